This is an optimization exercise on Yosys and OpenROAD, whose aim is small area, a short achievable clock period and few clock cycles, not a production implementation. At most, simulation tests tie the RTL to the original design; equivalence was not proved. Runs are listed by start time; runs that overlapped did not see each other's results, and the first one shown may already differ from the original design. Some runs may be left out. An edit can pass the tests and still lose a function that they never use. Only the layout flow was run in runs 2 to 10, 13, 14, 19, 24, 31, 34, 37 to 39, 43, 49, 52 and 62 to 64; the RTL was not checked for function there. Power figures rest on the tool's default switching activity, not on a simulated workload.

[flow/design.v]
`timescale 1ns / 1ps
module div32(
    input clk,
    input rst,
    input start,
    input [31:0] dividend,
    input [31:0] divisor,
    output [31:0] quotient,
    output [31:0] remainder,
    output reg finish
);
reg [63:0] rem_reg;
reg [31:0] divisor_reg;
reg [5:0] count;
reg running;
assign quotient = rem_reg[31:0];
assign remainder = rem_reg[63:32];
wire [63:0] rem_shifted = rem_reg << 1;
wire [32:0] sub_temp = {1'b0, rem_shifted[63:32]} - {1'b0, divisor_reg}; 
wire sub_borrow = sub_temp[32];
wire [31:0] sub_result = sub_temp[31:0];
always @(posedge clk or posedge rst) begin
    if (rst) begin
        rem_reg <= 64'b0;
        divisor_reg <= 32'b0;
        finish <= 1'b0;
        running <= 1'b0;
        count <= 6'b0;
    end else begin
        if (start) begin  
            if (divisor == 32'b0) begin   
                rem_reg <= 64'b0;
                finish <= 1'b1;
                running <= 1'b0;
            end 
            else if (dividend < divisor) begin  
                rem_reg <= {dividend, 32'b0};  
                finish <= 1'b1;
                running <= 1'b0;
            end 
            else begin  
                rem_reg <= {32'b0, dividend};  
                divisor_reg <= divisor;
                finish <= 1'b0;
                running <= 1'b1;
                count <= 6'b0;
            end
        end 
        else if (running) begin
            if (count < 32) begin
                if (sub_borrow) begin  
                    rem_reg <= {rem_shifted[63:32], rem_shifted[31:1], 1'b0};  
                end 
                else begin
                    rem_reg <= {sub_result, rem_shifted[31:1], 1'b1};  
                end
                count <= count + 1;
            end 
            else begin
                finish <= 1'b1;
                running <= 1'b0;
            end
        end
    end
end
endmodule
[flow/run.sh]
#!/bin/bash
# synth_recipe.tcl (not shown) runs the flow's synth.tcl, then flattens the netlist and writes it again
# the make line also repeats each setting of config.mk as NAME=value (left out here)
make -C /OpenROAD-flow-scripts/flow DESIGN_CONFIG=/design/flow/config.mk WORK_HOME=/design/flow/orfs CLKGATE_MAP_FILE= SYNTH_SCRIPT=/design/flow/synth_recipe.tcl finish
[flow/config.mk]
export PLATFORM = sky130hd
export DESIGN_NAME = div32
export DESIGN_NICKNAME = div32
export VERILOG_FILES = /design/flow/design.v
export SDC_FILE = /design/flow/constraint.sdc
export NUM_CORES = 8
export LEC_CHECK = 0
export CAP_MARGIN = 20
export CORE_MARGIN = 2
export CORE_UTILIZATION = 40
export PLACE_DENSITY = 0.6
export SLEW_MARGIN = 20
[flow/constraint.sdc]
create_clock -name core_clock -period 5.0 [get_ports {clk}]
set_input_delay 1.0000 -clock core_clock [delete_from_list [all_inputs] [get_ports {clk}]]
set_output_delay 1.0000 -clock core_clock [all_outputs]
set_load 0.01 [all_outputs]
==> results_dict.tcl, run 1 <==
set metrics [dict create \
    wire_per_inst_um 19.60 \
    worst_pin_slew_ns 0.9034 \
    timing.setup.tns_ns 0 \
    p_int_mw 2.522 \
    cts_setup_buffers 0 \
    syn_to_final_growth_pct 24.74 \
    grt_usage 0.2503 \
    ys_seq_area_frac 0.3541 \
    crit_slowest_cell "nor2b_4" \
    rsz0062_at_grt "no" \
    worstSetupEndpointType "register" \
    gp_congestion 0.9163 \
    synth_top_cell_by_area "dfrtp_1" \
    vdd_drop_max_uv 256.1 \
    drt_iter0_drc 487 \
    crit_family "simple AND/OR/NAND/NOR gates" \
    comb_power_share 0.552 \
    drt-total-wl_mm 24.05 \
    power_frac_seq 0.280 \
    drv_slew 0 \
    cp_max_fo 38 \
    fillers 1765 \
    grt_max_degree 64 \
    synth_area_mm2 0.007350 \
    startpoint_type "primary input" \
    drc_errors 0 \
    synth_top_area_frac 0.3541 \
    finalHoldViolCount 0 \
    gr-total-overflow 0 \
    clkPwrFrac 0.168 \
    synth_warnings 1 \
    fmax_ghz 0.2414 \
    p_total_mw 4.404 \
    layout.cells.non_filler 1227 \
    pre_cts_slack_ns 0.5002 \
    crit_chain "clkdlybuf4s50_1, inv_1, ha_1, a21o_1, a211o_1, a31oi_1, or4_1, o211ai_1, a211oi_4, nor2b_4, buf_4, nand2_1, o21ai_1" \
    outcome "timing/DRC/antenna clean" \
    dp_hpwl_mm 17.50 \
    die_width_um 139.6 \
    design.core.area_mm2 0.01802 \
    clk_latency_ns 0.37 \
    synth_ff_type "dfrtp_1" \
    cts-buffers-inserted 9 \
    swShare 0.4274 \
    placed_area_mm2 0.008867 \
    viasPerCell 5.767 \
    critical_path.max_stage_delay_ns 0.73 \
    postCtsResizedCells 0 \
    slew_headroom 0.3965 \
    design_area_mm2 0.009168 \
    crit_type "primary input to register" \
    clk_path_buf_depth 2 \
    cts_tree "built" \
    period_share 0.8284 \
    arrival_ns 4.43 \
    n_antenna_cell 0 \
    setup_ws_ns 0.8580 \
    period_needed_ns 4.142 \
    fin_skew_ns 0.01303 \
    drive_gt1_frac 0.04409 \
    synthCells 886 \
    critPathBufInv 3 \
    via_count 7076 \
    numClockSinks 104 \
    clock-root-buffer "clkbuf_16" \
    rows 49 \
    grt_first_pass_wirelength_mm 38.50 \
    min_path_type "register to register" \
    async_flop_share 1.000 \
    dp.cells 1212 \
    die-area_mm2 0.01947 \
    antenna_found_initial 0 \
    synth_area_leaders "dfrtp_1 (35%), ha_1 (11%), nand2_1 (5.3%)" \
    mostFrequentLayoutCells "clkdlybuf4s50_1 (130), nand2_1 (104), dfrtp_1 (104), nor2_1 (81), inv_1 (73)" \
    htreeDepth 3 \
    syn-num-nets 1018 \
    grt_pass1_vias 6654 \
    final_common_cell "clkdlybuf4s50_1" \
    die_h_um 139.6 \
    setup_viol 0 \
    drt_first_pass_iters 5 \
    clk_pin_slew_ns 0.07 \
    p_switching_mw 1.882 \
    yosys.cell_types.count 56 \
    synth_edf_count 0 \
    ant_nets 0 \
    crit_required_ns 5.29 \
    largest_reg_flops 64 \
    synth-seq-cells 104 \
    power.density_mw_per_mm2 480.4 \
    power.leakage_nw 4.079 \
    syn-mean-instance-area_um2 8.295 \
    initial_utilization 0.4077 \
    numPortBuffers 131 \
    fin_nets 1126 \
    hold_buffers 0 \
    maxCapViolCount 0 \
    io_pins 132 \
]
[synthesized netlist by cell type, drive strengths merged (4+ instances only)]
| library cell | count |
|---|---|
| nor2 | 82 |
| nand4 | 12 |
| a31oi | 10 |
| nor2b | 12 |
| clkbuf | 28 |
| o21ai | 77 |
| o211ai | 9 |
| a31o | 4 |
| xor2 | 11 |
| dfrtp | 104 |
| inv | 74 |
| o31ai | 5 |
| o22a | 4 |
| nor4 | 9 |
| mux2i | 6 |
| o31a | 4 |
| xnor2 | 16 |
| o21a | 36 |
| nand2 | 104 |
| nand3 | 10 |
| a21boi | 5 |
| o22ai | 30 |
| a21oi | 51 |
| buf | 21 |
| a211oi | 10 |
| and3 | 7 |
| a21o | 13 |
| a32oi | 25 |
| nand2b | 6 |
| o21bai | 4 |
| ha | 64 |
[cells by family after synthesis]
logic type               Yosys count  share of synthesized area
flip-flops                       104                     0.3541
AND/OR/NAND/NOR                  257                     0.1542
multiplexers                       7                   0.009704
adder cells (fa/ha/maj)           65                     0.1117
XOR/XNOR                          27                    0.03217
AO/OA/AOI/OAI                    303                     0.2712
buffers and inverters            123                    0.06691
[power groups by stage]
stage | clock network [mW] | registers [mW] | logic [mW]
after floorplan | 0 | 1.25 | 1.58
after global placement | 0 | 1.25 | 2.40
after detailed placement | 0 | 1.25 | 2.41
after CTS | 0.752 | 1.23 | 2.42
after global routing | 0.781 | 1.27 | 2.70
final | 0.739 | 1.23 | 2.43
[layout make-up]
type                            instances  area [µm²]  share of cell area
Multi-Input combinational cell        659        4269              0.4657
Sequential cell                       104        2603              0.2839
Timing Repair Buffer                  146        1431              0.1561
Tap cell                              229       286.5             0.03125
Inverter                               74       280.3             0.03057
Clock buffer                           11       242.7             0.02648
Clock inverter                          4       55.05            0.006005
[stage by stage]
stage / utilization / hold WS (ns)
finish: 0.5086 / 0.5011
global route: 0.5086 / 0.5265
CTS: 0.5085 / 0.5062
detailed placement: 0.4919 / 0.4909
global placement: 0.4919 / 0.4750
floorplan: - / 0.4623
[layer usage]
metal,GRT usage,up-vias,share of wire
li1,-,3392,-
met4,0.06684,0,0.019
met3,0.03613,34,0.061
met5,0,-,0
met1,0.3420,3403,0.45
met2,0.4182,247,0.47
[path summary, 6_finish.rpt]
check,from,to,slack (ns),cells after the start
max in group asynchronous,rst,divisor_reg[31],3.02,3
min reg2reg,divisor_reg[0],divisor_reg[0],0.50,1
min,divisor_reg[0],divisor_reg[0],0.50,1
min in group asynchronous,rst,rem_reg[3],1.12,2
max reg2reg,rem_reg[31],rem_reg[36],1.03,13
max,divisor[9],divisor_reg[8],0.86,13
Testbench counts, summed over its fixed seeds: cycles 136,437.
==> inputs of run 2 (changes only) <==
==> flow/design.v (replaced) <==
`timescale 1ns / 1ps
module div32(
    input clk,
    input rst,
    input start,
    input [31:0] dividend,
    input [31:0] divisor,
    output [31:0] quotient,
    output [31:0] remainder,
    output reg finish
);
reg [31:0] r;       
reg [31:0] q;       
reg [31:0] d;       
reg [4:0]  j;       
reg        norm;    
reg        iter;    
assign quotient  = q;
assign remainder = r;
function [5:0] lzc;
    input [31:0] x;
    integer i;
    begin
        lzc = 6'd32;
        for (i = 0; i < 32; i = i + 1)
            if (x[i]) lzc = 6'd31 - i[5:0];
    end
endfunction
wire [5:0] za = lzc(r);
wire [5:0] zb = lzc(d);
wire       dz = (d == 32'b0);
wire [5:0] sh = zb - za;           
wire       lt = zb < za;           
wire [32:0] sub = {1'b0, r} - {1'b0, d};
wire        ge  = ~sub[32];
always @(posedge clk or posedge rst) begin
    if (rst) begin
        finish <= 1'b0;
        norm   <= 1'b0;
        iter   <= 1'b0;
    end else if (start) begin
        finish <= 1'b0;
        norm   <= 1'b1;
        iter   <= 1'b0;
    end else if (norm) begin
        norm <= 1'b0;
        if (dz | lt) finish <= 1'b1;
        else         iter   <= 1'b1;
    end else if (iter) begin
        if (j == 5'd0) begin
            iter   <= 1'b0;
            finish <= 1'b1;
        end
    end
end
always @(posedge clk) begin
    if (start) begin
        r <= dividend;
        d <= divisor;
        q <= 32'b0;
    end else if (norm) begin
        if (dz) r <= 32'b0;
        d <= d << sh[4:0];
        j <= sh[4:0];
    end else if (iter) begin
        if (ge) r <= sub[31:0];
        q <= {q[30:0], ge};
        d <= d >> 1;
        j <= j - 5'd1;
    end
end
endmodule
==> results_dict.tcl, run 2 <==
set metrics [dict create \
    gp_congestion 0.9313 \
    drv_slew 0 \
    seqCellArea_mm2 0.002788 \
    synth_ff_type "edfxtp_1" \
    viasPerCell 5.834 \
    synth_common_cells "nand2_1 (171), a21oi_1 (88), o21ai_0 (80), edfxtp_1 (69), nor2_1 (58)" \
    worst_pin_slew_ns 0.6943 \
    design_area_mm2 0.01037 \
    rsz0062_at_grt "no" \
    fin_nets 1217 \
    dp.cells 1367 \
    cts_tree "built" \
    synth_top_area_frac 0.2509 \
    worstSetupEndpointType "register" \
    synthCells 984 \
    via_count 8068 \
    setup_ws_ns 0.3730 \
    placed_area_mm2 0.01006 \
    multi_input_area_mm2 0.005069 \
    clk_latency_ns 0.37 \
    crit_required_ns 5.12 \
    synth-seq-cells 104 \
    cts_setup_buffers 0 \
    slew_headroom 0.5362 \
    finalHoldViolCount 0 \
    drive_gt1_frac 0.08086 \
    die_width_um 147.7 \
    async_flop_share 0.02885 \
    drc_errors 0 \
    grt_first_pass_wirelength_mm 42.65 \
    period_share 0.9254 \
    ant_nets 0 \
    timing.setup.tns_ns 0 \
    dp_hpwl_mm 20.38 \
    gr-total-overflow 0 \
    fmax_ghz 0.2161 \
    design.core.area_mm2 0.02023 \
    synth_area_mm2 0.008257 \
    antenna_found_initial 0 \
    postCtsResizedCells 0 \
    fin_hold_ws_ns 0.4593 \
    yosysMostFrequentCell "nand2_1" \
    n_antenna_cell 0 \
    clock-root-buffer "clkbuf_16" \
    layout.cells.non_filler 1383 \
    numClockSinks 104 \
    period_needed_ns 4.627 \
    synth_area_leaders "edfxtp_1 (25%), nand2_1 (7.8%), dfxtp_1 (7.8%)" \
    utilization 0.5124 \
    startpoint_type "register" \
    pre_cts_slack_ns 0.4677 \
    drt-total-wl_mm 27.29 \
    htreeDepth 3 \
    outcome "timing/DRC/antenna clean" \
    initial_utilization 0.4081 \
    ys_seq_area_frac 0.3376 \
    wire_per_inst_um 19.73 \
    grt_max_degree 60 \
    cts-buffers-inserted 9 \
    die_h_um 147.7 \
    grt_pass1_vias 7593 \
    final_common_cell "nand2_1" \
    fin_skew_ns 0.01127 \
    min_path_type "register to register" \
    synth_edf_count 69 \
    crit_type "register to register" \
    setup_viol 0 \
    clk_path_buf_depth 2 \
    synth_top_cell_by_area "edfxtp_1" \
    hold_buffers 0 \
    arrival_ns 4.74 \
    die-area_mm2 0.02181 \
    maxCapViolCount 0 \
    syn-num-nets 1093 \
    drt_first_pass_iters 8 \
    fillers 1925 \
    cp_max_fo 26 \
    grt_usage 0.2496 \
    yosys.cell_types.count 74 \
    synth_warnings 1 \
    mostFrequentLayoutCells "nand2_1 (171), clkdlybuf4s50_1 (130), a21oi_1 (88), o21ai_0 (80), edfxtp_1 (69)" \
    clk_pin_slew_ns 0.08 \
    numPortBuffers 131 \
    syn-mean-instance-area_um2 8.391 \
    syn_to_final_growth_pct 25.56 \
    io_pins 132 \
    rows 52 \
    drt_iter0_drc 762 \
]
[run 2: area by class of cell]
cell class / count / area share
multi-input combinational: 768 / 0.4889
sequential: 104 / 0.2689
timing repair buffer: 168 / 0.1591
tap: 270 / 0.03259
clock buffer: 9 / 0.02172
inverter: 57 / 0.02064
clock inverter: 7 / 0.008207
[run 2: logic make-up (layout without fill, tap and decap cells)]
| family | count (synthesis) | after routing | synth area share |
|---|---|---|---|
| buf+inv | 112 | 241 | 0.05243 |
| flops | 104 | 104 | 0.3376 |
| simple gates | 339 | 339 | 0.1847 |
| fa+ha+maj | 42 | 42 | 0.06546 |
| mux | 51 | 51 | 0.08623 |
| compound gates | 309 | 309 | 0.2449 |
| xor+xnor | 27 | 27 | 0.02864 |
[run 2: critical path: stages, from the launching register on]
cell and delay (ns):
edfxtp_1 0.52, nor2_1 0.18, o311ai_0 0.14, a311oi_1 0.36
nor3_1 0.08, o311ai_0 0.45, a311oi_1 0.17, o31ai_1 0.27
a31oi_1 0.18, fa_1 0.56, buf_12 0.19, mux4_2 0.37
mux2i_1 0.31, mux2i_1 0.23, a221oi_1 0.27, o31ai_1 0.11
[run 2: worst paths after layout]
path | start | end | slack [ns] | cells past startpoint
setup / recovery | d[1] | d[30] | 0.37 | 15
hold reg to reg | q[31] | q[31] | 0.46 | 2
hold / removal | q[31] | q[31] | 0.46 | 2
setup reg to reg | d[1] | d[30] | 0.37 | 15
max in group asynchronous | rst | norm | 4.08 | 2
min in group asynchronous | rst | iter | 0.79 | 2
[run 2: per-layer routing]
layer / up-vias / GRT usage / part of all wire
met4: 0 / 0.06154 / 0.016
met1: 3815 / 0.3565 / 0.46
met3: 31 / 0.04167 / 0.071
met5: - / 0 / 0
li1: 3894 / - / -
met2: 328 / 0.3953 / 0.45
Power of run 2 is not shown: the default activity estimate is doubtful for this run.
==> inputs of run 3 (changes only) <==
==> flow/design.v (replaced) <==
`timescale 1ns / 1ps
module div32(
    input clk,
    input rst,
    input start,
    input [31:0] dividend,
    input [31:0] divisor,
    output [31:0] quotient,
    output [31:0] remainder,
    output reg finish
);
reg [31:0] r;       
reg [31:0] q;       
reg [31:0] d;       
reg [4:0]  j;       
reg        norm;    
reg        iter;    
assign quotient  = q;
assign remainder = r;
function [5:0] lzc32;    
    input [31:0] x;
    reg [15:0] v1; reg [15:0] c1;           
    reg [7:0]  v2; reg [15:0] c2;           
    reg [3:0]  v3; reg [11:0] c3;           
    reg [1:0]  v4; reg [7:0]  c4;           
    integer i;
    begin
        for (i = 0; i < 16; i = i + 1) begin
            v1[i] = x[2*i+1] | x[2*i];
            c1[i] = ~x[2*i+1];
        end
        for (i = 0; i < 8; i = i + 1) begin
            v2[i] = v1[2*i+1] | v1[2*i];
            c2[2*i+:2] = v1[2*i+1] ? {1'b0, c1[2*i+1]} : {1'b1, c1[2*i]};
        end
        for (i = 0; i < 4; i = i + 1) begin
            v3[i] = v2[2*i+1] | v2[2*i];
            c3[3*i+:3] = v2[2*i+1] ? {1'b0, c2[2*(2*i+1)+:2]} : {1'b1, c2[2*(2*i)+:2]};
        end
        for (i = 0; i < 2; i = i + 1) begin
            v4[i] = v3[2*i+1] | v3[2*i];
            c4[4*i+:4] = v3[2*i+1] ? {1'b0, c3[3*(2*i+1)+:3]} : {1'b1, c3[3*(2*i)+:3]};
        end
        lzc32 = {~(v4[1] | v4[0]), v4[1] ? {1'b0, c4[7:4]} : {1'b1, c4[3:0]}};
    end
endfunction
wire [5:0] la = lzc32(dividend);
wire [5:0] lb = lzc32(divisor);
wire       bz = lb[5];                           
wire [5:0] sh = {1'b0, lb[4:0]} - {1'b0, la[4:0]};   
wire       triv = bz | sh[5];                    
wire [32:0] sub = {1'b0, r} - {1'b0, d};
wire        ge  = ~sub[32];
always @(posedge clk or posedge rst) begin
    if (rst) begin
        finish <= 1'b0;
        norm   <= 1'b0;
        iter   <= 1'b0;
    end else if (start) begin
        finish <= triv;
        norm   <= ~triv;
        iter   <= 1'b0;
    end else if (norm) begin
        norm <= 1'b0;
        iter <= 1'b1;
    end else if (iter) begin
        if (j == 5'd0) begin
            iter   <= 1'b0;
            finish <= 1'b1;
        end
    end
end
always @(posedge clk) begin
    if (start) begin
        r <= bz ? 32'b0 : dividend;
        d <= divisor;
        q <= 32'b0;
        j <= sh[4:0];
    end else if (norm) begin
        d <= d << j;
    end else if (iter) begin
        if (ge) r <= sub[31:0];
        q <= {q[30:0], ge};
        d <= d >> 1;
        j <= j - 5'd1;
    end else begin
        d <= d >> 1;
    end
end
endmodule
--- a/flow/config.mk
+++ b/flow/config.mk
@@ -5,8 +5,10 @@
 export SDC_FILE = /design/flow/constraint.sdc
 export NUM_CORES = 8
 export LEC_CHECK = 0
+export ABC_CLOCK_PERIOD_IN_PS = 2500
 export CAP_MARGIN = 20
 export CORE_MARGIN = 2
 export CORE_UTILIZATION = 40
 export PLACE_DENSITY = 0.6
+export SETUP_SLACK_MARGIN = 2.5
 export SLEW_MARGIN = 20
==> results_dict.tcl, run 3 <==
set metrics [dict create \
    outcome "timing/DRC/antenna clean" \
    dp_hpwl_mm 20.40 \
    rows 51 \
    hold_buffers 0 \
    setup_ws_ns 1.706 \
    n_antenna_cell 0 \
    drt_first_pass_iters 6 \
    timing.setup.tns_ns 0 \
    r2r_start "r[17]" \
    reg2reg_depth 10 \
    pre_cts_slack_ns 0.8282 \
    synth_top_area_frac 0.1545 \
    hold_path_end "q[31]" \
    antenna_found_initial 0 \
    synth_mux_area_frac 0.1087 \
    die-area_mm2 0.02124 \
    synth_edf_count 39 \
    drv_slew 0 \
    met1_usage 0.3544 \
    use_met3 0.03793 \
    worst_pin_slew_ns 0.7943 \
    syn-num-nets 1132 \
    critPathBufInv 4 \
    clk_path_buf_depth 2 \
    grt_usage 0.2654 \
    synth-adder-area-share 0.06571 \
    synthCells 1024 \
    clk_pin_slew_ns 0.08 \
    hold_depth 2 \
    min_path_type "register to register" \
    ant_nets 0 \
    synth_common_cells "nand2_1 (193), a21oi_1 (102), o21ai_0 (87), nor2_1 (77), dfxtp_1 (62)" \
    ys_seq_area_frac 0.3096 \
    top_layer "met4" \
    gp_congestion 0.9235 \
    clock-root-buffer "clkbuf_16" \
    async_flop_share 0.02885 \
    synth_area_mm2 0.008035 \
    io_pins 132 \
    cts_tree "built" \
    synth_top_family_by_area "compound AO/OA/AOI/OAI gates" \
    grt_use_met2 0.4375 \
    synth_compound_area_frac 0.2339 \
    gr-total-overflow 0 \
    synth-seq-cells 104 \
    design.core.area_mm2 0.01959 \
    synth-simple-area-share 0.1932 \
    drt-total-wl_mm 29.04 \
    syn_to_final_growth_pct 37.73 \
    initial_utilization 0.4102 \
    synthXorXnorAreaFrac 0.03161 \
    die_h_um 145.7 \
    period_share 0.6588 \
    setup_viol 0 \
    design_area_mm2 0.01107 \
    arrival_ns 3.39 \
    wl_met2_mm 13.92 \
    drive_gt1_frac 0.2349 \
    dr_wl_met3_mm 1.577 \
    period_needed_ns 3.294 \
    crit_type "primary input to register" \
    clk_latency_ns 0.37 \
    grt_first_pass_wirelength_mm 44.62 \
    cts-buffers-inserted 9 \
    crit_family "buffers and inverters" \
    synth_top_cell_by_area "dfxtp_1" \
    via_count 8383 \
    drc_errors 0 \
    grt-busiest-layer "met2" \
    multi_input_area_mm2 0.005828 \
    grt_pass1_vias 8054 \
]
-- run 3: cell types whose count changed after synthesis, moves of 8 or more --
cell       delta
dfxtp_1      +30
edfxtp_1     -30
nand2_1      +22
nor2_1       +19
a21oi_1      +14
mux2_2        +9
a222oi_1      -8
a2bb2oi_1     -8
-- run 3: worst min-delay path, delay by kind of cell (launching register included) --
kind	cells	cell delay, ns
AO/OA/AOI/OAI	1	0.05
AND/OR/NAND/NOR	1	0.05
flip-flops	1	0.31
-- run 3: worst max-delay path by stage --
stage | to | cells after the start | start | slack [ns]
after floorplan | j[4] | 14 | dividend[27] | 1.68
after global placement | j[4] | 14 | divisor[15] | 0.86
after global routing | j[4] | 17 | dividend[15] | 1.63
after CTS | j[4] | 15 | dividend[25] | 1.78
final | j[2] | 14 | divisor[8] | 1.71
after detailed placement | j[4] | 14 | divisor[15] | 0.83
-- run 3: stage by stage --
| stage | cells | hold WS [ns] |
|---|---|---|
| after global placement | 1376 | 0.4436 |
| after CTS | 1440 | 0.4561 |
| after floorplan | 1024 | 0.4805 |
| final | 1457 | 0.4558 |
| after global routing | 1457 | 0.4875 |
| after detailed placement | 1376 | 0.4455 |
-- run 3: area by class of cell --
class	count	area share
clock buffer	9	0.02035
clock inverter	7	0.006670
inverter	60	0.02125
multi-input combinational	806	0.5266
sequential	104	0.2275
tap	265	0.02996
timing repair buffer	206	0.1677
-- run 3: where the power goes --
part	leakage, nW	total (mW)	internal (mW)	switching (mW)
clock network	0.147	0.735	0.356	0.379
logic	3.23	2.37	1.07	1.30
registers	0.942	1.17	1.05	0.128
total	4.32	4.28	2.47	1.81
-- run 3: what timing repair did --
item,4_1_cts,5_1_grt
cloned,4,0
buffers inserted,44,17
gates resized for setup,231,104
pin swaps,57,33
setup endpoints to repair,99,81
==> inputs of run 4 (changes only) <==
==> flow/config.mk (replaced) <==
export PLATFORM = sky130hd
export DESIGN_NAME = div32
export DESIGN_NICKNAME = div32
export VERILOG_FILES = /design/flow/design.v
export SDC_FILE = /design/flow/constraint.sdc
export NUM_CORES = 8
export LEC_CHECK = 0
export ABC_CLOCK_PERIOD_IN_PS = 2000
export CAP_MARGIN = 20
export CORE_MARGIN = 2
export CORE_UTILIZATION = 40
export PLACE_DENSITY = 0.6
export SETUP_SLACK_MARGIN = 3.0
export SLEW_MARGIN = 20
==> results_dict.tcl, run 4 <==
set metrics [dict create \
    outcome "timing/DRC/antenna clean" \
    crit_type "primary input to register" \
    gr-total-overflow 0 \
    clk_latency_ns 0.37 \
    ys_seq_area_frac 0.3096 \
    r2r_start "r[0]" \
    cts-buffers-inserted 9 \
    rows 51 \
    grt-busiest-layer "met2" \
    initial_utilization 0.4102 \
    syn_to_final_growth_pct 57.52 \
    synth_top_cell_by_area "dfxtp_1" \
    period_share 0.6520 \
    n_antenna_cell 0 \
    antenna_found_initial 0 \
    grt_usage 0.2876 \
    drt_first_pass_iters 6 \
    grt_use_met2 0.4778 \
    clock-root-buffer "clkbuf_16" \
    synth_compound_area_frac 0.2339 \
    grt_first_pass_wirelength_mm 48.16 \
    drc_errors 0 \
    synth_mux_area_frac 0.1087 \
    synth_common_cells "nand2_1 (193), a21oi_1 (102), o21ai_0 (87), nor2_1 (77), dfxtp_1 (62)" \
    min-delay-start "q[31]" \
    reg2reg_depth 12 \
    synth-seq-cells 104 \
    dr_wl_met3_mm 2.478 \
    clk_path_buf_depth 2 \
    gp_congestion 0.9077 \
    synthCells 1024 \
    synthXorXnorAreaFrac 0.03161 \
    hold_depth 2 \
    crit_family "compound AO/OA/AOI/OAI gates" \
    drv_slew 0 \
    wl_met2_mm 15.65 \
    synth_area_mm2 0.008035 \
    synth_top_family_by_area "compound AO/OA/AOI/OAI gates" \
    arrival_ns 3.37 \
    syn-num-nets 1132 \
    hold_buffers 0 \
    worstSetupPathDepth 15 \
    htreeDepth 3 \
    async_flop_share 0.02885 \
    use_met3 0.04828 \
    io_pins 132 \
    crit_top_cell "a211oi_2" \
    reg2reg_to "r[30]" \
    top_layer "met4" \
    period_needed_ns 3.260 \
    hold_path_end "q[31]" \
    synth_top_area_frac 0.1545 \
    synth_edf_count 39 \
    power.density_mw_per_mm2 393.7 \
    synth-adder-area-share 0.06571 \
    synth_area_leaders "dfxtp_1 (15%), edfxtp_1 (15%), nand2_1 (9.0%)" \
    cts_tree "built" \
    min_path_type "register to register" \
    worst_pin_slew_ns 0.5852 \
    die-area_mm2 0.02124 \
    drive_gt1_frac 0.4228 \
    dp_hpwl_mm 20.67 \
    design.core.area_mm2 0.01959 \
    via_count 9166 \
    drt-total-wl_mm 32.65 \
    crit_chain "buf_8, nor2_4, o31ai_4, a211oi_2, nor3_2, nor4_4, o41ai_2, a211oi_2, buf_4, fa_2, a21o_1, a21oi_2, xnor2_1, nand2_1, o21ai_1" \
    die_h_um 145.7 \
    met1_usage 0.3790 \
    timing.setup.tns_ns 0 \
    clk_pin_slew_ns 0.08 \
    critPathBufInv 2 \
]
run 4: cell counts after synthesis:
Identical to the previous run, type by type.
run 4: layout make-up:
cell class	instances	area [µm²]
Tap cell	265	331.6
Timing Repair inverter	1	7.507
Clock buffer	9	225.2
Inverter	60	251.5
Fill cell	1622	6933
Sequential cell	104	2550
Clock inverter	7	83.83
Multi-Input combinational cell	808	6513
Timing Repair Buffer	293	2695
run 4: worst max-delay path by stage:
| stage | start | to | slack [ns] |
|---|---|---|---|
| final | divisor[3] | j[4] | 1.74 |
| after global routing | dividend[26] | j[4] | 1.69 |
| after CTS | dividend[25] | j[4] | 1.75 |
| after detailed placement | divisor[3] | j[4] | 0.80 |
| after global placement | divisor[3] | j[4] | 0.87 |
| after floorplan | dividend[27] | j[4] | 1.68 |
run 4: repair_timing:
action,4_1_cts,5_1_grt
endpoints found under the hold margin,0,0
resized for setup,581,229
setup endpoints to repair,207,167
gates cloned,10,1
pin swaps,76,74
setup buffers,94,54
run 4: cell families after synthesis:
kind of cell | count (synthesis)
compound gates | 306
fa+ha+maj | 41
xor+xnor | 29
buf+inv | 117
mux | 66
flops | 104
simple gates | 361
run 4: stage by stage:
stage / cell area [µm²] / utilization / setup WS, ns / hold WS [ns] / cells
finish: 12660 / 0.6461 / 1.740 / 0.4548 / 1547
global placement: 9769 / 0.4987 / 0.8708 / 0.4458 / 1372
floorplan: 8357 / - / 1.677 / 0.4805 / 1024
detailed placement: 9769 / 0.4987 / 0.7979 / 0.4536 / 1372
CTS: 11750 / 0.5999 / 1.750 / 0.4595 / 1492
global route: 12660 / 0.6461 / 1.690 / 0.4756 / 1547
run 4: where the power goes:
part	internal (mW)	switching, mW	total (mW)
sequential	1.05	0.150	1.20
clock	0.361	0.389	0.750
combinational	1.45	1.59	3.04
==> inputs of run 5 (changes only) <==
--- a/flow/design.v
+++ b/flow/design.v
@@ -12,17 +12,18 @@
 reg [31:0] r;       
 reg [31:0] q;       
 reg [31:0] d;       
-reg [4:0]  j;       
+reg [4:0]  za;      
+reg [5:0]  j;       
 reg        norm;    
 reg        iter;    
 assign quotient  = q;
 assign remainder = r;
-function [5:0] lzc32;    
+function [5:0] lzc32;
     input [31:0] x;
-    reg [15:0] v1; reg [15:0] c1;           
-    reg [7:0]  v2; reg [15:0] c2;           
-    reg [3:0]  v3; reg [11:0] c3;           
-    reg [1:0]  v4; reg [7:0]  c4;           
+    reg [15:0] v1; reg [15:0] c1;
+    reg [7:0]  v2; reg [15:0] c2;
+    reg [3:0]  v3; reg [11:0] c3;
+    reg [1:0]  v4; reg [7:0]  c4;
     integer i;
     begin
         for (i = 0; i < 16; i = i + 1) begin
@@ -46,9 +47,8 @@
 endfunction
 wire [5:0] la = lzc32(dividend);
 wire [5:0] lb = lzc32(divisor);
-wire       bz = lb[5];                           
-wire [5:0] sh = {1'b0, lb[4:0]} - {1'b0, la[4:0]};   
-wire       triv = bz | sh[5];                    
+wire [5:0] sh   = {1'b0, j[4:0]} - {1'b0, za};    
+wire       triv = j[5] | sh[5];                   
 wire [32:0] sub = {1'b0, r} - {1'b0, d};
 wire        ge  = ~sub[32];
 always @(posedge clk or posedge rst) begin
@@ -57,14 +57,15 @@
         norm   <= 1'b0;
         iter   <= 1'b0;
     end else if (start) begin
-        finish <= triv;
-        norm   <= ~triv;
+        finish <= 1'b0;
+        norm   <= 1'b1;
         iter   <= 1'b0;
     end else if (norm) begin
-        norm <= 1'b0;
-        iter <= 1'b1;
+        norm   <= 1'b0;
+        finish <= triv;
+        iter   <= ~triv;
     end else if (iter) begin
-        if (j == 5'd0) begin
+        if (j[4:0] == 5'd0) begin
             iter   <= 1'b0;
             finish <= 1'b1;
         end
@@ -72,17 +73,19 @@
 end
 always @(posedge clk) begin
     if (start) begin
-        r <= bz ? 32'b0 : dividend;
-        d <= divisor;
-        q <= 32'b0;
-        j <= sh[4:0];
+        r  <= lb[5] ? 32'b0 : dividend;
+        d  <= divisor;
+        q  <= 32'b0;
+        za <= la[4:0];
+        j  <= lb;
     end else if (norm) begin
-        d <= d << j;
+        d <= d << sh[4:0];
+        j <= sh;
     end else if (iter) begin
         if (ge) r <= sub[31:0];
         q <= {q[30:0], ge};
         d <= d >> 1;
-        j <= j - 5'd1;
+        j <= j - 6'd1;
     end else begin
         d <= d >> 1;
     end
==> flow/config.mk (replaced) <==
export PLATFORM = sky130hd
export DESIGN_NAME = div32
export DESIGN_NICKNAME = div32
export VERILOG_FILES = /design/flow/design.v
export SDC_FILE = /design/flow/constraint.sdc
export NUM_CORES = 8
export LEC_CHECK = 0
export CAP_MARGIN = 20
export CORE_MARGIN = 2
export CORE_UTILIZATION = 40
export PLACE_DENSITY = 0.6
export SETUP_SLACK_MARGIN = 2.8
export SLEW_MARGIN = 20
==> results_dict.tcl, run 5 <==
set metrics [dict create \
    viasPerCell 5.976 \
    num-multi-input-gates 819 \
    synth_ff_type "dfxtp_1" \
    power.leakage_nw 4.941 \
    syn-num-nets 1159 \
    drv_slew 0 \
    fmax_ghz 0.3363 \
    drt-total-wl_mm 31.91 \
    worstSetupEndpointType "register" \
    crit_family "adder cells" \
    drc_errors 0 \
    startpoint_type "register" \
    maxCapViolCount 0 \
    drt_iter0_drc 904 \
    dominant_cells "multi-input combinational cells" \
    finalHoldViolCount 0 \
    clk_path_buf_depth 2 \
    arrival_ns 3.22 \
    multi_input_area_mm2 0.006545 \
    final_common_cell "nand2_1" \
    outcome "timing/DRC/antenna clean" \
    fillers 1854 \
    yosysMostFrequentCell "nand2_1" \
    worst_pin_slew_ns 0.5796 \
    synth_top_cell_by_area "edfxtp_1" \
    numClockSinks 110 \
    die_h_um 149.0 \
    crit_chain "inv_2, ha_4, inv_2, fa_2, buf_6, buf_12, mux4_2, nand2_2, nand2_2, or2_1, a32oi_1, o21ai_1" \
    yosys.cell_types.count 72 \
    rsz0062_at_grt "yes" \
    setup_ws_ns 2.027 \
    drive_gt1_frac 0.3163 \
    timing.setup.tns_ns 0 \
    antenna_found_initial 0 \
    grt_max_degree 75 \
    clkbuf_count 9 \
    tap_cells 275 \
    cts_tree "built" \
    p_total_mw 6.071 \
    numPortBuffers 131 \
    synthCells 1052 \
    critPathBufInv 4 \
    placed_area_mm2 0.01021 \
    initial_utilization 0.4038 \
    io_pins 132 \
    period_needed_ns 2.973 \
    ant_nets 0 \
    design.core.area_mm2 0.02082 \
    dp_hpwl_mm 21.68 \
    clk_latency_ns 0.38 \
    cts-buffers-inserted 9 \
    clk_pin_slew_ns 0.08 \
    async_flop_share 0.02727 \
    syn_to_final_growth_pct 46.00 \
    via_count 9108 \
    crit_type "register to register" \
    die_width_um 149.0 \
    pre_cts_slack_ns 1.400 \
    syn-mean-instance-area_um2 7.992 \
    layout.cells.non_filler 1524 \
    drt_first_pass_iters 5 \
    n_antenna_cell 0 \
    dp.cells 1415 \
    design_area_mm2 0.01228 \
    flops_and_latches 110 \
    critical_path.max_stage_delay_ns 0.62 \
    crit_required_ns 5.25 \
    postCtsResizedCells 370 \
    synth-seq-cells 110 \
    rows 53 \
    fin_skew_ns 0.01345 \
    fin_hold_ws_ns 0.4670 \
    multi_input_area_share 0.5332 \
    min_path_type "register to register" \
    grt_usage 0.2798 \
    grt_first_pass_wirelength_mm 47.53 \
    htreeDepth 3 \
    clock-root-buffer "clkbuf_16" \
    vdd_drop_max_uv 232.7 \
    final-clk-cell-share 0.02538 \
    nNonClkBuffers 234 \
    ys_seq_area_frac 0.3173 \
    synth_area_leaders "edfxtp_1 (16%), dfxtp_1 (15%), nand2_1 (8.4%)" \
    final-nonclk-buf-share 0.1710 \
    gp_congestion 0.9243 \
    synth_common_cells "nand2_1 (188), a21oi_1 (109), inv_1 (69), dfxtp_1 (62), nor2_1 (61)" \
    gr-total-overflow 0 \
    cts_setup_buffers 69 \
    grt_pass1_vias 8540 \
    seqCellArea_mm2 0.002713 \
    seq_share 0.2210 \
    period_share 0.5947 \
    setup_viol 0 \
    synth_area_mm2 0.008408 \
    crit_slowest_cell "fa_2" \
    utilization 0.5895 \
    synth_top_area_frac 0.1607 \
    hold_buffers 0 \
    synth_edf_count 45 \
    power.density_mw_per_mm2 494.5 \
    die-area_mm2 0.02220 \
    inv_count 70 \
]
-- run 5: cell types whose count changed in the layout (fill, tap and decap cells not counted), moves of 16 or more --
cell	before	now
mux2i_4	19	3
nor3_1	12	47
buf_4	99	72
dfxtp_2	26	9
clkbuf_2	34	9
buf_6	84	25
dlygate4sd2_1	13	80
-- run 5: per-layer routing --
| layer | wire [µm] | track usage | vias up |
|---|---|---|---|
| met1 | 13280 | 0.3755 | 4340 |
| met3 | 2501 | 0.05566 | 90 |
| li1 | - | - | 4231 |
| met2 | 14930 | 0.4369 | 447 |
| met5 | 0 | 0 | - |
| met4 | 1193 | 0.1267 | 0 |
-- run 5: worst paths after layout --
kind	endpoint	cells after the start	slack [ns]	startpoint
max	d[12]	12	2.03	j[0]
min	q[26]	2	0.47	q[25]
max reg2reg	d[12]	12	2.03	j[0]
min reg2reg	q[26]	2	0.47	q[25]
max in group asynchronous	finish	2	4.07	rst
min in group asynchronous	norm	2	0.80	rst
-- run 5: worst min-delay path, stage by stage (launching register included) --
cell	delay, ns
dfxtp_1	0.33
nand2_1	0.05
a21oi_1	0.05
-- run 5: logic make-up (layout without fill, tap and decap cells) --
logic type | after synthesis | count (layout) | share of synthesized area
multiplexers | 49 | 49 | 0.09048
AO/OA/AOI/OAI | 311 | 314 | 0.2338
XOR/XNOR | 33 | 33 | 0.03438
AND/OR/NAND/NOR | 380 | 383 | 0.2021
adder cells (fa/ha/maj) | 40 | 40 | 0.06131
buffers and inverters | 129 | 320 | 0.06071
flip-flops | 110 | 110 | 0.3173
-- run 5: power breakdown --
part | internal, mW | leakage (nW) | total (mW) | switching, mW
registers | 1.14 | 1.01 | 1.31 | 0.168
clock network | 0.366 | 0.154 | 0.779 | 0.413
logic | 1.79 | 3.78 | 3.98 | 2.19
==> inputs of run 6 (changes only) <==
--- a/flow/config.mk
+++ b/flow/config.mk
@@ -5,6 +5,7 @@
 export SDC_FILE = /design/flow/constraint.sdc
 export NUM_CORES = 8
 export LEC_CHECK = 0
+export ABC_CLOCK_PERIOD_IN_PS = 2000
 export CAP_MARGIN = 20
 export CORE_MARGIN = 2
 export CORE_UTILIZATION = 40
==> results_dict.tcl, run 6 <==
set metrics [dict create \
    rows 53 \
    seqCellArea_mm2 0.002713 \
    rsz0062_at_grt "yes" \
    synth_top_cell_by_area "edfxtp_1" \
    dr_wl_met3_mm 2.501 \
    wl_met2_mm 14.93 \
    use_met3 0.05566 \
    yosysMostFrequentCell "nand2_1" \
    numPortBuffers 131 \
    grt_usage 0.2798 \
    min_path_type "register to register" \
    initial_utilization 0.4038 \
    synth_ff_type "dfxtp_1" \
    synth_top_family_by_area "compound AO/OA/AOI/OAI gates" \
    io_pins 132 \
    vdd_drop_max_uv 232.7 \
    final_common_cell "nand2_1" \
    numClockSinks 110 \
    period_share 0.5947 \
    grt_first_pass_wirelength_mm 47.53 \
    fin_skew_ns 0.01345 \
    clk_path_buf_depth 2 \
    crit_family "adder cells" \
    syn-num-nets 1159 \
    antenna_found_initial 0 \
    htreeDepth 3 \
    timing.setup.tns_ns 0 \
    clock-root-buffer "clkbuf_16" \
    arrival_ns 3.22 \
    cts_tree "built" \
    async_flop_share 0.02727 \
    power.leakage_nw 4.941 \
    cp_max_fo 7 \
    die-area_mm2 0.02220 \
    grt_max_degree 75 \
    synth_area_leaders "edfxtp_1 (16%), dfxtp_1 (15%), nand2_1 (8.4%)" \
    synth-adder-area-share 0.06131 \
    synth_edf_count 45 \
    wire_per_inst_um 20.94 \
    crit_required_ns 5.25 \
    via_count 9108 \
    mostFrequentLayoutCells "nand2_1 (169), a21oi_1 (93), dlygate4sd2_1 (80), buf_4 (72), inv_1 (61)" \
    synthXorXnorAreaFrac 0.03438 \
    gp_congestion 0.9243 \
    drc_errors 0 \
    slew_headroom 0.6136 \
    grt-busiest-layer "met2" \
    dp_hpwl_mm 21.68 \
    grt_pass1_vias 8540 \
    worst_pin_slew_ns 0.5796 \
    critical_path.max_stage_delay_ns 0.62 \
    maxCapViolCount 0 \
    cts-buffers-inserted 9 \
    ys_seq_area_frac 0.3173 \
    synth_mux_area_frac 0.09048 \
    power.density_mw_per_mm2 494.5 \
    synth-seq-cells 110 \
    critPathBufInv 4 \
    hold_buffers 0 \
    die_h_um 149.0 \
    worstSetupEndpointType "register" \
    fillers 1854 \
    synth_top_area_frac 0.1607 \
    outcome "timing/DRC/antenna clean" \
    fmax_ghz 0.3363 \
    multi_input_area_mm2 0.006545 \
    drt_first_pass_iters 5 \
    fin_nets 1351 \
    grt_use_met2 0.4369 \
    viasPerCell 5.976 \
    gr-total-overflow 0 \
    n_antenna_cell 0 \
    met1_usage 0.3755 \
    synth-simple-area-share 0.2021 \
    crit_chain "inv_2, ha_4, inv_2, fa_2, buf_6, buf_12, mux4_2, nand2_2, nand2_2, or2_1, a32oi_1, o21ai_1" \
    drv_slew 0 \
    yosys.cell_types.count 72 \
    clk_pin_slew_ns 0.08 \
    crit_type "register to register" \
    ant_nets 0 \
    die_width_um 149.0 \
    top_layer "met4" \
    synth_warnings 1 \
    synthCells 1052 \
    synth_compound_area_frac 0.2338 \
    startpoint_type "register" \
    design.core.area_mm2 0.02082 \
    clk_latency_ns 0.38 \
    wl_met1_mm 13.28 \
    setup_ws_ns 2.027 \
    synth_common_cells "nand2_1 (188), a21oi_1 (109), inv_1 (69), dfxtp_1 (62), nor2_1 (61)" \
    syn_to_final_growth_pct 46.00 \
    drt_iter0_drc 904 \
    pre_cts_slack_ns 1.400 \
    crit_slowest_cell "fa_2" \
    finalHoldViolCount 0 \
    synth_area_mm2 0.008408 \
    syn-mean-instance-area_um2 7.992 \
    period_needed_ns 2.973 \
    drive_gt1_frac 0.3163 \
    setup_viol 0 \
    drt-total-wl_mm 31.91 \
]
-- run 6: cell counts after synthesis --
Identical to the previous run, type by type.
-- run 6: repair_timing --
action / CTS / global route
pin swaps: 84 / 67
gates resized for setup: 370 / 117
gates cloned: 5 / 3
buffers inserted: 69 / 16
endpoints found under the setup margin: 174 / 113
-- run 6: final timing paths --
kind	startpoint	endpoint	slack (ns)	cells past startpoint
max	j[0]	d[12]	2.03	12
min	q[25]	q[26]	0.47	2
max reg2reg	j[0]	d[12]	2.03	12
min reg2reg	q[25]	q[26]	0.47	2
max in group asynchronous	rst	finish	4.07	2
min in group asynchronous	rst	norm	0.80	2
-- run 6: logic make-up after synthesis --
group | Yosys count
compound gates | 311
xor+xnor | 33
fa+ha+maj | 40
buf+inv | 129
flops | 110
mux | 49
simple gates | 380
-- run 6: stage by stage --
stage | instance area [µm²] | util | std cells | hold WS (ns) | power [mW]
floorplan | 8711 | - | 1052 | 0.4805 | 3.432
global placement | 10210 | 0.4904 | 1415 | 0.4460 | 4.302
detailed placement | 10210 | 0.4904 | 1415 | 0.4598 | 4.292
CTS | 11760 | 0.5649 | 1505 | 0.4696 | 5.658
global route | 12280 | 0.5895 | 1524 | 0.4852 | 6.400
finish | 12280 | 0.5895 | 1524 | 0.4670 | 6.071
-- run 6: layout make-up --
cell class / instances / area share
multi-input cells: 819 / 0.5332
flip-flops and latches: 110 / 0.2210
repair buffers: 234 / 0.1710
well taps: 275 / 0.02803
inverters: 70 / 0.02140
clock buffers: 9 / 0.01835
clock inverters: 7 / 0.007033
-- run 6: where the power goes --
group	internal, mW	switching, mW
combinational	1.79	2.19
clock	0.366	0.413
sequential	1.14	0.168
total	3.30	2.77
==> inputs of run 7 (changes only) <==
--- a/flow/design.v
+++ b/flow/design.v
@@ -47,7 +47,18 @@
 endfunction
 wire [5:0] la = lzc32(dividend);
 wire [5:0] lb = lzc32(divisor);
-wire [5:0] sh   = {1'b0, j[4:0]} - {1'b0, za};    
+wire [4:0] sp = j[4:0] ^ ~za;
+wire [4:0] sg = j[4:0] & ~za;
+wire [5:0] sc;                                    
+assign sc[0] = 1'b1;
+assign sc[1] = sg[0] | sp[0];
+assign sc[2] = sg[1] | (sp[1] & sg[0]) | (sp[1] & sp[0]);
+assign sc[3] = sg[2] | (sp[2] & sg[1]) | (sp[2] & sp[1] & sg[0]) | (sp[2] & sp[1] & sp[0]);
+assign sc[4] = sg[3] | (sp[3] & sg[2]) | (sp[3] & sp[2] & sg[1]) | (sp[3] & sp[2] & sp[1] & sg[0])
+             | (sp[3] & sp[2] & sp[1] & sp[0]);
+assign sc[5] = sg[4] | (sp[4] & sg[3]) | (sp[4] & sp[3] & sg[2]) | (sp[4] & sp[3] & sp[2] & sg[1])
+             | (sp[4] & sp[3] & sp[2] & sp[1] & sg[0]) | (sp[4] & sp[3] & sp[2] & sp[1] & sp[0]);
+wire [5:0] sh   = {~sc[5], sp ^ sc[4:0]};         
 wire       triv = j[5] | sh[5];                   
 wire [32:0] sub = {1'b0, r} - {1'b0, d};
 wire        ge  = ~sub[32];
--- a/flow/config.mk
+++ b/flow/config.mk
@@ -5,7 +5,6 @@
 export SDC_FILE = /design/flow/constraint.sdc
 export NUM_CORES = 8
 export LEC_CHECK = 0
-export ABC_CLOCK_PERIOD_IN_PS = 2000
 export CAP_MARGIN = 20
 export CORE_MARGIN = 2
 export CORE_UTILIZATION = 40
==> results_dict.tcl, run 7 <==
set metrics [dict create \
    syn_to_final_growth_pct 54.64 \
    hold_buffers 0 \
    yosys.cell_types.count 77 \
    fmax_ghz 0.3531 \
    clk_pin_slew_ns 0.08 \
    synth_area_leaders "edfxtp_1 (16%), dfxtp_1 (14%), mux2i_1 (9.1%)" \
    power.leakage_nw 5.470 \
    r2r_slack_ns 2.17 \
    crit_family "multiplexers" \
    antenna_found_initial 0 \
    crit_chain "inv_2, ha_4, xnor2_4, buf_12, buf_8, mux2i_4, mux2i_1, mux2_4, mux2i_4, nand2_1, a32o_1" \
    startpoint_type "register" \
    critPathBufInv 3 \
    r2r_start "za[1]" \
    finalHoldViolCount 0 \
    layout.cells.non_filler 1590 \
    clock-root-buffer "clkbuf_16" \
    final_common_cell "nand2_1" \
    async_flop_share 0.02727 \
    period_share 0.5664 \
    synth_top_area_frac 0.1573 \
    rsz0062_at_grt "yes" \
    drt_iter0_drc 1073 \
    utilization 0.6320 \
    vdd_drop_max_uv 209.6 \
    wl_met2_mm 17.30 \
    synth_area_mm2 0.008592 \
    via_count 9718 \
    drv_slew 0 \
    synthCells 1079 \
    numClockSinks 110 \
    drt_first_pass_iters 5 \
    timing.setup.tns_ns 0 \
    cts-buffers-inserted 9 \
    wl_met1_mm 14.70 \
    dp_hpwl_mm 22.83 \
    min-delay-start "q[31]" \
    cts_tree "built" \
    maxCapViolCount 0 \
    grt_pass1_vias 8855 \
    ant_nets 0 \
    pre_cts_slack_ns 1.103 \
    fin_hold_ws_ns 0.4632 \
    met1_usage 0.4024 \
    numPortBuffers 131 \
    initial_utilization 0.4087 \
    synth_top_cell_by_area "edfxtp_1" \
    synth-seq-cells 110 \
    synth_ff_type "dfxtp_1" \
    reg2reg_to "d[31]" \
    drt-total-wl_mm 36.92 \
    gr-total-overflow 0 \
    gp_congestion 0.9301 \
    reg2reg_depth 11 \
    setup_viol 0 \
    design.core.area_mm2 0.02102 \
    fillers 1735 \
    n_antenna_cell 0 \
    clk_path_buf_depth 2 \
    crit_slowest_cell "edfxtp_1" \
    fin_skew_ns 0.009543 \
    p_total_mw 6.663 \
    synth_warnings 1 \
    syn-mean-instance-area_um2 7.963 \
    critical_path.max_stage_delay_ns 0.42 \
    grt_use_met2 0.4732 \
    crit_type "register to register" \
    mostFrequentLayoutCells "nand2_1 (125), buf_4 (98), a21oi_1 (89), dlygate4sd2_1 (81), nor2_1 (70)" \
    outcome "timing/DRC/antenna clean" \
    die_h_um 150.6 \
    clk_latency_ns 0.37 \
    die-area_mm2 0.02267 \
    die_width_um 150.6 \
    design_area_mm2 0.01329 \
    drive_gt1_frac 0.3483 \
    worst_pin_slew_ns 0.7939 \
    worstSetupEndpointType "register" \
    synth_common_cells "nand2_1 (157), a21oi_1 (110), mux2i_1 (78), nor2_1 (77), o21ai_0 (69)" \
    viasPerCell 6.112 \
    use_met3 0.03636 \
    placed_area_mm2 0.01027 \
    dp.cells 1436 \
    ys_seq_area_frac 0.3105 \
    arrival_ns 2.96 \
    io_pins 132 \
    synth_edf_count 45 \
    dr_wl_met3_mm 3.089 \
    htreeDepth 3 \
    crit_required_ns 5.12 \
    hold_depth 2 \
    drc_errors 0 \
    top_layer "met4" \
    setup_ws_ns 2.168 \
    min_path_type "register to register" \
    cp_max_fo 6 \
    slew_headroom 0.4708 \
    period_needed_ns 2.832 \
    grt_usage 0.2979 \
    grt-busiest-layer "met2" \
    fin_nets 1417 \
    wire_per_inst_um 23.22 \
    grt_max_degree 82 \
]
[run 7: power breakdown]
group	total, mW	switching [mW]	leakage [nW]	internal (mW)
Sequential	1.31	0.176	1.00	1.13
Combinational	4.63	2.47	4.33	2.17
Clock	0.723	0.374	0.140	0.349
Total	6.66	3.02	5.47	3.64
[run 7: final cells by class]
type / instances / area [µm²] / share of cell area
clock buffers: 10 / 229.0 / 0.01723
clock inverters: 6 / 52.55 / 0.003955
inverters: 66 / 251.5 / 0.01893
multi-input cells: 842 / 6922 / 0.5210
flip-flops and latches: 110 / 2701 / 0.2033
well taps: 275 / 344.1 / 0.02590
repair buffers: 281 / 2786 / 0.2097
[run 7: worst min-delay path, delay by kind of cell (launching register included)]
kind	cells	cell delay, ns
AOI/OAI and AO/OA	1	0.05
DFF	1	0.32
and+or+nand+nor	1	0.05
[run 7: worst max-delay path by stage]
stage	start	endpoint	slack, ns	cells after the start
finish	za[1]	d[31]	2.17	11
detailed placement	divisor[25]	r[31]	1.10	9
global placement	divisor[25]	r[31]	1.18	9
CTS	divisor[26]	r[31]	2.22	9
floorplan	divisor[25]	r[28]	1.99	7
global route	divisor[26]	r[31]	2.14	9
[run 7: cells by family after synthesis]
| family | share of synthesized area |
|---|---|
| xor+xnor | 0.02942 |
| flops | 0.3105 |
| fa+ha+maj | 0.05912 |
| simple gates | 0.2008 |
| mux | 0.1131 |
| buf+inv | 0.06145 |
| compound gates | 0.2256 |
[run 7: repair_timing]
| action | 4_1_cts | 5_1_grt |
|---|---|---|
| pin swaps | 65 | 57 |
| resized for setup | 372 | 218 |
| setup endpoints to repair | 182 | 117 |
| cloned | 10 | 3 |
| setup buffers | 80 | 45 |
==> inputs of run 8 (changes only) <==
--- a/flow/design.v
+++ b/flow/design.v
@@ -58,10 +58,12 @@
              | (sp[3] & sp[2] & sp[1] & sp[0]);
 assign sc[5] = sg[4] | (sp[4] & sg[3]) | (sp[4] & sp[3] & sg[2]) | (sp[4] & sp[3] & sp[2] & sg[1])
              | (sp[4] & sp[3] & sp[2] & sp[1] & sg[0]) | (sp[4] & sp[3] & sp[2] & sp[1] & sp[0]);
-wire [5:0] sh   = {~sc[5], sp ^ sc[4:0]};         
+wire [5:0] sh   = {~sc[5], sp ^ sc[4:0]};
 wire       triv = j[5] | sh[5];                   
 wire [32:0] sub = {1'b0, r} - {1'b0, d};
 wire        ge  = ~sub[32];
+wire        take = iter & ge;
+wire [31:0] flip = {32{take}} & (r ^ sub[31:0]);
 always @(posedge clk or posedge rst) begin
     if (rst) begin
         finish <= 1'b0;
@@ -83,22 +85,22 @@
     end
 end
 always @(posedge clk) begin
+    za <= la[4:0];
     if (start) begin
-        r  <= lb[5] ? 32'b0 : dividend;
-        d  <= divisor;
-        q  <= 32'b0;
-        za <= la[4:0];
-        j  <= lb;
-    end else if (norm) begin
-        d <= d << sh[4:0];
-        j <= sh;
-    end else if (iter) begin
-        if (ge) r <= sub[31:0];
-        q <= {q[30:0], ge};
-        d <= d >> 1;
-        j <= j - 6'd1;
+        r <= lb[5] ? 32'b0 : dividend;
+        d <= divisor;
+        j <= lb;
     end else begin
-        d <= d >> 1;
+        r <= r ^ flip;
+        if (norm) begin
+            d <= d << sh[4:0];
+            j <= sh;
+        end else begin
+            d <= d >> 1;
+            j <= j - 6'd1;
+        end
     end
+    if (start)     q <= 32'b0;
+    else if (iter) q <= {q[30:0], ge};
 end
 endmodule
--- a/flow/config.mk
+++ b/flow/config.mk
@@ -9,5 +9,5 @@
 export CORE_MARGIN = 2
 export CORE_UTILIZATION = 40
 export PLACE_DENSITY = 0.6
-export SETUP_SLACK_MARGIN = 2.8
+export SETUP_SLACK_MARGIN = 3.2
 export SLEW_MARGIN = 20
==> results_dict.tcl, run 8 <==
set metrics [dict create \
    outcome "timing/DRC/antenna clean" \
    synth_top_family_by_area "compound AO/OA/AOI/OAI gates" \
    min_path_type "register to register" \
    synth-adder-area-share 0.06163 \
    reg2reg_depth 13 \
    design.core.area_mm2 0.02023 \
    synthXorXnorAreaFrac 0.04129 \
    synth_top_area_frac 0.1773 \
    setup_viol 0 \
    power_frac_seq 0.235 \
    wl_met1_mm 13.65 \
    initial_utilization 0.4074 \
    grt-busiest-layer "met2" \
    worstSetupEndpointType "register" \
    drc_errors 0 \
    grt_use_met2 0.4270 \
    antenna_found_initial 0 \
    use_met3 0.04599 \
    fmax_ghz 0.3504 \
    synth-seq-cells 110 \
    crit_family "compound AO/OA/AOI/OAI gates" \
    p_switching_mw 2.214 \
    wl_met2_mm 14.20 \
    setup_ws_ns 2.146 \
    synth-simple-area-share 0.1554 \
    r2r_slack_ns 2.15 \
    die-area_mm2 0.02177 \
    cts_tree "built" \
    async_flop_share 0.02727 \
    drt_iter0_drc 825 \
    crit_type "register to register" \
    synth_edf_count 34 \
    fin_nets 1307 \
    drv_slew 0 \
    synth_common_cells "nor2_1 (100), mux2i_1 (89), dfxtp_1 (73), nand2_1 (73), a21oi_1 (66)" \
    top_layer "met4" \
    drive_gt1_frac 0.3983 \
    worst_pin_slew_ns 0.9773 \
    crit_chain "inv_2, ha_4, fa_2, nand2b_4, a21oi_4, o31a_4, o211ai_1, buf_4, a211oi_4, o21ai_4, nor2_4, buf_12, a32o_1" \
    cts-buffers-inserted 9 \
    grt_usage 0.2756 \
    vdd_drop_max_uv 203.2 \
    clock-root-buffer "clkbuf_16" \
    synth_area_leaders "dfxtp_1 (18%), edfxtp_1 (12%), mux2i_1 (11%)" \
    critPathBufInv 3 \
    numPortBuffers 131 \
    gp_congestion 0.9119 \
    clk_path_buf_depth 2 \
    final_common_cell "buf_6" \
    mostFrequentLayoutCells "buf_6 (104), nor2_1 (86), buf_4 (77), mux2i_1 (75), nand2_1 (69)" \
    met1_usage 0.3870 \
    min-delay-start "q[31]" \
    clkPwrFrac 0.145 \
    crit_required_ns 5.23 \
    timing.setup.tns_ns 0 \
    io_pins 132 \
    synth_warnings 1 \
    die_h_um 147.6 \
    startpoint_type "register" \
    numClockSinks 110 \
    viasPerCell 5.845 \
    period_needed_ns 2.854 \
    drt_first_pass_iters 5 \
    gr-total-overflow 0 \
    drt-total-wl_mm 31.00 \
    comb_power_share 0.620 \
    dp.cells 1329 \
    finalHoldViolCount 0 \
    grt_max_degree 58 \
    via_count 8622 \
    dr_wl_met3_mm 2.156 \
    fin_skew_ns 0.01213 \
    clk_latency_ns 0.37 \
    ant_nets 0 \
    synth_top_cell_by_area "dfxtp_1" \
    fin_hold_ws_ns 0.5163 \
    slew_headroom 0.3485 \
    n_antenna_cell 0 \
    swShare 0.4419 \
    syn-mean-instance-area_um2 8.498 \
    synthCells 970 \
    hold_buffers 0 \
    maxCapViolCount 0 \
    rows 52 \
    pre_cts_slack_ns 1.647 \
    yosys.cell_types.count 81 \
    ys_seq_area_frac 0.3103 \
    syn_to_final_growth_pct 50.61 \
    critical_path.max_stage_delay_ns 0.39 \
    hold_depth 2 \
    dp_hpwl_mm 20.92 \
    p_int_mw 2.797 \
    die_width_um 147.6 \
    utilization 0.6135 \
    wire_per_inst_um 21.01 \
    layout.cells.non_filler 1475 \
    power.leakage_nw 5.105 \
    synth_mux_area_frac 0.1340 \
    clk_pin_slew_ns 0.08 \
    crit_slowest_cell "fa_2" \
    synth_compound_area_frac 0.2406 \
    synth_area_mm2 0.008243 \
]
run 8: cell types whose count changed in the layout (fill, tap and decap cells not counted), sizes merged, moves of 24 or more:
cell         change
a22oi           +29
dlygate4sd2     -63
nor2            +24
buf             +50
a21oi           -43
nand2           -84
a22o            +27
run 8: layout make-up:
| class | count | area, µm² | share of cell area |
|---|---|---|---|
| repair buffers | 261 | 2522 | 0.2032 |
| well taps | 270 | 337.8 | 0.02721 |
| flip-flops and latches | 110 | 2619 | 0.2109 |
| clock buffers | 10 | 229.0 | 0.01844 |
| clock inverters | 6 | 51.30 | 0.004132 |
| multi-input cells | 753 | 6409 | 0.5162 |
| inverters | 65 | 246.5 | 0.01985 |
run 8: power groups by stage:
stage | Clock (mW) | Sequential [mW] | Combinational, mW
after floorplan | 0 | 1.15 | 1.77
after global placement | 0 | 1.18 | 2.37
after detailed placement | 0 | 1.17 | 2.35
after CTS | 0.737 | 1.16 | 2.87
after global routing | 0.774 | 1.19 | 3.31
final | 0.728 | 1.18 | 3.11
run 8: repair_timing:
item                       CTS  global route
setup buffers              104            16
resized for setup          666            99
setup endpoints to repair  181           177
gates cloned                 8             2
pin swaps                   74            61
run 8: metrics by stage:
step / instance area [µm²] / power [mW]
2_1_floorplan: 8613 / 2.923
3_3_place_gp: 9995 / 3.546
3_5_place_dp: 9995 / 3.528
4_1_cts: 11970 / 4.766
5_1_grt: 12410 / 5.268
6_report: 12410 / 5.011
run 8: worst max path at each step:
stage                 from       end  slack (ns)  cells after the start
3_3_place_gp   divisor[13]  register        1.65                      8
6_report          register  register        2.15                     13
4_1_cts              d[17]  register        2.21                     11
5_1_grt           register  register        2.09                     13
3_5_place_dp   divisor[13]  register        1.65                      8
2_1_floorplan  divisor[13]  register        2.34                      8
==> inputs of run 9 (changes only) <==
--- a/flow/config.mk
+++ b/flow/config.mk
@@ -9,5 +9,5 @@
 export CORE_MARGIN = 2
 export CORE_UTILIZATION = 40
 export PLACE_DENSITY = 0.6
-export SETUP_SLACK_MARGIN = 3.2
+export SETUP_SLACK_MARGIN = 2.8
 export SLEW_MARGIN = 20
==> results_dict.tcl, run 9 <==
set metrics [dict create \
    outcome "timing/DRC/antenna clean" \
    ant_nets 0 \
    gp_congestion 0.9246 \
    design_area_mm2 0.01164 \
    grt_max_degree 75 \
    die-area_mm2 0.02177 \
    period_needed_ns 2.890 \
    postCtsResizedCells 224 \
    clkPwrFrac 0.161 \
    min_path_type "register to register" \
    worstSetupPathDepth 12 \
    synth_area_leaders "dfxtp_1 (18%), edfxtp_1 (12%), mux2i_1 (11%)" \
    clk_path_buf_depth 2 \
    synth_top_cell_by_area "dfxtp_1" \
    synth_edf_count 34 \
    synthCells 970 \
    cts_setup_buffers 56 \
    drive_gt1_frac 0.2370 \
    slew_headroom 0.3386 \
    crit_family "compound AO/OA/AOI/OAI gates" \
    synth_top_area_frac 0.1773 \
    final_common_cell "nor2_1" \
    worst_pin_slew_ns 0.9921 \
    met1_usage 0.3585 \
    viasPerCell 5.901 \
    dp.cells 1329 \
    cts_tree "built" \
    die_width_um 147.6 \
    grt-busiest-layer "met2" \
    r2r_slack_ns 2.11 \
    vdd_drop_max_uv 252.3 \
    via_count 8391 \
    comb_power_share 0.600 \
    synth_warnings 1 \
    timing.setup.tns_ns 0 \
    min-delay-start "q[31]" \
    fmax_ghz 0.3460 \
    drt_iter0_drc 707 \
    setup_viol 0 \
    layout.cells.non_filler 1422 \
    io_pins 132 \
    use_met3 0.05463 \
    die_h_um 147.6 \
    power.leakage_nw 4.958 \
    numPortBuffers 131 \
    drt_first_pass_iters 6 \
    dp_hpwl_mm 20.18 \
    antenna_found_initial 0 \
    mostFrequentLayoutCells "nor2_1 (91), mux2i_1 (87), dlygate4sd2_1 (86), nand2_1 (71), inv_1 (64)" \
    power_frac_seq 0.239 \
    finalHoldViolCount 0 \
    design.core.area_mm2 0.02023 \
    synth_ff_type "dfxtp_1" \
    swShare 0.4460 \
    p_total_mw 4.990 \
    p_int_mw 2.765 \
    drt-total-wl_mm 29.91 \
    startpoint_type "register" \
    critical_path.max_stage_delay_ns 0.39 \
    hold_buffers 0 \
    drc_errors 0 \
    ys_seq_area_frac 0.3103 \
    drv_slew 0 \
    placed_area_mm2 0.009908 \
    utilization 0.5753 \
    yosysMostFrequentCell "nor2_1" \
    clock-root-buffer "clkbuf_16" \
    fin_skew_ns 0.01469 \
    cts-buffers-inserted 9 \
    crit_required_ns 5.13 \
    p_switching_mw 2.226 \
    fin_nets 1254 \
    n_antenna_cell 0 \
    worstSetupEndpointType "register" \
    synth_area_mm2 0.008243 \
    clk_latency_ns 0.38 \
    pre_cts_slack_ns 1.551 \
    reg2reg_depth 12 \
    grt_pass1_vias 8170 \
    hold_depth 2 \
    synth_common_cells "nor2_1 (100), mux2i_1 (89), dfxtp_1 (73), nand2_1 (73), a21oi_1 (66)" \
    setup_ws_ns 2.110 \
    maxCapViolCount 0 \
    crit_type "register to register" \
    syn-mean-instance-area_um2 8.498 \
    grt_use_met2 0.4179 \
    crit_slowest_cell "edfxtp_1" \
    wire_per_inst_um 21.04 \
    grt_usage 0.2683 \
    crit_chain "inv_1, ha_2, fa_2, nand2b_4, a21oi_2, o31a_2, o211ai_1, a211oi_2, o21ai_4, nor2_4, buf_12, a32o_1" \
    numClockSinks 110 \
    synth-seq-cells 110 \
    hold_path_end "q[31]" \
    gr-total-overflow 0 \
    critPathBufInv 2 \
    clk_pin_slew_ns 0.10 \
    rows 52 \
    async_flop_share 0.02727 \
    yosys.cell_types.count 81 \
    initial_utilization 0.4074 \
    syn_to_final_growth_pct 41.23 \
    fin_hold_ws_ns 0.5022 \
]
-- run 9: changes by cell type in the layout (fill, tap and decap cells not counted), sizes merged --
cell	before	now
or2	7	8
nand2b	11	10
dlymetal6s2s	1	10
bufbuf	0	2
clkdlybuf4s15	13	2
clkinv	0	2
buf	213	76
dlygate4sd2	18	86
clkbuf	22	19
clkinvlp	1	0
clkdlybuf4s50	4	22
-- run 9: kinds of logic (layout without fill, tap and decap cells) --
| logic type | after synthesis | count (layout) | synth area share |
|---|---|---|---|
| fa+ha+maj | 40 | 40 | 0.06163 |
| buf+inv | 115 | 289 | 0.05677 |
| flops | 110 | 110 | 0.3103 |
| xor+xnor | 35 | 39 | 0.04129 |
| simple gates | 274 | 278 | 0.1554 |
| mux | 107 | 107 | 0.1340 |
| compound gates | 289 | 289 | 0.2406 |
-- run 9: routing by layer --
layer | wire (µm) | vias to the layer above
li1 | - | 3939
met1 | 12910 | 3963
met2 | 13280 | 395
met3 | 2251 | 94
met4 | 1467 | 0
met5 | 0 | -
-- run 9: power by group through the flow --
stage                     logic, mW  registers (mW)  clock network (mW)
final                          2.99            1.19               0.803
after global routing           3.18            1.21               0.843
after CTS                      2.75            1.19               0.809
after detailed placement       2.30            1.21                   0
after global placement         2.32            1.21                   0
after floorplan                1.75            1.15                   0
-- run 9: area by class of cell --
cell class | instances | area (µm²)
multi-input combinational | 753 | 6150
inverter | 65 | 244.0
clock buffer | 9 | 225.2
tap | 270 | 337.8
clock inverter | 7 | 103.9
fill | 1823 | 8593
timing repair buffer | 208 | 2002
sequential | 110 | 2579
-- run 9: worst min-delay path: stages, from the launching register on --
cell and delay [ns]:
dfxtp_1 0.34, mux2i_1 0.06, nor2_1 0.07
==> inputs of run 10 (changes only) <==
==> flow/flow/run.sh (new file) <==
#!/bin/bash
# Standard layout, with plain buffers on the ports instead of the default delay-cell buffers.
set -euo pipefail
bash standard.sh BUFFER_PORTS_ARGS="-buffer_cell sky130_fd_sc_hd__buf_2" finish > standard.log 2>&1
==> flow/standard.sh (new file) <==
#!/bin/bash
# synth_recipe.tcl (not shown) runs the flow's synth.tcl, then flattens the netlist and writes it again
# the make line also repeats each setting of config.mk as NAME=value (left out here)
make -C /OpenROAD-flow-scripts/flow DESIGN_CONFIG=/design/flow/config.mk WORK_HOME=/design/flow/orfs CLKGATE_MAP_FILE= SYNTH_SCRIPT=/design/flow/synth_recipe.tcl "${@:-finish}"
removed: flow/run.sh
==> results_dict.tcl, run 10 <==
set metrics [dict create \
    synthCells 970 \
    seqCellArea_mm2 0.002567 \
    power.density_mw_per_mm2 457.1 \
    vdd_drop_max_uv 235.5 \
    gp_congestion 0.9100 \
    mostFrequentLayoutCells "buf_2 (131), nor2_1 (89), mux2i_1 (85), nand2_1 (68), dfxtp_1 (68)" \
    numClockSinks 110 \
    drt_first_pass_iters 5 \
    power.leakage_nw 4.623 \
    p_switching_mw 2.226 \
    hold_buffers 0 \
    wire_per_inst_um 20.73 \
    worst_pin_slew_ns 0.9540 \
    gr-total-overflow 0 \
    fin_hold_ws_ns 0.4769 \
    synth_area_leaders "dfxtp_1 (18%), edfxtp_1 (12%), mux2i_1 (11%)" \
    fmax_ghz 0.3439 \
    rows 52 \
    pre_cts_slack_ns 1.909 \
    synth-simple-area-share 0.1554 \
    synth_top_family_by_area "compound AO/OA/AOI/OAI gates" \
    die-area_mm2 0.02177 \
    startpoint_type "register" \
    ys_seq_area_frac 0.3103 \
    syn-num-nets 1077 \
    design_area_mm2 0.01082 \
    period_share 0.5816 \
    final_common_cell "buf_2" \
    initial_utilization 0.4074 \
    p_total_mw 4.947 \
    async_flop_share 0.02727 \
    crit_type "register to register" \
    drive_gt1_frac 0.3169 \
    synth_mux_area_frac 0.1340 \
    top_power_group "combinational cells" \
    clock-root-buffer "clkbuf_16" \
    timing.setup.tns_ns 0 \
    finalHoldViolCount 0 \
    die_h_um 147.6 \
    via_count 8329 \
    ant_nets 0 \
    synth-adder-area-share 0.06163 \
    clk_pin_slew_ns 0.09 \
    setup_ws_ns 2.092 \
    fillers 1856 \
    worstSetupEndpointType "register" \
    multi_input_area_mm2 0.006036 \
    setup_viol 0 \
    comb_power_share 0.602 \
    power_frac_seq 0.236 \
    antenna_found_initial 0 \
    synth_compound_area_frac 0.2406 \
    syn_to_final_growth_pct 31.30 \
    synth_warnings 1 \
    synth_edf_count 34 \
    numPortBuffers 131 \
    n_antenna_cell 0 \
    placed_area_mm2 0.009248 \
    swShare 0.4498 \
    p_comb_mw 2.98 \
    die_width_um 147.6 \
    maxCapViolCount 0 \
    p_int_mw 2.722 \
    dp_hpwl_mm 19.90 \
    drt-total-wl_mm 29.21 \
    outcome "timing/DRC/antenna clean" \
    synth_area_mm2 0.008243 \
    drt_iter0_drc 694 \
    grt_max_degree 66 \
    cts-buffers-inserted 9 \
    drv_slew 0 \
    yosys.cell_types.count 81 \
    synth_ff_type "dfxtp_1" \
    design.core.area_mm2 0.02023 \
    cts_tree "built" \
    synth_top_cell_by_area "dfxtp_1" \
    synth_common_cells "nor2_1 (100), mux2i_1 (89), dfxtp_1 (73), nand2_1 (73), a21oi_1 (66)" \
    viasPerCell 5.911 \
    clk_path_buf_depth 2 \
    fin_skew_ns 0.01443 \
    clk_latency_ns 0.38 \
    postCtsResizedCells 91 \
    syn-mean-instance-area_um2 8.498 \
    period_needed_ns 2.908 \
    drc_errors 0 \
    clkPwrFrac 0.162 \
    yosysMostFrequentCell "nor2_1" \
    min_path_type "primary input to asynchronous set/reset pin" \
    synth-seq-cells 110 \
    grt_first_pass_wirelength_mm 43.79 \
    synthXorXnorAreaFrac 0.04129 \
    pg_seq_mw 1.17 \
    io_pins 132 \
    p_clk_uw 801 \
    arrival_ns 3.14 \
    synth_top_area_frac 0.1773 \
    grt_usage 0.2565 \
    slew_headroom 0.3640 \
    grt_pass1_vias 7923 \
    crit_required_ns 5.23 \
    fin_nets 1241 \
    cts_setup_buffers 39 \
]
==> run 10: cell count changes in the layout (fill, tap and decap cells not counted), moves of 9 or more <==
cell	change
buf_2	+130
dlygate4sd2_1	-86
clkdlybuf4s50_1	-22
buf_4	-18
dlymetal6s2s_1	-10
buf_6	+9
clkbuf_2	-9
mux2_2	-9
mux2_4	+9
==> run 10: routing by layer <==
metal,vias up,part of all wire,track usage
met5,-,0,0
met4,0,0.058,0.1365
met3,102,0.059,0.03395
met2,350,0.45,0.4007
met1,3978,0.43,0.3457
li1,3899,-,-
==> run 10: per-stage QoR <==
stage / utilization / std cells
4_1_cts: 0.5141 / 1391
2_1_floorplan: - / 970
3_3_place_gp: 0.4570 / 1327
3_5_place_dp: 0.4570 / 1327
5_1_grt: 0.5349 / 1409
6_report: 0.5349 / 1409
==> run 10: critical path: stages, from the launching register on <==
cell,delay (ns)
dfxtp_1,0.39
ha_2,0.22
fa_2,0.40
nand2b_4,0.16
a21oi_2,0.13
o31a_2,0.19
o211ai_1,0.15
a211oi_2,0.45
o21ai_4,0.12
nor2_4,0.20
buf_12,0.19
a32o_1,0.17
==> run 10: worst paths after layout <==
kind / end / slack (ns) / depth (start not counted)
setup / recovery: register / 2.09 / 11
hold reg to reg: q[31] / 0.50 / 2
max in group asynchronous: iter / 4.38 / 2
min in group core_clock: q[31] / 0.50 / 2
hold / removal: finish / 0.48 / 2
setup reg to reg: register / 2.09 / 11
==> run 10: final cells by class <==
class / count / area share
Clock buffer: 9 / 0.02081
Clock inverter: 7 / 0.008208
Inverter: 65 / 0.02254
Multi-Input combinational cell: 753 / 0.5577
Sequential cell: 110 / 0.2372
Tap cell: 270 / 0.03121
Timing Repair Buffer: 195 / 0.1223
==> inputs of run 11 (changes only) <==
--- a/flow/design.v
+++ b/flow/design.v
@@ -60,7 +60,203 @@
              | (sp[4] & sp[3] & sp[2] & sp[1] & sg[0]) | (sp[4] & sp[3] & sp[2] & sp[1] & sp[0]);
 wire [5:0] sh   = {~sc[5], sp ^ sc[4:0]};
 wire       triv = j[5] | sh[5];                   
-wire [32:0] sub = {1'b0, r} - {1'b0, d};
+wire [31:0] kp = r ^ ~d;
+wire [31:0] kg = r & ~d;
+wire kc1 = r[0] | ~d[0];    
+wire kG0_1 = kg[1] | (kp[1] & kc1);
+wire kP0_1 = kp[1] & kp[0];
+wire kG0_3 = kg[3] | (kp[3] & kg[2]);
+wire kP0_3 = kp[3] & kp[2];
+wire kG0_5 = kg[5] | (kp[5] & kg[4]);
+wire kP0_5 = kp[5] & kp[4];
+wire kG0_7 = kg[7] | (kp[7] & kg[6]);
+wire kP0_7 = kp[7] & kp[6];
+wire kG0_9 = kg[9] | (kp[9] & kg[8]);
+wire kP0_9 = kp[9] & kp[8];
+wire kG0_11 = kg[11] | (kp[11] & kg[10]);
+wire kP0_11 = kp[11] & kp[10];
+wire kG0_13 = kg[13] | (kp[13] & kg[12]);
+wire kP0_13 = kp[13] & kp[12];
+wire kG0_15 = kg[15] | (kp[15] & kg[14]);
+wire kP0_15 = kp[15] & kp[14];
+wire kG0_17 = kg[17] | (kp[17] & kg[16]);
+wire kP0_17 = kp[17] & kp[16];
+wire kG0_19 = kg[19] | (kp[19] & kg[18]);
+wire kP0_19 = kp[19] & kp[18];
+wire kG0_21 = kg[21] | (kp[21] & kg[20]);
+wire kP0_21 = kp[21] & kp[20];
+wire kG0_23 = kg[23] | (kp[23] & kg[22]);
+wire kP0_23 = kp[23] & kp[22];
+wire kG0_25 = kg[25] | (kp[25] & kg[24]);
+wire kP0_25 = kp[25] & kp[24];
+wire kG0_27 = kg[27] | (kp[27] & kg[26]);
+wire kP0_27 = kp[27] & kp[26];
+wire kG0_29 = kg[29] | (kp[29] & kg[28]);
+wire kP0_29 = kp[29] & kp[28];
+wire kG0_31 = kg[31] | (kp[31] & kg[30]);
+wire kP0_31 = kp[31] & kp[30];
+wire kG1_2 = kg[2] | (kp[2] & kG0_1);
+wire kP1_2 = kp[2] & kP0_1;
+wire kG1_3 = kG0_3 | (kP0_3 & kG0_1);
+wire kP1_3 = kP0_3 & kP0_1;
+wire kG1_6 = kg[6] | (kp[6] & kG0_5);
+wire kP1_6 = kp[6] & kP0_5;
+wire kG1_7 = kG0_7 | (kP0_7 & kG0_5);
+wire kP1_7 = kP0_7 & kP0_5;
+wire kG1_10 = kg[10] | (kp[10] & kG0_9);
+wire kP1_10 = kp[10] & kP0_9;
+wire kG1_11 = kG0_11 | (kP0_11 & kG0_9);
+wire kP1_11 = kP0_11 & kP0_9;
+wire kG1_14 = kg[14] | (kp[14] & kG0_13);
+wire kP1_14 = kp[14] & kP0_13;
+wire kG1_15 = kG0_15 | (kP0_15 & kG0_13);
+wire kP1_15 = kP0_15 & kP0_13;
+wire kG1_18 = kg[18] | (kp[18] & kG0_17);
+wire kP1_18 = kp[18] & kP0_17;
+wire kG1_19 = kG0_19 | (kP0_19 & kG0_17);
+wire kP1_19 = kP0_19 & kP0_17;
+wire kG1_22 = kg[22] | (kp[22] & kG0_21);
+wire kP1_22 = kp[22] & kP0_21;
+wire kG1_23 = kG0_23 | (kP0_23 & kG0_21);
+wire kP1_23 = kP0_23 & kP0_21;
+wire kG1_26 = kg[26] | (kp[26] & kG0_25);
+wire kP1_26 = kp[26] & kP0_25;
+wire kG1_27 = kG0_27 | (kP0_27 & kG0_25);
+wire kP1_27 = kP0_27 & kP0_25;
+wire kG1_30 = kg[30] | (kp[30] & kG0_29);
+wire kP1_30 = kp[30] & kP0_29;
+wire kG1_31 = kG0_31 | (kP0_31 & kG0_29);
+wire kP1_31 = kP0_31 & kP0_29;
+wire kG2_4 = kg[4] | (kp[4] & kG1_3);
+wire kP2_4 = kp[4] & kP1_3;
+wire kG2_5 = kG0_5 | (kP0_5 & kG1_3);
+wire kP2_5 = kP0_5 & kP1_3;
+wire kG2_6 = kG1_6 | (kP1_6 & kG1_3);
+wire kP2_6 = kP1_6 & kP1_3;
+wire kG2_7 = kG1_7 | (kP1_7 & kG1_3);
+wire kP2_7 = kP1_7 & kP1_3;
+wire kG2_12 = kg[12] | (kp[12] & kG1_11);
+wire kP2_12 = kp[12] & kP1_11;
+wire kG2_13 = kG0_13 | (kP0_13 & kG1_11);
+wire kP2_13 = kP0_13 & kP1_11;
+wire kG2_14 = kG1_14 | (kP1_14 & kG1_11);
+wire kP2_14 = kP1_14 & kP1_11;
+wire kG2_15 = kG1_15 | (kP1_15 & kG1_11);
+wire kP2_15 = kP1_15 & kP1_11;
+wire kG2_20 = kg[20] | (kp[20] & kG1_19);
+wire kP2_20 = kp[20] & kP1_19;
+wire kG2_21 = kG0_21 | (kP0_21 & kG1_19);
+wire kP2_21 = kP0_21 & kP1_19;
+wire kG2_22 = kG1_22 | (kP1_22 & kG1_19);
+wire kP2_22 = kP1_22 & kP1_19;
+wire kG2_23 = kG1_23 | (kP1_23 & kG1_19);
+wire kP2_23 = kP1_23 & kP1_19;
+wire kG2_28 = kg[28] | (kp[28] & kG1_27);
+wire kP2_28 = kp[28] & kP1_27;
+wire kG2_29 = kG0_29 | (kP0_29 & kG1_27);
+wire kP2_29 = kP0_29 & kP1_27;
+wire kG2_30 = kG1_30 | (kP1_30 & kG1_27);
+wire kP2_30 = kP1_30 & kP1_27;
+wire kG2_31 = kG1_31 | (kP1_31 & kG1_27);
+wire kP2_31 = kP1_31 & kP1_27;
+wire kG3_8 = kg[8] | (kp[8] & kG2_7);
+wire kP3_8 = kp[8] & kP2_7;
+wire kG3_9 = kG0_9 | (kP0_9 & kG2_7);
+wire kP3_9 = kP0_9 & kP2_7;
+wire kG3_10 = kG1_10 | (kP1_10 & kG2_7);
+wire kP3_10 = kP1_10 & kP2_7;
+wire kG3_11 = kG1_11 | (kP1_11 & kG2_7);
+wire kP3_11 = kP1_11 & kP2_7;
+wire kG3_12 = kG2_12 | (kP2_12 & kG2_7);
+wire kP3_12 = kP2_12 & kP2_7;
+wire kG3_13 = kG2_13 | (kP2_13 & kG2_7);
+wire kP3_13 = kP2_13 & kP2_7;
+wire kG3_14 = kG2_14 | (kP2_14 & kG2_7);
+wire kP3_14 = kP2_14 & kP2_7;
+wire kG3_15 = kG2_15 | (kP2_15 & kG2_7);
+wire kP3_15 = kP2_15 & kP2_7;
+wire kG3_24 = kg[24] | (kp[24] & kG2_23);
+wire kP3_24 = kp[24] & kP2_23;
+wire kG3_25 = kG0_25 | (kP0_25 & kG2_23);
+wire kP3_25 = kP0_25 & kP2_23;
+wire kG3_26 = kG1_26 | (kP1_26 & kG2_23);
+wire kP3_26 = kP1_26 & kP2_23;
+wire kG3_27 = kG1_27 | (kP1_27 & kG2_23);
+wire kP3_27 = kP1_27 & kP2_23;
+wire kG3_28 = kG2_28 | (kP2_28 & kG2_23);
+wire kP3_28 = kP2_28 & kP2_23;
+wire kG3_29 = kG2_29 | (kP2_29 & kG2_23);
+wire kP3_29 = kP2_29 & kP2_23;
+wire kG3_30 = kG2_30 | (kP2_30 & kG2_23);
+wire kP3_30 = kP2_30 & kP2_23;
+wire kG3_31 = kG2_31 | (kP2_31 & kG2_23);
+wire kP3_31 = kP2_31 & kP2_23;
+wire kG4_16 = kg[16] | (kp[16] & kG3_15);
+wire kP4_16 = kp[16] & kP3_15;
+wire kG4_17 = kG0_17 | (kP0_17 & kG3_15);
+wire kP4_17 = kP0_17 & kP3_15;
+wire kG4_18 = kG1_18 | (kP1_18 & kG3_15);
+wire kP4_18 = kP1_18 & kP3_15;
+wire kG4_19 = kG1_19 | (kP1_19 & kG3_15);
+wire kP4_19 = kP1_19 & kP3_15;
+wire kG4_20 = kG2_20 | (kP2_20 & kG3_15);
+wire kP4_20 = kP2_20 & kP3_15;
+wire kG4_21 = kG2_21 | (kP2_21 & kG3_15);
+wire kP4_21 = kP2_21 & kP3_15;
+wire kG4_22 = kG2_22 | (kP2_22 & kG3_15);
+wire kP4_22 = kP2_22 & kP3_15;
+wire kG4_23 = kG2_23 | (kP2_23 & kG3_15);
+wire kP4_23 = kP2_23 & kP3_15;
+wire kG4_24 = kG3_24 | (kP3_24 & kG3_15);
+wire kP4_24 = kP3_24 & kP3_15;
+wire kG4_25 = kG3_25 | (kP3_25 & kG3_15);
+wire kP4_25 = kP3_25 & kP3_15;
+wire kG4_26 = kG3_26 | (kP3_26 & kG3_15);
+wire kP4_26 = kP3_26 & kP3_15;
+wire kG4_27 = kG3_27 | (kP3_27 & kG3_15);
+wire kP4_27 = kP3_27 & kP3_15;
+wire kG4_28 = kG3_28 | (kP3_28 & kG3_15);
+wire kP4_28 = kP3_28 & kP3_15;
+wire kG4_29 = kG3_29 | (kP3_29 & kG3_15);
+wire kP4_29 = kP3_29 & kP3_15;
+wire kG4_30 = kG3_30 | (kP3_30 & kG3_15);
+wire kP4_30 = kP3_30 & kP3_15;
+wire kG4_31 = kG3_31 | (kP3_31 & kG3_15);
+wire kP4_31 = kP3_31 & kP3_15;
+wire [32:0] sub;
+assign sub[0] = ~(r[0] ^ ~d[0]);
+assign sub[1] = kp[1] ^ ~(~r[0] & d[0]);
+assign sub[2] = kp[2] ^ kG0_1;
+assign sub[3] = kp[3] ^ kG1_2;
+assign sub[4] = kp[4] ^ kG1_3;
+assign sub[5] = kp[5] ^ kG2_4;
+assign sub[6] = kp[6] ^ kG2_5;
+assign sub[7] = kp[7] ^ kG2_6;
+assign sub[8] = kp[8] ^ kG2_7;
+assign sub[9] = kp[9] ^ kG3_8;
+assign sub[10] = kp[10] ^ kG3_9;
+assign sub[11] = kp[11] ^ kG3_10;
+assign sub[12] = kp[12] ^ kG3_11;
+assign sub[13] = kp[13] ^ kG3_12;
+assign sub[14] = kp[14] ^ kG3_13;
+assign sub[15] = kp[15] ^ kG3_14;
+assign sub[16] = kp[16] ^ kG3_15;
+assign sub[17] = kp[17] ^ kG4_16;
+assign sub[18] = kp[18] ^ kG4_17;
+assign sub[19] = kp[19] ^ kG4_18;
+assign sub[20] = kp[20] ^ kG4_19;
+assign sub[21] = kp[21] ^ kG4_20;
+assign sub[22] = kp[22] ^ kG4_21;
+assign sub[23] = kp[23] ^ kG4_22;
+assign sub[24] = kp[24] ^ kG4_23;
+assign sub[25] = kp[25] ^ kG4_24;
+assign sub[26] = kp[26] ^ kG4_25;
+assign sub[27] = kp[27] ^ kG4_26;
+assign sub[28] = kp[28] ^ kG4_27;
+assign sub[29] = kp[29] ^ kG4_28;
+assign sub[30] = kp[30] ^ kG4_29;
+assign sub[31] = kp[31] ^ kG4_30;
+assign sub[32] = ~kG4_31;
 wire        ge  = ~sub[32];
 wire        take = iter & ge;
 wire [31:0] flip = {32{take}} & (r ^ sub[31:0]);
@@ -87,11 +283,12 @@
 always @(posedge clk) begin
     za <= la[4:0];
     if (start) begin
-        r <= lb[5] ? 32'b0 : dividend;
+        r <= dividend;
         d <= divisor;
         j <= lb;
     end else begin
-        r <= r ^ flip;
+        if (norm & j[5]) r <= 32'b0;      
+        else             r <= r ^ flip;
         if (norm) begin
             d <= d << sh[4:0];
             j <= sh;
--- a/flow/config.mk
+++ b/flow/config.mk
@@ -5,9 +5,10 @@
 export SDC_FILE = /design/flow/constraint.sdc
 export NUM_CORES = 8
 export LEC_CHECK = 0
+export ABC_AREA = 1
 export CAP_MARGIN = 20
 export CORE_MARGIN = 2
 export CORE_UTILIZATION = 40
 export PLACE_DENSITY = 0.6
-export SETUP_SLACK_MARGIN = 2.8
+export SETUP_SLACK_MARGIN = 3.0
 export SLEW_MARGIN = 20
==> results_dict.tcl, run 11 <==
set metrics [dict create \
    outcome "timing/DRC/antenna clean" \
    syn_to_final_growth_pct 38.61 \
    grt_max_degree 42 \
    worstSetupEndpointType "register" \
    vdd_drop_max_uv 234.8 \
    fin_nets 1697 \
    crit_family "simple AND/OR/NAND/NOR gates" \
    ant_nets 0 \
    dp_hpwl_mm 20.96 \
    grt_usage 0.2771 \
    synth_compound_area_frac 0.1587 \
    fin_hold_ws_ns 0.4864 \
    clk_path_buf_depth 2 \
    critical_path.max_stage_delay_ns 0.37 \
    r2r_slack_ns 2.64 \
    ys_seq_area_frac 0.2657 \
    critPathBufInv 3 \
    period_share 0.4723 \
    startpoint_type "register" \
    period_needed_ns 2.362 \
    synth_ff_type "dfxtp_1" \
    gr-total-overflow 0 \
    clk_pin_slew_ns 0.09 \
    setup_ws_ns 2.638 \
    rows 53 \
    yosysMostFrequentCell "nand2_1" \
    yosys.cell_types.count 51 \
    synth_top_cell_by_area "dfxtp_1" \
    cts-buffers-inserted 9 \
    worst_pin_slew_ns 0.7338 \
    syn-num-nets 1514 \
    final_common_cell "nand2_1" \
    initial_utilization 0.4043 \
    multi_input_area_mm2 0.006301 \
    synthCells 1404 \
    async_flop_share 0.02727 \
    die_h_um 149.1 \
    numClockSinks 110 \
    cts_tree "built" \
    drt_first_pass_iters 5 \
    crit_chain "ha_4, nand2_2, nand3b_1, nand2_4, nand2_4, or2_1, nand2_2, buf_12, buf_8, buf_6, nand2_1, o21ai_1, o21ai_1, nand2_1" \
    synth-simple-area-share 0.3810 \
    maxCapViolCount 0 \
    design.core.area_mm2 0.02082 \
    viasPerCell 5.399 \
    syn-mean-instance-area_um2 5.997 \
    crit_type "register to register" \
    drt_iter0_drc 913 \
    n_antenna_cell 0 \
    fmax_ghz 0.4235 \
    reg2reg_to "d[23]" \
    synth_top_area_frac 0.2497 \
    arrival_ns 2.66 \
    reg2reg_depth 14 \
    synth_area_leaders "dfxtp_1 (25%), nand2_1 (21%), inv_1 (7.8%)" \
    crit_slowest_cell "dfxtp_4" \
    synth_top_family_by_area "simple AND/OR/NAND/NOR gates" \
    timing.setup.tns_ns 0 \
    grt_first_pass_wirelength_mm 48.16 \
    pre_cts_slack_ns 1.972 \
    die-area_mm2 0.02222 \
    wire_per_inst_um 17.00 \
    die_width_um 149.1 \
    synth_edf_count 2 \
    drt-total-wl_mm 31.73 \
    via_count 10080 \
    power.density_mw_per_mm2 557.6 \
    synth_warnings 1 \
    clk_latency_ns 0.37 \
    synth-adder-area-share 0.06836 \
    synth-seq-cells 110 \
]
run 11: cell types whose count changed after synthesis, sizes merged, moves of 19 or more:
cell / previous run / this run
nand2: 73 / 491
inv: 65 / 179
nand3: 12 / 102
mux2i: 89 / 0
o21ai: 60 / 141
nor2: 101 / 134
dfxtp: 73 / 105
edfxtp: 34 / 2
a22o: 27 / 0
a21oi: 67 / 48
run 11: worst max-delay path by stage:
stage,depth (start not counted),start,to
detailed placement,17,r[0],r[23]
global placement,17,r[0],r[23]
CTS,17,r[0],r[20]
global route,14,za[1],d[10]
finish,14,j[1],d[23]
floorplan,14,r[0],r[16]
run 11: layer usage:
layer  wire [µm]  global-route usage
met3        2358             0.04220
met1       13160              0.3590
met4        2003              0.1500
met5           0                   0
met2       14210              0.4442
run 11: power breakdown:
group	total [mW]	switching, mW	leakage [nW]	internal [mW]
clock network	0.797	0.388	0.156	0.408
registers	1.33	0.223	0.942	1.11
logic	4.38	2.64	4.76	1.74
run 11: area by class of cell:
type / count / area share
clock buffers: 9 / 0.01930
inverters: 179 / 0.06219
multi-input cells: 1065 / 0.5399
repair buffers: 215 / 0.1366
well taps: 275 / 0.02948
repair inverters: 7 / 0.006433
flip-flops and latches: 110 / 0.1976
clock inverters: 7 / 0.008470
run 11: stage by stage:
stage / area, µm² / instances / utilization
5_1_grt: 11670 / 1867 / 0.5604
3_3_place_gp: 9258 / 1764 / 0.4446
2_1_floorplan: 8492 / 1404 / -
6_report: 11670 / 1867 / 0.5604
3_5_place_dp: 9258 / 1764 / 0.4446
4_1_cts: 11100 / 1847 / 0.5329
run 11: what timing repair did:
item | CTS | global route
cloned | 19 | 1
gates resized for setup | 239 | 111
setup endpoints to repair | 72 | 79
hold buffers | 0 | 0
pin swaps | 62 | 46
buffers inserted | 48 | 19
Testbench counts for the RTL of run 11, summed over its fixed seeds: cycles 47,977.
==> inputs of run 12 (changes only) <==
--- a/flow/config.mk
+++ b/flow/config.mk
@@ -10,5 +10,5 @@
 export CORE_MARGIN = 2
 export CORE_UTILIZATION = 40
 export PLACE_DENSITY = 0.6
-export SETUP_SLACK_MARGIN = 3.0
+export SETUP_SLACK_MARGIN = 2.8
 export SLEW_MARGIN = 20
==> results_dict.tcl, run 12 <==
set metrics [dict create \
    dp_hpwl_mm 21.19 \
    power_frac_seq 0.216 \
    startpoint_type "register" \
    wl_met2_mm 14.55 \
    crit_top_cell "nand2_2" \
    synth_area_mm2 0.008419 \
    wire_per_inst_um 16.99 \
    ant_nets 0 \
    p_switching_mw 3.110 \
    fin_hold_ws_ns 0.4765 \
    syn-mean-instance-area_um2 5.997 \
    multi_input_area_mm2 0.006187 \
    power.leakage_nw 5.647 \
    grt_max_degree 67 \
    r2r_slack_ns 2.72 \
    clock-root-buffer "clkbuf_16" \
    swShare 0.5024 \
    synth_warnings 1 \
    fmax_ghz 0.4394 \
    initial_utilization 0.4043 \
    clk_path_buf_depth 2 \
    gr-total-overflow 0 \
    top_power_group "combinational cells" \
    dp.cells 1762 \
    grt_use_met2 0.4440 \
    drt_first_pass_iters 7 \
    design.core.area_mm2 0.02082 \
    maxCapViolCount 0 \
    die_width_um 149.1 \
    synth-seq-cells 110 \
    timing.setup.tns_ns 0 \
    power.density_mw_per_mm2 547.4 \
    synthCells 1404 \
    async_flop_share 0.02727 \
    clk_pin_slew_ns 0.09 \
    rows 53 \
    arrival_ns 2.59 \
    critPathBufInv 4 \
    synth_edf_count 2 \
    synth_area_leaders "dfxtp_1 (25%), nand2_1 (21%), inv_1 (7.8%)" \
    drt_iter0_drc 802 \
    yosysMostFrequentCell "nand2_1" \
    reg2reg_depth 16 \
    vdd_drop_max_uv 310.7 \
    grt_first_pass_wirelength_mm 47.55 \
    crit_slowest_cell "dfxtp_2" \
    synth_top_cell_by_area "dfxtp_1" \
    period_share 0.4552 \
    drt-total-wl_mm 31.40 \
    syn-num-nets 1514 \
    worstSetupEndpointType "register" \
    crit_chain "inv_2, ha_4, buf_12, nand2_4, nand3b_1, nand2_2, nand2_2, or2_1, nand2_2, buf_12, inv_12, nor2_4, nand2_2, nand2_2, o21ai_2, nand2_1" \
    mostFrequentLayoutCells "nand2_1 (439), inv_1 (158), buf_2 (131), nor2_1 (123), o21ai_0 (85)" \
    setup_ws_ns 2.724 \
    clk_latency_ns 0.37 \
    ys_seq_area_frac 0.2657 \
    worst_pin_slew_ns 0.7549 \
    clkPwrFrac 0.126 \
    pre_cts_slack_ns 1.932 \
    syn_to_final_growth_pct 34.30 \
    top_layer "met4" \
    die-area_mm2 0.02222 \
    dr_wl_met3_mm 1.741 \
    placed_area_mm2 0.009196 \
    outcome "timing/DRC/antenna clean" \
    met1_usage 0.3694 \
    crit_end "d[22]" \
    grt-busiest-layer "met2" \
    design_area_mm2 0.01131 \
    startpoint "za[0]" \
    yosys.cell_types.count 51 \
    via_count 9831 \
    hold_buffers 0 \
    numClockSinks 110 \
    cts_tree "built" \
    die_h_um 149.1 \
    io_pins 132 \
    numPortBuffers 131 \
    comb_power_share 0.658 \
    grt_usage 0.2736 \
    crit_family "simple AND/OR/NAND/NOR gates" \
    n_antenna_cell 0 \
    critical_path.max_stage_delay_ns 0.35 \
    final_common_cell "nand2_1" \
    use_met3 0.03180 \
    reg2reg_to "d[22]" \
    p_clk_uw 781 \
    p_comb_mw 4.07 \
    layout.cells.non_filler 1848 \
    crit_type "register to register" \
    worstSetupPathDepth 16 \
    viasPerCell 5.320 \
    fillers 2082 \
    synth_top_area_frac 0.2497 \
    utilization 0.5430 \
    period_needed_ns 2.276 \
    fin_nets 1678 \
    synth_ff_type "dfxtp_1" \
    wl_met1_mm 13.92 \
    pg_seq_mw 1.34 \
    cts-buffers-inserted 9 \
    p_int_mw 3.080 \
]
[run 12: cell counts after synthesis]
Identical to the previous run, type by type.
[run 12: worst register-to-register path, stage by stage (launching register included)]
cell	delay, ns
dfxtp_2	0.35
inv_2	0.05
ha_4	0.26
buf_12	0.14
nand2_4	0.05
nand3b_1	0.12
nand2_2	0.10
nand2_2	0.06
or2_1	0.22
nand2_2	0.12
buf_12	0.15
inv_12	0.08
nor2_4	0.21
nand2_2	0.13
nand2_2	0.08
o21ai_2	0.05
nand2_1	0.05
[run 12: area by class of cell]
class	instances	share of cell area
Inverter	179	0.06440
Sequential cell	110	0.2043
Tap cell	275	0.03043
Clock buffer	9	0.01992
Multi-Input combinational cell	1068	0.5472
Timing Repair inverter	5	0.005201
Timing Repair Buffer	195	0.1209
Clock inverter	7	0.007635
[run 12: how the worst min path moves through the flow]
| stage | endpoint | slack [ns] | start | cells past startpoint |
|---|---|---|---|---|
| after floorplan | d[19] | 0.44 | d[20] | 2 |
| after global placement | d[19] | 0.46 | d[20] | 2 |
| after detailed placement | d[19] | 0.47 | d[20] | 2 |
| after CTS | finish | 0.48 | rst | 2 |
| after global routing | iter | 0.48 | rst | 2 |
| final | norm | 0.48 | rst | 2 |
[run 12: repair_timing]
| action | 4_1_cts | 5_1_grt |
|---|---|---|
| gates cloned | 13 | 4 |
| setup endpoints to repair | 72 | 74 |
| setup buffers | 28 | 25 |
| pin swaps | 27 | 61 |
| resized for setup | 131 | 146 |
[run 12: kinds of logic after synthesis]
| family | count (synthesis) | share of synthesized area |
|---|---|---|
| compound gates | 239 | 0.1587 |
| xor+xnor | 9 | 0.01025 |
| fa+ha+maj | 43 | 0.06836 |
| buf+inv | 234 | 0.1159 |
| flops | 110 | 0.2657 |
| simple gates | 769 | 0.3810 |
==> inputs of run 13 (changes only) <==
--- a/flow/design.v
+++ b/flow/design.v
@@ -62,9 +62,8 @@
 wire       triv = j[5] | sh[5];                   
 wire [31:0] kp = r ^ ~d;
 wire [31:0] kg = r & ~d;
-wire kc1 = r[0] | ~d[0];    
-wire kG0_1 = kg[1] | (kp[1] & kc1);
-wire kP0_1 = kp[1] & kp[0];
+wire kC_0 = r[0] | ~d[0];
+wire kC_1 = kg[1] | (kp[1] & r[0]) | (kp[1] & ~d[0]);
 wire kG0_3 = kg[3] | (kp[3] & kg[2]);
 wire kP0_3 = kp[3] & kp[2];
 wire kG0_5 = kg[5] | (kp[5] & kg[4]);
@@ -95,10 +94,10 @@
 wire kP0_29 = kp[29] & kp[28];
 wire kG0_31 = kg[31] | (kp[31] & kg[30]);
 wire kP0_31 = kp[31] & kp[30];
-wire kG1_2 = kg[2] | (kp[2] & kG0_1);
-wire kP1_2 = kp[2] & kP0_1;
-wire kG1_3 = kG0_3 | (kP0_3 & kG0_1);
-wire kP1_3 = kP0_3 & kP0_1;
+wire kQ_2 = kg[2] | (kp[2] & kg[1]);
+wire kR_2 = kp[2] & kp[1];
+wire kC_2 = kQ_2 | (kR_2 & kC_0);
+wire kG1_3 = kG0_3 | (kP0_3 & kC_1);
 wire kG1_6 = kg[6] | (kp[6] & kG0_5);
 wire kP1_6 = kp[6] & kP0_5;
 wire kG1_7 = kG0_7 | (kP0_7 & kG0_5);
@@ -127,14 +126,12 @@
 wire kP1_30 = kp[30] & kP0_29;
 wire kG1_31 = kG0_31 | (kP0_31 & kG0_29);
 wire kP1_31 = kP0_31 & kP0_29;
-wire kG2_4 = kg[4] | (kp[4] & kG1_3);
-wire kP2_4 = kp[4] & kP1_3;
+wire kQ_4 = kg[4] | (kp[4] & kg[3]);
+wire kR_4 = kp[4] & kp[3];
+wire kC_4 = kQ_4 | (kR_4 & kC_2);
 wire kG2_5 = kG0_5 | (kP0_5 & kG1_3);
-wire kP2_5 = kP0_5 & kP1_3;
 wire kG2_6 = kG1_6 | (kP1_6 & kG1_3);
-wire kP2_6 = kP1_6 & kP1_3;
 wire kG2_7 = kG1_7 | (kP1_7 & kG1_3);
-wire kP2_7 = kP1_7 & kP1_3;
 wire kG2_12 = kg[12] | (kp[12] & kG1_11);
 wire kP2_12 = kp[12] & kP1_11;
 wire kG2_13 = kG0_13 | (kP0_13 & kG1_11);
@@ -159,22 +156,16 @@
 wire kP2_30 = kP1_30 & kP1_27;
 wire kG2_31 = kG1_31 | (kP1_31 & kG1_27);
 wire kP2_31 = kP1_31 & kP1_27;
-wire kG3_8 = kg[8] | (kp[8] & kG2_7);
-wire kP3_8 = kp[8] & kP2_7;
+wire kQ_8 = kg[8] | (kp[8] & kg[7]);
+wire kR_8 = kp[8] & kp[7];
+wire kC_8 = kQ_8 | (kR_8 & kG2_6);
 wire kG3_9 = kG0_9 | (kP0_9 & kG2_7);
-wire kP3_9 = kP0_9 & kP2_7;
 wire kG3_10 = kG1_10 | (kP1_10 & kG2_7);
-wire kP3_10 = kP1_10 & kP2_7;
 wire kG3_11 = kG1_11 | (kP1_11 & kG2_7);
-wire kP3_11 = kP1_11 & kP2_7;
 wire kG3_12 = kG2_12 | (kP2_12 & kG2_7);
-wire kP3_12 = kP2_12 & kP2_7;
 wire kG3_13 = kG2_13 | (kP2_13 & kG2_7);
-wire kP3_13 = kP2_13 & kP2_7;
 wire kG3_14 = kG2_14 | (kP2_14 & kG2_7);
-wire kP3_14 = kP2_14 & kP2_7;
 wire kG3_15 = kG2_15 | (kP2_15 & kG2_7);
-wire kP3_15 = kP2_15 & kP2_7;
 wire kG3_24 = kg[24] | (kp[24] & kG2_23);
 wire kP3_24 = kp[24] & kP2_23;
 wire kG3_25 = kG0_25 | (kP0_25 & kG2_23);
@@ -191,49 +182,35 @@
 wire kP3_30 = kP2_30 & kP2_23;
 wire kG3_31 = kG2_31 | (kP2_31 & kG2_23);
 wire kP3_31 = kP2_31 & kP2_23;
-wire kG4_16 = kg[16] | (kp[16] & kG3_15);
-wire kP4_16 = kp[16] & kP3_15;
+wire kQ_16 = kg[16] | (kp[16] & kg[15]);
+wire kR_16 = kp[16] & kp[15];
+wire kC_16 = kQ_16 | (kR_16 & kG3_14);
 wire kG4_17 = kG0_17 | (kP0_17 & kG3_15);
-wire kP4_17 = kP0_17 & kP3_15;
 wire kG4_18 = kG1_18 | (kP1_18 & kG3_15);
-wire kP4_18 = kP1_18 & kP3_15;
 wire kG4_19 = kG1_19 | (kP1_19 & kG3_15);
-wire kP4_19 = kP1_19 & kP3_15;
 wire kG4_20 = kG2_20 | (kP2_20 & kG3_15);
-wire kP4_20 = kP2_20 & kP3_15;
 wire kG4_21 = kG2_21 | (kP2_21 & kG3_15);
-wire kP4_21 = kP2_21 & kP3_15;
 wire kG4_22 = kG2_22 | (kP2_22 & kG3_15);
-wire kP4_22 = kP2_22 & kP3_15;
 wire kG4_23 = kG2_23 | (kP2_23 & kG3_15);
-wire kP4_23 = kP2_23 & kP3_15;
 wire kG4_24 = kG3_24 | (kP3_24 & kG3_15);
-wire kP4_24 = kP3_24 & kP3_15;
 wire kG4_25 = kG3_25 | (kP3_25 & kG3_15);
-wire kP4_25 = kP3_25 & kP3_15;
 wire kG4_26 = kG3_26 | (kP3_26 & kG3_15);
-wire kP4_26 = kP3_26 & kP3_15;
 wire kG4_27 = kG3_27 | (kP3_27 & kG3_15);
-wire kP4_27 = kP3_27 & kP3_15;
 wire kG4_28 = kG3_28 | (kP3_28 & kG3_15);
-wire kP4_28 = kP3_28 & kP3_15;
 wire kG4_29 = kG3_29 | (kP3_29 & kG3_15);
-wire kP4_29 = kP3_29 & kP3_15;
 wire kG4_30 = kG3_30 | (kP3_30 & kG3_15);
-wire kP4_30 = kP3_30 & kP3_15;
 wire kG4_31 = kG3_31 | (kP3_31 & kG3_15);
-wire kP4_31 = kP3_31 & kP3_15;
 wire [32:0] sub;
-assign sub[0] = ~(r[0] ^ ~d[0]);
-assign sub[1] = kp[1] ^ ~(~r[0] & d[0]);
-assign sub[2] = kp[2] ^ kG0_1;
-assign sub[3] = kp[3] ^ kG1_2;
+assign sub[0] = r[0] ^ d[0];
+assign sub[1] = kp[1] ^ kC_0;
+assign sub[2] = kp[2] ^ kC_1;
+assign sub[3] = kp[3] ^ kC_2;
 assign sub[4] = kp[4] ^ kG1_3;
-assign sub[5] = kp[5] ^ kG2_4;
+assign sub[5] = kp[5] ^ kC_4;
 assign sub[6] = kp[6] ^ kG2_5;
 assign sub[7] = kp[7] ^ kG2_6;
 assign sub[8] = kp[8] ^ kG2_7;
-assign sub[9] = kp[9] ^ kG3_8;
+assign sub[9] = kp[9] ^ kC_8;
 assign sub[10] = kp[10] ^ kG3_9;
 assign sub[11] = kp[11] ^ kG3_10;
 assign sub[12] = kp[12] ^ kG3_11;
@@ -241,7 +218,7 @@
 assign sub[14] = kp[14] ^ kG3_13;
 assign sub[15] = kp[15] ^ kG3_14;
 assign sub[16] = kp[16] ^ kG3_15;
-assign sub[17] = kp[17] ^ kG4_16;
+assign sub[17] = kp[17] ^ kC_16;
 assign sub[18] = kp[18] ^ kG4_17;
 assign sub[19] = kp[19] ^ kG4_18;
 assign sub[20] = kp[20] ^ kG4_19;
@@ -297,7 +274,7 @@
             j <= j - 6'd1;
         end
     end
-    if (start)     q <= 32'b0;
+    if (norm)      q <= 32'b0;
     else if (iter) q <= {q[30:0], ge};
 end
 endmodule
--- a/flow/config.mk
+++ b/flow/config.mk
@@ -10,5 +10,5 @@
 export CORE_MARGIN = 2
 export CORE_UTILIZATION = 40
 export PLACE_DENSITY = 0.6
-export SETUP_SLACK_MARGIN = 2.8
+export SETUP_SLACK_MARGIN = 2.9
 export SLEW_MARGIN = 20
==> results_dict.tcl, run 13 <==
set metrics [dict create \
    period_needed_ns 2.277 \
    viasPerCell 5.554 \
    gr-total-overflow 0 \
    cts-buffers-inserted 9 \
    synth_top_area_frac 0.2540 \
    synth-adder-area-share 0.05897 \
    power.density_mw_per_mm2 534.9 \
    drt_first_pass_iters 5 \
    mostFrequentLayoutCells "nand2_1 (349), inv_1 (140), buf_2 (131), nor2_1 (118), o21ai_0 (81)" \
    synth_mux_area_frac 0.002419 \
    worstSetupEndpointType "register" \
    design.core.area_mm2 0.02030 \
    pre_cts_slack_ns 1.960 \
    setup_ws_ns 2.723 \
    synthXorXnorAreaFrac 0.01663 \
    crit_slowest_cell "dfxtp_2" \
    clk_path_buf_depth 2 \
    crit_top_cell "nand2_1" \
    final_common_cell "nand2_1" \
    dp_hpwl_mm 20.81 \
    synth_edf_count 2 \
    syn-num-nets 1468 \
    synth_area_leaders "dfxtp_1 (25%), nand2_1 (18%), inv_1 (8.0%)" \
    io_pins 132 \
    synthCells 1362 \
    cts_tree "built" \
    synth_ff_type "dfxtp_1" \
    maxCapViolCount 0 \
    n_antenna_cell 0 \
    numClockSinks 110 \
    async_flop_share 0.02727 \
    timing.setup.tns_ns 0 \
    critPathBufInv 5 \
    ys_seq_area_frac 0.2704 \
    period_share 0.4554 \
    crit_chain "inv_2, ha_4, buf_12, nand2_8, nand3_4, nand2_4, nand2_4, buf_12, clkinvlp_4, buf_6, nand2_2, nand2_1, nand2_1, o21ai_1, nand2_1, nand3_1" \
    die_width_um 147.8 \
    die_h_um 147.8 \
    syn-mean-instance-area_um2 6.075 \
    grt_first_pass_wirelength_mm 49.70 \
    hold_buffers 0 \
    grt_usage 0.2849 \
    drt_iter0_drc 881 \
    crit_family "simple AND/OR/NAND/NOR gates" \
    vdd_drop_max_uv 246.3 \
    via_count 10180 \
    outcome "timing/DRC/antenna clean" \
    crit_type "register to register" \
    reg2reg_depth 16 \
    critical_path.max_stage_delay_ns 0.36 \
    drt-total-wl_mm 33.21 \
    drv_slew 0 \
    synth_compound_area_frac 0.2082 \
    startpoint_type "register" \
    numPortBuffers 131 \
    r2r_slack_ns 2.72 \
    synth_top_family_by_area "simple AND/OR/NAND/NOR gates" \
    synth_area_mm2 0.008274 \
    grt_max_degree 56 \
    synth_warnings 1 \
    clk_latency_ns 0.37 \
    synth_top_cell_by_area "dfxtp_1" \
    clock-root-buffer "clkbuf_16" \
    fin_hold_ws_ns 0.4810 \
    arrival_ns 2.40 \
    synth-simple-area-share 0.3263 \
    yosysMostFrequentCell "nand2_1" \
    die-area_mm2 0.02185 \
    rows 52 \
    reg2reg_to "d[30]" \
    fin_nets 1663 \
]
==> run 13: changes by cell type in the layout (fill, tap and decap cells not counted), sizes merged, moves of 8 or more <==
cell	before	now
a21oi	48	67
o221ai	2	12
nand4	12	3
or2	12	4
o21ai	141	174
buf	193	220
nand2	496	413
==> run 13: how the worst max path moves through the flow <==
stage | from | to | slack, ns | cells after the start
4_1_cts | za[0] | d[31] | 2.81 | 15
6_report | za[0] | d[30] | 2.72 | 16
2_1_floorplan | start | d[30] | 2.90 | 6
5_1_grt | za[0] | d[26] | 2.68 | 11
3_5_place_dp | za[0] | d[31] | 1.96 | 15
3_3_place_gp | za[0] | d[30] | 2.05 | 15
==> run 13: through the flow <==
stage	utilization	std cells	cell area [µm²]
floorplan	-	1362	8308
detailed placement	0.4484	1718	9102
global placement	0.4479	1718	9091
finish	0.5791	1832	11760
CTS	0.5483	1808	11130
global route	0.5791	1832	11760
==> run 13: metal layers <==
metal	vias up	global-route usage	part of all wire
li1	4847	-	-
met1	4655	0.3579	0.41
met2	540	0.4753	0.47
met3	133	0.05154	0.073
met4	0	0.1319	0.050
met5	-	0	0
==> run 13: power by group <==
group | internal [mW] | total (mW) | switching [mW]
logic | 1.70 | 4.18 | 2.48
clock network | 0.374 | 0.798 | 0.424
registers | 1.10 | 1.31 | 0.217
==> run 13: what timing repair did <==
action	CTS	global route
gates resized for setup	207	142
pin swaps	35	57
setup endpoints to repair	76	74
setup buffers	58	20
gates cloned	16	4
==> run 13: layout make-up <==
type / instances / area [µm²]
clock buffers: 9 / 225.2
clock inverters: 7 / 101.3
fillers: 1972 / 8544
inverters: 185 / 740.7
multi-input cells: 1023 / 6371
flip-flops and latches: 110 / 2300
well taps: 270 / 337.8
repair buffers: 224 / 1650
repair inverters: 4 / 28.78
==> inputs of run 14 (changes only) <==
--- a/flow/config.mk
+++ b/flow/config.mk
@@ -10,5 +10,5 @@
 export CORE_MARGIN = 2
 export CORE_UTILIZATION = 40
 export PLACE_DENSITY = 0.6
-export SETUP_SLACK_MARGIN = 2.9
+export SETUP_SLACK_MARGIN = 2.8
 export SLEW_MARGIN = 20
==> results_dict.tcl, run 14 <==
set metrics [dict create \
    clock-root-buffer "clkbuf_16" \
    synth_top_cell_by_area "dfxtp_1" \
    via_count 9738 \
    crit_family "simple AND/OR/NAND/NOR gates" \
    final_common_cell "nand2_1" \
    comb_power_share 0.644 \
    numPortBuffers 131 \
    worstSetupEndpointType "register" \
    top_power_group "combinational cells" \
    synth_mux_area_frac 0.002419 \
    synth_top_area_frac 0.2540 \
    p_switching_mw 2.980 \
    power_frac_seq 0.219 \
    cts_tree "built" \
    synth_top_family_by_area "simple AND/OR/NAND/NOR gates" \
    critPathBufInv 4 \
    fin_hold_ws_ns 0.4633 \
    cts-buffers-inserted 9 \
    synth_ff_type "dfxtp_1" \
    rsz0062_at_grt "yes" \
    worst_pin_slew_ns 0.6014 \
    min_path_type "primary input to asynchronous set/reset pin" \
    setup_viol 0 \
    pre_cts_slack_ns 2.144 \
    outcome "timing/DRC/antenna clean" \
    die-area_mm2 0.02185 \
    crit_type "register to register" \
    gp_congestion 0.9629 \
    drt_iter0_drc 756 \
    numClockSinks 110 \
    swShare 0.5030 \
    pg_seq_mw 1.30 \
    ys_seq_area_frac 0.2704 \
    gr-total-overflow 0 \
    dp_hpwl_mm 21.05 \
    synth_area_mm2 0.008274 \
    syn-mean-instance-area_um2 6.075 \
    hold_buffers 0 \
    async_flop_share 0.02727 \
    p_int_mw 2.945 \
    vdd_drop_max_uv 285.2 \
    grt_usage 0.2731 \
    yosys.cell_types.count 54 \
    yosysMostFrequentCell "nand2_1" \
    die_h_um 147.8 \
    synth_warnings 1 \
    n_antenna_cell 0 \
    initial_utilization 0.4076 \
    syn-num-nets 1468 \
    crit_required_ns 5.12 \
    p_total_mw 5.924 \
    synth_edf_count 2 \
    drive_gt1_frac 0.2670 \
    crit_slowest_cell "dfxtp_2" \
    grt_first_pass_wirelength_mm 47.28 \
    p_clk_uw 810 \
    period_share 0.4779 \
    clk_pin_slew_ns 0.09 \
    fin_nets 1629 \
    maxCapViolCount 0 \
    synth_area_leaders "dfxtp_1 (25%), nand2_1 (18%), inv_1 (8.0%)" \
    arrival_ns 2.51 \
    postCtsResizedCells 90 \
    timing.setup.tns_ns 0 \
    p_comb_mw 3.82 \
    drt_first_pass_iters 5 \
    cts_setup_buffers 23 \
    cp_max_fo 19 \
    rows 52 \
    slew_headroom 0.5986 \
    setup_ws_ns 2.611 \
    design.core.area_mm2 0.02030 \
    wire_per_inst_um 17.88 \
    io_pins 132 \
    synth-simple-area-share 0.3263 \
    antenna_found_initial 0 \
    drc_errors 0 \
    power.density_mw_per_mm2 531.6 \
    viasPerCell 5.416 \
    syn_to_final_growth_pct 34.69 \
    clk_latency_ns 0.38 \
    synth_compound_area_frac 0.2082 \
    period_needed_ns 2.389 \
    crit_chain "inv_2, ha_4, buf_12, nand2_8, nand3_4, nand2_4, inv_2, o21ai_4, nand2_1, nand2_2, nand2_4, nand2_8, inv_12, o211ai_1, nand3_1" \
    clkPwrFrac 0.137 \
    critical_path.max_stage_delay_ns 0.36 \
    drv_slew 0 \
    grt_pass1_vias 8785 \
    die_width_um 147.8 \
    ant_nets 0 \
    fmax_ghz 0.4185 \
    grt_max_degree 56 \
    synth-adder-area-share 0.05897 \
    htreeDepth 3 \
    startpoint_type "register" \
    mostFrequentLayoutCells "nand2_1 (366), inv_1 (157), buf_2 (131), nor2_1 (122), o21ai_0 (99)" \
    clk_path_buf_depth 2 \
    synth-seq-cells 110 \
    synthXorXnorAreaFrac 0.01663 \
    drt-total-wl_mm 32.16 \
    synthCells 1362 \
    r2r_slack_ns 2.61 \
]
==> run 14: changes by cell type in the layout (fill, tap and decap cells not counted), moves of 14 or more <==
| cell | delta |
|---|---|
| nand3_2 | -14 |
| buf_4 | -24 |
| nand2_1 | +17 |
| o21ai_0 | +18 |
| nand3_1 | +15 |
| inv_1 | +17 |
==> run 14: path summary, 6_finish.rpt <==
path                             from     to  cells past startpoint
worst min-delay path              rst   norm                      2
min in group core_clock          q[0]   q[0]                      2
worst max-delay path            za[0]  d[31]                     15
worst min register to register   q[0]   q[0]                      2
max in group asynchronous         rst   iter                      2
worst max register to register  za[0]  d[31]                     15
==> run 14: metal layers <==
layer / routed length [µm] / up-vias / GRT usage
met5: 0 / - / 0
met1: 13490 / 4446 / 0.3564
met2: 14890 / 420 / 0.4481
li1: - / 4773 / -
met4: 1504 / 0 / 0.1095
met3: 2266 / 99 / 0.04877
==> run 14: cell type report <==
type,count,area (µm²)
timing repair buffer,191,1313
clock inverter,7,101.3
fill,2004,9155
tap,270,337.8
inverter,185,723.2
sequential,110,2288
clock buffer,9,225.2
multi-input combinational,1021,6121
timing repair inverter,5,35.03
==> run 14: stage by stage <==
step / instance area (µm²) / std cells / util
finish: 11140 / 1798 / 0.5490
global route: 11140 / 1798 / 0.5490
CTS: 10180 / 1768 / 0.5013
detailed placement: 9075 / 1718 / 0.4471
global placement: 9064 / 1718 / 0.4465
floorplan: 8274 / 1362 / -
==> run 14: logic make-up (layout without fill, tap and decap cells) <==
logic type	Yosys count	after routing
xor gates and xnor gates	14	16
DFF	110	110
adders and majority gates	39	39
AOI/OAI and AO/OA	302	303
muxes	2	2
buffers and inverters	239	397
and+or+nand+nor	656	661
--- run 15: outline of the changes from run 14 ---
flow/design.v: 280 -> 280 lines; modules unchanged: 0
  div32: edited, 279 -> 279 lines, shown in part
==> module div32, changes in run 15, first 48 of 254 lines <==
@@ -59,104 +59,104 @@
              | (sp[4] & sp[3] & sp[2] & sp[1] & sg[0]) | (sp[4] & sp[3] & sp[2] & sp[1] & sp[0]);
 wire [5:0] sh   = {~sc[5], sp ^ sc[4:0]};
 wire       triv = j[5] | sh[5];                   
-wire [31:0] kp = r ^ ~d;
 wire [31:0] kg = r & ~d;
+wire [31:0] kt = r | ~d;
 wire kC_0 = r[0] | ~d[0];
-wire kC_1 = kg[1] | (kp[1] & r[0]) | (kp[1] & ~d[0]);
-wire kG0_3 = kg[3] | (kp[3] & kg[2]);
-wire kP0_3 = kp[3] & kp[2];
-wire kG0_5 = kg[5] | (kp[5] & kg[4]);
-wire kP0_5 = kp[5] & kp[4];
-wire kG0_7 = kg[7] | (kp[7] & kg[6]);
-wire kP0_7 = kp[7] & kp[6];
-wire kG0_9 = kg[9] | (kp[9] & kg[8]);
-wire kP0_9 = kp[9] & kp[8];
-wire kG0_11 = kg[11] | (kp[11] & kg[10]);
-wire kP0_11 = kp[11] & kp[10];
-wire kG0_13 = kg[13] | (kp[13] & kg[12]);
-wire kP0_13 = kp[13] & kp[12];
-wire kG0_15 = kg[15] | (kp[15] & kg[14]);
-wire kP0_15 = kp[15] & kp[14];
-wire kG0_17 = kg[17] | (kp[17] & kg[16]);
-wire kP0_17 = kp[17] & kp[16];
-wire kG0_19 = kg[19] | (kp[19] & kg[18]);
-wire kP0_19 = kp[19] & kp[18];
-wire kG0_21 = kg[21] | (kp[21] & kg[20]);
-wire kP0_21 = kp[21] & kp[20];
-wire kG0_23 = kg[23] | (kp[23] & kg[22]);
-wire kP0_23 = kp[23] & kp[22];
-wire kG0_25 = kg[25] | (kp[25] & kg[24]);
-wire kP0_25 = kp[25] & kp[24];
-wire kG0_27 = kg[27] | (kp[27] & kg[26]);
-wire kP0_27 = kp[27] & kp[26];
-wire kG0_29 = kg[29] | (kp[29] & kg[28]);
-wire kP0_29 = kp[29] & kp[28];
-wire kG0_31 = kg[31] | (kp[31] & kg[30]);
-wire kP0_31 = kp[31] & kp[30];
-wire kQ_2 = kg[2] | (kp[2] & kg[1]);
-wire kR_2 = kp[2] & kp[1];
+wire kC_1 = kg[1] | (kt[1] & r[0]) | (kt[1] & ~d[0]);
+wire kG0_3 = kg[3] | (kt[3] & kg[2]);
+wire kP0_3 = kt[3] & kt[2];
+wire kG0_5 = kg[5] | (kt[5] & kg[4]);
+wire kP0_5 = kt[5] & kt[4];
+wire kG0_7 = kg[7] | (kt[7] & kg[6]);
+wire kP0_7 = kt[7] & kt[6];
--- a/flow/config.mk
+++ b/flow/config.mk
@@ -10,5 +10,5 @@
 export CORE_MARGIN = 2
 export CORE_UTILIZATION = 40
 export PLACE_DENSITY = 0.6
-export SETUP_SLACK_MARGIN = 2.8
+export SETUP_SLACK_MARGIN = 3.0
 export SLEW_MARGIN = 20
==> results_dict.tcl, run 15 <==
set metrics [dict create \
    crit_type "register to register" \
    synth_ff_type "dfxtp_1" \
    pg_seq_mw 1.32 \
    synth_top_area_frac 0.2499 \
    ant_nets 0 \
    rsz0062_at_grt "yes" \
    hold_buffers 0 \
    fillers 1982 \
    synth_warnings 1 \
    htreeDepth 3 \
    grt_usage 0.2830 \
    cts_tree "built" \
    utilization 0.5975 \
    drv_slew 0 \
    gp_congestion 0.9727 \
    mostFrequentLayoutCells "nand2_1 (395), nor2_1 (137), inv_1 (130), buf_2 (128), buf_4 (74)" \
    crit_slowest_cell "dfxtp_4" \
    async_flop_share 0.02727 \
    maxCapViolCount 0 \
    grt_use_met2 0.4465 \
    drt-total-wl_mm 34.22 \
    crit_family "compound AO/OA/AOI/OAI gates" \
    syn_to_final_growth_pct 47.90 \
    reg2reg_to "d[22]" \
    drc_errors 0 \
    die-area_mm2 0.02221 \
    period_needed_ns 2.234 \
    power.density_mw_per_mm2 537.8 \
    drt_first_pass_iters 6 \
    synth-seq-cells 110 \
    fin_nets 1727 \
    numPortBuffers 131 \
    worst_pin_slew_ns 0.6737 \
    min_path_type "primary input to asynchronous set/reset pin" \
    antenna_found_initial 4 \
    gr-total-overflow 0 \
    synth_top_cell_by_area "dfxtp_1" \
    final_common_cell "nand2_1" \
    critPathBufInv 2 \
    clk_path_buf_depth 2 \
    startpoint "j[0]" \
    drt_iter0_drc 973 \
    startpoint_type "register" \
    p_total_mw 6.691 \
    top_layer "met5" \
    wl_met1_mm 14.26 \
    outcome "timing/DRC/antenna clean" \
    grt_max_degree 58 \
    design.core.area_mm2 0.02082 \
    syn-mean-instance-area_um2 5.842 \
    p_switching_mw 3.453 \
    p_clk_uw 811 \
    fmax_ghz 0.4476 \
    crit_chain "ha_4, buf_4, buf_16, o21ai_0, nand2_1, o21ai_2, o21ai_0, nand2_1, o21ai_1, o22ai_4, nand3_1" \
    p_int_mw 3.239 \
    clk_pin_slew_ns 0.09 \
    yosysMostFrequentCell "nand2_1" \
    die_h_um 149.0 \
    crit_required_ns 5.27 \
    arrival_ns 2.50 \
    cts-buffers-inserted 9 \
    worstSetupPathDepth 11 \
    synthCells 1440 \
    dp_hpwl_mm 21.12 \
    met1_usage 0.3819 \
    viasPerCell 5.484 \
    top_power_group "combinational cells" \
    rows 53 \
    r2r_start "j[0]" \
    fin_hold_ws_ns 0.4562 \
    clock-root-buffer "clkbuf_16" \
    grt-busiest-layer "met2" \
    swShare 0.5160 \
    timing.setup.tns_ns 0 \
    synth_area_mm2 0.008412 \
    clk_latency_ns 0.39 \
    ys_seq_area_frac 0.2660 \
    synth_area_leaders "dfxtp_1 (25%), nand2_1 (21%), nor2_1 (7.5%)" \
    io_pins 132 \
    comb_power_share 0.681 \
    reg2reg_depth 11 \
    crit_end "d[22]" \
    numClockSinks 110 \
    clkPwrFrac 0.121 \
    synth_edf_count 2 \
    die_width_um 149.0 \
    initial_utilization 0.4040 \
    use_met3 0.04801 \
    placed_area_mm2 0.009213 \
    r2r_slack_ns 2.77 \
    p_comb_mw 4.56 \
    wl_met2_mm 15.70 \
    drive_gt1_frac 0.3929 \
    vdd_drop_max_uv 246.3 \
    period_share 0.4468 \
    critical_path.max_stage_delay_ns 0.37 \
    worstSetupEndpointType "register" \
    syn-num-nets 1515 \
    yosys.cell_types.count 51 \
    grt_pass1_vias 9265 \
    via_count 10600 \
    setup_viol 0 \
]
run 15: stage by stage:
stage | cells | worst slack, ns
floorplan | 1440 | 2.917
global placement | 1796 | 1.739
detailed placement | 1796 | 1.747
CTS | 1875 | 2.907
global route | 1932 | 2.692
finish | 1933 | 2.766
run 15: worst register-to-register path: stages (launching register included):
cell and delay [ns]:
dfxtp_4 0.37, ha_4 0.29, buf_4 0.17, buf_16 0.16, o21ai_0 0.26, nand2_1 0.11
o21ai_2 0.09, o21ai_0 0.19, nand2_1 0.12, o21ai_1 0.10, o22ai_4 0.18, nand3_1 0.09
run 15: cell families (layout without fill, tap and decap cells):
group / count (synthesis) / in the layout / share of synthesized area
buffers and inverters: 237 / 444 / 0.1171
other: 0 / 1 / 0
AOI/OAI and AO/OA: 274 / 274 / 0.1868
adders and majority gates: 8 / 8 / 0.01190
DFF: 110 / 110 / 0.2660
and+or+nand+nor: 795 / 805 / 0.4007
xor gates and xnor gates: 16 / 16 / 0.01755
run 15: cell type report:
| type | instances | area (µm²) | share of cell area |
|---|---|---|---|
| multi-input combinational | 1103 | 6680 | 0.5370 |
| sequential | 110 | 2323 | 0.1868 |
| timing repair buffer | 242 | 1923 | 0.1546 |
| inverter | 181 | 787.0 | 0.06326 |
| tap | 275 | 344.1 | 0.02766 |
| clock buffer | 9 | 225.2 | 0.01810 |
| clock inverter | 7 | 93.84 | 0.007543 |
| timing repair inverter | 5 | 61.31 | 0.004928 |
| antenna | 1 | 2.502 | 0.0002011 |
run 15: timing repair:
item / in CTS / in global routing
gates cloned: 17 / 6
buffers inserted: 46 / 51
endpoints found under the setup margin: 78 / 85
gates resized for setup: 210 / 301
hold endpoints to repair: 0 / 0
pin swaps: 52 / 84
Testbench counts for the RTL of run 15, summed over its fixed seeds: cycles 47,977.
==> inputs of run 16 (changes only) <==
--- a/flow/config.mk
+++ b/flow/config.mk
@@ -10,5 +10,5 @@
 export CORE_MARGIN = 2
 export CORE_UTILIZATION = 40
 export PLACE_DENSITY = 0.6
-export SETUP_SLACK_MARGIN = 3.0
+export SETUP_SLACK_MARGIN = 2.8
 export SLEW_MARGIN = 20
==> results_dict.tcl, run 16 <==
set metrics [dict create \
    outcome "timing/DRC/antenna clean" \
    seq_share 0.2079 \
    die_width_um 149.0 \
    ys_seq_area_frac 0.2660 \
    drt-total-wl_mm 32.70 \
    synth_ff_type "dfxtp_1" \
    rows 53 \
    final_common_cell "nand2_1" \
    yosys.cell_types.count 51 \
    r2r_slack_ns 2.73 \
    cts-buffers-inserted 9 \
    vdd_drop_max_uv 235.0 \
    clk_latency_ns 0.38 \
    syn_to_final_growth_pct 28.40 \
    inv_count 187 \
    clk_pin_slew_ns 0.09 \
    met1_usage 0.3832 \
    multi_input_area_mm2 0.005881 \
    fmax_ghz 0.4397 \
    via_count 10050 \
    worst_pin_slew_ns 0.6934 \
    synth_edf_count 2 \
    io_pins 132 \
    tap_cells 275 \
    crit_end "d[20]" \
    maxCapViolCount 0 \
    top_layer "met4" \
    synth_area_mm2 0.008412 \
    synth_top_area_frac 0.2499 \
    startpoint "za[0]" \
    drive_gt1_frac 0.2533 \
    period_share 0.4549 \
    synth_top_family_by_area "simple AND/OR/NAND/NOR gates" \
    grt-busiest-layer "met2" \
    synth_mux_area_frac 0 \
    arrival_ns 2.54 \
    crit_required_ns 5.26 \
    synthCells 1440 \
    finalHoldViolCount 0 \
    worstSetupEndpointType "register" \
    nNonClkBuffers 181 \
    ant_nets 0 \
    crit_type "register to register" \
    clkbuf_count 9 \
    period_needed_ns 2.274 \
    syn-num-nets 1515 \
    seqCellArea_mm2 0.002246 \
    n_antenna_cell 0 \
    dp_hpwl_mm 22.36 \
    clk_path_buf_depth 2 \
    wl_met1_mm 14.08 \
    startpoint_type "register" \
    cts_tree "built" \
    synth-simple-area-share 0.4007 \
    numClockSinks 110 \
    drv_slew 0 \
    placed_area_mm2 0.009156 \
    initial_utilization 0.4040 \
    r2r_start "za[0]" \
    grt_use_met2 0.4309 \
    fillers 2147 \
    mostFrequentLayoutCells "nand2_1 (451), nor2_1 (153), inv_1 (148), buf_2 (131), dfxtp_1 (100)" \
    grt_usage 0.2755 \
    syn-mean-instance-area_um2 5.842 \
    reg2reg_to "d[20]" \
    async_flop_share 0.02727 \
    synth-adder-area-share 0.01190 \
    design.core.area_mm2 0.02082 \
    yosysMostFrequentCell "nand2_1" \
    drc_errors 0 \
    multi_input_area_share 0.5445 \
    use_met3 0.03639 \
    final-clk-cell-share 0.02908 \
    dr_wl_met3_mm 2.625 \
    timing.setup.tns_ns 0 \
    synth_warnings 1 \
    synth_compound_area_frac 0.1868 \
    dominant_cells "multi-input combinational cells" \
    setup_viol 0 \
    num-multi-input-gates 1101 \
    die-area_mm2 0.02221 \
    die_h_um 149.0 \
    drt_iter0_drc 1082 \
    final-nonclk-buf-share 0.1114 \
    flops_and_latches 110 \
    grt_pass1_vias 8775 \
    viasPerCell 5.372 \
    synth_top_cell_by_area "dfxtp_1" \
    min_path_type "primary input to asynchronous set/reset pin" \
    antenna_found_initial 0 \
    gp_congestion 0.9867 \
    power.density_mw_per_mm2 547.2 \
    drt_first_pass_iters 5 \
    gr-total-overflow 0 \
    synthXorXnorAreaFrac 0.01755 \
    numPortBuffers 131 \
    rsz0062_at_grt "yes" \
    fin_nets 1665 \
    synth_area_leaders "dfxtp_1 (25%), nand2_1 (21%), nor2_1 (7.5%)" \
    p_total_mw 5.910 \
    htreeDepth 3 \
    grt_max_degree 58 \
]
[run 16: cell count changes in the layout (fill, tap and decap cells not counted), sizes merged]
cell	before	now
clkbuf	11	9
clkinvlp	5	4
diode	1	0
bufbuf	0	2
nand2	499	498
buf	240	179
inv	183	185
nor2	181	180
[run 16: cells by family (layout without fill, tap and decap cells)]
family | Yosys count | after routing
and+or+nand+nor | 795 | 803
AOI/OAI and AO/OA | 274 | 274
buffers and inverters | 237 | 384
DFF | 110 | 110
xor gates and xnor gates | 16 | 16
adders and majority gates | 8 | 8
[run 16: critical path, cell delays in order (launching register included)]
cell and delay, ns:
dfxtp_2 0.37, inv_2 0.05, ha_4 0.27, nand2_4 0.09
nand3_4 0.09, nand2_4 0.12, inv_4 0.04, o21ai_4 0.16
inv_2 0.09, nor2_2 0.13, nand2_2 0.10, nand2_8 0.13
buf_4 0.14, inv_4 0.06, o22ai_1 0.25, nand2_1 0.07
[run 16: repair_timing]
action,4_1_cts,5_1_grt
endpoints found under the setup margin,74,75
pin swaps,20,34
hold buffers,0,0
setup buffers,15,26
gates cloned,9,8
resized for setup,107,99
[run 16: per-stage QoR]
stage               setup WS (ns)  hold WS, ns  utilization  std cells
floorplan                   2.821       0.4645            -       1440
global placement            1.753       0.4737       0.4397       1796
detailed placement          1.783       0.4746       0.4397       1796
CTS                         2.764       0.4829       0.4857       1836
global route                2.666       0.4850       0.5187       1870
finish                      2.726       0.4833       0.5187       1870
[run 16: power breakdown]
group	leakage (nW)	internal, mW	switching [mW]	total (mW)
clock network	0.153	0.367	0.434	0.800
registers	0.935	1.09	0.215	1.30
logic	4.43	1.35	2.45	3.81
==> inputs of run 17 (changes only) <==
--- a/flow/design.v
+++ b/flow/design.v
@@ -47,18 +47,23 @@
 endfunction
 wire [5:0] la = lzc32(dividend);
 wire [5:0] lb = lzc32(divisor);
-wire [4:0] sp = j[4:0] ^ ~za;
-wire [4:0] sg = j[4:0] & ~za;
+wire [4:0] sp = j[4:0] | ~za;                     
+wire [4:0] sg = j[4:0] & ~za;                     
 wire [5:0] sc;                                    
 assign sc[0] = 1'b1;
-assign sc[1] = sg[0] | sp[0];
-assign sc[2] = sg[1] | (sp[1] & sg[0]) | (sp[1] & sp[0]);
-assign sc[3] = sg[2] | (sp[2] & sg[1]) | (sp[2] & sp[1] & sg[0]) | (sp[2] & sp[1] & sp[0]);
-assign sc[4] = sg[3] | (sp[3] & sg[2]) | (sp[3] & sp[2] & sg[1]) | (sp[3] & sp[2] & sp[1] & sg[0])
-             | (sp[3] & sp[2] & sp[1] & sp[0]);
+assign sc[1] = sp[0];
+assign sc[2] = sg[1] | (sp[1] & j[0]) | (sp[1] & ~za[0]);
+assign sc[3] = sg[2] | (sp[2] & sg[1]) | (sp[2] & sp[1] & sp[0]);
+assign sc[4] = sg[3] | (sp[3] & sg[2]) | (sp[3] & sp[2] & sg[1]) | (sp[3] & sp[2] & sp[1] & sp[0]);
 assign sc[5] = sg[4] | (sp[4] & sg[3]) | (sp[4] & sp[3] & sg[2]) | (sp[4] & sp[3] & sp[2] & sg[1])
-             | (sp[4] & sp[3] & sp[2] & sp[1] & sg[0]) | (sp[4] & sp[3] & sp[2] & sp[1] & sp[0]);
-wire [5:0] sh   = {~sc[5], sp ^ sc[4:0]};
+             | (sp[4] & sp[3] & sp[2] & sp[1] & sp[0]);
+wire [5:0] sh;                                    
+assign sh[0] = j[0] ^ za[0];
+assign sh[1] = j[1] ^ (~za[1] ^ sc[1]);
+assign sh[2] = j[2] ^ (~za[2] ^ sc[2]);
+assign sh[3] = j[3] ^ (~za[3] ^ sc[3]);
+assign sh[4] = j[4] ^ (~za[4] ^ sc[4]);
+assign sh[5] = ~sc[5];
 wire       triv = j[5] | sh[5];                   
 wire [31:0] kg = r & ~d;
 wire [31:0] kt = r | ~d;
--- a/flow/config.mk
+++ b/flow/config.mk
@@ -10,5 +10,5 @@
 export CORE_MARGIN = 2
 export CORE_UTILIZATION = 40
 export PLACE_DENSITY = 0.6
-export SETUP_SLACK_MARGIN = 2.8
+export SETUP_SLACK_MARGIN = 2.9
 export SLEW_MARGIN = 20
==> results_dict.tcl, run 17 <==
set metrics [dict create \
    use_met3 0.06166 \
    ant_nets 0 \
    period_share 0.4327 \
    setup_ws_ns 2.837 \
    pre_cts_slack_ns 2.097 \
    drc_errors 0 \
    synth_area_mm2 0.008309 \
    r2r_start "j[0]" \
    die_width_um 148.1 \
    syn-num-nets 1505 \
    final_common_cell "nand2_1" \
    finalHoldViolCount 0 \
    p_int_mw 2.615 \
    outcome "timing/DRC/antenna clean" \
    period_needed_ns 2.163 \
    gr-total-overflow 0 \
    synth_top_area_frac 0.2530 \
    fillers 2115 \
    rows 52 \
    grt_use_met2 0.4481 \
    fmax_ghz 0.4623 \
    worstSetupEndpointType "register" \
    synth-adder-area-share 0.004517 \
    drt_first_pass_iters 6 \
    fin_hold_ws_ns 0.4835 \
    die-area_mm2 0.02194 \
    viasPerCell 5.366 \
    setup_viol 0 \
    p_total_mw 5.118 \
    synthXorXnorAreaFrac 0.01671 \
    placed_area_mm2 0.009111 \
    crit_family "simple AND/OR/NAND/NOR gates" \
    worstSetupPathDepth 12 \
    initial_utilization 0.4093 \
    fin_nets 1673 \
    r2r_slack_ns 2.84 \
    met1_usage 0.3696 \
    comb_power_share 0.601 \
    drt-total-wl_mm 32.35 \
    cts-buffers-inserted 9 \
    grt-busiest-layer "met2" \
    numClockSinks 110 \
    clk_latency_ns 0.37 \
    timing.setup.tns_ns 0 \
    synth_compound_area_frac 0.1882 \
    yosys.cell_types.count 50 \
    clk_pin_slew_ns 0.08 \
    mostFrequentLayoutCells "nand2_1 (458), nor2_1 (151), inv_1 (143), buf_2 (129), dfxtp_1 (87)" \
    ys_seq_area_frac 0.2692 \
    numPortBuffers 131 \
    synth_edf_count 2 \
    maxCapViolCount 0 \
    grt_usage 0.2787 \
    grt_first_pass_wirelength_mm 48.03 \
    worst_pin_slew_ns 0.6032 \
    swShare 0.4890 \
    io_pins 132 \
    yosysMostFrequentCell "nand2_1" \
    crit_type "register to register" \
    synth-simple-area-share 0.4011 \
    synth_top_cell_by_area "dfxtp_1" \
    synth_warnings 1 \
    min_path_type "primary input to asynchronous set/reset pin" \
    hold_buffers 0 \
    drt_iter0_drc 809 \
    antenna_found_initial 1 \
    syn-mean-instance-area_um2 5.790 \
    cts_tree "built" \
    crit_chain "inv_4, buf_4, a31oi_2, or2_1, nand2_4, buf_12, clkinvlp_4, nand2_1, o21ai_2, or2_1, nand3_1, nand3_1" \
    synth_top_family_by_area "simple AND/OR/NAND/NOR gates" \
    dp_hpwl_mm 21.83 \
    p_switching_mw 2.503 \
    postCtsResizedCells 61 \
    clkPwrFrac 0.152 \
    startpoint "j[0]" \
    critical_path.max_stage_delay_ns 0.33 \
    async_flop_share 0.02727 \
    arrival_ns 2.29 \
    power_frac_seq 0.247 \
    crit_end "d[30]" \
    synthCells 1435 \
    htreeDepth 3 \
    vdd_drop_max_uv 202.1 \
    cts_setup_buffers 29 \
    rsz0062_at_grt "yes" \
    design_area_mm2 0.01079 \
    syn_to_final_growth_pct 29.86 \
    clk_path_buf_depth 2 \
    critPathBufInv 4 \
    synth_ff_type "dfxtp_1" \
    synth_mux_area_frac 0.006023 \
    die_h_um 148.1 \
    grt_max_degree 56 \
    gp_congestion 0.9390 \
    n_antenna_cell 0 \
    reg2reg_to "d[30]" \
    synth_area_leaders "dfxtp_1 (25%), nand2_1 (22%), nor2_1 (7.8%)" \
    drv_slew 0 \
    drive_gt1_frac 0.2525 \
    grt_pass1_vias 8983 \
    via_count 10080 \
    power.density_mw_per_mm2 474.3 \
]
## run 17: area by class of cell
class / count / area [µm²] / area share
multi-input combinational: 1101 / 5662 / 0.5247
sequential: 110 / 2266 / 0.2100
timing repair buffer: 206 / 1526 / 0.1415
inverter: 173 / 675.6 / 0.06262
tap: 270 / 337.8 / 0.03131
clock buffer: 11 / 264.0 / 0.02447
clock inverter: 5 / 46.29 / 0.004290
timing repair inverter: 2 / 12.51 / 0.001160
## run 17: logic make-up (layout without fill, tap and decap cells)
kind of cell               Yosys count  count (layout)
AOI/OAI and AO/OA                  272             273
xor gates and xnor gates            15              15
adders and majority gates            3               3
buffers and inverters              229             397
DFF                                110             110
muxes                                5               5
and+or+nand+nor                    801             805
## run 17: metal layers
| metal | vias up | part of all wire | wire length [µm] |
|---|---|---|---|
| met1 | 4598 | 0.44 | 14170 |
| met2 | 439 | 0.45 | 14560 |
| met4 | 2 | 0.037 | 1199 |
| met3 | 75 | 0.074 | 2404 |
| met5 | - | 0.00040 | 13 |
| li1 | 4963 | - | - |
## run 17: per-stage QoR
stage | std cells | util
finish | 1878 | 0.5316
floorplan | 1435 | -
detailed placement | 1789 | 0.4488
CTS | 1841 | 0.4920
global placement | 1789 | 0.4488
global route | 1878 | 0.5316
## run 17: power groups by stage
stage          Clock (mW)  Combinational [mW]  Sequential, mW
2_1_floorplan           0                1.73            1.23
3_3_place_gp            0                2.31            1.25
3_5_place_dp            0                2.31            1.25
4_1_cts             0.785                2.55            1.24
5_1_grt             0.823                3.38            1.28
6_report            0.780                3.08            1.26
## run 17: worst reg2reg max path, delay by kind of cell, from the launching register on
family / cells / cell delay [ns]
buffers and inverters: 4 / 0.52
flip-flops: 1 / 0.33
AO/OA/AOI/OAI: 2 / 0.16
AND/OR/NAND/NOR: 6 / 0.90
Testbench counts for the RTL of run 17, summed over its fixed seeds: cycles 47,977.
==> inputs of run 18 (changes only) <==
--- a/flow/config.mk
+++ b/flow/config.mk
@@ -10,5 +10,5 @@
 export CORE_MARGIN = 2
 export CORE_UTILIZATION = 40
 export PLACE_DENSITY = 0.6
-export SETUP_SLACK_MARGIN = 2.9
+export SETUP_SLACK_MARGIN = 3.0
 export SLEW_MARGIN = 20
==> results_dict.tcl, run 18 <==
set metrics [dict create \
    num-multi-input-gates 1101 \
    async_flop_share 0.02727 \
    synthXorXnorAreaFrac 0.01671 \
    setup_ws_ns 2.777 \
    maxCapViolCount 0 \
    die_h_um 148.1 \
    synth-adder-area-share 0.004517 \
    met1_usage 0.3848 \
    arrival_ns 2.51 \
    period_share 0.4445 \
    crit_end "j[2]" \
    synth_area_leaders "dfxtp_1 (25%), nand2_1 (22%), nor2_1 (7.8%)" \
    syn-num-nets 1505 \
    clk_latency_ns 0.37 \
    cts_tree "built" \
    grt_usage 0.2912 \
    drt-total-wl_mm 34.97 \
    yosysMostFrequentCell "nand2_1" \
    ys_seq_area_frac 0.2692 \
    worst_pin_slew_ns 0.5279 \
    synth_top_family_by_area "simple AND/OR/NAND/NOR gates" \
    synth-simple-area-share 0.4011 \
    htreeDepth 3 \
    synthCells 1435 \
    numPortBuffers 131 \
    dp.cells 1790 \
    drive_gt1_frac 0.3569 \
    synth_mux_area_frac 0.006023 \
    synth_top_cell_by_area "dfxtp_1" \
    drv_slew 0 \
    reg2reg_to "d[30]" \
    crit_chain "buf_8, nor2_4, nand2_2, nor2_2, nand3b_1, nor3_4, buf_12, nand4_1, o31ai_1, nand2_1, o221ai_1" \
    seqCellArea_mm2 0.002327 \
    synth_area_mm2 0.008309 \
    period_needed_ns 2.223 \
    hold_buffers 0 \
    crit_slowest_cell "nor3_4" \
    seq_share 0.1965 \
    r2r_slack_ns 2.85 \
    outcome "timing/DRC/antenna clean" \
    final_common_cell "nand2_1" \
    inv_count 176 \
    crit_type "primary input to register" \
    cts-buffers-inserted 9 \
    synth_ff_type "dfxtp_1" \
    worstSetupEndpointType "register" \
    startpoint "divisor[22]" \
    utilization 0.5835 \
    top_layer "met4" \
    n_antenna_cell 0 \
    yosys.cell_types.count 50 \
    initial_utilization 0.4093 \
    pre_cts_slack_ns 1.888 \
    nNonClkBuffers 253 \
    syn-mean-instance-area_um2 5.790 \
    synth_compound_area_frac 0.1882 \
    fmax_ghz 0.4499 \
    syn_to_final_growth_pct 42.55 \
    grt-busiest-layer "met2" \
    drt_first_pass_iters 9 \
    dominant_cells "multi-input combinational cells" \
    wl_met2_mm 15.81 \
    numClockSinks 110 \
    synth_warnings 1 \
    p_total_mw 5.548 \
    io_pins 132 \
    synth_top_area_frac 0.2530 \
    use_met3 0.05429 \
    layout.cells.non_filler 1926 \
    viasPerCell 5.482 \
    gp_congestion 0.9392 \
    drt_iter0_drc 905 \
    flops_and_latches 110 \
    critical_path.max_stage_delay_ns 0.25 \
    finalHoldViolCount 0 \
    fin_nets 1721 \
    final-nonclk-buf-share 0.1730 \
    setup_viol 0 \
    power.density_mw_per_mm2 468.4 \
    ant_nets 0 \
    via_count 10560 \
    grt_max_degree 37 \
    gr-total-overflow 0 \
    grt_use_met2 0.4711 \
    wl_met1_mm 14.31 \
    mostFrequentLayoutCells "nand2_1 (408), nor2_1 (139), buf_2 (129), inv_1 (127), buf_4 (77)" \
    rows 52 \
    die_width_um 148.1 \
    clkbuf_count 9 \
    antenna_found_initial 0 \
    drc_errors 0 \
    tap_cells 270 \
    multi_input_area_mm2 0.006111 \
    fillers 1932 \
    dp_hpwl_mm 22.15 \
    clk_pin_slew_ns 0.08 \
    die-area_mm2 0.02194 \
    multi_input_area_share 0.5159 \
    final-clk-cell-share 0.02472 \
    synth_edf_count 2 \
    dr_wl_met3_mm 3.340 \
    r2r_start "za[1]" \
]
==> run 18: cell count changes in the layout (fill, tap and decap cells not counted), moves of 14 or more <==
cell / previous run / this run
dfxtp_1: 87 / 56
nand2_1: 458 / 408
buf_6: 8 / 22
inv_1: 143 / 127
nand2_2: 26 / 69
dfxtp_2: 17 / 39
buf_4: 50 / 77
==> run 18: repair_timing <==
item | 4_1_cts | 5_1_grt
resized for setup | 126 | 315
setup buffers | 58 | 43
pin swaps | 22 | 80
endpoints found under the setup margin | 76 | 78
cloned | 11 | 8
==> run 18: critical path: cells and delay by family <==
family | cells | cell delay [ns]
AOI/OAI and AO/OA | 2 | 0.22
buffers and inverters | 2 | 0.25
and+or+nand+nor | 7 | 1.04
==> run 18: cell families after synthesis <==
| family | count (synthesis) |
|---|---|
| simple gates | 801 |
| buf+inv | 229 |
| xor+xnor | 15 |
| mux | 5 |
| compound gates | 272 |
| flops | 110 |
| fa+ha+maj | 3 |
==> run 18: worst min path at each step <==
stage,slack (ns),end,from
floorplan,0.46,q[0],norm
global placement,0.47,q[31],q[31]
CTS,0.48,iter,rst
global route,0.48,iter,rst
detailed placement,0.48,q[0],q[0]
finish,0.48,iter,rst
==> run 18: power by group <==
group	leakage, nW	internal (mW)	switching [mW]	total, mW
Sequential	0.943	1.08	0.221	1.30
Clock	0.141	0.351	0.399	0.750
Combinational	4.78	1.39	2.11	3.50
Total	5.86	2.82	2.73	5.55
==> run 18: through the flow <==
stage | hold slack [ns] | cell area, µm²
2_1_floorplan | 0.4613 | 8351
3_3_place_gp | 0.4748 | 9126
3_5_place_dp | 0.4833 | 9126
4_1_cts | 0.4788 | 10450
5_1_grt | 0.4771 | 11850
6_report | 0.4772 | 11850
==> inputs of run 19 (changes only) <==
--- a/flow/design.v
+++ b/flow/design.v
@@ -13,6 +13,7 @@
 reg [31:0] q;       
 reg [31:0] d;       
 reg [4:0]  za;      
+reg [5:0]  zb;      
 reg [5:0]  j;       
 reg        norm;    
 reg        iter;    
@@ -47,24 +48,24 @@
 endfunction
 wire [5:0] la = lzc32(dividend);
 wire [5:0] lb = lzc32(divisor);
-wire [4:0] sp = j[4:0] | ~za;                     
-wire [4:0] sg = j[4:0] & ~za;                     
+wire [4:0] sp = zb[4:0] | ~za;                     
+wire [4:0] sg = zb[4:0] & ~za;                     
 wire [5:0] sc;                                    
 assign sc[0] = 1'b1;
 assign sc[1] = sp[0];
-assign sc[2] = sg[1] | (sp[1] & j[0]) | (sp[1] & ~za[0]);
+assign sc[2] = sg[1] | (sp[1] & zb[0]) | (sp[1] & ~za[0]);
 assign sc[3] = sg[2] | (sp[2] & sg[1]) | (sp[2] & sp[1] & sp[0]);
 assign sc[4] = sg[3] | (sp[3] & sg[2]) | (sp[3] & sp[2] & sg[1]) | (sp[3] & sp[2] & sp[1] & sp[0]);
 assign sc[5] = sg[4] | (sp[4] & sg[3]) | (sp[4] & sp[3] & sg[2]) | (sp[4] & sp[3] & sp[2] & sg[1])
              | (sp[4] & sp[3] & sp[2] & sp[1] & sp[0]);
 wire [5:0] sh;                                    
-assign sh[0] = j[0] ^ za[0];
-assign sh[1] = j[1] ^ (~za[1] ^ sc[1]);
-assign sh[2] = j[2] ^ (~za[2] ^ sc[2]);
-assign sh[3] = j[3] ^ (~za[3] ^ sc[3]);
-assign sh[4] = j[4] ^ (~za[4] ^ sc[4]);
+assign sh[0] = zb[0] ^ za[0];
+assign sh[1] = zb[1] ^ (~za[1] ^ sc[1]);
+assign sh[2] = zb[2] ^ (~za[2] ^ sc[2]);
+assign sh[3] = zb[3] ^ (~za[3] ^ sc[3]);
+assign sh[4] = zb[4] ^ (~za[4] ^ sc[4]);
 assign sh[5] = ~sc[5];
-wire       triv = j[5] | sh[5];                   
+wire       triv = zb[5] | sh[5];                   
 wire [31:0] kg = r & ~d;
 wire [31:0] kt = r | ~d;
 wire kC_0 = r[0] | ~d[0];
@@ -264,21 +265,18 @@
 end
 always @(posedge clk) begin
     za <= la[4:0];
+    zb <= lb;
     if (start) begin
         r <= dividend;
         d <= divisor;
-        j <= lb;
     end else begin
-        if (norm & j[5]) r <= 32'b0;      
+        if (norm & zb[5]) r <= 32'b0;     
         else             r <= r ^ flip;
-        if (norm) begin
-            d <= d << sh[4:0];
-            j <= sh;
-        end else begin
-            d <= d >> 1;
-            j <= j - 6'd1;
-        end
+        if (norm) d <= d << sh[4:0];
+        else      d <= d >> 1;
     end
+    if (norm) j <= sh;
+    else      j <= j - 6'd1;
     if (norm)      q <= 32'b0;
     else if (iter) q <= {q[30:0], ge};
 end
--- a/flow/config.mk
+++ b/flow/config.mk
@@ -10,5 +10,5 @@
 export CORE_MARGIN = 2
 export CORE_UTILIZATION = 40
 export PLACE_DENSITY = 0.6
-export SETUP_SLACK_MARGIN = 3.0
+export SETUP_SLACK_MARGIN = 2.8
 export SLEW_MARGIN = 20
==> results_dict.tcl, run 19 <==
set metrics [dict create \
    seqCellArea_mm2 0.002341 \
    grt_pass1_vias 8767 \
    drt_first_pass_iters 6 \
    multi_input_area_share 0.5114 \
    io_pins 132 \
    tap_cells 275 \
    drive_gt1_frac 0.1953 \
    rows 53 \
    synth_top_area_frac 0.2601 \
    critPathBufInv 3 \
    reg2reg_depth 11 \
    crit_chain "inv_1, ha_4, buf_4, nand2_1, o21ai_0, inv_1, nor2_1, o21ai_0, nor2_4, a21oi_1, o21ai_0" \
    worst_pin_slew_ns 0.9926 \
    clk_latency_ns 0.43 \
    synth_edf_count 2 \
    n_antenna_cell 0 \
    drt_iter0_drc 748 \
    synth_top_cell_by_area "dfxtp_1" \
    min_path_type "primary input to asynchronous set/reset pin" \
    num-multi-input-gates 1102 \
    final-nonclk-buf-share 0.1006 \
    fillers 2232 \
    via_count 9901 \
    drt-total-wl_mm 31.08 \
    arrival_ns 2.50 \
    clkbuf_count 17 \
    crit_required_ns 5.30 \
    async_flop_share 0.02609 \
    inv_count 196 \
    crit_top_cell "o21ai_0" \
    htreeDepth 4 \
    yosysMostFrequentCell "nand2_1" \
    gp_congestion 0.9253 \
    grt_usage 0.2673 \
    maxCapViolCount 0 \
    numPortBuffers 131 \
    worstSetupEndpointType "register" \
    initial_utilization 0.4053 \
    multi_input_area_mm2 0.005373 \
    vdd_drop_max_uv 241.8 \
    gr-total-overflow 0 \
    grt_first_pass_wirelength_mm 46.23 \
    worstSetupPathDepth 11 \
    wire_per_inst_um 16.46 \
    cp_max_fo 10 \
    dp.cells 1819 \
    ys_seq_area_frac 0.2761 \
    die_width_um 149.5 \
    utilization 0.5030 \
    setup_ws_ns 2.800 \
    synth_warnings 1 \
    cts_tree "built" \
    clk_pin_slew_ns 0.06 \
    outcome "timing/DRC/antenna clean" \
    pre_cts_slack_ns 1.852 \
    crit_slowest_cell "o21ai_0" \
    dominant_cells "multi-input combinational cells" \
    die-area_mm2 0.02234 \
    crit_family "compound AO/OA/AOI/OAI gates" \
    antenna_found_initial 0 \
    viasPerCell 5.244 \
    period_needed_ns 2.200 \
    die_h_um 149.5 \
    reg2reg_to "d[21]" \
    synth_ff_type "dfxtp_1" \
    fmax_ghz 0.4545 \
    crit_type "register to register" \
    syn-num-nets 1532 \
    final_common_cell "nand2_1" \
    hold_buffers 0 \
    crit_end "d[21]" \
    flops_and_latches 115 \
    numClockSinks 115 \
    nNonClkBuffers 168 \
    mostFrequentLayoutCells "nand2_1 (477), nor2_1 (173), inv_1 (171), buf_2 (130), o21ai_0 (111)" \
    period_share 0.4400 \
    ant_nets 0 \
    r2r_start "zb[0]" \
    critical_path.max_stage_delay_ns 0.46 \
    finalHoldViolCount 0 \
    syn-mean-instance-area_um2 5.790 \
    seq_share 0.2228 \
    dp_hpwl_mm 22.13 \
    grt_max_degree 46 \
    syn_to_final_growth_pct 24.11 \
    startpoint "zb[0]" \
    synthCells 1462 \
    drc_errors 0 \
    layout.cells.non_filler 1888 \
    startpoint_type "register" \
    fin_skew_ns 0.01044 \
    cts-buffers-inserted 17 \
    drv_slew 0 \
    fin_nets 1670 \
    fin_hold_ws_ns 0.4258 \
    synth_area_mm2 0.008466 \
    r2r_slack_ns 2.80 \
    setup_viol 0 \
    yosys.cell_types.count 52 \
    final-clk-cell-share 0.05562 \
    synth_area_leaders "dfxtp_1 (26%), nand2_1 (21%), o21ai_0 (8.8%)" \
    power.density_mw_per_mm2 394.5 \
]
==> run 19: cell types whose count changed after synthesis, moves of 9 or more <==
cell,previous run,this run
a21oi_1,53,44
inv_1,155,176
nand3b_1,15,4
nor2_1,173,184
o21ai_0,129,149
o21ai_1,27,10
==> run 19: worst min-delay path by stage <==
stage | from | to
final | rst | iter
after global routing | rst | finish
after CTS | rst | iter
after detailed placement | j[0] | j[0]
after global placement | j[0] | j[0]
after floorplan | j[0] | j[0]
==> run 19: what timing repair did <==
action                                  CTS  global route
gates cloned                              4             7
pin swaps                                 3             6
gates resized for setup                  38            93
endpoints found under the setup margin   69            70
setup buffers                             9            17
==> run 19: metal layers <==
metal,global-route usage,vias up,routed length (µm)
met1,0.3676,4487,13620
li1,-,4945,-
met5,0,-,0
met4,0.07714,0,622
met2,0.4287,430,13830
met3,0.04787,39,3012
==> run 19: stage by stage <==
step / power, mW / instance area [µm²]
final: 4.145 / 10510
after detailed placement: 2.677 / 9236
after floorplan: 2.263 / 8466
after CTS: 3.974 / 10050
after global placement: 2.670 / 9236
after global routing: 4.417 / 10510
==> run 19: logic make-up after synthesis <==
| group | after synthesis | share of synthesized area |
|---|---|---|
| muxes | 1 | 0.001182 |
| buffers and inverters | 248 | 0.1191 |
| DFF | 115 | 0.2761 |
| and+or+nand+nor | 811 | 0.4017 |
| AOI/OAI and AO/OA | 268 | 0.1809 |
| adders and majority gates | 3 | 0.004434 |
| xor gates and xnor gates | 16 | 0.01655 |
==> run 19: report_power, final <==
part           internal, mW  switching [mW]  leakage (nW)
registers              1.04           0.116         0.977
clock network         0.709           0.532         0.288
logic                 0.602            1.15          4.19
==> inputs of run 20 (changes only) <==
--- a/flow/design.v
+++ b/flow/design.v
@@ -13,7 +13,6 @@
 reg [31:0] q;       
 reg [31:0] d;       
 reg [4:0]  za;      
-reg [5:0]  zb;      
 reg [5:0]  j;       
 reg        norm;    
 reg        iter;    
@@ -48,24 +47,24 @@
 endfunction
 wire [5:0] la = lzc32(dividend);
 wire [5:0] lb = lzc32(divisor);
-wire [4:0] sp = zb[4:0] | ~za;                     
-wire [4:0] sg = zb[4:0] & ~za;                     
+wire [4:0] sp = j[4:0] | ~za;                     
+wire [4:0] sg = j[4:0] & ~za;                     
 wire [5:0] sc;                                    
 assign sc[0] = 1'b1;
 assign sc[1] = sp[0];
-assign sc[2] = sg[1] | (sp[1] & zb[0]) | (sp[1] & ~za[0]);
+assign sc[2] = sg[1] | (sp[1] & j[0]) | (sp[1] & ~za[0]);
 assign sc[3] = sg[2] | (sp[2] & sg[1]) | (sp[2] & sp[1] & sp[0]);
 assign sc[4] = sg[3] | (sp[3] & sg[2]) | (sp[3] & sp[2] & sg[1]) | (sp[3] & sp[2] & sp[1] & sp[0]);
 assign sc[5] = sg[4] | (sp[4] & sg[3]) | (sp[4] & sp[3] & sg[2]) | (sp[4] & sp[3] & sp[2] & sg[1])
              | (sp[4] & sp[3] & sp[2] & sp[1] & sp[0]);
 wire [5:0] sh;                                    
-assign sh[0] = zb[0] ^ za[0];
-assign sh[1] = zb[1] ^ (~za[1] ^ sc[1]);
-assign sh[2] = zb[2] ^ (~za[2] ^ sc[2]);
-assign sh[3] = zb[3] ^ (~za[3] ^ sc[3]);
-assign sh[4] = zb[4] ^ (~za[4] ^ sc[4]);
+assign sh[0] = j[0] ^ za[0];
+assign sh[1] = j[1] ^ (~za[1] ^ sc[1]);
+assign sh[2] = j[2] ^ (~za[2] ^ sc[2]);
+assign sh[3] = j[3] ^ (~za[3] ^ sc[3]);
+assign sh[4] = j[4] ^ (~za[4] ^ sc[4]);
 assign sh[5] = ~sc[5];
-wire       triv = zb[5] | sh[5];                   
+wire       triv = j[5] | sh[5];                   
 wire [31:0] kg = r & ~d;
 wire [31:0] kt = r | ~d;
 wire kC_0 = r[0] | ~d[0];
@@ -265,18 +264,21 @@
 end
 always @(posedge clk) begin
     za <= la[4:0];
-    zb <= lb;
     if (start) begin
         r <= dividend;
         d <= divisor;
+        j <= lb;
     end else begin
-        if (norm & zb[5]) r <= 32'b0;     
+        if (norm & j[5]) r <= 32'b0;      
         else             r <= r ^ flip;
-        if (norm) d <= d << sh[4:0];
-        else      d <= d >> 1;
+        if (norm) begin
+            d <= d << sh[4:0];
+            j <= sh;
+        end else begin
+            d <= d >> 1;
+            j <= j - 6'd1;
+        end
     end
-    if (norm) j <= sh;
-    else      j <= j - 6'd1;
     if (norm)      q <= 32'b0;
     else if (iter) q <= {q[30:0], ge};
 end
==> results_dict.tcl, run 20 <==
set metrics [dict create \
    viasPerCell 5.324 \
    grt_usage 0.2740 \
    outcome "timing/DRC/antenna clean" \
    r2r_start "j[0]" \
    numPortBuffers 131 \
    clk_pin_slew_ns 0.08 \
    synthCells 1435 \
    htreeDepth 3 \
    wl_met2_mm 14.03 \
    ant_nets 0 \
    synth_area_leaders "dfxtp_1 (25%), nand2_1 (22%), nor2_1 (7.8%)" \
    synth_edf_count 2 \
    synth_top_area_frac 0.2530 \
    drt_first_pass_iters 5 \
    critPathBufInv 1 \
    power_frac_seq 0.266 \
    syn-num-nets 1505 \
    fin_nets 1644 \
    grt_use_met2 0.4361 \
    p_clk_uw 754 \
    initial_utilization 0.4093 \
    worst_pin_slew_ns 0.5711 \
    dp_hpwl_mm 21.67 \
    die-area_mm2 0.02194 \
    die_width_um 148.1 \
    vdd_drop_max_uv 200.1 \
    multi_input_area_mm2 0.005385 \
    numClockSinks 110 \
    gp_congestion 0.8910 \
    synth_top_cell_by_area "dfxtp_1" \
    maxCapViolCount 0 \
    top_layer "met4" \
    syn-mean-instance-area_um2 5.790 \
    startpoint_type "primary input" \
    critical_path.max_stage_delay_ns 0.35 \
    wire_per_inst_um 17.09 \
    power.density_mw_per_mm2 463.1 \
    n_antenna_cell 0 \
    synth_ff_type "dfxtp_1" \
    worstSetupPathDepth 10 \
    grt_pass1_vias 8809 \
    period_needed_ns 2.255 \
    grt-busiest-layer "met2" \
    final_common_cell "nand2_1" \
    synth_warnings 1 \
    clkPwrFrac 0.160 \
    reg2reg_to "d[26]" \
    fin_skew_ns 0.01058 \
    use_met3 0.05859 \
    fmax_ghz 0.4435 \
    yosys.cell_types.count 50 \
    wl_met1_mm 13.75 \
    cts-buffers-inserted 9 \
    drc_errors 0 \
    p_switching_mw 2.340 \
    cp_max_fo 5 \
    swShare 0.4958 \
    comb_power_share 0.574 \
    grt_max_degree 42 \
    layout.cells.non_filler 1849 \
    crit_type "primary input to register" \
    async_flop_share 0.02727 \
    synth_area_mm2 0.008309 \
    r2r_slack_ns 2.86 \
    mostFrequentLayoutCells "nand2_1 (470), nor2_1 (162), inv_1 (147), buf_2 (129), o21ai_0 (103)" \
    seqCellArea_mm2 0.002260 \
    gr-total-overflow 0 \
    dr_wl_met3_mm 2.634 \
    finalHoldViolCount 0 \
    crit_chain "buf_8, nor2_4, nand2_2, nor2_2, nand3b_1, nor3_4, nand4_1, nor4_2, nor2_1, o21ai_1" \
    startpoint "divisor[22]" \
    period_share 0.4509 \
    cts_tree "built" \
    met1_usage 0.3621 \
    grt_first_pass_wirelength_mm 47.22 \
    worstSetupEndpointType "register" \
    rows 52 \
    arrival_ns 2.57 \
    p_total_mw 4.720 \
    crit_required_ns 5.31 \
    via_count 9845 \
    fillers 2169 \
    utilization 0.5020 \
    crit_family "simple AND/OR/NAND/NOR gates" \
    io_pins 132 \
    reg2reg_depth 12 \
    min_path_type "primary input to asynchronous set/reset pin" \
    drt_iter0_drc 902 \
    drive_gt1_frac 0.2008 \
    yosysMostFrequentCell "nand2_1" \
    drv_slew 0 \
    die_h_um 148.1 \
    dp.cells 1789 \
    p_int_mw 2.380 \
    drt-total-wl_mm 31.60 \
    ys_seq_area_frac 0.2692 \
    p_comb_mw 2.71 \
    clk_latency_ns 0.38 \
    pg_seq_mw 1.26 \
    top_power_group "combinational cells" \
    antenna_found_initial 0 \
    syn_to_final_growth_pct 22.65 \
]
run 20: cell types whose count changed after synthesis, moves of 5 or more:
cell      previous run  this run
a21oi_1             44        53
buf_2               24        17
buf_4                4        10
dfxtp_1            110       105
inv_1              176       155
nand2_1            482       476
nand2_2             17        11
nand3_1             79        84
nand3_2              9         1
nand3b_1             4        15
nor2_1             184       173
o21ai_0            149       129
o21ai_1             10        27
run 20: what timing repair did:
item,CTS,global route
hold endpoints to repair,0,0
endpoints found under the setup margin,73,67
hold buffers,0,0
resized for setup,38,86
pin swaps,7,20
cloned,5,7
setup buffers,19,13
run 20: stage by stage:
stage	cell area [µm²]	hold WS [ns]	setup WS [ns]
floorplan	8315	0.4613	2.740
CTS	9764	0.4821	2.804
detailed placement	9085	0.4900	1.913
global placement	9085	0.4733	1.979
finish	10190	0.4907	2.745
global route	10190	0.4901	2.647
run 20: kinds of logic (layout without fill, tap and decap cells):
| family | count (synthesis) | in the layout | synth area share |
|---|---|---|---|
| DFF | 110 | 110 | 0.2692 |
| muxes | 5 | 5 | 0.006023 |
| buffers and inverters | 229 | 370 | 0.1141 |
| adders and majority gates | 3 | 3 | 0.004518 |
| and+or+nand+nor | 801 | 803 | 0.4011 |
| xor gates and xnor gates | 15 | 15 | 0.01671 |
| AOI/OAI and AO/OA | 272 | 273 | 0.1882 |
run 20: worst max-delay path by stage:
stage	to	slack, ns
global route	j[5]	2.65
CTS	r[3]	2.80
global placement	d[31]	1.98
floorplan	j[0]	2.74
finish	j[5]	2.75
detailed placement	d[31]	1.91
run 20: area by class of cell:
class                      instances  area share
timing repair inverter             2    0.001228
multi-input combinational       1099      0.5284
tap                              270     0.03315
sequential                       110      0.2217
timing repair buffer             179      0.1214
inverter                         173     0.06568
clock inverter                     7    0.006262
clock buffer                       9     0.02210
Testbench counts for the RTL of run 20, summed over its fixed seeds: cycles 47,977.
==> inputs of run 21 (changes only) <==
--- a/flow/config.mk
+++ b/flow/config.mk
@@ -9,6 +9,7 @@
 export CAP_MARGIN = 20
 export CORE_MARGIN = 2
 export CORE_UTILIZATION = 40
+export CTS_BUF_LIST = sky130_fd_sc_hd__clkbuf_8
 export PLACE_DENSITY = 0.6
 export SETUP_SLACK_MARGIN = 2.8
 export SLEW_MARGIN = 20
==> results_dict.tcl, run 21 <==
set metrics [dict create \
    clkPwrFrac 0.121 \
    n_antenna_cell 0 \
    cts_tree "built" \
    crit_required_ns 5.35 \
    worst_pin_slew_ns 0.5149 \
    synth-adder-area-share 0.004517 \
    r2r_start "d[12]" \
    cp_max_fo 5 \
    grt_use_met2 0.4370 \
    dr_wl_met3_mm 2.626 \
    antenna_found_initial 0 \
    gr-total-overflow 0 \
    wl_met1_mm 13.47 \
    period_needed_ns 2.191 \
    synth_warnings 1 \
    met1_usage 0.3611 \
    crit_type "primary input to register" \
    dp_hpwl_mm 21.67 \
    p_clk_uw 561 \
    syn_to_final_growth_pct 22.36 \
    numClockSinks 110 \
    final_common_cell "nand2_1" \
    synth_area_mm2 0.008309 \
    drt-total-wl_mm 31.21 \
    top_layer "met4" \
    grt_usage 0.2727 \
    reg2reg_depth 13 \
    power_frac_seq 0.273 \
    fin_hold_ws_ns 0.4532 \
    via_count 9822 \
    drv_slew 0 \
    mostFrequentLayoutCells "nand2_1 (470), nor2_1 (166), inv_1 (148), buf_2 (128), o21ai_0 (106)" \
    drc_errors 0 \
    fin_nets 1654 \
    finalHoldViolCount 0 \
    wire_per_inst_um 16.79 \
    die_h_um 148.1 \
    synth_compound_area_frac 0.1882 \
    top_power_group "combinational cells" \
    initial_utilization 0.4093 \
    cts-buffers-inserted 9 \
    die-area_mm2 0.02194 \
    synth_top_cell_by_area "dfxtp_1" \
    pg_seq_mw 1.26 \
    drt_first_pass_iters 5 \
    worstSetupEndpointType "register" \
    clk_latency_ns 0.42 \
    maxCapViolCount 0 \
    clk_pin_slew_ns 0.11 \
    rows 52 \
    drt_iter0_drc 774 \
    period_share 0.4381 \
    synthXorXnorAreaFrac 0.01671 \
    gp_congestion 0.8910 \
    yosys.cell_types.count 50 \
    setup_ws_ns 2.809 \
    r2r_slack_ns 2.84 \
    grt_first_pass_wirelength_mm 46.91 \
    syn-num-nets 1505 \
    use_met3 0.05675 \
    grt_max_degree 42 \
    io_pins 132 \
    synth_area_leaders "dfxtp_1 (25%), nand2_1 (22%), nor2_1 (7.8%)" \
    yosysMostFrequentCell "nand2_1" \
    die_width_um 148.1 \
    synth_edf_count 2 \
    wl_met2_mm 13.92 \
    synth_mux_area_frac 0.006023 \
    arrival_ns 2.54 \
    async_flop_share 0.02727 \
    numPortBuffers 131 \
    grt-busiest-layer "met2" \
    drive_gt1_frac 0.2077 \
    grt_pass1_vias 8744 \
    ant_nets 0 \
    outcome "timing/DRC/antenna clean" \
    syn-mean-instance-area_um2 5.790 \
    utilization 0.5009 \
    fmax_ghz 0.4565 \
    synthCells 1435 \
    swShare 0.5046 \
    ys_seq_area_frac 0.2692 \
    startpoint "divisor[21]" \
    synth_top_area_frac 0.2530 \
    startpoint_type "primary input" \
    synth_ff_type "dfxtp_1" \
    p_int_mw 2.294 \
    min_path_type "primary input to asynchronous set/reset pin" \
    p_comb_mw 2.81 \
    power.density_mw_per_mm2 455.3 \
    comb_power_share 0.606 \
    pre_cts_slack_ns 1.913 \
    htreeDepth 3 \
    p_switching_mw 2.336 \
    vdd_drop_max_uv 161.2 \
    synth-simple-area-share 0.4011 \
    crit_end "j[5]" \
    synth_top_family_by_area "simple AND/OR/NAND/NOR gates" \
    hold_buffers 0 \
    viasPerCell 5.283 \
    reg2reg_to "q[0]" \
    fin_skew_ns 0.01607 \
]
-- run 21: cell counts after synthesis --
No cell type changed its count.
-- run 21: cells by family after synthesis --
group | count (synthesis)
and+or+nand+nor | 801
AOI/OAI and AO/OA | 272
buffers and inverters | 229
DFF | 110
xor gates and xnor gates | 15
muxes | 5
adders and majority gates | 3
-- run 21: critical path, cell delays in order --
cell	delay, ns
buf_2	0.12
inv_2	0.08
nand2_2	0.06
nor2_2	0.12
nand3b_1	0.13
nor3_4	0.31
nand4_1	0.20
nor4_2	0.35
nor2_1	0.08
o21ai_1	0.07
-- run 21: timing repair --
action,in CTS,in global routing
pin swaps,5,18
endpoints found under the setup margin,72,66
gates cloned,6,5
resized for setup,37,92
buffers inserted,15,28
hold endpoints to repair,0,0
-- run 21: cell type report --
type	instances	area, µm²
Fill cell	2184	10130
Multi-Input combinational cell	1100	5394
Sequential cell	110	2277
Timing Repair Buffer	188	1289
Inverter	173	669.4
Tap cell	270	337.8
Clock buffer	9	123.9
Clock inverter	7	63.81
Timing Repair inverter	2	12.51
-- run 21: per-stage QoR --
step	instance area (µm²)	cells
floorplan	8315	1435
global placement	9085	1789
detailed placement	9085	1789
CTS	9648	1826
global route	10170	1859
finish	10170	1859
-- run 21: worst min-delay path by stage --
| stage | start | endpoint | slack (ns) |
|---|---|---|---|
| after global routing | rst | iter | 0.44 |
| after CTS | rst | finish | 0.43 |
| after detailed placement | q[17] | q[18] | 0.49 |
| final | rst | norm | 0.45 |
| after floorplan | norm | q[0] | 0.46 |
| after global placement | q[31] | q[31] | 0.47 |
==> inputs of run 22 (changes only) <==
==> flow/flow/run.sh (replaced) <==
#!/bin/bash
# Standard layout, with plain buffers on the ports instead of the default delay-cell buffers.
set -euo pipefail
bash standard.sh BUFFER_PORTS_ARGS="-buffer_cell sky130_fd_sc_hd__buf_1" finish > standard.log 2>&1
--- a/flow/config.mk
+++ b/flow/config.mk
@@ -9,7 +9,6 @@
 export CAP_MARGIN = 20
 export CORE_MARGIN = 2
 export CORE_UTILIZATION = 40
-export CTS_BUF_LIST = sky130_fd_sc_hd__clkbuf_8
 export PLACE_DENSITY = 0.6
 export SETUP_SLACK_MARGIN = 2.8
 export SLEW_MARGIN = 20
==> results_dict.tcl, run 22 <==
set metrics [dict create \
    yosysMostFrequentCell "nand2_1" \
    clkbuf_count 9 \
    synth_top_cell_by_area "dfxtp_1" \
    p_int_mw 2.369 \
    crit_type "primary input to register" \
    nNonClkBuffers 186 \
    drt_first_pass_iters 6 \
    mostFrequentLayoutCells "nand2_1 (469), nor2_1 (160), inv_1 (147), buf_1 (121), o21ai_0 (107)" \
    finalHoldViolCount 0 \
    setup_ws_ns 2.832 \
    critical_path.max_stage_delay_ns 0.38 \
    n_antenna_cell 0 \
    drive_gt1_frac 0.1236 \
    design.core.area_mm2 0.02030 \
    die_h_um 148.1 \
    grt_first_pass_wirelength_mm 47.06 \
    crit_top_cell "nand2_1" \
    period_needed_ns 2.168 \
    placed_area_mm2 0.008922 \
    crit_chain "clkbuf_2, nor2_4, nand4_1, nor3_4, buf_6, inv_4, or2_0, o21ai_1, nand2_1, nand2_1" \
    grt_max_degree 41 \
    syn-mean-instance-area_um2 5.790 \
    synth_ff_type "dfxtp_1" \
    dominant_cells "multi-input combinational cells" \
    cts-buffers-inserted 9 \
    clkPwrFrac 0.154 \
    io_pins 132 \
    gp_congestion 0.9379 \
    synth_area_mm2 0.008309 \
    power.leakage_nw 4.882 \
    clk_latency_ns 0.36 \
    grt_usage 0.2728 \
    ys_seq_area_frac 0.2692 \
    htreeDepth 3 \
    swShare 0.4964 \
    syn-num-nets 1505 \
    drc_errors 0 \
    comb_power_share 0.579 \
    layout.cells.non_filler 1856 \
    via_count 9787 \
    tap_cells 270 \
    pre_cts_slack_ns 1.923 \
    fillers 2242 \
    yosys.cell_types.count 50 \
    synth_edf_count 2 \
    drt_iter0_drc 1107 \
    min_path_type "primary input to asynchronous set/reset pin" \
    initial_utilization 0.4093 \
    p_total_mw 4.703 \
    maxCapViolCount 0 \
    clk_path_buf_depth 2 \
    numPortBuffers 131 \
    synth_area_leaders "dfxtp_1 (25%), nand2_1 (22%), nor2_1 (7.8%)" \
    cp_max_fo 4 \
    final_common_cell "nand2_1" \
    startpoint_type "primary input" \
    p_switching_mw 2.335 \
    arrival_ns 2.48 \
    multi_input_area_mm2 0.005401 \
    rows 52 \
    period_share 0.4335 \
    utilization 0.4977 \
    hold_buffers 0 \
    inv_count 175 \
    final-clk-cell-share 0.02749 \
    die_width_um 148.1 \
    design_area_mm2 0.01010 \
    wire_per_inst_um 17.00 \
    dp_hpwl_mm 21.67 \
    async_flop_share 0.02727 \
    cts_tree "built" \
    fin_hold_ws_ns 0.4666 \
    synthCells 1435 \
    dp.cells 1789 \
    outcome "timing/DRC/antenna clean" \
    multi_input_area_share 0.5346 \
    flops_and_latches 110 \
    fin_nets 1652 \
    die-area_mm2 0.02194 \
    clk_pin_slew_ns 0.08 \
    crit_slowest_cell "nor3_4" \
    seqCellArea_mm2 0.002257 \
    fmax_ghz 0.4613 \
    antenna_found_initial 0 \
    synth_warnings 1 \
    crit_required_ns 5.31 \
    power.density_mw_per_mm2 465.5 \
    vdd_drop_max_uv 192.5 \
    syn_to_final_growth_pct 21.59 \
    numClockSinks 110 \
    viasPerCell 5.273 \
    gr-total-overflow 0 \
    drt-total-wl_mm 31.55 \
    worst_pin_slew_ns 0.5397 \
    fin_skew_ns 0.006704 \
    num-multi-input-gates 1100 \
    seq_share 0.2234 \
    power_frac_seq 0.267 \
    worstSetupEndpointType "register" \
    ant_nets 0 \
    final-nonclk-buf-share 0.1131 \
    grt_pass1_vias 8682 \
]
==> run 22: cell counts after synthesis <==
No cell type changed its count.
==> run 22: worst paths after layout <==
kind | start | end | slack, ns | depth (start not counted)
worst max-delay path | divisor[29] | j[0] | 2.83 | 10
worst min-delay path | rst | iter | 0.47 | 2
worst max register to register | j[0] | d[30] | 2.85 | 10
worst min register to register | q[31] | q[31] | 0.51 | 2
max in group asynchronous | rst | iter | 4.38 | 2
min in group core_clock | q[31] | q[31] | 0.51 | 2
==> run 22: timing repair <==
item                                    in CTS  in global routing
gates resized for setup                     31                111
pin swaps                                    7                 19
endpoints found under the setup margin      76                 73
setup buffers                               20                 22
cloned                                       4                  6
==> run 22: critical path, delay by kind of cell <==
kind	cells	cell delay (ns)
AND/OR/NAND/NOR	6	1.01
buffers and inverters	3	0.32
AO/OA/AOI/OAI	1	0.13
==> run 22: power groups by stage <==
stage          clock network, mW  logic, mW  registers, mW
3_5_place_dp                   0       2.26           1.26
6_report                   0.724       2.72           1.26
5_1_grt                    0.767       3.04           1.28
4_1_cts                    0.736       2.41           1.24
2_1_floorplan                  0       1.73           1.23
3_3_place_gp                   0       2.25           1.26
==> run 22: kinds of logic after synthesis <==
| logic type | Yosys count | synth area share |
|---|---|---|
| buffers and inverters | 229 | 0.1141 |
| xor gates and xnor gates | 15 | 0.01671 |
| adders and majority gates | 3 | 0.004518 |
| AOI/OAI and AO/OA | 272 | 0.1882 |
| and+or+nand+nor | 801 | 0.4011 |
| muxes | 5 | 0.006023 |
| DFF | 110 | 0.2692 |
==> run 22: routing by layer <==
metal  wire [µm]  global-route usage  vias to the layer above
met3        2559             0.04939                       63
li1            -                   -                     4915
met2       14100              0.4310                      434
met5           0                   0                        -
met4        1100              0.1076                        0
met1       13790              0.3699                     4375
==> inputs of run 23 (changes only) <==
--- a/flow/config.mk
+++ b/flow/config.mk
@@ -9,6 +9,7 @@
 export CAP_MARGIN = 20
 export CORE_MARGIN = 2
 export CORE_UTILIZATION = 40
+export CTS_BUF_LIST = sky130_fd_sc_hd__clkbuf_8
 export PLACE_DENSITY = 0.6
 export SETUP_SLACK_MARGIN = 2.8
 export SLEW_MARGIN = 20
==> results_dict.tcl, run 23 <==
set metrics [dict create \
    slew_headroom 0.6483 \
    wire_per_inst_um 16.77 \
    final_common_cell "nand2_1" \
    timing.setup.tns_ns 0 \
    reg2reg_to "d[31]" \
    io_pins 132 \
    hold_buffers 0 \
    die_width_um 148.1 \
    power.leakage_nw 4.805 \
    synth_area_leaders "dfxtp_1 (25%), nand2_1 (22%), nor2_1 (7.8%)" \
    initial_utilization 0.4093 \
    crit_type "register to register" \
    cts_tree "built" \
    fin_skew_ns 0.01049 \
    rows 52 \
    design_area_mm2 0.009980 \
    min_path_type "primary input to asynchronous set/reset pin" \
    die-area_mm2 0.02194 \
    synthCells 1435 \
    dp.cells 1789 \
    power.density_mw_per_mm2 451.5 \
    rsz0062_at_grt "yes" \
    drc_errors 0 \
    antenna_found_initial 0 \
    utilization 0.4916 \
    die_h_um 148.1 \
    numPortBuffers 131 \
    critical_path.max_stage_delay_ns 0.33 \
    drv_slew 0 \
    worst_pin_slew_ns 0.5246 \
    syn-num-nets 1505 \
    grt_pass1_vias 8757 \
    startpoint "j[0]" \
    drive_gt1_frac 0.1234 \
    period_share 0.4373 \
    synth-seq-cells 110 \
    fmax_ghz 0.4574 \
    viasPerCell 5.314 \
    cts-buffers-inserted 9 \
    synth_top_cell_by_area "dfxtp_1" \
    synth_top_area_frac 0.2530 \
    period_needed_ns 2.186 \
    synth_edf_count 2 \
    gr-total-overflow 0 \
    setup_viol 0 \
    grt_first_pass_wirelength_mm 47.53 \
    gp_congestion 0.9379 \
    fin_hold_ws_ns 0.4194 \
    synth_area_mm2 0.008309 \
    worstSetupEndpointType "register" \
    ys_seq_area_frac 0.2692 \
    htreeDepth 3 \
    n_antenna_cell 0 \
    worstSetupPathDepth 11 \
    crit_chain "inv_2, ha_4, buf_12, nand2_1, o21ai_0, nand2_1, o21ai_0, o21ai_0, nand2_1, nand3_2, nand3_1" \
    critPathBufInv 2 \
    clk_pin_slew_ns 0.12 \
    maxCapViolCount 0 \
    postCtsResizedCells 35 \
    crit_slowest_cell "dfxtp_1" \
    crit_end "d[31]" \
    numClockSinks 110 \
    outcome "timing/DRC/antenna clean" \
    fin_nets 1646 \
    startpoint_type "register" \
    pre_cts_slack_ns 1.923 \
    cp_max_fo 18 \
    mostFrequentLayoutCells "nand2_1 (469), nor2_1 (163), inv_1 (149), buf_1 (123), o21ai_0 (105)" \
    crit_family "compound AO/OA/AOI/OAI gates" \
    clk_path_buf_depth 2 \
    grt_max_degree 41 \
    grt_usage 0.2752 \
    setup_ws_ns 2.814 \
    synth_ff_type "dfxtp_1" \
    cts_setup_buffers 18 \
    drt-total-wl_mm 31.03 \
    yosysMostFrequentCell "nand2_1" \
    syn_to_final_growth_pct 20.10 \
    r2r_start "j[0]" \
    async_flop_share 0.02727 \
    ant_nets 0 \
    drt_iter0_drc 917 \
    clk_latency_ns 0.40 \
    finalHoldViolCount 0 \
    via_count 9830 \
    drt_first_pass_iters 6 \
    yosys.cell_types.count 50 \
    synth_common_cells "nand2_1 (476), nor2_1 (173), inv_1 (155), o21ai_0 (129), dfxtp_1 (105)" \
    crit_required_ns 5.17 \
    reg2reg_depth 11 \
    r2r_slack_ns 2.81 \
    layout.cells.non_filler 1850 \
    arrival_ns 2.35 \
    p_total_mw 4.506 \
    vdd_drop_max_uv 220.2 \
    syn-mean-instance-area_um2 5.790 \
    synth_warnings 1 \
    design.core.area_mm2 0.02030 \
    placed_area_mm2 0.008922 \
    dp_hpwl_mm 21.67 \
    clock-root-buffer "clkbuf_8" \
]
[run 23: how the worst min path moves through the flow]
stage / startpoint / slack (ns) / cells after the start / endpoint
after detailed placement: q[0] / 0.47 / 2 / q[0]
after global placement: q[31] / 0.48 / 2 / q[31]
after global routing: rst / 0.42 / 2 / iter
after floorplan: norm / 0.46 / 1 / q[0]
after CTS: rst / 0.40 / 2 / finish
final: rst / 0.42 / 2 / finish
[run 23: per-layer routing]
metal / up-vias / GRT usage / part of all wire
li1: 4893 / - / -
met1: 4460 / 0.3779 / 0.43
met2: 418 / 0.4343 / 0.45
met3: 59 / 0.04325 / 0.080
met4: 0 / 0.1076 / 0.037
met5: - / 0 / 0
[run 23: cell families (layout without fill, tap and decap cells)]
group           after synthesis  count (layout)  synth area share
flops                       110             110            0.2692
buf+inv                     229             372            0.1141
xor+xnor                     15              15           0.01671
fa+ha+maj                     3               3          0.004518
mux                           5               5          0.006023
compound gates              272             273            0.1882
simple gates                801             802            0.4011
[run 23: layout make-up]
cell class	instances	area [µm²]
Clock inverter	6	52.55
Inverter	173	678.2
Multi-Input combinational cell	1098	5389
Sequential cell	110	2267
Timing Repair inverter	2	12.51
Tap cell	270	337.8
Timing Repair Buffer	182	1119
Fill cell	2257	10320
Clock buffer	9	123.9
[run 23: power breakdown]
part	total (mW)	switching (mW)	leakage, nW	internal [mW]
Sequential	1.26	0.197	0.936	1.06
Clock	0.545	0.357	0.0911	0.188
Combinational	2.70	1.74	3.78	0.961
[run 23: worst reg2reg max path, delay by kind of cell, from the launching register on]
kind	cells	cell delay [ns]
AO/OA/AOI/OAI	3	0.57
adder cells (fa/ha/maj)	1	0.26
buffers and inverters	2	0.27
flip-flops	1	0.33
AND/OR/NAND/NOR	5	0.52
==> inputs of run 24 (changes only) <==
--- a/flow/design.v
+++ b/flow/design.v
@@ -13,6 +13,7 @@
 reg [31:0] q;       
 reg [31:0] d;       
 reg [4:0]  za;      
+reg [5:0]  zb;      
 reg [5:0]  j;       
 reg        norm;    
 reg        iter;    
@@ -47,24 +48,24 @@
 endfunction
 wire [5:0] la = lzc32(dividend);
 wire [5:0] lb = lzc32(divisor);
-wire [4:0] sp = j[4:0] | ~za;                     
-wire [4:0] sg = j[4:0] & ~za;                     
+wire [4:0] sp = zb[4:0] | ~za;                     
+wire [4:0] sg = zb[4:0] & ~za;                     
 wire [5:0] sc;                                    
 assign sc[0] = 1'b1;
 assign sc[1] = sp[0];
-assign sc[2] = sg[1] | (sp[1] & j[0]) | (sp[1] & ~za[0]);
+assign sc[2] = sg[1] | (sp[1] & zb[0]) | (sp[1] & ~za[0]);
 assign sc[3] = sg[2] | (sp[2] & sg[1]) | (sp[2] & sp[1] & sp[0]);
 assign sc[4] = sg[3] | (sp[3] & sg[2]) | (sp[3] & sp[2] & sg[1]) | (sp[3] & sp[2] & sp[1] & sp[0]);
 assign sc[5] = sg[4] | (sp[4] & sg[3]) | (sp[4] & sp[3] & sg[2]) | (sp[4] & sp[3] & sp[2] & sg[1])
              | (sp[4] & sp[3] & sp[2] & sp[1] & sp[0]);
 wire [5:0] sh;                                    
-assign sh[0] = j[0] ^ za[0];
-assign sh[1] = j[1] ^ (~za[1] ^ sc[1]);
-assign sh[2] = j[2] ^ (~za[2] ^ sc[2]);
-assign sh[3] = j[3] ^ (~za[3] ^ sc[3]);
-assign sh[4] = j[4] ^ (~za[4] ^ sc[4]);
+assign sh[0] = zb[0] ^ za[0];
+assign sh[1] = zb[1] ^ (~za[1] ^ sc[1]);
+assign sh[2] = zb[2] ^ (~za[2] ^ sc[2]);
+assign sh[3] = zb[3] ^ (~za[3] ^ sc[3]);
+assign sh[4] = zb[4] ^ (~za[4] ^ sc[4]);
 assign sh[5] = ~sc[5];
-wire       triv = j[5] | sh[5];                   
+wire       triv = zb[5] | sh[5];                   
 wire [31:0] kg = r & ~d;
 wire [31:0] kt = r | ~d;
 wire kC_0 = r[0] | ~d[0];
@@ -264,21 +265,18 @@
 end
 always @(posedge clk) begin
     za <= la[4:0];
+    zb <= lb;
     if (start) begin
         r <= dividend;
         d <= divisor;
-        j <= lb;
     end else begin
-        if (norm & j[5]) r <= 32'b0;      
+        if (norm & zb[5]) r <= 32'b0;     
         else             r <= r ^ flip;
-        if (norm) begin
-            d <= d << sh[4:0];
-            j <= sh;
-        end else begin
-            d <= d >> 1;
-            j <= j - 6'd1;
-        end
+        if (norm) d <= d << sh[4:0];
+        else      d <= d >> 1;
     end
+    if (norm) j <= sh;
+    else      j <= j - 6'd1;
     if (norm)      q <= 32'b0;
     else if (iter) q <= {q[30:0], ge};
 end
==> results_dict.tcl, run 24 <==
set metrics [dict create \
    seqCellArea_mm2 0.002345 \
    period_needed_ns 2.157 \
    vdd_drop_max_uv 223.1 \
    inv_count 195 \
    rsz0062_at_grt "yes" \
    clock-root-buffer "clkbuf_8" \
    synthCells 1462 \
    worstSetupEndpointType "register" \
    arrival_ns 2.50 \
    clkbuf_count 17 \
    numClockSinks 115 \
    hold_buffers 0 \
    ant_nets 0 \
    flops_and_latches 115 \
    fin_skew_ns 0.01855 \
    grt_first_pass_wirelength_mm 45.40 \
    clkPwrFrac 0.244 \
    drt-total-wl_mm 30.10 \
    crit_chain "buf_1, nor2_1, nand2_1, nor2_1, nand2_1, nor4_4, buf_4, buf_4, nor2_1, o2bb2ai_1" \
    wl_met1_mm 13.28 \
    power.density_mw_per_mm2 369.5 \
    cp_max_fo 6 \
    pg_seq_mw 1.16 \
    dp_hpwl_mm 21.22 \
    finalHoldViolCount 0 \
    crit_slowest_cell "nor2_1" \
    fmax_ghz 0.4636 \
    grt_usage 0.2625 \
    fillers 2268 \
    initial_utilization 0.4053 \
    synth_area_mm2 0.008466 \
    power_frac_seq 0.311 \
    grt_max_degree 52 \
    viasPerCell 5.187 \
    mostFrequentLayoutCells "nand2_1 (478), nor2_1 (174), inv_1 (170), o21ai_0 (131), buf_1 (130)" \
    postCtsResizedCells 35 \
    dr_wl_met3_mm 2.839 \
    fin_nets 1671 \
    placed_area_mm2 0.009059 \
    syn-mean-instance-area_um2 5.790 \
    maxCapViolCount 0 \
    dominant_cells "multi-input combinational cells" \
    outcome "timing/DRC/antenna clean" \
    yosysMostFrequentCell "nand2_1" \
    synth_edf_count 2 \
    gp_congestion 0.9297 \
    comb_power_share 0.445 \
    nNonClkBuffers 170 \
    drv_slew 0 \
    final-clk-cell-share 0.03833 \
    seq_share 0.2332 \
    p_total_mw 3.715 \
    top_layer "met4" \
    syn_to_final_growth_pct 18.77 \
    cts_tree "built" \
    yosys.cell_types.count 52 \
    synth_top_cell_by_area "dfxtp_1" \
    slew_headroom 0.3123 \
    n_antenna_cell 0 \
    period_share 0.4314 \
    cts-buffers-inserted 17 \
    wire_per_inst_um 15.93 \
    synth_area_leaders "dfxtp_1 (26%), nand2_1 (21%), o21ai_0 (8.8%)" \
    p_switching_mw 1.748 \
    top_power_group "combinational cells" \
    fin_hold_ws_ns 0.3456 \
    setup_viol 0 \
    synth-seq-cells 115 \
    final_common_cell "nand2_1" \
    gr-total-overflow 0 \
    drt_first_pass_iters 5 \
    critPathBufInv 3 \
    rows 53 \
    synth_top_area_frac 0.2601 \
    crit_type "primary input to register" \
    drive_gt1_frac 0.1140 \
    tap_cells 275 \
    numPortBuffers 131 \
    antenna_found_initial 0 \
    startpoint_type "primary input" \
    syn-num-nets 1532 \
    htreeDepth 4 \
    multi_input_area_share 0.5302 \
    synth_common_cells "nand2_1 (482), nor2_1 (184), inv_1 (176), o21ai_0 (149), dfxtp_1 (110)" \
    p_int_mw 1.967 \
    die_h_um 149.5 \
    crit_family "simple AND/OR/NAND/NOR gates" \
    ys_seq_area_frac 0.2761 \
    crit_required_ns 5.35 \
    critical_path.max_stage_delay_ns 0.28 \
    p_clk_uw 906 \
    clk_latency_ns 0.47 \
    num-multi-input-gates 1102 \
    swShare 0.4705 \
    async_flop_share 0.02609 \
    cts_setup_buffers 11 \
    design.core.area_mm2 0.02089 \
    grt_pass1_vias 8614 \
    worst_pin_slew_ns 1.030 \
    die_width_um 149.5 \
    min_path_type "primary input to asynchronous set/reset pin" \
    die-area_mm2 0.02234 \
]
-- run 24: cell count changes in the layout (fill, tap and decap cells not counted), moves of 8 or more --
| cell | change |
|---|---|
| clkbuf_8 | +8 |
| dfxtp_2 | -12 |
| nand3b_1 | -11 |
| inv_1 | +21 |
| o21ai_1 | -20 |
| nor2_1 | +11 |
| nand2_1 | +9 |
| o21ai_0 | +26 |
| dfxtp_1 | +18 |
-- run 24: logic make-up (layout without fill, tap and decap cells) --
group | after synthesis | count (layout) | share of synthesized area
muxes | 1 | 1 | 0.001182
adders and majority gates | 3 | 3 | 0.004434
DFF | 115 | 115 | 0.2761
xor gates and xnor gates | 16 | 16 | 0.01655
buffers and inverters | 248 | 397 | 0.1191
and+or+nand+nor | 811 | 814 | 0.4017
AOI/OAI and AO/OA | 268 | 268 | 0.1809
-- run 24: routing by layer --
metal / GRT usage / vias to the layer above
li1: - / 4946
met1: 0.3679 / 4352
met2: 0.3922 / 438
met3: 0.05396 / 62
met4: 0.1067 / 0
met5: 0 / -
-- run 24: path summary, 6_finish.rpt --
kind	startpoint	end	cells past startpoint
worst max-delay path	dividend[27]	za[0]	10
worst min-delay path	rst	iter	2
worst max register to register	zb[0]	d[22]	14
worst min register to register	j[0]	j[0]	1
max in group asynchronous	rst	norm	2
min in group core_clock	j[0]	j[0]	1
-- run 24: stage by stage --
step	setup WS, ns	utilization	std cells
3_5_place_dp	1.827	0.4337	1817
2_1_floorplan	2.830	-	1462
6_report	2.843	0.4813	1889
3_3_place_gp	1.860	0.4337	1817
4_1_cts	2.802	0.4644	1865
5_1_grt	2.704	0.4813	1889
==> inputs of run 25 (changes only) <==
--- a/flow/design.v
+++ b/flow/design.v
@@ -13,7 +13,6 @@
 reg [31:0] q;       
 reg [31:0] d;       
 reg [4:0]  za;      
-reg [5:0]  zb;      
 reg [5:0]  j;       
 reg        norm;    
 reg        iter;    
@@ -48,24 +47,24 @@
 endfunction
 wire [5:0] la = lzc32(dividend);
 wire [5:0] lb = lzc32(divisor);
-wire [4:0] sp = zb[4:0] | ~za;                     
-wire [4:0] sg = zb[4:0] & ~za;                     
+wire [4:0] sp = j[4:0] | ~za;                     
+wire [4:0] sg = j[4:0] & ~za;                     
 wire [5:0] sc;                                    
 assign sc[0] = 1'b1;
 assign sc[1] = sp[0];
-assign sc[2] = sg[1] | (sp[1] & zb[0]) | (sp[1] & ~za[0]);
+assign sc[2] = sg[1] | (sp[1] & j[0]) | (sp[1] & ~za[0]);
 assign sc[3] = sg[2] | (sp[2] & sg[1]) | (sp[2] & sp[1] & sp[0]);
 assign sc[4] = sg[3] | (sp[3] & sg[2]) | (sp[3] & sp[2] & sg[1]) | (sp[3] & sp[2] & sp[1] & sp[0]);
 assign sc[5] = sg[4] | (sp[4] & sg[3]) | (sp[4] & sp[3] & sg[2]) | (sp[4] & sp[3] & sp[2] & sg[1])
              | (sp[4] & sp[3] & sp[2] & sp[1] & sp[0]);
 wire [5:0] sh;                                    
-assign sh[0] = zb[0] ^ za[0];
-assign sh[1] = zb[1] ^ (~za[1] ^ sc[1]);
-assign sh[2] = zb[2] ^ (~za[2] ^ sc[2]);
-assign sh[3] = zb[3] ^ (~za[3] ^ sc[3]);
-assign sh[4] = zb[4] ^ (~za[4] ^ sc[4]);
+assign sh[0] = j[0] ^ za[0];
+assign sh[1] = j[1] ^ (~za[1] ^ sc[1]);
+assign sh[2] = j[2] ^ (~za[2] ^ sc[2]);
+assign sh[3] = j[3] ^ (~za[3] ^ sc[3]);
+assign sh[4] = j[4] ^ (~za[4] ^ sc[4]);
 assign sh[5] = ~sc[5];
-wire       triv = zb[5] | sh[5];                   
+wire       triv = j[5] | sh[5];                   
 wire [31:0] kg = r & ~d;
 wire [31:0] kt = r | ~d;
 wire kC_0 = r[0] | ~d[0];
@@ -265,18 +264,21 @@
 end
 always @(posedge clk) begin
     za <= la[4:0];
-    zb <= lb;
     if (start) begin
         r <= dividend;
         d <= divisor;
+        j <= lb;
     end else begin
-        if (norm & zb[5]) r <= 32'b0;     
+        if (norm & j[5]) r <= 32'b0;      
         else             r <= r ^ flip;
-        if (norm) d <= d << sh[4:0];
-        else      d <= d >> 1;
+        if (norm) begin
+            d <= d << sh[4:0];
+            j <= sh;
+        end else begin
+            d <= d >> 1;
+            j <= j - 6'd1;
+        end
     end
-    if (norm) j <= sh;
-    else      j <= j - 6'd1;
     if (norm)      q <= 32'b0;
     else if (iter) q <= {q[30:0], ge};
 end
--- a/flow/config.mk
+++ b/flow/config.mk
@@ -8,8 +8,8 @@
 export ABC_AREA = 1
 export CAP_MARGIN = 20
 export CORE_MARGIN = 2
-export CORE_UTILIZATION = 40
+export CORE_UTILIZATION = 55
 export CTS_BUF_LIST = sky130_fd_sc_hd__clkbuf_8
-export PLACE_DENSITY = 0.6
+export PLACE_DENSITY = 0.75
 export SETUP_SLACK_MARGIN = 2.8
 export SLEW_MARGIN = 20
==> results_dict.tcl, run 25 <==
set metrics [dict create \
    reg2reg_depth 7 \
    synthXorXnorAreaFrac 0.01671 \
    p_int_mw 2.270 \
    drive_gt1_frac 0.1410 \
    fillers 1384 \
    htreeDepth 3 \
    hold_buffers 0 \
    synth_top_family_by_area "simple AND/OR/NAND/NOR gates" \
    outcome "timing/DRC/antenna clean" \
    finalHoldViolCount 0 \
    postCtsResizedCells 31 \
    top_layer "met4" \
    synth_compound_area_frac 0.1882 \
    clkPwrFrac 0.120 \
    syn-mean-instance-area_um2 5.790 \
    reg2reg_to "d[4]" \
    clk_latency_ns 0.42 \
    crit_slowest_cell "nor3_4" \
    wl_met1_mm 12.61 \
    r2r_start "norm" \
    setup_viol 0 \
    yosysMostFrequentCell "nand2_1" \
    yosys.cell_types.count 50 \
    initial_utilization 0.5674 \
    use_met3 0.08393 \
    worstSetupEndpointType "register" \
    ys_seq_area_frac 0.2692 \
    dr_wl_met3_mm 3.433 \
    grt_usage 0.3499 \
    fmax_ghz 0.4461 \
    synth_mux_area_frac 0.006023 \
    drv_slew 0 \
    syn-num-nets 1505 \
    final_common_cell "nand2_1" \
    fin_nets 1661 \
    synth_common_cells "nand2_1 (476), nor2_1 (173), inv_1 (155), o21ai_0 (129), dfxtp_1 (105)" \
    crit_chain "clkbuf_2, nor2_4, nand2_2, nor2_2, nand3b_1, nor3_4, nand4_1, o31ai_1, nand2_1, o221ai_2" \
    grt_max_degree 56 \
    synth_area_mm2 0.008309 \
    rsz0062_at_grt "yes" \
    viasPerCell 5.795 \
    numPortBuffers 131 \
    arrival_ns 2.58 \
    fin_skew_ns 0.008935 \
    min_path_type "primary input to asynchronous set/reset pin" \
    drt_first_pass_iters 8 \
    wire_per_inst_um 17.66 \
    drt-total-wl_mm 31.43 \
    clock-root-buffer "clkbuf_8" \
    cp_max_fo 5 \
    async_flop_share 0.02727 \
    swShare 0.5169 \
    power_frac_seq 0.269 \
    die_h_um 126.9 \
    n_antenna_cell 0 \
    grt_first_pass_wirelength_mm 44.70 \
    synth_area_leaders "dfxtp_1 (25%), nand2_1 (22%), nor2_1 (7.8%)" \
    numClockSinks 110 \
    ant_nets 0 \
    startpoint_type "primary input" \
    utilization 0.6883 \
    worst_pin_slew_ns 0.5581 \
    grt-busiest-layer "met2" \
    p_switching_mw 2.429 \
    gp_congestion 0.9563 \
    vdd_drop_max_uv 319.2 \
    grt_use_met2 0.5493 \
    slew_headroom 0.6259 \
    synth_edf_count 2 \
    period_share 0.4483 \
    design.core.area_mm2 0.01464 \
]
==> run 25: changes by cell type after synthesis, sizes merged, moves of 5 or more <==
cell    delta
a21oi      +9
dfxtp      -5
inv       -18
nand2     -13
nand3b    +11
nor2       -8
o21ai      -5
==> run 25: worst max path at each step <==
stage,from,endpoint,depth (start not counted)
after detailed placement,start,r[1],8
after global routing,j[0],d[31],9
after global placement,start,r[1],8
final,divisor[23],j[2],10
after CTS,j[0],d[31],12
after floorplan,divisor[27],j[0],8
==> run 25: layout make-up <==
| type | instances | area (µm²) | share of cell area |
|---|---|---|---|
| clock buffers | 9 | 123.9 | 0.01229 |
| repair inverters | 2 | 12.51 | 0.001241 |
| multi-input cells | 1103 | 5519 | 0.5475 |
| inverters | 173 | 678.2 | 0.06728 |
| flip-flops and latches | 110 | 2271 | 0.2253 |
| repair buffers | 192 | 1181 | 0.1172 |
| well taps | 184 | 230.2 | 0.02284 |
| clock inverters | 7 | 63.81 | 0.006331 |
==> run 25: power groups by stage <==
stage | Sequential [mW] | Combinational (mW) | Clock (mW)
CTS | 1.24 | 2.37 | 0.564
detailed placement | 1.25 | 2.24 | 0
floorplan | 1.23 | 1.73 | 0
global placement | 1.25 | 2.23 | 0
finish | 1.27 | 2.87 | 0.565
global route | 1.28 | 3.14 | 0.598
==> run 25: critical path, delay by kind of cell <==
family	cells	cell delay [ns]
simple gates	7	1.23
compound gates	2	0.22
buf+inv	1	0.12
==> run 25: through the flow <==
step	hold WS, ns	instances	setup slack, ns	cell area (µm²)	total power, mW
floorplan	0.4613	1435	2.740	8315	2.962
global placement	0.4876	1703	1.889	8815	3.484
detailed placement	0.4851	1703	1.768	8815	3.498
CTS	0.3930	1740	2.742	9310	4.175
global route	0.4024	1780	2.644	10080	5.015
finish	0.3912	1780	2.758	10080	4.699
Testbench counts for the RTL of run 25, summed over its fixed seeds: cycles 47,977.
==> inputs of run 26 (changes only) <==
--- a/flow/config.mk
+++ b/flow/config.mk
@@ -8,8 +8,8 @@
 export ABC_AREA = 1
 export CAP_MARGIN = 20
 export CORE_MARGIN = 2
-export CORE_UTILIZATION = 55
+export CORE_UTILIZATION = 40
 export CTS_BUF_LIST = sky130_fd_sc_hd__clkbuf_8
-export PLACE_DENSITY = 0.75
-export SETUP_SLACK_MARGIN = 2.8
+export PLACE_DENSITY = 0.6
+export SETUP_SLACK_MARGIN = 2.6
 export SLEW_MARGIN = 20
==> results_dict.tcl, run 26 <==
set metrics [dict create \
    synth-seq-cells 110 \
    drt_first_pass_iters 6 \
    flops_and_latches 110 \
    synth_top_cell_by_area "dfxtp_1" \
    numClockSinks 110 \
    grt_first_pass_wirelength_mm 46.82 \
    min_path_type "primary input to asynchronous set/reset pin" \
    initial_utilization 0.4093 \
    synth_area_mm2 0.008309 \
    viasPerCell 5.260 \
    grt_pass1_vias 8810 \
    fin_nets 1621 \
    critPathBufInv 3 \
    clk_pin_slew_ns 0.12 \
    hold_buffers 0 \
    vdd_drop_max_uv 153.8 \
    dominant_cells "multi-input combinational cells" \
    fin_skew_ns 0.01194 \
    tap_cells 270 \
    syn-num-nets 1505 \
    die_h_um 148.1 \
    fillers 2271 \
    power.leakage_nw 4.589 \
    clkbuf_count 9 \
    dp_hpwl_mm 21.82 \
    drive_gt1_frac 0.07584 \
    synth_top_area_frac 0.2530 \
    cts_tree "built" \
    inv_count 175 \
    grt_usage 0.2695 \
    n_antenna_cell 0 \
    wire_per_inst_um 16.34 \
    seq_share 0.2374 \
    multi_input_area_mm2 0.005216 \
    cts_setup_buffers 7 \
    maxCapViolCount 0 \
    drt_iter0_drc 884 \
    antenna_found_initial 0 \
    synth_ff_type "dfxtp_1" \
    nNonClkBuffers 158 \
    timing.setup.tns_ns 0 \
    worst_pin_slew_ns 0.5871 \
    grt_max_degree 56 \
    drt-total-wl_mm 29.85 \
    cts-buffers-inserted 9 \
    synthCells 1435 \
    die-area_mm2 0.02194 \
    fmax_ghz 0.4348 \
    period_share 0.4599 \
    postCtsResizedCells 15 \
    rsz0062_at_grt "yes" \
    synth_common_cells "nand2_1 (476), nor2_1 (173), inv_1 (155), o21ai_0 (129), dfxtp_1 (105)" \
    power.density_mw_per_mm2 452.4 \
    startpoint_type "register" \
    arrival_ns 2.62 \
    design_area_mm2 0.009443 \
    finalHoldViolCount 0 \
    syn-mean-instance-area_um2 5.790 \
    drv_slew 0 \
    seqCellArea_mm2 0.002242 \
    crit_family "compound AO/OA/AOI/OAI gates" \
    outcome "timing/DRC/antenna clean" \
    final-nonclk-buf-share 0.08334 \
    synth_area_leaders "dfxtp_1 (25%), nand2_1 (22%), nor2_1 (7.8%)" \
    gp_congestion 0.9508 \
    ant_nets 0 \
    clk_path_buf_depth 2 \
    crit_required_ns 5.32 \
    yosysMostFrequentCell "nand2_1" \
    crit_type "register to register" \
    num-multi-input-gates 1097 \
    design.core.area_mm2 0.02030 \
    final_common_cell "nand2_1" \
    yosys.cell_types.count 50 \
    crit_chain "inv_2, ha_4, a21oi_1, o21ai_2, xor2_2, buf_4, inv_4, o21ai_1, nand2_1, o221ai_1" \
    worstSetupEndpointType "register" \
    crit_slowest_cell "o21ai_1" \
    synth_warnings 1 \
    numPortBuffers 131 \
    io_pins 132 \
    r2r_slack_ns 2.70 \
    via_count 9605 \
    clk_latency_ns 0.41 \
    syn_to_final_growth_pct 13.64 \
    htreeDepth 3 \
    async_flop_share 0.02727 \
    ys_seq_area_frac 0.2692 \
    final-clk-cell-share 0.01895 \
    rows 52 \
    synth_edf_count 2 \
    mostFrequentLayoutCells "nand2_1 (475), nor2_1 (171), inv_1 (151), buf_1 (130), o21ai_0 (126)" \
    placed_area_mm2 0.008916 \
    die_width_um 148.1 \
    gr-total-overflow 0 \
    slew_headroom 0.6086 \
    critical_path.max_stage_delay_ns 0.36 \
    period_needed_ns 2.300 \
    clock-root-buffer "clkbuf_8" \
    drc_errors 0 \
    cp_max_fo 29 \
    setup_viol 0 \
    multi_input_area_share 0.5524 \
]
## run 26: cell families (layout without fill, tap and decap cells)
| group | Yosys count | count (layout) | synth area share |
|---|---|---|---|
| DFF | 110 | 110 | 0.2692 |
| AOI/OAI and AO/OA | 272 | 273 | 0.1882 |
| muxes | 5 | 5 | 0.006023 |
| adders and majority gates | 3 | 3 | 0.004518 |
| xor gates and xnor gates | 15 | 15 | 0.01671 |
| buffers and inverters | 229 | 349 | 0.1141 |
| and+or+nand+nor | 801 | 801 | 0.4011 |
## run 26: power by group
part	switching, mW	total [mW]	internal [mW]
Clock	0.361	0.549	0.189
Sequential	0.198	1.25	1.05
Combinational	1.65	2.47	0.826
## run 26: through the flow
stage	hold WS (ns)	utilization	std cells	power [mW]	worst slack, ns
2_1_floorplan	0.4613	-	1435	2.961	2.722
3_3_place_gp	0.4777	0.4392	1789	3.534	1.947
3_5_place_dp	0.4854	0.4392	1789	3.538	1.892
4_1_cts	0.4138	0.4553	1815	4.155	2.603
5_1_grt	0.4312	0.4652	1826	4.650	2.579
6_report	0.4293	0.4652	1826	4.272	2.700
## run 26: worst paths after layout
kind,start,endpoint,cells past startpoint
hold / removal,rst,finish,2
min in group core_clock,q[0],q[0],2
hold reg to reg,q[0],q[0],2
setup reg to reg,j[0],d[11],10
setup / recovery,j[0],d[11],10
max in group asynchronous,rst,iter,2
## run 26: routing by layer
layer | global-route usage | up-vias | part of all wire
met3 | 0.04540 | 65 | 0.090
met1 | 0.3647 | 4271 | 0.43
met4 | 0.1133 | 0 | 0.040
met2 | 0.4264 | 436 | 0.44
li1 | - | 4833 | -
met5 | 0 | - | 0
==> inputs of run 27 (changes only) <==
--- a/flow/config.mk
+++ b/flow/config.mk
@@ -11,5 +11,5 @@
 export CORE_UTILIZATION = 40
 export CTS_BUF_LIST = sky130_fd_sc_hd__clkbuf_8
 export PLACE_DENSITY = 0.6
-export SETUP_SLACK_MARGIN = 2.6
+export SETUP_SLACK_MARGIN = 2.5
 export SLEW_MARGIN = 20
==> results_dict.tcl, run 27 <==
set metrics [dict create \
    outcome "timing/DRC/antenna clean" \
    fin_skew_ns 0.009517 \
    timing.setup.tns_ns 0 \
    drt_first_pass_iters 5 \
    yosys.cell_types.count 50 \
    ys_seq_area_frac 0.2692 \
    synthCells 1435 \
    yosysMostFrequentCell "nand2_1" \
    worstSetupEndpointType "register" \
    fin_nets 1615 \
    setup_ws_ns 2.596 \
    wl_met1_mm 12.97 \
    flops_and_latches 110 \
    n_antenna_cell 0 \
    grt_max_degree 56 \
    via_count 9677 \
    syn_to_final_growth_pct 12.41 \
    finalHoldViolCount 0 \
    grt_usage 0.2678 \
    met1_usage 0.3623 \
    antenna_found_initial 0 \
    synth-adder-area-share 0.004517 \
    grt_use_met2 0.4225 \
    htreeDepth 3 \
    crit_top_cell "nand2_1" \
    drive_gt1_frac 0.06839 \
    dp_hpwl_mm 21.82 \
    async_flop_share 0.02727 \
    viasPerCell 5.317 \
    die_h_um 148.1 \
    mostFrequentLayoutCells "nand2_1 (476), nor2_1 (173), inv_1 (151), buf_1 (130), o21ai_0 (128)" \
    synth_warnings 1 \
    pre_cts_slack_ns 1.892 \
    ant_nets 0 \
    clk_pin_slew_ns 0.12 \
    num-multi-input-gates 1097 \
    design.core.area_mm2 0.02030 \
    drt-total-wl_mm 29.71 \
    synth_area_mm2 0.008309 \
    synth-simple-area-share 0.4011 \
    crit_slowest_cell "nor3_4" \
    synth_ff_type "dfxtp_1" \
    initial_utilization 0.4093 \
    synth_top_area_frac 0.2530 \
    rows 52 \
    worst_pin_slew_ns 0.5861 \
    dr_wl_met3_mm 2.526 \
    numPortBuffers 131 \
    multi_input_area_share 0.5559 \
    cp_max_fo 6 \
    design_area_mm2 0.009340 \
    io_pins 132 \
    cts-buffers-inserted 9 \
    fin_hold_ws_ns 0.4305 \
    drc_errors 0 \
    synth_top_family_by_area "simple AND/OR/NAND/NOR gates" \
    tap_cells 270 \
    syn-num-nets 1505 \
    final-clk-cell-share 0.01916 \
    crit_required_ns 5.36 \
    top_layer "met4" \
    critical_path.max_stage_delay_ns 0.40 \
    setup_viol 0 \
    gr-total-overflow 0 \
    drt_iter0_drc 798 \
    power.density_mw_per_mm2 451.3 \
    syn-mean-instance-area_um2 5.790 \
    gp_congestion 0.9508 \
    numClockSinks 110 \
    startpoint_type "primary input" \
    grt-busiest-layer "met2" \
    maxCapViolCount 0 \
    inv_count 175 \
    slew_headroom 0.6093 \
    placed_area_mm2 0.008916 \
    die-area_mm2 0.02194 \
    use_met3 0.04540 \
    wl_met2_mm 13.06 \
    final-nonclk-buf-share 0.07622 \
    synth-seq-cells 110 \
    synth_top_cell_by_area "dfxtp_1" \
    crit_type "primary input to register" \
    vdd_drop_max_uv 162.7 \
    synth_edf_count 2 \
    clkbuf_count 9 \
    die_width_um 148.1 \
    wire_per_inst_um 16.33 \
    rsz0062_at_grt "yes" \
    drv_slew 0 \
    power.leakage_nw 4.544 \
    multi_input_area_mm2 0.005192 \
    fillers 2287 \
    grt_first_pass_wirelength_mm 46.58 \
    seqCellArea_mm2 0.002238 \
    fmax_ghz 0.4160 \
    synth_area_leaders "dfxtp_1 (25%), nand2_1 (22%), nor2_1 (7.8%)" \
    grt_pass1_vias 8773 \
    synth_compound_area_frac 0.1882 \
    arrival_ns 2.76 \
    clk_latency_ns 0.41 \
    hold_buffers 0 \
    cts_tree "built" \
]
==> run 27: cell types whose count changed in the layout (fill, tap and decap cells not counted), moves of 2 or more <==
cell     change
dfxtp_2      -3
buf_4        -4
o21ai_1      -2
nor2_1       +2
o21ai_0      +2
dfxtp_1      +3
nor2_2       -2
==> run 27: through the flow <==
| stage | util | power, mW | cells |
|---|---|---|---|
| floorplan | - | 2.961 | 1435 |
| global placement | 0.4392 | 3.534 | 1789 |
| detailed placement | 0.4392 | 3.538 | 1789 |
| CTS | 0.4527 | 4.136 | 1811 |
| global route | 0.4601 | 4.589 | 1820 |
| finish | 0.4601 | 4.215 | 1820 |
==> run 27: worst paths after layout <==
check	start	endpoint	slack, ns
setup / recovery	divisor[30]	j[0]	2.60
hold / removal	rst	finish	0.43
setup reg to reg	j[2]	d[9]	2.70
hold reg to reg	q[0]	q[0]	0.51
max in group asynchronous	rst	iter	4.42
min in group core_clock	q[0]	q[0]	0.51
==> run 27: power breakdown <==
part | internal [mW] | total, mW | switching, mW
combinational | 0.789 | 2.42 | 1.63
sequential | 1.05 | 1.25 | 0.198
clock | 0.189 | 0.549 | 0.361
total | 2.03 | 4.22 | 2.19
==> run 27: logic make-up (layout without fill, tap and decap cells) <==
kind of cell | Yosys count | count (layout)
flops | 110 | 110
buf+inv | 229 | 343
mux | 5 | 5
xor+xnor | 15 | 15
compound gates | 272 | 273
simple gates | 801 | 801
fa+ha+maj | 3 | 3
==> run 27: timing repair <==
action	CTS	global route
hold endpoints to repair	0	0
setup endpoints to repair	60	57
gates resized for setup	11	17
pin swaps	0	4
cloned	2	1
setup buffers	4	8
==> run 27: critical path, delay by kind of cell <==
kind | cells | cell delay, ns
simple gates | 6 | 1.36
buf+inv | 2 | 0.25
compound gates | 1 | 0.16
==> inputs of run 28 (changes only) <==
--- a/flow/config.mk
+++ b/flow/config.mk
@@ -11,5 +11,5 @@
 export CORE_UTILIZATION = 40
 export CTS_BUF_LIST = sky130_fd_sc_hd__clkbuf_8
 export PLACE_DENSITY = 0.6
-export SETUP_SLACK_MARGIN = 2.5
+export SETUP_SLACK_MARGIN = 2.7
 export SLEW_MARGIN = 20
==> results_dict.tcl, run 28 <==
set metrics [dict create \
    via_count 9792 \
    syn-num-nets 1505 \
    clk_pin_slew_ns 0.12 \
    wire_per_inst_um 16.71 \
    synth_compound_area_frac 0.1882 \
    drt-total-wl_mm 30.66 \
    design_area_mm2 0.009618 \
    synth_warnings 1 \
    fin_nets 1630 \
    die_h_um 148.1 \
    synth-seq-cells 110 \
    drt_iter0_drc 811 \
    rows 52 \
    power.density_mw_per_mm2 457.4 \
    numClockSinks 110 \
    startpoint "j[0]" \
    outcome "timing/DRC/antenna clean" \
    synthCells 1435 \
    synth_top_area_frac 0.2530 \
    crit_slowest_cell "dfxtp_1" \
    timing.setup.tns_ns 0 \
    placed_area_mm2 0.008916 \
    crit_end "d[30]" \
    vdd_drop_max_uv 155.4 \
    io_pins 132 \
    crit_family "buffers and inverters" \
    dp_hpwl_mm 21.82 \
    cts-buffers-inserted 9 \
    rsz0062_at_grt "yes" \
    arrival_ns 2.37 \
    use_met3 0.04785 \
    synth-adder-area-share 0.004517 \
    grt_pass1_vias 8907 \
    viasPerCell 5.336 \
    maxCapViolCount 0 \
    r2r_slack_ns 2.81 \
    drt_first_pass_iters 5 \
    slew_headroom 0.5184 \
    crit_type "register to register" \
    async_flop_share 0.02727 \
    critical_path.max_stage_delay_ns 0.33 \
    power.leakage_nw 4.656 \
    comb_power_share 0.589 \
    r2r_start "j[0]" \
    wl_met1_mm 13.51 \
    worst_pin_slew_ns 0.7224 \
    top_layer "met4" \
    p_int_mw 2.129 \
    clkPwrFrac 0.125 \
    cp_max_fo 25 \
    gp_congestion 0.9508 \
    design.core.area_mm2 0.02030 \
    htreeDepth 3 \
    syn_to_final_growth_pct 15.75 \
    dr_wl_met3_mm 2.540 \
    synth_top_family_by_area "simple AND/OR/NAND/NOR gates" \
    synth_edf_count 2 \
    met1_usage 0.3687 \
    swShare 0.5160 \
    power_frac_seq 0.285 \
    crit_required_ns 5.18 \
    synth_ff_type "dfxtp_1" \
    reg2reg_to "d[30]" \
    drc_errors 0 \
    setup_viol 0 \
    die_width_um 148.1 \
    fmax_ghz 0.4564 \
    cts_tree "built" \
    worstSetupEndpointType "register" \
    numPortBuffers 131 \
    critPathBufInv 5 \
    synth_area_mm2 0.008309 \
    fin_hold_ws_ns 0.4281 \
    syn-mean-instance-area_um2 5.790 \
    startpoint_type "register" \
    p_switching_mw 2.270 \
    fin_skew_ns 0.01546 \
    ant_nets 0 \
    drv_slew 0 \
    grt_max_degree 56 \
    grt_first_pass_wirelength_mm 47.15 \
    n_antenna_cell 0 \
    drive_gt1_frac 0.09073 \
    yosysMostFrequentCell "nand2_1" \
    finalHoldViolCount 0 \
    grt_use_met2 0.4222 \
    gr-total-overflow 0 \
    wl_met2_mm 13.29 \
    grt-busiest-layer "met2" \
    ys_seq_area_frac 0.2692 \
    mostFrequentLayoutCells "nand2_1 (473), nor2_1 (168), inv_1 (148), buf_1 (130), o21ai_0 (121)" \
    synth_area_leaders "dfxtp_1 (25%), nand2_1 (22%), nor2_1 (7.8%)" \
    clk_latency_ns 0.41 \
    synth-simple-area-share 0.4011 \
    die-area_mm2 0.02194 \
    crit_top_cell "nand2_1" \
    worstSetupPathDepth 14 \
    grt_usage 0.2716 \
    initial_utilization 0.4093 \
    antenna_found_initial 0 \
    synth_top_cell_by_area "dfxtp_1" \
    yosys.cell_types.count 50 \
]
run 28: area by class of cell:
class | count | area, µm²
Clock buffer | 9 | 123.9
Inverter | 173 | 668.1
Clock inverter | 7 | 55.05
Sequential cell | 110 | 2245
Multi-Input combinational cell | 1098 | 5280
Tap cell | 270 | 337.8
Timing Repair Buffer | 166 | 895.9
Fill cell | 2254 | 10680
Timing Repair inverter | 2 | 12.51
run 28: worst min path at each step:
stage	start	end	slack [ns]
2_1_floorplan	norm	q[0]	0.46
3_3_place_gp	q[31]	q[31]	0.48
3_5_place_dp	q[0]	q[0]	0.49
4_1_cts	rst	norm	0.41
5_1_grt	rst	finish	0.43
6_report	rst	finish	0.43
run 28: cell families after synthesis:
group                    Yosys count
flip-flops                       110
multiplexers                       5
AO/OA/AOI/OAI                    272
buffers and inverters            229
adder cells (fa/ha/maj)            3
AND/OR/NAND/NOR                  801
XOR/XNOR                          15
run 28: stage by stage:
stage	utilization	cells	worst slack, ns	power (mW)
after floorplan	-	1435	2.722	2.961
after global placement	0.4392	1789	1.947	3.534
after detailed placement	0.4392	1789	1.892	3.538
after CTS	0.4600	1821	2.700	4.192
after global routing	0.4738	1835	2.627	4.766
final	0.4738	1835	2.809	4.400
run 28: power by group through the flow:
stage,combinational [mW],clock (mW),sequential (mW)
after floorplan,1.73,0,1.23
after global placement,2.27,0,1.27
after detailed placement,2.27,0,1.26
after CTS,2.38,0.563,1.25
after global routing,2.90,0.593,1.27
final,2.59,0.551,1.26
run 28: timing repair:
| action | in CTS | in global routing |
|---|---|---|
| setup buffers | 13 | 10 |
| hold buffers | 0 | 0 |
| cloned | 3 | 4 |
| endpoints found under the setup margin | 67 | 67 |
| gates resized for setup | 23 | 41 |
| pin swaps | 4 | 9 |
==> inputs of run 29 (changes only) <==
--- a/flow/config.mk
+++ b/flow/config.mk
@@ -13,3 +13,4 @@
 export PLACE_DENSITY = 0.6
 export SETUP_SLACK_MARGIN = 2.7
 export SLEW_MARGIN = 20
+export TNS_END_PERCENT = 50
==> results_dict.tcl, run 29 <==
set metrics [dict create \
    swShare 0.5157 \
    slew_headroom 0.5202 \
    fmax_ghz 0.4440 \
    layout.cells.non_filler 1835 \
    async_flop_share 0.02727 \
    grt_use_met2 0.4218 \
    utilization 0.4733 \
    p_int_mw 2.128 \
    fin_hold_ws_ns 0.4297 \
    crit_slowest_cell "clkbuf_8" \
    comb_power_share 0.589 \
    vdd_drop_max_uv 156.5 \
    arrival_ns 2.53 \
    syn-mean-instance-area_um2 5.790 \
    grt_max_degree 56 \
    drc_errors 0 \
    synth_top_family_by_area "simple AND/OR/NAND/NOR gates" \
    synth_area_leaders "dfxtp_1 (25%), nand2_1 (22%), nor2_1 (7.8%)" \
    n_antenna_cell 0 \
    p_total_mw 4.395 \
    drt-total-wl_mm 30.59 \
    htreeDepth 3 \
    rows 52 \
    critical_path.max_stage_delay_ns 0.30 \
    pre_cts_slack_ns 1.892 \
    syn_to_final_growth_pct 15.62 \
    drt_first_pass_iters 5 \
    rsz0062_at_grt "yes" \
    startpoint "start" \
    synth_compound_area_frac 0.1882 \
    synth_top_cell_by_area "dfxtp_1" \
    die_width_um 148.1 \
    met1_usage 0.3683 \
    wl_met1_mm 13.39 \
    die_h_um 148.1 \
    fin_skew_ns 0.01220 \
    p_switching_mw 2.266 \
    synth-adder-area-share 0.004517 \
    synth_ff_type "dfxtp_1" \
    wl_met2_mm 13.19 \
    dp_hpwl_mm 21.82 \
    cts-buffers-inserted 9 \
    setup_ws_ns 2.748 \
    synth-seq-cells 110 \
    maxCapViolCount 0 \
    grt_usage 0.2713 \
    via_count 9792 \
    yosysMostFrequentCell "nand2_1" \
    dr_wl_met3_mm 2.664 \
    crit_required_ns 5.28 \
    clk_latency_ns 0.41 \
    drv_slew 0 \
    synth_warnings 1 \
    gr-total-overflow 0 \
    drt_iter0_drc 832 \
    hold_buffers 0 \
    dp.cells 1789 \
    die-area_mm2 0.02194 \
    power_frac_seq 0.286 \
    use_met3 0.04785 \
    worstSetupEndpointType "register" \
    gp_congestion 0.9508 \
    ys_seq_area_frac 0.2692 \
    synth_edf_count 2 \
    yosys.cell_types.count 50 \
    timing.setup.tns_ns 0 \
    grt_pass1_vias 8895 \
    synth_top_area_frac 0.2530 \
    worst_pin_slew_ns 0.7197 \
    io_pins 132 \
    period_needed_ns 2.252 \
    grt_first_pass_wirelength_mm 47.09 \
    syn-num-nets 1505 \
    top_layer "met4" \
    viasPerCell 5.336 \
    outcome "timing/DRC/antenna clean" \
    drive_gt1_frac 0.08882 \
    antenna_found_initial 0 \
    finalHoldViolCount 0 \
    synth_area_mm2 0.008309 \
    mostFrequentLayoutCells "nand2_1 (473), nor2_1 (169), inv_1 (148), buf_1 (130), o21ai_0 (121)" \
    crit_type "primary input to register" \
    design_area_mm2 0.009607 \
    initial_utilization 0.4093 \
    r2r_start "j[0]" \
    placed_area_mm2 0.008916 \
    synthCells 1435 \
    numClockSinks 110 \
    wire_per_inst_um 16.67 \
    setup_viol 0 \
    grt-busiest-layer "met2" \
    ant_nets 0 \
    cp_max_fo 55 \
    design.core.area_mm2 0.02030 \
    power.density_mw_per_mm2 457.4 \
    fin_nets 1630 \
    startpoint_type "primary input" \
    numPortBuffers 131 \
    clk_pin_slew_ns 0.12 \
    fillers 2255 \
    clkPwrFrac 0.125 \
    synth-simple-area-share 0.4011 \
]
[run 29: cell count changes in the layout (fill, tap and decap cells not counted)]
| cell | delta |
|---|---|
| nor2_2 | -1 |
| nor3_2 | -1 |
| o21ai_2 | -1 |
| nor3_1 | +1 |
| nor2_1 | +1 |
| o21ai_1 | +1 |
[run 29: worst max-delay path, delay by kind of cell]
family / cells / cell delay (ns)
compound gates: 1 / 0.13
simple gates: 3 / 0.53
buf+inv: 4 / 0.83
[run 29: final cells by class]
type	instances	area, µm²	share of cell area
Sequential cell	110	2245	0.2337
Clock buffer	9	123.9	0.01289
Multi-Input combinational cell	1098	5269	0.5484
Timing Repair Buffer	166	895.9	0.09325
Tap cell	270	337.8	0.03517
Timing Repair inverter	2	12.51	0.001302
Clock inverter	7	55.05	0.005731
Inverter	173	668.1	0.06955
[run 29: worst paths after layout]
| path | end | slack [ns] | cells after the start |
|---|---|---|---|
| setup / recovery | d[31] | 2.75 | 8 |
| hold / removal | finish | 0.43 | 2 |
| setup reg to reg | d[11] | 2.78 | 10 |
| hold reg to reg | q[0] | 0.51 | 2 |
| max in group asynchronous | iter | 4.42 | 2 |
| min in group core_clock | q[0] | 0.51 | 2 |
[run 29: what timing repair did]
action                                  CTS  global route
buffers inserted                         13            10
cloned                                    3             4
endpoints found under the setup margin   67            69
pin swaps                                 4             9
resized for setup                        22            39
[run 29: power groups by stage]
stage / clock network [mW] / registers [mW] / logic [mW]
after floorplan: 0 / 1.23 / 1.73
after global placement: 0 / 1.27 / 2.27
after detailed placement: 0 / 1.26 / 2.27
after CTS: 0.563 / 1.25 / 2.38
after global routing: 0.593 / 1.27 / 2.89
final: 0.551 / 1.26 / 2.59
==> inputs of run 30 (changes only) <==
--- a/flow/config.mk
+++ b/flow/config.mk
@@ -10,7 +10,7 @@
 export CORE_MARGIN = 2
 export CORE_UTILIZATION = 40
 export CTS_BUF_LIST = sky130_fd_sc_hd__clkbuf_8
+export GPL_TIMING_DRIVEN = 0
 export PLACE_DENSITY = 0.6
 export SETUP_SLACK_MARGIN = 2.7
 export SLEW_MARGIN = 20
-export TNS_END_PERCENT = 50
==> results_dict.tcl, run 30 <==
set metrics [dict create \
    outcome "timing/DRC/antenna clean" \
    cts-buffers-inserted 9 \
    grt_first_pass_wirelength_mm 48.24 \
    design.core.area_mm2 0.02030 \
    dp_hpwl_mm 24.83 \
    arrival_ns 2.51 \
    drive_gt1_frac 0.09742 \
    ys_seq_area_frac 0.2692 \
    power.density_mw_per_mm2 455.5 \
    met1_usage 0.3873 \
    syn-mean-instance-area_um2 5.790 \
    die-area_mm2 0.02194 \
    wl_met1_mm 14.05 \
    mostFrequentLayoutCells "nand2_1 (474), nor2_1 (167), inv_1 (152), buf_1 (130), o21ai_0 (100)" \
    synth-seq-cells 110 \
    grt_max_degree 21 \
    hold_buffers 0 \
    drt_first_pass_iters 6 \
    synth_top_area_frac 0.2530 \
    drt-total-wl_mm 31.47 \
    clkPwrFrac 0.130 \
    swShare 0.5202 \
    via_count 9729 \
    maxCapViolCount 0 \
    synth_area_mm2 0.008309 \
    cts_setup_buffers 3 \
    htreeDepth 3 \
    antenna_found_initial 0 \
    p_int_mw 2.095 \
    ant_nets 0 \
    fmax_ghz 0.4470 \
    top_layer "met4" \
    numClockSinks 110 \
    postCtsResizedCells 29 \
    top_power_group "combinational cells" \
    n_antenna_cell 0 \
    die_width_um 148.1 \
    grt_pass1_vias 8998 \
    pg_seq_mw 1.23 \
    synth_ff_type "dfxtp_1" \
    crit_type "primary input to register" \
    clock-root-buffer "clkbuf_8" \
    timing.setup.tns_ns 0 \
    yosysMostFrequentCell "nand2_1" \
    fin_nets 1656 \
    period_share 0.4474 \
    p_switching_mw 2.272 \
    slew_headroom 0.5296 \
    numPortBuffers 131 \
    initial_utilization 0.4093 \
    synth_edf_count 2 \
    clk_path_buf_depth 2 \
    worst_pin_slew_ns 0.7057 \
    syn-num-nets 1505 \
    gp_congestion 0.9854 \
    rows 52 \
    rsz0062_at_grt "yes" \
    worstSetupEndpointType "register" \
    viasPerCell 5.228 \
    drt_iter0_drc 761 \
    utilization 0.4723 \
    min_path_type "primary input to asynchronous set/reset pin" \
    synthCells 1435 \
    r2r_slack_ns 2.78 \
    synth_area_leaders "dfxtp_1 (25%), nand2_1 (22%), nor2_1 (7.8%)" \
    grt-busiest-layer "met2" \
    synth_top_cell_by_area "dfxtp_1" \
    drc_errors 0 \
    die_h_um 148.1 \
    use_met3 0.05276 \
    p_total_mw 4.367 \
    p_clk_uw 567 \
    finalHoldViolCount 0 \
    drv_slew 0 \
    clk_latency_ns 0.41 \
    fillers 2307 \
    setup_viol 0 \
    async_flop_share 0.02727 \
    startpoint_type "primary input" \
    vdd_drop_max_uv 160.3 \
    wl_met2_mm 13.85 \
    period_needed_ns 2.237 \
    fin_skew_ns 0.01446 \
    synth_common_cells "nand2_1 (476), nor2_1 (173), inv_1 (155), o21ai_0 (129), dfxtp_1 (105)" \
    yosys.cell_types.count 50 \
    synth_warnings 1 \
    grt_usage 0.2832 \
    power.leakage_nw 4.711 \
    comb_power_share 0.587 \
    final_common_cell "nand2_1" \
    clk_pin_slew_ns 0.12 \
    io_pins 132 \
    dp.cells 1836 \
    syn_to_final_growth_pct 15.37 \
    cts_tree "built" \
    cp_max_fo 10 \
    p_comb_mw 2.57 \
    power_frac_seq 0.283 \
    layout.cells.non_filler 1861 \
    dr_wl_met3_mm 2.516 \
    grt_use_met2 0.4465 \
    gr-total-overflow 0 \
    wire_per_inst_um 16.91 \
    crit_required_ns 5.28 \
]
[run 30: cell count changes in the layout (fill, tap and decap cells not counted), moves of 5 or more]
cell,previous run,this run
clkbuf_4,0,5
buf_12,5,0
o21ai_2,1,9
buf_6,3,8
o21ai_0,121,100
buf_2,0,11
clkbuf_1,0,17
o21ai_1,34,47
[run 30: final cells by class]
cell class	count	area, µm²	share of cell area
multi-input combinational	1096	5241	0.5467
sequential	110	2246	0.2343
inverter	173	649.4	0.06774
timing repair buffer	140	578.1	0.06030
buffer	56	341.6	0.03563
tap	270	337.8	0.03524
clock buffer	9	123.9	0.01292
clock inverter	7	68.82	0.007178
[run 30: cell families (layout without fill, tap and decap cells)]
family / count (synthesis) / in the layout / share of synthesized area
xor+xnor: 15 / 15 / 0.01671
flops: 110 / 110 / 0.2692
buf+inv: 229 / 385 / 0.1141
mux: 5 / 5 / 0.006023
compound gates: 272 / 272 / 0.1882
simple gates: 801 / 801 / 0.4011
fa+ha+maj: 3 / 3 / 0.004518
[run 30: worst max-delay path: stages]
cell and delay, ns:
buf_1 0.08, clkbuf_2 0.23, nor2_2 0.27, inv_1 0.19, nor2_2 0.21, buf_2 0.27, o211ai_1 0.15, nand3_1 0.11
[run 30: through the flow]
step,instance area [µm²],hold WS (ns),setup slack (ns)
final,9587,0.4145,2.763
after global routing,9587,0.4195,2.640
after CTS,9390,0.3977,2.622
after detailed placement,9143,0.4819,2.002
after global placement,9139,0.4795,1.581
after floorplan,8309,0.4613,2.722
[run 30: worst paths after layout]
check / startpoint / to / cells after the start
max in group asynchronous: rst / norm / 2
min in group core_clock: q[22] / q[23] / 2
min: rst / iter / 2
min reg2reg: q[22] / q[23] / 2
max: start / d[31] / 8
max reg2reg: j[0] / d[31] / 12
==> inputs of run 31 (changes only) <==
--- a/flow/design.v
+++ b/flow/design.v
@@ -13,6 +13,7 @@
 reg [31:0] q;       
 reg [31:0] d;       
 reg [4:0]  za;      
+reg [5:0]  zb;      
 reg [5:0]  j;       
 reg        norm;    
 reg        iter;    
@@ -47,24 +48,24 @@
 endfunction
 wire [5:0] la = lzc32(dividend);
 wire [5:0] lb = lzc32(divisor);
-wire [4:0] sp = j[4:0] | ~za;                     
-wire [4:0] sg = j[4:0] & ~za;                     
+wire [4:0] sp = zb[4:0] | ~za;                     
+wire [4:0] sg = zb[4:0] & ~za;                     
 wire [5:0] sc;                                    
 assign sc[0] = 1'b1;
 assign sc[1] = sp[0];
-assign sc[2] = sg[1] | (sp[1] & j[0]) | (sp[1] & ~za[0]);
+assign sc[2] = sg[1] | (sp[1] & zb[0]) | (sp[1] & ~za[0]);
 assign sc[3] = sg[2] | (sp[2] & sg[1]) | (sp[2] & sp[1] & sp[0]);
 assign sc[4] = sg[3] | (sp[3] & sg[2]) | (sp[3] & sp[2] & sg[1]) | (sp[3] & sp[2] & sp[1] & sp[0]);
 assign sc[5] = sg[4] | (sp[4] & sg[3]) | (sp[4] & sp[3] & sg[2]) | (sp[4] & sp[3] & sp[2] & sg[1])
              | (sp[4] & sp[3] & sp[2] & sp[1] & sp[0]);
 wire [5:0] sh;                                    
-assign sh[0] = j[0] ^ za[0];
-assign sh[1] = j[1] ^ (~za[1] ^ sc[1]);
-assign sh[2] = j[2] ^ (~za[2] ^ sc[2]);
-assign sh[3] = j[3] ^ (~za[3] ^ sc[3]);
-assign sh[4] = j[4] ^ (~za[4] ^ sc[4]);
+assign sh[0] = zb[0] ^ za[0];
+assign sh[1] = zb[1] ^ (~za[1] ^ sc[1]);
+assign sh[2] = zb[2] ^ (~za[2] ^ sc[2]);
+assign sh[3] = zb[3] ^ (~za[3] ^ sc[3]);
+assign sh[4] = zb[4] ^ (~za[4] ^ sc[4]);
 assign sh[5] = ~sc[5];
-wire       triv = j[5] | sh[5];                   
+wire       triv = zb[5] | sh[5];                   
 wire [31:0] kg = r & ~d;
 wire [31:0] kt = r | ~d;
 wire kC_0 = r[0] | ~d[0];
@@ -264,21 +265,18 @@
 end
 always @(posedge clk) begin
     za <= la[4:0];
+    zb <= lb;
     if (start) begin
         r <= dividend;
         d <= divisor;
-        j <= lb;
     end else begin
-        if (norm & j[5]) r <= 32'b0;      
+        if (norm & zb[5]) r <= 32'b0;     
         else             r <= r ^ flip;
-        if (norm) begin
-            d <= d << sh[4:0];
-            j <= sh;
-        end else begin
-            d <= d >> 1;
-            j <= j - 6'd1;
-        end
+        if (norm) d <= d << sh[4:0];
+        else      d <= d >> 1;
     end
+    if (norm) j <= sh;
+    else      j <= j - 6'd1;
     if (norm)      q <= 32'b0;
     else if (iter) q <= {q[30:0], ge};
 end
--- a/flow/config.mk
+++ b/flow/config.mk
@@ -10,7 +10,6 @@
 export CORE_MARGIN = 2
 export CORE_UTILIZATION = 40
 export CTS_BUF_LIST = sky130_fd_sc_hd__clkbuf_8
-export GPL_TIMING_DRIVEN = 0
 export PLACE_DENSITY = 0.6
 export SETUP_SLACK_MARGIN = 2.7
 export SLEW_MARGIN = 20
==> results_dict.tcl, run 31 <==
set metrics [dict create \
    drc_errors 0 \
    clk_latency_ns 0.47 \
    antenna_found_initial 0 \
    crit_slowest_cell "dfxtp_1" \
    drive_gt1_frac 0.09461 \
    synth_area_mm2 0.008466 \
    outcome "timing/DRC/antenna clean" \
    hold_buffers 0 \
    crit_type "register to register" \
    rows 53 \
    layout.cells.non_filler 1871 \
    gp_congestion 0.9297 \
    rsz0062_at_grt "yes" \
    pre_cts_slack_ns 1.827 \
    synth_top_cell_by_area "dfxtp_1" \
    synth-seq-cells 115 \
    synth_ff_type "dfxtp_1" \
    slew_headroom 0.3231 \
    power.density_mw_per_mm2 369.8 \
    numClockSinks 115 \
    placed_area_mm2 0.009059 \
    viasPerCell 5.165 \
    drt_first_pass_iters 8 \
    synth_warnings 1 \
    fin_hold_ws_ns 0.3444 \
    drt_iter0_drc 766 \
    period_needed_ns 2.215 \
    gr-total-overflow 0 \
    syn-num-nets 1532 \
    grt_usage 0.2601 \
    synth_common_cells "nand2_1 (482), nor2_1 (184), inv_1 (176), o21ai_0 (149), dfxtp_1 (110)" \
    crit_family "simple AND/OR/NAND/NOR gates" \
    grt_pass1_vias 8563 \
    clk_path_buf_depth 2 \
    critPathBufInv 1 \
    synthCells 1462 \
    min_path_type "primary input to asynchronous set/reset pin" \
    die_h_um 149.5 \
    startpoint_type "register" \
    yosys.cell_types.count 52 \
    power_frac_seq 0.317 \
    cp_max_fo 17 \
    synth_top_area_frac 0.2601 \
    setup_ws_ns 2.785 \
    synth_area_leaders "dfxtp_1 (26%), nand2_1 (21%), o21ai_0 (8.8%)" \
    synth_edf_count 2 \
    initial_utilization 0.4053 \
    power.leakage_nw 4.796 \
    numPortBuffers 131 \
    async_flop_share 0.02609 \
    clock-root-buffer "clkbuf_8" \
    fin_nets 1653 \
    setup_viol 0 \
    arrival_ns 2.57 \
    pg_seq_mw 1.15 \
    mostFrequentLayoutCells "nand2_1 (480), nor2_1 (175), inv_1 (170), o21ai_0 (136), buf_1 (130)" \
    comb_power_share 0.434 \
    p_clk_uw 903 \
    p_comb_mw 1.58 \
    design_area_mm2 0.009828 \
    grt_first_pass_wirelength_mm 45.02 \
    drt-total-wl_mm 29.32 \
    utilization 0.4705 \
    dp.cells 1817 \
    top_power_group "combinational cells" \
    dp_hpwl_mm 21.22 \
    cts_tree "built" \
    crit_top_cell "nand2_1" \
    die-area_mm2 0.02234 \
    swShare 0.4700 \
    clkPwrFrac 0.249 \
    critical_path.max_stage_delay_ns 0.44 \
    wire_per_inst_um 15.67 \
    fin_skew_ns 0.01770 \
    htreeDepth 4 \
    design.core.area_mm2 0.02089 \
    drv_slew 0 \
    vdd_drop_max_uv 222.4 \
    cts-buffers-inserted 17 \
    syn-mean-instance-area_um2 5.790 \
    n_antenna_cell 0 \
    io_pins 132 \
    fillers 2298 \
    finalHoldViolCount 0 \
    p_switching_mw 1.708 \
    period_share 0.4429 \
    ant_nets 0 \
    ys_seq_area_frac 0.2761 \
    worstSetupEndpointType "register" \
    grt_max_degree 52 \
    yosysMostFrequentCell "nand2_1" \
    final_common_cell "nand2_1" \
    fmax_ghz 0.4515 \
    worst_pin_slew_ns 1.014 \
    syn_to_final_growth_pct 16.10 \
    crit_chain "inv_1, nand2_1, nand2_1, nand2_2, o21ai_4, nand2_1, nand2_2, a21oi_4, nand2_8, nand2_4, nand2_1, nand3_1, o21ai_0" \
    p_total_mw 3.635 \
    crit_required_ns 5.35 \
    timing.setup.tns_ns 0 \
    via_count 9663 \
    p_int_mw 1.927 \
    clk_pin_slew_ns 0.10 \
]
-- run 31: changes by cell type after synthesis, sizes merged, moves of 8 or more --
cell,delta
a21oi,-9
inv,+18
nand2,+13
nand3b,-11
nor2,+8
-- run 31: area by class of cell --
cell class / instances / area (µm²) / area share
clock inverter: 15 / 151.4 / 0.01540
timing repair inverter: 3 / 20.02 / 0.002037
clock buffer: 17 / 234.0 / 0.02381
timing repair buffer: 154 / 701.9 / 0.07142
sequential: 115 / 2340 / 0.2381
tap: 275 / 344.1 / 0.03501
inverter: 191 / 775.7 / 0.07893
multi-input combinational: 1101 / 5261 / 0.5353
-- run 31: path summary, 6_finish.rpt --
path                            startpoint      to  slack (ns)  cells past startpoint
worst min register to register        j[0]    j[0]        0.44                      1
worst max-delay path                 d[17]    r[6]        2.79                     13
min in group core_clock               j[0]    j[0]        0.44                      1
worst min-delay path                   rst  finish        0.34                      2
worst max register to register       d[17]    r[6]        2.79                     13
max in group asynchronous              rst    norm        4.51                      2
-- run 31: cell families (layout without fill, tap and decap cells) --
kind of cell             Yosys count  after routing  share of synthesized area
flip-flops                       115            115                     0.2761
XOR/XNOR                          16             16                    0.01655
adder cells (fa/ha/maj)            3              3                   0.004434
buffers and inverters            248            380                     0.1191
AO/OA/AOI/OAI                    268            268                     0.1809
AND/OR/NAND/NOR                  811            813                     0.4017
multiplexers                       1              1                   0.001182
-- run 31: timing repair --
action | CTS | global route
pin swaps | 2 | 3
endpoints found under the hold margin | 0 | 0
resized for setup | 25 | 42
endpoints found under the setup margin | 66 | 60
setup buffers | 8 | 9
gates cloned | 4 | 1
-- run 31: per-layer routing --
layer	global-route usage	routed length, µm
met1	0.3639	13250
met5	0	0
met2	0.3888	12310
met4	0.1062	1107
met3	0.05396	2647
==> inputs of run 32 (changes only) <==
--- a/flow/design.v
+++ b/flow/design.v
@@ -13,7 +13,6 @@
 reg [31:0] q;       
 reg [31:0] d;       
 reg [4:0]  za;      
-reg [5:0]  zb;      
 reg [5:0]  j;       
 reg        norm;    
 reg        iter;    
@@ -48,24 +47,24 @@
 endfunction
 wire [5:0] la = lzc32(dividend);
 wire [5:0] lb = lzc32(divisor);
-wire [4:0] sp = zb[4:0] | ~za;                     
-wire [4:0] sg = zb[4:0] & ~za;                     
+wire [4:0] sp = j[4:0] | ~za;                     
+wire [4:0] sg = j[4:0] & ~za;                     
 wire [5:0] sc;                                    
 assign sc[0] = 1'b1;
 assign sc[1] = sp[0];
-assign sc[2] = sg[1] | (sp[1] & zb[0]) | (sp[1] & ~za[0]);
+assign sc[2] = sg[1] | (sp[1] & j[0]) | (sp[1] & ~za[0]);
 assign sc[3] = sg[2] | (sp[2] & sg[1]) | (sp[2] & sp[1] & sp[0]);
 assign sc[4] = sg[3] | (sp[3] & sg[2]) | (sp[3] & sp[2] & sg[1]) | (sp[3] & sp[2] & sp[1] & sp[0]);
 assign sc[5] = sg[4] | (sp[4] & sg[3]) | (sp[4] & sp[3] & sg[2]) | (sp[4] & sp[3] & sp[2] & sg[1])
              | (sp[4] & sp[3] & sp[2] & sp[1] & sp[0]);
 wire [5:0] sh;                                    
-assign sh[0] = zb[0] ^ za[0];
-assign sh[1] = zb[1] ^ (~za[1] ^ sc[1]);
-assign sh[2] = zb[2] ^ (~za[2] ^ sc[2]);
-assign sh[3] = zb[3] ^ (~za[3] ^ sc[3]);
-assign sh[4] = zb[4] ^ (~za[4] ^ sc[4]);
+assign sh[0] = j[0] ^ za[0];
+assign sh[1] = j[1] ^ (~za[1] ^ sc[1]);
+assign sh[2] = j[2] ^ (~za[2] ^ sc[2]);
+assign sh[3] = j[3] ^ (~za[3] ^ sc[3]);
+assign sh[4] = j[4] ^ (~za[4] ^ sc[4]);
 assign sh[5] = ~sc[5];
-wire       triv = zb[5] | sh[5];                   
+wire       triv = j[5] | sh[5];                   
 wire [31:0] kg = r & ~d;
 wire [31:0] kt = r | ~d;
 wire kC_0 = r[0] | ~d[0];
@@ -265,18 +264,21 @@
 end
 always @(posedge clk) begin
     za <= la[4:0];
-    zb <= lb;
     if (start) begin
         r <= dividend;
         d <= divisor;
+        j <= lb;
     end else begin
-        if (norm & zb[5]) r <= 32'b0;     
+        if (norm & j[5]) r <= 32'b0;      
         else             r <= r ^ flip;
-        if (norm) d <= d << sh[4:0];
-        else      d <= d >> 1;
+        if (norm) begin
+            d <= d << sh[4:0];
+            j <= sh;
+        end else begin
+            d <= d >> 1;
+            j <= j - 6'd1;
+        end
     end
-    if (norm) j <= sh;
-    else      j <= j - 6'd1;
     if (norm)      q <= 32'b0;
     else if (iter) q <= {q[30:0], ge};
 end
--- a/flow/config.mk
+++ b/flow/config.mk
@@ -10,6 +10,7 @@
 export CORE_MARGIN = 2
 export CORE_UTILIZATION = 40
 export CTS_BUF_LIST = sky130_fd_sc_hd__clkbuf_8
+export CTS_CLUSTER_SIZE = 10
 export PLACE_DENSITY = 0.6
 export SETUP_SLACK_MARGIN = 2.7
 export SLEW_MARGIN = 20
==> results_dict.tcl, run 32 <==
set metrics [dict create \
    ant_nets 0 \
    fin_hold_ws_ns 0.4281 \
    fillers 2254 \
    multi_input_area_mm2 0.005280 \
    drv_slew 0 \
    fin_nets 1630 \
    crit_chain "inv_2, ha_4, inv_1, nand2_1, nand2_2, buf_12, inv_6, o21ai_0, inv_1, nand2_1, o21ai_1, nand2_1, nand3_1, nand3_1" \
    die-area_mm2 0.02194 \
    period_needed_ns 2.191 \
    timing.setup.tns_ns 0 \
    cts-buffers-inserted 9 \
    antenna_found_initial 0 \
    design_area_mm2 0.009618 \
    synth-seq-cells 110 \
    io_pins 132 \
    crit_required_ns 5.18 \
    crit_family "buffers and inverters" \
    drc_errors 0 \
    final_common_cell "nand2_1" \
    grt_max_degree 56 \
    finalHoldViolCount 0 \
    postCtsResizedCells 23 \
    syn_to_final_growth_pct 15.75 \
    placed_area_mm2 0.008916 \
    layout.cells.non_filler 1835 \
    cp_max_fo 25 \
    via_count 9792 \
    ys_seq_area_frac 0.2692 \
    power.leakage_nw 4.656 \
    synthCells 1435 \
    setup_viol 0 \
    period_share 0.4382 \
    clk_path_buf_depth 2 \
    cts_tree "built" \
    grt_usage 0.2716 \
    worst_pin_slew_ns 0.7224 \
    synth_edf_count 2 \
    cts_setup_buffers 13 \
    outcome "timing/DRC/antenna clean" \
    crit_type "register to register" \
    synth_top_area_frac 0.2530 \
    hold_buffers 0 \
    gr-total-overflow 0 \
    n_antenna_cell 0 \
    power.density_mw_per_mm2 457.4 \
    drt_iter0_drc 811 \
    setup_ws_ns 2.809 \
    grt_first_pass_wirelength_mm 47.15 \
    dp_hpwl_mm 21.82 \
    critical_path.max_stage_delay_ns 0.33 \
    fmax_ghz 0.4564 \
    htreeDepth 3 \
    crit_top_cell "nand2_1" \
    fin_skew_ns 0.01546 \
    yosys.cell_types.count 50 \
    drive_gt1_frac 0.09073 \
    drt_first_pass_iters 5 \
    clk_pin_slew_ns 0.12 \
    arrival_ns 2.37 \
    synth_area_mm2 0.008309 \
    synth_common_cells "nand2_1 (476), nor2_1 (173), inv_1 (155), o21ai_0 (129), dfxtp_1 (105)" \
    syn-mean-instance-area_um2 5.790 \
    rsz0062_at_grt "yes" \
    r2r_slack_ns 2.81 \
    reg2reg_to "d[30]" \
    crit_slowest_cell "dfxtp_1" \
    p_total_mw 4.400 \
    async_flop_share 0.02727 \
    initial_utilization 0.4093 \
    dp.cells 1789 \
    reg2reg_depth 14 \
]
[run 32: changes by cell type after synthesis, sizes merged, moves of 3 or more]
cell    delta
a21oi      +9
inv       -18
nand3b    +11
o211ai     -4
nand2     -13
o31ai      +3
o21ai      -5
or2        +4
dfxtp      -5
nand3      -3
mux2i      +4
nor2       -8
a22oi      +4
[run 32: cell families after synthesis]
family	count (synthesis)	share of synthesized area
and+or+nand+nor	801	0.4011
AOI/OAI and AO/OA	272	0.1882
buffers and inverters	229	0.1141
DFF	110	0.2692
xor gates and xnor gates	15	0.01671
muxes	5	0.006023
adders and majority gates	3	0.004518
[run 32: cell type report]
type | instances | share of cell area
clock buffer | 9 | 0.01288
clock inverter | 7 | 0.005724
inverter | 173 | 0.06947
multi-input combinational | 1098 | 0.5490
sequential | 110 | 0.2334
tap | 270 | 0.03512
timing repair buffer | 166 | 0.09314
timing repair inverter | 2 | 0.001301
[run 32: worst max path at each step]
stage / startpoint / endpoint / slack, ns / depth (start not counted)
3_3_place_gp: start / r[1] / 1.95 / 7
5_1_grt: j[0] / d[26] / 2.63 / 15
4_1_cts: divisor[30] / j[0] / 2.70 / 9
6_report: j[0] / d[30] / 2.81 / 14
3_5_place_dp: start / r[1] / 1.89 / 7
2_1_floorplan: divisor[30] / j[0] / 2.72 / 8
[run 32: where the power goes]
part / leakage, nW / internal, mW / switching, mW / total (mW)
Sequential: 0.935 / 1.05 / 0.203 / 1.26
Combinational: 3.63 / 0.888 / 1.71 / 2.59
Clock: 0.0949 / 0.189 / 0.362 / 0.551
[run 32: metal layers]
metal | global-route usage | up-vias | share of wire
met3 | 0.04785 | 73 | 0.083
met1 | 0.3687 | 4424 | 0.44
met4 | 0.1229 | 0 | 0.043
li1 | - | 4846 | -
met5 | 0 | - | 0
met2 | 0.4222 | 449 | 0.43
Testbench counts for the RTL of run 32, summed over its fixed seeds: cycles 47,977.
==> inputs of run 33 (changes only) <==
--- a/flow/config.mk
+++ b/flow/config.mk
@@ -10,7 +10,7 @@
 export CORE_MARGIN = 2
 export CORE_UTILIZATION = 40
 export CTS_BUF_LIST = sky130_fd_sc_hd__clkbuf_8
-export CTS_CLUSTER_SIZE = 10
+export CTS_CLUSTER_SIZE = 16
 export PLACE_DENSITY = 0.6
 export SETUP_SLACK_MARGIN = 2.7
 export SLEW_MARGIN = 20
==> results_dict.tcl, run 33 <==
set metrics [dict create \
    outcome "timing/DRC/antenna clean" \
    final-nonclk-buf-share 0.09314 \
    multi_input_area_share 0.5490 \
    synth_edf_count 2 \
    antenna_found_initial 0 \
    num-multi-input-gates 1098 \
    multi_input_area_mm2 0.005280 \
    wl_met2_mm 13.29 \
    synth_area_mm2 0.008309 \
    cts-buffers-inserted 9 \
    yosys.cell_types.count 50 \
    syn_to_final_growth_pct 15.75 \
    final_common_cell "nand2_1" \
    seq_share 0.2334 \
    design.core.area_mm2 0.02030 \
    reg2reg_depth 14 \
    clk_path_buf_depth 2 \
    dr_wl_met3_mm 2.540 \
    fin_skew_ns 0.01546 \
    drt_iter0_drc 811 \
    die-area_mm2 0.02194 \
    drv_slew 0 \
    crit_chain "inv_2, ha_4, inv_1, nand2_1, nand2_2, buf_12, inv_6, o21ai_0, inv_1, nand2_1, o21ai_1, nand2_1, nand3_1, nand3_1" \
    period_needed_ns 2.191 \
    final-clk-cell-share 0.01860 \
    ant_nets 0 \
    htreeDepth 3 \
    power.leakage_nw 4.656 \
    grt_usage 0.2716 \
    cp_max_fo 25 \
    crit_required_ns 5.18 \
    dp_hpwl_mm 21.82 \
    rsz0062_at_grt "yes" \
    crit_top_cell "nand2_1" \
    nNonClkBuffers 166 \
    async_flop_share 0.02727 \
    clkbuf_count 9 \
    fmax_ghz 0.4564 \
    synth_common_cells "nand2_1 (476), nor2_1 (173), inv_1 (155), o21ai_0 (129), dfxtp_1 (105)" \
    synth_top_area_frac 0.2530 \
    syn-mean-instance-area_um2 5.790 \
    worstSetupPathDepth 14 \
    via_count 9792 \
    worst_pin_slew_ns 0.7224 \
    n_antenna_cell 0 \
    setup_viol 0 \
    clk_pin_slew_ns 0.12 \
    io_pins 132 \
    critical_path.max_stage_delay_ns 0.33 \
    tap_cells 270 \
    drt_first_pass_iters 5 \
    crit_slowest_cell "dfxtp_1" \
    dominant_cells "multi-input combinational cells" \
    crit_family "buffers and inverters" \
    initial_utilization 0.4093 \
    synthCells 1435 \
    inv_count 175 \
    flops_and_latches 110 \
    arrival_ns 2.37 \
    cts_tree "built" \
    grt_first_pass_wirelength_mm 47.15 \
    grt_max_degree 56 \
    top_layer "met4" \
    crit_type "register to register" \
    finalHoldViolCount 0 \
    drc_errors 0 \
    fin_nets 1630 \
    fillers 2254 \
    drive_gt1_frac 0.09073 \
    timing.setup.tns_ns 0 \
    gr-total-overflow 0 \
]
run 33: cell counts after synthesis:
No cell type changed its count.
run 33: logic make-up (layout without fill, tap and decap cells):
| kind of cell | after synthesis | after routing | synth area share |
|---|---|---|---|
| buffers and inverters | 229 | 357 | 0.1141 |
| DFF | 110 | 110 | 0.2692 |
| muxes | 5 | 5 | 0.006023 |
| adders and majority gates | 3 | 3 | 0.004518 |
| xor gates and xnor gates | 15 | 15 | 0.01671 |
| AOI/OAI and AO/OA | 272 | 273 | 0.1882 |
| and+or+nand+nor | 801 | 802 | 0.4011 |
run 33: layer usage:
metal | global-route usage | up-vias
li1 | - | 4846
met1 | 0.3687 | 4424
met2 | 0.4222 | 449
met3 | 0.04785 | 73
met4 | 0.1229 | 0
met5 | 0 | -
run 33: per-stage QoR:
stage               instance area (µm²)  hold WS (ns)  cells  setup slack (ns)  utilization
CTS                                9338        0.4138   1821             2.700       0.4600
global placement                   8916        0.4777   1789             1.947       0.4392
floorplan                          8309        0.4613   1435             2.722            -
detailed placement                 8916        0.4854   1789             1.892       0.4392
global route                       9618        0.4315   1835             2.627       0.4738
finish                             9618        0.4281   1835             2.809       0.4738
run 33: power by group:
group          internal [mW]  switching, mW  total [mW]
Combinational          0.888           1.71        2.59
Sequential              1.05          0.203        1.26
Clock                  0.189          0.362       0.551
Total                   2.13           2.27        4.40
run 33: worst paths after layout:
kind,to,startpoint
min,finish,rst
min reg2reg,q[0],q[0]
min in group core_clock,q[0],q[0]
max in group asynchronous,iter,rst
max reg2reg,d[30],j[0]
max,d[30],j[0]
run 33: timing repair:
action                                  in CTS  in global routing
gates cloned                                 3                  4
pin swaps                                    4                  9
setup buffers                               13                 10
hold buffers                                 0                  0
resized for setup                           23                 41
endpoints found under the setup margin      67                 67
==> inputs of run 34 (changes only) <==
--- a/flow/design.v
+++ b/flow/design.v
@@ -13,6 +13,7 @@
 reg [31:0] q;       
 reg [31:0] d;       
 reg [4:0]  za;      
+reg [5:0]  zb;      
 reg [5:0]  j;       
 reg        norm;    
 reg        iter;    
@@ -47,24 +48,24 @@
 endfunction
 wire [5:0] la = lzc32(dividend);
 wire [5:0] lb = lzc32(divisor);
-wire [4:0] sp = j[4:0] | ~za;                     
-wire [4:0] sg = j[4:0] & ~za;                     
+wire [4:0] sp = zb[4:0] | ~za;                     
+wire [4:0] sg = zb[4:0] & ~za;                     
 wire [5:0] sc;                                    
 assign sc[0] = 1'b1;
 assign sc[1] = sp[0];
-assign sc[2] = sg[1] | (sp[1] & j[0]) | (sp[1] & ~za[0]);
+assign sc[2] = sg[1] | (sp[1] & zb[0]) | (sp[1] & ~za[0]);
 assign sc[3] = sg[2] | (sp[2] & sg[1]) | (sp[2] & sp[1] & sp[0]);
 assign sc[4] = sg[3] | (sp[3] & sg[2]) | (sp[3] & sp[2] & sg[1]) | (sp[3] & sp[2] & sp[1] & sp[0]);
 assign sc[5] = sg[4] | (sp[4] & sg[3]) | (sp[4] & sp[3] & sg[2]) | (sp[4] & sp[3] & sp[2] & sg[1])
              | (sp[4] & sp[3] & sp[2] & sp[1] & sp[0]);
 wire [5:0] sh;                                    
-assign sh[0] = j[0] ^ za[0];
-assign sh[1] = j[1] ^ (~za[1] ^ sc[1]);
-assign sh[2] = j[2] ^ (~za[2] ^ sc[2]);
-assign sh[3] = j[3] ^ (~za[3] ^ sc[3]);
-assign sh[4] = j[4] ^ (~za[4] ^ sc[4]);
+assign sh[0] = zb[0] ^ za[0];
+assign sh[1] = zb[1] ^ (~za[1] ^ sc[1]);
+assign sh[2] = zb[2] ^ (~za[2] ^ sc[2]);
+assign sh[3] = zb[3] ^ (~za[3] ^ sc[3]);
+assign sh[4] = zb[4] ^ (~za[4] ^ sc[4]);
 assign sh[5] = ~sc[5];
-wire       triv = j[5] | sh[5];                   
+wire       triv = zb[5] | sh[5];                   
 wire [31:0] kg = r & ~d;
 wire [31:0] kt = r | ~d;
 wire kC_0 = r[0] | ~d[0];
@@ -264,21 +265,17 @@
 end
 always @(posedge clk) begin
     za <= la[4:0];
+    zb <= lb;
     if (start) begin
-        r <= dividend;
+        r <= dividend & {32{~lb[5]}};    
         d <= divisor;
-        j <= lb;
     end else begin
-        if (norm & j[5]) r <= 32'b0;      
-        else             r <= r ^ flip;
-        if (norm) begin
-            d <= d << sh[4:0];
-            j <= sh;
-        end else begin
-            d <= d >> 1;
-            j <= j - 6'd1;
-        end
+        r <= r ^ flip;
+        if (norm) d <= d << sh[4:0];
+        else      d <= d >> 1;
     end
+    if (norm) j <= sh;
+    else      j <= j - 6'd1;
     if (norm)      q <= 32'b0;
     else if (iter) q <= {q[30:0], ge};
 end
--- a/flow/config.mk
+++ b/flow/config.mk
@@ -10,7 +10,6 @@
 export CORE_MARGIN = 2
 export CORE_UTILIZATION = 40
 export CTS_BUF_LIST = sky130_fd_sc_hd__clkbuf_8
-export CTS_CLUSTER_SIZE = 16
 export PLACE_DENSITY = 0.6
 export SETUP_SLACK_MARGIN = 2.7
 export SLEW_MARGIN = 20
==> results_dict.tcl, run 34 <==
set metrics [dict create \
    setup_viol 0 \
    use_met3 0.04404 \
    io_pins 132 \
    antenna_found_initial 0 \
    syn_to_final_growth_pct 18.76 \
    period_needed_ns 2.264 \
    die-area_mm2 0.02223 \
    initial_utilization 0.4045 \
    arrival_ns 2.67 \
    crit_type "register to register" \
    clk_pin_slew_ns 0.08 \
    synthCells 1353 \
    async_flop_share 0.02609 \
    pre_cts_slack_ns 1.966 \
    top_layer "met4" \
    final_common_cell "nand2_1" \
    drt_iter0_drc 1000 \
    htreeDepth 4 \
    wl_met2_mm 13.62 \
    grt-busiest-layer "met2" \
    cts_tree "built" \
    cp_max_fo 13 \
    fin_skew_ns 0.01447 \
    grt_usage 0.2608 \
    via_count 9399 \
    design.core.area_mm2 0.02082 \
    finalHoldViolCount 0 \
    hold_buffers 0 \
    power.leakage_nw 4.757 \
    utilization 0.4804 \
    critical_path.max_stage_delay_ns 0.36 \
    yosys.cell_types.count 50 \
    reg2reg_to "d[28]" \
    syn-mean-instance-area_um2 6.225 \
    crit_top_cell "nand2_1" \
    synth_area_mm2 0.008423 \
    crit_chain "inv_1, ha_4, inv_1, nand2_1, nand3_1, o21ai_0, nand2_1, o21ai_1, o21ai_0, nand2_1, nand3_1" \
    drv_slew 0 \
    reg2reg_depth 11 \
    wire_per_inst_um 16.39 \
    gr-total-overflow 0 \
    grt_max_degree 41 \
    n_antenna_cell 0 \
    fin_hold_ws_ns 0.3660 \
    design_area_mm2 0.01000 \
    rsz0062_at_grt "yes" \
    met1_usage 0.3500 \
    grt_use_met2 0.4247 \
    dp_hpwl_mm 20.71 \
    critPathBufInv 2 \
    drive_gt1_frac 0.1304 \
    drt_first_pass_iters 5 \
    layout.cells.non_filler 1786 \
    worst_pin_slew_ns 0.9805 \
    grt_pass1_vias 8490 \
    fillers 2253 \
    crit_family "simple AND/OR/NAND/NOR gates" \
    synth_edf_count 34 \
    crit_required_ns 5.40 \
    fmax_ghz 0.4416 \
    fin_nets 1568 \
    synth_common_cells "nand2_1 (419), nor2_1 (187), inv_1 (135), o21ai_0 (125), dfxtp_1 (78)" \
    synth_top_area_frac 0.1867 \
    r2r_start "zb[0]" \
    gp_congestion 0.9750 \
    setup_ws_ns 2.736 \
    placed_area_mm2 0.009081 \
    timing.setup.tns_ns 0 \
    grt_first_pass_wirelength_mm 44.88 \
    ant_nets 0 \
    outcome "timing/DRC/antenna clean" \
]
-- run 34: changes by cell type after synthesis, sizes merged, moves of 14 or more --
cell / previous run / this run
nand2: 492 / 443
dfxtp: 105 / 78
nand3: 85 / 57
a21oi: 60 / 46
edfxtp: 2 / 34
-- run 34: kinds of logic (layout without fill, tap and decap cells) --
group | count (synthesis) | in the layout | share of synthesized area
adder cells (fa/ha/maj) | 3 | 3 | 0.004457
AO/OA/AOI/OAI | 269 | 269 | 0.1907
flip-flops | 115 | 115 | 0.3155
XOR/XNOR | 17 | 17 | 0.01768
multiplexers | 1 | 1 | 0.001188
buffers and inverters | 213 | 367 | 0.1031
AND/OR/NAND/NOR | 735 | 739 | 0.3674
-- run 34: what timing repair did --
item,CTS,global route
resized for setup,29,46
buffers inserted,12,16
endpoints found under the setup margin,100,98
pin swaps,5,9
gates cloned,5,2
-- run 34: power breakdown --
part           switching, mW  internal (mW)  total [mW]  leakage, nW
sequential            0.0970           1.08        1.18         1.04
combinational          0.964          0.480        1.44         3.52
clock                  0.479          0.407       0.886        0.196
-- run 34: final cells by class --
cell class	instances	area [µm²]	share of cell area
Multi-Input combinational cell	1029	5117	0.5116
Sequential cell	115	2660	0.2659
Timing Repair Buffer	167	835.8	0.08355
Inverter	165	644.4	0.06442
Tap cell	275	344.1	0.03440
Clock buffer	17	234.0	0.02339
Clock inverter	15	146.4	0.01463
Timing Repair inverter	3	21.27	0.002126
-- run 34: worst max path at each step --
stage                start  endpoint  slack (ns)  cells after the start
2_1_floorplan  divisor[31]  register        2.52                     10
5_1_grt              zb[0]     d[30]        2.63                     13
3_5_place_dp   divisor[10]  register        1.97                      9
6_report             zb[0]     d[28]        2.74                     11
4_1_cts        divisor[31]  register        2.69                     11
3_3_place_gp   divisor[10]  register        2.00                      9
==> inputs of run 35 (changes only) <==
--- a/flow/design.v
+++ b/flow/design.v
@@ -13,7 +13,6 @@
 reg [31:0] q;       
 reg [31:0] d;       
 reg [4:0]  za;      
-reg [5:0]  zb;      
 reg [5:0]  j;       
 reg        norm;    
 reg        iter;    
@@ -48,24 +47,24 @@
 endfunction
 wire [5:0] la = lzc32(dividend);
 wire [5:0] lb = lzc32(divisor);
-wire [4:0] sp = zb[4:0] | ~za;                     
-wire [4:0] sg = zb[4:0] & ~za;                     
+wire [4:0] sp = j[4:0] | ~za;                     
+wire [4:0] sg = j[4:0] & ~za;                     
 wire [5:0] sc;                                    
 assign sc[0] = 1'b1;
 assign sc[1] = sp[0];
-assign sc[2] = sg[1] | (sp[1] & zb[0]) | (sp[1] & ~za[0]);
+assign sc[2] = sg[1] | (sp[1] & j[0]) | (sp[1] & ~za[0]);
 assign sc[3] = sg[2] | (sp[2] & sg[1]) | (sp[2] & sp[1] & sp[0]);
 assign sc[4] = sg[3] | (sp[3] & sg[2]) | (sp[3] & sp[2] & sg[1]) | (sp[3] & sp[2] & sp[1] & sp[0]);
 assign sc[5] = sg[4] | (sp[4] & sg[3]) | (sp[4] & sp[3] & sg[2]) | (sp[4] & sp[3] & sp[2] & sg[1])
              | (sp[4] & sp[3] & sp[2] & sp[1] & sp[0]);
 wire [5:0] sh;                                    
-assign sh[0] = zb[0] ^ za[0];
-assign sh[1] = zb[1] ^ (~za[1] ^ sc[1]);
-assign sh[2] = zb[2] ^ (~za[2] ^ sc[2]);
-assign sh[3] = zb[3] ^ (~za[3] ^ sc[3]);
-assign sh[4] = zb[4] ^ (~za[4] ^ sc[4]);
+assign sh[0] = j[0] ^ za[0];
+assign sh[1] = j[1] ^ (~za[1] ^ sc[1]);
+assign sh[2] = j[2] ^ (~za[2] ^ sc[2]);
+assign sh[3] = j[3] ^ (~za[3] ^ sc[3]);
+assign sh[4] = j[4] ^ (~za[4] ^ sc[4]);
 assign sh[5] = ~sc[5];
-wire       triv = zb[5] | sh[5];                   
+wire       triv = j[5] | sh[5];                   
 wire [31:0] kg = r & ~d;
 wire [31:0] kt = r | ~d;
 wire kC_0 = r[0] | ~d[0];
@@ -265,17 +264,21 @@
 end
 always @(posedge clk) begin
     za <= la[4:0];
-    zb <= lb;
     if (start) begin
-        r <= dividend & {32{~lb[5]}};    
+        r <= dividend;
         d <= divisor;
+        j <= lb;
     end else begin
-        r <= r ^ flip;
-        if (norm) d <= d << sh[4:0];
-        else      d <= d >> 1;
+        if (norm & j[5]) r <= 32'b0;      
+        else             r <= r ^ flip;
+        if (norm) begin
+            d <= d << sh[4:0];
+            j <= sh;
+        end else begin
+            d <= d >> 1;
+            j <= j - 6'd1;
+        end
     end
-    if (norm) j <= sh;
-    else      j <= j - 6'd1;
     if (norm)      q <= 32'b0;
     else if (iter) q <= {q[30:0], ge};
 end
--- a/flow/config.mk
+++ b/flow/config.mk
@@ -10,6 +10,7 @@
 export CORE_MARGIN = 2
 export CORE_UTILIZATION = 40
 export CTS_BUF_LIST = sky130_fd_sc_hd__clkbuf_8
+export CTS_CLUSTER_DIAMETER = 40
 export PLACE_DENSITY = 0.6
 export SETUP_SLACK_MARGIN = 2.7
 export SLEW_MARGIN = 20
==> results_dict.tcl, run 35 <==
set metrics [dict create \
    setup_viol 0 \
    ys_seq_area_frac 0.2692 \
    synth_area_mm2 0.008309 \
    critical_path.max_stage_delay_ns 0.33 \
    synth_compound_area_frac 0.1882 \
    crit_family "buffers and inverters" \
    synth-simple-area-share 0.4011 \
    drt_iter0_drc 811 \
    fin_skew_ns 0.01546 \
    synthXorXnorAreaFrac 0.01671 \
    fin_nets 1630 \
    cts_tree "built" \
    synth_area_leaders "dfxtp_1 (25%), nand2_1 (22%), nor2_1 (7.8%)" \
    fmax_ghz 0.4564 \
    synth_top_area_frac 0.2530 \
    synth_top_cell_by_area "dfxtp_1" \
    fillers 2254 \
    syn-mean-instance-area_um2 5.790 \
    grt_first_pass_wirelength_mm 47.15 \
    slew_headroom 0.5184 \
    dp.cells 1789 \
    grt_use_met2 0.4222 \
    drc_errors 0 \
    drt_first_pass_iters 5 \
    yosys.cell_types.count 50 \
    grt-busiest-layer "met2" \
    clk_path_buf_depth 2 \
    layout.cells.non_filler 1835 \
    numClockSinks 110 \
    synthCells 1435 \
    utilization 0.4738 \
    synth_mux_area_frac 0.006023 \
    power.leakage_nw 4.656 \
    outcome "timing/DRC/antenna clean" \
    hold_buffers 0 \
    design.core.area_mm2 0.02030 \
    synth_top_family_by_area "simple AND/OR/NAND/NOR gates" \
    power_frac_seq 0.285 \
    p_int_mw 2.129 \
    synth_warnings 1 \
    die_h_um 148.1 \
    pre_cts_slack_ns 1.892 \
    arrival_ns 2.37 \
    p_switching_mw 2.270 \
    top_layer "met4" \
    die_width_um 148.1 \
    use_met3 0.04785 \
    clk_pin_slew_ns 0.12 \
    met1_usage 0.3687 \
    ant_nets 0 \
    synth_edf_count 2 \
    grt_usage 0.2716 \
    final_common_cell "nand2_1" \
    grt_pass1_vias 8907 \
    rsz0062_at_grt "yes" \
    async_flop_share 0.02727 \
    clock-root-buffer "clkbuf_8" \
    critPathBufInv 5 \
    worstSetupEndpointType "register" \
    dp_hpwl_mm 21.82 \
    finalHoldViolCount 0 \
    design_area_mm2 0.009618 \
    gr-total-overflow 0 \
    gp_congestion 0.9508 \
    worst_pin_slew_ns 0.7224 \
    comb_power_share 0.589 \
    n_antenna_cell 0 \
    wl_met2_mm 13.29 \
    io_pins 132 \
    grt_max_degree 56 \
    clkPwrFrac 0.125 \
    crit_chain "inv_2, ha_4, inv_1, nand2_1, nand2_2, buf_12, inv_6, o21ai_0, inv_1, nand2_1, o21ai_1, nand2_1, nand3_1, nand3_1" \
    placed_area_mm2 0.008916 \
    cp_max_fo 25 \
    wire_per_inst_um 16.71 \
    startpoint_type "register" \
    antenna_found_initial 0 \
    crit_top_cell "nand2_1" \
    htreeDepth 3 \
    syn-num-nets 1505 \
    timing.setup.tns_ns 0 \
    synth-adder-area-share 0.004517 \
    synth_ff_type "dfxtp_1" \
    power.density_mw_per_mm2 457.4 \
    crit_type "register to register" \
    setup_ws_ns 2.809 \
    crit_slowest_cell "dfxtp_1" \
    drive_gt1_frac 0.09073 \
    period_share 0.4382 \
    rows 52 \
    fin_hold_ws_ns 0.4281 \
    min_path_type "primary input to asynchronous set/reset pin" \
    die-area_mm2 0.02194 \
    swShare 0.5160 \
    period_needed_ns 2.191 \
    dr_wl_met3_mm 2.540 \
    syn_to_final_growth_pct 15.75 \
    synth_common_cells "nand2_1 (476), nor2_1 (173), inv_1 (155), o21ai_0 (129), dfxtp_1 (105)" \
    initial_utilization 0.4093 \
    via_count 9792 \
    drv_slew 0 \
    crit_required_ns 5.18 \
]
==> run 35: cell types whose count changed after synthesis, sizes merged, moves of 14 or more <==
cell / before / now
nand2: 443 / 492
edfxtp: 34 / 2
nand3: 57 / 85
dfxtp: 78 / 105
a21oi: 46 / 60
==> run 35: cell type report <==
cell class | count | area (µm²) | share of cell area
multi-input combinational | 1098 | 5280 | 0.5490
sequential | 110 | 2245 | 0.2334
timing repair buffer | 166 | 895.9 | 0.09314
inverter | 173 | 668.1 | 0.06947
tap | 270 | 337.8 | 0.03512
clock buffer | 9 | 123.9 | 0.01288
clock inverter | 7 | 55.05 | 0.005724
timing repair inverter | 2 | 12.51 | 0.001301
==> run 35: cell families (layout without fill, tap and decap cells) <==
kind of cell	Yosys count	in the layout
xor+xnor	15	15
fa+ha+maj	3	3
flops	110	110
simple gates	801	802
buf+inv	229	357
compound gates	272	273
mux	5	5
==> run 35: what timing repair did <==
item	CTS	global route
endpoints found under the hold margin	0	0
resized for setup	23	41
endpoints found under the setup margin	67	67
cloned	3	4
pin swaps	4	9
setup buffers	13	10
==> run 35: worst paths after layout <==
path | from | to | slack [ns] | cells after the start
setup / recovery | j[0] | d[30] | 2.81 | 14
hold / removal | rst | finish | 0.43 | 2
setup reg to reg | j[0] | d[30] | 2.81 | 14
hold reg to reg | q[0] | q[0] | 0.51 | 2
max in group asynchronous | rst | iter | 4.41 | 2
min in group core_clock | q[0] | q[0] | 0.51 | 2
==> run 35: power by group through the flow <==
stage	registers [mW]	logic, mW	clock network (mW)
finish	1.26	2.59	0.551
global placement	1.27	2.27	0
CTS	1.25	2.38	0.563
floorplan	1.23	1.73	0
global route	1.27	2.90	0.593
detailed placement	1.26	2.27	0
Testbench counts for the RTL of run 35, summed over its fixed seeds: cycles 47,977.
==> inputs of run 36 (changes only) <==
--- a/flow/config.mk
+++ b/flow/config.mk
@@ -9,8 +9,7 @@
 export CAP_MARGIN = 20
 export CORE_MARGIN = 2
 export CORE_UTILIZATION = 40
-export CTS_BUF_LIST = sky130_fd_sc_hd__clkbuf_8
-export CTS_CLUSTER_DIAMETER = 40
+export CTS_BUF_LIST = sky130_fd_sc_hd__clkbuf_8 sky130_fd_sc_hd__clkbuf_16
 export PLACE_DENSITY = 0.6
 export SETUP_SLACK_MARGIN = 2.7
 export SLEW_MARGIN = 20
==> results_dict.tcl, run 36 <==
set metrics [dict create \
    outcome "timing/DRC/antenna clean" \
    fin_hold_ws_ns 0.4626 \
    drt-total-wl_mm 30.90 \
    die_h_um 148.1 \
    gp_congestion 0.9508 \
    grt_max_degree 56 \
    yosys.cell_types.count 50 \
    grt_first_pass_wirelength_mm 47.17 \
    n_antenna_cell 0 \
    pre_cts_slack_ns 1.892 \
    synth_area_leaders "dfxtp_1 (25%), nand2_1 (22%), nor2_1 (7.8%)" \
    crit_slowest_cell "ha_4" \
    clkPwrFrac 0.159 \
    rsz0062_at_grt "yes" \
    worstSetupEndpointType "register" \
    reg2reg_to "d[30]" \
    utilization 0.4805 \
    viasPerCell 5.334 \
    reg2reg_depth 10 \
    crit_end "d[30]" \
    power_frac_seq 0.274 \
    synth_ff_type "dfxtp_1" \
    setup_viol 0 \
    mostFrequentLayoutCells "nand2_1 (473), nor2_1 (168), inv_1 (149), buf_1 (130), o21ai_0 (119)" \
    layout.cells.non_filler 1839 \
    fin_skew_ns 0.01020 \
    synth_edf_count 2 \
    swShare 0.5005 \
    synth_top_area_frac 0.2530 \
    crit_family "compound AO/OA/AOI/OAI gates" \
    ys_seq_area_frac 0.2692 \
    maxCapViolCount 0 \
    fin_nets 1634 \
    dp.cells 1789 \
    drt_iter0_drc 814 \
    final_common_cell "nand2_1" \
    critical_path.max_stage_delay_ns 0.37 \
    syn-num-nets 1505 \
    wire_per_inst_um 16.80 \
    drv_slew 0 \
    timing.setup.tns_ns 0 \
    r2r_start "j[0]" \
    synth_top_cell_by_area "dfxtp_1" \
    crit_required_ns 5.13 \
    design.core.area_mm2 0.02030 \
    arrival_ns 2.37 \
    grt_pass1_vias 8938 \
    clk_pin_slew_ns 0.08 \
    drc_errors 0 \
    async_flop_share 0.02727 \
    cts_tree "built" \
    via_count 9809 \
    synth_area_mm2 0.008309 \
    antenna_found_initial 0 \
    die-area_mm2 0.02194 \
    crit_chain "inv_2, ha_4, clkbuf_4, o21ai_0, nand2_1, o21ai_1, o21ai_0, nand2_1, nand3_1, nand3_1" \
    period_needed_ns 2.241 \
    hold_buffers 0 \
    min_path_type "primary input to asynchronous set/reset pin" \
    setup_ws_ns 2.759 \
    power.density_mw_per_mm2 470.1 \
    dp_hpwl_mm 21.82 \
    syn_to_final_growth_pct 17.38 \
    die_width_um 148.1 \
    worst_pin_slew_ns 0.7163 \
    period_share 0.4481 \
    startpoint_type "register" \
    drt_first_pass_iters 5 \
    initial_utilization 0.4093 \
    fmax_ghz 0.4463 \
    synth_common_cells "nand2_1 (476), nor2_1 (173), inv_1 (155), o21ai_0 (129), dfxtp_1 (105)" \
    placed_area_mm2 0.008916 \
    synthCells 1435 \
    power.leakage_nw 4.721 \
    ant_nets 0 \
    cp_max_fo 7 \
    startpoint "j[0]" \
    grt_usage 0.2717 \
    p_int_mw 2.290 \
    htreeDepth 3 \
    comb_power_share 0.567 \
    r2r_slack_ns 2.76 \
    io_pins 132 \
    finalHoldViolCount 0 \
    drive_gt1_frac 0.09305 \
    clk_path_buf_depth 2 \
    numClockSinks 110 \
    numPortBuffers 131 \
    fillers 2262 \
    syn-mean-instance-area_um2 5.790 \
    p_switching_mw 2.295 \
    gr-total-overflow 0 \
    worstSetupPathDepth 10 \
    cts-buffers-inserted 9 \
    rows 52 \
    vdd_drop_max_uv 184.5 \
    clock-root-buffer "clkbuf_16" \
    slew_headroom 0.5224 \
    design_area_mm2 0.009753 \
    crit_type "register to register" \
    synth_warnings 1 \
    critPathBufInv 2 \
]
[run 36: cell counts after synthesis]
No cell type changed its count.
[run 36: area by class of cell]
type	count	area (µm²)	area share
timing repair buffer	170	922.1	0.09455
clock inverter	7	55.05	0.005645
inverter	173	670.6	0.06876
sequential	110	2245	0.2301
timing repair inverter	2	12.51	0.001283
tap	270	337.8	0.03464
clock buffer	9	225.2	0.02309
multi-input combinational	1098	5285	0.5419
[run 36: worst min path at each step]
stage	slack, ns	end	cells past startpoint
after floorplan	0.46	q[0]	1
after global placement	0.48	q[31]	2
after detailed placement	0.49	q[0]	2
after CTS	0.46	norm	2
after global routing	0.48	norm	2
final	0.46	finish	2
[run 36: cell families (layout without fill, tap and decap cells)]
family / count (synthesis) / after routing / share of synthesized area
buffers and inverters: 229 / 361 / 0.1141
XOR/XNOR: 15 / 15 / 0.01671
adder cells (fa/ha/maj): 3 / 3 / 0.004518
multiplexers: 5 / 5 / 0.006023
AND/OR/NAND/NOR: 801 / 802 / 0.4011
flip-flops: 110 / 110 / 0.2692
AO/OA/AOI/OAI: 272 / 273 / 0.1882
[run 36: power groups by stage]
stage	clock network [mW]	logic [mW]	registers (mW)
2_1_floorplan	0	1.73	1.23
3_3_place_gp	0	2.27	1.27
3_5_place_dp	0	2.27	1.26
4_1_cts	0.741	2.38	1.25
5_1_grt	0.768	2.90	1.27
6_report	0.730	2.60	1.25
[run 36: repair_timing]
action,in CTS,in global routing
gates resized for setup,24,45
setup endpoints to repair,67,64
cloned,3,4
setup buffers,15,12
pin swaps,5,8
[run 36: metal layers]
layer	global-route usage	wire length [µm]	vias to the layer above	part of all wire
li1	-	-	4864	-
met1	0.3691	13460	4404	0.44
met2	0.4234	13330	462	0.43
met3	0.05460	2688	79	0.087
met4	0.1100	1417	0	0.046
met5	0	0	-	0
==> inputs of run 37 (changes only) <==
==> flow/design.v (replaced) <==
`timescale 1ns / 1ps
module div32(
    input clk,
    input rst,
    input start,
    input [31:0] dividend,
    input [31:0] divisor,
    output [31:0] quotient,
    output [31:0] remainder,
    output reg finish
);
reg [31:0] r;       
reg [31:0] q;       
reg [31:0] d;       
reg [4:0]  za;      
reg [5:0]  j;       
reg        norm;    
reg        iter;    
assign quotient  = q;
assign remainder = r;
function [5:0] lzc32;
    input [31:0] x;
    reg [15:0] v1; reg [15:0] c1;
    reg [7:0]  v2; reg [15:0] c2;
    reg [3:0]  v3; reg [11:0] c3;
    reg [1:0]  v4; reg [7:0]  c4;
    integer i;
    begin
        for (i = 0; i < 16; i = i + 1) begin
            v1[i] = x[2*i+1] | x[2*i];
            c1[i] = ~x[2*i+1];
        end
        for (i = 0; i < 8; i = i + 1) begin
            v2[i] = v1[2*i+1] | v1[2*i];
            c2[2*i+:2] = v1[2*i+1] ? {1'b0, c1[2*i+1]} : {1'b1, c1[2*i]};
        end
        for (i = 0; i < 4; i = i + 1) begin
            v3[i] = v2[2*i+1] | v2[2*i];
            c3[3*i+:3] = v2[2*i+1] ? {1'b0, c2[2*(2*i+1)+:2]} : {1'b1, c2[2*(2*i)+:2]};
        end
        for (i = 0; i < 2; i = i + 1) begin
            v4[i] = v3[2*i+1] | v3[2*i];
            c4[4*i+:4] = v3[2*i+1] ? {1'b0, c3[3*(2*i+1)+:3]} : {1'b1, c3[3*(2*i)+:3]};
        end
        lzc32 = {~(v4[1] | v4[0]), v4[1] ? {1'b0, c4[7:4]} : {1'b1, c4[3:0]}};
    end
endfunction
wire [5:0] la = lzc32(dividend);
wire [5:0] lb = lzc32(divisor);
wire [4:0] sp = j[4:0] | ~za;                     
wire [4:0] sg = j[4:0] & ~za;                     
wire [5:0] sc;                                    
assign sc[0] = 1'b1;
assign sc[1] = sp[0];
assign sc[2] = sg[1] | (sp[1] & j[0]) | (sp[1] & ~za[0]);
assign sc[3] = sg[2] | (sp[2] & sg[1]) | (sp[2] & sp[1] & sp[0]);
assign sc[4] = sg[3] | (sp[3] & sg[2]) | (sp[3] & sp[2] & sg[1]) | (sp[3] & sp[2] & sp[1] & sp[0]);
assign sc[5] = sg[4] | (sp[4] & sg[3]) | (sp[4] & sp[3] & sg[2]) | (sp[4] & sp[3] & sp[2] & sg[1])
             | (sp[4] & sp[3] & sp[2] & sp[1] & sp[0]);
wire [5:0] sh;                                    
assign sh[0] = j[0] ^ za[0];
assign sh[1] = j[1] ^ (~za[1] ^ sc[1]);
assign sh[2] = j[2] ^ (~za[2] ^ sc[2]);
assign sh[3] = j[3] ^ (~za[3] ^ sc[3]);
assign sh[4] = j[4] ^ (~za[4] ^ sc[4]);
assign sh[5] = ~sc[5];
wire       triv = j[5] | sh[5];                   
wire [31:0] kg = r & ~d;
wire [31:0] kt = r | ~d;
wire kC_0 = r[0] | ~d[0];
wire kC_1 = kg[1] | (kt[1] & r[0]) | (kt[1] & ~d[0]);
wire kG_3_2 = kg[3] | (kt[3] & kg[2]);
wire kP_3_2 = kt[3] & kt[2];
wire kG_5_4 = kg[5] | (kt[5] & kg[4]);
wire kP_5_4 = kt[5] & kt[4];
wire kG_7_6 = kg[7] | (kt[7] & kg[6]);
wire kP_7_6 = kt[7] & kt[6];
wire kG_9_8 = kg[9] | (kt[9] & kg[8]);
wire kP_9_8 = kt[9] & kt[8];
wire kG_11_10 = kg[11] | (kt[11] & kg[10]);
wire kP_11_10 = kt[11] & kt[10];
wire kG_13_12 = kg[13] | (kt[13] & kg[12]);
wire kP_13_12 = kt[13] & kt[12];
wire kG_15_14 = kg[15] | (kt[15] & kg[14]);
wire kP_15_14 = kt[15] & kt[14];
wire kG_17_16 = kg[17] | (kt[17] & kg[16]);
wire kP_17_16 = kt[17] & kt[16];
wire kG_19_18 = kg[19] | (kt[19] & kg[18]);
wire kP_19_18 = kt[19] & kt[18];
wire kG_21_20 = kg[21] | (kt[21] & kg[20]);
wire kP_21_20 = kt[21] & kt[20];
wire kG_23_22 = kg[23] | (kt[23] & kg[22]);
wire kP_23_22 = kt[23] & kt[22];
wire kG_25_24 = kg[25] | (kt[25] & kg[24]);
wire kP_25_24 = kt[25] & kt[24];
wire kG_27_26 = kg[27] | (kt[27] & kg[26]);
wire kP_27_26 = kt[27] & kt[26];
wire kG_29_28 = kg[29] | (kt[29] & kg[28]);
wire kP_29_28 = kt[29] & kt[28];
wire kG_31_30 = kg[31] | (kt[31] & kg[30]);
wire kP_31_30 = kt[31] & kt[30];
wire kC_3 = kG_3_2 | (kP_3_2 & kC_1);
wire kG_7_4 = kG_7_6 | (kP_7_6 & kG_5_4);
wire kP_7_4 = kP_7_6 & kP_5_4;
wire kG_11_8 = kG_11_10 | (kP_11_10 & kG_9_8);
wire kP_11_8 = kP_11_10 & kP_9_8;
wire kG_15_12 = kG_15_14 | (kP_15_14 & kG_13_12);
wire kP_15_12 = kP_15_14 & kP_13_12;
wire kG_19_16 = kG_19_18 | (kP_19_18 & kG_17_16);
wire kP_19_16 = kP_19_18 & kP_17_16;
wire kG_23_20 = kG_23_22 | (kP_23_22 & kG_21_20);
wire kP_23_20 = kP_23_22 & kP_21_20;
wire kG_27_24 = kG_27_26 | (kP_27_26 & kG_25_24);
wire kP_27_24 = kP_27_26 & kP_25_24;
wire kG_31_28 = kG_31_30 | (kP_31_30 & kG_29_28);
wire kP_31_28 = kP_31_30 & kP_29_28;
wire kC_7 = kG_7_4 | (kP_7_4 & kC_3);
wire kG_15_8 = kG_15_12 | (kP_15_12 & kG_11_8);
wire kP_15_8 = kP_15_12 & kP_11_8;
wire kG_23_16 = kG_23_20 | (kP_23_20 & kG_19_16);
wire kP_23_16 = kP_23_20 & kP_19_16;
wire kG_31_24 = kG_31_28 | (kP_31_28 & kG_27_24);
wire kP_31_24 = kP_31_28 & kP_27_24;
wire kC_15 = kG_15_8 | (kP_15_8 & kC_7);
wire kG_31_16 = kG_31_24 | (kP_31_24 & kG_23_16);
wire kP_31_16 = kP_31_24 & kP_23_16;
wire kC_31 = kG_31_16 | (kP_31_16 & kC_15);
wire kC_23 = kG_23_16 | (kP_23_16 & kC_15);
wire kC_11 = kG_11_8 | (kP_11_8 & kC_7);
wire kC_19 = kG_19_16 | (kP_19_16 & kC_15);
wire kC_27 = kG_27_24 | (kP_27_24 & kC_23);
wire kC_5 = kG_5_4 | (kP_5_4 & kC_3);
wire kC_9 = kG_9_8 | (kP_9_8 & kC_7);
wire kC_13 = kG_13_12 | (kP_13_12 & kC_11);
wire kC_17 = kG_17_16 | (kP_17_16 & kC_15);
wire kC_21 = kG_21_20 | (kP_21_20 & kC_19);
wire kC_25 = kG_25_24 | (kP_25_24 & kC_23);
wire kC_29 = kG_29_28 | (kP_29_28 & kC_27);
wire kG_2_1 = kg[2] | (kt[2] & kg[1]);
wire kP_2_1 = kt[2] & kt[1];
wire kC_2 = kG_2_1 | (kP_2_1 & kC_0);
wire kG_4_3 = kg[4] | (kt[4] & kg[3]);
wire kP_4_3 = kt[4] & kt[3];
wire kC_4 = kG_4_3 | (kP_4_3 & kC_2);
wire kG_6_5 = kg[6] | (kt[6] & kg[5]);
wire kP_6_5 = kt[6] & kt[5];
wire kC_6 = kG_6_5 | (kP_6_5 & kC_4);
wire kG_8_7 = kg[8] | (kt[8] & kg[7]);
wire kP_8_7 = kt[8] & kt[7];
wire kC_8 = kG_8_7 | (kP_8_7 & kC_6);
wire kG_10_9 = kg[10] | (kt[10] & kg[9]);
wire kP_10_9 = kt[10] & kt[9];
wire kC_10 = kG_10_9 | (kP_10_9 & kC_8);
wire kG_12_11 = kg[12] | (kt[12] & kg[11]);
wire kP_12_11 = kt[12] & kt[11];
wire kC_12 = kG_12_11 | (kP_12_11 & kC_10);
wire kG_14_13 = kg[14] | (kt[14] & kg[13]);
wire kP_14_13 = kt[14] & kt[13];
wire kC_14 = kG_14_13 | (kP_14_13 & kC_12);
wire kG_16_15 = kg[16] | (kt[16] & kg[15]);
wire kP_16_15 = kt[16] & kt[15];
wire kC_16 = kG_16_15 | (kP_16_15 & kC_14);
wire kG_18_17 = kg[18] | (kt[18] & kg[17]);
wire kP_18_17 = kt[18] & kt[17];
wire kC_18 = kG_18_17 | (kP_18_17 & kC_16);
wire kG_20_19 = kg[20] | (kt[20] & kg[19]);
wire kP_20_19 = kt[20] & kt[19];
wire kC_20 = kG_20_19 | (kP_20_19 & kC_18);
wire kG_22_21 = kg[22] | (kt[22] & kg[21]);
wire kP_22_21 = kt[22] & kt[21];
wire kC_22 = kG_22_21 | (kP_22_21 & kC_20);
wire kG_24_23 = kg[24] | (kt[24] & kg[23]);
wire kP_24_23 = kt[24] & kt[23];
wire kC_24 = kG_24_23 | (kP_24_23 & kC_22);
wire kG_26_25 = kg[26] | (kt[26] & kg[25]);
wire kP_26_25 = kt[26] & kt[25];
wire kC_26 = kG_26_25 | (kP_26_25 & kC_24);
wire kG_28_27 = kg[28] | (kt[28] & kg[27]);
wire kP_28_27 = kt[28] & kt[27];
wire kC_28 = kG_28_27 | (kP_28_27 & kC_26);
wire kG_30_29 = kg[30] | (kt[30] & kg[29]);
wire kP_30_29 = kt[30] & kt[29];
wire kC_30 = kG_30_29 | (kP_30_29 & kC_28);
wire [32:0] sub;
assign sub[0] = r[0] ^ d[0];
assign sub[1] = r[1] ^ (~d[1] ^ kC_0);
assign sub[2] = r[2] ^ (~d[2] ^ kC_1);
assign sub[3] = r[3] ^ (~d[3] ^ kC_2);
assign sub[4] = r[4] ^ (~d[4] ^ kC_3);
assign sub[5] = r[5] ^ (~d[5] ^ kC_4);
assign sub[6] = r[6] ^ (~d[6] ^ kC_5);
assign sub[7] = r[7] ^ (~d[7] ^ kC_6);
assign sub[8] = r[8] ^ (~d[8] ^ kC_7);
assign sub[9] = r[9] ^ (~d[9] ^ kC_8);
assign sub[10] = r[10] ^ (~d[10] ^ kC_9);
assign sub[11] = r[11] ^ (~d[11] ^ kC_10);
assign sub[12] = r[12] ^ (~d[12] ^ kC_11);
assign sub[13] = r[13] ^ (~d[13] ^ kC_12);
assign sub[14] = r[14] ^ (~d[14] ^ kC_13);
assign sub[15] = r[15] ^ (~d[15] ^ kC_14);
assign sub[16] = r[16] ^ (~d[16] ^ kC_15);
assign sub[17] = r[17] ^ (~d[17] ^ kC_16);
assign sub[18] = r[18] ^ (~d[18] ^ kC_17);
assign sub[19] = r[19] ^ (~d[19] ^ kC_18);
assign sub[20] = r[20] ^ (~d[20] ^ kC_19);
assign sub[21] = r[21] ^ (~d[21] ^ kC_20);
assign sub[22] = r[22] ^ (~d[22] ^ kC_21);
assign sub[23] = r[23] ^ (~d[23] ^ kC_22);
assign sub[24] = r[24] ^ (~d[24] ^ kC_23);
assign sub[25] = r[25] ^ (~d[25] ^ kC_24);
assign sub[26] = r[26] ^ (~d[26] ^ kC_25);
assign sub[27] = r[27] ^ (~d[27] ^ kC_26);
assign sub[28] = r[28] ^ (~d[28] ^ kC_27);
assign sub[29] = r[29] ^ (~d[29] ^ kC_28);
assign sub[30] = r[30] ^ (~d[30] ^ kC_29);
assign sub[31] = r[31] ^ (~d[31] ^ kC_30);
assign sub[32] = ~kC_31;
wire        ge  = ~sub[32];
wire        take = iter & ge;
wire [31:0] flip = {32{take}} & (r ^ sub[31:0]);
always @(posedge clk or posedge rst) begin
    if (rst) begin
        finish <= 1'b0;
        norm   <= 1'b0;
        iter   <= 1'b0;
    end else if (start) begin
        finish <= 1'b0;
        norm   <= 1'b1;
        iter   <= 1'b0;
    end else if (norm) begin
        norm   <= 1'b0;
        finish <= triv;
        iter   <= ~triv;
    end else if (iter) begin
        if (j[4:0] == 5'd0) begin
            iter   <= 1'b0;
            finish <= 1'b1;
        end
    end
end
always @(posedge clk) begin
    za <= la[4:0];
    if (start) begin
        r <= dividend;
        d <= divisor;
        j <= lb;
    end else begin
        if (norm & j[5]) r <= 32'b0;      
        else             r <= r ^ flip;
        if (norm) begin
            d <= d << sh[4:0];
            j <= sh;
        end else begin
            d <= d >> 1;
            j <= j - 6'd1;
        end
    end
    if (norm)      q <= 32'b0;
    else if (iter) q <= {q[30:0], ge};
end
endmodule
--- a/flow/config.mk
+++ b/flow/config.mk
@@ -9,7 +9,7 @@
 export CAP_MARGIN = 20
 export CORE_MARGIN = 2
 export CORE_UTILIZATION = 40
-export CTS_BUF_LIST = sky130_fd_sc_hd__clkbuf_8 sky130_fd_sc_hd__clkbuf_16
+export CTS_BUF_LIST = sky130_fd_sc_hd__clkbuf_8
 export PLACE_DENSITY = 0.6
 export SETUP_SLACK_MARGIN = 2.7
 export SLEW_MARGIN = 20
==> results_dict.tcl, run 37 <==
set metrics [dict create \
    outcome "timing/DRC/antenna clean" \
    synth_area_leaders "dfxtp_1 (27%), nand2_1 (13%), o21ai_0 (12%)" \
    design.core.area_mm2 0.01927 \
    grt_pass1_vias 8877 \
    fmax_ghz 0.3527 \
    syn_to_final_growth_pct 42.28 \
    top_layer "met4" \
    syn-mean-instance-area_um2 6.026 \
    synth_ff_type "dfxtp_1" \
    drt_iter0_drc 996 \
    setup_ws_ns 2.164 \
    p_switching_mw 2.626 \
    rsz0062_at_grt "yes" \
    fin_nets 1593 \
    power.density_mw_per_mm2 468.6 \
    grt_use_met2 0.4962 \
    critPathBufInv 4 \
    crit_type "register to register" \
    fillers 1887 \
    initial_utilization 0.4049 \
    die-area_mm2 0.02064 \
    swShare 0.5047 \
    crit_required_ns 5.29 \
    ant_nets 0 \
    period_needed_ns 2.836 \
    maxCapViolCount 0 \
    htreeDepth 3 \
    drc_errors 0 \
    drv_slew 0 \
    numClockSinks 110 \
    worstSetupPathDepth 22 \
    synthCells 1295 \
    cp_max_fo 7 \
    cts-buffers-inserted 9 \
    viasPerCell 5.493 \
    clk_path_buf_depth 2 \
    synth_edf_count 2 \
    crit_chain "inv_4, buf_6, nand3_4, nand4_1, nand2_2, nand2_2, nand2_2, nand2_2, nand3_2, a31o_4, a31oi_4, o21ai_2, nand2_1, nand2_2, nand3_4, o31ai_4, nand2_4, buf_12, clkinv_8, o21ai_2, o21ai_1, o21ai_1" \
    synth_area_mm2 0.007804 \
    vdd_drop_max_uv 191.0 \
    io_pins 132 \
    wl_met1_mm 13.27 \
    grt-busiest-layer "met2" \
    worst_pin_slew_ns 0.9659 \
    reg2reg_depth 22 \
    critical_path.max_stage_delay_ns 0.37 \
    power_frac_seq 0.243 \
    rows 51 \
    slew_headroom 0.3554 \
    syn-num-nets 1365 \
    r2r_start "r[0]" \
    met1_usage 0.3818 \
    reg2reg_to "r[29]" \
    grt_usage 0.2969 \
    drt_first_pass_iters 5 \
    synth_top_area_frac 0.2694 \
    die_width_um 143.7 \
    final_common_cell "nand2_1" \
    arrival_ns 3.13 \
    async_flop_share 0.02727 \
    mostFrequentLayoutCells "nand2_1 (219), inv_1 (170), nor2_1 (166), buf_1 (128), o21ai_0 (96)" \
    power.leakage_nw 5.013 \
    dr_wl_met3_mm 2.875 \
    comb_power_share 0.655 \
    n_antenna_cell 0 \
    timing.setup.tns_ns 0 \
    gp_congestion 0.9845 \
    crit_end "r[29]" \
    grt_first_pass_wirelength_mm 47.27 \
    hold_buffers 0 \
    layout.cells.non_filler 1793 \
]
run 37: changes by cell type after synthesis, sizes merged, moves of 7 or more:
cell / previous run / this run
o221ai: 10 / 17
xor2: 10 / 22
nand3b: 15 / 0
o22ai: 2 / 15
nand3: 85 / 26
o21ai: 157 / 208
a21oi: 60 / 67
clkbuf: 24 / 42
inv: 172 / 184
nand2: 492 / 308
buf: 32 / 12
run 37: timing repair:
| item | CTS | global route |
|---|---|---|
| hold endpoints to repair | 0 | 0 |
| gates cloned | 13 | 5 |
| pin swaps | 47 | 83 |
| resized for setup | 165 | 233 |
| buffers inserted | 86 | 25 |
| setup endpoints to repair | 73 | 72 |
run 37: logic make-up (layout without fill, tap and decap cells):
logic type	count (synthesis)	count (layout)	synth area share
compound gates	363	363	0.2670
simple gates	542	544	0.2833
xor+xnor	31	31	0.03479
mux	2	2	0.002565
flops	110	110	0.2867
fa+ha+maj	3	3	0.004811
buf+inv	244	475	0.1209
run 37: power groups by stage:
stage / Sequential, mW / Clock, mW / Combinational [mW]
2_1_floorplan: 1.24 / 0 / 1.57
3_3_place_gp: 1.27 / 0 / 2.12
3_5_place_dp: 1.27 / 0 / 2.12
4_1_cts: 1.25 / 0.530 / 2.75
5_1_grt: 1.28 / 0.571 / 3.67
6_report: 1.27 / 0.527 / 3.41
run 37: layout make-up:
| cell class | instances | area [µm²] | share of cell area |
|---|---|---|---|
| clock inverters | 6 | 30.03 | 0.002705 |
| multi-input cells | 943 | 5714 | 0.5147 |
| well taps | 265 | 331.6 | 0.02986 |
| inverters | 190 | 762.0 | 0.06863 |
| clock buffers | 10 | 137.6 | 0.01240 |
| repair buffers | 259 | 1723 | 0.1552 |
| flip-flops and latches | 110 | 2267 | 0.2042 |
| repair inverters | 10 | 137.6 | 0.01240 |
==> inputs of run 38 (changes only) <==
--- a/flow/design.v
+++ b/flow/design.v
@@ -99,43 +99,89 @@
 wire kP_29_28 = kt[29] & kt[28];
 wire kG_31_30 = kg[31] | (kt[31] & kg[30]);
 wire kP_31_30 = kt[31] & kt[30];
-wire kC_3 = kG_3_2 | (kP_3_2 & kC_1);
+wire kG_31_28 = kG_31_30 | (kP_31_30 & kG_29_28);
+wire kP_31_28 = kP_31_30 & kP_29_28;
+wire kG_29_26 = kG_29_28 | (kP_29_28 & kG_27_26);
+wire kP_29_26 = kP_29_28 & kP_27_26;
+wire kG_27_24 = kG_27_26 | (kP_27_26 & kG_25_24);
+wire kP_27_24 = kP_27_26 & kP_25_24;
+wire kG_25_22 = kG_25_24 | (kP_25_24 & kG_23_22);
+wire kP_25_22 = kP_25_24 & kP_23_22;
+wire kG_23_20 = kG_23_22 | (kP_23_22 & kG_21_20);
+wire kP_23_20 = kP_23_22 & kP_21_20;
+wire kG_21_18 = kG_21_20 | (kP_21_20 & kG_19_18);
+wire kP_21_18 = kP_21_20 & kP_19_18;
+wire kG_19_16 = kG_19_18 | (kP_19_18 & kG_17_16);
+wire kP_19_16 = kP_19_18 & kP_17_16;
+wire kG_17_14 = kG_17_16 | (kP_17_16 & kG_15_14);
+wire kP_17_14 = kP_17_16 & kP_15_14;
+wire kG_15_12 = kG_15_14 | (kP_15_14 & kG_13_12);
+wire kP_15_12 = kP_15_14 & kP_13_12;
+wire kG_13_10 = kG_13_12 | (kP_13_12 & kG_11_10);
+wire kP_13_10 = kP_13_12 & kP_11_10;
+wire kG_11_8 = kG_11_10 | (kP_11_10 & kG_9_8);
+wire kP_11_8 = kP_11_10 & kP_9_8;
+wire kG_9_6 = kG_9_8 | (kP_9_8 & kG_7_6);
+wire kP_9_6 = kP_9_8 & kP_7_6;
 wire kG_7_4 = kG_7_6 | (kP_7_6 & kG_5_4);
 wire kP_7_4 = kP_7_6 & kP_5_4;
-wire kG_11_8 = kG_11_10 | (kP_11_10 & kG_9_8);
-wire kP_11_8 = kP_11_10 & kP_9_8;
-wire kG_15_12 = kG_15_14 | (kP_15_14 & kG_13_12);
-wire kP_15_12 = kP_15_14 & kP_13_12;
-wire kG_19_16 = kG_19_18 | (kP_19_18 & kG_17_16);
-wire kP_19_16 = kP_19_18 & kP_17_16;
-wire kG_23_20 = kG_23_22 | (kP_23_22 & kG_21_20);
-wire kP_23_20 = kP_23_22 & kP_21_20;
-wire kG_27_24 = kG_27_26 | (kP_27_26 & kG_25_24);
-wire kP_27_24 = kP_27_26 & kP_25_24;
-wire kG_31_28 = kG_31_30 | (kP_31_30 & kG_29_28);
-wire kP_31_28 = kP_31_30 & kP_29_28;
-wire kC_7 = kG_7_4 | (kP_7_4 & kC_3);
+wire kG_5_2 = kG_5_4 | (kP_5_4 & kG_3_2);
+wire kP_5_2 = kP_5_4 & kP_3_2;
+wire kC_3 = kG_3_2 | (kP_3_2 & kC_1);
+wire kG_31_24 = kG_31_28 | (kP_31_28 & kG_27_24);
+wire kP_31_24 = kP_31_28 & kP_27_24;
+wire kG_29_22 = kG_29_26 | (kP_29_26 & kG_25_22);
+wire kP_29_22 = kP_29_26 & kP_25_22;
+wire kG_27_20 = kG_27_24 | (kP_27_24 & kG_23_20);
+wire kP_27_20 = kP_27_24 & kP_23_20;
+wire kG_25_18 = kG_25_22 | (kP_25_22 & kG_21_18);
+wire kP_25_18 = kP_25_22 & kP_21_18;
+wire kG_23_16 = kG_23_20 | (kP_23_20 & kG_19_16);
+wire kP_23_16 = kP_23_20 & kP_19_16;
+wire kG_21_14 = kG_21_18 | (kP_21_18 & kG_17_14);
+wire kP_21_14 = kP_21_18 & kP_17_14;
+wire kG_19_12 = kG_19_16 | (kP_19_16 & kG_15_12);
+wire kP_19_12 = kP_19_16 & kP_15_12;
+wire kG_17_10 = kG_17_14 | (kP_17_14 & kG_13_10);
+wire kP_17_10 = kP_17_14 & kP_13_10;
 wire kG_15_8 = kG_15_12 | (kP_15_12 & kG_11_8);
 wire kP_15_8 = kP_15_12 & kP_11_8;
-wire kG_23_16 = kG_23_20 | (kP_23_20 & kG_19_16);
-wire kP_23_16 = kP_23_20 & kP_19_16;
-wire kG_31_24 = kG_31_28 | (kP_31_28 & kG_27_24);
-wire kP_31_24 = kP_31_28 & kP_27_24;
-wire kC_15 = kG_15_8 | (kP_15_8 & kC_7);
+wire kG_13_6 = kG_13_10 | (kP_13_10 & kG_9_6);
+wire kP_13_6 = kP_13_10 & kP_9_6;
+wire kG_11_4 = kG_11_8 | (kP_11_8 & kG_7_4);
+wire kP_11_4 = kP_11_8 & kP_7_4;
+wire kG_9_2 = kG_9_6 | (kP_9_6 & kG_5_2);
+wire kP_9_2 = kP_9_6 & kP_5_2;
+wire kC_7 = kG_7_4 | (kP_7_4 & kC_3);
+wire kC_5 = kG_5_2 | (kP_5_2 & kC_1);
 wire kG_31_16 = kG_31_24 | (kP_31_24 & kG_23_16);
 wire kP_31_16 = kP_31_24 & kP_23_16;
+wire kG_29_14 = kG_29_22 | (kP_29_22 & kG_21_14);
+wire kP_29_14 = kP_29_22 & kP_21_14;
+wire kG_27_12 = kG_27_20 | (kP_27_20 & kG_19_12);
+wire kP_27_12 = kP_27_20 & kP_19_12;
+wire kG_25_10 = kG_25_18 | (kP_25_18 & kG_17_10);
+wire kP_25_10 = kP_25_18 & kP_17_10;
+wire kG_23_8 = kG_23_16 | (kP_23_16 & kG_15_8);
+wire kP_23_8 = kP_23_16 & kP_15_8;
+wire kG_21_6 = kG_21_14 | (kP_21_14 & kG_13_6);
+wire kP_21_6 = kP_21_14 & kP_13_6;
+wire kG_19_4 = kG_19_12 | (kP_19_12 & kG_11_4);
+wire kP_19_4 = kP_19_12 & kP_11_4;
+wire kG_17_2 = kG_17_10 | (kP_17_10 & kG_9_2);
+wire kP_17_2 = kP_17_10 & kP_9_2;
+wire kC_15 = kG_15_8 | (kP_15_8 & kC_7);
+wire kC_13 = kG_13_6 | (kP_13_6 & kC_5);
+wire kC_11 = kG_11_4 | (kP_11_4 & kC_3);
+wire kC_9 = kG_9_2 | (kP_9_2 & kC_1);
 wire kC_31 = kG_31_16 | (kP_31_16 & kC_15);
-wire kC_23 = kG_23_16 | (kP_23_16 & kC_15);
-wire kC_11 = kG_11_8 | (kP_11_8 & kC_7);
-wire kC_19 = kG_19_16 | (kP_19_16 & kC_15);
-wire kC_27 = kG_27_24 | (kP_27_24 & kC_23);
-wire kC_5 = kG_5_4 | (kP_5_4 & kC_3);
-wire kC_9 = kG_9_8 | (kP_9_8 & kC_7);
-wire kC_13 = kG_13_12 | (kP_13_12 & kC_11);
-wire kC_17 = kG_17_16 | (kP_17_16 & kC_15);
-wire kC_21 = kG_21_20 | (kP_21_20 & kC_19);
-wire kC_25 = kG_25_24 | (kP_25_24 & kC_23);
-wire kC_29 = kG_29_28 | (kP_29_28 & kC_27);
+wire kC_29 = kG_29_14 | (kP_29_14 & kC_13);
+wire kC_27 = kG_27_12 | (kP_27_12 & kC_11);
+wire kC_25 = kG_25_10 | (kP_25_10 & kC_9);
+wire kC_23 = kG_23_8 | (kP_23_8 & kC_7);
+wire kC_21 = kG_21_6 | (kP_21_6 & kC_5);
+wire kC_19 = kG_19_4 | (kP_19_4 & kC_3);
+wire kC_17 = kG_17_2 | (kP_17_2 & kC_1);
 wire kG_2_1 = kg[2] | (kt[2] & kg[1]);
 wire kP_2_1 = kt[2] & kt[1];
 wire kC_2 = kG_2_1 | (kP_2_1 & kC_0);
==> results_dict.tcl, run 38 <==
set metrics [dict create \
    grt_usage 0.2974 \
    die_width_um 144.5 \
    clk_latency_ns 0.40 \
    synth_ff_type "dfxtp_1" \
    fmax_ghz 0.3474 \
    clk_pin_slew_ns 0.12 \
    cts_tree "built" \
    async_flop_share 0.02727 \
    ant_nets 0 \
    wl_met2_mm 14.87 \
    arrival_ns 3.16 \
    postCtsResizedCells 152 \
    timing.setup.tns_ns 0 \
    placed_area_mm2 0.008635 \
    n_antenna_cell 0 \
    use_met3 0.05298 \
    power.density_mw_per_mm2 496.2 \
    finalHoldViolCount 0 \
    syn-num-nets 1394 \
    maxCapViolCount 0 \
    cp_max_fo 2 \
    slew_headroom 0.4255 \
    p_clk_uw 626 \
    dr_wl_met3_mm 3.494 \
    final_common_cell "nand2_1" \
    fin_hold_ws_ns 0.4227 \
    via_count 9993 \
    top_layer "met4" \
    r2r_start "r[0]" \
    synth_edf_count 2 \
    wire_per_inst_um 18.87 \
    wl_met1_mm 13.90 \
    p_int_mw 2.682 \
    synthCells 1324 \
    drc_errors 0 \
    crit_required_ns 5.28 \
    reg2reg_to "r[9]" \
    io_pins 132 \
    p_comb_mw 3.39 \
    syn_to_final_growth_pct 34.88 \
    drt_first_pass_iters 7 \
    comb_power_share 0.641 \
    synth_top_area_frac 0.2664 \
    p_total_mw 5.281 \
    fin_nets 1590 \
    swShare 0.4921 \
    grt_pass1_vias 8628 \
    synth_top_cell_by_area "dfxtp_1" \
    numPortBuffers 131 \
    initial_utilization 0.4068 \
    setup_viol 0 \
    outcome "timing/DRC/antenna clean" \
    htreeDepth 3 \
    grt_max_degree 62 \
    period_needed_ns 2.878 \
    cts_setup_buffers 49 \
    synth_area_leaders "dfxtp_1 (27%), nand2_1 (14%), o21ai_0 (12%)" \
    yosys.cell_types.count 45 \
    drive_gt1_frac 0.2033 \
    clk_path_buf_depth 2 \
    pg_seq_mw 1.27 \
    design_area_mm2 0.01064 \
    crit_end "r[9]" \
    drv_slew 0 \
    synth-seq-cells 110 \
    gp_congestion 0.9531 \
    p_switching_mw 2.599 \
    grt_use_met2 0.4582 \
    critical_path.max_stage_delay_ns 0.35 \
    die_h_um 144.5 \
    grt-busiest-layer "met2" \
    dp_hpwl_mm 21.35 \
    hold_buffers 0 \
    vdd_drop_max_uv 183.5 \
    cts-buffers-inserted 9 \
    crit_top_cell "buf_6" \
    die-area_mm2 0.02087 \
    power_frac_seq 0.240 \
    power.leakage_nw 4.805 \
    fillers 1943 \
    mostFrequentLayoutCells "nand2_1 (265), inv_1 (184), nor2_1 (169), buf_1 (129), o21ai_0 (118)" \
    top_power_group "combinational cells" \
    synth_common_cells "nand2_1 (295), inv_1 (193), o21ai_0 (186), nor2_1 (182), dfxtp_1 (105)" \
    fin_skew_ns 0.01843 \
    rows 51 \
    yosysMostFrequentCell "nand2_1" \
    startpoint_type "register" \
    rsz0062_at_grt "yes" \
    synth_warnings 1 \
    worst_pin_slew_ns 0.8510 \
    viasPerCell 5.583 \
    drt_iter0_drc 1162 \
    crit_type "register to register" \
    r2r_slack_ns 2.12 \
    synth_area_mm2 0.007891 \
    gr-total-overflow 0 \
    numClockSinks 110 \
    design.core.area_mm2 0.01940 \
    reg2reg_depth 26 \
    syn-mean-instance-area_um2 5.960 \
    met1_usage 0.4111 \
    grt_first_pass_wirelength_mm 47.26 \
]
==> run 38: cell types whose count changed after synthesis, sizes merged, moves of 7 or more <==
| cell | change |
|---|---|
| inv | +13 |
| nand2 | +18 |
| nand3 | +7 |
| o21ai | -7 |
==> run 38: cell families after synthesis <==
| logic type | after synthesis | synth area share |
|---|---|---|
| and+or+nand+nor | 563 | 0.2906 |
| AOI/OAI and AO/OA | 357 | 0.2548 |
| buffers and inverters | 256 | 0.1273 |
| DFF | 110 | 0.2835 |
| xor gates and xnor gates | 34 | 0.03774 |
| adders and majority gates | 3 | 0.004757 |
| muxes | 1 | 0.001268 |
==> run 38: per-stage QoR <==
stage               worst slack (ns)    util  instances
floorplan                      2.444       -       1324
global placement               1.618  0.4451       1680
detailed placement             1.567  0.4451       1680
CTS                            2.248  0.5099       1757
global route                   1.978  0.5487       1790
finish                         2.122  0.5487       1790
==> run 38: critical path: cells and delay by family, from the launching register on <==
| family | cells | cell delay, ns |
|---|---|---|
| flip-flops | 1 | 0.35 |
| adder cells (fa/ha/maj) | 1 | 0.13 |
| XOR/XNOR | 1 | 0.13 |
| buffers and inverters | 14 | 1.40 |
| AO/OA/AOI/OAI | 2 | 0.22 |
| AND/OR/NAND/NOR | 8 | 0.52 |
==> run 38: layout make-up <==
type / count / area (µm²) / area share
inverters: 203 / 814.5 / 0.07652
clock buffers: 10 / 137.6 / 0.01293
well taps: 265 / 331.6 / 0.03115
repair buffers: 226 / 1511 / 0.1420
repair inverters: 5 / 61.31 / 0.005760
multi-input cells: 965 / 5449 / 0.5119
flip-flops and latches: 110 / 2261 / 0.2124
clock inverters: 6 / 77.57 / 0.007288
==> inputs of run 39 (changes only) <==
--- a/flow/design.v
+++ b/flow/design.v
@@ -99,134 +99,112 @@
 wire kP_29_28 = kt[29] & kt[28];
 wire kG_31_30 = kg[31] | (kt[31] & kg[30]);
 wire kP_31_30 = kt[31] & kt[30];
-wire kG_31_28 = kG_31_30 | (kP_31_30 & kG_29_28);
-wire kP_31_28 = kP_31_30 & kP_29_28;
-wire kG_29_26 = kG_29_28 | (kP_29_28 & kG_27_26);
-wire kP_29_26 = kP_29_28 & kP_27_26;
-wire kG_27_24 = kG_27_26 | (kP_27_26 & kG_25_24);
-wire kP_27_24 = kP_27_26 & kP_25_24;
-wire kG_25_22 = kG_25_24 | (kP_25_24 & kG_23_22);
-wire kP_25_22 = kP_25_24 & kP_23_22;
-wire kG_23_20 = kG_23_22 | (kP_23_22 & kG_21_20);
-wire kP_23_20 = kP_23_22 & kP_21_20;
-wire kG_21_18 = kG_21_20 | (kP_21_20 & kG_19_18);
-wire kP_21_18 = kP_21_20 & kP_19_18;
-wire kG_19_16 = kG_19_18 | (kP_19_18 & kG_17_16);
-wire kP_19_16 = kP_19_18 & kP_17_16;
-wire kG_17_14 = kG_17_16 | (kP_17_16 & kG_15_14);
-wire kP_17_14 = kP_17_16 & kP_15_14;
-wire kG_15_12 = kG_15_14 | (kP_15_14 & kG_13_12);
-wire kP_15_12 = kP_15_14 & kP_13_12;
-wire kG_13_10 = kG_13_12 | (kP_13_12 & kG_11_10);
-wire kP_13_10 = kP_13_12 & kP_11_10;
-wire kG_11_8 = kG_11_10 | (kP_11_10 & kG_9_8);
-wire kP_11_8 = kP_11_10 & kP_9_8;
-wire kG_9_6 = kG_9_8 | (kP_9_8 & kG_7_6);
-wire kP_9_6 = kP_9_8 & kP_7_6;
-wire kG_7_4 = kG_7_6 | (kP_7_6 & kG_5_4);
-wire kP_7_4 = kP_7_6 & kP_5_4;
-wire kG_5_2 = kG_5_4 | (kP_5_4 & kG_3_2);
-wire kP_5_2 = kP_5_4 & kP_3_2;
-wire kC_3 = kG_3_2 | (kP_3_2 & kC_1);
-wire kG_31_24 = kG_31_28 | (kP_31_28 & kG_27_24);
-wire kP_31_24 = kP_31_28 & kP_27_24;
-wire kG_29_22 = kG_29_26 | (kP_29_26 & kG_25_22);
-wire kP_29_22 = kP_29_26 & kP_25_22;
-wire kG_27_20 = kG_27_24 | (kP_27_24 & kG_23_20);
-wire kP_27_20 = kP_27_24 & kP_23_20;
-wire kG_25_18 = kG_25_22 | (kP_25_22 & kG_21_18);
-wire kP_25_18 = kP_25_22 & kP_21_18;
-wire kG_23_16 = kG_23_20 | (kP_23_20 & kG_19_16);
-wire kP_23_16 = kP_23_20 & kP_19_16;
-wire kG_21_14 = kG_21_18 | (kP_21_18 & kG_17_14);
-wire kP_21_14 = kP_21_18 & kP_17_14;
-wire kG_19_12 = kG_19_16 | (kP_19_16 & kG_15_12);
-wire kP_19_12 = kP_19_16 & kP_15_12;
-wire kG_17_10 = kG_17_14 | (kP_17_14 & kG_13_10);
-wire kP_17_10 = kP_17_14 & kP_13_10;
-wire kG_15_8 = kG_15_12 | (kP_15_12 & kG_11_8);
-wire kP_15_8 = kP_15_12 & kP_11_8;
-wire kG_13_6 = kG_13_10 | (kP_13_10 & kG_9_6);
-wire kP_13_6 = kP_13_10 & kP_9_6;
-wire kG_11_4 = kG_11_8 | (kP_11_8 & kG_7_4);
-wire kP_11_4 = kP_11_8 & kP_7_4;
-wire kG_9_2 = kG_9_6 | (kP_9_6 & kG_5_2);
-wire kP_9_2 = kP_9_6 & kP_5_2;
-wire kC_7 = kG_7_4 | (kP_7_4 & kC_3);
-wire kC_5 = kG_5_2 | (kP_5_2 & kC_1);
-wire kG_31_16 = kG_31_24 | (kP_31_24 & kG_23_16);
-wire kP_31_16 = kP_31_24 & kP_23_16;
-wire kG_29_14 = kG_29_22 | (kP_29_22 & kG_21_14);
-wire kP_29_14 = kP_29_22 & kP_21_14;
-wire kG_27_12 = kG_27_20 | (kP_27_20 & kG_19_12);
-wire kP_27_12 = kP_27_20 & kP_19_12;
-wire kG_25_10 = kG_25_18 | (kP_25_18 & kG_17_10);
-wire kP_25_10 = kP_25_18 & kP_17_10;
-wire kG_23_8 = kG_23_16 | (kP_23_16 & kG_15_8);
-wire kP_23_8 = kP_23_16 & kP_15_8;
-wire kG_21_6 = kG_21_14 | (kP_21_14 & kG_13_6);
-wire kP_21_6 = kP_21_14 & kP_13_6;
-wire kG_19_4 = kG_19_12 | (kP_19_12 & kG_11_4);
-wire kP_19_4 = kP_19_12 & kP_11_4;
-wire kG_17_2 = kG_17_10 | (kP_17_10 & kG_9_2);
-wire kP_17_2 = kP_17_10 & kP_9_2;
-wire kC_15 = kG_15_8 | (kP_15_8 & kC_7);
-wire kC_13 = kG_13_6 | (kP_13_6 & kC_5);
-wire kC_11 = kG_11_4 | (kP_11_4 & kC_3);
-wire kC_9 = kG_9_2 | (kP_9_2 & kC_1);
-wire kC_31 = kG_31_16 | (kP_31_16 & kC_15);
-wire kC_29 = kG_29_14 | (kP_29_14 & kC_13);
-wire kC_27 = kG_27_12 | (kP_27_12 & kC_11);
-wire kC_25 = kG_25_10 | (kP_25_10 & kC_9);
-wire kC_23 = kG_23_8 | (kP_23_8 & kC_7);
-wire kC_21 = kG_21_6 | (kP_21_6 & kC_5);
-wire kC_19 = kG_19_4 | (kP_19_4 & kC_3);
-wire kC_17 = kG_17_2 | (kP_17_2 & kC_1);
 wire kG_2_1 = kg[2] | (kt[2] & kg[1]);
 wire kP_2_1 = kt[2] & kt[1];
 wire kC_2 = kG_2_1 | (kP_2_1 & kC_0);
+wire kC_3 = kG_3_2 | (kP_3_2 & kC_1);
+wire kG_6_4 = kg[6] | (kt[6] & kG_5_4);
+wire kP_6_4 = kt[6] & kP_5_4;
+wire kG_7_4 = kG_7_6 | (kP_7_6 & kG_5_4);
+wire kP_7_4 = kP_7_6 & kP_5_4;
+wire kG_10_8 = kg[10] | (kt[10] & kG_9_8);
+wire kP_10_8 = kt[10] & kP_9_8;
+wire kG_11_8 = kG_11_10 | (kP_11_10 & kG_9_8);
+wire kP_11_8 = kP_11_10 & kP_9_8;
+wire kG_14_12 = kg[14] | (kt[14] & kG_13_12);
+wire kP_14_12 = kt[14] & kP_13_12;
+wire kG_15_12 = kG_15_14 | (kP_15_14 & kG_13_12);
+wire kP_15_12 = kP_15_14 & kP_13_12;
+wire kG_18_16 = kg[18] | (kt[18] & kG_17_16);
+wire kP_18_16 = kt[18] & kP_17_16;
+wire kG_19_16 = kG_19_18 | (kP_19_18 & kG_17_16);
+wire kP_19_16 = kP_19_18 & kP_17_16;
+wire kG_22_20 = kg[22] | (kt[22] & kG_21_20);
+wire kP_22_20 = kt[22] & kP_21_20;
+wire kG_23_20 = kG_23_22 | (kP_23_22 & kG_21_20);
+wire kP_23_20 = kP_23_22 & kP_21_20;
+wire kG_26_24 = kg[26] | (kt[26] & kG_25_24);
+wire kP_26_24 = kt[26] & kP_25_24;
+wire kG_27_24 = kG_27_26 | (kP_27_26 & kG_25_24);
+wire kP_27_24 = kP_27_26 & kP_25_24;
+wire kG_30_28 = kg[30] | (kt[30] & kG_29_28);
+wire kP_30_28 = kt[30] & kP_29_28;
+wire kG_31_28 = kG_31_30 | (kP_31_30 & kG_29_28);
+wire kP_31_28 = kP_31_30 & kP_29_28;
 wire kG_4_3 = kg[4] | (kt[4] & kg[3]);
 wire kP_4_3 = kt[4] & kt[3];
 wire kC_4 = kG_4_3 | (kP_4_3 & kC_2);
-wire kG_6_5 = kg[6] | (kt[6] & kg[5]);
-wire kP_6_5 = kt[6] & kt[5];
-wire kC_6 = kG_6_5 | (kP_6_5 & kC_4);
+wire kC_5 = kG_5_4 | (kP_5_4 & kC_3);
+wire kC_6 = kG_6_4 | (kP_6_4 & kC_3);
+wire kC_7 = kG_7_4 | (kP_7_4 & kC_3);
+wire kG_12_8 = kg[12] | (kt[12] & kG_11_8);
+wire kP_12_8 = kt[12] & kP_11_8;
+wire kG_13_8 = kG_13_12 | (kP_13_12 & kG_11_8);
+wire kP_13_8 = kP_13_12 & kP_11_8;
+wire kG_14_8 = kG_14_12 | (kP_14_12 & kG_11_8);
+wire kP_14_8 = kP_14_12 & kP_11_8;
+wire kG_15_8 = kG_15_12 | (kP_15_12 & kG_11_8);
+wire kP_15_8 = kP_15_12 & kP_11_8;
+wire kG_20_16 = kg[20] | (kt[20] & kG_19_16);
+wire kP_20_16 = kt[20] & kP_19_16;
+wire kG_21_16 = kG_21_20 | (kP_21_20 & kG_19_16);
+wire kP_21_16 = kP_21_20 & kP_19_16;
+wire kG_22_16 = kG_22_20 | (kP_22_20 & kG_19_16);
+wire kP_22_16 = kP_22_20 & kP_19_16;
+wire kG_23_16 = kG_23_20 | (kP_23_20 & kG_19_16);
+wire kP_23_16 = kP_23_20 & kP_19_16;
+wire kG_28_24 = kg[28] | (kt[28] & kG_27_24);
+wire kP_28_24 = kt[28] & kP_27_24;
+wire kG_29_24 = kG_29_28 | (kP_29_28 & kG_27_24);
+wire kP_29_24 = kP_29_28 & kP_27_24;
+wire kG_30_24 = kG_30_28 | (kP_30_28 & kG_27_24);
+wire kP_30_24 = kP_30_28 & kP_27_24;
+wire kG_31_24 = kG_31_28 | (kP_31_28 & kG_27_24);
+wire kP_31_24 = kP_31_28 & kP_27_24;
 wire kG_8_7 = kg[8] | (kt[8] & kg[7]);
 wire kP_8_7 = kt[8] & kt[7];
 wire kC_8 = kG_8_7 | (kP_8_7 & kC_6);
-wire kG_10_9 = kg[10] | (kt[10] & kg[9]);
-wire kP_10_9 = kt[10] & kt[9];
-wire kC_10 = kG_10_9 | (kP_10_9 & kC_8);
-wire kG_12_11 = kg[12] | (kt[12] & kg[11]);
-wire kP_12_11 = kt[12] & kt[11];
-wire kC_12 = kG_12_11 | (kP_12_11 & kC_10);
-wire kG_14_13 = kg[14] | (kt[14] & kg[13]);
-wire kP_14_13 = kt[14] & kt[13];
-wire kC_14 = kG_14_13 | (kP_14_13 & kC_12);
+wire kC_9 = kG_9_8 | (kP_9_8 & kC_7);
+wire kC_10 = kG_10_8 | (kP_10_8 & kC_7);
+wire kC_11 = kG_11_8 | (kP_11_8 & kC_7);
+wire kC_12 = kG_12_8 | (kP_12_8 & kC_7);
+wire kC_13 = kG_13_8 | (kP_13_8 & kC_7);
+wire kC_14 = kG_14_8 | (kP_14_8 & kC_7);
+wire kC_15 = kG_15_8 | (kP_15_8 & kC_7);
+wire kG_24_16 = kg[24] | (kt[24] & kG_23_16);
+wire kP_24_16 = kt[24] & kP_23_16;
+wire kG_25_16 = kG_25_24 | (kP_25_24 & kG_23_16);
+wire kP_25_16 = kP_25_24 & kP_23_16;
+wire kG_26_16 = kG_26_24 | (kP_26_24 & kG_23_16);
+wire kP_26_16 = kP_26_24 & kP_23_16;
+wire kG_27_16 = kG_27_24 | (kP_27_24 & kG_23_16);
+wire kP_27_16 = kP_27_24 & kP_23_16;
+wire kG_28_16 = kG_28_24 | (kP_28_24 & kG_23_16);
+wire kP_28_16 = kP_28_24 & kP_23_16;
+wire kG_29_16 = kG_29_24 | (kP_29_24 & kG_23_16);
+wire kP_29_16 = kP_29_24 & kP_23_16;
+wire kG_30_16 = kG_30_24 | (kP_30_24 & kG_23_16);
+wire kP_30_16 = kP_30_24 & kP_23_16;
+wire kG_31_16 = kG_31_24 | (kP_31_24 & kG_23_16);
+wire kP_31_16 = kP_31_24 & kP_23_16;
 wire kG_16_15 = kg[16] | (kt[16] & kg[15]);
 wire kP_16_15 = kt[16] & kt[15];
 wire kC_16 = kG_16_15 | (kP_16_15 & kC_14);
-wire kG_18_17 = kg[18] | (kt[18] & kg[17]);
-wire kP_18_17 = kt[18] & kt[17];
-wire kC_18 = kG_18_17 | (kP_18_17 & kC_16);
-wire kG_20_19 = kg[20] | (kt[20] & kg[19]);
-wire kP_20_19 = kt[20] & kt[19];
-wire kC_20 = kG_20_19 | (kP_20_19 & kC_18);
-wire kG_22_21 = kg[22] | (kt[22] & kg[21]);
-wire kP_22_21 = kt[22] & kt[21];
-wire kC_22 = kG_22_21 | (kP_22_21 & kC_20);
-wire kG_24_23 = kg[24] | (kt[24] & kg[23]);
-wire kP_24_23 = kt[24] & kt[23];
-wire kC_24 = kG_24_23 | (kP_24_23 & kC_22);
-wire kG_26_25 = kg[26] | (kt[26] & kg[25]);
-wire kP_26_25 = kt[26] & kt[25];
-wire kC_26 = kG_26_25 | (kP_26_25 & kC_24);
-wire kG_28_27 = kg[28] | (kt[28] & kg[27]);
-wire kP_28_27 = kt[28] & kt[27];
-wire kC_28 = kG_28_27 | (kP_28_27 & kC_26);
-wire kG_30_29 = kg[30] | (kt[30] & kg[29]);
-wire kP_30_29 = kt[30] & kt[29];
-wire kC_30 = kG_30_29 | (kP_30_29 & kC_28);
+wire kC_17 = kG_17_16 | (kP_17_16 & kC_15);
+wire kC_18 = kG_18_16 | (kP_18_16 & kC_15);
+wire kC_19 = kG_19_16 | (kP_19_16 & kC_15);
+wire kC_20 = kG_20_16 | (kP_20_16 & kC_15);
+wire kC_21 = kG_21_16 | (kP_21_16 & kC_15);
+wire kC_22 = kG_22_16 | (kP_22_16 & kC_15);
+wire kC_23 = kG_23_16 | (kP_23_16 & kC_15);
+wire kC_24 = kG_24_16 | (kP_24_16 & kC_15);
+wire kC_25 = kG_25_16 | (kP_25_16 & kC_15);
+wire kC_26 = kG_26_16 | (kP_26_16 & kC_15);
+wire kC_27 = kG_27_16 | (kP_27_16 & kC_15);
+wire kC_28 = kG_28_16 | (kP_28_16 & kC_15);
+wire kC_29 = kG_29_16 | (kP_29_16 & kC_15);
+wire kC_30 = kG_30_16 | (kP_30_16 & kC_15);
+wire kC_31 = kG_31_16 | (kP_31_16 & kC_15);
 wire [32:0] sub;
 assign sub[0] = r[0] ^ d[0];
 assign sub[1] = r[1] ^ (~d[1] ^ kC_0);
==> results_dict.tcl, run 39 <==
set metrics [dict create \
    viasPerCell 5.336 \
    mostFrequentLayoutCells "nand2_1 (473), nor2_1 (168), inv_1 (148), buf_1 (130), o21ai_0 (121)" \
    synth_area_leaders "dfxtp_1 (25%), nand2_1 (22%), nor2_1 (7.8%)" \
    die_width_um 148.1 \
    gp_congestion 0.9508 \
    utilization 0.4738 \
    hold_buffers 0 \
    fmax_ghz 0.4564 \
    setup_viol 0 \
    synthCells 1435 \
    flops_and_latches 110 \
    synth_top_cell_by_area "dfxtp_1" \
    p_total_mw 4.400 \
    nNonClkBuffers 166 \
    gr-total-overflow 0 \
    initial_utilization 0.4093 \
    io_pins 132 \
    worst_pin_slew_ns 0.7224 \
    seqCellArea_mm2 0.002245 \
    drt-total-wl_mm 30.66 \
    grt_max_degree 56 \
    grt_usage 0.2716 \
    final-nonclk-buf-share 0.09314 \
    synth_ff_type "dfxtp_1" \
    pre_cts_slack_ns 1.892 \
    yosysMostFrequentCell "nand2_1" \
    synth_top_area_frac 0.2530 \
    cts_tree "built" \
    rows 52 \
    yosys.cell_types.count 50 \
    crit_family "buffers and inverters" \
    synth-seq-cells 110 \
    dp.cells 1789 \
    clk_path_buf_depth 2 \
    die-area_mm2 0.02194 \
    drt_first_pass_iters 5 \
    dominant_cells "multi-input combinational cells" \
    startpoint_type "register" \
    drt_iter0_drc 811 \
    wire_per_inst_um 16.71 \
    final_common_cell "nand2_1" \
    cp_max_fo 25 \
    fillers 2254 \
    multi_input_area_mm2 0.005280 \
    clk_pin_slew_ns 0.12 \
    layout.cells.non_filler 1835 \
    grt_pass1_vias 8907 \
    synth_common_cells "nand2_1 (476), nor2_1 (173), inv_1 (155), o21ai_0 (129), dfxtp_1 (105)" \
    n_antenna_cell 0 \
    synth_warnings 1 \
    num-multi-input-gates 1098 \
    placed_area_mm2 0.008916 \
    power.leakage_nw 4.656 \
    syn-mean-instance-area_um2 5.790 \
    clkbuf_count 9 \
    die_h_um 148.1 \
    final-clk-cell-share 0.01860 \
    crit_top_cell "nand2_1" \
    crit_type "register to register" \
    fin_hold_ws_ns 0.4281 \
    syn_to_final_growth_pct 15.75 \
    ant_nets 0 \
    inv_count 175 \
    antenna_found_initial 0 \
    critical_path.max_stage_delay_ns 0.33 \
    drv_slew 0 \
    fin_skew_ns 0.01546 \
    synth_area_mm2 0.008309 \
    async_flop_share 0.02727 \
    arrival_ns 2.37 \
    via_count 9792 \
    rsz0062_at_grt "yes" \
    synth_edf_count 2 \
    maxCapViolCount 0 \
    ys_seq_area_frac 0.2692 \
    crit_required_ns 5.18 \
    drive_gt1_frac 0.09073 \
    multi_input_area_share 0.5490 \
    setup_ws_ns 2.809 \
    clock-root-buffer "clkbuf_8" \
    tap_cells 270 \
    outcome "timing/DRC/antenna clean" \
    grt_first_pass_wirelength_mm 47.15 \
    htreeDepth 3 \
    timing.setup.tns_ns 0 \
    numPortBuffers 131 \
    clk_latency_ns 0.41 \
    syn-num-nets 1505 \
    power.density_mw_per_mm2 457.4 \
    dp_hpwl_mm 21.82 \
    seq_share 0.2334 \
    cts-buffers-inserted 9 \
    numClockSinks 110 \
    design.core.area_mm2 0.02030 \
    vdd_drop_max_uv 155.4 \
    drc_errors 0 \
    slew_headroom 0.5184 \
    period_needed_ns 2.191 \
    finalHoldViolCount 0 \
    critPathBufInv 5 \
    design_area_mm2 0.009618 \
    fin_nets 1630 \
]
## run 39: changes by cell type after synthesis, moves of 16 or more
cell,change
nand2_1,+181
o21ai_0,-57
nand3_1,+54
inv_1,-38
nand2_2,-20
clkbuf_1,-19
a21oi_1,-18
buf_2,+16
## run 39: per-layer routing
layer | up-vias | wire length (µm) | track usage
li1 | 4846 | - | -
met2 | 449 | 13290 | 0.4222
met4 | 0 | 1309 | 0.1229
met5 | - | 0 | 0
met3 | 73 | 2540 | 0.04785
met1 | 4424 | 13510 | 0.3687
## run 39: cell families after synthesis
group | after synthesis | synth area share
simple gates | 801 | 0.4011
compound gates | 272 | 0.1882
buf+inv | 229 | 0.1141
flops | 110 | 0.2692
xor+xnor | 15 | 0.01671
mux | 5 | 0.006023
fa+ha+maj | 3 | 0.004518
## run 39: repair_timing
item	CTS	global route
endpoints found under the hold margin	0	0
pin swaps	4	9
cloned	3	4
gates resized for setup	23	41
endpoints found under the setup margin	67	67
setup buffers	13	10
## run 39: final timing paths
kind / from / end / slack, ns / cells after the start
min in group core_clock: q[0] / q[0] / 0.51 / 2
setup reg to reg: j[0] / d[30] / 2.81 / 14
max in group asynchronous: rst / iter / 4.41 / 2
hold reg to reg: q[0] / q[0] / 0.51 / 2
hold / removal: rst / finish / 0.43 / 2
setup / recovery: j[0] / d[30] / 2.81 / 14
## run 39: worst reg2reg max path, delay by kind of cell, from the launching register on
family                   cells  cell delay (ns)
AND/OR/NAND/NOR              6             0.52
adder cells (fa/ha/maj)      1             0.16
flip-flops                   1             0.33
buffers and inverters        5             0.66
AO/OA/AOI/OAI                2             0.27
## run 39: power breakdown
part           switching (mW)  leakage (nW)  internal [mW]  total, mW
combinational            1.71          3.63          0.888       2.59
clock                   0.362        0.0949          0.189      0.551
sequential              0.203         0.935           1.05       1.26
==> inputs of run 40 (changes only) <==
==> flow/design.v: back to that of run 17 <==
--- a/flow/config.mk
+++ b/flow/config.mk
@@ -11,5 +11,5 @@
 export CORE_UTILIZATION = 40
 export CTS_BUF_LIST = sky130_fd_sc_hd__clkbuf_8
 export PLACE_DENSITY = 0.6
-export SETUP_SLACK_MARGIN = 2.7
+export SETUP_SLACK_MARGIN = 2.65
 export SLEW_MARGIN = 20
==> results_dict.tcl, run 40 <==
set metrics [dict create \
    min_path_type "primary input to asynchronous set/reset pin" \
    placed_area_mm2 0.008916 \
    gp_congestion 0.9508 \
    top_layer "met4" \
    fin_nets 1625 \
    synth_warnings 1 \
    mostFrequentLayoutCells "nand2_1 (473), nor2_1 (169), inv_1 (150), buf_1 (130), o21ai_0 (124)" \
    grt-busiest-layer "met2" \
    cts-buffers-inserted 9 \
    antenna_found_initial 0 \
    vdd_drop_max_uv 155.9 \
    maxCapViolCount 0 \
    period_needed_ns 2.291 \
    fin_skew_ns 0.01424 \
    drt_first_pass_iters 5 \
    use_met3 0.04785 \
    via_count 9763 \
    io_pins 132 \
    yosys.cell_types.count 50 \
    slew_headroom 0.5192 \
    crit_type "primary input to register" \
    rows 52 \
    wire_per_inst_um 16.68 \
    drive_gt1_frac 0.08269 \
    dr_wl_met3_mm 2.713 \
    rsz0062_at_grt "no" \
    grt_use_met2 0.4218 \
    clk_path_buf_depth 2 \
    met1_usage 0.3681 \
    pre_cts_slack_ns 1.892 \
    outcome "timing/DRC/antenna clean" \
    fmax_ghz 0.4364 \
    worst_pin_slew_ns 0.7212 \
    design.core.area_mm2 0.02030 \
    gr-total-overflow 0 \
    dp_hpwl_mm 21.82 \
    htreeDepth 3 \
    n_antenna_cell 0 \
    synth_top_cell_by_area "dfxtp_1" \
    viasPerCell 5.335 \
    finalHoldViolCount 0 \
    initial_utilization 0.4093 \
    grt_usage 0.2712 \
    setup_ws_ns 2.709 \
    dp.cells 1789 \
    syn-mean-instance-area_um2 5.790 \
    syn_to_final_growth_pct 14.71 \
    synth_area_leaders "dfxtp_1 (25%), nand2_1 (22%), nor2_1 (7.8%)" \
    synth-seq-cells 110 \
    synth_top_area_frac 0.2530 \
    grt_first_pass_wirelength_mm 47.07 \
    numClockSinks 110 \
    die_h_um 148.1 \
    grt_max_degree 56 \
    p_total_mw 4.347 \
    cp_max_fo 55 \
    utilization 0.4696 \
    clk_pin_slew_ns 0.12 \
    numPortBuffers 131 \
    final_common_cell "nand2_1" \
    synth_common_cells "nand2_1 (476), nor2_1 (173), inv_1 (155), o21ai_0 (129), dfxtp_1 (105)" \
    grt_pass1_vias 8896 \
    async_flop_share 0.02727 \
    synthCells 1435 \
    hold_buffers 0 \
    wl_met1_mm 13.21 \
    ant_nets 0 \
    drt_iter0_drc 797 \
    drt-total-wl_mm 30.52 \
    layout.cells.non_filler 1830 \
    worstSetupEndpointType "register" \
    synth_ff_type "dfxtp_1" \
    die-area_mm2 0.02194 \
    clock-root-buffer "clkbuf_8" \
    drv_slew 0 \
    wl_met2_mm 13.20 \
    design_area_mm2 0.009532 \
    timing.setup.tns_ns 0 \
    cts_tree "built" \
    startpoint_type "primary input" \
    fin_hold_ws_ns 0.4297 \
    syn-num-nets 1505 \
    drc_errors 0 \
    setup_viol 0 \
    arrival_ns 2.46 \
    clk_latency_ns 0.41 \
    power.density_mw_per_mm2 456.1 \
    ys_seq_area_frac 0.2692 \
    period_share 0.4583 \
    crit_required_ns 5.17 \
    synth_edf_count 2 \
    yosysMostFrequentCell "nand2_1" \
    synth_area_mm2 0.008309 \
    power.leakage_nw 4.619 \
    die_width_um 148.1 \
]
[run 40: power by group]
group          internal, mW  leakage, nW  switching (mW)  total, mW
registers              1.05        0.934           0.203       1.26
logic                 0.852         3.59            1.69       2.54
clock network         0.189       0.0949           0.362      0.551
[run 40: final timing paths]
| path | slack [ns] | startpoint | depth (start not counted) | end |
|---|---|---|---|---|
| min reg2reg | 0.51 | q[0] | 2 | q[0] |
| min | 0.43 | rst | 2 | finish |
| min in group core_clock | 0.51 | q[0] | 2 | q[0] |
| max in group asynchronous | 4.41 | rst | 2 | iter |
| max reg2reg | 2.78 | j[0] | 12 | d[30] |
| max | 2.71 | start | 8 | d[31] |
[run 40: repair_timing]
item / in CTS / in global routing
resized for setup: 20 / 30
gates cloned: 3 / 3
endpoints found under the setup margin: 65 / 66
setup buffers: 13 / 6
pin swaps: 4 / 5
[run 40: final cells by class]
type / instances / area (µm²)
Multi-Input combinational cell: 1098 / 5259
Timing Repair Buffer: 161 / 830.8
Sequential cell: 110 / 2242
Clock inverter: 7 / 55.05
Timing Repair inverter: 2 / 12.51
Tap cell: 270 / 337.8
Clock buffer: 9 / 123.9
Fill cell: 2267 / 10770
Inverter: 173 / 670.6
[run 40: logic make-up (layout without fill, tap and decap cells)]
kind of cell               Yosys count  after routing  synth area share
AOI/OAI and AO/OA                  272            273            0.1882
muxes                                5              5          0.006023
xor gates and xnor gates            15             15           0.01671
DFF                                110            110            0.2692
and+or+nand+nor                    801            802            0.4011
adders and majority gates            3              3          0.004518
buffers and inverters              229            352            0.1141
[run 40: worst max-delay path, stage by stage]
cell,delay [ns]
clkbuf_2,0.10
buf_6,0.41
nor2_1,0.18
inv_1,0.23
nor2_2,0.06
buf_4,0.25
o211ai_1,0.12
nand3_1,0.08
Testbench counts for the RTL of run 40, summed over its fixed seeds: cycles 47,977.
==> inputs of run 41 (changes only) <==
--- a/flow/config.mk
+++ b/flow/config.mk
@@ -11,5 +11,5 @@
 export CORE_UTILIZATION = 40
 export CTS_BUF_LIST = sky130_fd_sc_hd__clkbuf_8
 export PLACE_DENSITY = 0.6
-export SETUP_SLACK_MARGIN = 2.65
+export SETUP_SLACK_MARGIN = 2.75
 export SLEW_MARGIN = 20
==> results_dict.tcl, run 41 <==
set metrics [dict create \
    setup_ws_ns 2.792 \
    slew_headroom 0.5229 \
    syn_to_final_growth_pct 17.33 \
    hold_buffers 0 \
    grt-busiest-layer "met2" \
    dp_hpwl_mm 21.67 \
    outcome "timing/DRC/antenna clean" \
    synth_edf_count 2 \
    crit_required_ns 5.17 \
    rows 52 \
    viasPerCell 5.243 \
    ant_nets 0 \
    drive_gt1_frac 0.1091 \
    r2r_start "j[0]" \
    cts-buffers-inserted 9 \
    synth_mux_area_frac 0.006023 \
    power.leakage_nw 4.711 \
    timing.setup.tns_ns 0 \
    arrival_ns 2.38 \
    numClockSinks 110 \
    dp.cells 1789 \
    async_flop_share 0.02727 \
    vdd_drop_max_uv 198.4 \
    worst_pin_slew_ns 0.7157 \
    setup_viol 0 \
    die_width_um 148.1 \
    synth_area_mm2 0.008309 \
    io_pins 132 \
    die-area_mm2 0.02194 \
    grt_usage 0.2705 \
    yosys.cell_types.count 50 \
    clk_path_buf_depth 2 \
    reg2reg_depth 10 \
    min_path_type "primary input to asynchronous set/reset pin" \
    initial_utilization 0.4093 \
    syn-num-nets 1505 \
    period_needed_ns 2.208 \
    synth-seq-cells 110 \
    numPortBuffers 131 \
    r2r_slack_ns 2.79 \
    mostFrequentLayoutCells "nand2_1 (471), nor2_1 (164), inv_1 (149), buf_1 (130), o21ai_0 (117)" \
    wire_per_inst_um 16.59 \
    layout.cells.non_filler 1846 \
    synth_area_leaders "dfxtp_1 (25%), nand2_1 (22%), nor2_1 (7.8%)" \
    n_antenna_cell 0 \
    yosysMostFrequentCell "nand2_1" \
    met1_usage 0.3755 \
    synthCells 1435 \
    synth_top_cell_by_area "dfxtp_1" \
    final_common_cell "nand2_1" \
    wl_met2_mm 13.55 \
    rsz0062_at_grt "yes" \
    wl_met1_mm 13.49 \
    fmax_ghz 0.4528 \
    cp_max_fo 8 \
    synth-adder-area-share 0.004517 \
    finalHoldViolCount 0 \
    period_share 0.4417 \
    fin_nets 1642 \
    clk_pin_slew_ns 0.12 \
    clock-root-buffer "clkbuf_8" \
    synth_warnings 1 \
    fin_skew_ns 0.009657 \
    clk_latency_ns 0.41 \
    synth_ff_type "dfxtp_1" \
    grt_pass1_vias 8628 \
    use_met3 0.04110 \
    startpoint_type "register" \
    crit_type "register to register" \
    gr-total-overflow 0 \
    p_total_mw 4.400 \
    drc_errors 0 \
    ys_seq_area_frac 0.2692 \
    top_layer "met4" \
    dr_wl_met3_mm 2.443 \
    synth_common_cells "nand2_1 (476), nor2_1 (173), inv_1 (155), o21ai_0 (129), dfxtp_1 (105)" \
    crit_end "d[31]" \
    grt_first_pass_wirelength_mm 46.84 \
    startpoint "j[0]" \
    synth-simple-area-share 0.4011 \
    synthXorXnorAreaFrac 0.01671 \
    htreeDepth 3 \
    drv_slew 0 \
    synth_top_family_by_area "simple AND/OR/NAND/NOR gates" \
    grt_use_met2 0.4248 \
    drt-total-wl_mm 30.63 \
    maxCapViolCount 0 \
    power.density_mw_per_mm2 451.4 \
    cts_tree "built" \
    grt_max_degree 50 \
    pre_cts_slack_ns 1.923 \
    synth_compound_area_frac 0.1882 \
    gp_congestion 0.9379 \
    syn-mean-instance-area_um2 5.790 \
    die_h_um 148.1 \
    worstSetupEndpointType "register" \
    placed_area_mm2 0.008922 \
    design.core.area_mm2 0.02030 \
    via_count 9678 \
    drt_first_pass_iters 6 \
    synth_top_area_frac 0.2530 \
    drt_iter0_drc 853 \
    antenna_found_initial 0 \
    reg2reg_to "d[31]" \
    design_area_mm2 0.009749 \
]
-- run 41: cell counts after synthesis --
No cell type changed its count.
-- run 41: worst min-delay path by stage --
stage / start / slack [ns] / cells after the start / endpoint
after floorplan: norm / 0.46 / 1 / q[0]
after global placement: q[31] / 0.48 / 2 / q[31]
after detailed placement: q[0] / 0.47 / 2 / q[0]
after CTS: rst / 0.40 / 2 / finish
after global routing: rst / 0.42 / 2 / finish
final: rst / 0.42 / 2 / finish
-- run 41: where the power goes --
group	leakage [nW]	switching [mW]	internal [mW]
logic	3.68	1.70	0.899
registers	0.937	0.197	1.06
clock network	0.0911	0.359	0.188
-- run 41: stage by stage --
step,hold slack [ns],util
global placement,0.4779,0.4395
finish,0.4151,0.4803
CTS,0.4039,0.4618
floorplan,0.4613,-
global route,0.4240,0.4803
detailed placement,0.4747,0.4395
-- run 41: layout make-up --
cell class | instances | area, µm²
clock inverters | 6 | 52.55
repair inverters | 2 | 12.51
inverters | 173 | 668.1
repair buffers | 178 | 977.2
flip-flops and latches | 110 | 2261
fillers | 2284 | 10550
well taps | 270 | 337.8
clock buffers | 9 | 123.9
multi-input cells | 1098 | 5316
-- run 41: what timing repair did --
item                                    4_1_cts  5_1_grt
gates cloned                                  4        3
pin swaps                                     4       11
gates resized for setup                      28       61
endpoints found under the setup margin       73       73
buffers inserted                             13       22
endpoints found under the hold margin         0        0
-- run 41: worst max-delay path, stage by stage (launching register included) --
cell and delay [ns]:
dfxtp_1 0.34, inv_2 0.06, ha_4 0.35, buf_4 0.22, o21ai_0 0.22, nand2_1 0.11
o21ai_0 0.10, o21ai_1 0.23, nand2_1 0.11, nand3_1 0.14, nand3_1 0.08
==> inputs of run 42 (changes only) <==
--- a/flow/config.mk
+++ b/flow/config.mk
@@ -10,6 +10,7 @@
 export CORE_MARGIN = 2
 export CORE_UTILIZATION = 40
 export CTS_BUF_LIST = sky130_fd_sc_hd__clkbuf_8
+export GPL_ROUTABILITY_DRIVEN = 0
 export PLACE_DENSITY = 0.6
-export SETUP_SLACK_MARGIN = 2.75
+export SETUP_SLACK_MARGIN = 2.7
 export SLEW_MARGIN = 20
==> results_dict.tcl, run 42 <==
set metrics [dict create \
    ant_nets 0 \
    drt-total-wl_mm 30.41 \
    r2r_start "d[13]" \
    period_share 0.4439 \
    crit_type "primary input to register" \
    crit_required_ns 5.35 \
    drt_iter0_drc 887 \
    drc_errors 0 \
    startpoint "start" \
    worst_pin_slew_ns 0.7943 \
    arrival_ns 2.57 \
    grt_first_pass_wirelength_mm 45.66 \
    timing.setup.tns_ns 0 \
    clock-root-buffer "clkbuf_8" \
    grt_max_degree 56 \
    worstSetupEndpointType "register" \
    gr-total-overflow 0 \
    dp_hpwl_mm 22.02 \
    antenna_found_initial 0 \
    r2r_slack_ns 2.82 \
    crit_slowest_cell "o21ai_0" \
    p_comb_mw 2.51 \
    die_width_um 148.1 \
    rsz0062_at_grt "no" \
    utilization 0.4702 \
    reg2reg_to "r[24]" \
    mostFrequentLayoutCells "nand2_1 (474), nor2_1 (169), inv_1 (150), buf_1 (130), o21ai_0 (121)" \
    fin_hold_ws_ns 0.4160 \
    vdd_drop_max_uv 176.2 \
    p_clk_uw 563 \
    io_pins 132 \
    synth_top_cell_by_area "dfxtp_1" \
    synth-seq-cells 110 \
    synth_warnings 1 \
    syn-mean-instance-area_um2 5.790 \
    wire_per_inst_um 16.65 \
    syn_to_final_growth_pct 14.88 \
    setup_ws_ns 2.780 \
    drive_gt1_frac 0.08478 \
    p_total_mw 4.337 \
    cp_max_fo 55 \
    top_power_group "combinational cells" \
    fin_nets 1622 \
    yosys.cell_types.count 50 \
    die_h_um 148.1 \
    reg2reg_depth 13 \
    slew_headroom 0.4705 \
    period_needed_ns 2.220 \
    finalHoldViolCount 0 \
    comb_power_share 0.580 \
    critical_path.max_stage_delay_ns 0.37 \
    fin_skew_ns 0.01190 \
    grt_usage 0.2660 \
    viasPerCell 5.272 \
    final_common_cell "nand2_1" \
    ys_seq_area_frac 0.2692 \
    clk_path_buf_depth 2 \
    startpoint_type "primary input" \
    numClockSinks 110 \
    synth_top_area_frac 0.2530 \
    synth_area_leaders "dfxtp_1 (25%), nand2_1 (22%), nor2_1 (7.8%)" \
    clk_latency_ns 0.40 \
    maxCapViolCount 0 \
    p_switching_mw 2.223 \
    critPathBufInv 3 \
    drv_slew 0 \
    pre_cts_slack_ns 1.780 \
    async_flop_share 0.02727 \
    n_antenna_cell 0 \
    synthCells 1435 \
    htreeDepth 3 \
    crit_family "buffers and inverters" \
    clk_pin_slew_ns 0.12 \
    cts-buffers-inserted 9 \
    drt_first_pass_iters 5 \
    crit_end "d[19]" \
    initial_utilization 0.4093 \
    fmax_ghz 0.4505 \
    synth_edf_count 2 \
    outcome "timing/DRC/antenna clean" \
    die-area_mm2 0.02194 \
    yosysMostFrequentCell "nand2_1" \
    design.core.area_mm2 0.02030 \
    cts_tree "built" \
    power.density_mw_per_mm2 454.4 \
    synth_common_cells "nand2_1 (476), nor2_1 (173), inv_1 (155), o21ai_0 (129), dfxtp_1 (105)" \
    min_path_type "primary input to asynchronous set/reset pin" \
    numPortBuffers 131 \
    power_frac_seq 0.291 \
    fillers 2234 \
    swShare 0.5126 \
    crit_chain "clkbuf_2, clkbuf_8, nor2_1, clkinvlp_4, o21ai_0, a21oi_1, nand2_1" \
    synth_area_mm2 0.008309 \
    p_int_mw 2.114 \
    power.leakage_nw 4.619 \
    setup_viol 0 \
    pg_seq_mw 1.26 \
    clkPwrFrac 0.130 \
    syn-num-nets 1505 \
    rows 52 \
    worstSetupPathDepth 7 \
    synth_ff_type "dfxtp_1" \
    grt_pass1_vias 8597 \
    via_count 9632 \
]
==> run 42: cell count changes in the layout (fill, tap and decap cells not counted), sizes merged <==
cell and delta:
bufbuf +1, buf -21, inv -1, nand2 +1, clkinvlp +1
==> run 42: area by class of cell <==
cell class                 instances  area [µm²]  share of cell area
clock buffer                      10       137.6             0.01442
clock inverter                     6       51.30            0.005374
inverter                         173       669.4             0.07013
multi-input combinational       1099        5278              0.5529
sequential                       110        2252              0.2359
tap                              270       337.8             0.03539
timing repair buffer             157       807.0             0.08455
timing repair inverter             2       12.51            0.001311
==> run 42: per-stage QoR <==
stage	instance area [µm²]	cells
after CTS	9340	1818
after global routing	9545	1827
after floorplan	8309	1435
after detailed placement	8916	1789
after global placement	8916	1789
final	9545	1827
==> run 42: layer usage <==
metal  vias to the layer above  GRT usage  share of wire
li1                       4845          -              -
met1                      4292     0.3429           0.43
met2                       431     0.4313           0.44
met3                        64    0.05644          0.088
met4                         0     0.1138          0.041
met5                         -          0              0
==> run 42: cells by family (layout without fill, tap and decap cells) <==
kind of cell / after synthesis / in the layout / synth area share
mux: 5 / 5 / 0.006023
xor+xnor: 15 / 15 / 0.01671
compound gates: 272 / 273 / 0.1882
buf+inv: 229 / 348 / 0.1141
flops: 110 / 110 / 0.2692
fa+ha+maj: 3 / 3 / 0.004518
simple gates: 801 / 803 / 0.4011
==> run 42: what timing repair did <==
action                                  4_1_cts  5_1_grt
setup buffers                                 9        6
gates resized for setup                      22       40
pin swaps                                     4        7
cloned                                        4        3
endpoints found under the setup margin       65       66
hold buffers                                  0        0
==> inputs of run 43 (changes only) <==
--- a/flow/design.v
+++ b/flow/design.v
@@ -13,6 +13,7 @@
 reg [31:0] q;       
 reg [31:0] d;       
 reg [4:0]  za;      
+reg [5:0]  zb;      
 reg [5:0]  j;       
 reg        norm;    
 reg        iter;    
@@ -47,24 +48,24 @@
 endfunction
 wire [5:0] la = lzc32(dividend);
 wire [5:0] lb = lzc32(divisor);
-wire [4:0] sp = j[4:0] | ~za;                     
-wire [4:0] sg = j[4:0] & ~za;                     
+wire [4:0] sp = zb[4:0] | ~za;                     
+wire [4:0] sg = zb[4:0] & ~za;                     
 wire [5:0] sc;                                    
 assign sc[0] = 1'b1;
 assign sc[1] = sp[0];
-assign sc[2] = sg[1] | (sp[1] & j[0]) | (sp[1] & ~za[0]);
+assign sc[2] = sg[1] | (sp[1] & zb[0]) | (sp[1] & ~za[0]);
 assign sc[3] = sg[2] | (sp[2] & sg[1]) | (sp[2] & sp[1] & sp[0]);
 assign sc[4] = sg[3] | (sp[3] & sg[2]) | (sp[3] & sp[2] & sg[1]) | (sp[3] & sp[2] & sp[1] & sp[0]);
 assign sc[5] = sg[4] | (sp[4] & sg[3]) | (sp[4] & sp[3] & sg[2]) | (sp[4] & sp[3] & sp[2] & sg[1])
              | (sp[4] & sp[3] & sp[2] & sp[1] & sp[0]);
 wire [5:0] sh;                                    
-assign sh[0] = j[0] ^ za[0];
-assign sh[1] = j[1] ^ (~za[1] ^ sc[1]);
-assign sh[2] = j[2] ^ (~za[2] ^ sc[2]);
-assign sh[3] = j[3] ^ (~za[3] ^ sc[3]);
-assign sh[4] = j[4] ^ (~za[4] ^ sc[4]);
+assign sh[0] = zb[0] ^ za[0];
+assign sh[1] = zb[1] ^ (~za[1] ^ sc[1]);
+assign sh[2] = zb[2] ^ (~za[2] ^ sc[2]);
+assign sh[3] = zb[3] ^ (~za[3] ^ sc[3]);
+assign sh[4] = zb[4] ^ (~za[4] ^ sc[4]);
 assign sh[5] = ~sc[5];
-wire       triv = j[5] | sh[5];                   
+wire       triv = zb[5] | sh[5];                   
 wire [31:0] kg = r & ~d;
 wire [31:0] kt = r | ~d;
 wire kC_0 = r[0] | ~d[0];
@@ -264,21 +265,18 @@
 end
 always @(posedge clk) begin
     za <= la[4:0];
+    zb <= lb;
     if (start) begin
         r <= dividend;
         d <= divisor;
-        j <= lb;
     end else begin
-        if (norm & j[5]) r <= 32'b0;      
+        if (norm & zb[5]) r <= 32'b0;     
         else             r <= r ^ flip;
-        if (norm) begin
-            d <= d << sh[4:0];
-            j <= sh;
-        end else begin
-            d <= d >> 1;
-            j <= j - 6'd1;
-        end
+        if (norm) d <= d << sh[4:0];
+        else      d <= d >> 1;
     end
+    if (norm) j <= sh;
+    else      j <= j - 6'd1;
     if (norm)      q <= 32'b0;
     else if (iter) q <= {q[30:0], ge};
 end
--- a/flow/config.mk
+++ b/flow/config.mk
@@ -10,7 +10,6 @@
 export CORE_MARGIN = 2
 export CORE_UTILIZATION = 40
 export CTS_BUF_LIST = sky130_fd_sc_hd__clkbuf_8
-export GPL_ROUTABILITY_DRIVEN = 0
 export PLACE_DENSITY = 0.6
-export SETUP_SLACK_MARGIN = 2.7
+export SETUP_SLACK_MARGIN = 2.9
 export SLEW_MARGIN = 20
==> results_dict.tcl, run 43 <==
set metrics [dict create \
    timing.setup.tns_ns 0 \
    fin_skew_ns 0.01840 \
    synthXorXnorAreaFrac 0.01655 \
    cts-buffers-inserted 17 \
    numPortBuffers 131 \
    synth_top_area_frac 0.2601 \
    dr_wl_met3_mm 3.068 \
    ant_nets 0 \
    clk_path_buf_depth 2 \
    outcome "timing/DRC/antenna clean" \
    arrival_ns 2.47 \
    synth_mux_area_frac 0.001182 \
    power.density_mw_per_mm2 366.1 \
    drt-total-wl_mm 31.66 \
    grt_use_met2 0.4117 \
    grt_max_degree 48 \
    maxCapViolCount 0 \
    via_count 10030 \
    numClockSinks 115 \
    final_common_cell "nand2_1" \
    period_share 0.4272 \
    design.core.area_mm2 0.02089 \
    async_flop_share 0.02609 \
    synth-adder-area-share 0.004434 \
    rows 53 \
    clk_latency_ns 0.47 \
    power.leakage_nw 5.102 \
    synth-seq-cells 115 \
    top_power_group "combinational cells" \
    n_antenna_cell 0 \
    synth_area_mm2 0.008466 \
    grt_usage 0.2695 \
    synth_compound_area_frac 0.1809 \
    fmax_ghz 0.4681 \
    synth_common_cells "nand2_1 (482), nor2_1 (184), inv_1 (176), o21ai_0 (149), dfxtp_1 (110)" \
    comb_power_share 0.475 \
    setup_viol 0 \
    p_switching_mw 1.819 \
    initial_utilization 0.4053 \
    use_met3 0.06555 \
    p_clk_uw 878 \
    rsz0062_at_grt "yes" \
    crit_type "register to register" \
    cts_tree "built" \
    cp_max_fo 8 \
    yosysMostFrequentCell "nand2_1" \
    met1_usage 0.3716 \
    swShare 0.4678 \
    syn-mean-instance-area_um2 5.790 \
    syn_to_final_growth_pct 25.44 \
    grt-busiest-layer "met2" \
    startpoint_type "register" \
    slew_headroom 0.5784 \
    synth_warnings 1 \
    min_path_type "primary input to asynchronous set/reset pin" \
    die_width_um 149.5 \
    hold_buffers 0 \
    synthCells 1462 \
    synth-simple-area-share 0.4017 \
    antenna_found_initial 0 \
    drt_first_pass_iters 6 \
    grt_first_pass_wirelength_mm 46.62 \
    synth_ff_type "dfxtp_1" \
    viasPerCell 5.258 \
    gr-total-overflow 0 \
    top_layer "met4" \
    drc_errors 0 \
    syn-num-nets 1532 \
    period_needed_ns 2.136 \
    layout.cells.non_filler 1907 \
    drv_slew 0 \
    r2r_start "zb[0]" \
    power_frac_seq 0.299 \
    drive_gt1_frac 0.1728 \
    seqCellArea_mm2 0.002366 \
    synth_area_leaders "dfxtp_1 (26%), nand2_1 (21%), o21ai_0 (8.8%)" \
    fin_nets 1689 \
    synth_edf_count 2 \
    multi_input_area_mm2 0.005590 \
    p_int_mw 2.069 \
    crit_required_ns 5.34 \
    clkPwrFrac 0.226 \
    dp.cells 1817 \
    reg2reg_depth 13 \
    fillers 2231 \
    r2r_slack_ns 2.86 \
    worstSetupEndpointType "register" \
    clock-root-buffer "clkbuf_8" \
    vdd_drop_max_uv 202.1 \
    grt_pass1_vias 8860 \
    cts_setup_buffers 20 \
    mostFrequentLayoutCells "nand2_1 (463), nor2_1 (164), inv_1 (163), buf_1 (130), o21ai_0 (98)" \
    postCtsResizedCells 70 \
    wire_per_inst_um 16.60 \
    io_pins 132 \
    clk_pin_slew_ns 0.09 \
    synth_top_cell_by_area "dfxtp_1" \
    ys_seq_area_frac 0.2761 \
    yosys.cell_types.count 52 \
    drt_iter0_drc 810 \
    wl_met1_mm 13.84 \
    p_comb_mw 1.85 \
]
-- run 43: cell types whose count changed in the layout (fill, tap and decap cells not counted), moves of 7 or more --
cell and change:
clkinvlp_4 +7, inv_1 +13, nand3b_1 -11, nand3_1 -8, o21ai_2 +29, buf_4 +20, nand2_1 -11, dfxtp_2 +11
nand3_2 +11, nand2_2 +19, o21ai_0 -23, a21oi_1 -10, nor2_4 +10
-- run 43: how the worst max path moves through the flow --
stage	cells past startpoint	end	slack [ns]	start
2_1_floorplan	7	zb[0]	2.84	divisor[27]
3_3_place_gp	6	r[6]	1.59	start
3_5_place_dp	6	r[6]	1.52	start
4_1_cts	7	r[4]	2.90	start
5_1_grt	11	d[30]	2.84	zb[0]
6_report	13	d[30]	2.86	zb[0]
-- run 43: worst max-delay path, stage by stage (launching register included) --
cell       delay (ns)
dfxtp_2          0.33
inv_2            0.05
ha_4             0.26
buf_12           0.16
clkbuf_16        0.16
o21ai_0          0.16
inv_1            0.10
o21ai_2          0.16
nand2_1          0.09
o21ai_1          0.15
nand2_1          0.10
o21ai_2          0.12
nand2_1          0.09
nand3_1          0.07
-- run 43: layout make-up --
cell class	count	share of cell area
flip-flops and latches	115	0.2228
multi-input cells	1104	0.5265
inverters	191	0.07376
clock buffers	17	0.02203
well taps	275	0.03240
repair inverters	8	0.006127
clock inverters	15	0.01390
repair buffers	182	0.1025
-- run 43: stage by stage --
stage	cell area, µm²	hold slack (ns)	total power, mW	util	setup slack, ns
6_report	10620	0.3578	3.888	0.5084	2.864
5_1_grt	10620	0.3346	4.154	0.5084	2.840
4_1_cts	9972	0.3408	3.648	0.4774	2.904
3_5_place_dp	9116	0.4320	2.636	0.4364	1.516
3_3_place_gp	9116	0.4256	2.630	0.4364	1.587
2_1_floorplan	8524	0.4115	2.265	-	2.843
==> inputs of run 44 (changes only) <==
--- a/flow/design.v
+++ b/flow/design.v
@@ -13,7 +13,6 @@
 reg [31:0] q;       
 reg [31:0] d;       
 reg [4:0]  za;      
-reg [5:0]  zb;      
 reg [5:0]  j;       
 reg        norm;    
 reg        iter;    
@@ -48,24 +47,24 @@
 endfunction
 wire [5:0] la = lzc32(dividend);
 wire [5:0] lb = lzc32(divisor);
-wire [4:0] sp = zb[4:0] | ~za;                     
-wire [4:0] sg = zb[4:0] & ~za;                     
+wire [4:0] sp = j[4:0] | ~za;                     
+wire [4:0] sg = j[4:0] & ~za;                     
 wire [5:0] sc;                                    
 assign sc[0] = 1'b1;
 assign sc[1] = sp[0];
-assign sc[2] = sg[1] | (sp[1] & zb[0]) | (sp[1] & ~za[0]);
+assign sc[2] = sg[1] | (sp[1] & j[0]) | (sp[1] & ~za[0]);
 assign sc[3] = sg[2] | (sp[2] & sg[1]) | (sp[2] & sp[1] & sp[0]);
 assign sc[4] = sg[3] | (sp[3] & sg[2]) | (sp[3] & sp[2] & sg[1]) | (sp[3] & sp[2] & sp[1] & sp[0]);
 assign sc[5] = sg[4] | (sp[4] & sg[3]) | (sp[4] & sp[3] & sg[2]) | (sp[4] & sp[3] & sp[2] & sg[1])
              | (sp[4] & sp[3] & sp[2] & sp[1] & sp[0]);
 wire [5:0] sh;                                    
-assign sh[0] = zb[0] ^ za[0];
-assign sh[1] = zb[1] ^ (~za[1] ^ sc[1]);
-assign sh[2] = zb[2] ^ (~za[2] ^ sc[2]);
-assign sh[3] = zb[3] ^ (~za[3] ^ sc[3]);
-assign sh[4] = zb[4] ^ (~za[4] ^ sc[4]);
+assign sh[0] = j[0] ^ za[0];
+assign sh[1] = j[1] ^ (~za[1] ^ sc[1]);
+assign sh[2] = j[2] ^ (~za[2] ^ sc[2]);
+assign sh[3] = j[3] ^ (~za[3] ^ sc[3]);
+assign sh[4] = j[4] ^ (~za[4] ^ sc[4]);
 assign sh[5] = ~sc[5];
-wire       triv = zb[5] | sh[5];                   
+wire       triv = j[5] | sh[5];                   
 wire [31:0] kg = r & ~d;
 wire [31:0] kt = r | ~d;
 wire kC_0 = r[0] | ~d[0];
@@ -265,18 +264,21 @@
 end
 always @(posedge clk) begin
     za <= la[4:0];
-    zb <= lb;
     if (start) begin
         r <= dividend;
         d <= divisor;
+        j <= lb;
     end else begin
-        if (norm & zb[5]) r <= 32'b0;     
+        if (norm & j[5]) r <= 32'b0;      
         else             r <= r ^ flip;
-        if (norm) d <= d << sh[4:0];
-        else      d <= d >> 1;
+        if (norm) begin
+            d <= d << sh[4:0];
+            j <= sh;
+        end else begin
+            d <= d >> 1;
+            j <= j - 6'd1;
+        end
     end
-    if (norm) j <= sh;
-    else      j <= j - 6'd1;
     if (norm)      q <= 32'b0;
     else if (iter) q <= {q[30:0], ge};
 end
==> flow/flow/run.sh (replaced) <==
#!/bin/bash
# Standard layout with plain buffers on the ports, and one more setup repair after global
# routing (flow/post_grt.tcl).
set -euo pipefail
bash standard.sh BUFFER_PORTS_ARGS="-buffer_cell sky130_fd_sc_hd__buf_1" POST_GLOBAL_ROUTE_TCL="$PWD/flow/post_grt.tcl" finish > standard.log 2>&1
==> flow/flow/post_grt.tcl (new file) <==
# One more setup repair after global routing, on the worst path only (repair_tns 0), with a
# higher margin than the standard step; the changed nets are routed again incrementally and the
# route guides rewritten for the detailed router.
set_propagated_clock [all_clocks]
estimate_parasitics -global_routing
global_route -start_incremental
repair_timing -setup -setup_margin 2.9 -repair_tns 0 -verbose
detailed_placement
global_route -end_incremental
check_placement -verbose
estimate_parasitics -global_routing
write_guides $::env(RESULTS_DIR)/route.guide
--- a/flow/config.mk
+++ b/flow/config.mk
@@ -11,5 +11,5 @@
 export CORE_UTILIZATION = 40
 export CTS_BUF_LIST = sky130_fd_sc_hd__clkbuf_8
 export PLACE_DENSITY = 0.6
-export SETUP_SLACK_MARGIN = 2.9
+export SETUP_SLACK_MARGIN = 2.7
 export SLEW_MARGIN = 20
==> results_dict.tcl, run 44 <==
set metrics [dict create \
    outcome "timing/DRC/antenna clean" \
    synth_top_area_frac 0.2530 \
    multi_input_area_share 0.5347 \
    crit_slowest_cell "dfxtp_1" \
    grt_pass1_vias 8907 \
    drc_errors 0 \
    initial_utilization 0.4093 \
    period_needed_ns 2.111 \
    wl_met1_mm 13.62 \
    slew_headroom 0.6531 \
    ys_seq_area_frac 0.2692 \
    setup_viol 0 \
    yosys.cell_types.count 50 \
    maxCapViolCount 0 \
    postCtsResizedCells 23 \
    numPortBuffers 131 \
    drv_slew 0 \
    final_common_cell "nand2_1" \
    gr-total-overflow 0 \
    synth_warnings 1 \
    nNonClkBuffers 200 \
    final-clk-cell-share 0.01753 \
    fillers 2206 \
    fmax_ghz 0.4738 \
    reg2reg_depth 12 \
    grt_first_pass_wirelength_mm 47.15 \
    crit_type "register to register" \
    hold_buffers 0 \
    synth_top_cell_by_area "dfxtp_1" \
    tap_cells 270 \
    critical_path.max_stage_delay_ns 0.49 \
    flops_and_latches 110 \
    synth-seq-cells 110 \
    crit_family "compound AO/OA/AOI/OAI gates" \
    cp_max_fo 8 \
    mostFrequentLayoutCells "nand2_1 (462), nor2_1 (159), inv_1 (144), buf_1 (129), o21ai_0 (105)" \
    design_area_mm2 0.01020 \
    clk_pin_slew_ns 0.12 \
    clock-root-buffer "clkbuf_8" \
    viasPerCell 5.344 \
    period_share 0.4221 \
    final-nonclk-buf-share 0.1232 \
    drt_iter0_drc 910 \
    syn_to_final_growth_pct 22.81 \
    layout.cells.non_filler 1870 \
    numClockSinks 110 \
    yosysMostFrequentCell "nand2_1" \
    p_total_mw 4.741 \
    power.leakage_nw 4.885 \
    crit_top_cell "nand2_1" \
    grt_usage 0.2716 \
    syn-mean-instance-area_um2 5.790 \
    clkbuf_count 9 \
    cts_setup_buffers 13 \
    ant_nets 0 \
    top_layer "met4" \
    io_pins 132 \
    r2r_start "d[27]" \
    placed_area_mm2 0.008916 \
    timing.setup.tns_ns 0 \
    startpoint_type "register" \
    worstSetupEndpointType "register" \
    clk_latency_ns 0.42 \
    crit_chain "nand2_1, a21oi_1, nand2_2, nand2_1, nand2_1, a21oi_4, buf_4, a21oi_4, clkbuf_16, nand2_1, nand3_1, o21ai_1" \
    die_h_um 148.1 \
    async_flop_share 0.02727 \
    via_count 9994 \
    fin_skew_ns 0.01707 \
    critPathBufInv 2 \
    num-multi-input-gates 1099 \
    dp.cells 1789 \
    wire_per_inst_um 17.01 \
    syn-num-nets 1505 \
    seqCellArea_mm2 0.002283 \
    synth_edf_count 2 \
    synthCells 1435 \
    design.core.area_mm2 0.02030 \
    arrival_ns 2.46 \
    multi_input_area_mm2 0.005456 \
    synth_area_leaders "dfxtp_1 (25%), nand2_1 (22%), nor2_1 (7.8%)" \
    min_path_type "primary input to asynchronous set/reset pin" \
    dominant_cells "multi-input combinational cells" \
    clk_path_buf_depth 2 \
    fin_nets 1665 \
    inv_count 175 \
    crit_required_ns 5.34 \
    vdd_drop_max_uv 159.0 \
    seq_share 0.2238 \
    n_antenna_cell 0 \
    cts-buffers-inserted 9 \
    synth_common_cells "nand2_1 (476), nor2_1 (173), inv_1 (155), o21ai_0 (129), dfxtp_1 (105)" \
    rows 52 \
    die_width_um 148.1 \
    synth_ff_type "dfxtp_1" \
    r2r_slack_ns 2.89 \
    antenna_found_initial 0 \
    cts_tree "built" \
    grt_max_degree 56 \
    drt-total-wl_mm 31.81 \
    power.density_mw_per_mm2 464.6 \
    drt_first_pass_iters 5 \
    dr_wl_met3_mm 2.882 \
]
run 44: changes by cell type in the layout (fill, tap and decap cells not counted), moves of 8 or more:
cell        delta
dfxtp_2        +9
nand3_2       -11
nand2_2        -8
nand3_1        +8
o21ai_2       -22
dfxtp_1       -15
inv_1         -19
clkbuf_8       -8
buf_4         +14
o21ai_1       +11
nand3b_1      +11
clkinvlp_4     -8
nor2_4         -9
run 44: kinds of logic after synthesis:
logic type      count (synthesis)  synth area share
xor+xnor                       15           0.01671
compound gates                272            0.1882
buf+inv                       229            0.1141
simple gates                  801            0.4011
fa+ha+maj                       3          0.004518
mux                             5          0.006023
flops                         110            0.2692
run 44: worst max path at each step:
stage	startpoint	end	slack [ns]	cells after the start
3_3_place_gp	start	r[1]	1.95	7
4_1_cts	divisor[30]	j[0]	2.70	9
3_5_place_dp	start	r[1]	1.89	7
6_report	d[27]	r[5]	2.89	12
2_1_floorplan	divisor[30]	j[0]	2.72	8
run 44: stage by stage:
| stage | hold slack [ns] | setup slack, ns | util |
|---|---|---|---|
| 4_1_cts | 0.4138 | 2.700 | 0.4600 |
| 2_1_floorplan | 0.4613 | 2.722 | - |
| 3_3_place_gp | 0.4777 | 1.947 | 0.4392 |
| 6_report | 0.4248 | 2.889 | 0.5027 |
| 3_5_place_dp | 0.4854 | 1.892 | 0.4392 |
run 44: where the power goes:
| part | leakage [nW] | switching, mW | internal, mW |
|---|---|---|---|
| registers | 0.938 | 0.206 | 1.07 |
| logic | 3.85 | 1.83 | 1.09 |
| clock network | 0.0949 | 0.366 | 0.189 |
run 44: metal layers:
metal  global-route usage  vias to the layer above
met5                    0                        -
met4               0.1229                        0
met3              0.04785                       77
met2               0.4222                      453
met1               0.3687                     4528
li1                     -                     4936
Testbench counts for the RTL of run 44, summed over its fixed seeds: cycles 47,977.
==> inputs of run 45 (changes only) <==
--- a/flow/flow/post_grt.tcl
+++ b/flow/flow/post_grt.tcl
@@ -4,7 +4,7 @@
 set_propagated_clock [all_clocks]
 estimate_parasitics -global_routing
 global_route -start_incremental
-repair_timing -setup -setup_margin 2.9 -repair_tns 0 -verbose
+repair_timing -setup -setup_margin 3.0 -repair_tns 0 -verbose
 detailed_placement
 global_route -end_incremental
 check_placement -verbose
==> results_dict.tcl, run 45 <==
set metrics [dict create \
    die-area_mm2 0.02194 \
    timing.setup.tns_ns 0 \
    min_path_type "primary input to asynchronous set/reset pin" \
    grt_use_met2 0.4222 \
    synth_edf_count 2 \
    via_count 10080 \
    synth_warnings 1 \
    mostFrequentLayoutCells "nand2_1 (461), nor2_1 (158), inv_1 (142), buf_1 (129), o21ai_0 (100)" \
    utilization 0.5085 \
    crit_required_ns 5.14 \
    finalHoldViolCount 0 \
    grt_pass1_vias 8907 \
    synth_area_leaders "dfxtp_1 (25%), nand2_1 (22%), nor2_1 (7.8%)" \
    setup_viol 0 \
    arrival_ns 2.22 \
    worstSetupEndpointType "register" \
    period_needed_ns 2.088 \
    synth_mux_area_frac 0.006023 \
    final_common_cell "nand2_1" \
    met1_usage 0.3687 \
    design.core.area_mm2 0.02030 \
    clk_path_buf_depth 2 \
    clk_pin_slew_ns 0.12 \
    maxCapViolCount 0 \
    wire_per_inst_um 17.12 \
    synthXorXnorAreaFrac 0.01671 \
    gp_congestion 0.9508 \
    numPortBuffers 131 \
    grt-busiest-layer "met2" \
    ant_nets 0 \
    synth-simple-area-share 0.4011 \
    worst_pin_slew_ns 0.5151 \
    rows 52 \
    power.leakage_nw 4.929 \
    htreeDepth 3 \
    outcome "timing/DRC/antenna clean" \
    drt_iter0_drc 885 \
    hold_buffers 0 \
    initial_utilization 0.4093 \
    grt_max_degree 56 \
    period_share 0.4176 \
    yosys.cell_types.count 50 \
    cts_tree "built" \
    clock-root-buffer "clkbuf_8" \
    grt_first_pass_wirelength_mm 47.15 \
    clk_latency_ns 0.41 \
    syn_to_final_growth_pct 24.23 \
    drc_errors 0 \
    drv_slew 0 \
    async_flop_share 0.02727 \
    synthCells 1435 \
    io_pins 132 \
    synth_area_mm2 0.008309 \
    use_met3 0.04785 \
    synth_ff_type "dfxtp_1" \
    dr_wl_met3_mm 2.685 \
    top_layer "met4" \
    slew_headroom 0.6547 \
    synth-seq-cells 110 \
    die_width_um 148.1 \
    n_antenna_cell 0 \
    cp_max_fo 7 \
    synth_top_area_frac 0.2530 \
    ys_seq_area_frac 0.2692 \
    cts-buffers-inserted 9 \
    yosysMostFrequentCell "nand2_1" \
    fmax_ghz 0.4789 \
    synth_top_family_by_area "simple AND/OR/NAND/NOR gates" \
    cts_setup_buffers 13 \
    die_h_um 148.1 \
    crit_type "register to register" \
    wl_met2_mm 14.11 \
    fin_nets 1669 \
    grt_usage 0.2716 \
    gr-total-overflow 0 \
    synth_top_cell_by_area "dfxtp_1" \
    vdd_drop_max_uv 165.7 \
    fin_skew_ns 0.01405 \
    synth_common_cells "nand2_1 (476), nor2_1 (173), inv_1 (155), o21ai_0 (129), dfxtp_1 (105)" \
    drt_first_pass_iters 5 \
    viasPerCell 5.381 \
    postCtsResizedCells 23 \
    antenna_found_initial 0 \
    numClockSinks 110 \
    drive_gt1_frac 0.1627 \
    syn-mean-instance-area_um2 5.790 \
    synth-adder-area-share 0.004517 \
    wl_met1_mm 13.92 \
    synth_compound_area_frac 0.1882 \
    startpoint_type "register" \
    power.density_mw_per_mm2 464.9 \
    drt-total-wl_mm 32.08 \
    dp_hpwl_mm 21.82 \
    syn-num-nets 1505 \
]
-- run 45: report_power, final --
group          switching [mW]  internal (mW)  leakage [nW]
clock network           0.364          0.189        0.0949
logic                    1.86           1.11          3.89
registers               0.208           1.07         0.940
total                    2.43           2.37          4.93
-- run 45: through the flow --
| stage | total power [mW] | setup WS, ns | cells | area [µm²] | hold slack [ns] |
|---|---|---|---|---|---|
| floorplan | 2.961 | 2.722 | 1435 | 8309 | 0.4613 |
| global placement | 3.534 | 1.947 | 1789 | 8916 | 0.4777 |
| detailed placement | 3.538 | 1.892 | 1789 | 8916 | 0.4854 |
| CTS | 4.192 | 2.700 | 1821 | 9338 | 0.4138 |
| finish | 4.799 | 2.912 | 1874 | 10320 | 0.4257 |
-- run 45: final cells by class --
type	count	area, µm²
Tap cell	270	337.8
Sequential cell	110	2296
Clock inverter	7	55.05
Fill cell	2189	9977
Timing Repair inverter	2	12.51
Clock buffer	9	123.9
Timing Repair Buffer	204	1291
Inverter	173	688.2
Multi-Input combinational cell	1099	5518
-- run 45: final timing paths --
check                           start     end  slack [ns]  cells past startpoint
worst min-delay path              rst  finish        0.43                      2
min in group core_clock          q[0]    q[0]        0.51                      2
worst max-delay path            za[1]   d[31]        2.91                     10
worst max register to register  za[1]   d[31]        2.91                     10
worst min register to register   q[0]    q[0]        0.51                      2
max in group asynchronous         rst    iter        4.41                      2
-- run 45: critical path: stages (launching register included) --
cell and delay (ns):
dfxtp_4 0.39, inv_4 0.05, nand2_4 0.09, a31oi_4 0.08, or2_1 0.27, nand2_4 0.11, buf_12 0.13, clkinvlp_4 0.14
buf_4 0.18, nor3_2 0.16, nand4_1 0.20
==> inputs of run 46 (changes only) <==
==> flow/flow/run.sh (replaced) <==
#!/bin/bash
# Standard layout, with plain buffers on the ports instead of the default delay-cell buffers.
set -euo pipefail
bash standard.sh BUFFER_PORTS_ARGS="-buffer_cell sky130_fd_sc_hd__buf_1" finish > standard.log 2>&1
--- a/flow/config.mk
+++ b/flow/config.mk
@@ -10,6 +10,6 @@
 export CORE_MARGIN = 2
 export CORE_UTILIZATION = 40
 export CTS_BUF_LIST = sky130_fd_sc_hd__clkbuf_8
-export PLACE_DENSITY = 0.6
+export PLACE_DENSITY = 0.5
 export SETUP_SLACK_MARGIN = 2.7
 export SLEW_MARGIN = 20
removed: flow/flow/post_grt.tcl
==> results_dict.tcl, run 46 <==
set metrics [dict create \
    p_clk_uw 579 \
    grt_usage 0.2856 \
    synth_area_leaders "dfxtp_1 (25%), nand2_1 (22%), nor2_1 (7.8%)" \
    power_frac_seq 0.282 \
    initial_utilization 0.4093 \
    min_path_type "primary input to asynchronous set/reset pin" \
    drv_slew 0 \
    design.core.area_mm2 0.02030 \
    syn-mean-instance-area_um2 5.790 \
    hold_buffers 0 \
    p_switching_mw 2.321 \
    numPortBuffers 131 \
    period_share 0.4413 \
    clock-root-buffer "clkbuf_8" \
    synthCells 1435 \
    wire_per_inst_um 17.66 \
    dp_hpwl_mm 22.95 \
    synth-seq-cells 110 \
    clk_pin_slew_ns 0.12 \
    postCtsResizedCells 31 \
    n_antenna_cell 0 \
    syn-num-nets 1505 \
    die_width_um 148.1 \
    synth_top_cell_by_area "dfxtp_1" \
    p_int_mw 2.134 \
    clk_latency_ns 0.41 \
    drive_gt1_frac 0.09821 \
    rows 52 \
    synth_top_area_frac 0.2530 \
    cts-buffers-inserted 9 \
    p_total_mw 4.454 \
    io_pins 132 \
    synth_ff_type "dfxtp_1" \
    grt_pass1_vias 8939 \
    ys_seq_area_frac 0.2692 \
    cts_setup_buffers 16 \
    htreeDepth 3 \
    numClockSinks 110 \
    crit_required_ns 5.33 \
    yosys.cell_types.count 50 \
    dp.cells 1789 \
    design_area_mm2 0.009683 \
    top_power_group "combinational cells" \
    die-area_mm2 0.02194 \
    clkPwrFrac 0.130 \
    placed_area_mm2 0.008916 \
    swShare 0.5210 \
    viasPerCell 5.253 \
    yosysMostFrequentCell "nand2_1" \
    async_flop_share 0.02727 \
    antenna_found_initial 0 \
    vdd_drop_max_uv 171.3 \
    fin_skew_ns 0.01283 \
    synth_area_mm2 0.008309 \
    setup_viol 0 \
    finalHoldViolCount 0 \
    rsz0062_at_grt "no" \
    timing.setup.tns_ns 0 \
    drt-total-wl_mm 32.45 \
    synth_common_cells "nand2_1 (476), nor2_1 (173), inv_1 (155), o21ai_0 (129), dfxtp_1 (105)" \
    fin_nets 1633 \
    mostFrequentLayoutCells "nand2_1 (473), nor2_1 (166), inv_1 (150), buf_1 (130), o21ai_0 (114)" \
    maxCapViolCount 0 \
    layout.cells.non_filler 1838 \
    worstSetupEndpointType "register" \
    grt_first_pass_wirelength_mm 48.93 \
    slew_headroom 0.5119 \
    gp_congestion 0.8752 \
    pg_seq_mw 1.25 \
    gr-total-overflow 0 \
    power.leakage_nw 4.685 \
    power.density_mw_per_mm2 460.0 \
    drc_errors 0 \
    drt_first_pass_iters 6 \
    via_count 9655 \
    clk_path_buf_depth 2 \
    die_h_um 148.1 \
    comb_power_share 0.588 \
    period_needed_ns 2.206 \
    ant_nets 0 \
    startpoint_type "primary input" \
    crit_type "primary input to register" \
    worst_pin_slew_ns 0.7322 \
    cp_max_fo 5 \
    synth_warnings 1 \
    fin_hold_ws_ns 0.4055 \
    cts_tree "built" \
    grt_max_degree 50 \
    arrival_ns 2.54 \
    syn_to_final_growth_pct 16.53 \
    outcome "timing/DRC/antenna clean" \
    fmax_ghz 0.4532 \
    drt_iter0_drc 680 \
    final_common_cell "nand2_1" \
    synth_edf_count 2 \
    p_comb_mw 2.62 \
    reg2reg_depth 13 \
]
==> run 46: logic make-up after synthesis <==
logic type / after synthesis / synth area share
xor+xnor: 15 / 0.01671
mux: 5 / 0.006023
flops: 110 / 0.2692
compound gates: 272 / 0.1882
buf+inv: 229 / 0.1141
fa+ha+maj: 3 / 0.004518
simple gates: 801 / 0.4011
==> run 46: worst max-delay path, stage by stage <==
cell and delay [ns]:
buf_1 0.12, nor2_1 0.15, nand2_1 0.10, nor2_2 0.11, nand3b_1 0.12, nor3_4 0.29
nand4_1 0.27, o31ai_1 0.17, nand2_1 0.12, o221ai_1 0.09
==> run 46: area by class of cell <==
class	instances	area, µm²
Fill cell	2306	10620
Multi-Input combinational cell	1099	5315
Sequential cell	110	2253
Timing Repair Buffer	168	908.4
Inverter	173	668.1
Tap cell	270	337.8
Clock buffer	9	123.9
Clock inverter	7	63.81
Timing Repair inverter	2	12.51
==> run 46: metrics by stage <==
stage,util,setup slack (ns)
after floorplan,-,2.722
after global placement,0.4392,1.715
after detailed placement,0.4392,1.581
after CTS,0.4631,2.701
after global routing,0.4770,2.687
final,0.4770,2.794
==> run 46: metal layers <==
metal  global-route usage  part of all wire  wire length (µm)  vias to the layer above
met5                    0                 0                 0                        -
met4              0.08571             0.029               925                        0
met3              0.03681             0.070              2277                       48
met2               0.4775              0.46             14840                      380
met1               0.3859              0.44             14410                     4367
li1                     -                 -                 -                     4860
==> run 46: worst paths after layout <==
path	slack, ns	end	from
setup / recovery	2.79	j[2]	divisor[23]
hold / removal	0.41	norm	rst
setup reg to reg	2.82	r[17]	d[14]
hold reg to reg	0.51	q[0]	q[0]
max in group asynchronous	4.45	iter	rst
min in group core_clock	0.51	q[0]	q[0]
==> inputs of run 47 (changes only) <==
--- a/flow/config.mk
+++ b/flow/config.mk
@@ -7,9 +7,11 @@
 export LEC_CHECK = 0
 export ABC_AREA = 1
 export CAP_MARGIN = 20
+export CELL_PAD_IN_SITES_DETAIL_PLACEMENT = 0
+export CELL_PAD_IN_SITES_GLOBAL_PLACEMENT = 0
 export CORE_MARGIN = 2
 export CORE_UTILIZATION = 40
 export CTS_BUF_LIST = sky130_fd_sc_hd__clkbuf_8
-export PLACE_DENSITY = 0.5
+export PLACE_DENSITY = 0.6
 export SETUP_SLACK_MARGIN = 2.7
 export SLEW_MARGIN = 20
==> results_dict.tcl, run 47 <==
set metrics [dict create \
    period_share 0.4382 \
    worstSetupPathDepth 14 \
    synthCells 1435 \
    worst_pin_slew_ns 0.7224 \
    async_flop_share 0.02727 \
    maxCapViolCount 0 \
    startpoint "j[0]" \
    startpoint_type "register" \
    initial_utilization 0.4093 \
    synth_ff_type "dfxtp_1" \
    clk_pin_slew_ns 0.12 \
    critPathBufInv 5 \
    n_antenna_cell 0 \
    drc_errors 0 \
    power.density_mw_per_mm2 457.4 \
    cp_max_fo 25 \
    die-area_mm2 0.02194 \
    reg2reg_depth 14 \
    rows 52 \
    utilization 0.4738 \
    period_needed_ns 2.191 \
    wire_per_inst_um 16.71 \
    finalHoldViolCount 0 \
    crit_chain "inv_2, ha_4, inv_1, nand2_1, nand2_2, buf_12, inv_6, o21ai_0, inv_1, nand2_1, o21ai_1, nand2_1, nand3_1, nand3_1" \
    synth_area_mm2 0.008309 \
    crit_slowest_cell "dfxtp_1" \
    r2r_start "j[0]" \
    yosys.cell_types.count 50 \
    numPortBuffers 131 \
    setup_viol 0 \
    crit_end "d[30]" \
    synth_common_cells "nand2_1 (476), nor2_1 (173), inv_1 (155), o21ai_0 (129), dfxtp_1 (105)" \
    gr-total-overflow 0 \
    design_area_mm2 0.009618 \
    r2r_slack_ns 2.81 \
    die_h_um 148.1 \
    worstSetupEndpointType "register" \
    fin_skew_ns 0.01546 \
    clock-root-buffer "clkbuf_8" \
    crit_top_cell "nand2_1" \
    synth-seq-cells 110 \
    via_count 9792 \
    io_pins 132 \
    critical_path.max_stage_delay_ns 0.33 \
    power.leakage_nw 4.656 \
    design.core.area_mm2 0.02030 \
    viasPerCell 5.336 \
    dp_hpwl_mm 21.82 \
    timing.setup.tns_ns 0 \
    arrival_ns 2.37 \
    min_path_type "primary input to asynchronous set/reset pin" \
    rsz0062_at_grt "yes" \
    grt_max_degree 56 \
    ant_nets 0 \
    mostFrequentLayoutCells "nand2_1 (473), nor2_1 (168), inv_1 (148), buf_1 (130), o21ai_0 (121)" \
    layout.cells.non_filler 1835 \
    placed_area_mm2 0.008916 \
    fin_hold_ws_ns 0.4281 \
    drv_slew 0 \
    fmax_ghz 0.4564 \
    clk_path_buf_depth 2 \
    grt_usage 0.2716 \
    vdd_drop_max_uv 155.4 \
    syn-num-nets 1505 \
    syn-mean-instance-area_um2 5.790 \
    synth_warnings 1 \
    dp.cells 1789 \
    pre_cts_slack_ns 1.892 \
    synth_edf_count 2 \
    ys_seq_area_frac 0.2692 \
    grt_first_pass_wirelength_mm 47.15 \
    p_total_mw 4.400 \
    numClockSinks 110 \
    clk_latency_ns 0.41 \
    drt_first_pass_iters 5 \
    cts-buffers-inserted 9 \
    outcome "timing/DRC/antenna clean" \
    drt-total-wl_mm 30.66 \
    setup_ws_ns 2.809 \
    htreeDepth 3 \
    fin_nets 1630 \
    crit_family "buffers and inverters" \
    die_width_um 148.1 \
    reg2reg_to "d[30]" \
    synth_top_cell_by_area "dfxtp_1" \
    crit_required_ns 5.18 \
    grt_pass1_vias 8907 \
    synth_area_leaders "dfxtp_1 (25%), nand2_1 (22%), nor2_1 (7.8%)" \
    gp_congestion 0.9508 \
    syn_to_final_growth_pct 15.75 \
    crit_type "register to register" \
    synth_top_area_frac 0.2530 \
    drt_iter0_drc 811 \
    slew_headroom 0.5184 \
    cts_tree "built" \
    antenna_found_initial 0 \
    drive_gt1_frac 0.09073 \
    final_common_cell "nand2_1" \
    yosysMostFrequentCell "nand2_1" \
]
[run 47: cell counts after synthesis]
Identical to the previous run, type by type.
[run 47: repair_timing]
action / in CTS / in global routing
gates resized for setup: 23 / 41
pin swaps: 4 / 9
hold buffers: 0 / 0
gates cloned: 3 / 4
buffers inserted: 13 / 10
setup endpoints to repair: 67 / 67
[run 47: area by class of cell]
| type | count | area (µm²) |
|---|---|---|
| Fill cell | 2254 | 10680 |
| Clock buffer | 9 | 123.9 |
| Clock inverter | 7 | 55.05 |
| Tap cell | 270 | 337.8 |
| Inverter | 173 | 668.1 |
| Multi-Input combinational cell | 1098 | 5280 |
| Sequential cell | 110 | 2245 |
| Timing Repair inverter | 2 | 12.51 |
| Timing Repair Buffer | 166 | 895.9 |
[run 47: cells by family after synthesis]
family / count (synthesis) / synth area share
compound gates: 272 / 0.1882
xor+xnor: 15 / 0.01671
fa+ha+maj: 3 / 0.004518
buf+inv: 229 / 0.1141
flops: 110 / 0.2692
mux: 5 / 0.006023
simple gates: 801 / 0.4011
[run 47: worst min path at each step]
stage	depth (start not counted)	from	end
after floorplan	1	norm	q[0]
after global routing	2	rst	finish
after detailed placement	2	q[0]	q[0]
after CTS	2	rst	norm
final	2	rst	finish
after global placement	2	q[31]	q[31]
[run 47: routing by layer]
metal	track usage	wire, µm	share of wire	vias to the layer above
li1	-	-	-	4846
met1	0.3687	13510	0.44	4424
met2	0.4222	13290	0.43	449
met3	0.04785	2540	0.083	73
met4	0.1229	1309	0.043	0
met5	0	0	0	-
[run 47: power breakdown]
part           switching [mW]  leakage [nW]  internal [mW]  total [mW]
sequential              0.203         0.935           1.05        1.26
clock                   0.362        0.0949          0.189       0.551
combinational            1.71          3.63          0.888        2.59
==> inputs of run 48 (changes only) <==
==> flow/config.mk (replaced) <==
export PLATFORM = sky130hd
export DESIGN_NAME = div32
export DESIGN_NICKNAME = div32
export VERILOG_FILES = /design/flow/design.v
export SDC_FILE = /design/flow/constraint.sdc
export NUM_CORES = 8
export LEC_CHECK = 0
export ABC_AREA = 1
export CAP_MARGIN = 20
export CORE_MARGIN = 2
export CORE_UTILIZATION = 40
export PLACE_DENSITY = 0.6
export SETUP_SLACK_MARGIN = 2.7
export SLEW_MARGIN = 20
==> results_dict.tcl, run 48 <==
set metrics [dict create \
    startpoint_type "register" \
    initial_utilization 0.4093 \
    drv_slew 0 \
    layout.cells.non_filler 1839 \
    grt_usage 0.2717 \
    vdd_drop_max_uv 184.5 \
    drc_errors 0 \
    arrival_ns 2.37 \
    grt_max_degree 56 \
    critPathBufInv 2 \
    rsz0062_at_grt "yes" \
    crit_type "register to register" \
    maxCapViolCount 0 \
    power.leakage_nw 4.721 \
    syn-num-nets 1505 \
    r2r_slack_ns 2.76 \
    antenna_found_initial 0 \
    outcome "timing/DRC/antenna clean" \
    drt_iter0_drc 814 \
    gr-total-overflow 0 \
    design.core.area_mm2 0.02030 \
    power.density_mw_per_mm2 470.1 \
    die_h_um 148.1 \
    yosysMostFrequentCell "nand2_1" \
    synth_area_mm2 0.008309 \
    worstSetupEndpointType "register" \
    reg2reg_depth 10 \
    design_area_mm2 0.009753 \
    io_pins 132 \
    clk_pin_slew_ns 0.08 \
    rows 52 \
    p_total_mw 4.585 \
    fin_nets 1634 \
    viasPerCell 5.334 \
    worst_pin_slew_ns 0.7163 \
    yosys.cell_types.count 50 \
    synth_edf_count 2 \
    timing.setup.tns_ns 0 \
    hold_buffers 0 \
    slew_headroom 0.5224 \
    cp_max_fo 7 \
    period_needed_ns 2.241 \
    grt_pass1_vias 8938 \
    synth_area_leaders "dfxtp_1 (25%), nand2_1 (22%), nor2_1 (7.8%)" \
    numClockSinks 110 \
    finalHoldViolCount 0 \
    synth_common_cells "nand2_1 (476), nor2_1 (173), inv_1 (155), o21ai_0 (129), dfxtp_1 (105)" \
    period_share 0.4481 \
    wire_per_inst_um 16.80 \
    drive_gt1_frac 0.09305 \
    ys_seq_area_frac 0.2692 \
    fin_hold_ws_ns 0.4626 \
    synth_top_area_frac 0.2530 \
    synth_top_cell_by_area "dfxtp_1" \
    utilization 0.4805 \
    via_count 9809 \
    die_width_um 148.1 \
    final_common_cell "nand2_1" \
    fin_skew_ns 0.01020 \
    htreeDepth 3 \
    setup_ws_ns 2.759 \
    numPortBuffers 131 \
    min_path_type "primary input to asynchronous set/reset pin" \
    gp_congestion 0.9508 \
    crit_required_ns 5.13 \
    syn_to_final_growth_pct 17.38 \
    pre_cts_slack_ns 1.892 \
    setup_viol 0 \
    die-area_mm2 0.02194 \
    async_flop_share 0.02727 \
    synthCells 1435 \
    crit_family "compound AO/OA/AOI/OAI gates" \
    r2r_start "j[0]" \
    clock-root-buffer "clkbuf_16" \
    dp.cells 1789 \
    synth_warnings 1 \
    reg2reg_to "d[30]" \
    syn-mean-instance-area_um2 5.790 \
    ant_nets 0 \
    placed_area_mm2 0.008916 \
    critical_path.max_stage_delay_ns 0.37 \
    drt_first_pass_iters 5 \
    clk_path_buf_depth 2 \
    mostFrequentLayoutCells "nand2_1 (473), nor2_1 (168), inv_1 (149), buf_1 (130), o21ai_0 (119)" \
    grt_first_pass_wirelength_mm 47.17 \
    synth_ff_type "dfxtp_1" \
    cts-buffers-inserted 9 \
    fmax_ghz 0.4463 \
    crit_chain "inv_2, ha_4, clkbuf_4, o21ai_0, nand2_1, o21ai_1, o21ai_0, nand2_1, nand3_1, nand3_1" \
    dp_hpwl_mm 21.82 \
    n_antenna_cell 0 \
    crit_slowest_cell "ha_4" \
    clk_latency_ns 0.37 \
    synth-seq-cells 110 \
    drt-total-wl_mm 30.90 \
    cts_tree "built" \
]
-- run 48: routing by layer --
layer	wire (µm)	share of wire	global-route usage	vias up
met3	2688	0.087	0.05460	79
li1	-	-	-	4864
met5	0	0	0	-
met2	13330	0.43	0.4234	462
met1	13460	0.44	0.3691	4404
met4	1417	0.046	0.1100	0
-- run 48: kinds of logic after synthesis --
group,count (synthesis),share of synthesized area
XOR/XNOR,15,0.01671
flip-flops,110,0.2692
adder cells (fa/ha/maj),3,0.004518
AND/OR/NAND/NOR,801,0.4011
multiplexers,5,0.006023
buffers and inverters,229,0.1141
AO/OA/AOI/OAI,272,0.1882
-- run 48: power breakdown --
part | switching, mW | internal (mW)
Clock | 0.384 | 0.346
Combinational | 1.71 | 0.891
Sequential | 0.201 | 1.05
Total | 2.29 | 2.29
-- run 48: worst max-delay path by stage --
stage,slack (ns),to,startpoint,depth (start not counted)
2_1_floorplan,2.72,j[0],divisor[30],8
3_3_place_gp,1.95,r[1],start,7
3_5_place_dp,1.89,r[1],start,7
4_1_cts,2.73,d[31],start,8
5_1_grt,2.66,d[9],za[1],13
6_report,2.76,d[30],j[0],10
-- run 48: repair_timing --
item / in CTS / in global routing
setup endpoints to repair: 67 / 64
cloned: 3 / 4
endpoints found under the hold margin: 0 / 0
buffers inserted: 15 / 12
pin swaps: 5 / 8
resized for setup: 24 / 45
-- run 48: area by class of cell --
type / count / area [µm²]
Timing Repair Buffer: 170 / 922.1
Multi-Input combinational cell: 1098 / 5285
Clock inverter: 7 / 55.05
Timing Repair inverter: 2 / 12.51
Tap cell: 270 / 337.8
Inverter: 173 / 670.6
Sequential cell: 110 / 2245
Clock buffer: 9 / 225.2
Fill cell: 2262 / 10550
==> inputs of run 49 (changes only) <==
--- a/flow/design.v
+++ b/flow/design.v
@@ -241,7 +241,8 @@
 assign sub[32] = ~kG4_31;
 wire        ge  = ~sub[32];
 wire        take = iter & ge;
-wire [31:0] flip = {32{take}} & (r ^ sub[31:0]);
+wire [31:0] rkeep = start ? dividend : ((norm & j[5]) ? 32'b0 : r);    
+wire [31:0] rnext = (take & ~start) ? sub[31:0] : rkeep;
 always @(posedge clk or posedge rst) begin
     if (rst) begin
         finish <= 1'b0;
@@ -264,13 +265,11 @@
 end
 always @(posedge clk) begin
     za <= la[4:0];
+    r <= rnext;
     if (start) begin
-        r <= dividend;
         d <= divisor;
         j <= lb;
     end else begin
-        if (norm & j[5]) r <= 32'b0;      
-        else             r <= r ^ flip;
         if (norm) begin
             d <= d << sh[4:0];
             j <= sh;
--- a/flow/config.mk
+++ b/flow/config.mk
@@ -9,6 +9,7 @@
 export CAP_MARGIN = 20
 export CORE_MARGIN = 2
 export CORE_UTILIZATION = 40
+export CTS_BUF_LIST = sky130_fd_sc_hd__clkbuf_8
 export PLACE_DENSITY = 0.6
 export SETUP_SLACK_MARGIN = 2.7
 export SLEW_MARGIN = 20
==> results_dict.tcl, run 49 <==
set metrics [dict create \
    outcome "timing/DRC/antenna clean" \
    setup_viol 0 \
    multi_input_area_share 0.5246 \
    final-nonclk-buf-share 0.1042 \
    crit_end "r[19]" \
    worstSetupEndpointType "register" \
    startpoint "r[25]" \
    viasPerCell 5.296 \
    final-clk-cell-share 0.01637 \
    finalHoldViolCount 0 \
    p_switching_mw 2.262 \
    synth_area_mm2 0.008506 \
    die-area_mm2 0.02245 \
    reg2reg_depth 14 \
    ant_nets 0 \
    grt_first_pass_wirelength_mm 44.79 \
    gr-total-overflow 0 \
    clk_latency_ns 0.40 \
    drt-total-wl_mm 30.05 \
    synth_top_cell_by_area "nand2_1" \
    timing.setup.tns_ns 0 \
    critical_path.max_stage_delay_ns 0.39 \
    critPathBufInv 3 \
    power.leakage_nw 4.848 \
    final_common_cell "nand2_1" \
    design_area_mm2 0.01009 \
    maxCapViolCount 0 \
    synthCells 1386 \
    p_int_mw 2.210 \
    die_h_um 149.8 \
    reg2reg_to "r[19]" \
    drive_gt1_frac 0.1327 \
    drv_slew 0 \
    inv_count 168 \
    multi_input_area_mm2 0.005291 \
    worstSetupPathDepth 14 \
    dominant_cells "multi-input combinational cells" \
    swShare 0.5059 \
    dp.cells 1748 \
    rsz0062_at_grt "yes" \
    vdd_drop_max_uv 178.1 \
    syn_to_final_growth_pct 18.59 \
    crit_type "register to register" \
    ys_seq_area_frac 0.3007 \
    tap_cells 275 \
    clk_path_buf_depth 2 \
    clkPwrFrac 0.116 \
    grt_pass1_vias 8444 \
    fin_nets 1602 \
    crit_chain "inv_1, nand2_2, nand2_4, nor2_4, nand2_4, nor2_4, nand2_4, nor3_4, nand2_2, nand2_4, nand2_2, o211ai_1, buf_4, clkbuf_16" \
    synth_area_leaders "nand2_1 (19%), dfxtp_1 (17%), edfxtp_1 (12%)" \
    seq_share 0.2544 \
    syn-num-nets 1456 \
    io_pins 132 \
    setup_ws_ns 2.729 \
    synth_common_cells "nand2_1 (441), nor2_1 (175), inv_1 (147), o21ai_0 (116)" \
    crit_required_ns 5.13 \
    clock-root-buffer "clkbuf_8" \
    crit_slowest_cell "edfxtp_1" \
    syn-mean-instance-area_um2 6.137 \
    period_share 0.4542 \
    numClockSinks 110 \
    synth_top_area_frac 0.1946 \
    r2r_slack_ns 2.73 \
    htreeDepth 3 \
    drt_first_pass_iters 6 \
    synth_ff_type "dfxtp_1" \
    arrival_ns 2.40 \
    placed_area_mm2 0.009138 \
    n_antenna_cell 0 \
    crit_family "simple AND/OR/NAND/NOR gates" \
    drt_iter0_drc 862 \
    flops_and_latches 110 \
    antenna_found_initial 0 \
    initial_utilization 0.4059 \
    die_width_um 149.8 \
    comb_power_share 0.598 \
    utilization 0.4814 \
    wire_per_inst_um 16.59 \
    nNonClkBuffers 184 \
    period_needed_ns 2.271 \
    synth_warnings 1 \
    cts_tree "built" \
    grt_usage 0.2575 \
    fin_skew_ns 0.01151 \
    cts-buffers-inserted 9 \
    power_frac_seq 0.286 \
    synth_edf_count 34 \
    yosysMostFrequentCell "nand2_1" \
    seqCellArea_mm2 0.002566 \
    async_flop_share 0.02727 \
    grt_max_degree 46 \
    power.density_mw_per_mm2 443.4 \
    r2r_start "r[25]" \
    yosys.cell_types.count 54 \
    gp_congestion 0.8788 \
    layout.cells.non_filler 1812 \
    p_total_mw 4.472 \
    fmax_ghz 0.4403 \
    synth-seq-cells 110 \
    num-multi-input-gates 1059 \
    fin_hold_ws_ns 0.4442 \
]
[run 49: cell count changes after synthesis, sizes merged, moves of 5 or more]
cell	previous run	this run
a21oi	60	54
edfxtp	2	34
nand2	492	480
dfxtp	105	73
o31ai	8	2
nand3b	15	5
nand3	85	75
xnor2	5	10
o211ai	3	9
inv	172	166
nor3	11	16
o21ai	157	146
a22oi	20	15
[run 49: power groups by stage]
| stage | registers (mW) | clock network [mW] | logic [mW] |
|---|---|---|---|
| after detailed placement | 1.29 | 0 | 2.27 |
| after floorplan | 1.28 | 0 | 1.72 |
| after global routing | 1.30 | 0.559 | 2.95 |
| after CTS | 1.27 | 0.528 | 2.41 |
| after global placement | 1.29 | 0 | 2.27 |
| final | 1.28 | 0.520 | 2.67 |
[run 49: how the worst min path moves through the flow]
stage | from | to | slack (ns)
after floorplan | norm | q[0] | 0.45
after global placement | q[28] | q[29] | 0.49
after detailed placement | norm | q[0] | 0.49
after CTS | rst | finish | 0.43
after global routing | rst | norm | 0.43
final | rst | iter | 0.44
[run 49: cells by family after synthesis]
logic type / Yosys count / share of synthesized area
DFF: 110 / 0.3007
buffers and inverters: 220 / 0.1081
AOI/OAI and AO/OA: 259 / 0.1795
muxes: 2 / 0.002354
xor gates and xnor gates: 19 / 0.02177
adders and majority gates: 3 / 0.004414
and+or+nand+nor: 773 / 0.3832
[run 49: repair_timing]
item                       4_1_cts  5_1_grt
hold buffers                     0        0
gates cloned                     3        5
resized for setup               46       46
pin swaps                        2       17
setup endpoints to repair      101       80
setup buffers                    8       31
[run 49: metal layers]
metal	wire (µm)	global-route usage	up-vias
met5	0	0	-
met4	1205	0.1113	0
met3	2147	0.03476	75
met2	13500	0.4107	406
met1	13200	0.3486	4370
li1	-	-	4746
==> inputs of run 50 (changes only) <==
--- a/flow/design.v
+++ b/flow/design.v
@@ -241,8 +241,7 @@
 assign sub[32] = ~kG4_31;
 wire        ge  = ~sub[32];
 wire        take = iter & ge;
-wire [31:0] rkeep = start ? dividend : ((norm & j[5]) ? 32'b0 : r);    
-wire [31:0] rnext = (take & ~start) ? sub[31:0] : rkeep;
+wire [31:0] flip = {32{take}} & (r ^ sub[31:0]);
 always @(posedge clk or posedge rst) begin
     if (rst) begin
         finish <= 1'b0;
@@ -265,11 +264,13 @@
 end
 always @(posedge clk) begin
     za <= la[4:0];
-    r <= rnext;
     if (start) begin
+        r <= dividend;
         d <= divisor;
         j <= lb;
     end else begin
+        if (norm & j[5]) r <= 32'b0;      
+        else             r <= r ^ flip;
         if (norm) begin
             d <= d << sh[4:0];
             j <= sh;
==> flow/flow/run.sh (replaced) <==
#!/bin/bash
# Standard layout with plain buffers on the ports, and a clock tree of sky130_fd_sc_hd__clkbuf_8 buffers
# without dummy loads.
set -euo pipefail
bash standard.sh BUFFER_PORTS_ARGS="-buffer_cell sky130_fd_sc_hd__buf_1" CTS_ARGS="-sink_clustering_enable -repair_clock_nets -buf_list sky130_fd_sc_hd__clkbuf_8 -dont_use_dummy_load" finish > standard.log 2>&1
--- a/flow/config.mk
+++ b/flow/config.mk
@@ -9,7 +9,6 @@
 export CAP_MARGIN = 20
 export CORE_MARGIN = 2
 export CORE_UTILIZATION = 40
-export CTS_BUF_LIST = sky130_fd_sc_hd__clkbuf_8
 export PLACE_DENSITY = 0.6
 export SETUP_SLACK_MARGIN = 2.7
 export SLEW_MARGIN = 20
==> results_dict.tcl, run 50 <==
set metrics [dict create \
    outcome "timing/DRC/antenna clean" \
    initial_utilization 0.4093 \
    finalHoldViolCount 0 \
    numClockSinks 110 \
    io_pins 132 \
    synth_area_leaders "dfxtp_1 (25%), nand2_1 (22%), nor2_1 (7.8%)" \
    crit_required_ns 5.15 \
    fin_hold_ws_ns 0.4366 \
    die_h_um 148.1 \
    startpoint "j[0]" \
    drt-total-wl_mm 30.79 \
    p_total_mw 4.337 \
    synth_top_cell_by_area "dfxtp_1" \
    dr_wl_met3_mm 2.658 \
    inv_count 175 \
    grt_usage 0.2712 \
    synthCells 1435 \
    reg2reg_to "d[30]" \
    setup_viol 0 \
    ys_seq_area_frac 0.2692 \
    power_frac_seq 0.289 \
    drt_iter0_drc 878 \
    multi_input_area_mm2 0.005275 \
    cts_tree "built" \
    power.density_mw_per_mm2 450.8 \
    clock-root-buffer "clkbuf_8" \
    worstSetupEndpointType "register" \
    clk_pin_slew_ns 0.11 \
    clk_path_buf_depth 2 \
    dominant_cells "multi-input combinational cells" \
    tap_cells 270 \
    final-clk-cell-share 0.01288 \
    grt-busiest-layer "met2" \
    crit_type "register to register" \
    grt_pass1_vias 8903 \
    synth_edf_count 2 \
    timing.setup.tns_ns 0 \
    ant_nets 0 \
    vdd_drop_max_uv 152.4 \
    hold_buffers 0 \
    fin_skew_ns 0.02753 \
    antenna_found_initial 0 \
    clk_latency_ns 0.40 \
    drt_first_pass_iters 7 \
    drv_slew 0 \
    use_met3 0.04785 \
    setup_ws_ns 2.809 \
    crit_slowest_cell "dfxtp_1" \
    viasPerCell 5.330 \
    async_flop_share 0.02727 \
    wire_per_inst_um 16.80 \
    flops_and_latches 110 \
    layout.cells.non_filler 1833 \
    synth_common_cells "nand2_1 (476), nor2_1 (173), inv_1 (155), o21ai_0 (129), dfxtp_1 (105)" \
    critical_path.max_stage_delay_ns 0.33 \
    grt_use_met2 0.4245 \
    design_area_mm2 0.009620 \
    die_width_um 148.1 \
    maxCapViolCount 0 \
    r2r_start "j[0]" \
    utilization 0.4739 \
    crit_family "simple AND/OR/NAND/NOR gates" \
    comb_power_share 0.601 \
    cts-buffers-inserted 9 \
    fmax_ghz 0.4565 \
    syn-num-nets 1505 \
    grt_max_degree 56 \
    synth_top_area_frac 0.2530 \
    nNonClkBuffers 171 \
    cts_setup_buffers 16 \
    wl_met2_mm 13.35 \
    final_common_cell "nand2_1" \
    r2r_slack_ns 2.81 \
    seq_share 0.2333 \
    p_int_mw 2.116 \
    gp_congestion 0.9508 \
    yosys.cell_types.count 50 \
    period_needed_ns 2.191 \
    pre_cts_slack_ns 1.892 \
    synth-seq-cells 110 \
    crit_chain "inv_2, ha_4, nand3_1, nand2_4, buf_12, clkinv_8, nand2_1, o21ai_1, nand2_1, o21ai_1, or2_1, nand3_1, nand3_1" \
    seqCellArea_mm2 0.002245 \
    critPathBufInv 3 \
    die-area_mm2 0.02194 \
    final-nonclk-buf-share 0.09884 \
    wl_met1_mm 13.49 \
    top_layer "met4" \
    synth_warnings 1 \
    synth_ff_type "dfxtp_1" \
    grt_first_pass_wirelength_mm 47.06 \
    rsz0062_at_grt "no" \
    gr-total-overflow 0 \
    power.leakage_nw 4.660 \
    clkPwrFrac 0.110 \
    fin_nets 1635 \
    p_switching_mw 2.220 \
    met1_usage 0.3670 \
    drive_gt1_frac 0.08765 \
    worstSetupPathDepth 13 \
    n_antenna_cell 0 \
    reg2reg_depth 13 \
    num-multi-input-gates 1098 \
]
==> run 50: cell types whose count changed after synthesis, moves of 6 or more <==
cell	delta
o211ai_1	-6
o21ai_0	+13
buf_4	+7
dfxtp_1	+32
nand2_2	-23
o31ai_1	+6
inv_1	+8
o21ai_2	-7
nand3b_1	+10
nand2_1	+35
edfxtp_1	-32
nand3_1	+11
==> run 50: power groups by stage <==
| stage | Clock (mW) | Sequential (mW) | Combinational, mW |
|---|---|---|---|
| after detailed placement | 0 | 1.26 | 2.27 |
| after CTS | 0.482 | 1.25 | 2.38 |
| after floorplan | 0 | 1.23 | 1.73 |
| after global placement | 0 | 1.27 | 2.27 |
| after global routing | 0.511 | 1.27 | 2.92 |
| final | 0.475 | 1.25 | 2.61 |
==> run 50: worst register-to-register path, stage by stage, from the launching register on <==
cell	delay, ns
dfxtp_1	0.33
inv_2	0.14
ha_4	0.16
nand3_1	0.12
nand2_4	0.14
buf_12	0.16
clkinv_8	0.13
nand2_1	0.09
o21ai_1	0.09
nand2_1	0.11
o21ai_1	0.10
or2_1	0.23
nand3_1	0.08
nand3_1	0.07
==> run 50: kinds of logic after synthesis <==
| kind of cell | Yosys count | synth area share |
|---|---|---|
| xor+xnor | 15 | 0.01671 |
| simple gates | 801 | 0.4011 |
| buf+inv | 229 | 0.1141 |
| fa+ha+maj | 3 | 0.004518 |
| compound gates | 272 | 0.1882 |
| flops | 110 | 0.2692 |
| mux | 5 | 0.006023 |
==> run 50: how the worst max path moves through the flow <==
stage | to | slack, ns
after detailed placement | r[1] | 1.89
after global routing | d[9] | 2.67
final | d[30] | 2.81
after floorplan | j[0] | 2.72
after global placement | r[1] | 1.95
after CTS | d[30] | 2.72
Testbench counts for the RTL of run 50, summed over its fixed seeds: cycles 47,977.
==> inputs of run 51 (changes only) <==
==> flow/flow/run.sh (replaced) <==
#!/bin/bash
# Standard layout with plain buffers on the ports, and a clock tree of sky130_fd_sc_hd__clkbuf_16 buffers
# without dummy loads.
set -euo pipefail
bash standard.sh BUFFER_PORTS_ARGS="-buffer_cell sky130_fd_sc_hd__buf_1" CTS_ARGS="-sink_clustering_enable -repair_clock_nets -buf_list sky130_fd_sc_hd__clkbuf_16 -dont_use_dummy_load" finish > standard.log 2>&1
==> results_dict.tcl, run 51 <==
set metrics [dict create \
    fin_nets 1634 \
    r2r_slack_ns 2.76 \
    via_count 9734 \
    syn-num-nets 1505 \
    grt_first_pass_wirelength_mm 47.11 \
    design.core.area_mm2 0.02030 \
    arrival_ns 2.53 \
    synth_edf_count 2 \
    synth_area_leaders "dfxtp_1 (25%), nand2_1 (22%), nor2_1 (7.8%)" \
    utilization 0.4767 \
    p_switching_mw 2.232 \
    p_total_mw 4.486 \
    crit_required_ns 5.23 \
    io_pins 132 \
    period_needed_ns 2.295 \
    power.leakage_nw 4.684 \
    placed_area_mm2 0.008916 \
    power_frac_seq 0.280 \
    power.density_mw_per_mm2 463.5 \
    startpoint_type "primary input" \
    cts_tree "built" \
    vdd_drop_max_uv 184.0 \
    outcome "timing/DRC/antenna clean" \
    design_area_mm2 0.009677 \
    antenna_found_initial 0 \
    clk_latency_ns 0.37 \
    rsz0062_at_grt "yes" \
    crit_type "primary input to register" \
    setup_viol 0 \
    clk_path_buf_depth 2 \
    pg_seq_mw 1.26 \
    grt_max_degree 56 \
    rows 52 \
    drt_first_pass_iters 5 \
    setup_ws_ns 2.705 \
    wire_per_inst_um 16.83 \
    gr-total-overflow 0 \
    synth_common_cells "nand2_1 (476), nor2_1 (173), inv_1 (155), o21ai_0 (129), dfxtp_1 (105)" \
    swShare 0.4975 \
    reg2reg_depth 13 \
    fmax_ghz 0.4358 \
    drt-total-wl_mm 30.83 \
    reg2reg_to "d[26]" \
    initial_utilization 0.4093 \
    min_path_type "primary input to asynchronous set/reset pin" \
    drc_errors 0 \
    fin_hold_ws_ns 0.4718 \
    n_antenna_cell 0 \
    cts-buffers-inserted 9 \
    p_comb_mw 2.59 \
    final_common_cell "nand2_1" \
    synth-seq-cells 110 \
    r2r_start "j[0]" \
    p_int_mw 2.254 \
    timing.setup.tns_ns 0 \
    synth_warnings 1 \
    fillers 2262 \
    synth_ff_type "dfxtp_1" \
    synth_top_cell_by_area "dfxtp_1" \
    synth_area_mm2 0.008309 \
    syn-mean-instance-area_um2 5.790 \
    die_h_um 148.1 \
    fin_skew_ns 0.01584 \
    gp_congestion 0.9508 \
    die_width_um 148.1 \
    top_power_group "combinational cells" \
    clock-root-buffer "clkbuf_16" \
    drv_slew 0 \
    synth_top_area_frac 0.2530 \
    period_share 0.4589 \
    comb_power_share 0.576 \
    mostFrequentLayoutCells "nand2_1 (472), nor2_1 (168), inv_1 (149), buf_1 (130), o21ai_0 (123)" \
    async_flop_share 0.02727 \
    yosys.cell_types.count 50 \
    worstSetupEndpointType "register" \
    numClockSinks 110 \
    numPortBuffers 131 \
    grt_usage 0.2714 \
    p_clk_uw 644 \
    ant_nets 0 \
    dp_hpwl_mm 21.82 \
    die-area_mm2 0.02194 \
    dp.cells 1789 \
    drive_gt1_frac 0.08899 \
    finalHoldViolCount 0 \
    clkPwrFrac 0.144 \
    hold_buffers 0 \
    clk_pin_slew_ns 0.07 \
    worst_pin_slew_ns 0.7268 \
    pre_cts_slack_ns 1.892 \
    syn_to_final_growth_pct 16.46 \
    cp_max_fo 55 \
    maxCapViolCount 0 \
    viasPerCell 5.313 \
    layout.cells.non_filler 1832 \
    ys_seq_area_frac 0.2692 \
    synthCells 1435 \
    grt_pass1_vias 8921 \
    drt_iter0_drc 964 \
    htreeDepth 3 \
    yosysMostFrequentCell "nand2_1" \
    slew_headroom 0.5155 \
]
==> run 51: cell counts after synthesis <==
Identical to the previous run, type by type.
==> run 51: final cells by class <==
class	instances	area [µm²]	area share
tap	270	337.8	0.03491
multi-input combinational	1098	5284	0.5460
sequential	110	2242	0.2317
timing repair inverter	2	12.51	0.001293
timing repair buffer	170	904.6	0.09348
clock buffer	9	225.2	0.02327
inverter	173	670.6	0.06930
==> run 51: how the worst max path moves through the flow <==
stage / from / end / slack (ns) / cells past startpoint
after floorplan: divisor[30] / j[0] / 2.72 / 8
after global placement: start / r[1] / 1.95 / 7
after detailed placement: start / r[1] / 1.89 / 7
after CTS: start / d[31] / 2.72 / 8
after global routing: j[0] / d[26] / 2.60 / 15
final: start / d[31] / 2.71 / 8
==> run 51: critical path, stage by stage <==
cell and delay, ns:
clkbuf_2 0.10, clkbuf_8 0.30, nor2_1 0.30, inv_1 0.19, nor2_2 0.15, buf_6 0.26
o211ai_1 0.13, nand3_1 0.08
==> run 51: repair_timing <==
item,4_1_cts,5_1_grt
setup endpoints to repair,68,65
gates cloned,3,4
pin swaps,5,9
resized for setup,24,40
setup buffers,15,12
==> run 51: metal layers <==
metal | global-route usage | vias to the layer above | part of all wire
met5 | 0 | - | 0
met4 | 0.1114 | 0 | 0.046
met3 | 0.05920 | 75 | 0.087
met2 | 0.4248 | 431 | 0.43
met1 | 0.3635 | 4380 | 0.44
li1 | - | 4848 | -
==> run 51: cell families after synthesis <==
| group | share of synthesized area |
|---|---|
| compound gates | 0.1882 |
| xor+xnor | 0.01671 |
| fa+ha+maj | 0.004518 |
| buf+inv | 0.1141 |
| flops | 0.2692 |
| mux | 0.006023 |
| simple gates | 0.4011 |
==> inputs of run 52 (changes only) <==
--- a/flow/design.v
+++ b/flow/design.v
@@ -264,20 +264,15 @@
 end
 always @(posedge clk) begin
     za <= la[4:0];
+    d <= (norm & ~start) ? (d << sh[4:0]) : (start ? divisor : (d >> 1));
     if (start) begin
         r <= dividend;
-        d <= divisor;
         j <= lb;
     end else begin
         if (norm & j[5]) r <= 32'b0;      
         else             r <= r ^ flip;
-        if (norm) begin
-            d <= d << sh[4:0];
-            j <= sh;
-        end else begin
-            d <= d >> 1;
-            j <= j - 6'd1;
-        end
+        if (norm) j <= sh;
+        else      j <= j - 6'd1;
     end
     if (norm)      q <= 32'b0;
     else if (iter) q <= {q[30:0], ge};
==> flow/flow/run.sh (replaced) <==
#!/bin/bash
# Standard layout, with plain buffers on the ports instead of the default delay-cell buffers.
set -euo pipefail
bash standard.sh BUFFER_PORTS_ARGS="-buffer_cell sky130_fd_sc_hd__buf_1" finish > standard.log 2>&1
==> results_dict.tcl, run 52 <==
set metrics [dict create \
    outcome "timing/DRC/antenna clean" \
    p_switching_mw 2.482 \
    fillers 2273 \
    ys_seq_area_frac 0.2645 \
    io_pins 132 \
    synth_warnings 1 \
    period_share 0.4489 \
    p_int_mw 2.340 \
    critical_path.max_stage_delay_ns 0.36 \
    syn_to_final_growth_pct 18.54 \
    multi_input_area_mm2 0.005484 \
    drv_slew 0 \
    vdd_drop_max_uv 187.1 \
    grt_pass1_vias 8551 \
    maxCapViolCount 0 \
    grt_usage 0.2634 \
    wire_per_inst_um 16.44 \
    slew_headroom 0.3074 \
    worst_pin_slew_ns 1.038 \
    design_area_mm2 0.01003 \
    drt_iter0_drc 936 \
    cp_max_fo 12 \
    worstSetupEndpointType "register" \
    rows 53 \
    critPathBufInv 3 \
    fin_hold_ws_ns 0.4711 \
    final-nonclk-buf-share 0.08499 \
    yosysMostFrequentCell "nand2_1" \
    hold_buffers 0 \
    clk_latency_ns 0.38 \
    power.density_mw_per_mm2 481.0 \
    fin_nets 1651 \
    tap_cells 275 \
    clk_path_buf_depth 2 \
    cts_tree "built" \
    multi_input_area_share 0.5470 \
    rsz0062_at_grt "yes" \
    placed_area_mm2 0.009055 \
    synth_top_area_frac 0.2485 \
    initial_utilization 0.4049 \
    seq_share 0.2235 \
    die_width_um 149.4 \
    numPortBuffers 131 \
    die_h_um 149.4 \
    synth_top_cell_by_area "dfxtp_1" \
    period_needed_ns 2.244 \
    drt-total-wl_mm 30.59 \
    pre_cts_slack_ns 1.729 \
    power_frac_seq 0.259 \
    synth_common_cells "nand2_1 (464), nor2_1 (177), inv_1 (159), dfxtp_1 (105), o21ai_0 (103)" \
    mostFrequentLayoutCells "nand2_1 (459), nor2_1 (170), inv_1 (153), buf_1 (130), dfxtp_1 (102)" \
    drc_errors 0 \
    synth_edf_count 2 \
    drt_first_pass_iters 5 \
    n_antenna_cell 0 \
    crit_required_ns 5.32 \
    async_flop_share 0.02727 \
    min_path_type "primary input to asynchronous set/reset pin" \
    timing.setup.tns_ns 0 \
    synthCells 1446 \
    nNonClkBuffers 169 \
    num-multi-input-gates 1102 \
    dp.cells 1803 \
    clkPwrFrac 0.168 \
    setup_viol 0 \
    arrival_ns 2.57 \
    design.core.area_mm2 0.02089 \
    fin_skew_ns 0.01389 \
    fmax_ghz 0.4455 \
    numClockSinks 110 \
    synth_area_leaders "dfxtp_1 (25%), nand2_1 (21%), nor2_1 (7.9%)" \
    startpoint_type "register" \
    comb_power_share 0.572 \
    crit_type "register to register" \
    dominant_cells "multi-input combinational cells" \
    syn-num-nets 1516 \
    htreeDepth 3 \
    inv_count 189 \
    r2r_slack_ns 2.76 \
    die-area_mm2 0.02232 \
    crit_slowest_cell "ha_4" \
    ant_nets 0 \
    final_common_cell "nand2_1" \
    drive_gt1_frac 0.1198 \
    p_total_mw 4.822 \
    layout.cells.non_filler 1861 \
    gr-total-overflow 0 \
    crit_family "compound AO/OA/AOI/OAI gates" \
    viasPerCell 5.250 \
    via_count 9771 \
    final-clk-cell-share 0.03282 \
    utilization 0.4800 \
    antenna_found_initial 0 \
    grt_max_degree 61 \
    dp_hpwl_mm 21.29 \
    gp_congestion 0.9404 \
    clock-root-buffer "clkbuf_16" \
    synth_ff_type "dfxtp_1" \
    syn-mean-instance-area_um2 5.849 \
    finalHoldViolCount 0 \
    setup_ws_ns 2.756 \
    yosys.cell_types.count 52 \
]
[run 52: cell count changes after synthesis, sizes merged, moves of 4 or more]
| cell | delta |
|---|---|
| o211ai | +20 |
| inv | +13 |
| nand3b | -10 |
| o21ai | -10 |
| nand3 | +9 |
| a21oi | -6 |
| a22oi | -6 |
| nand2 | -5 |
| o31ai | -4 |
| xor2 | +4 |
[run 52: logic make-up (layout without fill, tap and decap cells)]
family,count (synthesis),in the layout,share of synthesized area
AOI/OAI and AO/OA,266,266,0.1867
xor gates and xnor gates,20,21,0.02293
adders and majority gates,3,3,0.004438
buffers and inverters,242,374,0.1182
DFF,110,110,0.2645
muxes,2,2,0.002367
and+or+nand+nor,803,810,0.4009
[run 52: layer usage]
| layer | GRT usage | vias to the layer above | wire [µm] |
|---|---|---|---|
| met5 | 0 | - | 0 |
| met4 | 0.1005 | 0 | 1051 |
| met3 | 0.05152 | 53 | 2817 |
| met2 | 0.4073 | 441 | 13380 |
| met1 | 0.3622 | 4384 | 13340 |
| li1 | - | 4893 | - |
[run 52: what timing repair did]
action,in CTS,in global routing
resized for setup,32,38
endpoints found under the setup margin,70,75
setup buffers,7,23
pin swaps,7,10
cloned,6,6
[run 52: power groups by stage]
stage | clock network [mW] | registers (mW) | logic [mW]
6_report | 0.811 | 1.25 | 2.76
2_1_floorplan | 0 | 1.24 | 1.88
5_1_grt | 0.858 | 1.27 | 3.09
3_3_place_gp | 0 | 1.26 | 2.43
3_5_place_dp | 0 | 1.26 | 2.44
4_1_cts | 0.820 | 1.25 | 2.56
[run 52: final timing paths]
kind                        from  endpoint  cells after the start
min reg2reg                q[31]     q[31]                      2
max                         j[0]     d[24]                     11
max in group asynchronous    rst      norm                      2
max reg2reg                 j[0]     d[24]                     11
min in group core_clock    q[31]     q[31]                      2
min                          rst      iter                      2
==> inputs of run 53 (changes only) <==
--- a/flow/design.v
+++ b/flow/design.v
@@ -264,15 +264,20 @@
 end
 always @(posedge clk) begin
     za <= la[4:0];
-    d <= (norm & ~start) ? (d << sh[4:0]) : (start ? divisor : (d >> 1));
     if (start) begin
         r <= dividend;
+        d <= divisor;
         j <= lb;
     end else begin
         if (norm & j[5]) r <= 32'b0;      
         else             r <= r ^ flip;
-        if (norm) j <= sh;
-        else      j <= j - 6'd1;
+        if (norm) begin
+            d <= d << sh[4:0];
+            j <= sh;
+        end else begin
+            d <= d >> 1;
+            j <= j - 6'd1;
+        end
     end
     if (norm)      q <= 32'b0;
     else if (iter) q <= {q[30:0], ge};
--- a/flow/config.mk
+++ b/flow/config.mk
@@ -9,6 +9,7 @@
 export CAP_MARGIN = 20
 export CORE_MARGIN = 2
 export CORE_UTILIZATION = 40
+export MAX_ROUTING_LAYER = met5
 export PLACE_DENSITY = 0.6
 export SETUP_SLACK_MARGIN = 2.7
 export SLEW_MARGIN = 20
==> results_dict.tcl, run 53 <==
set metrics [dict create \
    outcome "timing/DRC/antenna clean" \
    gp_congestion 0.9508 \
    drt-total-wl_mm 30.90 \
    crit_required_ns 5.13 \
    power.density_mw_per_mm2 470.1 \
    period_share 0.4481 \
    drive_gt1_frac 0.09305 \
    synth_top_area_frac 0.2530 \
    synth_edf_count 2 \
    worstSetupEndpointType "register" \
    grt_max_degree 56 \
    fillers 2262 \
    final_common_cell "nand2_1" \
    fin_skew_ns 0.01020 \
    synth_area_leaders "dfxtp_1 (25%), nand2_1 (22%), nor2_1 (7.8%)" \
    yosys.cell_types.count 50 \
    synth_ff_type "dfxtp_1" \
    ys_seq_area_frac 0.2692 \
    rows 52 \
    clk_pin_slew_ns 0.08 \
    met1_usage 0.3691 \
    crit_family "compound AO/OA/AOI/OAI gates" \
    slew_headroom 0.5224 \
    fin_nets 1634 \
    synth_top_cell_by_area "dfxtp_1" \
    grt_pass1_vias 8938 \
    dp_hpwl_mm 21.82 \
    reg2reg_depth 10 \
    wl_met1_mm 13.46 \
    syn_to_final_growth_pct 17.38 \
    htreeDepth 3 \
    use_met3 0.05460 \
    finalHoldViolCount 0 \
    arrival_ns 2.37 \
    numPortBuffers 131 \
    wire_per_inst_um 16.80 \
    drt_first_pass_iters 5 \
    synth_common_cells "nand2_1 (476), nor2_1 (173), inv_1 (155), o21ai_0 (129), dfxtp_1 (105)" \
    wl_met2_mm 13.33 \
    grt_first_pass_wirelength_mm 47.17 \
    dr_wl_met3_mm 2.688 \
    drv_slew 0 \
    initial_utilization 0.4093 \
    rsz0062_at_grt "yes" \
    die_width_um 148.1 \
    mostFrequentLayoutCells "nand2_1 (473), nor2_1 (168), inv_1 (149), buf_1 (130), o21ai_0 (119)" \
    worst_pin_slew_ns 0.7163 \
    cp_max_fo 7 \
    crit_type "register to register" \
    clock-root-buffer "clkbuf_16" \
    pre_cts_slack_ns 1.892 \
    die_h_um 148.1 \
    antenna_found_initial 0 \
    syn-mean-instance-area_um2 5.790 \
    drc_errors 0 \
    synth_area_mm2 0.008309 \
    min_path_type "primary input to asynchronous set/reset pin" \
    synthCells 1435 \
    crit_slowest_cell "ha_4" \
    critPathBufInv 2 \
    cts_tree "built" \
    cts-buffers-inserted 9 \
    die-area_mm2 0.02194 \
    clk_path_buf_depth 2 \
    via_count 9809 \
    design.core.area_mm2 0.02030 \
    grt_use_met2 0.4234 \
    startpoint_type "register" \
    clk_latency_ns 0.37 \
    setup_ws_ns 2.759 \
    grt_usage 0.2717 \
    worstSetupPathDepth 10 \
    fin_hold_ws_ns 0.4626 \
    synth-seq-cells 110 \
    seqCellArea_mm2 0.002245 \
    timing.setup.tns_ns 0 \
    setup_viol 0 \
    yosysMostFrequentCell "nand2_1" \
    multi_input_area_mm2 0.005285 \
    syn-num-nets 1505 \
    io_pins 132 \
    top_layer "met4" \
    r2r_slack_ns 2.76 \
    fmax_ghz 0.4463 \
    gr-total-overflow 0 \
    synth_warnings 1 \
    r2r_start "j[0]" \
    viasPerCell 5.334 \
    ant_nets 0 \
    grt-busiest-layer "met2" \
    vdd_drop_max_uv 184.5 \
    reg2reg_to "d[30]" \
    period_needed_ns 2.241 \
    n_antenna_cell 0 \
    crit_chain "inv_2, ha_4, clkbuf_4, o21ai_0, nand2_1, o21ai_1, o21ai_0, nand2_1, nand3_1, nand3_1" \
    drt_iter0_drc 814 \
    maxCapViolCount 0 \
    async_flop_share 0.02727 \
    numClockSinks 110 \
    critical_path.max_stage_delay_ns 0.37 \
    power.leakage_nw 4.721 \
]
==> run 53: cell count changes after synthesis, moves of 8 or more <==
cell      change
o21ai_0      +26
o211ai_1     -20
o21ai_1      -13
nand2_1      +12
a21oi_1      +11
nand3b_1     +10
inv_2         -8
==> run 53: timing repair <==
item	CTS	global route
hold buffers	0	0
setup endpoints to repair	67	64
endpoints found under the hold margin	0	0
buffers inserted	15	12
gates resized for setup	24	45
cloned	3	4
pin swaps	5	8
==> run 53: area by class of cell <==
type / instances / area share
repair inverters: 2 / 0.001283
inverters: 173 / 0.06876
clock buffers: 9 / 0.02309
flip-flops and latches: 110 / 0.2301
repair buffers: 170 / 0.09455
well taps: 270 / 0.03464
clock inverters: 7 / 0.005645
multi-input cells: 1098 / 0.5419
==> run 53: worst max path at each step <==
stage,slack [ns],end,from
after floorplan,2.72,j[0],divisor[30]
after global placement,1.95,r[1],start
after detailed placement,1.89,r[1],start
after CTS,2.73,d[31],start
after global routing,2.66,d[9],za[1]
final,2.76,d[30],j[0]
==> run 53: cell families after synthesis <==
kind of cell    after synthesis  synth area share
compound gates              272            0.1882
xor+xnor                     15           0.01671
fa+ha+maj                     3          0.004518
buf+inv                     229            0.1141
flops                       110            0.2692
mux                           5          0.006023
simple gates                801            0.4011
==> run 53: through the flow <==
stage,utilization,instances,total power [mW],area (µm²)
finish,0.4805,1839,4.585,9753
global route,0.4805,1839,4.945,9753
floorplan,-,1435,2.961,8309
CTS,0.4660,1823,4.373,9460
global placement,0.4392,1789,3.534,8916
detailed placement,0.4392,1789,3.538,8916
==> run 53: where the power goes <==
part	switching, mW	leakage, nW	internal (mW)
Clock	0.384	0.141	0.346
Combinational	1.71	3.65	0.891
Sequential	0.201	0.935	1.05
Testbench counts for the RTL of run 53, summed over its fixed seeds: cycles 47,977.
==> inputs of run 54 (changes only) <==
--- a/flow/config.mk
+++ b/flow/config.mk
@@ -9,7 +9,7 @@
 export CAP_MARGIN = 20
 export CORE_MARGIN = 2
 export CORE_UTILIZATION = 40
-export MAX_ROUTING_LAYER = met5
+export GPL_TIMING_DRIVEN = 0
 export PLACE_DENSITY = 0.6
 export SETUP_SLACK_MARGIN = 2.7
 export SLEW_MARGIN = 20
==> results_dict.tcl, run 54 <==
set metrics [dict create \
    maxCapViolCount 0 \
    worstSetupEndpointType "register" \
    startpoint_type "primary input" \
    ant_nets 0 \
    via_count 9773 \
    drt_iter0_drc 726 \
    slew_headroom 0.5284 \
    io_pins 132 \
    fin_nets 1657 \
    drc_errors 0 \
    critical_path.max_stage_delay_ns 0.33 \
    mostFrequentLayoutCells "nand2_1 (473), nor2_1 (165), inv_1 (152), buf_1 (126), o21ai_0 (103)" \
    p_int_mw 2.250 \
    startpoint "divisor[29]" \
    yosysMostFrequentCell "nand2_1" \
    antenna_found_initial 0 \
    synth_top_area_frac 0.2530 \
    synth_mux_area_frac 0.006023 \
    synth_common_cells "nand2_1 (476), nor2_1 (173), inv_1 (155), o21ai_0 (129), dfxtp_1 (105)" \
    synth_edf_count 2 \
    syn-mean-instance-area_um2 5.790 \
    p_total_mw 4.542 \
    grt_usage 0.2839 \
    async_flop_share 0.02727 \
    synth_compound_area_frac 0.1882 \
    design.core.area_mm2 0.02030 \
    dp.cells 1836 \
    arrival_ns 2.53 \
    synth_top_cell_by_area "dfxtp_1" \
    fmax_ghz 0.4457 \
    seqCellArea_mm2 0.002245 \
    drv_slew 0 \
    power_frac_seq 0.272 \
    crit_slowest_cell "nor3_4" \
    fillers 2297 \
    grt_max_degree 21 \
    numPortBuffers 131 \
    worst_pin_slew_ns 0.7073 \
    wire_per_inst_um 17.02 \
    final_common_cell "nand2_1" \
    grt_use_met2 0.4470 \
    dp_hpwl_mm 24.83 \
    drt_first_pass_iters 5 \
    clock-root-buffer "clkbuf_16" \
    setup_viol 0 \
    n_antenna_cell 0 \
    placed_area_mm2 0.009143 \
    synth-adder-area-share 0.004517 \
    layout.cells.non_filler 1862 \
    period_share 0.4487 \
    reg2reg_to "d[31]" \
    crit_type "primary input to register" \
    met1_usage 0.3858 \
    synth-simple-area-share 0.4011 \
    clk_pin_slew_ns 0.08 \
    die-area_mm2 0.02194 \
    yosys.cell_types.count 50 \
    crit_required_ns 5.28 \
    synth-seq-cells 110 \
    syn_to_final_growth_pct 17.06 \
    cts_tree "built" \
    synth_ff_type "dfxtp_1" \
    reg2reg_depth 10 \
    grt-busiest-layer "met2" \
    multi_input_area_mm2 0.005256 \
    use_met3 0.06288 \
    grt_pass1_vias 9022 \
    min_path_type "primary input to asynchronous set/reset pin" \
    cp_max_fo 4 \
    rsz0062_at_grt "yes" \
    finalHoldViolCount 0 \
    die_h_um 148.1 \
    synth_top_family_by_area "simple AND/OR/NAND/NOR gates" \
    drt-total-wl_mm 31.69 \
    pre_cts_slack_ns 2.002 \
    numClockSinks 110 \
    gp_congestion 0.9854 \
    r2r_slack_ns 2.76 \
    initial_utilization 0.4093 \
    fin_skew_ns 0.01167 \
    timing.setup.tns_ns 0 \
    synthCells 1435 \
    viasPerCell 5.249 \
    r2r_start "j[0]" \
    drive_gt1_frac 0.09987 \
    crit_chain "buf_1, nor2_2, nand4_1, nor3_4, buf_6, nand4_1, o31ai_1, nand2_1, o221ai_1" \
    design_area_mm2 0.009727 \
    gr-total-overflow 0 \
    grt_first_pass_wirelength_mm 48.30 \
    outcome "timing/DRC/antenna clean" \
    utilization 0.4792 \
    rows 52 \
    swShare 0.5046 \
    power.density_mw_per_mm2 466.9 \
    clk_latency_ns 0.37 \
    crit_end "j[2]" \
    fin_hold_ws_ns 0.4652 \
    synth_area_leaders "dfxtp_1 (25%), nand2_1 (22%), nor2_1 (7.8%)" \
    synth_warnings 1 \
    clk_path_buf_depth 2 \
    syn-num-nets 1505 \
    setup_ws_ns 2.756 \
]
-- run 54: cell counts after synthesis --
No cell type changed its count.
-- run 54: what timing repair did --
| item | in CTS | in global routing |
|---|---|---|
| gates resized for setup | 29 | 82 |
| hold buffers | 0 | 0 |
| pin swaps | 3 | 14 |
| endpoints found under the setup margin | 58 | 66 |
| buffers inserted | 4 | 6 |
-- run 54: routing by layer --
metal / share of wire / wire length [µm]
met2: 0.44 / 13960
met1: 0.45 / 14270
met3: 0.077 / 2450
met5: 0 / 0
met4: 0.032 / 1007
-- run 54: critical path: cells and delay by family --
kind,cells,cell delay [ns]
simple gates,5,0.96
buf+inv,2,0.30
compound gates,2,0.27
-- run 54: cell type report --
cell class              instances  area share
clock buffers                  10     0.02354
clock inverters                 6    0.006689
flip-flops and latches        110      0.2308
repair buffers                141     0.06136
multi-input cells            1096      0.5404
well taps                     270     0.03473
plain buffers                  56     0.03576
inverters                     173     0.06676
-- run 54: kinds of logic (layout without fill, tap and decap cells) --
logic type,count (synthesis),count (layout)
compound gates,272,272
xor+xnor,15,15
fa+ha+maj,3,3
buf+inv,229,386
flops,110,110
mux,5,5
simple gates,801,801
-- run 54: power groups by stage --
stage,clock (mW),sequential [mW],combinational [mW]
final,0.743,1.24,2.56
after global routing,0.782,1.26,2.86
after CTS,0.755,1.23,2.46
after detailed placement,0,1.25,2.42
after global placement,0,1.24,2.42
after floorplan,0,1.23,1.73
==> inputs of run 55 (changes only) <==
--- a/flow/config.mk
+++ b/flow/config.mk
@@ -9,7 +9,6 @@
 export CAP_MARGIN = 20
 export CORE_MARGIN = 2
 export CORE_UTILIZATION = 40
-export GPL_TIMING_DRIVEN = 0
 export PLACE_DENSITY = 0.6
-export SETUP_SLACK_MARGIN = 2.7
+export SETUP_SLACK_MARGIN = 2.75
 export SLEW_MARGIN = 20
==> results_dict.tcl, run 55 <==
set metrics [dict create \
    cts_tree "built" \
    gp_congestion 0.9379 \
    synth_edf_count 2 \
    power.density_mw_per_mm2 465.8 \
    crit_chain "clkbuf_2, nor2_2, nand4_1, buf_4, buf_4, o21ai_0, nand2_1, nand2_1, nand2_1, o221ai_1" \
    fmax_ghz 0.4456 \
    yosysMostFrequentCell "nand2_1" \
    setup_viol 0 \
    period_share 0.4488 \
    initial_utilization 0.4093 \
    die-area_mm2 0.02194 \
    p_total_mw 4.663 \
    postCtsResizedCells 26 \
    synth_area_leaders "dfxtp_1 (25%), nand2_1 (22%), nor2_1 (7.8%)" \
    grt_usage 0.2697 \
    dp_hpwl_mm 21.67 \
    grt_pass1_vias 8643 \
    synth_warnings 1 \
    grt_max_degree 50 \
    grt_first_pass_wirelength_mm 46.72 \
    finalHoldViolCount 0 \
    fillers 2252 \
    drt_first_pass_iters 5 \
    clk_path_buf_depth 2 \
    maxCapViolCount 0 \
    synthCells 1435 \
    synth_ff_type "dfxtp_1" \
    numPortBuffers 131 \
    design.core.area_mm2 0.02030 \
    drc_errors 0 \
    critPathBufInv 3 \
    power.leakage_nw 4.825 \
    fin_hold_ws_ns 0.4592 \
    clk_latency_ns 0.37 \
    synth_area_mm2 0.008309 \
    rsz0062_at_grt "yes" \
    syn_to_final_growth_pct 20.48 \
    clk_pin_slew_ns 0.08 \
    slew_headroom 0.6375 \
    htreeDepth 3 \
    vdd_drop_max_uv 189.3 \
    worstSetupEndpointType "register" \
    crit_slowest_cell "o21ai_0" \
    gr-total-overflow 0 \
    clock-root-buffer "clkbuf_16" \
    reg2reg_depth 12 \
    drv_slew 0 \
    n_antenna_cell 0 \
    ant_nets 0 \
    fin_skew_ns 0.006410 \
    drive_gt1_frac 0.1120 \
    fin_nets 1647 \
    cts-buffers-inserted 9 \
    timing.setup.tns_ns 0 \
    design_area_mm2 0.01001 \
    numClockSinks 110 \
    yosys.cell_types.count 50 \
    syn-mean-instance-area_um2 5.790 \
    critical_path.max_stage_delay_ns 0.39 \
    outcome "timing/DRC/antenna clean" \
    setup_ws_ns 2.756 \
    syn-num-nets 1505 \
    crit_family "simple AND/OR/NAND/NOR gates" \
    worstSetupPathDepth 10 \
    io_pins 132 \
    antenna_found_initial 0 \
    hold_buffers 0 \
    worst_pin_slew_ns 0.5408 \
    synth-seq-cells 110 \
    min_path_type "primary input to asynchronous set/reset pin" \
    crit_required_ns 5.28 \
    drt-total-wl_mm 31.17 \
    placed_area_mm2 0.008922 \
    ys_seq_area_frac 0.2692 \
    crit_top_cell "nand2_1" \
    synth_top_area_frac 0.2530 \
    die_width_um 148.1 \
    via_count 9779 \
    wire_per_inst_um 16.84 \
    cts_setup_buffers 17 \
    rows 52 \
    async_flop_share 0.02727 \
    die_h_um 148.1 \
    viasPerCell 5.283 \
    final_common_cell "nand2_1" \
    period_needed_ns 2.244 \
    synth_top_cell_by_area "dfxtp_1" \
    crit_type "primary input to register" \
    mostFrequentLayoutCells "nand2_1 (470), nor2_1 (163), inv_1 (148), buf_1 (122), o21ai_0 (108)" \
    drt_iter0_drc 930 \
    synth_common_cells "nand2_1 (476), nor2_1 (173), inv_1 (155), o21ai_0 (129), dfxtp_1 (105)" \
    startpoint_type "primary input" \
    arrival_ns 2.52 \
    pre_cts_slack_ns 1.923 \
    cp_max_fo 4 \
]
==> run 55: cell families after synthesis <==
group / synth area share
XOR/XNOR: 0.01671
multiplexers: 0.006023
flip-flops: 0.2692
adder cells (fa/ha/maj): 0.004518
AO/OA/AOI/OAI: 0.1882
AND/OR/NAND/NOR: 0.4011
buffers and inverters: 0.1141
==> run 55: where the power goes <==
group          internal [mW]  total (mW)  switching, mW
logic                  0.948        2.68           1.74
clock network          0.346       0.724          0.378
registers               1.05        1.26          0.201
==> run 55: per-stage QoR <==
step / cells / utilization
global placement: 1789 / 0.4395
floorplan: 1435 / -
global route: 1851 / 0.4932
detailed placement: 1789 / 0.4395
finish: 1851 / 0.4932
CTS: 1824 / 0.4671
==> run 55: worst paths after layout <==
| kind | from | endpoint | slack [ns] |
|---|---|---|---|
| max in group asynchronous | rst | iter | 4.39 |
| worst max-delay path | divisor[28] | j[1] | 2.76 |
| worst min-delay path | rst | iter | 0.46 |
| min in group core_clock | q[31] | q[31] | 0.51 |
| worst max register to register | za[0] | d[31] | 2.82 |
| worst min register to register | q[31] | q[31] | 0.51 |
==> run 55: area by class of cell <==
cell class	instances	area (µm²)	share of cell area
timing repair inverter	2	12.51	0.001250
inverter	173	675.6	0.06749
sequential	110	2246	0.2243
clock buffer	9	225.2	0.02250
timing repair buffer	181	1074	0.1072
multi-input combinational	1100	5388	0.5382
clock inverter	6	52.55	0.005249
tap	270	337.8	0.03375
==> run 55: routing by layer <==
metal | routed length (µm) | global-route usage | part of all wire
met1 | 13470 | 0.3657 | 0.43
met2 | 13940 | 0.4238 | 0.45
met3 | 2589 | 0.04877 | 0.083
met4 | 1166 | 0.1110 | 0.037
met5 | 0 | 0 | 0
==> inputs of run 56 (changes only) <==
==> flow/flow/run.sh (replaced) <==
#!/bin/bash
# Standard layout with plain buffers on the ports; repair option: SKIP_GATE_CLONING=1
set -euo pipefail
bash standard.sh BUFFER_PORTS_ARGS="-buffer_cell sky130_fd_sc_hd__buf_1" SKIP_GATE_CLONING=1 finish > standard.log 2>&1
--- a/flow/config.mk
+++ b/flow/config.mk
@@ -10,5 +10,5 @@
 export CORE_MARGIN = 2
 export CORE_UTILIZATION = 40
 export PLACE_DENSITY = 0.6
-export SETUP_SLACK_MARGIN = 2.75
+export SETUP_SLACK_MARGIN = 2.7
 export SLEW_MARGIN = 20
==> results_dict.tcl, run 56 <==
set metrics [dict create \
    min_path_type "primary input to asynchronous set/reset pin" \
    numPortBuffers 131 \
    drv_slew 0 \
    crit_top_cell "nor2_2" \
    clk_pin_slew_ns 0.08 \
    cts-buffers-inserted 9 \
    clkPwrFrac 0.160 \
    io_pins 132 \
    syn_to_final_growth_pct 16.71 \
    grt_max_degree 56 \
    drive_gt1_frac 0.09642 \
    die-area_mm2 0.02194 \
    arrival_ns 2.46 \
    rows 52 \
    drt_first_pass_iters 5 \
    grt_first_pass_wirelength_mm 46.79 \
    wire_per_inst_um 16.73 \
    cts_setup_buffers 12 \
    cp_max_fo 55 \
    numClockSinks 110 \
    p_total_mw 4.542 \
    maxCapViolCount 0 \
    reg2reg_depth 11 \
    comb_power_share 0.564 \
    p_int_mw 2.280 \
    outcome "timing/DRC/antenna clean" \
    slew_headroom 0.6084 \
    setup_viol 0 \
    syn-mean-instance-area_um2 5.790 \
    final_common_cell "nand2_1" \
    synth_area_leaders "dfxtp_1 (25%), nand2_1 (22%), nor2_1 (7.8%)" \
    period_needed_ns 2.219 \
    clk_path_buf_depth 2 \
    die_width_um 148.1 \
    vdd_drop_max_uv 184.3 \
    grt_usage 0.2688 \
    layout.cells.non_filler 1836 \
    grt_pass1_vias 8864 \
    cts_tree "built" \
    die_h_um 148.1 \
    pre_cts_slack_ns 1.892 \
    setup_ws_ns 2.781 \
    gr-total-overflow 0 \
    fin_nets 1631 \
    mostFrequentLayoutCells "nand2_1 (476), nor2_1 (167), inv_1 (149), buf_1 (130), o21ai_0 (121)" \
    synth_common_cells "nand2_1 (476), nor2_1 (173), inv_1 (155), o21ai_0 (129), dfxtp_1 (105)" \
    startpoint "start" \
    initial_utilization 0.4093 \
    critical_path.max_stage_delay_ns 0.30 \
    crit_type "primary input to register" \
    viasPerCell 5.313 \
    ant_nets 0 \
    synthCells 1435 \
    finalHoldViolCount 0 \
    rsz0062_at_grt "yes" \
    clock-root-buffer "clkbuf_16" \
    synth_warnings 1 \
    worst_pin_slew_ns 0.5873 \
    n_antenna_cell 0 \
    power_frac_seq 0.277 \
    via_count 9754 \
    critPathBufInv 4 \
    gp_congestion 0.9508 \
    crit_family "buffers and inverters" \
    fmax_ghz 0.4506 \
    synth_area_mm2 0.008309 \
    period_share 0.4439 \
    crit_slowest_cell "clkbuf_8" \
    drt_iter0_drc 980 \
    design.core.area_mm2 0.02030 \
    ys_seq_area_frac 0.2692 \
    worstSetupEndpointType "register" \
    async_flop_share 0.02727 \
    hold_buffers 0 \
    p_switching_mw 2.262 \
    timing.setup.tns_ns 0 \
    power.density_mw_per_mm2 468.4 \
    yosys.cell_types.count 50 \
    fin_skew_ns 0.01021 \
    dp_hpwl_mm 21.82 \
    synth_ff_type "dfxtp_1" \
    crit_required_ns 5.24 \
    startpoint_type "primary input" \
    swShare 0.4980 \
    dp.cells 1789 \
    synth_top_cell_by_area "dfxtp_1" \
    htreeDepth 3 \
    worstSetupPathDepth 8 \
    power.leakage_nw 4.713 \
    fin_hold_ws_ns 0.4664 \
    synth_top_area_frac 0.2530 \
    syn-num-nets 1505 \
    yosysMostFrequentCell "nand2_1" \
    synth_edf_count 2 \
    antenna_found_initial 0 \
    r2r_start "j[0]" \
    drc_errors 0 \
    crit_chain "clkbuf_2, clkbuf_8, nor2_2, inv_1, nor2_2, buf_6, o211ai_1, nand3_1" \
    synth-seq-cells 110 \
    drt-total-wl_mm 30.71 \
    postCtsResizedCells 20 \
    clk_latency_ns 0.37 \
]
-- run 56: final timing paths --
check	slack (ns)	endpoint
worst max-delay path	2.78	d[31]
worst max register to register	2.79	d[28]
max in group asynchronous	4.38	iter
worst min register to register	0.50	q[27]
worst min-delay path	0.47	finish
min in group core_clock	0.50	q[27]
-- run 56: final cells by class --
class,count,area (µm²)
Fill cell,2271,10600
Multi-Input combinational cell,1096,5234
Sequential cell,110,2257
Timing Repair Buffer,171,920.9
Inverter,173,668.1
Tap cell,270,337.8
Clock buffer,9,225.2
Clock inverter,7,55.05
-- run 56: stage by stage --
step | area [µm²] | utilization
after global placement | 8916 | 0.4392
after CTS | 9392 | 0.4626
after floorplan | 8309 | -
final | 9698 | 0.4777
after global routing | 9698 | 0.4777
after detailed placement | 8916 | 0.4392
-- run 56: layer usage --
layer  vias up  global-route usage  share of wire
met3        69             0.05859          0.087
met2       460              0.4183           0.44
met1      4374              0.3624           0.43
li1       4851                   -              -
met5         -                   0              0
met4         0              0.1100          0.043
-- run 56: power groups by stage --
stage / logic [mW] / clock network, mW / registers (mW)
floorplan: 1.73 / 0 / 1.23
global placement: 2.27 / 0 / 1.27
detailed placement: 2.27 / 0 / 1.26
CTS: 2.36 / 0.741 / 1.25
global route: 2.87 / 0.768 / 1.28
finish: 2.56 / 0.725 / 1.26
-- run 56: kinds of logic (layout without fill, tap and decap cells) --
logic type / count (synthesis) / count (layout) / share of synthesized area
AOI/OAI and AO/OA: 272 / 272 / 0.1882
xor gates and xnor gates: 15 / 15 / 0.01671
adders and majority gates: 3 / 3 / 0.004518
buffers and inverters: 229 / 360 / 0.1141
DFF: 110 / 110 / 0.2692
muxes: 5 / 5 / 0.006023
and+or+nand+nor: 801 / 801 / 0.4011
==> inputs of run 57 (changes only) <==
==> flow/flow/run.sh (replaced) <==
#!/bin/bash
# Standard layout with plain buffers on the ports; repair option: SETUP_MOVE_SEQUENCE=unbuffer,sizeup,swap
set -euo pipefail
bash standard.sh BUFFER_PORTS_ARGS="-buffer_cell sky130_fd_sc_hd__buf_1" SETUP_MOVE_SEQUENCE=unbuffer,sizeup,swap finish > standard.log 2>&1
==> results_dict.tcl, run 57 <==
set metrics [dict create \
    final-clk-cell-share 0.02913 \
    drt_iter0_drc 643 \
    clkbuf_count 9 \
    top_layer "met4" \
    grt_pass1_vias 8734 \
    wl_met2_mm 12.99 \
    grt_first_pass_wirelength_mm 46.04 \
    grt_usage 0.2638 \
    synth_top_cell_by_area "dfxtp_1" \
    inv_count 173 \
    power.density_mw_per_mm2 462.6 \
    synth_ff_type "dfxtp_1" \
    viasPerCell 5.291 \
    drv_slew 0 \
    hold_buffers 0 \
    gp_congestion 0.9508 \
    placed_area_mm2 0.008916 \
    die-area_mm2 0.02194 \
    gr-total-overflow 0 \
    initial_utilization 0.4093 \
    multi_input_area_share 0.5628 \
    die_width_um 148.1 \
    drive_gt1_frac 0.1192 \
    arrival_ns 2.82 \
    via_count 9551 \
    nNonClkBuffers 140 \
    postCtsResizedCells 54 \
    cts_setup_buffers 0 \
    clk_latency_ns 0.37 \
    htreeDepth 3 \
    seq_share 0.2367 \
    numClockSinks 110 \
    syn-num-nets 1505 \
    vdd_drop_max_uv 185.6 \
    num-multi-input-gates 1096 \
    setup_viol 0 \
    yosysMostFrequentCell "nand2_1" \
    startpoint_type "register" \
    dr_wl_met3_mm 2.475 \
    async_flop_share 0.02727 \
    period_needed_ns 2.570 \
    outcome "timing/DRC/antenna clean" \
    crit_type "register to register" \
    final-nonclk-buf-share 0.06659 \
    fmax_ghz 0.3890 \
    crit_required_ns 5.25 \
    rsz0062_at_grt "yes" \
    seqCellArea_mm2 0.002277 \
    dp_hpwl_mm 21.82 \
    cts_tree "built" \
    period_share 0.5141 \
    die_h_um 148.1 \
    fin_skew_ns 0.008732 \
    yosys.cell_types.count 50 \
    synthCells 1435 \
    design_area_mm2 0.009620 \
    ys_seq_area_frac 0.2692 \
    cts-buffers-inserted 9 \
    fin_nets 1600 \
    synth-seq-cells 110 \
    multi_input_area_mm2 0.005414 \
    drt-total-wl_mm 29.23 \
    wire_per_inst_um 16.19 \
    clk_pin_slew_ns 0.08 \
    design.core.area_mm2 0.02030 \
    worst_pin_slew_ns 1.010 \
    io_pins 132 \
    fillers 2280 \
    syn-mean-instance-area_um2 5.790 \
    timing.setup.tns_ns 0 \
    antenna_found_initial 0 \
    synthXorXnorAreaFrac 0.01671 \
    synth-simple-area-share 0.4011 \
    wl_met1_mm 12.68 \
    drc_errors 0 \
    drt_first_pass_iters 6 \
    synth_area_leaders "dfxtp_1 (25%), nand2_1 (22%), nor2_1 (7.8%)" \
    synth_common_cells "nand2_1 (476), nor2_1 (173), inv_1 (155), o21ai_0 (129), dfxtp_1 (105)" \
    syn_to_final_growth_pct 15.78 \
    synth_warnings 1 \
    synth_area_mm2 0.008309 \
    clk_path_buf_depth 2 \
    power.leakage_nw 4.588 \
    maxCapViolCount 0 \
    ant_nets 0 \
    worstSetupEndpointType "register" \
    mostFrequentLayoutCells "nand2_1 (453), nor2_1 (156), inv_1 (143), o21ai_0 (124), buf_1 (122)" \
    synth_edf_count 2 \
    n_antenna_cell 0 \
    synth-adder-area-share 0.004517 \
    flops_and_latches 110 \
    rows 52 \
    tap_cells 270 \
    synth_top_area_frac 0.2530 \
    finalHoldViolCount 0 \
    cp_max_fo 34 \
    final_common_cell "nand2_1" \
    slew_headroom 0.3254 \
    synth_mux_area_frac 0.006023 \
    dominant_cells "multi-input combinational cells" \
    synth_top_family_by_area "simple AND/OR/NAND/NOR gates" \
    grt_max_degree 56 \
]
run 57: logic make-up after synthesis:
group,Yosys count
flops,110
compound gates,272
simple gates,801
xor+xnor,15
buf+inv,229
mux,5
fa+ha+maj,3
run 57: path summary, 6_finish.rpt:
check                      endpoint  from  slack (ns)  cells past startpoint
setup / recovery               r[1]  norm        2.43                      5
hold / removal               finish   rst        0.46                      2
setup reg to reg               r[1]  norm        2.43                      5
hold reg to reg                q[0]  q[0]        0.51                      2
max in group asynchronous      iter   rst        4.38                      2
min in group core_clock        q[0]  q[0]        0.51                      2
run 57: routing by layer:
layer | up-vias | track usage
met5 | - | 0
met4 | 0 | 0.09714
met3 | 57 | 0.05276
met2 | 410 | 0.4178
met1 | 4302 | 0.3568
li1 | 4782 | -
run 57: stage by stage:
| step | worst slack, ns | util | cells | power, mW |
|---|---|---|---|---|
| 6_report | 2.430 | 0.4739 | 1805 | 4.451 |
| 5_1_grt | 2.246 | 0.4739 | 1805 | 4.820 |
| 4_1_cts | 2.448 | 0.4614 | 1805 | 4.342 |
| 3_5_place_dp | 1.892 | 0.4392 | 1789 | 3.538 |
| 3_3_place_gp | 1.947 | 0.4392 | 1789 | 3.534 |
| 2_1_floorplan | 2.722 | - | 1435 | 2.961 |
run 57: critical path, cell delays in order (launching register included):
cell,delay [ns]
dfrtp_2,0.44
clkinvlp_4,0.48
o21ai_4,0.60
clkinvlp_4,0.59
nand3_1,0.23
o21ai_0,0.09
run 57: power breakdown:
group / internal, mW / leakage, nW / switching [mW] / total [mW]
Sequential: 1.06 / 0.937 / 0.205 / 1.27
Clock: 0.346 / 0.141 / 0.382 / 0.728
Combinational: 0.793 / 3.51 / 1.66 / 2.46
Total: 2.20 / 4.59 / 2.25 / 4.45
==> inputs of run 58 (changes only) <==
==> flow/flow/run.sh (replaced) <==
#!/bin/bash
# Standard layout with plain buffers on the ports; repair option: MATCH_CELL_FOOTPRINT=0
set -euo pipefail
bash standard.sh BUFFER_PORTS_ARGS="-buffer_cell sky130_fd_sc_hd__buf_1" MATCH_CELL_FOOTPRINT=0 finish > standard.log 2>&1
==> results_dict.tcl, run 58 <==
set metrics [dict create \
    synth_top_area_frac 0.2530 \
    fin_nets 1634 \
    setup_viol 0 \
    period_needed_ns 2.241 \
    p_comb_mw 2.60 \
    worstSetupEndpointType "register" \
    min_path_type "primary input to asynchronous set/reset pin" \
    ant_nets 0 \
    antenna_found_initial 0 \
    n_antenna_cell 0 \
    r2r_slack_ns 2.76 \
    top_power_group "combinational cells" \
    gr-total-overflow 0 \
    synth_top_cell_by_area "dfxtp_1" \
    fmax_ghz 0.4463 \
    grt_usage 0.2717 \
    design_area_mm2 0.009753 \
    drv_slew 0 \
    die-area_mm2 0.02194 \
    arrival_ns 2.37 \
    hold_buffers 0 \
    die_width_um 148.1 \
    finalHoldViolCount 0 \
    power.density_mw_per_mm2 470.1 \
    layout.cells.non_filler 1839 \
    mostFrequentLayoutCells "nand2_1 (473), nor2_1 (168), inv_1 (149), buf_1 (130), o21ai_0 (119)" \
    yosys.cell_types.count 50 \
    synth_area_leaders "dfxtp_1 (25%), nand2_1 (22%), nor2_1 (7.8%)" \
    crit_type "register to register" \
    synth_common_cells "nand2_1 (476), nor2_1 (173), inv_1 (155), o21ai_0 (129), dfxtp_1 (105)" \
    cts-buffers-inserted 9 \
    gp_congestion 0.9508 \
    drt-total-wl_mm 30.90 \
    via_count 9809 \
    drive_gt1_frac 0.09305 \
    worst_pin_slew_ns 0.7163 \
    yosysMostFrequentCell "nand2_1" \
    design.core.area_mm2 0.02030 \
    numPortBuffers 131 \
    startpoint_type "register" \
    fin_skew_ns 0.01020 \
    wire_per_inst_um 16.80 \
    drc_errors 0 \
    synthCells 1435 \
    critical_path.max_stage_delay_ns 0.37 \
    clk_latency_ns 0.37 \
    swShare 0.5005 \
    reg2reg_depth 10 \
    syn_to_final_growth_pct 17.38 \
    die_h_um 148.1 \
    initial_utilization 0.4093 \
    dp_hpwl_mm 21.82 \
    drt_iter0_drc 814 \
    maxCapViolCount 0 \
    cp_max_fo 7 \
    ys_seq_area_frac 0.2692 \
    crit_chain "inv_2, ha_4, clkbuf_4, o21ai_0, nand2_1, o21ai_1, o21ai_0, nand2_1, nand3_1, nand3_1" \
    syn-mean-instance-area_um2 5.790 \
    rows 52 \
    viasPerCell 5.334 \
    clock-root-buffer "clkbuf_16" \
    dp.cells 1789 \
    clk_path_buf_depth 2 \
    critPathBufInv 2 \
    timing.setup.tns_ns 0 \
    crit_required_ns 5.13 \
    placed_area_mm2 0.008916 \
    synth_edf_count 2 \
    synth_warnings 1 \
    synth_ff_type "dfxtp_1" \
    htreeDepth 3 \
    outcome "timing/DRC/antenna clean" \
    p_int_mw 2.290 \
    pg_seq_mw 1.25 \
    power.leakage_nw 4.721 \
    io_pins 132 \
    reg2reg_to "d[30]" \
    rsz0062_at_grt "yes" \
    r2r_start "j[0]" \
    cts_tree "built" \
    synth_area_mm2 0.008309 \
    power_frac_seq 0.274 \
    clk_pin_slew_ns 0.08 \
    grt_first_pass_wirelength_mm 47.17 \
    grt_pass1_vias 8938 \
    crit_family "compound AO/OA/AOI/OAI gates" \
    comb_power_share 0.567 \
    async_flop_share 0.02727 \
    syn-num-nets 1505 \
    crit_slowest_cell "ha_4" \
    numClockSinks 110 \
    drt_first_pass_iters 5 \
    p_clk_uw 730 \
    p_switching_mw 2.295 \
    synth-seq-cells 110 \
    utilization 0.4805 \
    slew_headroom 0.5224 \
    period_share 0.4481 \
    clkPwrFrac 0.159 \
    final_common_cell "nand2_1" \
    vdd_drop_max_uv 184.5 \
    grt_max_degree 56 \
]
[run 58: worst max-delay path by stage]
| stage | end | start | cells past startpoint | slack [ns] |
|---|---|---|---|---|
| final | d[30] | j[0] | 10 | 2.76 |
| after global routing | d[9] | za[1] | 13 | 2.66 |
| after CTS | d[31] | start | 8 | 2.73 |
| after detailed placement | r[1] | start | 7 | 1.89 |
| after global placement | r[1] | start | 7 | 1.95 |
| after floorplan | j[0] | divisor[30] | 8 | 2.72 |
[run 58: routing by layer]
metal	track usage	wire length, µm	up-vias	part of all wire
li1	-	-	4864	-
met1	0.3691	13460	4404	0.44
met2	0.4234	13330	462	0.43
met3	0.05460	2688	79	0.087
met4	0.1100	1417	0	0.046
met5	0	0	-	0
[run 58: cell families after synthesis]
logic type	synth area share
XOR/XNOR	0.01671
adder cells (fa/ha/maj)	0.004518
AND/OR/NAND/NOR	0.4011
multiplexers	0.006023
AO/OA/AOI/OAI	0.1882
flip-flops	0.2692
buffers and inverters	0.1141
[run 58: metrics by stage]
stage          worst slack, ns  power, mW  hold WS (ns)
3_3_place_gp             1.947      3.534        0.4777
5_1_grt                  2.655      4.945        0.4787
4_1_cts                  2.728      4.373        0.4618
6_report                 2.759      4.585        0.4626
3_5_place_dp             1.892      3.538        0.4854
2_1_floorplan            2.722      2.961        0.4613
[run 58: area by class of cell]
type / instances / area [µm²]
inverters: 173 / 670.6
clock inverters: 7 / 55.05
fillers: 2262 / 10550
multi-input cells: 1098 / 5285
flip-flops and latches: 110 / 2245
repair buffers: 170 / 922.1
well taps: 270 / 337.8
repair inverters: 2 / 12.51
clock buffers: 9 / 225.2
[run 58: what timing repair did]
action / CTS / global route
pin swaps: 5 / 8
cloned: 3 / 4
endpoints found under the setup margin: 67 / 64
setup buffers: 15 / 12
gates resized for setup: 27 / 45
==> inputs of run 59 (changes only) <==
==> flow/flow/run.sh (replaced) <==
#!/bin/bash
# Standard layout with plain buffers on the ports and no gate cloning in the timing repair.
set -euo pipefail
bash standard.sh BUFFER_PORTS_ARGS="-buffer_cell sky130_fd_sc_hd__buf_1" SKIP_GATE_CLONING=1 finish > standard.log 2>&1
--- a/flow/config.mk
+++ b/flow/config.mk
@@ -10,5 +10,5 @@
 export CORE_MARGIN = 2
 export CORE_UTILIZATION = 40
 export PLACE_DENSITY = 0.6
-export SETUP_SLACK_MARGIN = 2.7
+export SETUP_SLACK_MARGIN = 2.8
 export SLEW_MARGIN = 20
==> results_dict.tcl, run 59 <==
set metrics [dict create \
    startpoint_type "primary input" \
    mostFrequentLayoutCells "nand2_1 (470), nor2_1 (159), inv_1 (144), buf_1 (121), o21ai_0 (108)" \
    cp_max_fo 4 \
    outcome "timing/DRC/antenna clean" \
    viasPerCell 5.249 \
    dp_hpwl_mm 21.67 \
    power_frac_seq 0.272 \
    p_comb_mw 2.64 \
    maxCapViolCount 0 \
    die_width_um 148.1 \
    period_share 0.4368 \
    power.density_mw_per_mm2 462.2 \
    synth_edf_count 2 \
    grt_first_pass_wirelength_mm 46.77 \
    cts_tree "built" \
    met1_usage 0.3739 \
    setup_ws_ns 2.816 \
    initial_utilization 0.4093 \
    final_common_cell "nand2_1" \
    synth_common_cells "nand2_1 (476), nor2_1 (173), inv_1 (155), o21ai_0 (129), dfxtp_1 (105)" \
    p_total_mw 4.620 \
    synth_area_mm2 0.008309 \
    drt_iter0_drc 950 \
    pg_seq_mw 1.25 \
    min_path_type "primary input to asynchronous set/reset pin" \
    utilization 0.4924 \
    wire_per_inst_um 16.56 \
    die-area_mm2 0.02194 \
    multi_input_area_mm2 0.005310 \
    rows 52 \
    dr_wl_met3_mm 2.629 \
    reg2reg_depth 15 \
    yosys.cell_types.count 50 \
    synth-seq-cells 110 \
    power.leakage_nw 4.859 \
    timing.setup.tns_ns 0 \
    r2r_start "d[17]" \
    syn-mean-instance-area_um2 5.790 \
    fmax_ghz 0.4578 \
    clock-root-buffer "clkbuf_16" \
    numPortBuffers 131 \
    setup_viol 0 \
    wl_met1_mm 13.29 \
    gp_congestion 0.9379 \
    drive_gt1_frac 0.1295 \
    arrival_ns 2.48 \
    top_layer "met4" \
    die_h_um 148.1 \
    hold_buffers 0 \
    grt_use_met2 0.4215 \
    grt_pass1_vias 8645 \
    numClockSinks 110 \
    p_int_mw 2.348 \
    yosysMostFrequentCell "nand2_1" \
    synth_top_cell_by_area "dfxtp_1" \
    synthCells 1435 \
    drt_first_pass_iters 6 \
    cts-buffers-inserted 9 \
    layout.cells.non_filler 1853 \
    swShare 0.4918 \
    synth_top_area_frac 0.2530 \
    syn-num-nets 1505 \
    drv_slew 0 \
    grt-busiest-layer "met2" \
    via_count 9727 \
    crit_type "primary input to register" \
    drc_errors 0 \
    worstSetupEndpointType "register" \
    synth_area_leaders "dfxtp_1 (25%), nand2_1 (22%), nor2_1 (7.8%)" \
    seqCellArea_mm2 0.002261 \
    r2r_slack_ns 2.86 \
    synth_ff_type "dfxtp_1" \
    fin_nets 1649 \
    grt_usage 0.2709 \
    syn_to_final_growth_pct 20.28 \
    clkPwrFrac 0.157 \
    clk_pin_slew_ns 0.08 \
    wl_met2_mm 13.53 \
    clk_path_buf_depth 2 \
    antenna_found_initial 0 \
    finalHoldViolCount 0 \
    reg2reg_to "r[3]" \
    async_flop_share 0.02727 \
    ys_seq_area_frac 0.2692 \
    design.core.area_mm2 0.02030 \
    p_switching_mw 2.272 \
    grt_max_degree 41 \
    synth_warnings 1 \
    rsz0062_at_grt "yes" \
    dp.cells 1789 \
    period_needed_ns 2.184 \
    ant_nets 0 \
    slew_headroom 0.6059 \
    pre_cts_slack_ns 1.923 \
    io_pins 132 \
    use_met3 0.04632 \
    comb_power_share 0.572 \
    p_clk_uw 724 \
    fillers 2256 \
    top_power_group "combinational cells" \
    n_antenna_cell 0 \
    vdd_drop_max_uv 191.6 \
    clk_latency_ns 0.37 \
    gr-total-overflow 0 \
    htreeDepth 3 \
    drt-total-wl_mm 30.69 \
    worst_pin_slew_ns 0.5912 \
    fin_skew_ns 0.006125 \
    crit_required_ns 5.29 \
]
[run 59: critical path, stage by stage]
cell and delay [ns]:
clkbuf_2 0.14, nor2_4 0.11, nand4_1 0.21, nor3_4 0.38
nand4_1 0.20, nor4_2 0.28, nor2_1 0.07, o21ai_1 0.09
[run 59: cells by family (layout without fill, tap and decap cells)]
family,after synthesis,count (layout),synth area share
AO/OA/AOI/OAI,272,272,0.1882
XOR/XNOR,15,15,0.01671
adder cells (fa/ha/maj),3,3,0.004518
buffers and inverters,229,377,0.1141
flip-flops,110,110,0.2692
multiplexers,5,5,0.006023
AND/OR/NAND/NOR,801,801,0.4011
[run 59: per-stage QoR]
stage	hold WS (ns)	cell area, µm²
finish	0.4629	9995
global route	0.4722	9995
CTS	0.4546	9492
detailed placement	0.4747	8922
global placement	0.4779	8922
floorplan	0.4613	8315
[run 59: what timing repair did]
action	4_1_cts	5_1_grt
resized for setup	25	121
setup endpoints to repair	76	101
buffers inserted	21	28
pin swaps	6	18
[run 59: final cells by class]
cell class                      count  share of cell area
Multi-Input combinational cell   1096              0.5313
Sequential cell                   110              0.2262
Timing Repair Buffer              189              0.1135
Inverter                          173             0.06735
Tap cell                          270             0.03380
Clock buffer                        9             0.02253
Clock inverter                      6            0.005258
[run 59: how the worst max path moves through the flow]
| stage | endpoint | slack [ns] | start | cells past startpoint |
|---|---|---|---|---|
| final | j[5] | 2.82 | divisor[29] | 8 |
| after global routing | j[5] | 2.68 | divisor[29] | 8 |
| after CTS | d[31] | 2.78 | j[0] | 12 |
| after detailed placement | r[5] | 1.92 | start | 7 |
| after global placement | r[31] | 1.97 | start | 7 |
| after floorplan | j[0] | 2.74 | divisor[27] | 8 |
==> inputs of run 60 (changes only) <==
--- a/flow/config.mk
+++ b/flow/config.mk
@@ -10,5 +10,5 @@
 export CORE_MARGIN = 2
 export CORE_UTILIZATION = 40
 export PLACE_DENSITY = 0.6
-export SETUP_SLACK_MARGIN = 2.8
+export SETUP_SLACK_MARGIN = 2.6
 export SLEW_MARGIN = 20
==> results_dict.tcl, run 60 <==
set metrics [dict create \
    p_clk_uw 724 \
    fin_skew_ns 0.009767 \
    fin_nets 1616 \
    synthXorXnorAreaFrac 0.01671 \
    crit_type "primary input to register" \
    critPathBufInv 4 \
    die_width_um 148.1 \
    setup_viol 0 \
    mostFrequentLayoutCells "nand2_1 (476), nor2_1 (170), inv_1 (150), buf_1 (130), o21ai_0 (126)" \
    pg_seq_mw 1.25 \
    startpoint "start" \
    p_comb_mw 2.44 \
    power.leakage_nw 4.620 \
    synth_top_area_frac 0.2530 \
    worstSetupPathDepth 8 \
    design.core.area_mm2 0.02030 \
    design_area_mm2 0.009485 \
    yosysMostFrequentCell "nand2_1" \
    ant_nets 0 \
    power_frac_seq 0.283 \
    numPortBuffers 131 \
    cts-buffers-inserted 9 \
    synth_ff_type "dfxtp_1" \
    rsz0062_at_grt "no" \
    startpoint_type "primary input" \
    numClockSinks 110 \
    min_path_type "primary input to asynchronous set/reset pin" \
    yosys.cell_types.count 50 \
    crit_required_ns 5.12 \
    crit_family "buffers and inverters" \
    grt_first_pass_wirelength_mm 46.42 \
    setup_ws_ns 2.650 \
    synth_area_mm2 0.008309 \
    vdd_drop_max_uv 188.6 \
    synth-simple-area-share 0.4011 \
    p_int_mw 2.200 \
    comb_power_share 0.552 \
    period_needed_ns 2.350 \
    grt_pass1_vias 8768 \
    synth_common_cells "nand2_1 (476), nor2_1 (173), inv_1 (155), o21ai_0 (129), dfxtp_1 (105)" \
    r2r_slack_ns 2.71 \
    synth_compound_area_frac 0.1882 \
    grt_max_degree 56 \
    fmax_ghz 0.4255 \
    crit_end "d[31]" \
    wire_per_inst_um 16.33 \
    rows 52 \
    slew_headroom 0.6097 \
    io_pins 132 \
    syn_to_final_growth_pct 14.15 \
    ys_seq_area_frac 0.2692 \
    pre_cts_slack_ns 1.892 \
    arrival_ns 2.47 \
    cp_max_fo 55 \
    r2r_start "norm" \
    die-area_mm2 0.02194 \
    outcome "timing/DRC/antenna clean" \
    hold_buffers 0 \
    htreeDepth 3 \
    gr-total-overflow 0 \
    top_power_group "combinational cells" \
    synthCells 1435 \
    maxCapViolCount 0 \
    synth-adder-area-share 0.004517 \
    die_h_um 148.1 \
    async_flop_share 0.02727 \
    cts_tree "built" \
    dp.cells 1789 \
    syn-num-nets 1505 \
    drt_first_pass_iters 8 \
    grt_usage 0.2667 \
    placed_area_mm2 0.008916 \
    synth_area_leaders "dfxtp_1 (25%), nand2_1 (22%), nor2_1 (7.8%)" \
    synth_warnings 1 \
    period_share 0.4700 \
    gp_congestion 0.9508 \
    swShare 0.5010 \
    critical_path.max_stage_delay_ns 0.41 \
    clk_latency_ns 0.37 \
    worstSetupEndpointType "register" \
    finalHoldViolCount 0 \
    synth_top_family_by_area "simple AND/OR/NAND/NOR gates" \
    utilization 0.4673 \
    viasPerCell 5.310 \
    drt-total-wl_mm 29.74 \
    reg2reg_depth 7 \
    crit_slowest_cell "buf_6" \
    p_switching_mw 2.209 \
    timing.setup.tns_ns 0 \
    clock-root-buffer "clkbuf_16" \
    fin_hold_ws_ns 0.4655 \
    reg2reg_to "d[31]" \
    drv_slew 0 \
    syn-mean-instance-area_um2 5.790 \
    drive_gt1_frac 0.07157 \
    p_total_mw 4.409 \
    drc_errors 0 \
    clkPwrFrac 0.164 \
    antenna_found_initial 0 \
    crit_chain "clkbuf_2, buf_6, nor2_1, inv_1, nor2_2, buf_4, o211ai_1, nand3_1" \
    dp_hpwl_mm 21.82 \
    synth-seq-cells 110 \
]
-- run 60: cell counts after synthesis --
No cell type changed its count.
-- run 60: cell families after synthesis --
logic type / after synthesis
AND/OR/NAND/NOR: 801
XOR/XNOR: 15
adder cells (fa/ha/maj): 3
flip-flops: 110
buffers and inverters: 229
multiplexers: 5
AO/OA/AOI/OAI: 272
-- run 60: worst min path at each step --
stage                     startpoint     end  slack [ns]  depth (start not counted)
final                            rst  finish        0.47                          2
after global routing             rst    norm        0.48                          2
after CTS                        rst    norm        0.46                          2
after detailed placement        q[0]    q[0]        0.49                          2
after global placement         q[31]   q[31]        0.48                          2
after floorplan                 norm    q[0]        0.46                          1
-- run 60: metal layers --
metal / routed length [µm] / vias to the layer above / part of all wire / GRT usage
li1: - / 4824 / - / -
met1: 12780 / 4310 / 0.43 / 0.3611
met2: 13040 / 473 / 0.44 / 0.4181
met3: 2808 / 62 / 0.094 / 0.05552
met4: 1115 / 0 / 0.037 / 0.1029
met5: 0 / - / 0 / 0
-- run 60: final cells by class --
cell class / instances / area (µm²)
clock buffers: 9 / 225.2
repair buffers: 156 / 777.0
inverters: 173 / 668.1
well taps: 270 / 337.8
multi-input cells: 1096 / 5184
clock inverters: 7 / 55.05
flip-flops and latches: 110 / 2238
fillers: 2284 / 10810
-- run 60: what timing repair did --
item / 4_1_cts / 5_1_grt
gates resized for setup: 14 / 18
endpoints found under the setup margin: 64 / 64
pin swaps: 1 / 5
setup buffers: 8 / 8
gates cloned: 0 / 0
-- run 60: worst register-to-register path: cells and delay by family (launching register included) --
family                 cells  cell delay [ns]
AOI/OAI and AO/OA          1             0.16
DFF                        1             0.49
and+or+nand+nor            3             0.57
buffers and inverters      3             0.93
==> inputs of run 61 (changes only) <==
--- a/flow/config.mk
+++ b/flow/config.mk
@@ -9,6 +9,7 @@
 export CAP_MARGIN = 20
 export CORE_MARGIN = 2
 export CORE_UTILIZATION = 40
+export CTS_BUF_LIST = sky130_fd_sc_hd__clkbuf_8
 export PLACE_DENSITY = 0.6
-export SETUP_SLACK_MARGIN = 2.6
+export SETUP_SLACK_MARGIN = 2.7
 export SLEW_MARGIN = 20
==> results_dict.tcl, run 61 <==
set metrics [dict create \
    yosysMostFrequentCell "nand2_1" \
    synthXorXnorAreaFrac 0.01671 \
    design_area_mm2 0.009528 \
    antenna_found_initial 0 \
    power.leakage_nw 4.647 \
    synth_compound_area_frac 0.1882 \
    synth_area_mm2 0.008309 \
    async_flop_share 0.02727 \
    p_clk_uw 551 \
    comb_power_share 0.582 \
    syn-mean-instance-area_um2 5.790 \
    clk_pin_slew_ns 0.12 \
    period_share 0.4485 \
    dp_hpwl_mm 21.82 \
    synth-simple-area-share 0.4011 \
    fin_nets 1630 \
    startpoint_type "primary input" \
    power.density_mw_per_mm2 452.4 \
    gr-total-overflow 0 \
    htreeDepth 3 \
    fin_skew_ns 0.01623 \
    synthCells 1435 \
    cp_max_fo 55 \
    crit_type "primary input to register" \
    crit_chain "clkbuf_2, clkbuf_8, nor2_1, inv_1, nor2_2, buf_6, o211ai_1, nand3_1" \
    worstSetupEndpointType "register" \
    n_antenna_cell 0 \
    setup_viol 0 \
    rows 52 \
    synth_common_cells "nand2_1 (476), nor2_1 (173), inv_1 (155), o21ai_0 (129), dfxtp_1 (105)" \
    final_common_cell "nand2_1" \
    synth_warnings 1 \
    die_width_um 148.1 \
    synth_area_leaders "dfxtp_1 (25%), nand2_1 (22%), nor2_1 (7.8%)" \
    drc_errors 0 \
    worst_pin_slew_ns 0.5833 \
    swShare 0.5160 \
    clk_latency_ns 0.41 \
    grt_first_pass_wirelength_mm 47.13 \
    p_int_mw 2.086 \
    grt_max_degree 56 \
    crit_slowest_cell "nor2_1" \
    initial_utilization 0.4093 \
    timing.setup.tns_ns 0 \
    maxCapViolCount 0 \
    drt_first_pass_iters 7 \
    arrival_ns 2.53 \
    yosys.cell_types.count 50 \
    p_switching_mw 2.224 \
    clkPwrFrac 0.128 \
    mostFrequentLayoutCells "nand2_1 (475), nor2_1 (169), inv_1 (149), buf_1 (130), o21ai_0 (126)" \
    outcome "timing/DRC/antenna clean" \
    synth_top_area_frac 0.2530 \
    synth_mux_area_frac 0.006023 \
    io_pins 132 \
    period_needed_ns 2.243 \
    fmax_ghz 0.4459 \
    p_total_mw 4.311 \
    rsz0062_at_grt "yes" \
    ys_seq_area_frac 0.2692 \
    layout.cells.non_filler 1835 \
    cts-buffers-inserted 9 \
    min_path_type "primary input to asynchronous set/reset pin" \
    grt_usage 0.2716 \
    cts_tree "built" \
    synth_top_family_by_area "simple AND/OR/NAND/NOR gates" \
    die_h_um 148.1 \
    numClockSinks 110 \
    slew_headroom 0.6111 \
    p_comb_mw 2.51 \
    top_power_group "combinational cells" \
    drive_gt1_frac 0.08435 \
    finalHoldViolCount 0 \
    pg_seq_mw 1.25 \
    drt_iter0_drc 827 \
    synth-adder-area-share 0.004517 \
    clock-root-buffer "clkbuf_8" \
    critical_path.max_stage_delay_ns 0.31 \
    design.core.area_mm2 0.02030 \
    wire_per_inst_um 16.49 \
    die-area_mm2 0.02194 \
    via_count 9687 \
    drv_slew 0 \
    synth-seq-cells 110 \
    drt-total-wl_mm 30.26 \
    crit_required_ns 5.29 \
    dp.cells 1789 \
    grt_pass1_vias 8903 \
    placed_area_mm2 0.008916 \
    numPortBuffers 131 \
    hold_buffers 0 \
    clk_path_buf_depth 2 \
    vdd_drop_max_uv 164.9 \
    gp_congestion 0.9508 \
    synth_edf_count 2 \
    syn-num-nets 1505 \
    ant_nets 0 \
    synth_top_cell_by_area "dfxtp_1" \
    synth_ff_type "dfxtp_1" \
    viasPerCell 5.279 \
    syn_to_final_growth_pct 14.67 \
    power_frac_seq 0.290 \
]
run 61: final timing paths:
path | startpoint | to | slack, ns | depth (start not counted)
max | start | d[31] | 2.76 | 8
min | rst | finish | 0.43 | 2
max reg2reg | d[14] | r[24] | 2.77 | 13
min reg2reg | q[0] | q[0] | 0.51 | 2
max in group asynchronous | rst | iter | 4.42 | 2
min in group core_clock | q[0] | q[0] | 0.51 | 2
run 61: timing repair:
item,4_1_cts,5_1_grt
buffers inserted,14,16
gates resized for setup,20,25
pin swaps,4,5
endpoints found under the setup margin,67,70
run 61: metal layers:
| metal | track usage | vias up | wire (µm) |
|---|---|---|---|
| li1 | - | 4851 | - |
| met1 | 0.3691 | 4330 | 13310 |
| met2 | 0.4225 | 424 | 13080 |
| met3 | 0.04785 | 82 | 2515 |
| met4 | 0.1214 | 0 | 1350 |
| met5 | 0 | - | 0 |
run 61: per-stage QoR:
step	hold WS (ns)	utilization	worst slack, ns
2_1_floorplan	0.4613	-	2.722
3_3_place_gp	0.4777	0.4392	1.947
3_5_place_dp	0.4854	0.4392	1.892
4_1_cts	0.4138	0.4583	2.700
5_1_grt	0.4315	0.4694	2.632
6_report	0.4272	0.4694	2.757
run 61: cell type report:
class / instances / area (µm²)
fill: 2280 / 10770
inverter: 173 / 670.6
clock buffer: 9 / 123.9
clock inverter: 7 / 55.05
timing repair buffer: 170 / 892.1
tap: 270 / 337.8
multi-input combinational: 1096 / 5209
sequential: 110 / 2240
run 61: critical path: cells and delay by family:
family / cells / cell delay [ns]
buffers and inverters: 4 / 0.85
AND/OR/NAND/NOR: 3 / 0.54
AO/OA/AOI/OAI: 1 / 0.13
==> inputs of run 62 (changes only) <==
==> flow/design.v (replaced) <==
`timescale 1ns / 1ps
module div32(
    input clk,
    input rst,
    input start,
    input [31:0] dividend,
    input [31:0] divisor,
    output [31:0] quotient,
    output [31:0] remainder,
    output reg finish
);
reg [31:0] r;       
reg [31:0] q;       
reg [32:0] d;       
reg [4:0]  za;      
reg [5:0]  j;       
reg        norm;    
reg        iter;    
assign quotient  = q;
assign remainder = r;
function [5:0] lzc32;
    input [31:0] x;
    reg [15:0] v1; reg [15:0] c1;
    reg [7:0]  v2; reg [15:0] c2;
    reg [3:0]  v3; reg [11:0] c3;
    reg [1:0]  v4; reg [7:0]  c4;
    integer i;
    begin
        for (i = 0; i < 16; i = i + 1) begin
            v1[i] = x[2*i+1] | x[2*i];
            c1[i] = ~x[2*i+1];
        end
        for (i = 0; i < 8; i = i + 1) begin
            v2[i] = v1[2*i+1] | v1[2*i];
            c2[2*i+:2] = v1[2*i+1] ? {1'b0, c1[2*i+1]} : {1'b1, c1[2*i]};
        end
        for (i = 0; i < 4; i = i + 1) begin
            v3[i] = v2[2*i+1] | v2[2*i];
            c3[3*i+:3] = v2[2*i+1] ? {1'b0, c2[2*(2*i+1)+:2]} : {1'b1, c2[2*(2*i)+:2]};
        end
        for (i = 0; i < 2; i = i + 1) begin
            v4[i] = v3[2*i+1] | v3[2*i];
            c4[4*i+:4] = v3[2*i+1] ? {1'b0, c3[3*(2*i+1)+:3]} : {1'b1, c3[3*(2*i)+:3]};
        end
        lzc32 = {~(v4[1] | v4[0]), v4[1] ? {1'b0, c4[7:4]} : {1'b1, c4[3:0]}};
    end
endfunction
wire [5:0] la = lzc32(dividend);
wire [5:0] lb = lzc32(divisor);
wire [5:0] sh   = {1'b0, j[4:0]} - {1'b0, za};    
wire       triv = j[5] | sh[5];                   
wire [31:0] dh = d[32:1];
wire [34:0] x1 = {3'b0, r} - {3'b0, dh};
wire [34:0] x2 = {3'b0, r} - {2'b0, d};
wire [34:0] x3 = {3'b0, r} - {2'b0, d} - {3'b0, dh};
wire c1 = ~x1[34];
wire c2 = ~x2[34];
wire c3 = ~x3[34];
wire [1:0] qq = {c2, c3 | (c1 & ~c2)};
wire [31:0] rn = c3 ? x3[31:0] : c2 ? x2[31:0] : c1 ? x1[31:0] : r;
always @(posedge clk or posedge rst) begin
    if (rst) begin
        finish <= 1'b0;
        norm   <= 1'b0;
        iter   <= 1'b0;
    end else if (start) begin
        finish <= 1'b0;
        norm   <= 1'b1;
        iter   <= 1'b0;
    end else if (norm) begin
        norm   <= 1'b0;
        finish <= triv;
        iter   <= ~triv;
    end else if (iter) begin
        if (j[3:0] == 4'd0) begin
            iter   <= 1'b0;
            finish <= 1'b1;
        end
    end
end
always @(posedge clk) begin
    za <= la[4:0];
    if (start) begin
        r <= dividend;
        d <= {1'b0, divisor};
        j <= lb;
    end else begin
        if (norm & j[5]) r <= 32'b0;      
        else if (iter)   r <= rn;
        if (norm) begin
            d <= {d[31:0], 1'b0} << {sh[4:1], 1'b0};    
            j <= {2'b0, sh[4:1]};
        end else begin
            d <= d >> 2;
            j <= j - 6'd1;
        end
    end
    if (norm)      q <= 32'b0;
    else if (iter) q <= {q[29:0], qq};
end
endmodule
==> flow/flow/run.sh (replaced) <==
#!/bin/bash
# Standard layout, with plain buffers on the ports instead of the default delay-cell buffers.
set -euo pipefail
bash standard.sh BUFFER_PORTS_ARGS="-buffer_cell sky130_fd_sc_hd__buf_1" finish > standard.log 2>&1
--- a/flow/config.mk
+++ b/flow/config.mk
@@ -9,7 +9,6 @@
 export CAP_MARGIN = 20
 export CORE_MARGIN = 2
 export CORE_UTILIZATION = 40
-export CTS_BUF_LIST = sky130_fd_sc_hd__clkbuf_8
 export PLACE_DENSITY = 0.6
-export SETUP_SLACK_MARGIN = 2.7
+export SETUP_SLACK_MARGIN = 2.4
 export SLEW_MARGIN = 20
==> results_dict.tcl, run 62 <==
set metrics [dict create \
    outcome "timing/DRC/antenna clean" \
    synth_top_cell_by_area "nand2_1" \
    clk_pin_slew_ns 0.09 \
    clk_path_buf_depth 2 \
    min_path_type "primary input to asynchronous set/reset pin" \
    crit_slowest_cell "edfxtp_1" \
    via_count 16520 \
    synth_common_cells "nand2_1 (809), inv_1 (374), nor2_1 (241), nand3_1 (170), o21ai_0 (169)" \
    startpoint "r[1]" \
    ys_seq_area_frac 0.1904 \
    synth_area_mm2 0.01343 \
    hold_buffers 0 \
    drt_first_pass_iters 7 \
    rows 67 \
    synth_top_area_frac 0.2261 \
    reg2reg_to "r[10]" \
    drt-total-wl_mm 62.34 \
    ant_nets 0 \
    crit_end "r[10]" \
    io_pins 132 \
    final_common_cell "nand2_1" \
    numPortBuffers 131 \
    viasPerCell 5.423 \
    drc_errors 0 \
    synth_edf_count 32 \
    cp_max_fo 6 \
    syn-mean-instance-area_um2 5.642 \
    worstSetupPathDepth 28 \
    worst_pin_slew_ns 0.9604 \
    fmax_ghz 0.2293 \
    dp_hpwl_mm 48.97 \
    wire_per_inst_um 20.46 \
    mostFrequentLayoutCells "nand2_1 (768), inv_1 (353), nor2_1 (215), nand3_1 (158), o21ai_0 (150)" \
    syn_to_final_growth_pct 26.38 \
    reg2reg_depth 28 \
    grt_use_met2 0.5655 \
    synth_ff_type "dfxtp_1" \
    clk_latency_ns 0.38 \
    grt_first_pass_wirelength_mm 90.45 \
    cts-buffers-inserted 9 \
    startpoint_type "register" \
    timing.setup.tns_ns 0 \
    synth_warnings 1 \
    slew_headroom 0.3590 \
    fin_nets 2768 \
    initial_utilization 0.4036 \
    crit_type "register to register" \
    gr-total-overflow 0 \
    design.core.area_mm2 0.03328 \
    fin_skew_ns 0.01147 \
    r2r_slack_ns 0.64 \
    synthCells 2381 \
    grt_usage 0.3419 \
    synth_area_leaders "nand2_1 (23%), dfxtp_1 (11%), inv_1 (10%)" \
    crit_required_ns 5.09 \
    arrival_ns 4.45 \
    antenna_found_initial 0 \
    drive_gt1_frac 0.1401 \
    period_share 0.8721 \
    drt_iter0_drc 1431 \
    yosys.cell_types.count 50 \
    clock-root-buffer "clkbuf_16" \
    gp_congestion 1.009 \
    cts_tree "built" \
    use_met3 0.04859 \
    utilization 0.5101 \
    die-area_mm2 0.03506 \
    maxCapViolCount 0 \
    htreeDepth 3 \
    yosysMostFrequentCell "nand2_1" \
    n_antenna_cell 0 \
    die_width_um 187.3 \
    grt_pass1_vias 15450 \
    synth-seq-cells 111 \
    r2r_start "r[1]" \
    syn-num-nets 2555 \
    finalHoldViolCount 0 \
    crit_family "simple AND/OR/NAND/NOR gates" \
    async_flop_share 0.02703 \
    critical_path.max_stage_delay_ns 0.52 \
    die_h_um 187.3 \
    drv_slew 0 \
    grt_max_degree 62 \
    worstSetupEndpointType "register" \
    critPathBufInv 4 \
    rsz0062_at_grt "yes" \
    largest_reg_flops 33 \
    numClockSinks 111 \
    met1_usage 0.4532 \
    setup_viol 0 \
    grt-busiest-layer "met2" \
    period_needed_ns 4.361 \
]
run 62: cell types whose count changed after synthesis, sizes merged, moves of 30 or more:
cell / previous run / this run
nor2: 180 / 246
a21oi: 60 / 123
nand3: 85 / 171
inv: 172 / 378
ha: 3 / 103
nand2: 492 / 817
edfxtp: 2 / 32
run 62: cell type report:
type,instances,area [µm²]
clock buffers,9,225.2
clock inverters,7,88.84
fillers,3556,16300
inverters,382,1469
multi-input cells,1836,10470
flip-flops and latches,111,2571
well taps,448,560.5
repair buffers,249,1553
repair inverters,5,43.79
run 62: per-stage QoR:
step / hold WS [ns] / cell area [µm²] / worst slack (ns) / instances
finish: 0.4451 / 16980 / 0.6394 / 3047
global route: 0.4523 / 16980 / 0.4190 / 3047
CTS: 0.4362 / 16120 / 0.7726 / 3010
detailed placement: 0.4896 / 14730 / 0.2467 / 2951
global placement: 0.4750 / 14730 / 0.2216 / 2951
floorplan: 0.4621 / 13630 / 1.223 / 2381
run 62: timing repair:
item                       4_1_cts  5_1_grt
gates cloned                     6        6
setup buffers                   37       31
gates resized for setup        129      126
setup endpoints to repair       97       90
pin swaps                       15       37
run 62: cell families (layout without fill, tap and decap cells):
family | count (synthesis) | after routing | share of synthesized area
simple gates | 1305 | 1308 | 0.3957
buf+inv | 437 | 652 | 0.1270
compound gates | 377 | 377 | 0.1561
flops | 111 | 111 | 0.1904
fa+ha+maj | 107 | 107 | 0.1019
xor+xnor | 41 | 41 | 0.02673
mux | 3 | 3 | 0.002236
run 62: layer usage:
layer / part of all wire / vias up
li1: - / 8041
met1: 0.42 / 7665
met2: 0.45 / 699
met3: 0.083 / 119
met4: 0.039 / 0
met5: 0 / -
Power of run 62 is not shown: default switching activity piles up to over one toggle a cycle in this logic, so the estimate is an artifact.
==> inputs of run 63 (changes only) <==
--- a/flow/config.mk
+++ b/flow/config.mk
@@ -10,5 +10,5 @@
 export CORE_MARGIN = 2
 export CORE_UTILIZATION = 40
 export PLACE_DENSITY = 0.6
-export SETUP_SLACK_MARGIN = 2.4
+export SETUP_SLACK_MARGIN = 2.0
 export SLEW_MARGIN = 20
==> results_dict.tcl, run 63 <==
set metrics [dict create \
    outcome "timing/DRC/antenna clean" \
    period_share 0.8648 \
    initial_utilization 0.4036 \
    die_width_um 187.3 \
    cts-buffers-inserted 9 \
    crit_family "simple AND/OR/NAND/NOR gates" \
    maxCapViolCount 0 \
    timing.setup.tns_ns 0 \
    cts_tree "built" \
    grt_first_pass_wirelength_mm 90.04 \
    via_count 16550 \
    finalHoldViolCount 0 \
    wire_per_inst_um 20.36 \
    crit_type "register to register" \
    fillers 3579 \
    reg2reg_depth 27 \
    clk_path_buf_depth 2 \
    die-area_mm2 0.03506 \
    cp_max_fo 10 \
    numPortBuffers 131 \
    design.core.area_mm2 0.03328 \
    setup_viol 0 \
    grt_usage 0.3399 \
    hold_buffers 0 \
    synthCells 2381 \
    async_flop_share 0.02703 \
    drt-total-wl_mm 61.77 \
    yosysMostFrequentCell "nand2_1" \
    crit_required_ns 5.09 \
    rsz0062_at_grt "yes" \
    final_common_cell "nand2_1" \
    viasPerCell 5.456 \
    drv_slew 0 \
    dp.cells 2951 \
    critPathBufInv 3 \
    synth_warnings 1 \
    design_area_mm2 0.01676 \
    layout.cells.non_filler 3034 \
    worstSetupEndpointType "register" \
    synth_area_mm2 0.01343 \
    period_needed_ns 4.324 \
    syn-num-nets 2555 \
    fmax_ghz 0.2313 \
    clk_latency_ns 0.38 \
    crit_slowest_cell "edfxtp_1" \
    worstSetupPathDepth 27 \
    synth_common_cells "nand2_1 (809), inv_1 (374), nor2_1 (241), nand3_1 (170), o21ai_0 (169)" \
    slew_headroom 0.3507 \
    synth_top_family_by_area "simple AND/OR/NAND/NOR gates" \
    io_pins 132 \
    antenna_found_initial 0 \
    drt_first_pass_iters 7 \
    synth-simple-area-share 0.3957 \
    synth-seq-cells 111 \
    arrival_ns 4.42 \
    synth_ff_type "dfxtp_1" \
    yosys.cell_types.count 50 \
    gp_congestion 1.009 \
    ys_seq_area_frac 0.1904 \
    drive_gt1_frac 0.1346 \
    syn_to_final_growth_pct 24.75 \
    worst_pin_slew_ns 0.9728 \
    placed_area_mm2 0.01473 \
    rows 67 \
    synth_edf_count 32 \
    gr-total-overflow 0 \
    largest_reg_flops 33 \
    numClockSinks 111 \
    drc_errors 0 \
    synth_area_leaders "nand2_1 (23%), dfxtp_1 (11%), inv_1 (10%)" \
    drt_iter0_drc 1410 \
    grt_pass1_vias 15400 \
    synthXorXnorAreaFrac 0.02673 \
    mostFrequentLayoutCells "nand2_1 (768), inv_1 (353), nor2_1 (217), nand3_1 (159), o21ai_0 (155)" \
    fin_skew_ns 0.01166 \
    synth-adder-area-share 0.1019 \
    syn-mean-instance-area_um2 5.642 \
    synth_top_cell_by_area "nand2_1" \
    min_path_type "primary input to asynchronous set/reset pin" \
    synth_compound_area_frac 0.1561 \
    startpoint_type "register" \
    htreeDepth 3 \
    grt_max_degree 62 \
    critical_path.max_stage_delay_ns 0.52 \
    die_h_um 187.3 \
    clock-root-buffer "clkbuf_16" \
    synth_mux_area_frac 0.002235 \
    n_antenna_cell 0 \
    dp_hpwl_mm 48.97 \
    clk_pin_slew_ns 0.09 \
    ant_nets 0 \
    fin_nets 2755 \
    synth_top_area_frac 0.2261 \
]
-- run 63: final timing paths --
path	to	slack, ns	from
max	r[10]	0.68	r[1]
min	finish	0.44	rst
max reg2reg	r[10]	0.68	r[1]
min reg2reg	q[30]	0.50	q[28]
max in group asynchronous	iter	4.42	rst
min in group core_clock	q[30]	0.50	q[28]
-- run 63: routing by layer --
metal | track usage | routed length, µm
met5 | 0 | 0
met1 | 0.4517 | 25710
met3 | 0.04784 | 5558
met2 | 0.5591 | 27910
met4 | 0.1273 | 2594
-- run 63: through the flow --
stage / hold WS, ns / worst slack (ns) / util
3_5_place_dp: 0.4896 / 0.2467 / 0.4426
2_1_floorplan: 0.4621 / 1.223 / -
5_1_grt: 0.4542 / 0.4490 / 0.5035
6_report: 0.4448 / 0.6759 / 0.5035
3_3_place_gp: 0.4750 / 0.2216 / 0.4426
4_1_cts: 0.4362 / 0.7722 / 0.4805
-- run 63: repair_timing --
item                       in CTS  in global routing
gates cloned                    5                  3
buffers inserted               31                 28
resized for setup             109                119
setup endpoints to repair      65                 74
pin swaps                      14                 41
-- run 63: layout make-up --
| type | count | area, µm² | area share |
|---|---|---|---|
| Sequential cell | 111 | 2571 | 0.1534 |
| Inverter | 382 | 1463 | 0.08728 |
| Tap cell | 448 | 560.5 | 0.03345 |
| Multi-Input combinational cell | 1836 | 10420 | 0.6219 |
| Clock buffer | 9 | 225.2 | 0.01344 |
| Clock inverter | 7 | 88.84 | 0.005301 |
| Timing Repair Buffer | 239 | 1411 | 0.08422 |
| Timing Repair inverter | 2 | 16.27 | 0.0009707 |
Power of run 63 is left out for the same reason.
==> inputs of run 64 (changes only) <==
--- a/flow/config.mk
+++ b/flow/config.mk
@@ -10,5 +10,5 @@
 export CORE_MARGIN = 2
 export CORE_UTILIZATION = 40
 export PLACE_DENSITY = 0.6
-export SETUP_SLACK_MARGIN = 2.0
+export SETUP_SLACK_MARGIN = 2.7
 export SLEW_MARGIN = 20
==> results_dict.tcl, run 64 <==
set metrics [dict create \
    outcome "timing/DRC/antenna clean" \
    critPathBufInv 3 \
    numClockSinks 111 \
    synth_area_leaders "nand2_1 (23%), dfxtp_1 (11%), inv_1 (10%)" \
    synth_ff_type "dfxtp_1" \
    rsz0062_at_grt "yes" \
    yosysMostFrequentCell "nand2_1" \
    setup_ws_ns 0.6622 \
    synth_common_cells "nand2_1 (809), inv_1 (374), nor2_1 (241), nand3_1 (170), o21ai_0 (169)" \
    n_antenna_cell 0 \
    setup_viol 0 \
    synth_area_mm2 0.01343 \
    startpoint_type "register" \
    crit_type "register to register" \
    startpoint "r[10]" \
    drt_first_pass_iters 6 \
    viasPerCell 5.479 \
    synth-seq-cells 111 \
    synth_edf_count 32 \
    syn-num-nets 2555 \
    die_h_um 187.3 \
    design.core.area_mm2 0.03328 \
    worst_pin_slew_ns 0.9716 \
    crit_slowest_cell "edfxtp_1" \
    grt_pass1_vias 15650 \
    cts_tree "built" \
    min_path_type "primary input to asynchronous set/reset pin" \
    synthCells 2381 \
    mostFrequentLayoutCells "nand2_1 (761), inv_1 (341), nor2_1 (213), nand3_1 (158), o21ai_0 (131)" \
    clock-root-buffer "clkbuf_16" \
    die_width_um 187.3 \
    hold_buffers 0 \
    ys_seq_area_frac 0.1904 \
    grt_max_degree 62 \
    antenna_found_initial 0 \
    timing.setup.tns_ns 0 \
    largest_reg_flops 33 \
    wire_per_inst_um 20.71 \
    synth_warnings 1 \
    die-area_mm2 0.03506 \
    fin_skew_ns 0.01417 \
    critical_path.max_stage_delay_ns 0.47 \
    period_share 0.8676 \
    crit_family "simple AND/OR/NAND/NOR gates" \
    numPortBuffers 131 \
    slew_headroom 0.3516 \
    maxCapViolCount 0 \
    crit_top_cell "nand2_1" \
    syn_to_final_growth_pct 30.97 \
    fin_hold_ws_ns 0.4458 \
    grt_usage 0.3459 \
    gr-total-overflow 0 \
    clk_latency_ns 0.38 \
    fmax_ghz 0.2305 \
    finalHoldViolCount 0 \
    crit_required_ns 5.13 \
    design_area_mm2 0.01759 \
    synth_top_cell_by_area "nand2_1" \
    drv_slew 0 \
    fin_nets 2806 \
    r2r_start "r[10]" \
    initial_utilization 0.4036 \
    io_pins 132 \
    yosys.cell_types.count 50 \
    ant_nets 0 \
    async_flop_share 0.02703 \
    utilization 0.5286 \
    dp_hpwl_mm 48.97 \
    clk_path_buf_depth 2 \
    placed_area_mm2 0.01473 \
    synth_top_area_frac 0.2261 \
    grt_first_pass_wirelength_mm 91.48 \
    layout.cells.non_filler 3085 \
    cp_max_fo 6 \
    final_common_cell "nand2_1" \
    period_needed_ns 4.338 \
    gp_congestion 1.009 \
    drt-total-wl_mm 63.89 \
    arrival_ns 4.47 \
    rows 67 \
    syn-mean-instance-area_um2 5.642 \
    pre_cts_slack_ns 0.2467 \
    clk_pin_slew_ns 0.09 \
    drt_iter0_drc 1638 \
    drive_gt1_frac 0.1729 \
    cts-buffers-inserted 9 \
    htreeDepth 3 \
    drc_errors 0 \
    via_count 16900 \
    worstSetupEndpointType "register" \
    dp.cells 2951 \
]
-- run 64: changes by cell type in the layout (fill, tap and decap cells not counted), sizes merged --
cell,change
inv,+2
buf,+44
clkinvlp,+2
nand2,+1
clkbuf,+2
-- run 64: path summary, 6_finish.rpt --
kind                           to  slack, ns  depth (start not counted)
setup / recovery             r[6]       0.66                         25
hold / removal             finish       0.45                          2
setup reg to reg             r[6]       0.66                         25
hold reg to reg             q[30]       0.50                          2
max in group asynchronous    iter       4.42                          2
min in group core_clock     q[30]       0.50                          2
-- run 64: cell type report --
| class | instances | area, µm² |
|---|---|---|
| fill | 3479 | 15690 |
| multi-input combinational | 1837 | 10670 |
| sequential | 111 | 2581 |
| clock inverter | 7 | 88.84 |
| timing repair buffer | 285 | 1947 |
| inverter | 382 | 1475 |
| timing repair inverter | 6 | 50.05 |
| clock buffer | 9 | 225.2 |
| tap | 448 | 560.5 |
-- run 64: routing by layer --
metal  GRT usage  part of all wire
met1      0.4548              0.41
met2      0.5738              0.45
met3     0.04615             0.090
met4      0.1364             0.051
met5           0                 0
-- run 64: repair_timing --
item / 4_1_cts / 5_1_grt
pin swaps: 17 / 53
buffers inserted: 53 / 49
gates resized for setup: 170 / 180
cloned: 8 / 8
hold endpoints to repair: 0 / 0
setup endpoints to repair: 107 / 100
-- run 64: logic make-up after synthesis --
family                     Yosys count  synth area share
and+or+nand+nor                   1305            0.3957
buffers and inverters              437            0.1270
AOI/OAI and AO/OA                  377            0.1561
DFF                                111            0.1904
adders and majority gates          107            0.1019
xor gates and xnor gates            41           0.02673
muxes                                3          0.002236
Power of run 64 is left out for the same reason.
==> inputs of run 65 (changes only) <==
==> flow/design.v: back to that of run 17 <==
--- a/flow/config.mk
+++ b/flow/config.mk
@@ -6,9 +6,11 @@
 export NUM_CORES = 8
 export LEC_CHECK = 0
 export ABC_AREA = 1
+export ABC_CLOCK_PERIOD_IN_PS = 2200
 export CAP_MARGIN = 20
 export CORE_MARGIN = 2
 export CORE_UTILIZATION = 40
+export CTS_BUF_LIST = sky130_fd_sc_hd__clkbuf_8
 export PLACE_DENSITY = 0.6
 export SETUP_SLACK_MARGIN = 2.7
 export SLEW_MARGIN = 20
==> results_dict.tcl, run 65 <==
set metrics [dict create \
    slew_headroom 0.5184 \
    synthXorXnorAreaFrac 0.01671 \
    clk_path_buf_depth 2 \
    hold_buffers 0 \
    mostFrequentLayoutCells "nand2_1 (473), nor2_1 (168), inv_1 (148), buf_1 (130), o21ai_0 (121)" \
    crit_type "register to register" \
    grt_first_pass_wirelength_mm 47.15 \
    grt_usage 0.2716 \
    antenna_found_initial 0 \
    drive_gt1_frac 0.09073 \
    timing.setup.tns_ns 0 \
    viasPerCell 5.336 \
    crit_slowest_cell "dfxtp_1" \
    clk_latency_ns 0.41 \
    r2r_start "j[0]" \
    htreeDepth 3 \
    cts-buffers-inserted 9 \
    synth_warnings 1 \
    async_flop_share 0.02727 \
    syn-mean-instance-area_um2 5.790 \
    die-area_mm2 0.02194 \
    n_antenna_cell 0 \
    clock-root-buffer "clkbuf_8" \
    worstSetupEndpointType "register" \
    fin_skew_ns 0.01546 \
    critPathBufInv 5 \
    via_count 9792 \
    gp_congestion 0.9508 \
    layout.cells.non_filler 1835 \
    yosys.cell_types.count 50 \
    clk_pin_slew_ns 0.12 \
    p_total_mw 4.400 \
    design_area_mm2 0.009618 \
    cp_max_fo 25 \
    dp_hpwl_mm 21.82 \
    synth_area_leaders "dfxtp_1 (25%), nand2_1 (22%), nor2_1 (7.8%)" \
    synth_top_family_by_area "simple AND/OR/NAND/NOR gates" \
    period_needed_ns 2.191 \
    synth_ff_type "dfxtp_1" \
    fmax_ghz 0.4564 \
    numClockSinks 110 \
    initial_utilization 0.4093 \
    drt_iter0_drc 811 \
    numPortBuffers 131 \
    crit_required_ns 5.18 \
    ant_nets 0 \
    setup_ws_ns 2.809 \
    period_share 0.4382 \
    synth-seq-cells 110 \
    fin_hold_ws_ns 0.4281 \
    drv_slew 0 \
    synth_top_area_frac 0.2530 \
    setup_viol 0 \
    dp.cells 1789 \
    finalHoldViolCount 0 \
    reg2reg_to "d[30]" \
    gr-total-overflow 0 \
    die_h_um 148.1 \
    rsz0062_at_grt "yes" \
    r2r_slack_ns 2.81 \
    io_pins 132 \
    worstSetupPathDepth 14 \
    grt_pass1_vias 8907 \
    fin_nets 1630 \
    drt_first_pass_iters 5 \
    cts_tree "built" \
    pre_cts_slack_ns 1.892 \
    critical_path.max_stage_delay_ns 0.33 \
    synth_area_mm2 0.008309 \
    outcome "timing/DRC/antenna clean" \
    drc_errors 0 \
    rows 52 \
    min_path_type "primary input to asynchronous set/reset pin" \
    synth_mux_area_frac 0.006023 \
    die_width_um 148.1 \
    wire_per_inst_um 16.71 \
    utilization 0.4738 \
    startpoint_type "register" \
    design.core.area_mm2 0.02030 \
    drt-total-wl_mm 30.66 \
    placed_area_mm2 0.008916 \
    syn-num-nets 1505 \
    synth_compound_area_frac 0.1882 \
    synth_top_cell_by_area "dfxtp_1" \
    startpoint "j[0]" \
    synth-simple-area-share 0.4011 \
    crit_family "buffers and inverters" \
    vdd_drop_max_uv 155.4 \
    crit_top_cell "nand2_1" \
    syn_to_final_growth_pct 15.75 \
    reg2reg_depth 14 \
    synth-adder-area-share 0.004517 \
    synth_common_cells "nand2_1 (476), nor2_1 (173), inv_1 (155), o21ai_0 (129), dfxtp_1 (105)" \
    grt_max_degree 56 \
    synthCells 1435 \
    yosysMostFrequentCell "nand2_1" \
    worst_pin_slew_ns 0.7224 \
    synth_edf_count 2 \
    ys_seq_area_frac 0.2692 \
    maxCapViolCount 0 \
    arrival_ns 2.37 \
    crit_end "d[30]" \
]
==> run 65: cell types whose count changed in the layout (fill, tap and decap cells not counted), moves of 45 or more <==
cell	before	now
nand3_1	158	84
ha_4	47	1
ha_1	55	2
a21oi_1	102	50
nand2_1	761	473
inv_1	341	148
nor2_1	213	168
buf_4	123	22
==> run 65: per-layer routing <==
| metal | global-route usage | share of wire | vias to the layer above | wire, µm |
|---|---|---|---|---|
| met3 | 0.04785 | 0.083 | 73 | 2540 |
| met1 | 0.3687 | 0.44 | 4424 | 13510 |
| met2 | 0.4222 | 0.43 | 449 | 13290 |
| li1 | - | - | 4846 | - |
| met5 | 0 | 0 | - | 0 |
| met4 | 0.1229 | 0.043 | 0 | 1309 |
==> run 65: layout make-up <==
class	count	area, µm²
clock inverters	7	55.05
inverters	173	668.1
fillers	2254	10680
flip-flops and latches	110	2245
clock buffers	9	123.9
multi-input cells	1098	5280
well taps	270	337.8
repair buffers	166	895.9
repair inverters	2	12.51
==> run 65: logic make-up after synthesis <==
| kind of cell | after synthesis |
|---|---|
| muxes | 5 |
| and+or+nand+nor | 801 |
| xor gates and xnor gates | 15 |
| buffers and inverters | 229 |
| DFF | 110 |
| AOI/OAI and AO/OA | 272 |
| adders and majority gates | 3 |
==> run 65: power breakdown <==
| group | switching [mW] | leakage [nW] | internal, mW |
|---|---|---|---|
| clock | 0.362 | 0.0949 | 0.189 |
| sequential | 0.203 | 0.935 | 1.05 |
| combinational | 1.71 | 3.63 | 0.888 |
| total | 2.27 | 4.66 | 2.13 |
==> run 65: timing repair <==
action,4_1_cts,5_1_grt
endpoints found under the setup margin,67,67
gates resized for setup,23,41
pin swaps,4,9
buffers inserted,13,10
cloned,3,4
Testbench counts for the RTL of run 65, summed over its fixed seeds: cycles 47,977.
==> inputs of run 66 (changes only) <==
--- a/flow/config.mk
+++ b/flow/config.mk
@@ -6,7 +6,7 @@
 export NUM_CORES = 8
 export LEC_CHECK = 0
 export ABC_AREA = 1
-export ABC_CLOCK_PERIOD_IN_PS = 2200
+export ABC_CLOCK_PERIOD_IN_PS = 1800
 export CAP_MARGIN = 20
 export CORE_MARGIN = 2
 export CORE_UTILIZATION = 40
==> results_dict.tcl, run 66 <==
set metrics [dict create \
    clk_path_buf_depth 2 \
    die_width_um 148.1 \
    crit_top_cell "nand2_1" \
    wire_per_inst_um 16.71 \
    gr-total-overflow 0 \
    numPortBuffers 131 \
    startpoint_type "register" \
    p_total_mw 4.400 \
    yosysMostFrequentCell "nand2_1" \
    grt_first_pass_wirelength_mm 47.15 \
    yosys.cell_types.count 50 \
    grt_use_met2 0.4222 \
    drt-total-wl_mm 30.66 \
    fin_nets 1630 \
    min_path_type "primary input to asynchronous set/reset pin" \
    numClockSinks 110 \
    grt_pass1_vias 8907 \
    reg2reg_depth 14 \
    cts-buffers-inserted 9 \
    fmax_ghz 0.4564 \
    finalHoldViolCount 0 \
    synth_top_cell_by_area "dfxtp_1" \
    grt_usage 0.2716 \
    slew_headroom 0.5184 \
    clk_latency_ns 0.41 \
    design_area_mm2 0.009618 \
    outcome "timing/DRC/antenna clean" \
    ant_nets 0 \
    r2r_slack_ns 2.81 \
    r2r_start "j[0]" \
    cts_tree "built" \
    die-area_mm2 0.02194 \
    crit_family "buffers and inverters" \
    arrival_ns 2.37 \
    synth_area_leaders "dfxtp_1 (25%), nand2_1 (22%), nor2_1 (7.8%)" \
    setup_viol 0 \
    syn-mean-instance-area_um2 5.790 \
    rsz0062_at_grt "yes" \
    synth_area_mm2 0.008309 \
    pre_cts_slack_ns 1.892 \
    synth_edf_count 2 \
    gp_congestion 0.9508 \
    async_flop_share 0.02727 \
    synth_warnings 1 \
    rows 52 \
    crit_required_ns 5.18 \
    synth_top_area_frac 0.2530 \
    maxCapViolCount 0 \
    viasPerCell 5.336 \
    synth_common_cells "nand2_1 (476), nor2_1 (173), inv_1 (155), o21ai_0 (129), dfxtp_1 (105)" \
    grt-busiest-layer "met2" \
    hold_buffers 0 \
    crit_type "register to register" \
    drc_errors 0 \
    met1_usage 0.3687 \
    io_pins 132 \
    drt_iter0_drc 811 \
    n_antenna_cell 0 \
    layout.cells.non_filler 1835 \
    mostFrequentLayoutCells "nand2_1 (473), nor2_1 (168), inv_1 (148), buf_1 (130), o21ai_0 (121)" \
    period_needed_ns 2.191 \
    drv_slew 0 \
    syn-num-nets 1505 \
    clock-root-buffer "clkbuf_8" \
    worstSetupEndpointType "register" \
    cp_max_fo 25 \
    critPathBufInv 5 \
    dp.cells 1789 \
    antenna_found_initial 0 \
    synthCells 1435 \
    drive_gt1_frac 0.09073 \
]
[run 66: cell counts after synthesis]
Identical to the previous run, type by type.
[run 66: logic make-up (layout without fill, tap and decap cells)]
family	Yosys count	after routing	synth area share
buffers and inverters	229	357	0.1141
XOR/XNOR	15	15	0.01671
AND/OR/NAND/NOR	801	802	0.4011
adder cells (fa/ha/maj)	3	3	0.004518
flip-flops	110	110	0.2692
AO/OA/AOI/OAI	272	273	0.1882
multiplexers	5	5	0.006023
[run 66: cell type report]
| cell class | instances | area, µm² |
|---|---|---|
| timing repair buffer | 166 | 895.9 |
| tap | 270 | 337.8 |
| timing repair inverter | 2 | 12.51 |
| fill | 2254 | 10680 |
| inverter | 173 | 668.1 |
| clock inverter | 7 | 55.05 |
| clock buffer | 9 | 123.9 |
| multi-input combinational | 1098 | 5280 |
| sequential | 110 | 2245 |
[run 66: repair_timing]
action,in CTS,in global routing
buffers inserted,13,10
gates cloned,3,4
resized for setup,23,41
endpoints found under the setup margin,67,67
pin swaps,4,9
[run 66: how the worst max path moves through the flow]
stage                start    end  slack (ns)  cells past startpoint
2_1_floorplan  divisor[30]   j[0]        2.72                      8
3_3_place_gp         start   r[1]        1.95                      7
3_5_place_dp         start   r[1]        1.89                      7
4_1_cts        divisor[30]   j[0]        2.70                      9
5_1_grt               j[0]  d[26]        2.63                     15
6_report              j[0]  d[30]        2.81                     14
[run 66: report_power, final]
part / leakage, nW / switching (mW) / internal (mW)
sequential: 0.935 / 0.203 / 1.05
combinational: 3.63 / 1.71 / 0.888
clock: 0.0949 / 0.362 / 0.189
total: 4.66 / 2.27 / 2.13
[run 66: routing by layer]
metal | up-vias | share of wire
met5 | - | 0
met4 | 0 | 0.043
met3 | 73 | 0.083
met2 | 449 | 0.43
met1 | 4424 | 0.44
li1 | 4846 | -
==> inputs of run 67 (changes only) <==
--- a/flow/config.mk
+++ b/flow/config.mk
@@ -6,7 +6,7 @@
 export NUM_CORES = 8
 export LEC_CHECK = 0
 export ABC_AREA = 1
-export ABC_CLOCK_PERIOD_IN_PS = 1800
+export ABC_CLOCK_PERIOD_IN_PS = 3000
 export CAP_MARGIN = 20
 export CORE_MARGIN = 2
 export CORE_UTILIZATION = 40
==> results_dict.tcl, run 67 <==
set metrics [dict create \
    crit_type "register to register" \
    tap_cells 270 \
    ant_nets 0 \
    n_antenna_cell 0 \
    power_frac_seq 0.285 \
    outcome "timing/DRC/antenna clean" \
    crit_required_ns 5.18 \
    via_count 9792 \
    nNonClkBuffers 166 \
    worstSetupEndpointType "register" \
    multi_input_area_share 0.5490 \
    drt-total-wl_mm 30.66 \
    cp_max_fo 25 \
    slew_headroom 0.5184 \
    dp.cells 1789 \
    dominant_cells "multi-input combinational cells" \
    syn-num-nets 1505 \
    flops_and_latches 110 \
    clock-root-buffer "clkbuf_8" \
    fin_nets 1630 \
    p_int_mw 2.129 \
    grt_pass1_vias 8907 \
    synth_ff_type "dfxtp_1" \
    clk_path_buf_depth 2 \
    swShare 0.5160 \
    finalHoldViolCount 0 \
    pg_seq_mw 1.26 \
    synth_top_area_frac 0.2530 \
    gp_congestion 0.9508 \
    synth_warnings 1 \
    startpoint_type "register" \
    arrival_ns 2.37 \
    critPathBufInv 5 \
    die_h_um 148.1 \
    grt_usage 0.2716 \
    p_comb_mw 2.59 \
    antenna_found_initial 0 \
    die_width_um 148.1 \
    multi_input_area_mm2 0.005280 \
    top_power_group "combinational cells" \
    drc_errors 0 \
    rsz0062_at_grt "yes" \
    viasPerCell 5.336 \
    setup_viol 0 \
    worstSetupPathDepth 14 \
    final-nonclk-buf-share 0.09314 \
    async_flop_share 0.02727 \
    reg2reg_depth 14 \
    ys_seq_area_frac 0.2692 \
    syn-mean-instance-area_um2 5.790 \
    num-multi-input-gates 1098 \
    clk_pin_slew_ns 0.12 \
    fillers 2254 \
    crit_top_cell "nand2_1" \
    wl_met2_mm 13.29 \
    die-area_mm2 0.02194 \
    synth_area_mm2 0.008309 \
    comb_power_share 0.589 \
    p_switching_mw 2.270 \
    cts-buffers-inserted 9 \
    synth_area_leaders "dfxtp_1 (25%), nand2_1 (22%), nor2_1 (7.8%)" \
    cts_tree "built" \
    p_clk_uw 551 \
    numClockSinks 110 \
    rows 52 \
    seq_share 0.2334 \
    drive_gt1_frac 0.09073 \
    wl_met1_mm 13.51 \
    critical_path.max_stage_delay_ns 0.33 \
    inv_count 175 \
    gr-total-overflow 0 \
    synthCells 1435 \
    wire_per_inst_um 16.71 \
    fmax_ghz 0.4564 \
    seqCellArea_mm2 0.002245 \
    yosys.cell_types.count 50 \
    clk_latency_ns 0.41 \
    mostFrequentLayoutCells "nand2_1 (473), nor2_1 (168), inv_1 (148), buf_1 (130), o21ai_0 (121)" \
    drv_slew 0 \
    period_needed_ns 2.191 \
    crit_slowest_cell "dfxtp_1" \
    final-clk-cell-share 0.01860 \
    numPortBuffers 131 \
    htreeDepth 3 \
    clkPwrFrac 0.125 \
    design.core.area_mm2 0.02030 \
    synth_edf_count 2 \
    hold_buffers 0 \
    dr_wl_met3_mm 2.540 \
    clkbuf_count 9 \
    synth_common_cells "nand2_1 (476), nor2_1 (173), inv_1 (155), o21ai_0 (129), dfxtp_1 (105)" \
    synth_top_cell_by_area "dfxtp_1" \
    maxCapViolCount 0 \
    final_common_cell "nand2_1" \
    top_layer "met4" \
    drt_iter0_drc 811 \
    yosysMostFrequentCell "nand2_1" \
    io_pins 132 \
    crit_family "buffers and inverters" \
    min_path_type "primary input to asynchronous set/reset pin" \
    layout.cells.non_filler 1835 \
    grt_first_pass_wirelength_mm 47.15 \
]
run 67: cell counts in the layout (fill, tap and decap cells not counted):
Identical to the previous run, type by type.
run 67: repair_timing:
item,CTS,global route
resized for setup,23,41
setup endpoints to repair,67,67
buffers inserted,13,10
gates cloned,3,4
pin swaps,4,9
run 67: path summary, 6_finish.rpt:
path                       slack [ns]      to  start
min in group core_clock          0.51    q[0]   q[0]
max in group asynchronous        4.41    iter    rst
min                              0.43  finish    rst
min reg2reg                      0.51    q[0]   q[0]
max                              2.81   d[30]   j[0]
max reg2reg                      2.81   d[30]   j[0]
run 67: layer usage:
metal | global-route usage | up-vias
met4 | 0.1229 | 0
met1 | 0.3687 | 4424
li1 | - | 4846
met2 | 0.4222 | 449
met3 | 0.04785 | 73
met5 | 0 | -
run 67: cells by family after synthesis:
family                     Yosys count  synth area share
adders and majority gates            3          0.004518
xor gates and xnor gates            15           0.01671
buffers and inverters              229            0.1141
DFF                                110            0.2692
and+or+nand+nor                    801            0.4011
AOI/OAI and AO/OA                  272            0.1882
muxes                                5          0.006023
run 67: through the flow:
stage | instance area [µm²] | setup WS [ns] | power, mW | utilization | hold WS (ns)
final | 9618 | 2.809 | 4.400 | 0.4738 | 0.4281
after global routing | 9618 | 2.627 | 4.766 | 0.4738 | 0.4315
after CTS | 9338 | 2.700 | 4.192 | 0.4600 | 0.4138
after detailed placement | 8916 | 1.892 | 3.538 | 0.4392 | 0.4854
after global placement | 8916 | 1.947 | 3.534 | 0.4392 | 0.4777
after floorplan | 8309 | 2.722 | 2.961 | - | 0.4613

afterwards: timing with drivers on the ports:
The flow's constraints put no driver on any port. The routed layouts listed below were extracted and timed again, unchanged, in two steps. Step 1 (the two cells are an assumption about what drives the block):
set clk [get_ports {clk}]
set_driving_cell -lib_cell sky130_fd_sc_hd__clkbuf_16 $clk
set_driving_cell -lib_cell sky130_fd_sc_hd__buf_2 [delete_from_list [all_inputs] $clk]
Step 2 times the ports against the registers' clock, not the clock port: input delays grow and output delays shrink by t, the midpoint of the rising clock arrivals with the driver on. Slacks: ideal / step 1 / step 2; pairs: ideal / step 1.
run | shift t [ns] | setup WS [ns] | hold slack, ns | cell pins on the clock port's net
run 1 | 0.404 | 0.858 / 0.880 / 0.476 | 0.501 / 0.501 / 0.501 | 1
run 2 | 0.415 | 0.373 / 0.373 / 0.373 | 0.459 / 0.459 / 0.459 | 1
run 3 | 0.411 | 1.706 / 1.728 / 1.317 | 0.456 / 0.456 / 0.456 | 1
run 4 | 0.412 | 1.740 / 1.739 / 1.327 | 0.455 / 0.455 / 0.455 | 1
run 5 | 0.417 | 2.027 / 2.027 / 2.027 | 0.467 / 0.467 / 0.467 | 1
run 6 | 0.417 | 2.027 / 2.027 / 2.027 | 0.467 / 0.467 / 0.467 | 1
run 7 | 0.408 | 2.168 / 2.168 / 1.809 | 0.463 / 0.463 / 0.463 | 1
run 8 | 0.412 | 2.146 / 2.146 / 2.146 | 0.516 / 0.516 / 0.516 | 1
run 9 | 0.416 | 2.110 / 2.110 / 1.848 | 0.502 / 0.502 / 0.502 | 1
run 10 | 0.419 | 2.092 / 2.092 / 1.989 | 0.477 / 0.449 / 0.496 | 1
run 11 | 0.412 | 2.638 / 2.638 / 2.538 | 0.486 / 0.465 / 0.486 | 1
run 12 | 0.413 | 2.724 / 2.724 / 2.485 | 0.477 / 0.461 / 0.495 | 1
run 13 | 0.413 | 2.723 / 2.723 / 2.484 | 0.481 / 0.455 / 0.490 | 1
run 14 | 0.424 | 2.611 / 2.611 / 2.424 | 0.463 / 0.435 / 0.487 | 1
run 15 | 0.430 | 2.766 / 2.766 / 2.579 | 0.456 / 0.432 / 0.495 | 1
run 16 | 0.417 | 2.726 / 2.726 / 2.413 | 0.483 / 0.457 / 0.490 | 1
run 17 | 0.413 | 2.837 / 2.837 / 2.482 | 0.484 / 0.461 / 0.501 | 1
run 18 | 0.414 | 2.777 / 2.780 / 2.365 | 0.477 / 0.462 / 0.501 | 1
run 19 | 0.470 | 2.800 / 2.800 / 2.445 | 0.426 / 0.407 / 0.451 | 1
run 20 | 0.418 | 2.745 / 2.746 / 2.328 | 0.491 / 0.480 / 0.499 | 1
run 21 | 0.447 | 2.809 / 2.808 / 2.361 | 0.453 / 0.446 / 0.498 | 1
run 22 | 0.405 | 2.832 / 2.845 / 2.440 | 0.467 / 0.455 / 0.505 | 1
run 23 | 0.436 | 2.814 / 2.814 / 2.425 | 0.419 / 0.414 / 0.508 | 1
run 24 | 0.504 | 2.843 / 2.851 / 2.359 | 0.346 / 0.337 / 0.446 | 1
run 25 | 0.459 | 2.758 / 2.771 / 2.313 | 0.391 / 0.382 / 0.510 | 1
run 26 | 0.446 | 2.700 / 2.700 / 2.281 | 0.429 / 0.413 / 0.507 | 1
run 27 | 0.444 | 2.596 / 2.615 / 2.172 | 0.430 / 0.415 / 0.507 | 1
run 28 | 0.447 | 2.809 / 2.809 / 2.402 | 0.428 / 0.413 / 0.508 | 1
run 29 | 0.447 | 2.748 / 2.759 / 2.312 | 0.430 / 0.414 / 0.509 | 1
run 30 | 0.443 | 2.763 / 2.771 / 2.329 | 0.414 / 0.403 / 0.507 | 1
run 31 | 0.504 | 2.785 / 2.785 / 2.334 | 0.344 / 0.338 / 0.445 | 1
run 32 | 0.447 | 2.809 / 2.809 / 2.402 | 0.428 / 0.413 / 0.508 | 1
run 33 | 0.447 | 2.809 / 2.809 / 2.402 | 0.428 / 0.413 / 0.508 | 1
run 34 | 0.501 | 2.736 / 2.736 / 2.275 | 0.366 / 0.347 / 0.470 | 1
run 35 | 0.447 | 2.809 / 2.809 / 2.402 | 0.428 / 0.413 / 0.508 | 1
run 36 | 0.409 | 2.759 / 2.759 / 2.405 | 0.463 / 0.447 / 0.502 | 1
run 37 | 0.439 | 2.164 / 2.164 / 1.993 | 0.427 / 0.416 / 0.504 | 1
run 38 | 0.438 | 2.122 / 2.122 / 2.122 | 0.423 / 0.404 / 0.506 | 1
run 39 | 0.447 | 2.809 / 2.809 / 2.402 | 0.428 / 0.413 / 0.508 | 1
run 40 | 0.446 | 2.709 / 2.714 / 2.268 | 0.430 / 0.414 / 0.508 | 1
run 41 | 0.439 | 2.792 / 2.792 / 2.444 | 0.415 / 0.411 / 0.507 | 1
run 42 | 0.436 | 2.780 / 2.785 / 2.349 | 0.416 / 0.408 / 0.502 | 1
run 43 | 0.500 | 2.864 / 2.864 / 2.482 | 0.358 / 0.349 / 0.458 | 1
run 44 | 0.451 | 2.889 / 2.889 / 2.495 | 0.425 / 0.408 / 0.508 | 1
run 45 | 0.450 | 2.912 / 2.912 / 2.508 | 0.426 / 0.409 / 0.508 | 1
run 46 | 0.448 | 2.794 / 2.813 / 2.366 | 0.405 / 0.382 / 0.507 | 1
run 47 | 0.447 | 2.809 / 2.809 / 2.402 | 0.428 / 0.413 / 0.508 | 1
run 48 | 0.409 | 2.759 / 2.759 / 2.405 | 0.463 / 0.447 / 0.502 | 1
run 49 | 0.429 | 2.729 / 2.729 / 2.327 | 0.444 / 0.441 / 0.501 | 1
run 50 | 0.435 | 2.809 / 2.809 / 2.399 | 0.437 / 0.419 / 0.504 | 1
run 51 | 0.401 | 2.705 / 2.717 / 2.316 | 0.472 / 0.456 / 0.502 | 1
run 52 | 0.419 | 2.756 / 2.756 / 2.397 | 0.471 / 0.459 / 0.505 | 1
run 53 | 0.409 | 2.759 / 2.759 / 2.405 | 0.463 / 0.447 / 0.502 | 1
run 54 | 0.409 | 2.756 / 2.763 / 2.360 | 0.465 / 0.445 / 0.502 | 1
run 55 | 0.407 | 2.756 / 2.770 / 2.362 | 0.459 / 0.447 / 0.506 | 1
run 56 | 0.408 | 2.781 / 2.788 / 2.387 | 0.466 / 0.447 / 0.503 | 1
run 57 | 0.408 | 2.430 / 2.430 / 2.267 | 0.462 / 0.443 / 0.505 | 1
run 58 | 0.409 | 2.759 / 2.759 / 2.405 | 0.463 / 0.447 / 0.502 | 1
run 59 | 0.407 | 2.816 / 2.831 / 2.423 | 0.463 / 0.452 / 0.506 | 1
run 60 | 0.409 | 2.650 / 2.661 / 2.252 | 0.465 / 0.445 / 0.504 | 1
run 61 | 0.448 | 2.757 / 2.768 / 2.320 | 0.427 / 0.412 / 0.509 | 1
run 62 | 0.430 | 0.639 / 0.639 / 0.639 | 0.445 / 0.412 / 0.502 | 1
run 63 | 0.429 | 0.676 / 0.676 / 0.676 | 0.445 / 0.412 / 0.500 | 1
run 64 | 0.429 | 0.662 / 0.662 / 0.662 | 0.446 / 0.414 / 0.499 | 1
run 65 | 0.447 | 2.809 / 2.809 / 2.402 | 0.428 / 0.413 / 0.508 | 1
run 66 | 0.447 | 2.809 / 2.809 / 2.402 | 0.428 / 0.413 / 0.508 | 1
run 67 | 0.447 | 2.809 / 2.809 / 2.402 | 0.428 / 0.413 / 0.508 | 1
After both steps every run listed still meets setup and hold. The setup slack of run 24, which loses most, moves by +0.008 ns with the drivers and by -0.484 ns with both steps.
